What follows belongs to an exercise in optimizing a design on an open flow for small area and a short achievable clock period; a production flow would make more cautious choices.
At most, simulation tests tie the RTL to the original design; equivalence was not proved.
Runs are listed by start time; runs that overlapped did not see each other's results, and the first one shown may already differ from the original design.
Some runs may be left out. An edit can pass the tests and still lose a function that they never use.
No functional check of the RTL was part of runs 1 to 10, 12, 13, 19 to 21, 24 to 28, 31 to 33, 36 and 46.

==> flow/run.sh <==
#!/bin/bash
# synth_recipe.tcl (not shown) runs the flow's synth.tcl, then flattens the netlist and writes it again
# the make line also repeats each setting of config.mk as NAME=value (left out here)
make -C /OpenROAD-flow-scripts/flow DESIGN_CONFIG=/design/flow/config.mk WORK_HOME=/design/flow/orfs CLKGATE_MAP_FILE= SYNTH_SCRIPT=/design/flow/synth_recipe.tcl finish
==> flow/design.v <==
`timescale 1ns / 1ps
module SPI_slave(
    input clk,
    input SCK,
    input MOSI,
    input SSEL,
    output reg [39:0] DATA
    );
reg [2:0] SCKr;  always @(posedge clk) SCKr <= {SCKr[1:0], SCK};
wire SCK_risingedge = (SCKr[2:1]==2'b01);   
wire SCK_fallingedge = (SCKr[2:1]==2'b10);   
reg [2:0] SSELr;  always @(posedge clk) SSELr <= {SSELr[1:0], SSEL};
wire SSEL_active = ~SSELr[1];   
wire SSEL_startmessage = (SSELr[2:1]==2'b10);   
wire SSEL_endmessage = (SSELr[2:1]==2'b01);   
reg [1:0] MOSIr;  always @(posedge clk) MOSIr <= {MOSIr[0], MOSI};
wire MOSI_data = MOSIr[1];
reg [63:0] byte_data_received;
always @(posedge clk)
begin
  if(SCK_risingedge)
  begin
    byte_data_received <= {byte_data_received[62:0], MOSI_data};
  end
end
assign MISO = MOSI_data;
always @(posedge clk)
begin 
    if( ~SSEL_active)
    begin
        DATA[39:0] <= byte_data_received[39:0];
    end
end
endmodule
`timescale 1ns / 1ps
module getOmega(
   input clk,
   input sck,
   input mosi,
   input ssel,
   output wire [39:0] omega
);
    wire [39:0] dataOut;
    wire misoOut;
    SPI_slave SPI(clk, sck, mosi, ssel, dataOut);
    assign omega[39:0]=dataOut[39:0];
endmodule
module capped_adder #(parameter BITWIDTH=32) (a, b, out);
	localparam smallBW = BITWIDTH-1;
	input [BITWIDTH-1:0] a, b;
	output [BITWIDTH-1:0] out;
	wire [BITWIDTH:0] tempsum;
	wire overflow;
	wire signcheck;
	assign signcheck = !(a[BITWIDTH-1] ^ b[BITWIDTH-1]);
	assign tempsum = a + b;
	assign overflow = tempsum[BITWIDTH] ^ tempsum[BITWIDTH-1];
	assign out = (!(overflow&signcheck)) ? tempsum[BITWIDTH-1:0] : ((a[BITWIDTH-1]) ? {1'b1, {smallBW{1'b0}} } :{1'b0, {smallBW{1'b1}}});
endmodule
module sd2 #(parameter BW = 12, parameter RESETVAL = 0) (clk, reset, en, sd_in, bs_out);
input clk, reset;
input en;                        
input signed [BW-1:0] sd_in;     
output bs_out;                   
wire signed [BW-1:0] feedback;   
reg signed [BW+1:0] sd_reg1;
reg signed [BW+1:0] sd_reg2;
assign bs_out = sd_reg1[BW+1] ? 0 : 1;
assign feedback = sd_reg1[BW+1] ? -(2**(BW-1)) : (2**(BW-1) - 1);
always@(posedge clk) begin
	sd_reg1 <= (reset) ? RESETVAL : (en) ? sd_reg1 + sd_reg2 + sd_in - (feedback <<< 1) : sd_reg1;
	sd_reg2 <= (reset) ? RESETVAL : (en) ? sd_reg2 + sd_in - feedback : sd_reg2;
end
endmodule
module sd_two_piece #(parameter BITWIDTH = 40, parameter RESETVAL = 0) (clk, reset, en, kin1, kin2, muxin1, sd_out);
input clk, reset;
input en;
input [BITWIDTH-1:0] kin1, kin2;
input muxin1;
output sd_out;
	wire [BITWIDTH-1:0] muxout1, muxout3;
	wire [BITWIDTH-1:0] intermediate_builder;
	wire [BITWIDTH-1:0] small_feedback_sum, mid_feedback_sum;
	wire [BITWIDTH-1:0] gained;
	reg signed [BITWIDTH-1:0] feedback;
	assign muxout1 = muxin1 ? kin2 : kin1;
	assign muxout3 = sd_out ?  40'h0000010000: 40'hffffff0000;
	assign intermediate_builder = muxout1; 
	capped_adder #(.BITWIDTH(BITWIDTH)) add_1 (intermediate_builder, muxout3, small_feedback_sum);
	capped_adder #(.BITWIDTH(BITWIDTH)) add_2 (small_feedback_sum, feedback, mid_feedback_sum);
	always@(posedge clk)
	begin
		feedback <= (reset) ? RESETVAL : (en) ? mid_feedback_sum : feedback;
	end
	assign gained = feedback;
	sd2 # (.RESETVAL(0),
	.BW(12))
	sd_one(
	.clk(clk),
	.reset(reset),
	.en(en),
	.sd_in(gained[BITWIDTH-1 -: 12]),
	.bs_out(sd_out));
endmodule
module sigma_delta_twopiece #(parameter FSIG = 1000, BITWIDTH = 40)(clk, reset, en, kin, sd_out);
localparam BW_TOP = 12;
input clk, reset;
input en;
input [BITWIDTH-13:0] kin;
output [1:0] sd_out;
wire [BITWIDTH-1:0] kpos, kneg;
wire [BITWIDTH-1:0] temp_kin;
assign temp_kin = {{BW_TOP{1'b0}}, kin};
assign kpos = (reset) ? 0 : temp_kin;
assign kneg = (reset) ? 0 : -temp_kin;
	sd_two_piece #(.BITWIDTH(BITWIDTH),
		.RESETVAL(40'h7fffffffff))
	piece_0 (
		.clk(clk),
		.reset(reset),
		.en(en),
		.kin1(kneg),
		.kin2(kpos),
		.muxin1(sd_out[1]),
		.sd_out(sd_out[0]));
	sd_two_piece #(.BITWIDTH(BITWIDTH),
		.RESETVAL(40'h0000000000))
	piece_1 (
		.clk(clk),
		.reset(reset),
		.en(en),
		.kin1(kpos),
		.kin2(kneg),
		.muxin1(sd_out[0]),
		.sd_out(sd_out[1]));
endmodule
`timescale 1ns / 1ps
module clkDivider(
    input inClk,
    input reset,
    input wire [3:0] n,      
    output wire outEn
    );
    reg [10:0] cnt;
    wire [3:0] neff = (n > 4'd11) ? 4'd11 : n;
    wire [10:0] mask = (11'd1 << neff) - 11'd1;
    always @(posedge inClk) begin
        if (reset)
            cnt <= 11'd0;
        else
            cnt <= cnt + 11'd1;
    end
    assign outEn = (neff == 4'd0) || ((cnt & mask) == (mask >> 1));
endmodule
`timescale 1ns / 1ps
module main(
    input CLK67MHZ,
    input sckPort,
    input mosiPort,
    input sselPort,
    input resetPort,
    output upPort,
    output downPort
    );
    wire [39:0] omegaOut;
    getOmega omega(CLK67MHZ,sckPort,mosiPort,sselPort,omegaOut);
    wire [3:0] n, ntemp;
	assign n = 4'b1100 - ntemp;
    wire clkEn;
    clkDivider getClk(CLK67MHZ, resetPort, n, clkEn);
    wire [1:0] sdOut;
	wire [27:0] sd_kin;
	bitShifter bs(CLK67MHZ, omegaOut, sd_kin, ntemp);
    sigma_delta_twopiece sigma_delta_twopiece(CLK67MHZ,resetPort,clkEn,sd_kin,sdOut);
    reg delayOut1;
    reg delayOut2;
    always @ (posedge CLK67MHZ)
    begin
        delayOut1 <= sdOut[0];
        delayOut2 <= delayOut1;
    end
    assign upPort = ~ (delayOut2 & delayOut1);
    assign downPort = ~ (delayOut2 | delayOut1);   
endmodule
module bitShifter(clk, inval, outval, outdivider);
input clk;
input [39:0] inval;
output reg [27:0] outval;
output reg [3:0] outdivider;
localparam bitmask = 12'hfff;
reg [39:0] previnval, internal_reg;
reg [3:0] countshift;
reg enable, inreg;
wire  finished;
assign finished = |(internal_reg[39:28] & bitmask);  
always@(posedge clk)
begin
	previnval <= inval;
	if (previnval != inval)
	begin
		enable <= 1;
		inreg <= 1;
		countshift <= 0;
	end
	else if (enable)
	begin
		inreg <= 0;
		if (!inreg && finished)
		begin
			countshift <= countshift + 1;
		end
	end
	else if (finished == 1'b0)
	begin
		enable <= 0;
	end
	if (inreg)
	begin
		internal_reg <= previnval;
	end
	else if (finished)
	begin
		internal_reg <= internal_reg >> 1;
	end
	if (!finished)
	begin
		outval <= internal_reg[27:0];
		outdivider <= countshift;
	end
end
endmodule
==> flow/config.mk <==
export PLATFORM = sky130hd
export DESIGN_NAME = main
export DESIGN_NICKNAME = main
export VERILOG_FILES = /design/flow/design.v
export SDC_FILE = /design/flow/constraint.sdc
export NUM_CORES = 4
export LEC_CHECK = 0
export CAP_MARGIN = 20
export CORE_MARGIN = 2
export CORE_UTILIZATION = 40
export SLEW_MARGIN = 20
==> flow/constraint.sdc <==
create_clock -name core_clock -period 10.0 [get_ports {CLK67MHZ}]
set_input_delay 2.0000 -clock core_clock [delete_from_list [all_inputs] [get_ports {CLK67MHZ}]]
set_output_delay 2.0000 -clock core_clock [all_outputs]
set_load 0.01 [all_outputs]
==> run notes, run 1 <==
DRC violations left 0; final worst slack between 800 and 900 ps; routed length per instance roughly 17 um; RSZ-0062 raised after global routing no; most common cell in the netlist a21oi_1; synthesized flop and latch total about 350; endpoints failing hold 0; Synth Cell Area 24,200 sq um; Final min period around 9200 ps; Iter 0 DRT Violations approximately 950; Initial Utilization 0.402; HPWL Detailed 42.3 mm; Yosys Warn Count 8; post-route cell area roughly 26,000 sq um; Die X roughly 250 um; FMAX ~0.11 GHz; Syn Area/Cell slightly above 9 sq um; kind of critical path reg2reg; GR Overflow Total 0; CTS tree yes; outcome complete, no violations; first-pass GRT wire length ~95 mm; Critical Path Slowest Stage Cell a2111oi_0; H-tree levels 2; Worst Path Max Fanout 37; Tcrit/Tclk final 0.919; commonest cells in the synthesized netlist a21oi_1, dfxtp_1, nor2_1; largest net degree at the start of global routing 86; CORE AREA about 60,000 sq um; CP endpoint kind flop; final hold slack 322 ps; initial antenna violation count 0; diode count 0; CP max stage delay 570 ps; CTS Hold Buffers Added 0; Die Ht 250 um; Yosys top cell area share 0.189; maxcap violations 0; Vias/cell approximately 5.6; Critical Path AT ~9600 ps; synth top area cells edfxtp_1, dfxtp_1, ha_1; # IOs 7; Crit path required time approximately 10,000 ps; top_reg_cell synth dfxtp_1; type of the worst min-delay path reg2reg; DR vias 18,704; clock buffer depth 3; setup TNS 0 ps; Pre-Repair DR Iteration Count 6; Final Setup Violations 0; Final #Nets roughly 2,800; slew margin rel. 0.261; GRT Util Overall 0.183; CTS clock-pin slew for the worst setup and hold paths around 60 ps; Register Area around 8600 sq um; Post-Place Worst Slack between 5 and 6 ps; Worst Skew about 26 ps; area of the multi-input gates 14,800 sq um; post-synthesis cell type count 84; Clock Tree Root clkbuf_16; vias in the first global route 18,369; Routed Wire Length between 50 and 60 mm; placed cell areas roughly 25,000 sq um; sequential-to-total area share from yosys stat 0.356; remaining antenna violation count after routing 0; Post-synth ARST share 0; Inserted Clock Buffers 43; Mapped Cells 2,585; RePlAce Congestion between 0.8 and 0.9; Sink Count 353; # port buffers 6; row count 90; Worst-Skew Late Latency a little under 600 ps; startpoint types flop; # fillers around 5,700; layout cells sized above 1 0.0807; Die Area 62,400 sq um; final slew viol count 0; Post-synth EDFFs 152; cell accounting for the most synthesized area edfxtp_1; Syn Nets around 2,800; Slew @ Worst Pin 1100 ps; Layout area overhead 9.63%
[critical path, delay by kind of cell (launching register included)]
kind,cells,cell delay [ps]
flip-flops,1,430
multiplexers,1,510
adder cells (fa/ha/maj),3,920
XOR/XNOR,1,280
AO/OA/AOI/OAI,15,3800
AND/OR/NAND/NOR,11,2640
buffers and inverters,2,440
[kinds of logic after synthesis]
group,share of synthesized area
mux,0.0250
simple gates,0.146
compound gates,0.201
xor+xnor,0.0925
buf+inv,0.0337
flops,0.356
fa+ha+maj,0.146
[cell usage in the layout (no fill, tap or decap), types with 41 or more instances in the layout]
cell type and count:
a21oi_1 224, nor2_1 200, dfxtp_1 198, nand2_1 192, o21ai_0 189, ha_1 189
xnor2_1 152, edfxtp_1 152, xor2_1 103, inv_1 80, a21o_1 73, a211oi_1 61
fa_1 58, nand3_1 45, clkbuf_16 43, mux2_2 42, nor3_1 41
[final timing paths]
check	startpoint	end	slack, ps	cells past startpoint
worst max-delay path	bs.outval[1]$_DFFE_PN_	sigma_delta_twopiece.piece_0.feedback[0]$_SDFFE_PP1P_	810	33
worst min register to register	omega.SPI.SSELr[0]$_DFF_P_	omega.SPI.SSELr[1]$_DFF_P_	320	0
worst min-delay path	omega.SPI.SSELr[0]$_DFF_P_	omega.SPI.SSELr[1]$_DFF_P_	320	0
worst max register to register	bs.outval[1]$_DFFE_PN_	sigma_delta_twopiece.piece_0.feedback[0]$_SDFFE_PP1P_	810	33
[per-layer routing]
layer | routed length (um) | part of all wire | global-route usage
met1 | 26200 | 0.45 | 0.238
met2 | 28000 | 0.48 | 0.317
met3 | 2330 | 0.040 | 0.0242
met4 | 1260 | 0.022 | 0.0523
met5 | 0 | 0 | 0
[what timing repair did]
item	4_1_cts	5_1_grt
hold endpoints to repair	0	0
pin swaps	1	0
endpoints found under the setup margin	16	44
gates resized for setup	0	8
buffers inserted	1	0
[through the flow]
| step | utilization | cells |
|---|---|---|
| floorplan | - | 2585 |
| global placement | 0.415 | 3279 |
| detailed placement | 0.415 | 3279 |
| CTS | 0.440 | 3359 |
| global route | 0.441 | 3360 |
| finish | 0.441 | 3360 |
[final cells by class]
| cell class | count | share of cell area |
|---|---|---|
| inverters | 80 | 0.0113 |
| clock inverters | 24 | 0.0131 |
| multi-input cells | 2035 | 0.560 |
| well taps | 782 | 0.0369 |
| repair buffers | 31 | 0.00987 |
| flip-flops and latches | 353 | 0.324 |
| clock buffers | 55 | 0.0442 |
Power of run 1 is not shown: the default activity estimate is doubtful for this run.
==> run 2: changes to the inputs <==
==> flow/design.v (replaced) <==
`timescale 1ns / 1ps
module getOmega(
   input clk,
   input sck,
   input mosi,
   input ssel,
   output reg [39:0] omega,
   output reg chg,
   output wire [39:0] prev
);
    reg [2:0] SCKr;
    reg [1:0] SSELr;
    reg [1:0] MOSIr;
    always @(posedge clk) begin
        SCKr  <= {SCKr[1:0], sck};
        SSELr <= {SSELr[0], ssel};
        MOSIr <= {MOSIr[0], mosi};
    end
    wire sck_rise = ~SCKr[2] & SCKr[1];
    wire idle = SSELr[1];
    reg [40:0] sr;
    always @(posedge clk)
        if (sck_rise)
            sr <= {sr[39:0], MOSIr[1]};
    always @(posedge clk) begin
        if (idle)
            omega <= sr[39:0];
        chg <= idle & (sr[39:0] != omega);
    end
    assign prev = chg ? sr[40:1] : omega;
endmodule
module capped_adder(f, kin, en, sk, so, out);
	input [39:0] f;
	input [27:0] kin;
	input en, sk, so;
	output [39:0] out;
	wire nk = en & ~sk;                  
	wire no = en & ~so;                  
	wire [29:0] k = en ? (sk ? {2'b00, kin} : ~{2'b00, kin}) : 30'd0;
	wire [29:0] c = {{13{no}}, en, 16'd0};
	wire [29:0] hs = f[29:0] ^ k ^ c;
	wire [29:0] hc = (f[29:0] & k) | (f[29:0] & c) | (k & c);
	wire [30:0] t = {1'b0, hs} + {1'b0, hc[28:0], nk};
	wire [1:0] q = {1'b0, hc[29]} + {1'b0, t[30]};
	wire [1:0] m = {1'b0, nk} + {1'b0, no};
	wire inc = q > m;
	wire dec = q < m;
	wire [9:0] fh = f[39:30];
	wire [9:0] fh_inc = fh + 10'd1;
	wire [9:0] fh_dec = fh - 10'd1;
	wire [9:0] hi = inc ? fh_inc : dec ? fh_dec : fh;
	wire povf = inc & (fh == 10'h1ff);
	wire novf = dec & (fh == 10'h200);
	assign out = povf ? 40'h7fffffffff : novf ? 40'h8000000000 : {hi, t[29:0]};
endmodule
module sd2(clk, reset, en, sd_in, bs_out);
input clk, reset;
input en;
input [11:0] sd_in;
output bs_out;
reg [13:0] sd_reg1;
reg [13:0] sd_reg2;
wire s = sd_reg1[13];
assign bs_out = ~s;
wire [13:0] in = {{2{sd_in[11]}}, sd_in};
wire [13:0] c2 = s ? 14'h0800 : 14'h3801;
wire [13:0] c1 = s ? 14'h1000 : 14'h3002;
always @(posedge clk) begin
	sd_reg1 <= reset ? 14'd0 : en ? sd_reg1 + sd_reg2 + in + c1 : sd_reg1;
	sd_reg2 <= reset ? 14'd0 : en ? sd_reg2 + in + c2 : sd_reg2;
end
endmodule
module sd_two_piece #(parameter [39:0] RESETVAL = 40'd0) (clk, reset, en, kin, sk, sd_out);
input clk, reset;
input en;
input [27:0] kin;
input sk;
output sd_out;
	reg [39:0] feedback;
	wire [39:0] next;
	capped_adder add(feedback, kin, en, sk, sd_out, next);
	always @(posedge clk)
		feedback <= reset ? RESETVAL : next;
	sd2 sd_one(
	.clk(clk),
	.reset(reset),
	.en(en),
	.sd_in(feedback[39:28]),
	.bs_out(sd_out));
endmodule
module sigma_delta_twopiece(clk, reset, en, kin, sd_out);
input clk, reset;
input en;
input [27:0] kin;
output [1:0] sd_out;
	sd_two_piece #(.RESETVAL(40'h7fffffffff))
	piece_0 (
		.clk(clk),
		.reset(reset),
		.en(en),
		.kin(kin),
		.sk(sd_out[1]),
		.sd_out(sd_out[0]));
	sd_two_piece #(.RESETVAL(40'h0000000000))
	piece_1 (
		.clk(clk),
		.reset(reset),
		.en(en),
		.kin(kin),
		.sk(~sd_out[0]),
		.sd_out(sd_out[1]));
endmodule
`timescale 1ns / 1ps
module clkDivider(
    input inClk,
    input reset,
    input wire [3:0] od_nx,    
    output reg outEn
    );
    reg [10:0] cnt;
    wire [10:0] cnt_nx = reset ? 11'd0 : cnt + 11'd1;
    wire [3:0] n = 4'd12 - od_nx;
    wire [3:0] neff = (n > 4'd11) ? 4'd11 : n;
    wire [10:0] mask = (11'd1 << neff) - 11'd1;
    always @(posedge inClk) begin
        cnt <= cnt_nx;
        outEn <= (neff == 4'd0) || ((cnt_nx & mask) == (mask >> 1));
    end
endmodule
`timescale 1ns / 1ps
module main(
    input CLK67MHZ,
    input sckPort,
    input mosiPort,
    input sselPort,
    input resetPort,
    output upPort,
    output downPort
    );
    wire clk = CLK67MHZ;
    wire reset = resetPort;
    wire [39:0] data;
    wire        chg;
    wire [39:0] prev;
    getOmega omega(clk, sckPort, mosiPort, sselPort, data, chg, prev);
    wire [27:0] kin;
    wire [3:0]  od, od_nx;
    bitShifter bs(clk, chg, prev, kin, od, od_nx);
    wire en;
    clkDivider getClk(clk, reset, od_nx, en);
    wire [1:0] sdOut;
    sigma_delta_twopiece sigma_delta_twopiece(clk, reset, en, kin, sdOut);
    reg d1, up_r, dn_r;
    always @(posedge clk) begin
        d1   <= sdOut[0];
        up_r <= ~(d1 & sdOut[0]);
        dn_r <= ~(d1 | sdOut[0]);
    end
    assign upPort = up_r;
    assign downPort = dn_r;
endmodule
module bitShifter(clk, chg, prev, outval, outdivider, outdivider_nx);
input clk;
input chg;                   
input [39:0] prev;           
output reg [27:0] outval;
output reg [3:0] outdivider;
output [3:0] outdivider_nx;
reg [39:0] internal_reg;
reg [3:0] countshift;
reg enable, inreg;
wire finished = |internal_reg[39:28];
assign outdivider_nx = finished ? outdivider : countshift;
always @(posedge clk) begin
    if (chg) begin
        enable <= 1'b1;
        inreg <= 1'b1;
        countshift <= 4'd0;
    end else if (enable) begin
        inreg <= 1'b0;
        if (!inreg && finished)
            countshift <= countshift + 4'd1;
    end
    if (inreg)
        internal_reg <= prev;
    else if (finished)
        internal_reg <= internal_reg >> 1;
    if (!finished) begin
        outval <= internal_reg[27:0];
        outdivider <= countshift;
    end
end
endmodule
==> run 2 against run 1 <==
Compared with the run above:
- still clean
- worst hold slack improved by 6.9 ps
- utilization up 0.36 points
- first-iteration DRC count is 30% lower
- final area fell by 16%
- sequential cell count down 36
==> run notes, run 2 <==
layout cells sized above 1 0.0548; final hold slack between 300 and 400 ps; type of the worst min-delay path reg2reg; CTS tree yes; CP endpoint kind flop; setup bufs post-CTS 0; DR vias between 10,000 and 15,000; remaining antenna violation count after routing 0; Crit path required time approximately 10,000 ps; largest net degree at the start of global routing slightly above 80; Die X between 200 and 250 um; Sink Count between 300 and 400; # port buffers 6; sequential-to-total area share from yosys stat 0.386; Worst Hold End omega.SCKr[1]$_DFF_P_; post-synthesis cell type count 75; Mapped Cells 1,972; Iter 0 DRT Violations roughly 660; # IOs 7; CTS clock-pin slew for the worst setup and hold paths roughly 60 ps; max reg flops 41; final slew viol count 0; most frequent cells in the layout ha_1, dfxtp_1, nor2_1; FF-to-FF setup slack 2310 ps; Slew @ Worst Pin 1050 ps; Critical Path AT between 8000 and 9000 ps; Worst Path Max Fanout 81; final worst slack approximately 2300 ps; Syn Nets 2,257; Post-synth ARST share 0; setup TNS 0 ps; first-pass GRT wire length between 70 and 80 mm; outcome complete, no violations; RePlAce Congestion between 0.8 and 0.9; Synth Cell Area roughly 20,000 sq um; DRC violations left 0; clock buffer depth 3; dpl cells around 2,600; Yosys top cell area share 0.220; worst reg2reg path endpoint sigma_delta_twopiece.piece_1.feedback[38]$_SDFFE_PP0P_; GR Overflow Total 0; Reg2Reg Depth 34; synthesized flop and latch total between 300 and 400; Die Ht around 230 um; Final #Nets between 2,000 and 2,500; row count 82; Worst-Skew Late Latency 560 ps; CP max stage delay between 800 and 900 ps; Inserted Clock Buffers 38; Vias/cell between 5 and 6; Initial Utilization 0.405; Clock Tree Root clkbuf_16; Pre-Repair DR Iteration Count 5; diode count 0; Critical Path Slowest Stage Cell buf_4; Worst Skew approximately 24 ps; CORE AREA ~50,000 sq um; Layout area overhead 9.79%; worst r2r src getClk.outEn$_DFF_P_; Top reg by flops omega.sr; synth top area cells edfxtp_1, dfxtp_1, ha_1; post-cts sizing count 0; FMAX between 0.1 and 0.15 GHz; most common cell in the netlist ha_1; Final Setup Violations 0; Hold Crit Depth 0; HPWL Detailed approximately 30 mm; Tcrit/Tclk final 0.769; slew margin rel. 0.301; CTS Hold Buffers Added 0; endpoints failing hold 0; initial antenna violation count 0; vias in the first global route 14,288; hold wc startpoint omega.SCKr[0]$_DFF_P_; # fillers around 4,700; H-tree levels 2; Syn Area/Cell just over 10 sq um; Post-Place Worst Slack ~2300 ps; Die Area 52,600 sq um; GRT Util Overall 0.164; top_reg_cell synth dfxtp_1; cell accounting for the most synthesized area edfxtp_1; number of non-filler instances in the completed layout ~2,700; most common cell after layout, fill and taps aside ha_1; Yosys Warn Count 7; Final min period just under 8000 ps; startpoint types flop; kind of critical path reg2reg; routed length per instance approximately 16 um; commonest cells in the synthesized netlist ha_1, dfxtp_1, nor2_1; Post-synth EDFFs approximately 150; maxcap violations 0; RSZ-0062 raised after global routing no; Routed Wire Length around 42 mm
==> run 2: cell count changes after synthesis, moves of 33 or more <==
cell      delta
dfxtp_1     -33
xnor2_1     -43
a211oi_1    -48
nor2_1      -39
mux2i_1     +74
and2_1      +34
mux2_2      -42
a21oi_1     -73
o21ai_0    -103
nand2_1    -103
==> run 2: stage by stage <==
stage / util / area [sq um]
floorplan: - / 20300
global placement: 0.420 / 21100
detailed placement: 0.420 / 21100
CTS: 0.445 / 22300
global route: 0.445 / 22300
finish: 0.445 / 22300
==> run 2: critical path: cells and delay by family (launching register included) <==
family          cells  cell delay (ps)
compound gates     15             3160
xor+xnor            1              150
fa+ha+maj           6             1470
buf+inv             5             1230
flops               1              770
simple gates        7              770
==> run 2: logic make-up after synthesis <==
logic type | share of synthesized area
xor+xnor | 0.100
buf+inv | 0.0300
compound gates | 0.129
simple gates | 0.114
fa+ha+maj | 0.197
mux | 0.0443
flops | 0.386
==> run 2: area by class of cell <==
cell class / instances / area [sq um] / share of cell area
Tap cell: 672 / 841 / 0.0377
Clock inverter: 15 / 126 / 0.00566
Inverter: 90 / 339 / 0.0152
Timing Repair Buffer: 17 / 140 / 0.00628
Clock buffer: 55 / 1120 / 0.0500
Multi-Input combinational cell: 1495 / 11900 / 0.534
Sequential cell: 317 / 7850 / 0.352
==> run 2: metal layers <==
layer	routed length, um	vias up	track usage	part of all wire
met5	0	-	0	0
met4	1170	0	0.0574	0.028
met1	20100	6650	0.216	0.48
met2	19800	141	0.276	0.47
met3	1160	63	0.0232	0.027
li1	-	6996	-	-
==> run 2: how the worst max path moves through the flow <==
| stage | end | cells after the start | startpoint |
|---|---|---|---|
| after floorplan | sigma_delta_twopiece.piece_0.feedback[39]$_SDFFE_PP0P_ | 33 | sigma_delta_twopiece.piece_0.sd_one.sd_reg1[13]$_SDFFE_PP0P_ |
| after global placement | sigma_delta_twopiece.piece_1.feedback[38]$_SDFFE_PP0P_ | 34 | getClk.outEn$_DFF_P_ |
| after detailed placement | sigma_delta_twopiece.piece_1.feedback[38]$_SDFFE_PP0P_ | 34 | getClk.outEn$_DFF_P_ |
| after CTS | sigma_delta_twopiece.piece_1.feedback[38]$_SDFFE_PP0P_ | 34 | getClk.outEn$_DFF_P_ |
| after global routing | sigma_delta_twopiece.piece_1.feedback[38]$_SDFFE_PP0P_ | 34 | getClk.outEn$_DFF_P_ |
| final | sigma_delta_twopiece.piece_1.feedback[38]$_SDFFE_PP0P_ | 34 | getClk.outEn$_DFF_P_ |
Power of run 2 is not shown: the default activity estimate is doubtful for this run.
==> run 3: changes to the inputs <==
--- a/flow/config.mk
+++ b/flow/config.mk
@@ -8,4 +8,5 @@
 export CAP_MARGIN = 20
 export CORE_MARGIN = 2
 export CORE_UTILIZATION = 40
+export SETUP_SLACK_MARGIN = 5
 export SLEW_MARGIN = 20
==> run 3 against run 2 <==
Compared with the run above:
- still clean
- sequential share of layout area shrank 3.0 points
- synthesized cell count did not move
- clock skew is 9.0 ps higher
- sequential cell count stayed put
- worst setup slack better by 1600 ps
- first-iteration DRC count is 4.9% lower
- cell count increased by 3.7%
- worst hold slack barely moved
- critical path type unchanged
==> run notes, run 3 <==
outcome complete, no violations; CP max stage delay approximately 480 ps; CTS clock-pin slew for the worst setup and hold paths approximately 70 ps; Yosys top cell area share 0.220; fraction of synthesized cell area in xor and xnor cells 0.100; most common cell in the netlist ha_1; initial antenna violation count 0; Post-synth EDFFs 149; remaining antenna violation count after routing 0; Sink Count approximately 320; most common cell after layout, fill and taps aside ha_1; Vias/cell about 5.3; max reg flops between 40 and 50; row count 82; Final #Nets between 2,000 and 2,500; CTS Hold Buffers Added 0; synthesized flop and latch total 317; Mapped Cells 1,972; type of the worst min-delay path reg2reg; kind of critical path reg2reg; Layout area overhead 20.0%; CORE AREA around 50,000 sq um; Tcrit/Tclk final 0.606; endpoints failing hold 0; most frequent cells in the layout ha_1, dfxtp_1, nor2_1; Final Setup Violations 0; DRC violations left 0; H-tree levels 2; DR vias 14,553; Syn Nets about 2,300; # IOs 7; HPWL Detailed approximately 30 mm; FMAX between 0.15 and 0.2 GHz; Die X 229 um; Die Ht 229 um; maxcap violations 0; slew margin rel. 0.296; # port buffers 6; CP endpoint kind flop; largest family of logic cells by synthesized area adder cells; Final min period approximately 6100 ps; RSZ-0062 raised after global routing yes; routed length per instance around 17 um; synth top area cells edfxtp_1, dfxtp_1, ha_1; post-synthesis cell type count 75; final hold slack 329 ps; Iter 0 DRT Violations around 630; Syn Area/Cell 10.3 sq um; synthesized-area fraction occupied by adder cells 0.197; Post-Synth Simple-Gate Area 0.114; Synth Area in Compound Gates 0.129; GR Overflow Total 0; Worst-Skew Late Latency a little under 600 ps; mux cell area share after synthesis 0.0443; worst r2r src bs.outval[0]$_DFFE_PP_; Yosys Warn Count 7; Crit path required time around 10,000 ps; layout cells sized above 1 0.159; Clock Tree Root clkbuf_16; Inserted Clock Buffers 38; Routed Wire Length just under 50 mm; hold wc startpoint omega.SSELr[0]$_DFF_P_; Synth Cell Area approximately 20,000 sq um; cell accounting for the most synthesized area edfxtp_1; GRT Util Overall 0.180; Worst Path Max Fanout 3; commonest cells in the synthesized netlist ha_1, dfxtp_1, nor2_1; Post-synth ARST share 0; startpoint types flop; Top reg by flops omega.sr; sequential-to-total area share from yosys stat 0.386; first-pass GRT wire length about 77 mm; FF-to-FF setup slack around 3900 ps; Critical Path Slowest Stage Cell edfxtp_1; clock buffer depth 3; Die Area 52,600 sq um; top_reg_cell synth dfxtp_1; vias in the first global route between 10,000 and 15,000; Initial Utilization 0.405; largest net degree at the start of global routing slightly above 80; Slew @ Worst Pin 1060 ps; crit path from bs.outval[0]$_DFFE_PP_; final slew viol count 0; Post-Route Utilization 0.486; CTS tree yes; setup TNS 0 ps; RePlAce Congestion 0.823; diode count 0; Worst Skew roughly 33 ps; Pre-Repair DR Iteration Count 6; Critical Path AT between 6000 and 7000 ps
-- run 3: cell counts after synthesis --
No cell type changed its count.
-- run 3: area by class of cell --
type	count	area, sq um
tap	672	841
timing repair buffer	114	1250
clock inverter	15	223
fill	4532	25800
clock buffer	54	1110
multi-input combinational	1498	12700
sequential	317	7850
inverter	90	362
-- run 3: logic make-up (layout without fill, tap and decap cells) --
logic type               after synthesis  after routing
adder cells (fa/ha/maj)              280            280
flip-flops                           317            317
buffers and inverters                160            273
AND/OR/NAND/NOR                      475            478
XOR/XNOR                             233            233
AO/OA/AOI/OAI                        418            418
multiplexers                          89             89
-- run 3: metal layers --
metal  part of all wire  GRT usage
met1               0.46      0.234
met2               0.47      0.298
met3              0.036     0.0289
met4              0.036     0.0749
met5                  0          0
-- run 3: final timing paths --
path                                                                                to  depth (start not counted)
worst min-delay path                                            omega.SSELr[1]$_DFF_P_                          0
worst max register to register  sigma_delta_twopiece.piece_0.feedback[36]$_SDFFE_PP1P_                         35
worst max-delay path            sigma_delta_twopiece.piece_0.feedback[36]$_SDFFE_PP1P_                         35
worst min register to register                                  omega.SSELr[1]$_DFF_P_                          0
-- run 3: critical path, delay by kind of cell (launching register included) --
family,cells,cell delay (ps)
AND/OR/NAND/NOR,3,360
buffers and inverters,9,820
XOR/XNOR,2,260
adder cells (fa/ha/maj),6,1460
flip-flops,1,480
AO/OA/AOI/OAI,15,2560
-- run 3: through the flow --
step                      instances  worst slack [ps]  cell area [sq um]
after floorplan                1972              4050              20800
after detailed placement       2590              3050              21400
after global placement         2590              3230              21400
after CTS                      2724              3990              23700
final                          2760              3940              24400
after global routing           2760              3670              24400
-- run 3: what timing repair did --
item                                   in CTS  in global routing
setup endpoints to repair                  81                 81
cloned                                      7                  6
endpoints found under the hold margin       0                  0
buffers inserted                           58                 29
gates resized for setup                    83                 65
pin swaps                                  72                 30
Power of run 3 is not shown: the default activity estimate is doubtful for this run.
==> run 4: changes to the inputs <==
==> flow/design.v (replaced) <==
`timescale 1ns / 1ps
module getOmega(
   input clk,
   input sck,
   input mosi,
   input ssel,
   output reg [39:0] omega,
   output reg chg,
   output wire [39:0] prev
);
    reg [2:0] SCKr;
    reg [1:0] SSELr;
    reg [1:0] MOSIr;
    always @(posedge clk) begin
        SCKr  <= {SCKr[1:0], sck};
        SSELr <= {SSELr[0], ssel};
        MOSIr <= {MOSIr[0], mosi};
    end
    wire sck_rise = ~SCKr[2] & SCKr[1];
    wire idle = SSELr[1];
    reg [40:0] sr;
    always @(posedge clk)
        if (sck_rise)
            sr <= {sr[39:0], MOSIr[1]};
    always @(posedge clk) begin
        if (idle)
            omega <= sr[39:0];
        chg <= idle & (sr[39:0] != omega);
    end
    assign prev = chg ? sr[40:1] : omega;
endmodule
module pfx_add #(parameter W = 8) (a, b, ci, s, co);
	input [W-1:0] a, b;
	input ci;
	output [W-1:0] s;
	output co;
	localparam L = $clog2(W);
	wire [W-1:0] p = a ^ b;
	wire [W-1:0] g = a & b;
	wire [(L+1)*W-1:0] gg, pp;
	assign gg[W-1:0] = g;
	assign pp[W-1:0] = p;
	genvar l, i;
	generate
		for (l = 0; l < L; l = l + 1) begin : lv
			for (i = 0; i < W; i = i + 1) begin : bt
				if ((i >> l) & 1) begin : join_
					localparam integer J = ((i >> l) << l) - 1;
					assign gg[(l+1)*W+i] = gg[l*W+i] | (pp[l*W+i] & gg[l*W+J]);
					assign pp[(l+1)*W+i] = pp[l*W+i] & pp[l*W+J];
				end else begin : pass_
					assign gg[(l+1)*W+i] = gg[l*W+i];
					assign pp[(l+1)*W+i] = pp[l*W+i];
				end
			end
		end
	endgenerate
	wire [W-1:0] c = gg[L*W +: W] | (pp[L*W +: W] & {W{ci}});    
	assign s = p ^ {c[W-2:0], ci};
	assign co = c[W-1];
endmodule
module capped_adder(f, kl, kp, km, en, sk, so, out);
	input [39:0] f;
	input [15:0] kl;
	input [12:0] kp;
	input [13:0] km;
	input en, sk, so;
	output [39:0] out;
	wire q1 = en & sk;
	wire nk = en & ~sk;
	wire a1 = q1 & so, a2 = q1 & ~so, a3 = nk & so, a4 = nk & ~so;
	wire [29:0] k;
	assign k[15:0] = ({16{q1}} & kl) | ({16{nk}} & ~kl);
	assign k[29:16] = ({14{a1}} & {1'b0, kp}) | ({14{a4}} & ~{1'b0, kp})
	                | ({14{a2}} & km) | ({14{a3}} & ~km);
	wire [29:0] t;
	wire c30;
	pfx_add #(.W(30)) add(.a(f[29:0]), .b(k), .ci(nk), .s(t), .co(c30));
	wire inc = c30 & ~k[29];
	wire dec = ~c30 & k[29];
	wire [9:0] fh = f[39:30];
	wire [9:0] fh_inc = fh + 10'd1;
	wire [9:0] fh_dec = fh - 10'd1;
	wire [9:0] hi = ({10{inc}} & fh_inc) | ({10{dec}} & fh_dec) | ({10{~(inc | dec)}} & fh);
	wire povf = inc & (fh == 10'h1ff);
	wire novf = dec & (fh == 10'h200);
	assign out = povf ? 40'h7fffffffff : novf ? 40'h8000000000 : {hi, t};
endmodule
module sd2(clk, reset, en, sd_in, bs_out);
input clk, reset;
input en;
input [11:0] sd_in;
output bs_out;
reg [13:0] sd_reg1;
reg [13:0] sd_reg2;
wire ns = ~sd_reg1[13];
assign bs_out = ns;
wire [11:0] v = {~sd_in[11], sd_in[10:0]};
wire [12:0] w = {~sd_in[11], sd_in[11:0]};
wire [13:0] s2;
wire c2_unused;
pfx_add #(.W(14)) add2(.a(sd_reg2), .b({1'b0, ns, v}), .ci(ns), .s(s2), .co(c2_unused));
wire [13:0] nx2 = {s2[13] ^ ns, s2[12:0]};
wire [13:0] hs = sd_reg1 ^ sd_reg2 ^ {1'b0, w};
wire [12:0] hc = (sd_reg1[12:0] & sd_reg2[12:0]) | (sd_reg1[12:0] & w) | (sd_reg2[12:0] & w);
wire [13:0] s1;
wire c1_unused;
pfx_add #(.W(14)) add1(.a(hs), .b({hc, ns}), .ci(ns), .s(s1), .co(c1_unused));
wire [13:0] nx1 = {s1[13] ^ ns, s1[12:0]};
always @(posedge clk) begin
	sd_reg1 <= reset ? 14'd0 : en ? nx1 : sd_reg1;
	sd_reg2 <= reset ? 14'd0 : en ? nx2 : sd_reg2;
end
endmodule
module sd_two_piece #(parameter [39:0] RESETVAL = 40'd0) (clk, reset, en, kl, kp, km, sk, sd_out);
input clk, reset;
input en;
input [15:0] kl;
input [12:0] kp;
input [13:0] km;
input sk;
output sd_out;
	reg [39:0] feedback;
	wire [39:0] next;
	capped_adder add(feedback, kl, kp, km, en, sk, sd_out, next);
	always @(posedge clk)
		feedback <= reset ? RESETVAL : next;
	sd2 sd_one(
	.clk(clk),
	.reset(reset),
	.en(en),
	.sd_in(feedback[39:28]),
	.bs_out(sd_out));
endmodule
module sigma_delta_twopiece(clk, reset, en, kl, kp, km, sd_out);
input clk, reset;
input en;
input [15:0] kl;
input [12:0] kp;
input [13:0] km;
output [1:0] sd_out;
	sd_two_piece #(.RESETVAL(40'h7fffffffff))
	piece_0 (
		.clk(clk),
		.reset(reset),
		.en(en),
		.kl(kl), .kp(kp), .km(km),
		.sk(sd_out[1]),
		.sd_out(sd_out[0]));
	sd_two_piece #(.RESETVAL(40'h0000000000))
	piece_1 (
		.clk(clk),
		.reset(reset),
		.en(en),
		.kl(kl), .kp(kp), .km(km),
		.sk(~sd_out[0]),
		.sd_out(sd_out[1]));
endmodule
`timescale 1ns / 1ps
module clkDivider(
    input inClk,
    input reset,
    input wire [3:0] od_nx,    
    output reg outEn
    );
    reg [10:0] cnt;
    wire [10:0] cnt_nx = reset ? 11'd0 : cnt + 11'd1;
    wire [3:0] n = 4'd12 - od_nx;
    wire [3:0] neff = (n > 4'd11) ? 4'd11 : n;
    wire [11:0] t;
    genvar j;
    generate
        for (j = 0; j < 12; j = j + 1) begin : th
            assign t[j] = (j < neff);
        end
    endgenerate
    wire [10:0] ok = ~t[10:0] | ~(cnt_nx ^ t[11:1]);
    always @(posedge inClk) begin
        cnt <= cnt_nx;
        outEn <= &ok;
    end
endmodule
`timescale 1ns / 1ps
module main(
    input CLK67MHZ,
    input sckPort,
    input mosiPort,
    input sselPort,
    input resetPort,
    output upPort,
    output downPort
    );
    wire clk = CLK67MHZ;
    wire reset = resetPort;
    wire [39:0] data;
    wire        chg;
    wire [39:0] prev;
    getOmega omega(clk, sckPort, mosiPort, sselPort, data, chg, prev);
    wire [15:0] kl;
    wire [12:0] kp;
    wire [13:0] km;
    wire [3:0]  od, od_nx;
    bitShifter bs(clk, chg, prev, kl, kp, km, od, od_nx);
    wire en;
    clkDivider getClk(clk, reset, od_nx, en);
    wire [1:0] sdOut;
    sigma_delta_twopiece sigma_delta_twopiece(clk, reset, en, kl, kp, km, sdOut);
    reg d1, up_r, dn_r;
    always @(posedge clk) begin
        d1   <= sdOut[0];
        up_r <= ~(d1 & sdOut[0]);
        dn_r <= ~(d1 | sdOut[0]);
    end
    assign upPort = up_r;
    assign downPort = dn_r;
endmodule
module bitShifter(clk, chg, prev, kl, kp, km, outdivider, outdivider_nx);
input clk;
input chg;                   
input [39:0] prev;           
output reg [15:0] kl;
output reg [12:0] kp;
output reg [13:0] km;
output reg [3:0] outdivider;
output [3:0] outdivider_nx;
reg [39:0] internal_reg;
reg [3:0] countshift;
reg enable, inreg;
wire finished = |internal_reg[39:28];
assign outdivider_nx = finished ? outdivider : countshift;
always @(posedge clk) begin
    if (chg) begin
        enable <= 1'b1;
        inreg <= 1'b1;
        countshift <= 4'd0;
    end else if (enable) begin
        inreg <= 1'b0;
        if (!inreg && finished)
            countshift <= countshift + 4'd1;
    end
    if (inreg)
        internal_reg <= prev;
    else if (finished)
        internal_reg <= internal_reg >> 1;
    if (!finished) begin
        kl <= internal_reg[15:0];
        kp <= {1'b0, internal_reg[27:16]} + 13'd1;
        km <= {2'b00, internal_reg[27:16]} - 14'd1;
        outdivider <= countshift;
    end
end
endmodule
==> run 4 against run 3 <==
Compared with the run above:
- worst hold slack worse by 4.8 ps
- final area down 14%
- sequential share of layout area up 7.0 points
- non-clock buffer count down 78
- still clean
- register-to-register slack better by 1400 ps
- clock-buffer cell count up 2
- die area down 6.9%
- worst setup slack better by 1400 ps
- first-iteration DRC count up 15%
- critical path type unchanged
- synthesized area down 7.0%
==> run notes, run 4 <==
endpoints failing hold 0; sequential-to-total area share from yosys stat 0.435; Post-synth EDFFs approximately 160; cell accounting for the most synthesized area edfxtp_1; RePlAce Congestion 0.791; Tcrit/Tclk final 0.467; Inserted Clock Buffers 39; Die Ht roughly 220 um; Post-Route Utilization 0.450; Initial Utilization 0.405; final worst slack 5330 ps; commonest cells in the synthesized netlist nor2_1, dfxtp_1, edfxtp_1; diode count 0; Synth Cell Area roughly 19,000 sq um; Yosys Warn Count 7; Post-synth ARST share 0; placed cell areas approximately 19,000 sq um; # fillers around 4,400; Clock Tree Root clkbuf_16; most common cell after layout, fill and taps aside nor2_1; Sink Count between 300 and 400; top_reg_cell synth dfxtp_1; Pre-Repair DR Iteration Count 5; CORE AREA 46,700 sq um; vias in the first global route 13,485; Vias/cell roughly 5.4; GR Overflow Total 0; kind of critical path reg2reg; Die Area approximately 49,000 sq um; type of the worst min-delay path reg2reg; initial antenna violation count 0; H-tree levels 2; layout cells sized above 1 0.0701; DRC violations left 0; startpoint types flop; Syn Nets around 2,100; synthesized flop and latch total 330; Mapped Cells 1,911; Routed Wire Length just over 40 mm; most common cell in the netlist nor2_1; Worst Path Max Fanout 35; max reg flops 41; post-route cell area between 20,000 and 25,000 sq um; Final min period 4670 ps; setup TNS 0 ps; clock buffer depth 3; CP endpoint kind flop; outcome complete, no violations; Die X approximately 220 um; GRT Util Overall 0.166; Top reg by flops omega.sr; routed length per instance 16.1 um; Yosys top cell area share 0.257; HPWL Detailed between 20 and 30 mm; maxcap violations 0; hold wc startpoint omega.SCKr[0]$_DFF_P_; Layout area overhead 11.1%; CTS tree yes; worst r2r src sigma_delta_twopiece.piece_1.sd_one.sd_reg1[13]$_SDFFE_PP0P_; Iter 0 DRT Violations about 700; Slew @ Worst Pin just over 1000 ps; row count between 70 and 80; first-pass GRT wire length around 68 mm; post-synthesis cell type count 75; largest net degree at the start of global routing 82; slew margin rel. 0.316; Worst-Skew Late Latency ~570 ps; Final Setup Violations 0; synth top area cells edfxtp_1, dfxtp_1, ha_1; Syn Area/Cell 9.90 sq um; RSZ-0062 raised after global routing yes; Critical Path AT roughly 5100 ps; DR vias around 14,000; CTS clock-pin slew for the worst setup and hold paths around 60 ps; # port buffers 6; Crit path required time roughly 10,000 ps; FMAX roughly 0.21 GHz; Final #Nets ~2,000; remaining antenna violation count after routing 0; crit path from sigma_delta_twopiece.piece_1.sd_one.sd_reg1[13]$_SDFFE_PP0P_; Post-Place Worst Slack between 3000 and 4000 ps; # IOs 7; most frequent cells in the layout nor2_1, dfxtp_1, edfxtp_1; Worst Skew about 23 ps; final slew viol count 0
## run 4: changes by cell type after synthesis, sizes merged, moves of 16 or more
cell	previous run	this run
fa	66	30
nor2	163	212
mux2i	87	68
xnor2	109	89
xor2	124	105
and2	61	4
ha	214	125
a211oi	13	60
nor3	31	62
clkbuf	60	76
inv	89	60
nand2	91	110
## run 4: layout make-up
type	instances	area, sq um	area share
clock buffers	56	1080	0.0514
clock inverters	15	109	0.00518
inverters	61	253	0.0120
multi-input cells	1429	10200	0.487
flip-flops and latches	330	8240	0.392
well taps	607	759	0.0361
repair buffers	36	353	0.0168
## run 4: timing repair
item                       in CTS  in global routing
gates cloned                    1                  1
hold buffers                    0                  0
gates resized for setup        18                 26
setup buffers                  10                  8
setup endpoints to repair      80                 80
pin swaps                       1                  4
## run 4: final timing paths
path,slack [ps],cells past startpoint,endpoint
setup / recovery,5330,23,sigma_delta_twopiece.piece_1.feedback[15]$_SDFF_PP0_
hold / removal,320,0,omega.SCKr[1]$_DFF_P_
setup reg to reg,5330,23,sigma_delta_twopiece.piece_1.feedback[15]$_SDFF_PP0_
hold reg to reg,320,0,omega.SCKr[1]$_DFF_P_
## run 4: cells by family after synthesis
group / after synthesis / share of synthesized area
compound gates: 464 / 0.157
xor+xnor: 194 / 0.0902
fa+ha+maj: 155 / 0.114
buf+inv: 153 / 0.0307
flops: 330 / 0.435
mux: 72 / 0.0386
simple gates: 543 / 0.134
## run 4: worst max-delay path, stage by stage (launching register included)
cell and delay, ps:
dfxtp_2 380, buf_12 170, clkinvlp_4 120, buf_6 190
nor2_2 160, a21oi_1 70, a211oi_2 230, ha_1 300
a21o_1 190, a21oi_1 210, o21ai_1 140, o41ai_2 340
nor3b_4 270, a211oi_2 110, o31ai_2 260, a21oi_2 120
nor2_2 160, ha_4 170, nand4_1 70, buf_4 200
nor2b_1 170, and3_1 220, mux2i_1 120, o311ai_0 130
## run 4: per-stage QoR
| step | cells | hold slack (ps) |
|---|---|---|
| global route | 2534 | 336 |
| CTS | 2525 | 327 |
| floorplan | 1911 | 310 |
| detailed placement | 2443 | 313 |
| finish | 2534 | 324 |
| global placement | 2443 | 313 |
## run 4: layer usage
metal,wire [um],track usage
met3,1290,0.0235
met4,1090,0.0602
met1,19300,0.220
met5,0,0
met2,19100,0.277
Power of run 4 is not shown: the default activity estimate is doubtful for this run.
==> run 5: changes to the inputs <==
--- a/flow/config.mk
+++ b/flow/config.mk
@@ -8,5 +8,4 @@
 export CAP_MARGIN = 20
 export CORE_MARGIN = 2
 export CORE_UTILIZATION = 40
-export SETUP_SLACK_MARGIN = 5
 export SLEW_MARGIN = 20
==> run 5 against run 4 <==
Compared with the run above:
- clock-buffer cell count stayed put
- largest cell class unchanged
- sequential share of layout area is 0.66 points higher
- critical path depth is 4 lower
- routed wire length is 2.0% lower
- die area stayed put
- cell count is 0.79% lower
- via count is 0.82% lower
- non-clock buffer count is 19 lower
- worst setup slack worse by 2200 ps
- sequential cell count stayed put
- still clean on timing, DRC and antenna
- clock skew is 3.6 ps higher
- critical path type unchanged
==> run notes, run 5 <==
row count 79; setup TNS 0 ps; # port buffers 6; RePlAce Congestion a little under 0.8; Yosys top cell area share 0.257; Final Setup Violations 0; remaining antenna violation count after routing 0; post-synthesis cell type count between 70 and 80; Slew @ Worst Pin between 1000 and 1500 ps; Worst Path Max Fanout around 60; met1 usage 0.218; synthesized flop and latch total 330; hold wc startpoint omega.SCKr[0]$_DFF_P_; RSZ-0062 raised after global routing no; Tcrit/Tclk final 0.688; sequential-to-total area share from yosys stat 0.435; clock buffer depth 3; # IOs 7; most frequent cells in the layout nor2_1, dfxtp_1, edfxtp_1; vias in the first global route 13,438; CP endpoint kind flop; Final #Nets ~2,000; Inserted Clock Buffers 39; cell accounting for the most synthesized area edfxtp_1; Critical Path AT ~7300 ps; Vias/cell roughly 5.4; Routed Wire Length roughly 40 mm; GRT busiest layer met2; CORE AREA roughly 47,000 sq um; DR vias 13,615; Layout area overhead 9.28%; most common cell in the netlist nor2_1; Mapped Cells 1,911; endpoints failing hold 0; Pre-Repair DR Iteration Count 5; Initial Utilization 0.405; CTS clock-pin slew for the worst setup and hold paths 60 ps; GRT met2 Usage 0.275; Die Ht between 200 and 250 um; type of the worst min-delay path reg2reg; Post-synth EDFFs roughly 160; Crit path required time about 10,000 ps; Top reg by flops omega.sr; max reg flops 41; post-cts sizing count 0; Die X between 200 and 250 um; CTS Hold Buffers Added 0; first-pass GRT wire length roughly 67 mm; Syn Nets 2,071; Die Area roughly 49,000 sq um; layout cells sized above 1 0.0493; GR Layer Usage met3 0.0234; Clock Tree Root clkbuf_16; CTS tree yes; largest net degree at the start of global routing 82; synth top area cells edfxtp_1, dfxtp_1, ha_1; GR Overflow Total 0; most common cell after layout, fill and taps aside nor2_1; initial antenna violation count 0; Yosys Warn Count 7; Synth Cell Area roughly 19,000 sq um; HPWL Detailed between 20 and 30 mm; setup bufs post-CTS 0; Sink Count 330; worst r2r src getClk.outEn$_DFF_P_; final slew viol count 0; Worst-Skew Late Latency approximately 570 ps; H-tree levels 2; commonest cells in the synthesized netlist nor2_1, dfxtp_1, edfxtp_1; FMAX between 0.1 and 0.15 GHz; startpoint types flop; DRC violations left 0; routed length per instance between 15 and 20 um; Syn Area/Cell between 9 and 10 sq um; maxcap violations 0; GRT Util Overall 0.164; kind of critical path reg2reg; Iter 0 DRT Violations roughly 730; Worst Skew between 20 and 30 ps; Post-synth ARST share 0; final hold slack approximately 320 ps; outcome complete, no violations; slew margin rel. 0.303; crit path from getClk.outEn$_DFF_P_; diode count 0; top_reg_cell synth dfxtp_1; Final min period a little under 7000 ps
==> run 5: cell counts after synthesis <==
Identical to the previous run, type by type.
==> run 5: kinds of logic (layout without fill, tap and decap cells) <==
family,after synthesis,count (layout),share of synthesized area
AND/OR/NAND/NOR,543,543,0.134
XOR/XNOR,194,194,0.0902
adder cells (fa/ha/maj),155,155,0.114
multiplexers,72,72,0.0386
buffers and inverters,153,149,0.0307
flip-flops,330,330,0.435
AO/OA/AOI/OAI,464,464,0.157
==> run 5: routing by layer <==
metal	routed length [um]	share of wire
met1	19000	0.48
met4	875	0.022
met2	18800	0.47
met5	0	0
met3	1230	0.031
==> run 5: worst max-delay path, stage by stage (launching register included) <==
cell,delay (ps)
dfxtp_2,330
clkinv_2,670
buf_4,620
a211oi_1,260
ha_1,310
a21o_1,190
a21oi_1,210
o21ai_1,130
o41ai_1,330
nor3b_2,300
a211oi_1,130
o31ai_1,300
a21oi_1,160
nor2_1,120
ha_1,490
nand4_1,820
nand2b_1,980
nor2_1,70
mux2i_1,140
o311ai_0,130
==> run 5: layout make-up <==
cell class	instances	area (sq um)
Fill cell	4425	26000
Multi-Input combinational cell	1428	10100
Sequential cell	330	8230
Clock buffer	56	1080
Tap cell	607	759
Inverter	61	230
Timing Repair Buffer	17	140
Clock inverter	15	109
==> run 5: path summary, 6_finish.rpt <==
check | endpoint | slack (ps) | cells after the start
setup / recovery | sigma_delta_twopiece.piece_1.feedback[15]$_SDFF_PP0_ | 3120 | 19
hold / removal | omega.SCKr[1]$_DFF_P_ | 320 | 0
setup reg to reg | sigma_delta_twopiece.piece_1.feedback[15]$_SDFF_PP0_ | 3120 | 19
hold reg to reg | omega.SCKr[1]$_DFF_P_ | 320 | 0
==> run 5: through the flow <==
step	utilization	area [sq um]	worst slack [ps]	std cells
finish	0.443	20700	3120	2514
global route	0.443	20700	2240	2514
CTS	0.443	20700	3130	2514
detailed placement	0.417	19500	3140	2443
global placement	0.417	19500	3210	2443
floorplan	-	18900	5160	1911
Power of run 5 is not shown: the default activity estimate is doubtful for this run.
==> run 6: changes to the inputs <==
--- a/flow/design.v
+++ b/flow/design.v
@@ -59,12 +59,12 @@
 	assign s = p ^ {c[W-2:0], ci};
 	assign co = c[W-1];
 endmodule
-module capped_adder(f, kl, kp, km, en, sk, so, out);
+module capped_adder #(parameter RV1 = 0) (f, kl, kp, km, en, sk, so, reset, out);
 	input [39:0] f;
 	input [15:0] kl;
 	input [12:0] kp;
 	input [13:0] km;
-	input en, sk, so;
+	input en, sk, so, reset;
 	output [39:0] out;
 	wire q1 = en & sk;
 	wire nk = en & ~sk;
@@ -76,15 +76,27 @@
 	wire [29:0] t;
 	wire c30;
 	pfx_add #(.W(30)) add(.a(f[29:0]), .b(k), .ci(nk), .s(t), .co(c30));
-	wire inc = c30 & ~k[29];
-	wire dec = ~c30 & k[29];
 	wire [9:0] fh = f[39:30];
 	wire [9:0] fh_inc = fh + 10'd1;
 	wire [9:0] fh_dec = fh - 10'd1;
-	wire [9:0] hi = ({10{inc}} & fh_inc) | ({10{dec}} & fh_dec) | ({10{~(inc | dec)}} & fh);
-	wire povf = inc & (fh == 10'h1ff);
-	wire novf = dec & (fh == 10'h200);
-	assign out = povf ? 40'h7fffffffff : novf ? 40'h8000000000 : {hi, t};
+	wire [9:0] h1 = k[29] ? fh : fh_inc;
+	wire [9:0] h0 = k[29] ? fh_dec : fh;
+	wire [9:0] hi = ({10{c30}} & h1) | ({10{~c30}} & h0);
+	wire up_ok = ~k[29] & (fh == 10'h1ff);
+	wire dn_ok = k[29] & (fh == 10'h200);
+	wire pos, neg;    
+	generate
+		if (RV1) begin : rv1
+			assign pos = (c30 & up_ok) | reset;
+			assign neg = ~c30 & dn_ok & ~reset;
+		end else begin : rv0
+			assign pos = c30 & up_ok;
+			assign neg = (~c30 & dn_ok) | reset;
+		end
+	endgenerate
+	wire [38:0] x = {hi[8:0], t};
+	assign out[38:0] = (x | {39{pos}}) & ~{39{neg}};
+	assign out[39] = ~reset & ((hi[9] & ~(c30 & up_ok)) | (~c30 & dn_ok));
 endmodule
 module sd2(clk, reset, en, sd_in, bs_out);
 input clk, reset;
@@ -122,9 +134,9 @@
 output sd_out;
 	reg [39:0] feedback;
 	wire [39:0] next;
-	capped_adder add(feedback, kl, kp, km, en, sk, sd_out, next);
+	capped_adder #(.RV1(RESETVAL != 40'd0)) add(feedback, kl, kp, km, en, sk, sd_out, reset, next);
 	always @(posedge clk)
-		feedback <= reset ? RESETVAL : next;
+		feedback <= next;    
 	sd2 sd_one(
 	.clk(clk),
 	.reset(reset),
--- a/flow/config.mk
+++ b/flow/config.mk
@@ -7,5 +7,6 @@
 export LEC_CHECK = 0
 export CAP_MARGIN = 20
 export CORE_MARGIN = 2
-export CORE_UTILIZATION = 40
+export CORE_UTILIZATION = 60
+export SETUP_SLACK_MARGIN = 5
 export SLEW_MARGIN = 20
==> run 6 against run 5 <==
Compared with the run above:
- still clean
- synthesized cell count decreased by 3.9%
- non-clock buffer count grew 8
- synthesized area down 1.0%
- utilization increased by 22 points
- clock skew is 15 ps lower
- critical path depth shrank 3
- final area fell by 1.9%
- register-to-register slack better by 2200 ps
- cell count fell by 11%
- sequential share of layout area rose by 0.79 points
- via count decreased by 4.0%
- critical path type unchanged
==> run notes, run 6 <==
outcome complete, no violations; kind of critical path reg2reg; # fillers 2,434; Top reg by flops omega.sr; max reg flops 41; largest net degree at the start of global routing 81; Routed Wire Length between 30 and 40 mm; Vias/cell a little under 6; Syn Nets 1,993; Yosys top cell area share 0.260; worst r2r src sigma_delta_twopiece.piece_1.sd_one.sd_reg1[13]$_SDFFE_PP0P_; Sink Count between 300 and 400; Pre-Repair DR Iteration Count 5; Critical Path AT around 5100 ps; routed length per instance between 15 and 20 um; type of the worst min-delay path reg2reg; Inserted Clock Buffers 37; FMAX around 0.22 GHz; row count 64; layout cells sized above 1 0.0720; remaining antenna violation count after routing 0; hold wc startpoint omega.MOSIr[0]$_DFF_P_; CTS clock-pin slew for the worst setup and hold paths 60 ps; final slew viol count 0; RePlAce Congestion 0.849; Hold Crit Depth 0; Synth Cell Area 18,700 sq um; initial antenna violation count 0; Final min period about 4700 ps; Worst Path Max Fanout 44; Crit path required time around 10,000 ps; CP endpoint kind flop; Reg2Reg Depth 16; HPWL Detailed approximately 26 mm; post-synthesis cell type count between 70 and 80; most common cell after layout, fill and taps aside nor2_1; CTS Hold Buffers Added 0; Yosys Warn Count 7; clock buffer depth 3; Tcrit/Tclk final 0.465; Mapped Cells 1,837; Iter 0 DRT Violations 800; commonest cells in the synthesized netlist nor2_1, dfxtp_1, a21oi_1; DRC violations left 0; first-pass GRT wire length between 60 and 70 mm; Syn Area/Cell 10.2 sq um; CTS tree yes; vias in the first global route approximately 13,000; DR vias around 13,000; # IOs 7; GR Overflow Total 0; Worst Skew 11.8 ps; setup TNS 0 ps; Post-synth ARST share 0; cell accounting for the most synthesized area edfxtp_1; H-tree levels 2; area of the multi-input gates 9980 sq um; diode count 0; Worst-Skew Late Latency approximately 520 ps; Die X approximately 180 um; Post-synth EDFFs 162; most common cell in the netlist nor2_1; Layout area overhead 8.27%; crit path from sigma_delta_twopiece.piece_1.sd_one.sd_reg1[13]$_SDFFE_PP0P_; synthesized flop and latch total 330; synth top area cells edfxtp_1, dfxtp_1, ha_1; slew margin rel. 0.338; endpoints failing hold 0; startpoint types flop; CORE AREA 30,700 sq um; most frequent cells in the layout nor2_1, a21oi_1, dfxtp_1; top_reg_cell synth dfxtp_1; maxcap violations 0; GRT Util Overall 0.237; Clock Tree Root clkbuf_16; # port buffers 6; Die Area 32,600 sq um; sequential-to-total area share from yosys stat 0.440; Slew @ Worst Pin roughly 990 ps; RSZ-0062 raised after global routing no; Initial Utilization 0.610; Register Area approximately 8000 sq um; Final #Nets a little under 2,000; Die Ht between 150 and 200 um; Final Setup Violations 0
-- run 6: logic make-up after synthesis --
| group | Yosys count | synth area share |
|---|---|---|
| adder cells (fa/ha/maj) | 151 | 0.113 |
| buffers and inverters | 129 | 0.0293 |
| multiplexers | 88 | 0.0474 |
| AND/OR/NAND/NOR | 521 | 0.128 |
| XOR/XNOR | 210 | 0.0987 |
| flip-flops | 330 | 0.440 |
| AO/OA/AOI/OAI | 408 | 0.144 |
-- run 6: cell type report --
class,instances,area share
clock buffer,59,0.0533
clock inverter,7,0.00333
inverter,48,0.00951
multi-input combinational,1378,0.493
sequential,330,0.406
tap,396,0.0245
timing repair buffer,25,0.0104
-- run 6: routing by layer --
layer,global-route usage,wire length (um)
met1,0.317,17500
met4,0.0645,883
met3,0.0301,1320
met2,0.408,18200
met5,0,0
-- run 6: worst paths after layout --
| kind | end | slack [ps] |
|---|---|---|
| setup / recovery | sigma_delta_twopiece.piece_1.feedback[34]$_DFF_P_ | 5350 |
| hold / removal | omega.MOSIr[1]$_DFF_P_ | 330 |
| setup reg to reg | sigma_delta_twopiece.piece_1.feedback[34]$_DFF_P_ | 5350 |
| hold reg to reg | omega.MOSIr[1]$_DFF_P_ | 330 |
-- run 6: critical path, cell delays in order (launching register included) --
cell,delay [ps]
dfxtp_1,300
buf_4,380
clkinv_1,120
buf_4,300
nor2_1,200
a21oi_1,60
a211oi_1,380
ha_1,260
and4_1,250
o21a_1,120
o21ai_0,160
a32oi_4,390
a221oi_4,140
buf_4,180
or4_4,810
and3_1,290
nor3_1,160
-- run 6: per-stage QoR --
stage	hold WS [ps]	instance area [sq um]	setup slack, ps	utilization	instances
after floorplan	310	18700	6150	-	1837
after global placement	309	19000	4110	0.620	2171
after detailed placement	316	19000	3970	0.620	2171
after CTS	330	20200	5090	0.659	2237
after global routing	332	20300	5010	0.661	2243
final	328	20300	5350	0.661	2243
-- run 6: timing repair --
action / in CTS / in global routing
buffers inserted: 0 / 6
endpoints found under the setup margin: 80 / 63
pin swaps: 0 / 2
resized for setup: 7 / 3
Power of run 6 is not shown: the default activity estimate is doubtful for this run.
==> run 7: changes to the inputs <==
--- a/flow/config.mk
+++ b/flow/config.mk
@@ -7,6 +7,6 @@
 export LEC_CHECK = 0
 export CAP_MARGIN = 20
 export CORE_MARGIN = 2
-export CORE_UTILIZATION = 60
+export CORE_UTILIZATION = 40
 export SETUP_SLACK_MARGIN = 5
 export SLEW_MARGIN = 20
==> run 7 against run 6 <==
Compared with the run above:
- still clean
- clock skew rose by 4.8 ps
- die area is 49% higher
- synthesized cell count unchanged
==> run notes, run 7 <==
Die Area 48,500 sq um; Mapped Cells between 1,500 and 2,000; CP endpoint sigma_delta_twopiece.piece_1.feedback[35]$_DFF_P_; Tcrit/Tclk final 0.462; clock buffer depth 3; RSZ-0062 raised after global routing no; CORE AREA between 40,000 and 50,000 sq um; synthesized flop and latch total 330; HPWL Detailed between 20 and 30 mm; routed length per instance around 16 um; CTS tree yes; cell accounting for the most synthesized area edfxtp_1; Final Setup Violations 0; GR Overflow Total 0; type of the worst min-delay path reg2reg; FF-to-FF setup slack approximately 5400 ps; kind of critical path reg2reg; Post-synth ARST share 0; post-synthesis cell type count 75; Syn Nets about 2,000; Final #Nets roughly 2,000; Routed Wire Length between 30 and 40 mm; layout cells sized above 1 0.0703; top_reg_cell synth dfxtp_1; # port buffers 6; slew margin rel. 0.324; initial antenna violation count 0; startpoint types flop; Clock Tree Root clkbuf_16; DRC violations left 0; FMAX approximately 0.22 GHz; Final min period approximately 4600 ps; Worst Skew 16.7 ps; synth top area cells edfxtp_1, dfxtp_1, ha_1; GRT Util Overall 0.167; crit path from sigma_delta_twopiece.piece_1.sd_one.sd_reg1[13]$_SDFFE_PP0P_; Pre-Repair DR Iteration Count 5; most frequent cells in the layout nor2_1, a21oi_1, dfxtp_1; H-tree levels 2; # IOs 7; Yosys top cell area share 0.260; worst reg2reg path endpoint sigma_delta_twopiece.piece_1.feedback[35]$_DFF_P_; Initial Utilization 0.404; Yosys Warn Count 7; CTS clock-pin slew for the worst setup and hold paths ~60 ps; remaining antenna violation count after routing 0; diode count 0; row count 79; endpoints failing hold 0; Vias/cell 5.33; most common cell after layout, fill and taps aside nor2_1; setup TNS 0 ps; Worst-Skew Late Latency 570 ps; largest net degree at the start of global routing roughly 80; max reg flops 41; vias in the first global route approximately 13,000; Crit path required time ~10,000 ps; most common cell in the netlist nor2_1; DR vias between 10,000 and 15,000; commonest cells in the synthesized netlist nor2_1, dfxtp_1, a21oi_1; Synth Cell Area between 15,000 and 20,000 sq um; CTS Hold Buffers Added 0; maxcap violations 0; Iter 0 DRT Violations slightly above 700; RePlAce Congestion 0.826; CP endpoint kind flop; Layout area overhead 9.67%; Post-synth EDFFs 162; Critical Path AT around 5000 ps; Die Ht about 220 um; final slew viol count 0; first-pass GRT wire length 65.4 mm; Die X around 220 um; worst r2r src sigma_delta_twopiece.piece_1.sd_one.sd_reg1[13]$_SDFFE_PP0P_; Sink Count 330; outcome complete, no violations; Syn Area/Cell slightly above 10 sq um; Top reg by flops omega.sr; Slew @ Worst Pin roughly 1000 ps; Worst Path Max Fanout 44; Inserted Clock Buffers 37; Reg2Reg Depth 18; sequential-to-total area share from yosys stat 0.440
run 7: cell counts after synthesis:
No cell type changed its count.
run 7: worst min path at each step:
stage,startpoint,end,slack (ps),cells after the start
after floorplan,omega.MOSIr[0]$_DFF_P_,omega.MOSIr[1]$_DFF_P_,310,0
after global placement,omega.SSELr[0]$_DFF_P_,omega.SSELr[1]$_DFF_P_,310,0
after detailed placement,omega.MOSIr[0]$_DFF_P_,omega.MOSIr[1]$_DFF_P_,320,0
after CTS,omega.SCKr[0]$_DFF_P_,omega.SCKr[1]$_DFF_P_,330,0
after global routing,omega.SSELr[0]$_DFF_P_,omega.SSELr[1]$_DFF_P_,340,0
final,omega.SCKr[0]$_DFF_P_,omega.SCKr[1]$_DFF_P_,330,0
run 7: kinds of logic after synthesis:
group	Yosys count	synth area share
AOI/OAI and AO/OA	408	0.144
DFF	330	0.440
muxes	88	0.0474
xor gates and xnor gates	210	0.0987
buffers and inverters	129	0.0293
adders and majority gates	151	0.113
and+or+nand+nor	521	0.128
run 7: repair_timing:
item / 4_1_cts / 5_1_grt
resized for setup: 2 / 5
pin swaps: 0 / 1
endpoints found under the setup margin: 73 / 72
gates cloned: 0 / 0
buffers inserted: 0 / 3
run 7: critical path, cell delays in order (launching register included):
cell and delay [ps]:
dfxtp_1 320, buf_4 390, clkinv_1 120, buf_4 300, nor2_1 200, a21oi_1 80
a211oi_1 280, ha_1 320, a21o_1 200, a21o_1 170, a21oi_1 180, and3_1 230
a32oi_4 160, a221oi_4 410, nand3_1 240, o21ai_4 180, buf_6 390, o21bai_1 190
a31oi_1 60
run 7: cell type report:
type / instances / area, sq um
fillers: 4328 / 25800
multi-input cells: 1378 / 9980
flip-flops and latches: 330 / 8230
clock buffers: 52 / 1010
well taps: 607 / 759
repair buffers: 24 / 205
inverters: 48 / 185
clock inverters: 16 / 151
run 7: per-stage QoR:
| stage | setup WS [ps] | hold WS (ps) | utilization | instances | area, sq um |
|---|---|---|---|---|---|
| after CTS | 4990 | 332 | 0.442 | 2452 | 20500 |
| after global placement | 4700 | 313 | 0.416 | 2384 | 19300 |
| after global routing | 5010 | 337 | 0.443 | 2455 | 20500 |
| after detailed placement | 4570 | 318 | 0.416 | 2384 | 19300 |
| after floorplan | 6150 | 310 | - | 1837 | 18700 |
| final | 5380 | 328 | 0.443 | 2455 | 20500 |
run 7: layer usage:
layer / part of all wire / GRT usage / up-vias
met1: 0.47 / 0.221 / 6201
met3: 0.041 / 0.0316 / 69
li1: - / - / 6594
met5: 0 / 0 / -
met2: 0.46 / 0.274 / 214
met4: 0.030 / 0.0613 / 0
Power of run 7 is not shown: the default activity estimate is doubtful for this run.
==> run 8: changes to the inputs <==
--- a/flow/design.v
+++ b/flow/design.v
@@ -59,16 +59,14 @@
 	assign s = p ^ {c[W-2:0], ci};
 	assign co = c[W-1];
 endmodule
-module capped_adder #(parameter RV1 = 0) (f, kl, kp, km, en, sk, so, reset, out);
+module capped_adder #(parameter RV1 = 0) (f, kl, kp, km, q1, nk, a1, a2, a3, a4, reset, out);
 	input [39:0] f;
 	input [15:0] kl;
 	input [12:0] kp;
 	input [13:0] km;
-	input en, sk, so, reset;
+	input q1, nk, a1, a2, a3, a4;    
+	input reset;
 	output [39:0] out;
-	wire q1 = en & sk;
-	wire nk = en & ~sk;
-	wire a1 = q1 & so, a2 = q1 & ~so, a3 = nk & so, a4 = nk & ~so;
 	wire [29:0] k;
 	assign k[15:0] = ({16{q1}} & kl) | ({16{nk}} & ~kl);
 	assign k[29:16] = ({14{a1}} & {1'b0, kp}) | ({14{a4}} & ~{1'b0, kp})
@@ -98,11 +96,12 @@
 	assign out[38:0] = (x | {39{pos}}) & ~{39{neg}};
 	assign out[39] = ~reset & ((hi[9] & ~(c30 & up_ok)) | (~c30 & dn_ok));
 endmodule
-module sd2(clk, reset, en, sd_in, bs_out);
+module sd2(clk, reset, en, sd_in, bs_out, bs_out_nx);
 input clk, reset;
 input en;
 input [11:0] sd_in;
 output bs_out;
+output bs_out_nx;                
 reg [13:0] sd_reg1;
 reg [13:0] sd_reg2;
 wire ns = ~sd_reg1[13];
@@ -119,22 +118,26 @@
 wire c1_unused;
 pfx_add #(.W(14)) add1(.a(hs), .b({hc, ns}), .ci(ns), .s(s1), .co(c1_unused));
 wire [13:0] nx1 = {s1[13] ^ ns, s1[12:0]};
+wire [13:0] reg1_nx = reset ? 14'd0 : en ? nx1 : sd_reg1;
+assign bs_out_nx = ~reg1_nx[13];
 always @(posedge clk) begin
-	sd_reg1 <= reset ? 14'd0 : en ? nx1 : sd_reg1;
+	sd_reg1 <= reg1_nx;
 	sd_reg2 <= reset ? 14'd0 : en ? nx2 : sd_reg2;
 end
 endmodule
-module sd_two_piece #(parameter [39:0] RESETVAL = 40'd0) (clk, reset, en, kl, kp, km, sk, sd_out);
+module sd_two_piece #(parameter [39:0] RESETVAL = 40'd0) (clk, reset, en, kl, kp, km, sel, sd_out, sd_out_nx);
 input clk, reset;
 input en;
 input [15:0] kl;
 input [12:0] kp;
 input [13:0] km;
-input sk;
+input [5:0] sel;              
 output sd_out;
+output sd_out_nx;             
 	reg [39:0] feedback;
 	wire [39:0] next;
-	capped_adder #(.RV1(RESETVAL != 40'd0)) add(feedback, kl, kp, km, en, sk, sd_out, reset, next);
+	capped_adder #(.RV1(RESETVAL != 40'd0)) add(feedback, kl, kp, km,
+		sel[5], sel[4], sel[3], sel[2], sel[1], sel[0], reset, next);
 	always @(posedge clk)
 		feedback <= next;    
 	sd2 sd_one(
@@ -142,38 +145,51 @@
 	.reset(reset),
 	.en(en),
 	.sd_in(feedback[39:28]),
-	.bs_out(sd_out));
-endmodule
-module sigma_delta_twopiece(clk, reset, en, kl, kp, km, sd_out);
+	.bs_out(sd_out),
+	.bs_out_nx(sd_out_nx));
+endmodule
+module sigma_delta_twopiece(clk, reset, en, en_nx, kl, kp, km, sd_out);
 input clk, reset;
-input en;
+input en, en_nx;
 input [15:0] kl;
 input [12:0] kp;
 input [13:0] km;
 output [1:0] sd_out;
+	wire [1:0] nx;    
+	function [5:0] selects(input e, input sk, input so);
+		selects = {e & sk, e & ~sk, e & sk & so, e & sk & ~so, e & ~sk & so, e & ~sk & ~so};
+	endfunction
+	reg [5:0] sel0, sel1;
+	always @(posedge clk) begin
+		sel0 <= selects(en_nx, nx[1], nx[0]);
+		sel1 <= selects(en_nx, ~nx[0], nx[1]);
+	end
 	sd_two_piece #(.RESETVAL(40'h7fffffffff))
 	piece_0 (
 		.clk(clk),
 		.reset(reset),
 		.en(en),
 		.kl(kl), .kp(kp), .km(km),
-		.sk(sd_out[1]),
-		.sd_out(sd_out[0]));
+		.sel(sel0),
+		.sd_out(sd_out[0]),
+		.sd_out_nx(nx[0]));
 	sd_two_piece #(.RESETVAL(40'h0000000000))
 	piece_1 (
 		.clk(clk),
 		.reset(reset),
 		.en(en),
 		.kl(kl), .kp(kp), .km(km),
-		.sk(~sd_out[0]),
-		.sd_out(sd_out[1]));
+		.sel(sel1),
+		.sd_out(sd_out[1]),
+		.sd_out_nx(nx[1]));
 endmodule
 `timescale 1ns / 1ps
 module clkDivider(
     input inClk,
     input reset,
     input wire [3:0] od_nx,    
-    output reg outEn
+    output reg outEn,
+    output wire outEn_nx       
     );
     reg [10:0] cnt;
     wire [10:0] cnt_nx = reset ? 11'd0 : cnt + 11'd1;
@@ -187,9 +203,10 @@
         end
     endgenerate
     wire [10:0] ok = ~t[10:0] | ~(cnt_nx ^ t[11:1]);
+    assign outEn_nx = &ok;
     always @(posedge inClk) begin
         cnt <= cnt_nx;
-        outEn <= &ok;
+        outEn <= outEn_nx;
     end
 endmodule
 `timescale 1ns / 1ps
@@ -213,10 +230,10 @@
     wire [13:0] km;
     wire [3:0]  od, od_nx;
     bitShifter bs(clk, chg, prev, kl, kp, km, od, od_nx);
-    wire en;
-    clkDivider getClk(clk, reset, od_nx, en);
+    wire en, en_nx;
+    clkDivider getClk(clk, reset, od_nx, en, en_nx);
     wire [1:0] sdOut;
-    sigma_delta_twopiece sigma_delta_twopiece(clk, reset, en, kl, kp, km, sdOut);
+    sigma_delta_twopiece sigma_delta_twopiece(clk, reset, en, en_nx, kl, kp, km, sdOut);
     reg d1, up_r, dn_r;
     always @(posedge clk) begin
         d1   <= sdOut[0];
==> run 8 against run 7 <==
Compared with the run above:
- critical endpoint is now sigma_delta_twopiece.piece_0.feedback[37]$_DFF_P_
- largest cell class unchanged
- final area rose by 1.5%
- register-to-register slack improved by 80 ps
- die area rose by 0.83%
- cell count stayed put
- clock-buffer cell count rose by 7
- sequential cell count increased by 12
==> run notes, run 8 <==
outcome complete, no violations; GRT Util Overall 0.158; endpoints failing hold 0; Clock Tree Root clkbuf_16; Register Area between 8000 and 9000 sq um; sequential-to-total area share from yosys stat 0.449; Tcrit/Tclk final 0.453; Inserted Clock Buffers 40; largest net degree at the start of global routing 82; CTS Hold Buffers Added 0; final worst slack 5470 ps; most frequent cells in the layout dfxtp_1, nor2_1, edfxtp_1; GRT busiest layer met2; RePlAce Congestion slightly above 0.8; GR Overflow Total 0; initial antenna violation count 0; post-cts sizing count 0; Post-synth EDFFs ~160; startpoint types flop; GRT met2 Usage 0.264; synth top area cells edfxtp_1, dfxtp_1, ha_1; worst r2r src sigma_delta_twopiece.sel0[4]$_DFF_P_; CTS tree yes; cell mode on critical path inv_1; Final min period between 4000 and 5000 ps; mux cell area share after synthesis 0.0778; final slew viol count 0; RSZ-0062 raised after global routing no; Critical Path Slowest Stage Cell nor4_4; area of the multi-input gates roughly 10000 sq um; Initial Utilization 0.405; DRC violations left 0; Worst-Skew Late Latency 570 ps; CTS clock-pin slew for the worst setup and hold paths around 60 ps; largest family of logic cells by synthesized area simple AND/OR/NAND/NOR gates; DR vias 12,866; slew margin rel. 0.299; most common cell after layout, fill and taps aside dfxtp_1; clock buffer depth 3; Pre-Repair DR Iteration Count 6; final hold slack between 300 and 400 ps; Yosys Warn Count 8; Iter 0 DRT Violations roughly 750; Routed Wire Length 38.8 mm; Layout area overhead 10.4%; Post-Synth Simple-Gate Area 0.130; first-pass GRT wire length 64.4 mm; Top reg by flops omega.sr; Post-Place Worst Slack between 5000 and 6000 ps; CP Buf/Inv Count 3; setup TNS 0 ps; hold wc startpoint omega.SCKr[0]$_DFF_P_; row count ~80; HPWL Detailed between 20 and 30 mm; kind of critical path reg2reg; CP max stage delay approximately 810 ps; Mapped Cells roughly 1,800; Final Setup Violations 0; Die Ht 221 um; Die Area slightly below 50,000 sq um; Post-synth ARST share 0; worst-path cell chain inv_1 > o21a_1 > inv_1 > ha_1 > a211oi_1 > o21ai_1 > a2111oi_4 > o21ba_2 > a2bb2oi_2 > a21oi_2 > nor4_4 > buf_4 > nor2_1 > mux2i_1 > nand2_1; post-synthesis cell type count 83; cell family with most CP delay compound AO/OA/AOI/OAI gates; crit path from sigma_delta_twopiece.sel0[4]$_DFF_P_; # port buffers 6; cell accounting for the most synthesized area edfxtp_1; GR Layer Usage met3 0.0250; max reg flops about 40; Critical Path AT approximately 5000 ps; H-tree levels 2; setup bufs post-CTS 0; Worst Skew slightly above 20 ps; most common cell in the netlist dfxtp_1; CORE AREA roughly 47,000 sq um; Yosys top cell area share 0.258; Synth Area in Compound Gates 0.119; CP endpoint kind flop; Synth Cell Area 18,900 sq um; synthesized-area fraction occupied by adder cells 0.112; type of the worst min-delay path reg2reg; diode count 0; Vias/cell 5.24; commonest cells in the synthesized netlist dfxtp_1, nor2_1, edfxtp_1; Syn Area/Cell 10.3 sq um; met1 usage 0.211; synthesized flop and latch total roughly 340; maxcap violations 0; Slew @ Worst Pin around 1100 ps; top_reg_cell synth dfxtp_1; # fillers around 4,300; Die X between 200 and 250 um; Final #Nets ~2,000; remaining antenna violation count after routing 0; Worst Path Max Fanout 24; Crit path required time 10,450 ps; layout cells sized above 1 0.0601; Sink Count ~340; vias in the first global route between 10,000 and 15,000; # IOs 7; routed length per instance between 15 and 20 um; FMAX around 0.22 GHz; Syn Nets about 2,000; fraction of synthesized cell area in xor and xnor cells 0.0863
[run 8: changes by cell type after synthesis, sizes merged, moves of 12 or more]
cell | before | now
nor2 | 237 | 174
mux2i | 86 | 141
a211oi | 54 | 13
nand2 | 91 | 131
o21ai | 43 | 76
a21oi | 192 | 161
xor2 | 127 | 105
buf | 36 | 22
dfxtp | 168 | 180
nand3 | 47 | 35
[run 8: cells by family after synthesis]
family,after synthesis
buffers and inverters,124
and+or+nand+nor,515
adders and majority gates,151
DFF,342
AOI/OAI and AO/OA,366
xor gates and xnor gates,186
muxes,145
[run 8: metal layers]
metal	share of wire	routed length (um)
met5	0	0
met4	0.018	715
met3	0.032	1250
met2	0.47	18300
met1	0.48	18500
[run 8: final cells by class]
cell class	count	area share
multi-input combinational	1363	0.477
inverter	51	0.00919
timing repair buffer	18	0.00696
tap	607	0.0364
clock buffer	59	0.0553
sequential	342	0.407
clock inverter	15	0.00859
[run 8: per-stage QoR]
| step | cell area (sq um) | utilization | instances |
|---|---|---|---|
| 6_report | 20800 | 0.448 | 2455 |
| 3_3_place_gp | 19500 | 0.419 | 2381 |
| 2_1_floorplan | 18900 | - | 1829 |
| 5_1_grt | 20800 | 0.448 | 2455 |
| 3_5_place_dp | 19500 | 0.419 | 2381 |
| 4_1_cts | 20800 | 0.448 | 2455 |
[run 8: worst register-to-register path: stages (launching register included)]
cell	delay, ps
dfxtp_1	320
inv_1	340
o21a_1	240
inv_1	60
ha_1	300
a211oi_1	320
o21ai_1	200
a2111oi_4	380
o21ba_2	320
a2bb2oi_2	210
a21oi_2	220
nor4_4	810
buf_4	420
nor2_1	70
mux2i_1	150
nand2_1	60
[run 8: final timing paths]
check | end | cells past startpoint | slack (ps)
worst max-delay path | sigma_delta_twopiece.piece_0.feedback[37]$_DFF_P_ | 15 | 5470
worst min-delay path | omega.SCKr[1]$_DFF_P_ | 0 | 330
worst max register to register | sigma_delta_twopiece.piece_0.feedback[37]$_DFF_P_ | 15 | 5470
worst min register to register | omega.SCKr[1]$_DFF_P_ | 0 | 330
Power of run 8 is not shown: the default activity estimate is doubtful for this run.
==> run 9: changes to the inputs <==
==> flow/flow/run.sh (new file) <==
#!/bin/bash
set -euo pipefail
bash standard.sh SETUP_SLACK_MARGIN=7 finish > flow_standard.log 2>&1
==> flow/standard.sh (new file) <==
#!/bin/bash
# synth_recipe.tcl (not shown) runs the flow's synth.tcl, then flattens the netlist and writes it again
# the make line also repeats each setting of config.mk as NAME=value (left out here)
make -C /OpenROAD-flow-scripts/flow DESIGN_CONFIG=/design/flow/config.mk WORK_HOME=/design/flow/orfs CLKGATE_MAP_FILE= SYNTH_SCRIPT=/design/flow/synth_recipe.tcl "${@:-finish}"
--- a/flow/config.mk
+++ b/flow/config.mk
@@ -8,5 +8,4 @@
 export CAP_MARGIN = 20
 export CORE_MARGIN = 2
 export CORE_UTILIZATION = 40
-export SETUP_SLACK_MARGIN = 5
 export SLEW_MARGIN = 20
removed: flow/run.sh
==> run 9 against run 8 <==
Compared with the run above:
- highest routed layer unchanged
- global-route usage increased by 1.9 points
- cell count is 6.3% higher
- non-clock buffer count increased by 156
- critical path depth rose by 1
- worst setup slack better by 1200 ps
==> run notes, run 9 <==
CORE AREA 46,600 sq um; Inserted Clock Buffers 40; Vias/cell roughly 5.3; largest net degree at the start of global routing slightly above 80; Die Area approximately 49,000 sq um; layout cells sized above 1 0.226; type of the worst min-delay path reg2reg; RePlAce Congestion around 0.82; Final Setup Violations 0; synthesized flop and latch total approximately 340; HPWL Detailed approximately 26 mm; outcome complete, no violations; Syn Area/Cell 10.3 sq um; DRC violations left 0; Routed Wire Length 45.4 mm; initial antenna violation count 0; RSZ-0062 raised after global routing yes; top_reg_cell synth dfxtp_1; endpoints failing hold 0; maxcap violations 0; synth top area cells edfxtp_1, dfxtp_1, ha_1; slew margin rel. 0.282; Final #Nets ~2,100; Die X 221 um; most frequent cells in the layout edfxtp_1, nor2_1, dfxtp_1; Die Ht approximately 220 um; Slew @ Worst Pin around 1100 ps; Mapped Cells between 1,500 and 2,000; startpoint types flop; Post-synth ARST share 0; # port buffers 6; CP endpoint kind flop; Post-synth EDFFs approximately 160; sequential-to-total area share from yosys stat 0.449; Crit path required time roughly 10,000 ps; CTS tree yes; CTS Hold Buffers Added 0; post-synthesis cell type count between 80 and 90; first-pass GRT wire length 71.5 mm; Worst Path Max Fanout 5; Yosys top cell area share 0.258; # IOs 7; Worst Skew around 20 ps; clock buffer depth 3; GR Overflow Total 0; vias in the first global route about 14,000; commonest cells in the synthesized netlist dfxtp_1, nor2_1, edfxtp_1; max reg flops approximately 40; routed length per instance between 15 and 20 um; Final min period roughly 3300 ps; final slew viol count 0; Pre-Repair DR Iteration Count 5; area of the multi-input gates 10,900 sq um; FMAX between 0.2 and 0.3 GHz; most common cell after layout, fill and taps aside edfxtp_1; Clock Tree Root clkbuf_16; Synth Cell Area between 15,000 and 20,000 sq um; Initial Utilization 0.405; Tcrit/Tclk final 0.334; # fillers between 4,000 and 5,000; Sink Count about 340; diode count 0; Yosys Warn Count 8; CTS clock-pin slew for the worst setup and hold paths about 60 ps; most common cell in the netlist dfxtp_1; Critical Path AT about 3800 ps; Iter 0 DRT Violations roughly 730; H-tree levels 2; Layout area overhead 26.4%; Top reg by flops omega.sr; Syn Nets between 1,500 and 2,000; DR vias around 14,000; Worst-Skew Late Latency between 500 and 600 ps; GRT Util Overall 0.177; kind of critical path reg2reg; setup TNS 0 ps; row count 79; cell accounting for the most synthesized area edfxtp_1; Register Area roughly 8500 sq um; remaining antenna violation count after routing 0
run 9: cell counts after synthesis:
Identical to the previous run, type by type.
run 9: cells by family after synthesis:
kind of cell	Yosys count	share of synthesized area
buffers and inverters	124	0.0256
adder cells (fa/ha/maj)	151	0.112
AND/OR/NAND/NOR	515	0.130
flip-flops	342	0.449
AO/OA/AOI/OAI	366	0.119
XOR/XNOR	186	0.0863
multiplexers	145	0.0778
run 9: metal layers:
metal	routed length, um	vias up	GRT usage
met4	1340	0	0.0626
met1	20100	6757	0.226
met3	1410	88	0.0247
met2	22500	223	0.308
met5	0	-	0
li1	-	6874	-
run 9: critical path, stage by stage, from the launching register on:
cell and delay (ps):
dfxtp_4 380, clkinvlp_4 130, o21ai_1 220, ha_1 330, a211oi_1 320, o21bai_1 190, nor3_2 180, o21ai_2 90
o211ai_2 210, nand3_2 150, nand2_4 120, buf_4 110, buf_6 90, buf_6 80, mux2_4 290, and3_4 180
nor3_2 180
run 9: through the flow:
step	hold WS (ps)	std cells	worst slack (ps)	instance area, sq um	util
floorplan	310	1829	6710	19100	-
global placement	315	2381	5590	19600	0.420
detailed placement	315	2381	5540	19600	0.420
CTS	330	2571	6670	23000	0.494
global route	331	2609	6510	23900	0.513
finish	326	2609	6660	23900	0.513
run 9: what timing repair did:
action                     4_1_cts  5_1_grt
setup endpoints to repair      109      111
setup buffers                   97       36
cloned                          22        2
gates resized for setup        224      130
pin swaps                       71       58
run 9: final timing paths:
path                                             start                                                 to  slack (ps)  depth (start not counted)
setup / recovery  sigma_delta_twopiece.sel1[4]$_DFF_P_  sigma_delta_twopiece.piece_1.feedback[33]$_DFF_P_        6660                         16
hold / removal                  omega.MOSIr[0]$_DFF_P_                             omega.MOSIr[1]$_DFF_P_         330                          0
hold reg to reg                 omega.MOSIr[0]$_DFF_P_                             omega.MOSIr[1]$_DFF_P_         330                          0
setup reg to reg  sigma_delta_twopiece.sel1[4]$_DFF_P_  sigma_delta_twopiece.piece_1.feedback[33]$_DFF_P_        6660                         16
run 9: final cells by class:
| cell class | count | share of cell area |
|---|---|---|
| tap | 607 | 0.0318 |
| sequential | 342 | 0.357 |
| multi-input combinational | 1363 | 0.457 |
| clock buffer | 60 | 0.0468 |
| clock inverter | 11 | 0.00587 |
| timing repair inverter | 1 | 0.000262 |
| timing repair buffer | 174 | 0.0922 |
| inverter | 51 | 0.00881 |
Power of run 9 is not shown: the default activity estimate is doubtful for this run.
==> run 10: changes to the inputs <==
--- a/flow/design.v
+++ b/flow/design.v
@@ -59,14 +59,15 @@
 	assign s = p ^ {c[W-2:0], ci};
 	assign co = c[W-1];
 endmodule
-module capped_adder #(parameter RV1 = 0) (f, kl, kp, km, q1, nk, a1, a2, a3, a4, reset, out);
+module capped_adder #(parameter RV1 = 0) (f, kl, kp, km, q1, nk, a1, a2, a3, a4, reset, raw, pos, neg);
 	input [39:0] f;
 	input [15:0] kl;
 	input [12:0] kp;
 	input [13:0] km;
 	input q1, nk, a1, a2, a3, a4;    
 	input reset;
-	output [39:0] out;
+	output [39:0] raw;
+	output pos, neg;
 	wire [29:0] k;
 	assign k[15:0] = ({16{q1}} & kl) | ({16{nk}} & ~kl);
 	assign k[29:16] = ({14{a1}} & {1'b0, kp}) | ({14{a4}} & ~{1'b0, kp})
@@ -80,21 +81,18 @@
 	wire [9:0] h1 = k[29] ? fh : fh_inc;
 	wire [9:0] h0 = k[29] ? fh_dec : fh;
 	wire [9:0] hi = ({10{c30}} & h1) | ({10{~c30}} & h0);
+	assign raw = {hi, t};
 	wire up_ok = ~k[29] & (fh == 10'h1ff);
 	wire dn_ok = k[29] & (fh == 10'h200);
-	wire pos, neg;    
 	generate
 		if (RV1) begin : rv1
 			assign pos = (c30 & up_ok) | reset;
 			assign neg = ~c30 & dn_ok & ~reset;
 		end else begin : rv0
-			assign pos = c30 & up_ok;
+			assign pos = (c30 & up_ok) | reset;
 			assign neg = (~c30 & dn_ok) | reset;
 		end
 	endgenerate
-	wire [38:0] x = {hi[8:0], t};
-	assign out[38:0] = (x | {39{pos}}) & ~{39{neg}};
-	assign out[39] = ~reset & ((hi[9] & ~(c30 & up_ok)) | (~c30 & dn_ok));
 endmodule
 module sd2(clk, reset, en, sd_in, bs_out, bs_out_nx);
 input clk, reset;
@@ -134,12 +132,19 @@
 input [5:0] sel;              
 output sd_out;
 output sd_out_nx;             
-	reg [39:0] feedback;
-	wire [39:0] next;
+	reg [39:0] raw;
+	reg pos, neg;
+	wire [39:0] raw_nx;
+	wire pos_nx, neg_nx;
+	wire [39:0] feedback = {(raw[39] & ~pos) | (neg & ~pos),
+	                        (raw[38:0] | {39{pos & ~neg}}) & ~{39{neg}}};
 	capped_adder #(.RV1(RESETVAL != 40'd0)) add(feedback, kl, kp, km,
-		sel[5], sel[4], sel[3], sel[2], sel[1], sel[0], reset, next);
-	always @(posedge clk)
-		feedback <= next;    
+		sel[5], sel[4], sel[3], sel[2], sel[1], sel[0], reset, raw_nx, pos_nx, neg_nx);
+	always @(posedge clk) begin
+		raw <= raw_nx;
+		pos <= pos_nx;
+		neg <= neg_nx;
+	end
 	sd2 sd_one(
 	.clk(clk),
 	.reset(reset),
==> run 10 against run 9 <==
Compared with the run above:
- worst hold slack about the same
- still clean on timing, DRC and antenna
- synthesized area grew 2.8%
- worst setup slack got worse by 17 ps
- critical path depth is 1 higher
- cell count is 5.1% higher
- die area grew 2.8%
- final area increased by 4.3%
- sequential share of layout area down 1.3 points
==> run notes, run 10 <==
post-synthesis cell type count 81; number of non-filler instances in the completed layout about 2,700; layout cells sized above 1 0.269; startpoint types flop; final hold slack roughly 330 ps; HPWL Detailed 26.9 mm; worst r2r src sigma_delta_twopiece.piece_0.pos$_DFF_P_; GRT Util Overall 0.180; endpoints failing hold 0; GR Overflow Total 0; cell family with most CP delay buffers and inverters; diode count 0; clock buffer depth 3; final slew viol count 0; first-pass GRT wire length 73.2 mm; type of the worst min-delay path reg2reg; Layout area overhead 28.3%; kind of critical path reg2reg; Register Area 8570 sq um; Worst Path Max Fanout 8; Initial Utilization 0.406; Crit path required time 10,500 ps; area of the multi-input gates 11,700 sq um; CP max stage delay 390 ps; Final #Nets about 2,300; Post-synth EDFFs between 150 and 200; CTS Hold Buffers Added 0; cell mode on critical path buf_12; hold wc startpoint omega.SSELr[0]$_DFF_P_; crit path from sigma_delta_twopiece.piece_0.pos$_DFF_P_; row count 80; Critical Path Slowest Stage Cell dfxtp_4; CP endpoint sigma_delta_twopiece.piece_0.raw[34]$_DFF_P_; Syn Area/Cell approximately 10 sq um; Final min period 3360 ps; dpl cells ~2,500; H-tree levels 2; worst reg2reg path endpoint sigma_delta_twopiece.piece_0.raw[34]$_DFF_P_; initial antenna violation count 0; Die Area 50,300 sq um; commonest cells in the synthesized netlist nor2_1, dfxtp_1, edfxtp_1; Pre-Repair DR Iteration Count 5; sequential-to-total area share from yosys stat 0.441; CORE AREA roughly 48,000 sq um; DR vias between 10,000 and 15,000; Clock Tree Root clkbuf_16; maxcap violations 0; Yosys top cell area share 0.251; # IOs 7; cell accounting for the most synthesized area edfxtp_1; Final Setup Violations 0; # port buffers 6; Vias/cell about 5.2; worst-path cell chain buf_8 > buf_8 > buf_12 > buf_12 > nor2_4 > nor2_2 > ha_2 > nand4_1 > nor2_4 > nand4_1 > o211ai_1 > a41oi_4 > o31ai_4 > buf_12 > buf_12 > mux2i_2 > xor2_1; Worst-Skew Late Latency 590 ps; Top reg by flops omega.sr; Die X about 220 um; Inserted Clock Buffers 41; most common cell in the netlist nor2_1; Iter 0 DRT Violations 767; slew margin rel. 0.305; Routed Wire Length approximately 47 mm; Post-synth ARST share 0; FMAX just under 0.3 GHz; most common cell after layout, fill and taps aside nor2_1; synthesized flop and latch total about 350; DRC violations left 0; remaining antenna violation count after routing 0; max reg flops roughly 40; top_reg_cell synth dfxtp_1; vias in the first global route 14,280; Tcrit/Tclk final 0.336; Post-Place Worst Slack 5520 ps; routed length per instance around 17 um; RSZ-0062 raised after global routing yes; FF-to-FF setup slack 6640 ps; Slew @ Worst Pin roughly 1000 ps; RePlAce Congestion just over 0.8; Mapped Cells between 1,500 and 2,000; Synth Cell Area 19,400 sq um; Syn Nets approximately 2,100; CTS clock-pin slew for the worst setup and hold paths 60 ps; synth top area cells edfxtp_1, dfxtp_1, ha_1; CTS tree yes; Worst Skew ~43 ps; most frequent cells in the layout nor2_1, dfxtp_1, edfxtp_1; # fillers 4,077; Critical Path AT between 3000 and 4000 ps; CP endpoint kind flop; outcome complete, no violations; largest net degree at the start of global routing 83; Yosys Warn Count 8; Die Ht 224 um; CP Depth 17; CP Buf/Inv Count 6; Sink Count about 350; setup TNS 0 ps; Reg2Reg Depth 17; final worst slack around 6600 ps
==> run 10: cell families (layout without fill, tap and decap cells) <==
| group | count (synthesis) | count (layout) | share of synthesized area |
|---|---|---|---|
| buffers and inverters | 144 | 354 | 0.0297 |
| and+or+nand+nor | 638 | 638 | 0.150 |
| xor gates and xnor gates | 184 | 184 | 0.0844 |
| DFF | 346 | 346 | 0.441 |
| muxes | 164 | 164 | 0.0876 |
| adders and majority gates | 157 | 157 | 0.113 |
| AOI/OAI and AO/OA | 283 | 283 | 0.0947 |
==> run 10: how the worst min path moves through the flow <==
| stage | to | slack, ps | depth (start not counted) |
|---|---|---|---|
| after CTS | omega.SSELr[1]$_DFF_P_ | 330 | 0 |
| after floorplan | omega.MOSIr[1]$_DFF_P_ | 310 | 0 |
| after detailed placement | omega.SSELr[1]$_DFF_P_ | 310 | 0 |
| final | omega.SSELr[1]$_DFF_P_ | 330 | 0 |
| after global routing | omega.SSELr[1]$_DFF_P_ | 330 | 0 |
| after global placement | omega.SSELr[1]$_DFF_P_ | 310 | 0 |
==> run 10: area by class of cell <==
type                            count  area share
Sequential cell                   346       0.344
Clock buffer                       65      0.0497
Tap cell                          615      0.0309
Inverter                           68      0.0112
Clock inverter                     11     0.00648
Multi-Input combinational cell   1426       0.469
Timing Repair Buffer              210      0.0880
==> run 10: metrics by stage <==
stage | util | instance area (sq um)
finish | 0.520 | 24900
global route | 0.520 | 24900
CTS | 0.497 | 23800
detailed placement | 0.422 | 20200
global placement | 0.422 | 20200
floorplan | - | 19700
==> run 10: layer usage <==
layer / wire length, um / track usage / up-vias
met5: 0 / 0 / -
met4: 1660 / 0.0782 / 0
met3: 1380 / 0.0263 / 84
met2: 22800 / 0.303 / 228
met1: 21100 / 0.231 / 6970
li1: - / - / 7102
==> run 10: timing repair <==
action / CTS / global route
setup endpoints to repair: 114 / 91
gates cloned: 10 / 1
buffers inserted: 129 / 52
pin swaps: 113 / 122
gates resized for setup: 239 / 157
Power of run 10 is not shown: the default activity estimate is doubtful for this run.
==> run 11: changes to the inputs <==
--- a/flow/design.v
+++ b/flow/design.v
@@ -29,12 +29,11 @@
     end
     assign prev = chg ? sr[40:1] : omega;
 endmodule
-module pfx_add #(parameter W = 8) (a, b, ci, s, co);
+module pfx_add #(parameter W = 8, parameter L = 3) (a, b, ci, s, co);    
 	input [W-1:0] a, b;
 	input ci;
 	output [W-1:0] s;
 	output co;
-	localparam L = $clog2(W);
 	wire [W-1:0] p = a ^ b;
 	wire [W-1:0] g = a & b;
 	wire [(L+1)*W-1:0] gg, pp;
@@ -59,40 +58,42 @@
 	assign s = p ^ {c[W-2:0], ci};
 	assign co = c[W-1];
 endmodule
-module capped_adder #(parameter RV1 = 0) (f, kl, kp, km, q1, nk, a1, a2, a3, a4, reset, raw, pos, neg);
+module capped_adder #(parameter RV1 = 0) (f, kl, kp, km, q1, nk, a1, a2, a3, a4, reset, out);
 	input [39:0] f;
 	input [15:0] kl;
 	input [12:0] kp;
 	input [13:0] km;
 	input q1, nk, a1, a2, a3, a4;    
 	input reset;
-	output [39:0] raw;
-	output pos, neg;
+	output [39:0] out;
 	wire [29:0] k;
 	assign k[15:0] = ({16{q1}} & kl) | ({16{nk}} & ~kl);
 	assign k[29:16] = ({14{a1}} & {1'b0, kp}) | ({14{a4}} & ~{1'b0, kp})
 	                | ({14{a2}} & km) | ({14{a3}} & ~km);
 	wire [29:0] t;
 	wire c30;
-	pfx_add #(.W(30)) add(.a(f[29:0]), .b(k), .ci(nk), .s(t), .co(c30));
+	pfx_add #(.W(30), .L(5)) add(.a(f[29:0]), .b(k), .ci(nk), .s(t), .co(c30));
 	wire [9:0] fh = f[39:30];
 	wire [9:0] fh_inc = fh + 10'd1;
 	wire [9:0] fh_dec = fh - 10'd1;
 	wire [9:0] h1 = k[29] ? fh : fh_inc;
 	wire [9:0] h0 = k[29] ? fh_dec : fh;
 	wire [9:0] hi = ({10{c30}} & h1) | ({10{~c30}} & h0);
-	assign raw = {hi, t};
 	wire up_ok = ~k[29] & (fh == 10'h1ff);
 	wire dn_ok = k[29] & (fh == 10'h200);
+	wire pos, neg;    
 	generate
 		if (RV1) begin : rv1
 			assign pos = (c30 & up_ok) | reset;
 			assign neg = ~c30 & dn_ok & ~reset;
 		end else begin : rv0
-			assign pos = (c30 & up_ok) | reset;
+			assign pos = c30 & up_ok;
 			assign neg = (~c30 & dn_ok) | reset;
 		end
 	endgenerate
+	wire [38:0] x = {hi[8:0], t};
+	assign out[38:0] = (x | {39{pos}}) & ~{39{neg}};
+	assign out[39] = ~reset & ((hi[9] & ~(c30 & up_ok)) | (~c30 & dn_ok));
 endmodule
 module sd2(clk, reset, en, sd_in, bs_out, bs_out_nx);
 input clk, reset;
@@ -108,13 +109,13 @@
 wire [12:0] w = {~sd_in[11], sd_in[11:0]};
 wire [13:0] s2;
 wire c2_unused;
-pfx_add #(.W(14)) add2(.a(sd_reg2), .b({1'b0, ns, v}), .ci(ns), .s(s2), .co(c2_unused));
+pfx_add #(.W(14), .L(4)) add2(.a(sd_reg2), .b({1'b0, ns, v}), .ci(ns), .s(s2), .co(c2_unused));
 wire [13:0] nx2 = {s2[13] ^ ns, s2[12:0]};
 wire [13:0] hs = sd_reg1 ^ sd_reg2 ^ {1'b0, w};
 wire [12:0] hc = (sd_reg1[12:0] & sd_reg2[12:0]) | (sd_reg1[12:0] & w) | (sd_reg2[12:0] & w);
 wire [13:0] s1;
 wire c1_unused;
-pfx_add #(.W(14)) add1(.a(hs), .b({hc, ns}), .ci(ns), .s(s1), .co(c1_unused));
+pfx_add #(.W(14), .L(4)) add1(.a(hs), .b({hc, ns}), .ci(ns), .s(s1), .co(c1_unused));
 wire [13:0] nx1 = {s1[13] ^ ns, s1[12:0]};
 wire [13:0] reg1_nx = reset ? 14'd0 : en ? nx1 : sd_reg1;
 assign bs_out_nx = ~reg1_nx[13];
@@ -132,19 +133,12 @@
 input [5:0] sel;              
 output sd_out;
 output sd_out_nx;             
-	reg [39:0] raw;
-	reg pos, neg;
-	wire [39:0] raw_nx;
-	wire pos_nx, neg_nx;
-	wire [39:0] feedback = {(raw[39] & ~pos) | (neg & ~pos),
-	                        (raw[38:0] | {39{pos & ~neg}}) & ~{39{neg}}};
+	reg [39:0] feedback;
+	wire [39:0] next;
 	capped_adder #(.RV1(RESETVAL != 40'd0)) add(feedback, kl, kp, km,
-		sel[5], sel[4], sel[3], sel[2], sel[1], sel[0], reset, raw_nx, pos_nx, neg_nx);
-	always @(posedge clk) begin
-		raw <= raw_nx;
-		pos <= pos_nx;
-		neg <= neg_nx;
-	end
+		sel[5], sel[4], sel[3], sel[2], sel[1], sel[0], reset, next);
+	always @(posedge clk)
+		feedback <= next;    
 	sd2 sd_one(
 	.clk(clk),
 	.reset(reset),
==> run 11 against run 10 <==
Compared with the run above:
- worst hold slack barely moved
- first-iteration DRC count fell by 5.5%
- maximum frequency rose by 0.52%
- via count shrank 3.1%
- still clean on timing, DRC and antenna
- utilization shrank 0.77 points
==> run notes, run 11 <==
outcome complete, no violations; Post-synth ARST share 0; Final min period around 3300 ps; CP max stage delay 380 ps; slew margin rel. 0.282; CTS Hold Buffers Added 0; Clock Tree Root clkbuf_16; CP Buf/Inv Count 4; Yosys top cell area share 0.258; Layout area overhead 26.4%; layout cells sized above 1 0.226; Sink Count 342; most common cell after layout, fill and taps aside edfxtp_1; H-tree levels 2; FMAX 0.299 GHz; GRT Util Overall 0.177; post-synthesis cell type count 83; Yosys Warn Count 8; Initial Utilization 0.405; most frequent cells in the layout edfxtp_1, nor2_1, dfxtp_1; RePlAce Congestion slightly above 0.8; sequential-to-total area share from yosys stat 0.449; DRC violations left 0; Worst-Skew Late Latency ~560 ps; GR Overflow Total 0; top_reg_cell synth dfxtp_1; type of the worst min-delay path reg2reg; Iter 0 DRT Violations a little over 700; Die Ht ~220 um; Syn Area/Cell approximately 10 sq um; Tcrit/Tclk final 0.334; initial antenna violation count 0; Slew @ Worst Pin roughly 1100 ps; startpoint types flop; Synth Cell Area roughly 19,000 sq um; Worst Path Max Fanout 5; most common cell in the netlist dfxtp_1; endpoints failing hold 0; Mapped Cells roughly 1,800; setup TNS 0 ps; largest net degree at the start of global routing just over 80; Inserted Clock Buffers 40; vias in the first global route between 10,000 and 15,000; remaining antenna violation count after routing 0; Routed Wire Length ~45 mm; Final Setup Violations 0; CORE AREA 46,600 sq um; Die Area 48,900 sq um; worst-path cell chain clkinvlp_4 > o21ai_1 > ha_1 > a211oi_1 > o21bai_1 > nor3_2 > o21ai_2 > o211ai_2 > nand3_2 > nand2_4 > buf_4 > buf_6 > buf_6 > mux2_4 > and3_4 > nor3_2; commonest cells in the synthesized netlist dfxtp_1, nor2_1, edfxtp_1; synth top area cells edfxtp_1, dfxtp_1, ha_1; routed length per instance 17.4 um; Vias/cell about 5.3; Top reg by flops omega.sr; CP endpoint kind flop; Pre-Repair DR Iteration Count 5; max reg flops between 40 and 50; diode count 0; Critical Path Slowest Stage Cell dfxtp_4; HPWL Detailed 26.4 mm; Crit path required time between 10,000 and 15,000 ps; Syn Nets 1,985; Final #Nets roughly 2,100; CTS tree yes; maxcap violations 0; DR vias between 10,000 and 15,000; Die X 221 um; final slew viol count 0; CTS clock-pin slew for the worst setup and hold paths 60 ps; clock buffer depth 3; Post-synth EDFFs between 150 and 200; cell accounting for the most synthesized area edfxtp_1; Worst Skew ~20 ps; Critical Path AT roughly 3800 ps; kind of critical path reg2reg; cell family with most CP delay compound AO/OA/AOI/OAI gates; # port buffers 6; first-pass GRT wire length about 72 mm; synthesized flop and latch total 342; RSZ-0062 raised after global routing yes; row count between 70 and 80; # IOs 7
-- run 11: stage by stage --
stage	std cells	cell area, sq um	hold WS [ps]	util	worst slack, ps
floorplan	1829	19100	310	-	6710
global placement	2381	19600	315	0.420	5590
detailed placement	2381	19600	315	0.420	5540
CTS	2571	23000	330	0.494	6670
global route	2609	23900	331	0.513	6510
finish	2609	23900	326	0.513	6660
-- run 11: repair_timing --
item                                    in CTS  in global routing
setup buffers                               97                 36
gates cloned                                22                  2
endpoints found under the setup margin     109                111
pin swaps                                   71                 58
gates resized for setup                    224                130
-- run 11: cells by family after synthesis --
logic type	count (synthesis)	synth area share
AOI/OAI and AO/OA	366	0.119
xor gates and xnor gates	186	0.0863
adders and majority gates	151	0.112
muxes	145	0.0778
and+or+nand+nor	515	0.130
buffers and inverters	124	0.0256
DFF	342	0.449
-- run 11: worst paths after layout --
check	startpoint	end	slack, ps	depth (start not counted)
min	omega.MOSIr[0]$_DFF_P_	omega.MOSIr[1]$_DFF_P_	330	0
min reg2reg	omega.MOSIr[0]$_DFF_P_	omega.MOSIr[1]$_DFF_P_	330	0
max	sigma_delta_twopiece.sel1[4]$_DFF_P_	sigma_delta_twopiece.piece_1.feedback[33]$_DFF_P_	6660	16
max reg2reg	sigma_delta_twopiece.sel1[4]$_DFF_P_	sigma_delta_twopiece.piece_1.feedback[33]$_DFF_P_	6660	16
-- run 11: routing by layer --
layer  vias up  global-route usage  part of all wire
met2       223               0.308              0.50
li1       6874                   -                 -
met5         -                   0                 0
met1      6757               0.226              0.44
met3        88              0.0247             0.031
met4         0              0.0626             0.029
-- run 11: final cells by class --
type / instances / area [sq um]
Clock buffer: 60 / 1120
Clock inverter: 11 / 140
Fill cell: 4001 / 22700
Inverter: 51 / 210
Multi-Input combinational cell: 1363 / 10900
Sequential cell: 342 / 8520
Tap cell: 607 / 759
Timing Repair Buffer: 174 / 2200
Timing Repair inverter: 1 / 6.26
Power of run 11 is not shown: the default activity estimate is doubtful for this run.
==> run 12: changes to the inputs <==
--- a/flow/design.v
+++ b/flow/design.v
@@ -58,42 +58,40 @@
 	assign s = p ^ {c[W-2:0], ci};
 	assign co = c[W-1];
 endmodule
-module capped_adder #(parameter RV1 = 0) (f, kl, kp, km, q1, nk, a1, a2, a3, a4, reset, out);
+module capped_adder #(parameter RV1 = 0) (f, kl, kp, km, q1, nk, a1, a2, a3, a4, reset, hi, lo, pos, neg);
 	input [39:0] f;
 	input [15:0] kl;
 	input [12:0] kp;
 	input [13:0] km;
 	input q1, nk, a1, a2, a3, a4;    
 	input reset;
-	output [39:0] out;
+	output [9:0] hi;
+	output [29:0] lo;
+	output pos, neg;
 	wire [29:0] k;
 	assign k[15:0] = ({16{q1}} & kl) | ({16{nk}} & ~kl);
 	assign k[29:16] = ({14{a1}} & {1'b0, kp}) | ({14{a4}} & ~{1'b0, kp})
 	                | ({14{a2}} & km) | ({14{a3}} & ~km);
-	wire [29:0] t;
 	wire c30;
-	pfx_add #(.W(30), .L(5)) add(.a(f[29:0]), .b(k), .ci(nk), .s(t), .co(c30));
+	pfx_add #(.W(30), .L(5)) add(.a(f[29:0]), .b(k), .ci(nk), .s(lo), .co(c30));
 	wire [9:0] fh = f[39:30];
+	wire up_ok = ~k[29] & (fh == 10'h1ff);
+	wire dn_ok = k[29] & (fh == 10'h200);
 	wire [9:0] fh_inc = fh + 10'd1;
 	wire [9:0] fh_dec = fh - 10'd1;
-	wire [9:0] h1 = k[29] ? fh : fh_inc;
-	wire [9:0] h0 = k[29] ? fh_dec : fh;
-	wire [9:0] hi = ({10{c30}} & h1) | ({10{~c30}} & h0);
-	wire up_ok = ~k[29] & (fh == 10'h1ff);
-	wire dn_ok = k[29] & (fh == 10'h200);
-	wire pos, neg;    
+	wire [9:0] rv = RV1 ? 10'h1ff : 10'h000;
+	wire [9:0] h1 = reset ? rv : up_ok ? 10'h1ff : k[29] ? fh : fh_inc;
+	wire [9:0] h0 = reset ? rv : dn_ok ? 10'h200 : k[29] ? fh_dec : fh;
+	assign hi = ({10{c30}} & h1) | ({10{~c30}} & h0);
 	generate
 		if (RV1) begin : rv1
 			assign pos = (c30 & up_ok) | reset;
 			assign neg = ~c30 & dn_ok & ~reset;
 		end else begin : rv0
-			assign pos = c30 & up_ok;
+			assign pos = (c30 & up_ok) | reset;
 			assign neg = (~c30 & dn_ok) | reset;
 		end
 	endgenerate
-	wire [38:0] x = {hi[8:0], t};
-	assign out[38:0] = (x | {39{pos}}) & ~{39{neg}};
-	assign out[39] = ~reset & ((hi[9] & ~(c30 & up_ok)) | (~c30 & dn_ok));
 endmodule
 module sd2(clk, reset, en, sd_in, bs_out, bs_out_nx);
 input clk, reset;
@@ -133,12 +131,21 @@
 input [5:0] sel;              
 output sd_out;
 output sd_out_nx;             
-	reg [39:0] feedback;
-	wire [39:0] next;
+	reg [9:0] hi;
+	reg [29:0] lo;
+	reg pos, neg;
+	wire [9:0] hi_nx;
+	wire [29:0] lo_nx;
+	wire pos_nx, neg_nx;
+	wire [39:0] feedback = {hi, (lo | {30{pos}}) & ~{30{neg}}};
 	capped_adder #(.RV1(RESETVAL != 40'd0)) add(feedback, kl, kp, km,
-		sel[5], sel[4], sel[3], sel[2], sel[1], sel[0], reset, next);
-	always @(posedge clk)
-		feedback <= next;    
+		sel[5], sel[4], sel[3], sel[2], sel[1], sel[0], reset, hi_nx, lo_nx, pos_nx, neg_nx);
+	always @(posedge clk) begin
+		hi <= hi_nx;
+		lo <= lo_nx;
+		pos <= pos_nx;
+		neg <= neg_nx;
+	end
 	sd2 sd_one(
 	.clk(clk),
 	.reset(reset),
@@ -191,16 +198,24 @@
     output wire outEn_nx       
     );
     reg [10:0] cnt;
-    wire [10:0] cnt_nx = reset ? 11'd0 : cnt + 11'd1;
-    wire [3:0] n = 4'd12 - od_nx;
-    wire [3:0] neff = (n > 4'd11) ? 4'd11 : n;
-    wire [11:0] t;
+    wire [11:0] c;
+    assign c[0] = 1'b1;
     genvar j;
     generate
-        for (j = 0; j < 12; j = j + 1) begin : th
-            assign t[j] = (j < neff);
+        for (j = 0; j < 11; j = j + 1) begin : inc
+            assign c[j+1] = c[j] & cnt[j];
         end
     endgenerate
+    wire [10:0] cnt_inc = cnt ^ c[10:0];
+    wire [10:0] cnt_nx = reset ? 11'd0 : cnt_inc;
+    wire big = (od_nx <= 4'd1) | (od_nx >= 4'd13);
+    wire [11:0] t;
+    generate
+        for (j = 0; j < 11; j = j + 1) begin : th
+            assign t[j] = big | (od_nx <= 11 - j);
+        end
+    endgenerate
+    assign t[11] = 1'b0;
     wire [10:0] ok = ~t[10:0] | ~(cnt_nx ^ t[11:1]);
     assign outEn_nx = &ok;
     always @(posedge inClk) begin
==> run 12 against run 11 <==
Compared with the run above:
- register-to-register slack got worse by 250 ps
- worst setup slack got worse by 250 ps
- synthesized cell count rose by 6.9%
- worst hold slack got worse by 7.7 ps
- cell count rose by 2.6%
- maximum frequency fell by 7.0%
- synthesized area rose by 3.0%
- utilization fell by 2.3 points
- sequential share of layout area rose by 0.91 points
==> run notes, run 12 <==
HPWL Detailed approximately 28 mm; type of the worst min-delay path reg2reg; Die Area slightly above 50,000 sq um; Yosys Warn Count 8; Clock Tree Root clkbuf_16; Critical Path AT 4060 ps; Sink Count roughly 350; # IOs 7; Final Setup Violations 0; Worst Path Max Fanout 5; Yosys top cell area share 0.250; # fillers between 4,000 and 5,000; remaining antenna violation count after routing 0; post-synthesis cell type count 84; Synth Cell Area 19,400 sq um; most common cell in the netlist nor2_1; Vias/cell around 5.3; clock buffer depth 3; CORE AREA 47,800 sq um; max reg flops 41; CTS tree yes; Crit path required time around 10,000 ps; most frequent cells in the layout nor2_1, dfxtp_1, edfxtp_1; top_reg_cell synth dfxtp_1; DR vias 14,237; vias in the first global route approximately 14,000; slew margin rel. 0.305; sequential-to-total area share from yosys stat 0.440; Worst Skew 20.4 ps; RSZ-0062 raised after global routing yes; Syn Area/Cell approximately 9.9 sq um; Mapped Cells about 2,000; row count 80; endpoints failing hold 0; CTS Hold Buffers Added 0; kind of critical path reg2reg; Die Ht roughly 220 um; Worst-Skew Late Latency approximately 570 ps; GRT Util Overall 0.175; Die X ~220 um; startpoint types flop; GR Overflow Total 0; Pre-Repair DR Iteration Count 7; CP endpoint kind flop; post-route cell area about 23,000 sq um; synth top area cells edfxtp_1, dfxtp_1, ha_1; DRC violations left 0; Tcrit/Tclk final 0.360; Post-synth EDFFs approximately 160; diode count 0; layout cells sized above 1 0.190; # port buffers 6; maxcap violations 0; number of non-filler instances in the completed layout 2,677; routed length per instance 16.5 um; Register Area roughly 8600 sq um; final slew viol count 0; most common cell after layout, fill and taps aside nor2_1; first-pass GRT wire length 71.8 mm; RePlAce Congestion about 0.82; commonest cells in the synthesized netlist nor2_1, dfxtp_1, edfxtp_1; Routed Wire Length 44.1 mm; outcome complete, no violations; Slew @ Worst Pin approximately 1000 ps; Final #Nets roughly 2,200; Layout area overhead 20.5%; Final min period roughly 3600 ps; largest net degree at the start of global routing 82; Initial Utilization 0.406; H-tree levels 2; final hold slack ~320 ps; dpl cells between 2,000 and 3,000; cell accounting for the most synthesized area edfxtp_1; CTS clock-pin slew for the worst setup and hold paths ~60 ps; initial antenna violation count 0; Syn Nets about 2,100; placed cell areas slightly above 20,000 sq um; FMAX roughly 0.28 GHz; Iter 0 DRT Violations around 620; Inserted Clock Buffers 40; area of the multi-input gates 11,400 sq um; synthesized flop and latch total 346; setup TNS 0 ps; Post-synth ARST share 0
-- run 12: logic make-up after synthesis --
family | after synthesis | synth area share
compound gates | 334 | 0.113
xor+xnor | 163 | 0.0734
fa+ha+maj | 158 | 0.113
buf+inv | 150 | 0.0293
flops | 346 | 0.440
mux | 135 | 0.0717
simple gates | 670 | 0.159
-- run 12: final timing paths --
check                                                              start  slack (ps)                              endpoint  depth (start not counted)
worst min-delay path                               omega.SCKr[0]$_DFF_P_         320                 omega.SCKr[1]$_DFF_P_                          0
worst max-delay path            sigma_delta_twopiece.piece_0.neg$_DFF_P_        6400  sigma_delta_twopiece.sel0[1]$_DFF_P_                         16
worst min register to register                     omega.SCKr[0]$_DFF_P_         320                 omega.SCKr[1]$_DFF_P_                          0
worst max register to register  sigma_delta_twopiece.piece_0.neg$_DFF_P_        6400  sigma_delta_twopiece.sel0[1]$_DFF_P_                         16
-- run 12: metrics by stage --
stage,util,setup WS [ps]
2_1_floorplan,-,6290
3_3_place_gp,0.424,5510
3_5_place_dp,0.424,5480
4_1_cts,0.473,6290
5_1_grt,0.490,6200
6_report,0.490,6400
-- run 12: layout make-up --
| cell class | instances | area share |
|---|---|---|
| tap | 615 | 0.0328 |
| multi-input combinational | 1462 | 0.487 |
| timing repair buffer | 109 | 0.0479 |
| clock inverter | 24 | 0.0101 |
| clock buffer | 49 | 0.0442 |
| inverter | 72 | 0.0116 |
| sequential | 346 | 0.366 |
-- run 12: per-layer routing --
| metal | GRT usage | vias to the layer above | part of all wire | wire, um |
|---|---|---|---|---|
| li1 | - | 7114 | - | - |
| met1 | 0.237 | 6870 | 0.47 | 20800 |
| met2 | 0.295 | 199 | 0.48 | 21200 |
| met3 | 0.0242 | 54 | 0.030 | 1310 |
| met4 | 0.0457 | 0 | 0.016 | 714 |
| met5 | 0 | - | 0 | 0 |
-- run 12: worst max-delay path: stages, from the launching register on --
cell,delay [ps]
dfxtp_4,350
buf_12,120
nor2_4,110
inv_2,50
fa_1,500
inv_2,50
ha_4,200
nor2b_4,120
o21a_1,210
o21ai_2,160
nand3b_1,140
a221o_1,380
a211oi_4,360
a21oi_2,110
o32a_4,350
buf_6,140
and2_1,130
-- run 12: timing repair --
item,in CTS,in global routing
gates resized for setup,136,116
setup endpoints to repair,108,95
cloned,6,1
pin swaps,77,78
setup buffers,55,33
Power of run 12 is not shown: the default activity estimate is doubtful for this run.
==> run 13: changes to the inputs <==
--- a/flow/design.v
+++ b/flow/design.v
@@ -58,7 +58,7 @@
 	assign s = p ^ {c[W-2:0], ci};
 	assign co = c[W-1];
 endmodule
-module capped_adder #(parameter RV1 = 0) (f, kl, kp, km, q1, nk, a1, a2, a3, a4, reset, hi, lo, pos, neg);
+module capped_adder #(parameter RV1 = 0) (f, kl, kp, km, q1, nk, a1, a2, a3, a4, reset, hi, mid, lo, pos, neg);
 	input [39:0] f;
 	input [15:0] kl;
 	input [12:0] kp;
@@ -66,14 +66,17 @@
 	input q1, nk, a1, a2, a3, a4;    
 	input reset;
 	output [9:0] hi;
-	output [29:0] lo;
+	output [1:0] mid;
+	output [27:0] lo;
 	output pos, neg;
 	wire [29:0] k;
 	assign k[15:0] = ({16{q1}} & kl) | ({16{nk}} & ~kl);
 	assign k[29:16] = ({14{a1}} & {1'b0, kp}) | ({14{a4}} & ~{1'b0, kp})
 	                | ({14{a2}} & km) | ({14{a3}} & ~km);
+	wire [29:0] t;
 	wire c30;
-	pfx_add #(.W(30), .L(5)) add(.a(f[29:0]), .b(k), .ci(nk), .s(lo), .co(c30));
+	pfx_add #(.W(30), .L(5)) add(.a(f[29:0]), .b(k), .ci(nk), .s(t), .co(c30));
+	assign lo = t[27:0];
 	wire [9:0] fh = f[39:30];
 	wire up_ok = ~k[29] & (fh == 10'h1ff);
 	wire dn_ok = k[29] & (fh == 10'h200);
@@ -83,6 +86,7 @@
 	wire [9:0] h1 = reset ? rv : up_ok ? 10'h1ff : k[29] ? fh : fh_inc;
 	wire [9:0] h0 = reset ? rv : dn_ok ? 10'h200 : k[29] ? fh_dec : fh;
 	assign hi = ({10{c30}} & h1) | ({10{~c30}} & h0);
+	assign mid = (t[29:28] | {2{pos}}) & ~{2{neg}};
 	generate
 		if (RV1) begin : rv1
 			assign pos = (c30 & up_ok) | reset;
@@ -132,16 +136,19 @@
 output sd_out;
 output sd_out_nx;             
 	reg [9:0] hi;
-	reg [29:0] lo;
+	reg [1:0] mid;
+	reg [27:0] lo;
 	reg pos, neg;
 	wire [9:0] hi_nx;
-	wire [29:0] lo_nx;
+	wire [1:0] mid_nx;
+	wire [27:0] lo_nx;
 	wire pos_nx, neg_nx;
-	wire [39:0] feedback = {hi, (lo | {30{pos}}) & ~{30{neg}}};
+	wire [39:0] feedback = {hi, mid, (lo | {28{pos}}) & ~{28{neg}}};
 	capped_adder #(.RV1(RESETVAL != 40'd0)) add(feedback, kl, kp, km,
-		sel[5], sel[4], sel[3], sel[2], sel[1], sel[0], reset, hi_nx, lo_nx, pos_nx, neg_nx);
+		sel[5], sel[4], sel[3], sel[2], sel[1], sel[0], reset, hi_nx, mid_nx, lo_nx, pos_nx, neg_nx);
 	always @(posedge clk) begin
 		hi <= hi_nx;
+		mid <= mid_nx;
 		lo <= lo_nx;
 		pos <= pos_nx;
 		neg <= neg_nx;
==> run 13 against run 12 <==
Compared with the run above:
- non-clock buffer count is 32 lower
- first-iteration DRC count rose by 24%
- clock skew barely moved
- final area down 2.8%
- sequential share of layout area up 1.2 points
- register-to-register slack got worse by 30 ps
- critical path depth grew 2
- worst hold slack improved by 16 ps
- largest cell class unchanged
==> run notes, run 13 <==
outcome complete, no violations; maxcap violations 0; synth top area cells edfxtp_1, dfxtp_1, ha_1; GRT met2 Usage 0.286; worst r2r src getClk.cnt[1]$_DFF_P_; Die Ht 225 um; sequential-to-total area share from yosys stat 0.436; startpoint types flop; Final #Nets about 2,100; GR Overflow Total 0; remaining antenna violation count after routing 0; CP max stage delay between 300 and 400 ps; Syn Nets approximately 2,100; GRT Util Overall 0.171; Die X ~230 um; max reg flops approximately 40; Worst Path Max Fanout 7; Initial Utilization 0.403; Post-synth ARST share 0; Routed Wire Length 43.5 mm; H-tree levels 2; routed length per instance roughly 17 um; RSZ-0062 raised after global routing yes; cell mode on critical path ha_4; Die Area 50,800 sq um; Reg2Reg Depth 18; # port buffers 6; Worst Skew 20.5 ps; Final Setup Violations 0; slew margin rel. 0.290; Sink Count 346; # IOs 7; Final min period between 3000 and 4000 ps; Inserted Clock Buffers 39; cell accounting for the most synthesized area edfxtp_1; area of the multi-input gates about 11,000 sq um; synthesized flop and latch total about 350; DRC violations left 0; Synth Cell Area approximately 20,000 sq um; Mapped Cells 1,947; top_reg_cell synth dfxtp_1; most common cell after layout, fill and taps aside nor2_1; number of non-filler instances in the completed layout about 2,600; GRT busiest layer met2; row count between 80 and 90; FMAX ~0.28 GHz; hold wc startpoint omega.SSELr[0]$_DFF_P_; final hold slack ~330 ps; HPWL Detailed 28.4 mm; DR vias 14,183; Clock Tree Root clkbuf_16; Critical Path Slowest Stage Cell a221o_1; Vias/cell roughly 5.4; most common cell in the netlist nor2_1; Crit path required time around 10,000 ps; dpl cells 2,504; Layout area overhead 16.2%; largest net degree at the start of global routing 81; Syn Area/Cell 10.1 sq um; Post-Place Worst Slack ~4700 ps; layout cells sized above 1 0.155; kind of critical path reg2reg; GR Layer Usage met3 0.0206; Iter 0 DRT Violations between 700 and 800; Slew @ Worst Pin roughly 1100 ps; # fillers between 4,000 and 5,000; CTS clock-pin slew for the worst setup and hold paths roughly 60 ps; Tcrit/Tclk final 0.363; final slew viol count 0; RePlAce Congestion between 0.8 and 0.9; Critical Path AT roughly 4100 ps; first-pass GRT wire length between 70 and 80 mm; vias in the first global route around 14,000; CTS Hold Buffers Added 0; CTS tree yes; Post-synth EDFFs between 150 and 200; initial antenna violation count 0; most frequent cells in the layout nor2_1, edfxtp_1, dfxtp_1; type of the worst min-delay path reg2reg; commonest cells in the synthesized netlist nor2_1, dfxtp_1, edfxtp_1; crit path from getClk.cnt[1]$_DFF_P_; diode count 0; worst-path cell chain ha_4 > ha_4 > ha_4 > ha_4 > ha_4 > ha_4 > ha_4 > ha_4 > ha_4 > nor2b_4 > nand3b_1 > o21ai_2 > o21a_1 > a221o_1 > a2111oi_4 > buf_4 > nand4_4 > and3b_2; CP endpoint kind flop; final worst slack between 6000 and 7000 ps; clock buffer depth 3; Yosys Warn Count 8; endpoints failing hold 0; met1 usage 0.236; Yosys top cell area share 0.248; Pre-Repair DR Iteration Count 5; Register Area 8610 sq um; Worst-Skew Late Latency between 500 and 600 ps; Hold Crit Depth 0; post-synthesis cell type count between 80 and 90; CORE AREA around 50,000 sq um; setup TNS 0 ps
## run 13: cell count changes after synthesis, sizes merged, moves of 6 or more
cell	delta
buf	+8
nand2	-16
nand2b	-9
nand4	+6
nor2	-26
nor2b	+6
nor3	+9
o21ai	-8
xor2	-9
## run 13: routing by layer
layer | share of wire | vias to the layer above
met5 | 0 | -
met4 | 0.017 | 0
met3 | 0.035 | 54
met2 | 0.47 | 207
met1 | 0.47 | 6860
li1 | - | 7062
## run 13: final cells by class
cell class | count | area share
clock inverters | 15 | 0.00632
clock buffers | 53 | 0.0470
repair buffers | 77 | 0.0328
flip-flops and latches | 346 | 0.378
well taps | 622 | 0.0342
inverters | 72 | 0.0122
multi-input cells | 1447 | 0.489
## run 13: final timing paths
kind                                     endpoint  slack, ps
max          sigma_delta_twopiece.sel1[2]$_DFF_P_       6370
min                        omega.SSELr[1]$_DFF_P_        330
max reg2reg  sigma_delta_twopiece.sel1[2]$_DFF_P_       6370
min reg2reg                omega.SSELr[1]$_DFF_P_        330
## run 13: logic make-up (layout without fill, tap and decap cells)
family	Yosys count	count (layout)	share of synthesized area
multiplexers	137	137	0.0735
XOR/XNOR	158	158	0.0706
adder cells (fa/ha/maj)	159	159	0.113
flip-flops	346	346	0.436
AO/OA/AOI/OAI	353	353	0.120
buffers and inverters	157	217	0.0317
AND/OR/NAND/NOR	637	640	0.155
## run 13: per-stage QoR
stage	cell area (sq um)	utilization
after detailed placement	20300	0.418
after floorplan	19800	-
after global placement	20300	0.418
after CTS	22300	0.459
after global routing	22800	0.468
final	22800	0.468
## run 13: repair_timing
| action | 4_1_cts | 5_1_grt |
|---|---|---|
| setup endpoints to repair | 92 | 63 |
| resized for setup | 123 | 56 |
| cloned | 6 | 1 |
| setup buffers | 31 | 22 |
| pin swaps | 39 | 36 |
## run 13: critical path: cells and delay by family, from the launching register on
family          cells  cell delay, ps
buf+inv             1             190
simple gates        4             700
fa+ha+maj           9            1460
flops               1             330
compound gates      4             890
Power of run 13 is not shown: the default activity estimate is doubtful for this run.
==> run 14: changes to the inputs <==
--- a/flow/design.v
+++ b/flow/design.v
@@ -223,8 +223,9 @@
         end
     endgenerate
     assign t[11] = 1'b0;
-    wire [10:0] ok = ~t[10:0] | ~(cnt_nx ^ t[11:1]);
-    assign outEn_nx = &ok;
+    wire [10:0] r = {t[11:2], t[0] & ~t[1]};
+    wire [10:0] ok = ~t[10:0] | ~(cnt ^ r);
+    assign outEn_nx = reset ? ~t[1] : &ok;
     always @(posedge inClk) begin
         cnt <= cnt_nx;
         outEn <= outEn_nx;
==> flow/flow/run.sh (replaced) <==
#!/bin/bash
set -euo pipefail
bash standard.sh SETUP_SLACK_MARGIN=6.6 finish > flow_standard.log 2>&1
==> run 14 against run 13 <==
Compared with the run above:
- cell count fell by 1.3%
- clock-buffer cell count fell by 6
- synthesized area fell by 1.6%
- first-iteration DRC count rose by 1.0%
- sequential share of layout area rose by 0.21 points
- register-to-register slack improved by 20 ps
- final area fell by 0.65%
- via count fell by 3.6%
- non-clock buffer count rose by 7
- critical path type unchanged
- largest cell class unchanged
==> run notes, run 14 <==
largest net degree at the start of global routing 81; # IOs 7; Die Ht 224 um; Routed Wire Length 41.4 mm; Critical Path AT a little over 4000 ps; cell accounting for the most synthesized area edfxtp_1; H-tree levels 2; CORE AREA 47,600 sq um; GR Overflow Total 0; kind of critical path reg2reg; worst-path cell chain mux2_2 > ha_4 > a21o_1 > a221o_1 > a211o_1 > a2111o_1 > nand3_2 > o21ai_4 > buf_6 > nor4_4 > nor2_4 > or4_1 > a31oi_1; DR vias approximately 14,000; Crit path required time around 10,000 ps; Final Setup Violations 0; CTS clock-pin slew for the worst setup and hold paths around 60 ps; FMAX 0.278 GHz; max reg flops between 40 and 50; routed length per instance between 15 and 20 um; Tcrit/Tclk final 0.360; Sink Count approximately 350; Yosys top cell area share 0.252; most frequent cells in the layout nor2_1, edfxtp_1, dfxtp_1; Vias/cell between 5 and 6; endpoints failing hold 0; Yosys Warn Count 8; HPWL Detailed between 20 and 30 mm; synth top area cells edfxtp_1, dfxtp_1, ha_1; slew margin rel. 0.321; Iter 0 DRT Violations approximately 780; Mapped Cells 1,905; maxcap violations 0; diode count 0; row count 80; Critical Path Slowest Stage Cell a2111o_1; final slew viol count 0; Layout area overhead 17.3%; Final min period around 3600 ps; top_reg_cell synth dfxtp_1; # port buffers 6; remaining antenna violation count after routing 0; Worst Path Max Fanout 5; Slew @ Worst Pin slightly above 1000 ps; Inserted Clock Buffers 39; Die Area about 50,000 sq um; setup TNS 0 ps; Final #Nets 2,115; clock buffer depth 3; most common cell after layout, fill and taps aside nor2_1; most common cell in the netlist nor2_1; vias in the first global route between 10,000 and 15,000; post-synthesis cell type count 73; type of the worst min-delay path reg2reg; CP max stage delay approximately 450 ps; Pre-Repair DR Iteration Count 4; DRC violations left 0; CTS tree yes; initial antenna violation count 0; Syn Nets slightly above 2,000; RePlAce Congestion between 0.7 and 0.8; Syn Area/Cell a little over 10 sq um; startpoint types flop; Worst Skew roughly 31 ps; commonest cells in the synthesized netlist nor2_1, dfxtp_1, edfxtp_1; Initial Utilization 0.405; sequential-to-total area share from yosys stat 0.443; Worst-Skew Late Latency 570 ps; Post-synth EDFFs roughly 160; Post-synth ARST share 0; RSZ-0062 raised after global routing yes; Clock Tree Root clkbuf_16; Die X between 200 and 250 um; GRT Util Overall 0.167; synthesized flop and latch total 346; first-pass GRT wire length about 69 mm; # fillers 4,365; layout cells sized above 1 0.160; Synth Cell Area a little under 20,000 sq um; outcome complete, no violations; CP endpoint kind flop
-- run 14: final cells by class --
| cell class | count | area (sq um) | share of cell area |
|---|---|---|---|
| multi-input combinational | 1429 | 10900 | 0.483 |
| sequential | 346 | 8600 | 0.380 |
| clock buffer | 47 | 1020 | 0.0449 |
| timing repair buffer | 84 | 815 | 0.0360 |
| tap | 615 | 769 | 0.0340 |
| clock inverter | 24 | 288 | 0.0127 |
| inverter | 52 | 205 | 0.00907 |
-- run 14: layer usage --
metal | global-route usage | share of wire
met5 | 0 | 0
met4 | 0.0460 | 0.022
met3 | 0.0292 | 0.034
met2 | 0.277 | 0.46
met1 | 0.225 | 0.48
-- run 14: worst max-delay path, delay by kind of cell (launching register included) --
kind / cells / cell delay (ps)
DFF: 1 / 360
buffers and inverters: 1 / 140
and+or+nand+nor: 4 / 810
muxes: 1 / 370
AOI/OAI and AO/OA: 6 / 1580
adders and majority gates: 1 / 240
-- run 14: final timing paths --
check / start / to / slack [ps] / depth (start not counted)
setup reg to reg: bs.kl[5]$_DFFE_PP_ / sigma_delta_twopiece.piece_1.hi[8]$_DFF_P_ / 6400 / 13
setup / recovery: bs.kl[5]$_DFFE_PP_ / sigma_delta_twopiece.piece_1.hi[8]$_DFF_P_ / 6400 / 13
hold / removal: omega.MOSIr[0]$_DFF_P_ / omega.MOSIr[1]$_DFF_P_ / 330 / 0
hold reg to reg: omega.MOSIr[0]$_DFF_P_ / omega.MOSIr[1]$_DFF_P_ / 330 / 0
-- run 14: logic make-up after synthesis --
family,after synthesis,share of synthesized area
mux,163,0.0868
xor+xnor,161,0.0731
simple gates,642,0.154
buf+inv,131,0.0269
fa+ha+maj,158,0.114
flops,346,0.443
compound gates,304,0.101
-- run 14: per-stage QoR --
stage               utilization  hold slack [ps]  std cells  instance area, sq um  setup slack, ps
finish                    0.475              328       2597                 22600             6400
global route              0.475              339       2597                 22600             6300
detailed placement        0.418              316       2459                 19900             5570
CTS                       0.465              330       2577                 22200             6230
global placement          0.418              311       2459                 19900             5710
floorplan                     -              310       1905                 19400             6320
-- run 14: timing repair --
item,CTS,global route
setup buffers,42,20
endpoints found under the setup margin,52,55
gates cloned,5,0
hold buffers,0,0
pin swaps,51,41
resized for setup,117,83
Power of run 14 is not shown: the default activity estimate is doubtful for this run.
==> run 15: changes to the inputs <==
==> flow/flow/run.sh (replaced) <==
#!/bin/bash
set -euo pipefail
bash standard.sh SETUP_SLACK_MARGIN=7 finish > flow_standard.log 2>&1
==> run 15 against run 14 <==
Compared with the run above:
- first-iteration DRC count down 12%
- cell count increased by 0.89%
- synthesized area did not move
- maximum frequency down 0.36%
- critical path depth is the same
- synthesized cell count did not move
- die area stayed put
- routed wire length grew 3.2%
- sequential share of layout area shrank 1.1 points
- clock-buffer cell count increased by 5
- sequential cell count did not move
- via count up 1.0%
==> run notes, run 15 <==
initial antenna violation count 0; GRT Util Overall 0.171; Yosys Warn Count 8; final slew viol count 0; first-pass GRT wire length slightly above 70 mm; FF-to-FF setup slack 6390 ps; WL met3 1.45 mm; CTS clock-pin slew for the worst setup and hold paths approximately 60 ps; Syn Nets about 2,100; CP max stage delay approximately 470 ps; DR vias between 10,000 and 15,000; Post-synth ARST share 0; Met2 Routed Length roughly 20 mm; max reg flops 41; diode count 0; commonest cells in the synthesized netlist nor2_1, dfxtp_1, edfxtp_1; Iter 0 DRT Violations between 600 and 700; Die X around 220 um; post-route cell area about 23,000 sq um; Critical Path Slowest Stage Cell or4_1; worst-path cell chain mux2_4 > ha_4 > and3_4 > a221o_1 > a211o_1 > a2111o_1 > nand3_2 > o21ai_4 > buf_6 > nor4_4 > nor2_4 > or4_1 > a31oi_1; Sink Count approximately 350; slew margin rel. 0.322; row count 80; kind of critical path reg2reg; Critical Path AT about 4100 ps; setup TNS 0 ps; placed cell areas between 20,000 and 25,000 sq um; Worst Path Max Fanout 4; area of the multi-input gates between 10,000 and 15,000 sq um; HPWL Detailed roughly 27 mm; # port buffers 6; Slew @ Worst Pin just over 1000 ps; Final min period about 3600 ps; Final Setup Violations 0; Top Layer Used met4; Final #Nets 2,136; Die Area between 40,000 and 50,000 sq um; Crit path required time about 10,000 ps; Worst-Skew Late Latency about 570 ps; Die Ht ~220 um; Clock Tree Root clkbuf_16; Syn Area/Cell approximately 10 sq um; CP endpoint kind flop; DRC violations left 0; type of the worst min-delay path reg2reg; most common cell after layout, fill and taps aside nor2_1; FMAX 0.277 GHz; synth top area cells edfxtp_1, dfxtp_1, ha_1; cell accounting for the most synthesized area edfxtp_1; RePlAce Congestion roughly 0.77; H-tree levels 2; Yosys top cell area share 0.252; remaining antenna violation count after routing 0; sequential-to-total area share from yosys stat 0.443; Routed Wire Length around 43 mm; Vias/cell around 5.3; startpoint types flop; endpoints failing hold 0; Mapped Cells approximately 1,900; most common cell in the netlist nor2_1; layout cells sized above 1 0.194; top_reg_cell synth dfxtp_1; Pre-Repair DR Iteration Count 5; Initial Utilization 0.405; maxcap violations 0; post-synthesis cell type count 73; routed length per instance 16.3 um; # IOs 7; Inserted Clock Buffers 40; CTS tree yes; GR Overflow Total 0; largest net degree at the start of global routing approximately 80; Synth Cell Area ~19,000 sq um; Tcrit/Tclk final 0.361; synthesized flop and latch total roughly 350; Layout area overhead 21.0%; clock buffer depth 3; # fillers approximately 4,300; vias in the first global route around 14,000; Worst Skew 16.8 ps; Post-synth EDFFs between 150 and 200; Register Area roughly 8600 sq um; CORE AREA ~48,000 sq um; RSZ-0062 raised after global routing yes; outcome complete, no violations; detailed-routing wirelength on met1 slightly above 20 mm; most frequent cells in the layout nor2_1, edfxtp_1, dfxtp_1
[run 15: cell counts after synthesis]
No cell type changed its count.
[run 15: final cells by class]
class | count | share of cell area
Inverter | 52 | 0.00885
Sequential cell | 346 | 0.369
Timing Repair inverter | 1 | 0.000215
Timing Repair Buffer | 103 | 0.0483
Clock buffer | 52 | 0.0461
Tap cell | 615 | 0.0330
Clock inverter | 22 | 0.0135
Multi-Input combinational cell | 1429 | 0.481
[run 15: final timing paths]
kind,cells past startpoint,end,start
worst min-delay path,0,omega.SSELr[1]$_DFF_P_,omega.SSELr[0]$_DFF_P_
worst min register to register,0,omega.SSELr[1]$_DFF_P_,omega.SSELr[0]$_DFF_P_
worst max-delay path,13,sigma_delta_twopiece.piece_1.hi[8]$_DFF_P_,bs.kl[6]$_DFFE_PP_
worst max register to register,13,sigma_delta_twopiece.piece_1.hi[8]$_DFF_P_,bs.kl[6]$_DFFE_PP_
[run 15: kinds of logic (layout without fill, tap and decap cells)]
logic type	Yosys count	in the layout	synth area share
adder cells (fa/ha/maj)	158	158	0.114
multiplexers	163	163	0.0868
XOR/XNOR	161	161	0.0731
buffers and inverters	131	230	0.0269
flip-flops	346	346	0.443
AND/OR/NAND/NOR	642	643	0.154
AO/OA/AOI/OAI	304	304	0.101
[run 15: timing repair]
| action | CTS | global route |
|---|---|---|
| endpoints found under the setup margin | 118 | 119 |
| resized for setup | 180 | 65 |
| pin swaps | 76 | 39 |
| setup buffers | 51 | 27 |
| hold buffers | 0 | 0 |
| gates cloned | 9 | 1 |
[run 15: metal layers]
metal | vias up | track usage
li1 | 6953 | -
met1 | 6618 | 0.235
met2 | 190 | 0.278
met3 | 55 | 0.0278
met4 | 0 | 0.0503
met5 | - | 0
[run 15: metrics by stage]
step            util  hold WS (ps)  setup slack [ps]  instances
3_5_place_dp   0.422           312              5110       2458
5_1_grt        0.489           326              6230       2620
2_1_floorplan      -           310              6320       1905
4_1_cts        0.479           315              6240       2592
3_3_place_gp   0.422           310              5210       2458
6_report       0.489           317              6390       2620
[run 15: critical path, delay by kind of cell, from the launching register on]
| kind | cells | cell delay (ps) |
|---|---|---|
| muxes | 1 | 350 |
| and+or+nand+nor | 5 | 1030 |
| AOI/OAI and AO/OA | 5 | 1320 |
| adders and majority gates | 1 | 240 |
| buffers and inverters | 1 | 150 |
| DFF | 1 | 450 |
Power of run 15 is not shown: the default activity estimate is doubtful for this run.
==> run 16: changes to the inputs <==
==> flow/flow/run.sh (replaced) <==
#!/bin/bash
set -euo pipefail
bash standard.sh SETUP_SLACK_MARGIN=6.6 finish > flow_standard.log 2>&1
--- a/flow/config.mk
+++ b/flow/config.mk
@@ -7,5 +7,6 @@
 export LEC_CHECK = 0
 export CAP_MARGIN = 20
 export CORE_MARGIN = 2
-export CORE_UTILIZATION = 40
+export CORE_UTILIZATION = 55
+export PLACE_DENSITY = 0.7
 export SLEW_MARGIN = 20
==> run 16 against run 15 <==
Compared with the run above:
- still clean
- first-iteration DRC count up 35%
- worst setup slack better by 45 ps
- utilization grew 15 points
- clock skew grew 7.2 ps
- critical path type unchanged
- critical endpoint is now sigma_delta_twopiece.piece_1.hi[2]$_DFF_P_
==> run notes, run 16 <==
Syn Area/Cell 10.1 sq um; endpoints failing hold 0; Crit path required time between 10,000 and 15,000 ps; Yosys top cell area share 0.252; FF-to-FF setup slack 6430 ps; Die Area ~37,000 sq um; Layout area overhead 15.0%; # port buffers 6; synth top area cells edfxtp_1, dfxtp_1, ha_1; most common cell after layout, fill and taps aside nor2_1; largest net degree at the start of global routing 82; H-tree levels 2; most common cell in the netlist nor2_1; layout cells sized above 1 0.144; initial antenna violation count 0; Reg2Reg Depth 15; slew margin rel. 0.302; sequential-to-total area share from yosys stat 0.443; row count slightly below 70; most frequent cells in the layout nor2_1, dfxtp_1, edfxtp_1; type of the worst min-delay path reg2reg; final slew viol count 0; cell accounting for the most synthesized area edfxtp_1; vias in the first global route 13,677; outcome complete, no violations; maxcap violations 0; GR Overflow Total 0; worst reg2reg path endpoint sigma_delta_twopiece.piece_1.hi[2]$_DFF_P_; Final Setup Violations 0; RSZ-0062 raised after global routing yes; CTS clock-pin slew for the worst setup and hold paths approximately 60 ps; routed length per instance around 17 um; worst r2r src bs.kl[5]$_DFFE_PP_; DR vias roughly 14,000; Critical Path AT roughly 4000 ps; CORE AREA 34,500 sq um; Mapped Cells roughly 1,900; CTS Hold Buffers Added 0; CP endpoint kind flop; Synth Cell Area around 19,000 sq um; startpoint types flop; commonest cells in the synthesized netlist nor2_1, dfxtp_1, edfxtp_1; HPWL Detailed around 27 mm; Final min period between 3000 and 4000 ps; Post-synth EDFFs 162; Pre-Repair DR Iteration Count 7; Die Ht between 150 and 200 um; top_reg_cell synth dfxtp_1; first-pass GRT wire length ~68 mm; Iter 0 DRT Violations a little over 900; Die X approximately 190 um; max reg flops 41; DRC violations left 0; Routed Wire Length between 40 and 50 mm; crit path from bs.kl[5]$_DFFE_PP_; clock buffer depth 3; Final #Nets between 2,000 and 2,500; Clock Tree Root clkbuf_16; remaining antenna violation count after routing 0; synthesized flop and latch total 346; Vias/cell around 5.7; Yosys Warn Count 8; placed cell areas between 15,000 and 20,000 sq um; setup TNS 0 ps; Syn Nets between 2,000 and 2,500; FMAX roughly 0.28 GHz; # IOs 7; post-route cell area around 22,000 sq um; Slew @ Worst Pin between 1000 and 1500 ps; CP endpoint sigma_delta_twopiece.piece_1.hi[2]$_DFF_P_; Initial Utilization 0.558; Sink Count between 300 and 400; kind of critical path reg2reg; Post-synth ARST share 0; Worst-Skew Late Latency roughly 540 ps; Inserted Clock Buffers 38; post-synthesis cell type count between 70 and 80; CTS tree yes; Worst Skew 23.9 ps; # fillers ~2,800; RePlAce Congestion 0.825; GRT Util Overall 0.228; Tcrit/Tclk final 0.357; Worst Path Max Fanout 5; diode count 0
## run 16: cell type report
| class | count | area, sq um | area share |
|---|---|---|---|
| Clock inverter | 11 | 98.8 | 0.00446 |
| Clock buffer | 52 | 1010 | 0.0457 |
| Inverter | 52 | 201 | 0.00908 |
| Tap cell | 455 | 569 | 0.0257 |
| Sequential cell | 346 | 8590 | 0.387 |
| Timing Repair Buffer | 81 | 786 | 0.0354 |
| Multi-Input combinational cell | 1430 | 10900 | 0.492 |
## run 16: worst max-delay path, stage by stage (launching register included)
cell and delay, ps:
edfxtp_1 430, mux2_4 340, ha_4 240, and3_4 180
a221o_1 340, a211o_1 300, a2111o_1 430, nand3_2 100
o21ai_4 100, buf_4 160, buf_6 110, o41ai_4 280
buf_6 170, o21ai_0 90, o21ai_0 120, nor2_1 50
## run 16: how the worst min path moves through the flow
stage                                        end  slack [ps]  depth (start not counted)                   start
after floorplan           omega.MOSIr[1]$_DFF_P_         310                          0  omega.MOSIr[0]$_DFF_P_
after global placement    omega.SSELr[1]$_DFF_P_         310                          0  omega.SSELr[0]$_DFF_P_
after detailed placement  omega.MOSIr[1]$_DFF_P_         310                          0  omega.MOSIr[0]$_DFF_P_
after CTS                 omega.MOSIr[1]$_DFF_P_         330                          0  omega.MOSIr[0]$_DFF_P_
after global routing      omega.MOSIr[1]$_DFF_P_         330                          0  omega.MOSIr[0]$_DFF_P_
final                     omega.MOSIr[1]$_DFF_P_         330                          0  omega.MOSIr[0]$_DFF_P_
## run 16: what timing repair did
item / 4_1_cts / 5_1_grt
pin swaps: 47 / 41
buffers inserted: 45 / 17
endpoints found under the hold margin: 0 / 0
endpoints found under the setup margin: 53 / 54
gates cloned: 4 / 1
gates resized for setup: 113 / 56
## run 16: through the flow
step	hold slack, ps	cells	worst slack, ps	utilization
2_1_floorplan	310	1905	6320	-
3_3_place_gp	313	2297	5670	0.571
3_5_place_dp	312	2297	5570	0.571
4_1_cts	325	2409	6370	0.631
5_1_grt	330	2427	6320	0.642
6_report	325	2427	6430	0.642
## run 16: cell families after synthesis
kind of cell    count (synthesis)  share of synthesized area
flops                         346                      0.443
compound gates                304                      0.101
mux                           163                     0.0868
xor+xnor                      161                     0.0731
fa+ha+maj                     158                      0.114
simple gates                  642                      0.154
buf+inv                       131                     0.0269
## run 16: metal layers
metal	vias to the layer above	wire, um	part of all wire	GRT usage
li1	6882	-	-	-
met1	6691	19700	0.47	0.314
met2	239	19600	0.47	0.379
met3	60	1640	0.039	0.0325
met4	0	650	0.016	0.0533
met5	-	0	0	0
Power of run 16 is not shown: the default activity estimate is doubtful for this run.
==> run 17: changes to the inputs <==
--- a/flow/config.mk
+++ b/flow/config.mk
@@ -5,8 +5,8 @@
 export SDC_FILE = /design/flow/constraint.sdc
 export NUM_CORES = 4
 export LEC_CHECK = 0
+export ABC_AREA = 1
 export CAP_MARGIN = 20
 export CORE_MARGIN = 2
-export CORE_UTILIZATION = 55
-export PLACE_DENSITY = 0.7
+export CORE_UTILIZATION = 40
 export SLEW_MARGIN = 20
==> run 17 against run 16 <==
Compared with the run above:
- highest routed layer unchanged
- final area is 1.8% lower
- critical endpoint is now downPort
- maximum frequency up 12%
- critical path depth decreased by 14
- die area increased by 39%
- worst hold slack about the same
==> run notes, run 17 <==
outcome complete, no violations; Routed Wire Length roughly 40 mm; Clock Tree Root clkbuf_16; synth top area cells edfxtp_1, dfxtp_1, ha_1; worst-path cell chain dlygate4sd2_1; CP Buf/Inv Count 1; Sink Count between 300 and 400; final hold slack 326 ps; Die Ht between 200 and 250 um; Final Setup Violations 0; # port buffers 6; largest net degree at the start of global routing 82; largest family of logic cells by synthesized area simple AND/OR/NAND/NOR gates; Synth Area in Compound Gates 0.125; DRC violations left 0; final slew viol count 0; GR Overflow Total 0; most common cell in the netlist nor2_1; Pre-Repair DR Iteration Count 7; type of the worst min-delay path reg2reg; Post-Synth Simple-Gate Area 0.194; Layout area overhead 11.2%; remaining antenna violation count after routing 0; CP endpoint kind primary output; RePlAce Congestion about 0.85; Syn Area/Cell between 8 and 9 sq um; kind of critical path reg2out; sequential-to-total area share from yosys stat 0.437; Final min period approximately 3200 ps; initial antenna violation count 0; Critical Path AT around 1200 ps; routed length per instance between 10 and 15 um; Inserted Clock Buffers 40; Worst-Skew Late Latency roughly 580 ps; layout cells sized above 1 0.0689; CTS clock-pin slew for the worst setup and hold paths 60 ps; CORE AREA 48,600 sq um; cell accounting for the most synthesized area edfxtp_1; CTS Hold Buffers Added 0; diode count 0; mux cell area share after synthesis 0; CP max stage delay 320 ps; Yosys top cell area share 0.248; synthesized flop and latch total approximately 350; HPWL Detailed approximately 29 mm; Crit path required time 8000 ps; # IOs 7; Syn Nets about 2,500; startpoint types flop; max reg flops 41; GRT Util Overall 0.164; commonest cells in the synthesized netlist nor2_1, nand2_1, inv_1; RSZ-0062 raised after global routing no; fraction of synthesized cell area in xor and xnor cells 0.0742; FMAX 0.315 GHz; Worst Skew approximately 23 ps; vias in the first global route about 14,000; Tcrit/Tclk final 0.318; Critical Path Slowest Stage Cell dfxtp_1; endpoints failing hold 0; top_reg_cell synth dfxtp_1; Die Area between 50,000 and 60,000 sq um; row count just over 80; cell family with most CP delay flip-flops; post-synthesis cell type count 47; Iter 0 DRT Violations just over 700; most frequent cells in the layout nor2_1, nand2_1, inv_1; clock buffer depth 3; Post-synth EDFFs between 150 and 200; Die X about 230 um; setup TNS 0 ps; Post-synth ARST share 0; most common cell after layout, fill and taps aside nor2_1; maxcap violations 0; slew margin rel. 0.324; first-pass GRT wire length 68.7 mm; CTS tree yes; H-tree levels 2; Vias/cell 5.03; Yosys Warn Count 8; Final #Nets around 2,500; synthesized-area fraction occupied by adder cells 0.112; Synth Cell Area just under 20,000 sq um; Mapped Cells between 2,000 and 2,500; DR vias around 15,000; Worst Path Max Fanout 1; Slew @ Worst Pin around 1000 ps; Initial Utilization 0.403
run 17: cell type report:
class,instances,area (sq um)
sequential,346,8560
clock inverter,24,269
inverter,232,896
fill,4718,26900
multi-input combinational,1643,10000
timing repair buffer,27,214
tap,622,778
clock buffer,50,1070
run 17: kinds of logic after synthesis:
logic type      count (synthesis)
xor+xnor                      166
simple gates                  883
buf+inv                       301
fa+ha+maj                     158
compound gates                436
flops                         346
run 17: final timing paths:
| kind | from | to | slack (ps) | cells past startpoint |
|---|---|---|---|---|
| min | omega.MOSIr[0]$_DFF_P_ | omega.MOSIr[1]$_DFF_P_ | 330 | 0 |
| max | dn_r$_DFF_P_ | downPort | 6820 | 1 |
| min reg2reg | omega.MOSIr[0]$_DFF_P_ | omega.MOSIr[1]$_DFF_P_ | 330 | 0 |
| max reg2reg | sigma_delta_twopiece.sel1[0]$_DFF_P_ | sigma_delta_twopiece.piece_1.hi[4]$_DFF_P_ | 6900 | 14 |
run 17: per-stage QoR:
| step | util | setup slack [ps] | instances | instance area (sq um) |
|---|---|---|---|---|
| after floorplan | - | 6670 | 2290 | 19600 |
| after global placement | 0.416 | 5810 | 2861 | 20200 |
| after detailed placement | 0.416 | 5720 | 2861 | 20200 |
| after CTS | 0.444 | 6590 | 2935 | 21600 |
| after global routing | 0.448 | 6580 | 2944 | 21800 |
| final | 0.448 | 6820 | 2944 | 21800 |
run 17: repair_timing:
| action | CTS | global route |
|---|---|---|
| cloned | 0 | 0 |
| buffers inserted | 0 | 9 |
| gates resized for setup | 11 | 25 |
| hold endpoints to repair | 0 | 0 |
| pin swaps | 0 | 2 |
| endpoints found under the setup margin | 40 | 38 |
run 17: per-layer routing:
| layer | share of wire | track usage |
|---|---|---|
| met5 | 0 | 0 |
| met4 | 0.021 | 0.0442 |
| met3 | 0.032 | 0.0266 |
| met2 | 0.47 | 0.276 |
| met1 | 0.48 | 0.219 |
Power of run 17 is not shown: the default activity estimate is doubtful for this run.
==> run 18: changes to the inputs <==
==> flow/flow/run.sh (replaced) <==
#!/bin/bash
set -euo pipefail
bash standard.sh SETUP_SLACK_MARGIN=7.2 finish > flow_standard.log 2>&1
==> run 18 against run 17 <==
Compared with the run above:
- sequential cell count did not move
- global-route usage rose by 0.067 points
- highest routed layer unchanged
- register-to-register slack improved by 310 ps
- maximum frequency rose by 5.8%
- synthesized cell count did not move
- utilization rose by 2.8 points
- routed wire length rose by 5.7%
==> run notes, run 18 <==
outcome complete, no violations; WL met3 roughly 1.8 mm; diode count 0; Syn Area/Cell around 8.6 sq um; Vias/cell 5.15; post-synthesis cell type count 47; cell accounting for the most synthesized area edfxtp_1; CP Buf/Inv Count 1; max reg flops 41; GRT Util Overall 0.165; H-tree levels 2; kind of critical path reg2out; remaining antenna violation count after routing 0; Die Area between 50,000 and 60,000 sq um; CTS clock-pin slew for the worst setup and hold paths roughly 60 ps; Register Area approximately 8600 sq um; worst-path cell chain buf_6; Top Layer Used met4; FMAX between 0.3 and 0.4 GHz; detailed-routing wirelength on met1 19.8 mm; CP endpoint kind primary output; Tcrit/Tclk final 0.300; setup TNS 0 ps; Final #Nets ~2,500; top_reg_cell synth dfxtp_1; CTS tree yes; Critical Path AT 1000 ps; vias in the first global route between 10,000 and 15,000; clock buffer depth 3; RSZ-0062 raised after global routing yes; Syn Nets between 2,000 and 2,500; Sink Count between 300 and 400; first-pass GRT wire length 69.2 mm; Layout area overhead 18.1%; sequential-to-total area share from yosys stat 0.437; Final Setup Violations 0; synth top area cells edfxtp_1, dfxtp_1, ha_1; # port buffers 6; routed length per instance 14.4 um; Critical Path Slowest Stage Cell dfxtp_2; layout cells sized above 1 0.153; GR Overflow Total 0; # IOs 7; cell family with most CP delay flip-flops; final slew viol count 0; row count between 80 and 90; Mapped Cells 2,290; Final min period ~3000 ps; Post-synth ARST share 0; synthesized flop and latch total between 300 and 400; CORE AREA 48,600 sq um; maxcap violations 0; HPWL Detailed 28.7 mm; largest net degree at the start of global routing 83; Met2 Routed Length 20.8 mm; Clock Tree Root clkbuf_16; most common cell in the netlist nor2_1; DRC violations left 0; Yosys top cell area share 0.248; Slew @ Worst Pin 1000 ps; Die X between 200 and 250 um; Synth Cell Area 19,600 sq um; DR vias 15,501; CP Depth 1; slew margin rel. 0.332; Die Ht roughly 230 um; most common cell after layout, fill and taps aside nor2_1; # fillers 4,546; Initial Utilization 0.403; CP max stage delay slightly above 300 ps; endpoints failing hold 0; Hold Crit Depth 0; Post-synth EDFFs roughly 160; commonest cells in the synthesized netlist nor2_1, nand2_1, inv_1; Crit path required time 8000 ps; Worst Path Max Fanout 1; Routed Wire Length between 40 and 50 mm; Inserted Clock Buffers 39; Worst-Skew Late Latency approximately 580 ps; initial antenna violation count 0; most frequent cells in the layout nor2_1, nand2_1, inv_1; Yosys Warn Count 8; Reg2Reg Depth 16; RePlAce Congestion about 0.84; area of the multi-input gates ~11,000 sq um; Pre-Repair DR Iteration Count 5; startpoint types flop; Worst Skew roughly 24 ps; Iter 0 DRT Violations ~940; type of the worst min-delay path reg2reg
run 18: cell counts after synthesis:
No cell type changed its count.
run 18: path summary, 6_finish.rpt:
kind                                                            from                                         end  slack [ps]
worst min register to register                omega.SSELr[0]$_DFF_P_                      omega.SSELr[1]$_DFF_P_         330
worst min-delay path                          omega.SSELr[0]$_DFF_P_                      omega.SSELr[1]$_DFF_P_         330
worst max-delay path                                    up_r$_DFF_P_                                      upPort        7000
worst max register to register  sigma_delta_twopiece.sel1[0]$_DFF_P_  sigma_delta_twopiece.piece_1.hi[8]$_DFF_P_        7210
run 18: stage by stage:
| step | util | std cells | setup WS (ps) | hold WS, ps | cell area [sq um] |
|---|---|---|---|---|---|
| 2_1_floorplan | - | 2290 | 7200 | 310 | 19600 |
| 3_3_place_gp | 0.417 | 2861 | 6300 | 311 | 20300 |
| 3_5_place_dp | 0.417 | 2861 | 6260 | 313 | 20300 |
| 4_1_cts | 0.455 | 2959 | 6960 | 327 | 22100 |
| 5_1_grt | 0.475 | 3008 | 6960 | 331 | 23100 |
| 6_report | 0.475 | 3008 | 7000 | 326 | 23100 |
run 18: final cells by class:
cell class / instances / share of cell area
Clock buffer: 47 / 0.0435
Clock inverter: 25 / 0.0152
Inverter: 232 / 0.0403
Multi-Input combinational cell: 1645 / 0.462
Sequential cell: 346 / 0.373
Tap cell: 622 / 0.0337
Timing Repair Buffer: 89 / 0.0316
Timing Repair inverter: 2 / 0.000812
run 18: routing by layer:
metal  vias up  GRT usage
li1       7841          -
met1      7275      0.216
met2       309      0.279
met3        76     0.0213
met4         0     0.0617
met5         -          0
run 18: logic make-up (layout without fill, tap and decap cells):
kind of cell,count (synthesis),in the layout,synth area share
adder cells (fa/ha/maj),158,158,0.112
XOR/XNOR,166,166,0.0742
AND/OR/NAND/NOR,883,885,0.194
flip-flops,346,346,0.437
AO/OA/AOI/OAI,436,436,0.125
buffers and inverters,301,395,0.0581
run 18: timing repair:
item | in CTS | in global routing
setup buffers | 25 | 46
endpoints found under the setup margin | 92 | 60
resized for setup | 103 | 148
gates cloned | 1 | 3
hold buffers | 0 | 0
pin swaps | 12 | 53
Power of run 18 is not shown: the default activity estimate is doubtful for this run.
==> run 19: changes to the inputs <==
--- a/flow/design.v
+++ b/flow/design.v
@@ -29,7 +29,7 @@
     end
     assign prev = chg ? sr[40:1] : omega;
 endmodule
-module pfx_add #(parameter W = 8, parameter L = 3) (a, b, ci, s, co);    
+module pfx_add #(parameter W = 8, parameter L = 3, parameter CI_LATE = 1) (a, b, ci, s, co);    
 	input [W-1:0] a, b;
 	input ci;
 	output [W-1:0] s;
@@ -37,7 +37,7 @@
 	wire [W-1:0] p = a ^ b;
 	wire [W-1:0] g = a & b;
 	wire [(L+1)*W-1:0] gg, pp;
-	assign gg[W-1:0] = g;
+	assign gg[W-1:0] = CI_LATE ? g : {g[W-1:1], g[0] | (p[0] & ci)};
 	assign pp[W-1:0] = p;
 	genvar l, i;
 	generate
@@ -54,7 +54,7 @@
 			end
 		end
 	endgenerate
-	wire [W-1:0] c = gg[L*W +: W] | (pp[L*W +: W] & {W{ci}});    
+	wire [W-1:0] c = CI_LATE ? gg[L*W +: W] | (pp[L*W +: W] & {W{ci}}) : gg[L*W +: W];    
 	assign s = p ^ {c[W-2:0], ci};
 	assign co = c[W-1];
 endmodule
@@ -97,12 +97,12 @@
 		end
 	endgenerate
 endmodule
-module sd2(clk, reset, en, sd_in, bs_out, bs_out_nx);
+module sd2(clk, reset, en, sd_in, bs_out, bs_out_nr);
 input clk, reset;
 input en;
 input [11:0] sd_in;
 output bs_out;
-output bs_out_nx;                
+output bs_out_nr;                
 reg [13:0] sd_reg1;
 reg [13:0] sd_reg2;
 wire ns = ~sd_reg1[13];
@@ -111,22 +111,22 @@
 wire [12:0] w = {~sd_in[11], sd_in[11:0]};
 wire [13:0] s2;
 wire c2_unused;
-pfx_add #(.W(14), .L(4)) add2(.a(sd_reg2), .b({1'b0, ns, v}), .ci(ns), .s(s2), .co(c2_unused));
+pfx_add #(.W(14), .L(4), .CI_LATE(0)) add2(.a(sd_reg2), .b({1'b0, ns, v}), .ci(ns), .s(s2), .co(c2_unused));
 wire [13:0] nx2 = {s2[13] ^ ns, s2[12:0]};
 wire [13:0] hs = sd_reg1 ^ sd_reg2 ^ {1'b0, w};
 wire [12:0] hc = (sd_reg1[12:0] & sd_reg2[12:0]) | (sd_reg1[12:0] & w) | (sd_reg2[12:0] & w);
 wire [13:0] s1;
 wire c1_unused;
-pfx_add #(.W(14), .L(4)) add1(.a(hs), .b({hc, ns}), .ci(ns), .s(s1), .co(c1_unused));
+pfx_add #(.W(14), .L(4), .CI_LATE(0)) add1(.a(hs), .b({hc, ns}), .ci(ns), .s(s1), .co(c1_unused));
 wire [13:0] nx1 = {s1[13] ^ ns, s1[12:0]};
 wire [13:0] reg1_nx = reset ? 14'd0 : en ? nx1 : sd_reg1;
-assign bs_out_nx = ~reg1_nx[13];
+assign bs_out_nr = ~(en ? nx1[13] : sd_reg1[13]);
 always @(posedge clk) begin
 	sd_reg1 <= reg1_nx;
 	sd_reg2 <= reset ? 14'd0 : en ? nx2 : sd_reg2;
 end
 endmodule
-module sd_two_piece #(parameter [39:0] RESETVAL = 40'd0) (clk, reset, en, kl, kp, km, sel, sd_out, sd_out_nx);
+module sd_two_piece #(parameter [39:0] RESETVAL = 40'd0) (clk, reset, en, kl, kp, km, sel, sd_out, sd_out_nr);
 input clk, reset;
 input en;
 input [15:0] kl;
@@ -134,7 +134,7 @@
 input [13:0] km;
 input [5:0] sel;              
 output sd_out;
-output sd_out_nx;             
+output sd_out_nr;             
 	reg [9:0] hi;
 	reg [1:0] mid;
 	reg [27:0] lo;
@@ -159,23 +159,24 @@
 	.en(en),
 	.sd_in(feedback[39:28]),
 	.bs_out(sd_out),
-	.bs_out_nx(sd_out_nx));
+	.bs_out_nr(sd_out_nr));
 endmodule
-module sigma_delta_twopiece(clk, reset, en, en_nx, kl, kp, km, sd_out);
+module sigma_delta_twopiece(clk, reset, en, en_nr, en_rst, kl, kp, km, sd_out);
 input clk, reset;
-input en, en_nx;
+input en;
+input en_nr, en_rst;    
 input [15:0] kl;
 input [12:0] kp;
 input [13:0] km;
 output [1:0] sd_out;
-	wire [1:0] nx;    
+	wire [1:0] nr;    
 	function [5:0] selects(input e, input sk, input so);
 		selects = {e & sk, e & ~sk, e & sk & so, e & sk & ~so, e & ~sk & so, e & ~sk & ~so};
 	endfunction
 	reg [5:0] sel0, sel1;
 	always @(posedge clk) begin
-		sel0 <= selects(en_nx, nx[1], nx[0]);
-		sel1 <= selects(en_nx, ~nx[0], nx[1]);
+		sel0 <= reset ? selects(en_rst, 1'b1, 1'b1) : selects(en_nr, nr[1], nr[0]);
+		sel1 <= reset ? selects(en_rst, 1'b0, 1'b1) : selects(en_nr, ~nr[0], nr[1]);
 	end
 	sd_two_piece #(.RESETVAL(40'h7fffffffff))
 	piece_0 (
@@ -185,7 +186,7 @@
 		.kl(kl), .kp(kp), .km(km),
 		.sel(sel0),
 		.sd_out(sd_out[0]),
-		.sd_out_nx(nx[0]));
+		.sd_out_nr(nr[0]));
 	sd_two_piece #(.RESETVAL(40'h0000000000))
 	piece_1 (
 		.clk(clk),
@@ -194,7 +195,7 @@
 		.kl(kl), .kp(kp), .km(km),
 		.sel(sel1),
 		.sd_out(sd_out[1]),
-		.sd_out_nx(nx[1]));
+		.sd_out_nr(nr[1]));
 endmodule
 `timescale 1ns / 1ps
 module clkDivider(
@@ -202,7 +203,9 @@
     input reset,
     input wire [3:0] od_nx,    
     output reg outEn,
-    output wire outEn_nx       
+    output wire outEn_nx,      
+    output wire outEn_nr,      
+    output wire outEn_rst      
     );
     reg [10:0] cnt;
     wire [11:0] c;
@@ -225,7 +228,9 @@
     assign t[11] = 1'b0;
     wire [10:0] r = {t[11:2], t[0] & ~t[1]};
     wire [10:0] ok = ~t[10:0] | ~(cnt ^ r);
-    assign outEn_nx = reset ? ~t[1] : &ok;
+    assign outEn_nr = &ok;
+    assign outEn_rst = ~t[1];
+    assign outEn_nx = reset ? outEn_rst : outEn_nr;
     always @(posedge inClk) begin
         cnt <= cnt_nx;
         outEn <= outEn_nx;
@@ -252,10 +257,10 @@
     wire [13:0] km;
     wire [3:0]  od, od_nx;
     bitShifter bs(clk, chg, prev, kl, kp, km, od, od_nx);
-    wire en, en_nx;
-    clkDivider getClk(clk, reset, od_nx, en, en_nx);
+    wire en, en_nx, en_nr, en_rst;
+    clkDivider getClk(clk, reset, od_nx, en, en_nx, en_nr, en_rst);
     wire [1:0] sdOut;
-    sigma_delta_twopiece sigma_delta_twopiece(clk, reset, en, en_nx, kl, kp, km, sdOut);
+    sigma_delta_twopiece sigma_delta_twopiece(clk, reset, en, en_nr, en_rst, kl, kp, km, sdOut);
     reg d1, up_r, dn_r;
     always @(posedge clk) begin
         d1   <= sdOut[0];
==> run 19 against run 18 <==
Compared with the run above:
- maximum frequency about the same
- synthesized area decreased by 0.80%
- routed wire length decreased by 3.5%
- still clean
- largest cell class unchanged
- cell count shrank 2.6%
- global-route usage barely moved
- non-clock buffer count is the same
- critical path depth unchanged
- critical path type unchanged
- register-to-register slack got worse by 80 ps
- synthesized cell count is 3.1% lower
- first-iteration DRC count fell by 15%
- via count is 4.2% lower
- utilization increased by 0.15 points
==> run notes, run 19 <==
Syn Nets between 2,000 and 2,500; Final Setup Violations 0; commonest cells in the synthesized netlist nor2_1, nand2_1, inv_1; Syn Area/Cell 8.76 sq um; Critical Path AT between 1000 and 1500 ps; kind of critical path reg2out; row count 80; CTS tree yes; cell family with most CP delay flip-flops; post-synthesis cell type count 56; Vias/cell a little over 5; Pre-Repair DR Iteration Count 7; slew margin rel. 0.329; diode count 0; Worst Skew between 40 and 50 ps; Initial Utilization 0.406; Mapped Cells 2,218; max reg flops 41; Die Area around 50,000 sq um; outcome complete, no violations; FMAX about 0.33 GHz; CORE AREA 47,800 sq um; layout cells sized above 1 0.156; endpoints failing hold 0; post-route cell area ~23,000 sq um; Slew @ Worst Pin ~1000 ps; CP Buf/Inv Count 1; worst-path cell chain buf_6; Final #Nets roughly 2,500; Reg2Reg Depth 16; placed cell areas slightly above 20,000 sq um; Post-synth EDFFs 162; number of non-filler instances in the completed layout around 2,900; vias in the first global route roughly 14,000; routed length per instance approximately 14 um; synth top area cells edfxtp_1, dfxtp_1, ha_1; Post-synth ARST share 0; # IOs 7; CTS Hold Buffers Added 0; setup TNS 0 ps; worst r2r src sigma_delta_twopiece.piece_1.sd_one.sd_reg1[1]$_SDFFE_PP0P_; Yosys top cell area share 0.250; crit path from up_r$_DFF_P_; Worst-Skew Late Latency around 590 ps; DR vias 14,854; type of the worst min-delay path reg2reg; synthesized flop and latch total approximately 350; initial antenna violation count 0; sequential-to-total area share from yosys stat 0.440; Critical Path Slowest Stage Cell dfxtp_2; final hold slack approximately 330 ps; final slew viol count 0; RePlAce Congestion between 0.8 and 0.9; RSZ-0062 raised after global routing yes; HPWL Detailed ~28 mm; Layout area overhead 17.4%; # port buffers 6; Yosys Warn Count 8; top_reg_cell synth dfxtp_1; Routed Wire Length approximately 42 mm; worst reg2reg path endpoint sigma_delta_twopiece.sel0[3]$_DFF_P_; CP endpoint upPort; remaining antenna violation count after routing 0; maxcap violations 0; Die Ht between 200 and 250 um; largest net degree at the start of global routing 55; GRT Util Overall 0.165; Synth Cell Area about 20,000 sq um; CP Depth 1; cell accounting for the most synthesized area edfxtp_1; dpl cells approximately 2,800; most common cell in the netlist nor2_1; startpoint types flop; CP max stage delay 320 ps; Sink Count 346; Inserted Clock Buffers between 40 and 50; FF-to-FF setup slack ~7100 ps; Final min period 3010 ps; Die X between 200 and 250 um; H-tree levels 2; GR Overflow Total 0; Worst Path Max Fanout 1; Tcrit/Tclk final 0.301; Iter 0 DRT Violations 795; Clock Tree Root clkbuf_16; first-pass GRT wire length 69.1 mm; most common cell after layout, fill and taps aside nor2_1; CP endpoint kind primary output; most frequent cells in the layout nor2_1, nand2_1, inv_1; CTS clock-pin slew for the worst setup and hold paths 50 ps; clock buffer depth 3; DRC violations left 0; Crit path required time approximately 8000 ps
==> run 19: kinds of logic after synthesis <==
group	after synthesis	synth area share
AOI/OAI and AO/OA	451	0.132
buffers and inverters	318	0.0627
and+or+nand+nor	783	0.171
DFF	346	0.440
xor gates and xnor gates	154	0.0694
adders and majority gates	166	0.125
==> run 19: worst min-delay path by stage <==
stage	to	slack [ps]	cells after the start	start
6_report	omega.SCKr[1]$_DFF_P_	330	0	omega.SCKr[0]$_DFF_P_
5_1_grt	omega.SSELr[1]$_DFF_P_	330	0	omega.SSELr[0]$_DFF_P_
4_1_cts	omega.SCKr[1]$_DFF_P_	330	0	omega.SCKr[0]$_DFF_P_
3_5_place_dp	omega.SCKr[1]$_DFF_P_	310	0	omega.SCKr[0]$_DFF_P_
3_3_place_gp	omega.SCKr[1]$_DFF_P_	310	0	omega.SCKr[0]$_DFF_P_
2_1_floorplan	omega.MOSIr[1]$_DFF_P_	310	0	omega.MOSIr[0]$_DFF_P_
==> run 19: through the flow <==
step                      utilization  setup WS (ps)
after floorplan                     -           7210
after global placement          0.420           5910
after detailed placement        0.420           5930
after CTS                       0.459           6950
after global routing            0.477           6960
final                           0.477           6990
==> run 19: layer usage <==
layer	share of wire	routed length, um	global-route usage	vias to the layer above
met5	0	0	0	-
met4	0.027	1140	0.0596	0
met3	0.039	1630	0.0225	75
met2	0.46	19200	0.273	264
met1	0.48	20000	0.223	6920
li1	-	-	-	7595
==> run 19: repair_timing <==
item / in CTS / in global routing
pin swaps: 21 / 66
gates cloned: 3 / 0
gates resized for setup: 111 / 153
setup buffers: 30 / 40
setup endpoints to repair: 105 / 134
hold endpoints to repair: 0 / 0
==> run 19: final cells by class <==
| type | count | area, sq um |
|---|---|---|
| Multi-Input combinational cell | 1556 | 10400 |
| Clock buffer | 61 | 1210 |
| Tap cell | 615 | 769 |
| Sequential cell | 346 | 8590 |
| Timing Repair Buffer | 89 | 741 |
| Inverter | 248 | 958 |
| Timing Repair inverter | 1 | 7.51 |
| Clock inverter | 14 | 168 |
| Fill cell | 4468 | 25000 |
Power of run 19 is not shown: the default activity estimate is doubtful for this run.
==> run 20: changes to the inputs <==
==> flow/flow/run.sh (replaced) <==
#!/bin/bash
set -euo pipefail
bash standard.sh SETUP_SLACK_MARGIN=6.6 finish > flow_standard.log 2>&1
==> run 20 against run 19 <==
Compared with the run above:
- still clean on timing, DRC and antenna
- die area unchanged
- critical path depth unchanged
- highest routed layer unchanged
- largest cell class unchanged
- worst hold slack worse by 0.66 ps
==> run notes, run 20 <==
sequential-to-total area share from yosys stat 0.440; # fillers ~4,500; CORE AREA 47,800 sq um; Die X 224 um; Slew @ Worst Pin 1070 ps; most frequent cells in the layout nor2_1, nand2_1, inv_1; Critical Path AT between 1000 and 1500 ps; Worst-Skew Late Latency 570 ps; remaining antenna violation count after routing 0; slew margin rel. 0.290; H-tree levels 2; outcome complete, no violations; vias in the first global route ~14,000; largest net degree at the start of global routing 53; Die Area roughly 50,000 sq um; RePlAce Congestion about 0.84; # IOs 7; Syn Nets around 2,400; Hold Crit Depth 0; DRC violations left 0; worst-path cell chain dlygate4sd2_1; diode count 0; startpoint types flop; cell family with most CP delay flip-flops; # port buffers 6; Yosys Warn Count 8; most common cell after layout, fill and taps aside nor2_1; dpl cells 2,782; clock buffer depth 3; synth top area cells edfxtp_1, dfxtp_1, ha_1; initial antenna violation count 0; area of the multi-input gates 9730 sq um; DR vias about 15,000; worst r2r src sigma_delta_twopiece.piece_1.pos$_DFF_P_; endpoints failing hold 0; Tcrit/Tclk final 0.314; crit path from up_r$_DFF_P_; maxcap violations 0; Top Layer Used met4; setup TNS 0 ps; row count 80; Vias/cell a little over 5; Inserted Clock Buffers 40; Final #Nets about 2,400; Syn Area/Cell roughly 8.8 sq um; Sink Count ~350; HPWL Detailed approximately 28 mm; Die Ht 224 um; CTS clock-pin slew for the worst setup and hold paths 60 ps; Pre-Repair DR Iteration Count 5; CP endpoint kind primary output; detailed-routing wirelength on met1 19.8 mm; Worst Path Max Fanout 1; kind of critical path reg2out; Routed Wire Length approximately 41 mm; cell accounting for the most synthesized area edfxtp_1; Synth Cell Area 19,400 sq um; Mapped Cells about 2,200; Register Area between 8000 and 9000 sq um; CP Buf/Inv Count 1; max reg flops a little over 40; Yosys top cell area share 0.250; Layout area overhead 11.6%; Clock Tree Root clkbuf_16; layout cells sized above 1 0.0721; Final Setup Violations 0; GRT Util Overall 0.165; final slew viol count 0; WL met3 around 1.5 mm; GR Overflow Total 0; Critical Path Slowest Stage Cell dfxtp_1; post-synthesis cell type count 56; CTS tree yes; top_reg_cell synth dfxtp_1; FF-to-FF setup slack 6880 ps; Worst Skew 35.1 ps; routed length per instance 14.1 um; type of the worst min-delay path reg2reg; CP max stage delay just under 300 ps; final hold slack about 320 ps; FMAX around 0.32 GHz; Met2 Routed Length 18.3 mm; Initial Utilization 0.406; Final min period roughly 3100 ps; first-pass GRT wire length about 69 mm; Post-Route Utilization 0.453; CP Depth 1; most common cell in the netlist nor2_1; Post-synth ARST share 0; Crit path required time 8000 ps; synthesized flop and latch total between 300 and 400; hold wc startpoint omega.MOSIr[0]$_DFF_P_; number of non-filler instances in the completed layout between 2,000 and 3,000; Reg2Reg Depth 18; commonest cells in the synthesized netlist nor2_1, nand2_1, inv_1; Post-synth EDFFs 162; RSZ-0062 raised after global routing yes; Iter 0 DRT Violations between 800 and 900
-- run 20: worst register-to-register path, delay by kind of cell (launching register included) --
kind | cells | cell delay (ps)
fa+ha+maj | 1 | 280
buf+inv | 4 | 600
compound gates | 3 | 500
simple gates | 10 | 1330
flops | 1 | 310
-- run 20: what timing repair did --
item                       in CTS  in global routing
pin swaps                       1                  3
cloned                          0                  0
hold buffers                    0                  0
resized for setup              11                 24
setup buffers                   2                 18
setup endpoints to repair      30                 44
hold endpoints to repair        0                  0
-- run 20: logic make-up after synthesis --
| kind of cell | count (synthesis) | share of synthesized area |
|---|---|---|
| xor gates and xnor gates | 154 | 0.0694 |
| adders and majority gates | 166 | 0.125 |
| buffers and inverters | 318 | 0.0627 |
| and+or+nand+nor | 783 | 0.171 |
| AOI/OAI and AO/OA | 451 | 0.132 |
| DFF | 346 | 0.440 |
-- run 20: cell type report --
class                           count  share of cell area
Clock buffer                       52              0.0505
Clock inverter                     21              0.0122
Inverter                          248              0.0436
Multi-Input combinational cell   1554               0.449
Sequential cell                   346               0.395
Tap cell                          615              0.0355
Timing Repair Buffer               39              0.0149
-- run 20: worst paths after layout --
| kind | end |
|---|---|
| setup / recovery | upPort |
| hold / removal | omega.MOSIr[1]$_DFF_P_ |
| setup reg to reg | sigma_delta_twopiece.piece_1.mid[0]$_DFF_P_ |
| hold reg to reg | omega.MOSIr[1]$_DFF_P_ |
-- run 20: metal layers --
metal  GRT usage  up-vias
li1            -     7471
met1       0.223     6754
met2       0.272      238
met3      0.0243       70
met4      0.0566        0
met5           0        -
-- run 20: per-stage QoR --
stage	worst slack, ps	area, sq um
final	6860	21700
after global routing	6470	21700
after CTS	6620	21500
after detailed placement	6250	20100
after global placement	6280	20100
after floorplan	6740	19400
Power of run 20 is not shown: the default activity estimate is doubtful for this run.
==> run 21: changes to the inputs <==
==> flow/flow/run.sh (replaced) <==
#!/bin/bash
set -euo pipefail
bash standard.sh SETUP_SLACK_MARGIN=7.2 finish > flow_standard.log 2>&1
--- a/flow/config.mk
+++ b/flow/config.mk
@@ -9,4 +9,6 @@
 export CAP_MARGIN = 20
 export CORE_MARGIN = 2
 export CORE_UTILIZATION = 40
+export CTS_CLUSTER_DIAMETER = 150
+export CTS_CLUSTER_SIZE = 30
 export SLEW_MARGIN = 20
==> run 21 against run 20 <==
Compared with the run above:
- still clean on timing, DRC and antenna
- synthesized area stayed put
- die area stayed put
- final area is 0.88% higher
- sequential share of layout area is 0.13 points lower
- first-iteration DRC count is 11% higher
- critical path depth stayed put
- sequential cell count stayed put
- clock skew is 13 ps lower
- register-to-register slack better by 370 ps
- utilization is 0.40 points higher
- cell count is 0.31% higher
==> run notes, run 21 <==
post-synthesis cell type count between 50 and 60; Final Setup Violations 0; commonest cells in the synthesized netlist nor2_1, nand2_1, inv_1; CTS Hold Buffers Added 0; layout cells sized above 1 0.141; vias in the first global route approximately 14,000; CP max stage delay 340 ps; Synth Cell Area slightly below 20,000 sq um; setup TNS 0 ps; FF-to-FF setup slack 7250 ps; DRC violations left 0; kind of critical path reg2out; Crit path required time roughly 8000 ps; Yosys top cell area share 0.250; remaining antenna violation count after routing 0; Die X 224 um; Slew @ Worst Pin 1160 ps; Syn Nets around 2,400; Tcrit/Tclk final 0.298; Post-Route Utilization 0.457; most common cell in the netlist nor2_1; Register Area around 8600 sq um; # fillers 4,534; HPWL Detailed 27.8 mm; CP Buf/Inv Count 1; Worst-Skew Late Latency between 500 and 600 ps; CORE AREA 47,800 sq um; maxcap violations 0; cell family with most CP delay flip-flops; area of the multi-input gates between 10,000 and 15,000 sq um; startpoint types flop; Inserted Clock Buffers 15; worst-path cell chain buf_6; Layout area overhead 12.6%; Worst Path Max Fanout 1; Vias/cell 5.08; synthesized flop and latch total about 350; type of the worst min-delay path reg2reg; Final min period ~3000 ps; CP endpoint kind primary output; H-tree levels 1; clock buffer depth 3; Final #Nets ~2,400; Initial Utilization 0.406; Syn Area/Cell 8.76 sq um; diode count 0; Iter 0 DRT Violations between 900 and 1,000; DR vias roughly 15,000; FMAX 0.336 GHz; sequential-to-total area share from yosys stat 0.440; RePlAce Congestion ~0.86; routed length per instance roughly 14 um; Routed Wire Length approximately 41 mm; Post-synth ARST share 0; GRT Util Overall 0.160; cell accounting for the most synthesized area edfxtp_1; Yosys Warn Count 8; endpoints failing hold 0; Critical Path AT approximately 980 ps; # IOs 7; RSZ-0062 raised after global routing yes; largest net degree at the start of global routing 54; row count 80; CTS tree yes; Critical Path Slowest Stage Cell dfxtp_2; initial antenna violation count 0; most frequent cells in the layout nor2_1, nand2_1, inv_1; Die Ht 224 um; Pre-Repair DR Iteration Count 5; first-pass GRT wire length just under 70 mm; # port buffers 6; final slew viol count 0; final hold slack between 300 and 400 ps; CTS clock-pin slew for the worst setup and hold paths 120 ps; synth top area cells edfxtp_1, dfxtp_1, ha_1; Worst Skew 21.7 ps; max reg flops 41; most common cell after layout, fill and taps aside nor2_1; Post-synth EDFFs between 150 and 200; GR Overflow Total 0; Sink Count roughly 350; Die Area about 50,000 sq um; top_reg_cell synth dfxtp_1; Mapped Cells 2,218; Clock Tree Root clkbuf_16; outcome complete, no violations; slew margin rel. 0.219
[run 21: repair_timing]
| item | CTS | global route |
|---|---|---|
| endpoints found under the setup margin | 104 | 126 |
| pin swaps | 18 | 69 |
| resized for setup | 105 | 155 |
| buffers inserted | 33 | 44 |
| cloned | 1 | 1 |
[run 21: path summary, 6_finish.rpt]
check	start	endpoint	cells past startpoint
max	up_r$_DFF_P_	upPort	1
min	omega.SSELr[0]$_DFF_P_	omega.SSELr[1]$_DFF_P_	0
max reg2reg	sigma_delta_twopiece.piece_1.sd_one.sd_reg1[1]$_SDFFE_PP0P_	sigma_delta_twopiece.sel0[3]$_DFF_P_	17
min reg2reg	omega.SSELr[0]$_DFF_P_	omega.SSELr[1]$_DFF_P_	0
[run 21: per-layer routing]
layer | global-route usage | share of wire
met1 | 0.218 | 0.48
met2 | 0.270 | 0.47
met3 | 0.0170 | 0.032
met4 | 0.0414 | 0.022
met5 | 0 | 0
[run 21: cell type report]
type	count	area share
Timing Repair inverter	1	0.000343
Timing Repair Buffer	96	0.0373
Inverter	248	0.0442
Tap cell	615	0.0352
Clock inverter	2	0.00114
Multi-Input combinational cell	1555	0.470
Sequential cell	346	0.393
Clock buffer	21	0.0182
[run 21: stage by stage]
| stage | cells | cell area (sq um) | setup WS, ps |
|---|---|---|---|
| 5_1_grt | 2884 | 21900 | 6990 |
| 3_3_place_gp | 2782 | 20100 | 5910 |
| 6_report | 2884 | 21900 | 7020 |
| 3_5_place_dp | 2782 | 20100 | 5930 |
| 4_1_cts | 2839 | 21000 | 6990 |
| 2_1_floorplan | 2218 | 19500 | 7210 |
[run 21: logic make-up (layout without fill, tap and decap cells)]
group | count (synthesis) | count (layout) | synth area share
adder cells (fa/ha/maj) | 166 | 166 | 0.125
AND/OR/NAND/NOR | 783 | 784 | 0.171
AO/OA/AOI/OAI | 451 | 451 | 0.132
buffers and inverters | 318 | 368 | 0.0627
flip-flops | 346 | 346 | 0.440
XOR/XNOR | 154 | 154 | 0.0694
Power of run 21 is not shown: the default activity estimate is doubtful for this run.
==> run 22: changes to the inputs <==
--- a/flow/design.v
+++ b/flow/design.v
@@ -75,7 +75,7 @@
 	                | ({14{a2}} & km) | ({14{a3}} & ~km);
 	wire [29:0] t;
 	wire c30;
-	pfx_add #(.W(30), .L(5)) add(.a(f[29:0]), .b(k), .ci(nk), .s(t), .co(c30));
+	pfx_add #(.W(30), .L(5), .CI_LATE(0)) add(.a(f[29:0]), .b(k), .ci(nk), .s(t), .co(c30));
 	assign lo = t[27:0];
 	wire [9:0] fh = f[39:30];
 	wire up_ok = ~k[29] & (fh == 10'h1ff);
--- a/flow/config.mk
+++ b/flow/config.mk
@@ -9,6 +9,6 @@
 export CAP_MARGIN = 20
 export CORE_MARGIN = 2
 export CORE_UTILIZATION = 40
-export CTS_CLUSTER_DIAMETER = 150
-export CTS_CLUSTER_SIZE = 30
+export CTS_CLUSTER_DIAMETER = 120
+export CTS_CLUSTER_SIZE = 24
 export SLEW_MARGIN = 20
==> run 22 against run 21 <==
Compared with the run above:
- still clean on timing, DRC and antenna
- via count fell by 3.3%
- routed wire length fell by 2.3%
- synthesized area fell by 1.1%
- sequential share of layout area fell by 0.13 points
- highest routed layer unchanged
==> run notes, run 22 <==
outcome complete, no violations; # port buffers 6; final slew viol count 0; remaining antenna violation count after routing 0; max reg flops 41; Syn Area/Cell 8.91 sq um; Layout area overhead 14.4%; routed length per instance roughly 14 um; layout cells sized above 1 0.153; top_reg_cell synth dfxtp_1; # IOs 7; row count 80; Tcrit/Tclk final 0.298; post-route cell area between 20,000 and 25,000 sq um; most common cell after layout, fill and taps aside nor2_1; clock buffer depth 3; Routed Wire Length about 40 mm; dpl cells roughly 2,700; Die Area roughly 50,000 sq um; CORE AREA 47,500 sq um; CP endpoint kind primary output; CTS Hold Buffers Added 0; most frequent cells in the layout nor2_1, nand2_1, inv_1; synth top area cells edfxtp_1, dfxtp_1, ha_1; worst-path cell chain buf_6; Vias/cell 5.01; sequential-to-total area share from yosys stat 0.445; Die Ht ~220 um; Critical Path AT roughly 980 ps; Crit path required time ~8000 ps; RePlAce Congestion 0.825; post-synthesis cell type count 52; Final Setup Violations 0; vias in the first global route around 14,000; Mapped Cells around 2,200; DRC violations left 0; Post-synth ARST share 0; DR vias roughly 14,000; Worst-Skew Late Latency ~540 ps; setup TNS 0 ps; Synth Area in Compound Gates 0.119; FMAX 0.336 GHz; Die X 223 um; Inserted Clock Buffers 18; Syn Nets 2,335; largest net degree at the start of global routing 67; Hold Crit Depth 0; Synth Cell Area slightly below 20,000 sq um; kind of critical path reg2out; Worst Hold End omega.SSELr[1]$_DFF_P_; type of the worst min-delay path reg2reg; GR Overflow Total 0; worst r2r src bs.kl[0]$_DFFE_PP_; Final min period between 2000 and 3000 ps; Yosys Warn Count 8; Worst Path Max Fanout 1; number of non-filler instances in the completed layout about 2,800; diode count 0; initial antenna violation count 0; CP Buf/Inv Count 1; FF-to-FF setup slack roughly 7100 ps; Post-Place Worst Slack around 6500 ps; commonest cells in the synthesized netlist nor2_1, nand2_1, inv_1; hold wc startpoint omega.SSELr[0]$_DFF_P_; RSZ-0062 raised after global routing yes; worst reg2reg path endpoint sigma_delta_twopiece.piece_1.lo[17]$_DFF_P_; slew margin rel. 0.328; cell family with most CP delay flip-flops; largest family of logic cells by synthesized area simple AND/OR/NAND/NOR gates; Final #Nets approximately 2,400; CP max stage delay between 300 and 400 ps; Iter 0 DRT Violations just over 900; Reg2Reg Depth 16; CTS clock-pin slew for the worst setup and hold paths roughly 100 ps; HPWL Detailed 26.8 mm; mux cell area share after synthesis 0; cell accounting for the most synthesized area edfxtp_1; Worst Skew around 14 ps; Yosys top cell area share 0.253; GRT Util Overall 0.161; Clock Tree Root clkbuf_16; Critical Path Slowest Stage Cell dfxtp_2; first-pass GRT wire length ~67 mm; placed cell areas around 20,000 sq um; startpoint types flop; final worst slack between 7000 and 8000 ps; Post-synth EDFFs between 150 and 200; maxcap violations 0; Initial Utilization 0.404; Sink Count roughly 350; endpoints failing hold 0; most common cell in the netlist nor2_1; fraction of synthesized cell area in xor and xnor cells 0.0674; H-tree levels 1; Slew @ Worst Pin 1010 ps; synthesized flop and latch total between 300 and 400; CTS tree yes; Post-Synth Simple-Gate Area 0.175; synthesized-area fraction occupied by adder cells 0.134; Pre-Repair DR Iteration Count 5
-- run 22: changes by cell type after synthesis, sizes merged, moves of 5 or more --
cell / change
a21boi: -7
a211oi: -5
inv: -12
o21ai: -6
a21oi: -15
clkbuf: +5
nand3: +14
nor2: -6
nor4: -7
buf: -8
fa: +10
-- run 22: cell families after synthesis --
| group | Yosys count |
|---|---|
| AND/OR/NAND/NOR | 779 |
| AO/OA/AOI/OAI | 407 |
| flip-flops | 346 |
| buffers and inverters | 306 |
| adder cells (fa/ha/maj) | 172 |
| XOR/XNOR | 148 |
-- run 22: layout make-up --
class / count / area (sq um)
Fill cell: 4328 / 25600
Multi-Input combinational cell: 1507 / 10300
Sequential cell: 346 / 8620
Inverter: 239 / 932
Timing Repair Buffer: 88 / 902
Tap cell: 615 / 769
Clock buffer: 25 / 477
Clock inverter: 4 / 35.0
-- run 22: layer usage --
metal | wire length (um) | vias up | track usage
li1 | - | 7265 | -
met3 | 1400 | 36 | 0.0171
met4 | 661 | 0 | 0.0368
met2 | 19700 | 191 | 0.288
met5 | 0 | - | 0
met1 | 18400 | 6656 | 0.211
-- run 22: what timing repair did --
action                                  4_1_cts  5_1_grt
endpoints found under the hold margin         0        0
cloned                                        5        0
buffers inserted                             40       24
endpoints found under the setup margin      102       86
pin swaps                                    53       55
gates resized for setup                     161      109
-- run 22: how the worst max path moves through the flow --
stage                                                        to  cells past startpoint  slack [ps]                from
floorplan           sigma_delta_twopiece.piece_0.mid[0]$_DFF_P_                     18        7200  bs.kl[0]$_DFFE_PP_
global placement    sigma_delta_twopiece.piece_1.mid[0]$_DFF_P_                      8        6450           resetPort
detailed placement  sigma_delta_twopiece.piece_1.mid[0]$_DFF_P_                      8        6480           resetPort
CTS                                                      upPort                      1        7000        up_r$_DFF_P_
global route        sigma_delta_twopiece.piece_0.mid[0]$_DFF_P_                     19        6970  bs.kl[0]$_DFFE_PP_
finish                                                 downPort                      1        7020        dn_r$_DFF_P_
-- run 22: metrics by stage --
step	utilization	hold WS, ps
after floorplan	-	310
after global placement	0.421	312
after detailed placement	0.421	314
after CTS	0.451	332
after global routing	0.462	335
final	0.462	330
Power of run 22 is not shown: the default activity estimate is doubtful for this run.
==> run 23: changes to the inputs <==
--- a/flow/config.mk
+++ b/flow/config.mk
@@ -12,3 +12,4 @@
 export CTS_CLUSTER_DIAMETER = 120
 export CTS_CLUSTER_SIZE = 24
 export SLEW_MARGIN = 20
+export TNS_END_PERCENT = 10
==> run 23 against run 22 <==
Compared with the run above:
- register-to-register slack about the same
- highest routed layer unchanged
- clock-buffer cell count rose by 3
- final area down 2.2%
- critical path depth stayed put
- routed wire length is 0.79% lower
- global-route usage is essentially flat
- utilization fell by 1.0 points
- non-clock buffer count shrank 6
- critical endpoint is now upPort
==> run notes, run 23 <==
most common cell in the netlist nor2_1; Iter 0 DRT Violations slightly below 900; Worst Path Max Fanout 1; layout cells sized above 1 0.126; RSZ-0062 raised after global routing yes; sequential-to-total area share from yosys stat 0.445; GRT Util Overall 0.162; Vias/cell 5.00; largest net degree at the start of global routing 67; FMAX around 0.34 GHz; outcome complete, no violations; crit path from up_r$_DFF_P_; cell family with most CP delay flip-flops; worst r2r src sigma_delta_twopiece.piece_1.pos$_DFF_P_; Inserted Clock Buffers 18; Post-Route Utilization 0.452; max reg flops slightly above 40; final hold slack between 300 and 400 ps; Synth Cell Area slightly below 20,000 sq um; RePlAce Congestion between 0.8 and 0.9; Worst-Skew Late Latency approximately 540 ps; # fillers 4,468; worst-path cell chain buf_2; # port buffers 6; Synth Area in Compound Gates 0.119; Yosys Warn Count 8; Critical Path Slowest Stage Cell dfxtp_1; Tcrit/Tclk final 0.296; kind of critical path reg2out; endpoints failing hold 0; diode count 0; Clock Tree Root clkbuf_16; Final min period between 2000 and 3000 ps; first-pass GRT wire length about 67 mm; Final Setup Violations 0; post-route cell area between 20,000 and 25,000 sq um; hold wc startpoint omega.SSELr[0]$_DFF_P_; vias in the first global route between 10,000 and 15,000; CP endpoint kind primary output; Layout area overhead 11.8%; HPWL Detailed around 27 mm; CP max stage delay between 300 and 400 ps; Post-synth EDFFs about 160; # IOs 7; clock buffer depth 3; CTS tree yes; synthesized-area fraction occupied by adder cells 0.134; top_reg_cell synth dfxtp_1; mux cell area share after synthesis 0; type of the worst min-delay path reg2reg; fraction of synthesized cell area in xor and xnor cells 0.0674; GR Overflow Total 0; DRC violations left 0; Syn Nets about 2,300; startpoint types flop; Routed Wire Length 39.9 mm; synth top area cells edfxtp_1, dfxtp_1, ha_1; maxcap violations 0; routed length per instance between 10 and 15 um; Critical Path AT around 960 ps; DR vias 14,097; Die Ht 223 um; post-synthesis cell type count between 50 and 60; remaining antenna violation count after routing 0; Yosys top cell area share 0.253; Sink Count 346; Mapped Cells 2,158; Slew @ Worst Pin approximately 1000 ps; Syn Area/Cell just under 9 sq um; synthesized flop and latch total 346; Die X around 220 um; cell accounting for the most synthesized area edfxtp_1; Post-synth ARST share 0; most frequent cells in the layout nor2_1, nand2_1, inv_1; largest family of logic cells by synthesized area simple AND/OR/NAND/NOR gates; most common cell after layout, fill and taps aside nor2_1; Initial Utilization 0.404; row count 80; Pre-Repair DR Iteration Count 5; placed cell areas about 20,000 sq um; CP Buf/Inv Count 1; CTS Hold Buffers Added 0; slew margin rel. 0.332; CTS clock-pin slew for the worst setup and hold paths approximately 100 ps; Die Area 49,800 sq um; H-tree levels 1; Worst Skew 18.9 ps; CORE AREA ~48,000 sq um; Crit path required time 8000 ps; commonest cells in the synthesized netlist nor2_1, nand2_1, inv_1; final slew viol count 0; initial antenna violation count 0; Final #Nets around 2,400; setup TNS 0 ps; Post-Synth Simple-Gate Area 0.175
run 23: changes by cell type in the layout (fill, tap and decap cells not counted), moves of 6 or more:
cell / change
inv_2: -6
a21oi_1: +12
o21ai_1: -8
o21ai_4: -6
dfxtp_2: -9
buf_6: -11
dfxtp_1: +12
inv_1: +6
a21oi_4: -9
o21ai_0: +19
run 23: metal layers:
layer / up-vias / global-route usage / share of wire
met3: 43 / 0.0163 / 0.026
met5: - / 0 / 0
met2: 161 / 0.278 / 0.48
li1: 7249 / - / -
met4: 0 / 0.0511 / 0.024
met1: 6644 / 0.214 / 0.47
run 23: repair_timing:
| item | in CTS | in global routing |
|---|---|---|
| endpoints found under the setup margin | 95 | 130 |
| pin swaps | 22 | 38 |
| buffers inserted | 28 | 31 |
| hold endpoints to repair | 0 | 0 |
| cloned | 3 | 0 |
| resized for setup | 99 | 65 |
run 23: worst register-to-register path, cell delays in order (launching register included):
cell     delay (ps)
dfxtp_4         360
buf_12          130
nor2_4          110
nor2_2           50
fa_2            380
fa_2            350
nand3_1          70
nand2_1          80
nand2_1          90
nand2_2          60
nand3_2          60
nand2_2          80
a21oi_4         220
o21ai_4         130
buf_4           160
fa_2            320
xor2_1          140
run 23: cells by family after synthesis:
logic type               Yosys count
adder cells (fa/ha/maj)          172
AO/OA/AOI/OAI                    407
flip-flops                       346
XOR/XNOR                         148
buffers and inverters            306
AND/OR/NAND/NOR                  779
run 23: layout make-up:
class / instances / area (sq um) / area share
Tap cell: 615 / 769 / 0.0358
Timing Repair Buffer: 82 / 773 / 0.0360
Clock buffer: 28 / 541 / 0.0251
Clock inverter: 1 / 8.76 / 0.000407
Sequential cell: 346 / 8600 / 0.400
Multi-Input combinational cell: 1506 / 9880 / 0.460
Inverter: 239 / 923 / 0.0430
run 23: path summary, 6_finish.rpt:
check,to,slack (ps),depth (start not counted)
worst min register to register,omega.SSELr[1]$_DFF_P_,330,0
worst max register to register,sigma_delta_twopiece.piece_1.lo[17]$_DFF_P_,7110,16
worst max-delay path,upPort,7040,1
worst min-delay path,omega.SSELr[1]$_DFF_P_,330,0
run 23: through the flow:
step / cells / setup WS (ps)
4_1_cts: 2786 / 7010
2_1_floorplan: 2158 / 7120
6_report: 2817 / 7040
3_5_place_dp: 2726 / 6540
3_3_place_gp: 2726 / 6600
5_1_grt: 2817 / 6920
Power of run 23 is not shown: the default activity estimate is doubtful for this run.
==> run 24: changes to the inputs <==
--- a/flow/design.v
+++ b/flow/design.v
@@ -58,6 +58,47 @@
 	assign s = p ^ {c[W-2:0], ci};
 	assign co = c[W-1];
 endmodule
+module bk_add #(parameter W = 8, parameter L = 3) (a, b, ci, s, co);    
+	input [W-1:0] a, b;
+	input ci;
+	output [W-1:0] s;
+	output co;
+	wire [W-1:0] p = a ^ b;
+	wire [W-1:0] g = a & b;
+	wire [(L+1)*W-1:0] ug, up;
+	assign ug[W-1:0] = {g[W-1:1], g[0] | (p[0] & ci)};
+	assign up[W-1:0] = p;
+	genvar l, i;
+	generate
+		for (l = 0; l < L; l = l + 1) begin : us
+			for (i = 0; i < W; i = i + 1) begin : bt
+				if (((i + 1) % (1 << (l + 1)) == 0)) begin : join_
+					assign ug[(l+1)*W+i] = ug[l*W+i] | (up[l*W+i] & ug[l*W+i-(1<<l)]);
+					assign up[(l+1)*W+i] = up[l*W+i] & up[l*W+i-(1<<l)];
+				end else begin : pass_
+					assign ug[(l+1)*W+i] = ug[l*W+i];
+					assign up[(l+1)*W+i] = up[l*W+i];
+				end
+			end
+		end
+	endgenerate
+	wire [(L+1)*W-1:0] dg;
+	assign dg[L*W +: W] = ug[L*W +: W];
+	generate
+		for (l = L - 1; l >= 1; l = l - 1) begin : ds
+			for (i = 0; i < W; i = i + 1) begin : bt
+				if (((i + 1) % (1 << l) == (1 << (l - 1))) && (i >= (1 << l))) begin : join_
+					assign dg[l*W+i] = dg[(l+1)*W+i] | (up[(l-1)*W+i] & dg[(l+1)*W+i-(1<<(l-1))]);
+				end else begin : pass_
+					assign dg[l*W+i] = dg[(l+1)*W+i];
+				end
+			end
+		end
+	endgenerate
+	wire [W-1:0] c = dg[W +: W];    
+	assign s = p ^ {c[W-2:0], ci};
+	assign co = c[W-1];
+endmodule
 module capped_adder #(parameter RV1 = 0) (f, kl, kp, km, q1, nk, a1, a2, a3, a4, reset, hi, mid, lo, pos, neg);
 	input [39:0] f;
 	input [15:0] kl;
@@ -78,13 +119,21 @@
 	pfx_add #(.W(30), .L(5), .CI_LATE(0)) add(.a(f[29:0]), .b(k), .ci(nk), .s(t), .co(c30));
 	assign lo = t[27:0];
 	wire [9:0] fh = f[39:30];
-	wire up_ok = ~k[29] & (fh == 10'h1ff);
-	wire dn_ok = k[29] & (fh == 10'h200);
-	wire [9:0] fh_inc = fh + 10'd1;
-	wire [9:0] fh_dec = fh - 10'd1;
+	wire [10:0] ci1, bo0;
+	assign ci1[0] = ~k[29];
+	assign bo0[0] = k[29];
+	genvar j;
+	generate
+		for (j = 0; j < 10; j = j + 1) begin : hb
+			assign ci1[j+1] = ci1[j] & fh[j];
+			assign bo0[j+1] = bo0[j] & ~fh[j];
+		end
+	endgenerate
+	wire up_ok = ci1[9] & ~fh[9];    
+	wire dn_ok = bo0[9] & fh[9];     
 	wire [9:0] rv = RV1 ? 10'h1ff : 10'h000;
-	wire [9:0] h1 = reset ? rv : up_ok ? 10'h1ff : k[29] ? fh : fh_inc;
-	wire [9:0] h0 = reset ? rv : dn_ok ? 10'h200 : k[29] ? fh_dec : fh;
+	wire [9:0] h1 = reset ? rv : up_ok ? 10'h1ff : fh ^ ci1[9:0];
+	wire [9:0] h0 = reset ? rv : dn_ok ? 10'h200 : fh ^ bo0[9:0];
 	assign hi = ({10{c30}} & h1) | ({10{~c30}} & h0);
 	assign mid = (t[29:28] | {2{pos}}) & ~{2{neg}};
 	generate
@@ -111,7 +160,7 @@
 wire [12:0] w = {~sd_in[11], sd_in[11:0]};
 wire [13:0] s2;
 wire c2_unused;
-pfx_add #(.W(14), .L(4), .CI_LATE(0)) add2(.a(sd_reg2), .b({1'b0, ns, v}), .ci(ns), .s(s2), .co(c2_unused));
+bk_add #(.W(14), .L(4)) add2(.a(sd_reg2), .b({1'b0, ns, v}), .ci(ns), .s(s2), .co(c2_unused));
 wire [13:0] nx2 = {s2[13] ^ ns, s2[12:0]};
 wire [13:0] hs = sd_reg1 ^ sd_reg2 ^ {1'b0, w};
 wire [12:0] hc = (sd_reg1[12:0] & sd_reg2[12:0]) | (sd_reg1[12:0] & w) | (sd_reg2[12:0] & w);
==> flow/flow/run.sh (replaced) <==
#!/bin/bash
set -euo pipefail
bash standard.sh SETUP_SLACK_MARGIN=7.0 finish > flow_standard.log 2>&1
--- a/flow/config.mk
+++ b/flow/config.mk
@@ -12,4 +12,4 @@
 export CTS_CLUSTER_DIAMETER = 120
 export CTS_CLUSTER_SIZE = 24
 export SLEW_MARGIN = 20
-export TNS_END_PERCENT = 10
+export TNS_END_PERCENT = 5
==> run 24 against run 23 <==
Compared with the run above:
- worst setup slack lost 110 ps
- non-clock buffer count shrank 11
- worst hold slack lost 0.61 ps
- via count shrank 4.5%
- largest cell class unchanged
==> run notes, run 24 <==
CP max stage delay roughly 220 ps; endpoints failing hold 0; Die Area between 40,000 and 50,000 sq um; RePlAce Congestion around 0.81; Register Area between 8000 and 9000 sq um; CTS tree yes; worst reg2reg path endpoint sigma_delta_twopiece.piece_1.hi[7]$_DFF_P_; Critical Path Slowest Stage Cell buf_12; synth top area cells edfxtp_1, dfxtp_1, ha_1; type of the worst min-delay path reg2reg; Iter 0 DRT Violations ~740; synthesized flop and latch total about 350; DRC violations left 0; Pre-Repair DR Iteration Count 16; Vias/cell around 5; most common cell after layout, fill and taps aside nor2_1; Synth Area in Compound Gates 0.118; outcome complete, no violations; # fillers roughly 4,400; Synth Cell Area ~19,000 sq um; CTS clock-pin slew for the worst setup and hold paths 100 ps; GR Overflow Total 0; startpoint types input pin; Reg2Reg Depth 16; Routed Wire Length 37.8 mm; Inserted Clock Buffers 18; FF-to-FF setup slack roughly 7000 ps; Tcrit/Tclk final 0.308; top_reg_cell synth dfxtp_1; sequential-to-total area share from yosys stat 0.451; post-route cell area 21,400 sq um; Yosys Warn Count 8; final slew viol count 0; vias in the first global route 13,135; remaining antenna violation count after routing 0; most frequent cells in the layout nor2_1, inv_1, nand2_1; Layout area overhead 13.1%; Critical Path AT around 3500 ps; FMAX 0.325 GHz; row count roughly 80; fraction of synthesized cell area in xor and xnor cells 0.0569; # port buffers 6; most common cell in the netlist nor2_1; first-pass GRT wire length approximately 64 mm; worst r2r src bs.km[12]$_DFFE_PP_; placed cell areas slightly below 20,000 sq um; kind of critical path in2reg; Final Setup Violations 0; CP endpoint kind flop; Syn Area/Cell a little over 9 sq um; Die Ht between 200 and 250 um; slew margin rel. 0.341; mux cell area share after synthesis 0.000528; Syn Nets 2,267; largest net degree at the start of global routing 66; HPWL Detailed ~26 mm; Post-synth EDFFs 162; Worst Skew 17.7 ps; cell accounting for the most synthesized area edfxtp_1; CORE AREA roughly 47,000 sq um; H-tree levels 1; Final min period slightly above 3000 ps; Final #Nets roughly 2,300; # IOs 7; diode count 0; Initial Utilization 0.406; layout cells sized above 1 0.139; setup TNS 0 ps; Crit path required time around 10,000 ps; CTS Hold Buffers Added 0; Mapped Cells between 2,000 and 2,500; Worst-Skew Late Latency around 540 ps; worst-path cell chain buf_2 > buf_6 > inv_1 > buf_12 > nand2_1 > nor2_2 > nand3_2 > nor2_4 > nand3_4 > nor2_1; area of the multi-input gates ~10,000 sq um; largest family of logic cells by synthesized area adder cells; initial antenna violation count 0; max reg flops 41; Worst Path Max Fanout 49; synthesized-area fraction occupied by adder cells 0.161; Slew @ Worst Pin roughly 1000 ps; GRT Util Overall 0.154; Sink Count between 300 and 400; clock buffer depth 3; Worst Hold End omega.SSELr[1]$_DFF_P_; routed length per instance approximately 14 um; Yosys top cell area share 0.257; commonest cells in the synthesized netlist nor2_1, nand2_1, inv_1; Hold Crit Depth 0; Post-Synth Simple-Gate Area 0.153; DR vias 13,463; hold wc startpoint omega.SSELr[0]$_DFF_P_; post-synthesis cell type count 49; RSZ-0062 raised after global routing yes; Clock Tree Root clkbuf_16; Die X between 200 and 250 um; Post-synth ARST share 0; maxcap violations 0
==> run 24: changes by cell type after synthesis, sizes merged, moves of 9 or more <==
cell,previous run,this run
nand2,277,248
nand4,27,14
xor2,93,78
nor3,24,15
nor2,343,328
xnor2,55,45
nand3,88,60
ha,116,144
==> run 24: metal layers <==
layer,vias up,routed length [um],GRT usage,part of all wire
li1,6911,-,-,-
met5,-,0,0,0
met4,0,800,0.0364,0.021
met2,153,18100,0.268,0.48
met3,48,934,0.0148,0.025
met1,6351,17900,0.206,0.47
==> run 24: timing repair <==
| action | in CTS | in global routing |
|---|---|---|
| gates resized for setup | 173 | 79 |
| setup endpoints to repair | 95 | 81 |
| pin swaps | 41 | 43 |
| buffers inserted | 28 | 22 |
| cloned | 3 | 2 |
==> run 24: critical path: cells and delay by family <==
kind / cells / cell delay, ps
AND/OR/NAND/NOR: 6 / 760
buffers and inverters: 4 / 680
==> run 24: worst max path at each step <==
stage	start	to	slack (ps)	cells after the start
after floorplan	sigma_delta_twopiece.piece_1.neg$_DFF_P_	sigma_delta_twopiece.piece_1.hi[0]$_DFF_P_	6770	18
after global placement	resetPort	sigma_delta_twopiece.sel0[4]$_SDFF_PP0_	6180	10
after detailed placement	sigma_delta_twopiece.piece_0.mid[1]$_DFF_P_	sigma_delta_twopiece.sel1[4]$_DFF_P_	6040	17
after CTS	bs.kl[0]$_DFFE_PP_	sigma_delta_twopiece.piece_0.hi[5]$_DFF_P_	6950	18
after global routing	bs.km[12]$_DFFE_PP_	sigma_delta_twopiece.piece_1.hi[0]$_DFF_P_	6790	19
final	resetPort	sigma_delta_twopiece.sel0[4]$_SDFF_PP0_	6920	10
==> run 24: logic make-up (layout without fill, tap and decap cells) <==
| family | Yosys count | count (layout) |
|---|---|---|
| AO/OA/AOI/OAI | 401 | 401 |
| XOR/XNOR | 123 | 123 |
| adder cells (fa/ha/maj) | 206 | 206 |
| buffers and inverters | 296 | 332 |
| flip-flops | 346 | 346 |
| multiplexers | 1 | 1 |
| AND/OR/NAND/NOR | 683 | 685 |
==> run 24: cell type report <==
type,count,area share
clock inverters,2,0.00152
flip-flops and latches,346,0.401
clock buffers,25,0.0227
inverters,232,0.0420
repair inverters,2,0.000584
repair buffers,71,0.0297
multi-input cells,1416,0.467
well taps,607,0.0354
==> run 24: metrics by stage <==
stage                     hold slack [ps]   util  instances  setup slack, ps
after floorplan                       310      -       2056             6770
after global placement                310  0.421       2619             6180
final                                 330  0.459       2701             6920
after CTS                             331  0.448       2677             6950
after global routing                  349  0.459       2701             6790
after detailed placement              312  0.421       2619             6040
Power of run 24 is not shown: the default activity estimate is doubtful for this run.
==> run 25: changes to the inputs <==
--- a/flow/config.mk
+++ b/flow/config.mk
@@ -6,10 +6,10 @@
 export NUM_CORES = 4
 export LEC_CHECK = 0
 export ABC_AREA = 1
-export CAP_MARGIN = 20
+export CAP_MARGIN = 5
 export CORE_MARGIN = 2
 export CORE_UTILIZATION = 40
 export CTS_CLUSTER_DIAMETER = 120
 export CTS_CLUSTER_SIZE = 24
-export SLEW_MARGIN = 20
+export SLEW_MARGIN = 5
 export TNS_END_PERCENT = 5
==> run 25 against run 24 <==
Compared with the run above:
- sequential share of layout area did not move
- die area did not move
- routed wire length did not move
- final area did not move
- non-clock buffer count did not move
- critical path depth did not move
- highest routed layer unchanged
==> run notes, run 25 <==
worst r2r src bs.km[12]$_DFFE_PP_; setup TNS 0 ps; Iter 0 DRT Violations roughly 740; GRT Util Overall 0.154; Final Setup Violations 0; slew margin rel. 0.341; DRC violations left 0; kind of critical path in2reg; Die Area a little under 50,000 sq um; routed length per instance between 10 and 15 um; row count 79; Final min period 3080 ps; FF-to-FF setup slack 6930 ps; final slew viol count 0; number of non-filler instances in the completed layout between 2,000 and 3,000; Yosys top cell area share 0.257; layout cells sized above 1 0.139; type of the worst min-delay path reg2reg; # IOs 7; largest net degree at the start of global routing 66; hold wc startpoint omega.SSELr[0]$_DFF_P_; CP endpoint kind flop; outcome complete, no violations; Clock Tree Root clkbuf_16; clock buffer depth 3; Routed Wire Length about 38 mm; endpoints failing hold 0; Pre-Repair DR Iteration Count 16; CTS clock-pin slew for the worst setup and hold paths 100 ps; Sink Count between 300 and 400; Post-synth EDFFs 162; first-pass GRT wire length between 60 and 70 mm; Synth Cell Area ~19,000 sq um; # fillers approximately 4,400; RSZ-0062 raised after global routing yes; dpl cells about 2,600; Slew @ Worst Pin a little under 1000 ps; Vias/cell roughly 5; HPWL Detailed between 20 and 30 mm; startpoint types input pin; Post-synth ARST share 0; most common cell in the netlist nor2_1; maxcap violations 0; diode count 0; crit path from resetPort; most frequent cells in the layout nor2_1, inv_1, nand2_1; initial antenna violation count 0; DR vias about 13,000; Worst Skew roughly 18 ps; CP max stage delay roughly 220 ps; commonest cells in the synthesized netlist nor2_1, nand2_1, inv_1; post-synthesis cell type count 49; Die Ht 222 um; Worst-Skew Late Latency 540 ps; Layout area overhead 13.1%; Mapped Cells about 2,100; synthesized flop and latch total around 350; Die X 222 um; Initial Utilization 0.406; CP Buf/Inv Count 4; Yosys Warn Count 8; vias in the first global route between 10,000 and 15,000; synth top area cells edfxtp_1, dfxtp_1, ha_1; Final #Nets ~2,300; CORE AREA between 40,000 and 50,000 sq um; CTS tree yes; worst-path cell chain buf_2 > buf_6 > inv_1 > buf_12 > nand2_1 > nor2_2 > nand3_2 > nor2_4 > nand3_4 > nor2_1; max reg flops about 40; Worst Path Max Fanout 49; H-tree levels 1; Critical Path AT 3520 ps; Tcrit/Tclk final 0.308; FMAX 0.325 GHz; cell family with most CP delay simple AND/OR/NAND/NOR gates; GR Overflow Total 0; Critical Path Slowest Stage Cell buf_12; RePlAce Congestion about 0.8; # port buffers 6; sequential-to-total area share from yosys stat 0.451; Syn Nets about 2,300; Syn Area/Cell between 9 and 10 sq um; Inserted Clock Buffers 18; remaining antenna violation count after routing 0; Crit path required time 10,450 ps; most common cell after layout, fill and taps aside nor2_1; cell accounting for the most synthesized area edfxtp_1; top_reg_cell synth dfxtp_1
[run 25: cell counts after synthesis]
No cell type changed its count.
[run 25: path summary, 6_finish.rpt]
kind / to / cells past startpoint
worst max-delay path: sigma_delta_twopiece.sel0[4]$_SDFF_PP0_ / 10
worst min-delay path: omega.SSELr[1]$_DFF_P_ / 0
worst min register to register: omega.SSELr[1]$_DFF_P_ / 0
worst max register to register: sigma_delta_twopiece.piece_1.hi[7]$_DFF_P_ / 16
[run 25: area by class of cell]
| cell class | count | area (sq um) | share of cell area |
|---|---|---|---|
| Multi-Input combinational cell | 1416 | 10000 | 0.467 |
| Sequential cell | 346 | 8590 | 0.401 |
| Inverter | 232 | 900 | 0.0420 |
| Tap cell | 607 | 759 | 0.0354 |
| Timing Repair Buffer | 71 | 636 | 0.0297 |
| Clock buffer | 25 | 487 | 0.0227 |
| Clock inverter | 2 | 32.5 | 0.00152 |
| Timing Repair inverter | 2 | 12.5 | 0.000584 |
[run 25: repair_timing]
item | in CTS | in global routing
setup buffers | 28 | 22
endpoints found under the hold margin | 0 | 0
gates cloned | 3 | 2
pin swaps | 41 | 43
endpoints found under the setup margin | 95 | 81
hold buffers | 0 | 0
gates resized for setup | 173 | 79
[run 25: routing by layer]
layer  up-vias  GRT usage  share of wire
li1       6911          -              -
met1      6351      0.206           0.47
met2       153      0.268           0.48
met3        48     0.0148          0.025
met4         0     0.0364          0.021
met5         -          0              0
[run 25: logic make-up (layout without fill, tap and decap cells)]
logic type	count (synthesis)	in the layout	synth area share
buffers and inverters	296	332	0.0592
multiplexers	1	1	0.000528
flip-flops	346	346	0.451
adder cells (fa/ha/maj)	206	206	0.161
XOR/XNOR	123	123	0.0569
AND/OR/NAND/NOR	683	685	0.153
AO/OA/AOI/OAI	401	401	0.118
[run 25: worst register-to-register path: cells and delay by family (launching register included)]
family	cells	cell delay, ps
AO/OA/AOI/OAI	2	340
buffers and inverters	2	240
AND/OR/NAND/NOR	3	240
adder cells (fa/ha/maj)	9	1610
flip-flops	1	500
[run 25: metrics by stage]
step | utilization | worst slack (ps) | cell area, sq um | hold slack (ps)
floorplan | - | 6770 | 18900 | 310
global placement | 0.421 | 6180 | 19600 | 310
detailed placement | 0.421 | 6040 | 19600 | 312
CTS | 0.448 | 6950 | 20900 | 331
global route | 0.459 | 6790 | 21400 | 349
finish | 0.459 | 6920 | 21400 | 330
Power of run 25 is not shown: the default activity estimate is doubtful for this run.
==> run 26: changes to the inputs <==
--- a/flow/design.v
+++ b/flow/design.v
@@ -120,8 +120,8 @@
 	assign lo = t[27:0];
 	wire [9:0] fh = f[39:30];
 	wire [10:0] ci1, bo0;
-	assign ci1[0] = ~k[29];
-	assign bo0[0] = k[29];
+	assign ci1[0] = 1'b1;
+	assign bo0[0] = 1'b1;
 	genvar j;
 	generate
 		for (j = 0; j < 10; j = j + 1) begin : hb
@@ -129,11 +129,11 @@
 			assign bo0[j+1] = bo0[j] & ~fh[j];
 		end
 	endgenerate
-	wire up_ok = ci1[9] & ~fh[9];    
-	wire dn_ok = bo0[9] & fh[9];     
+	wire up_ok = ~k[29] & ci1[9] & ~fh[9];    
+	wire dn_ok = k[29] & bo0[9] & fh[9];      
 	wire [9:0] rv = RV1 ? 10'h1ff : 10'h000;
-	wire [9:0] h1 = reset ? rv : up_ok ? 10'h1ff : fh ^ ci1[9:0];
-	wire [9:0] h0 = reset ? rv : dn_ok ? 10'h200 : fh ^ bo0[9:0];
+	wire [9:0] h1 = reset ? rv : up_ok ? 10'h1ff : k[29] ? fh : fh ^ ci1[9:0];
+	wire [9:0] h0 = reset ? rv : dn_ok ? 10'h200 : k[29] ? fh ^ bo0[9:0] : fh;
 	assign hi = ({10{c30}} & h1) | ({10{~c30}} & h0);
 	assign mid = (t[29:28] | {2{pos}}) & ~{2{neg}};
 	generate
@@ -332,6 +332,19 @@
 reg [3:0] countshift;
 reg enable, inreg;
 wire finished = |internal_reg[39:28];
+wire [11:0] x = internal_reg[27:16];
+wire [12:0] xc, xb;
+assign xc[0] = 1'b1;
+assign xb[0] = 1'b1;
+genvar j;
+generate
+    for (j = 0; j < 12; j = j + 1) begin : kpm
+        assign xc[j+1] = xc[j] & x[j];
+        assign xb[j+1] = xb[j] & ~x[j];
+    end
+endgenerate
+wire [12:0] kp_nx = {xc[12], x ^ xc[11:0]};
+wire [13:0] km_nx = {xb[12], xb[12], x ^ xb[11:0]};
 assign outdivider_nx = finished ? outdivider : countshift;
 always @(posedge clk) begin
     if (chg) begin
@@ -349,8 +362,8 @@
         internal_reg <= internal_reg >> 1;
     if (!finished) begin
         kl <= internal_reg[15:0];
-        kp <= {1'b0, internal_reg[27:16]} + 13'd1;
-        km <= {2'b00, internal_reg[27:16]} - 14'd1;
+        kp <= kp_nx;
+        km <= km_nx;
         outdivider <= countshift;
     end
 end
--- a/flow/config.mk
+++ b/flow/config.mk
@@ -6,10 +6,10 @@
 export NUM_CORES = 4
 export LEC_CHECK = 0
 export ABC_AREA = 1
-export CAP_MARGIN = 5
+export CAP_MARGIN = 20
 export CORE_MARGIN = 2
 export CORE_UTILIZATION = 40
 export CTS_CLUSTER_DIAMETER = 120
 export CTS_CLUSTER_SIZE = 24
-export SLEW_MARGIN = 5
+export SLEW_MARGIN = 20
 export TNS_END_PERCENT = 5
==> run 26 against run 25 <==
Compared with the run above:
- die area rose by 1.6%
- synthesized area rose by 1.6%
- final area fell by 1.0%
- worst setup slack better by 6.5 ps
- sequential share of layout area increased by 0.39 points
- critical path type is now reg2reg
- via count is 2.9% higher
- synthesized cell count is 2.8% higher
- clock skew up 4.7 ps
- cell count grew 1.9%
- clock-buffer cell count rose by 3
- critical endpoint is now sigma_delta_twopiece.piece_1.sd_one.sd_reg1[9]$_SDFFE_PP0P_
- global-route usage grew 0.13 points
==> run notes, run 26 <==
Reg2Reg Depth 15; Sink Count between 300 and 400; slew margin rel. 0.303; Final min period 3070 ps; clock buffer depth 3; HPWL Detailed between 20 and 30 mm; RSZ-0062 raised after global routing yes; worst r2r src sigma_delta_twopiece.piece_1.mid[1]$_DFF_P_; setup TNS 0 ps; Top Layer Used met4; RePlAce Congestion between 0.8 and 0.9; detailed-routing wirelength on met1 between 15 and 20 mm; CTS tree yes; Die X 223 um; Final Setup Violations 0; synth top area cells edfxtp_1, dfxtp_1, ha_1; outcome complete, no violations; GR Overflow Total 0; Die Area about 50,000 sq um; FF-to-FF setup slack 6930 ps; Worst-Skew Late Latency between 500 and 600 ps; # fillers 4,482; Clock Tree Root clkbuf_16; DR vias between 10,000 and 15,000; worst reg2reg path endpoint sigma_delta_twopiece.piece_1.sd_one.sd_reg1[9]$_SDFFE_PP0P_; Tcrit/Tclk final 0.307; Vias/cell ~5.0; Final #Nets ~2,400; CTS clock-pin slew for the worst setup and hold paths 100 ps; final worst slack 6930 ps; CP endpoint sigma_delta_twopiece.piece_1.sd_one.sd_reg1[9]$_SDFFE_PP0P_; Post-Place Worst Slack ~5800 ps; CTS Hold Buffers Added 0; Post-synth ARST share 0; Routed Wire Length between 30 and 40 mm; cell accounting for the most synthesized area edfxtp_1; Inserted Clock Buffers 18; maxcap violations 0; DRC violations left 0; Pre-Repair DR Iteration Count 5; CORE AREA 47,600 sq um; largest net degree at the start of global routing 67; Synth Cell Area 19,200 sq um; Yosys Warn Count 8; max reg flops approximately 40; # port buffers 6; commonest cells in the synthesized netlist nor2_1, nand2_1, o21ai_0; Met2 Routed Length 18.4 mm; # IOs 7; sequential-to-total area share from yosys stat 0.444; endpoints failing hold 0; most frequent cells in the layout nor2_1, nand2_1, inv_1; Critical Path AT approximately 3500 ps; post-synthesis cell type count 48; Initial Utilization 0.404; final slew viol count 0; vias in the first global route roughly 14,000; Post-synth EDFFs between 150 and 200; kind of critical path reg2reg; Worst Skew ~22 ps; Syn Nets roughly 2,300; Die Ht 223 um; most common cell in the netlist nor2_1; CP endpoint kind flop; initial antenna violation count 0; FMAX around 0.33 GHz; Mapped Cells 2,114; remaining antenna violation count after routing 0; crit path from sigma_delta_twopiece.piece_1.mid[1]$_DFF_P_; Yosys top cell area share 0.253; Slew @ Worst Pin about 1000 ps; Iter 0 DRT Violations between 800 and 900; diode count 0; type of the worst min-delay path reg2reg; GRT Util Overall 0.155; startpoint types flop; Worst Path Max Fanout 3; routed length per instance 14.0 um; synthesized flop and latch total between 300 and 400; row count 80; most common cell after layout, fill and taps aside nor2_1; Syn Area/Cell 9.10 sq um; first-pass GRT wire length between 60 and 70 mm; top_reg_cell synth dfxtp_1; Layout area overhead 10.2%; H-tree levels 1; Crit path required time ~10,000 ps; WL met3 about 1.2 mm; layout cells sized above 1 0.0993
-- run 26: what timing repair did --
action / in CTS / in global routing
resized for setup: 114 / 38
hold endpoints to repair: 0 / 0
gates cloned: 2 / 0
endpoints found under the setup margin: 107 / 91
pin swaps: 26 / 10
buffers inserted: 29 / 10
-- run 26: layout make-up --
| cell class | count | area, sq um | area share |
|---|---|---|---|
| multi-input combinational | 1462 | 9870 | 0.465 |
| sequential | 346 | 8590 | 0.405 |
| inverter | 239 | 918 | 0.0433 |
| tap | 615 | 769 | 0.0363 |
| timing repair buffer | 59 | 529 | 0.0249 |
| clock buffer | 28 | 519 | 0.0245 |
| clock inverter | 2 | 25.0 | 0.00118 |
-- run 26: metal layers --
| layer | track usage | up-vias |
|---|---|---|
| li1 | - | 7052 |
| met1 | 0.209 | 6587 |
| met2 | 0.270 | 183 |
| met3 | 0.0161 | 36 |
| met4 | 0.0329 | 0 |
| met5 | 0 | - |
-- run 26: metrics by stage --
stage	instance area, sq um	utilization	std cells	hold WS, ps
after floorplan	19300	-	2114	310
after CTS	21000	0.441	2741	330
final	21200	0.445	2751	330
after global routing	21200	0.445	2751	347
after detailed placement	19900	0.418	2680	312
after global placement	19900	0.418	2680	310
-- run 26: logic make-up (layout without fill, tap and decap cells) --
group	count (synthesis)	count (layout)	share of synthesized area
xor gates and xnor gates	106	106	0.0482
muxes	6	6	0.00312
AOI/OAI and AO/OA	439	440	0.127
adders and majority gates	224	224	0.170
DFF	346	346	0.444
and+or+nand+nor	685	686	0.148
buffers and inverters	308	328	0.0604
-- run 26: how the worst min path moves through the flow --
| stage | start | end | slack (ps) | cells after the start |
|---|---|---|---|---|
| after global routing | omega.SSELr[0]$_DFF_P_ | omega.SSELr[1]$_DFF_P_ | 350 | 0 |
| after floorplan | omega.MOSIr[0]$_DFF_P_ | omega.MOSIr[1]$_DFF_P_ | 310 | 0 |
| after detailed placement | omega.SSELr[0]$_DFF_P_ | omega.SSELr[1]$_DFF_P_ | 310 | 0 |
| final | omega.SSELr[0]$_DFF_P_ | omega.SSELr[1]$_DFF_P_ | 330 | 0 |
| after CTS | omega.SSELr[0]$_DFF_P_ | omega.SSELr[1]$_DFF_P_ | 330 | 0 |
| after global placement | omega.SSELr[0]$_DFF_P_ | omega.SSELr[1]$_DFF_P_ | 310 | 0 |
-- run 26: worst max-delay path, stage by stage, from the launching register on --
cell	delay, ps
dfxtp_1	410
inv_1	80
fa_1	510
fa_2	460
inv_1	70
nand3_1	60
nand2_1	90
inv_2	50
o21ai_2	160
inv_2	70
o21ai_4	180
inv_1	100
fa_1	390
xnor2_1	140
o21ai_0	150
inv_1	50
Power of run 26 is not shown: the default activity estimate is doubtful for this run.
==> run 27: changes to the inputs <==
--- a/flow/design.v
+++ b/flow/design.v
@@ -120,8 +120,8 @@
 	assign lo = t[27:0];
 	wire [9:0] fh = f[39:30];
 	wire [10:0] ci1, bo0;
-	assign ci1[0] = 1'b1;
-	assign bo0[0] = 1'b1;
+	assign ci1[0] = ~k[29];
+	assign bo0[0] = k[29];
 	genvar j;
 	generate
 		for (j = 0; j < 10; j = j + 1) begin : hb
@@ -129,11 +129,11 @@
 			assign bo0[j+1] = bo0[j] & ~fh[j];
 		end
 	endgenerate
-	wire up_ok = ~k[29] & ci1[9] & ~fh[9];    
-	wire dn_ok = k[29] & bo0[9] & fh[9];      
+	wire up_ok = ci1[9] & ~fh[9];    
+	wire dn_ok = bo0[9] & fh[9];     
 	wire [9:0] rv = RV1 ? 10'h1ff : 10'h000;
-	wire [9:0] h1 = reset ? rv : up_ok ? 10'h1ff : k[29] ? fh : fh ^ ci1[9:0];
-	wire [9:0] h0 = reset ? rv : dn_ok ? 10'h200 : k[29] ? fh ^ bo0[9:0] : fh;
+	wire [9:0] h1 = reset ? rv : up_ok ? 10'h1ff : fh ^ ci1[9:0];
+	wire [9:0] h0 = reset ? rv : dn_ok ? 10'h200 : fh ^ bo0[9:0];
 	assign hi = ({10{c30}} & h1) | ({10{~c30}} & h0);
 	assign mid = (t[29:28] | {2{pos}}) & ~{2{neg}};
 	generate
==> flow/flow/run.sh (replaced) <==
#!/bin/bash
set -euo pipefail
bash standard.sh SETUP_SLACK_MARGIN=7.2 finish > flow_standard.log 2>&1
--- a/flow/config.mk
+++ b/flow/config.mk
@@ -12,4 +12,4 @@
 export CTS_CLUSTER_DIAMETER = 120
 export CTS_CLUSTER_SIZE = 24
 export SLEW_MARGIN = 20
-export TNS_END_PERCENT = 5
+export TNS_END_PERCENT = 10
==> run 27 against run 26 <==
Compared with the run above:
- global-route usage hardly changed
- synthesized cell count down 3.3%
- die area shrank 2.0%
- sequential cell count stayed put
- sequential share of layout area shrank 0.98 points
- non-clock buffer count up 40
- critical endpoint is now sigma_delta_twopiece.piece_0.hi[3]$_DFF_P_
==> run notes, run 27 <==
outcome complete, no violations; Critical Path AT between 3000 and 4000 ps; maxcap violations 0; Tcrit/Tclk final 0.307; Reg2Reg Depth 17; Synth Cell Area ~19,000 sq um; final worst slack 6930 ps; RSZ-0062 raised after global routing yes; Yosys top cell area share 0.258; layout cells sized above 1 0.156; remaining antenna violation count after routing 0; Syn Area/Cell slightly above 9 sq um; type of the worst min-delay path reg2reg; Synth Area in Compound Gates 0.119; worst r2r src bs.km[12]$_DFFE_PP_; final slew viol count 0; cell mode on critical path ha_1; Post-synth ARST share 0; CTS tree yes; Die Area 48,900 sq um; Sink Count ~350; post-synthesis cell type count 44; Vias/cell about 5; CP max stage delay ~490 ps; largest net degree at the start of global routing 66; Worst Skew ~21 ps; fraction of synthesized cell area in xor and xnor cells 0.0488; Critical Path Slowest Stage Cell edfxtp_1; commonest cells in the synthesized netlist nor2_1, inv_1, nand2_1; Post-Synth Simple-Gate Area 0.144; # IOs 7; Post-synth EDFFs around 160; number of non-filler instances in the completed layout roughly 2,700; most frequent cells in the layout nor2_1, inv_1, o21ai_0; Layout area overhead 15.5%; Mapped Cells 2,044; endpoints failing hold 0; Crit path required time 10,490 ps; clock buffer depth 3; crit path from bs.km[12]$_DFFE_PP_; RePlAce Congestion roughly 0.8; sequential-to-total area share from yosys stat 0.453; worst reg2reg path endpoint sigma_delta_twopiece.piece_0.hi[3]$_DFF_P_; CTS clock-pin slew for the worst setup and hold paths roughly 100 ps; diode count 0; Syn Nets around 2,300; CORE AREA 46,600 sq um; dpl cells between 2,000 and 3,000; FMAX 0.325 GHz; synth top area cells edfxtp_1, dfxtp_1, ha_1; FF-to-FF setup slack between 6000 and 7000 ps; top_reg_cell synth dfxtp_1; worst-path cell chain buf_4 > a21oi_2 > nand2_2 > ha_4 > ha_1 > ha_2 > ha_1 > ha_1 > ha_1 > ha_2 > ha_4 > nand2_4 > nor2_2 > nor2_4 > buf_4 > nand2_2 > nand3_2; CP endpoint kind flop; most common cell in the netlist nor2_1; first-pass GRT wire length roughly 64 mm; Die X between 200 and 250 um; HPWL Detailed approximately 25 mm; startpoint types flop; Initial Utilization 0.405; Worst-Skew Late Latency ~540 ps; Worst Path Max Fanout 4; Iter 0 DRT Violations between 900 and 1,000; synthesized-area fraction occupied by adder cells 0.175; placed cell areas 19,600 sq um; Clock Tree Root clkbuf_16; Post-Place Worst Slack roughly 6000 ps; # port buffers 6; GR Overflow Total 0; CP endpoint sigma_delta_twopiece.piece_0.hi[3]$_DFF_P_; Final min period between 3000 and 4000 ps; initial antenna violation count 0; vias in the first global route ~13,000; DRC violations left 0; max reg flops between 40 and 50; Pre-Repair DR Iteration Count 5; Final Setup Violations 0; slew margin rel. 0.329; most common cell after layout, fill and taps aside nor2_1; routed length per instance between 10 and 15 um; cell accounting for the most synthesized area edfxtp_1; H-tree levels 1; post-route cell area ~22,000 sq um; Yosys Warn Count 8; DR vias 13,655; mux cell area share after synthesis 0.000531; Die Ht about 220 um; largest family of logic cells by synthesized area adder cells; Slew @ Worst Pin between 1000 and 1500 ps; synthesized flop and latch total 346; setup TNS 0 ps; row count 79; Final #Nets 2,334; GRT Util Overall 0.155; Inserted Clock Buffers 18; kind of critical path reg2reg; Routed Wire Length a little under 40 mm
==> run 27: cell types whose count changed in the layout (fill, tap and decap cells not counted), moves of 10 or more <==
cell,delta
nand2_1,-41
nand3_1,-14
o211ai_1,-10
o21ai_0,-18
buf_4,+32
ha_1,-29
a21oi_1,-12
nand2_2,+11
ha_4,+24
==> run 27: worst max-delay path: cells and delay by family (launching register included) <==
kind            cells  cell delay, ps
simple gates        6             540
compound gates      1             140
buf+inv             2             350
flops               1             490
fa+ha+maj           8            1520
==> run 27: through the flow <==
step / utilization / hold slack (ps)
global route: 0.468 / 337
global placement: 0.421 / 311
floorplan: - / 310
detailed placement: 0.421 / 312
CTS: 0.451 / 330
finish: 0.468 / 329
==> run 27: logic make-up (layout without fill, tap and decap cells) <==
group | Yosys count | in the layout
and+or+nand+nor | 660 | 661
AOI/OAI and AO/OA | 404 | 404
DFF | 346 | 346
buffers and inverters | 302 | 369
adders and majority gates | 226 | 226
xor gates and xnor gates | 105 | 105
muxes | 1 | 1
==> run 27: how the worst min path moves through the flow <==
stage	startpoint	to	slack [ps]	depth (start not counted)
finish	omega.SSELr[0]$_DFF_P_	omega.SSELr[1]$_DFF_P_	330	0
CTS	omega.SSELr[0]$_DFF_P_	omega.SSELr[1]$_DFF_P_	330	0
global placement	omega.SSELr[0]$_DFF_P_	omega.SSELr[1]$_DFF_P_	310	0
detailed placement	omega.SSELr[0]$_DFF_P_	omega.SSELr[1]$_DFF_P_	310	0
global route	omega.SSELr[0]$_DFF_P_	omega.SSELr[1]$_DFF_P_	340	0
floorplan	omega.MOSIr[0]$_DFF_P_	omega.MOSIr[1]$_DFF_P_	310	0
==> run 27: area by class of cell <==
class / instances / area, sq um
clock buffers: 27 / 505
clock inverters: 2 / 17.5
fillers: 4310 / 24800
inverters: 239 / 945
multi-input cells: 1397 / 9980
flip-flops and latches: 346 / 8610
well taps: 607 / 759
repair buffers: 99 / 965
repair inverters: 2 / 13.8
==> run 27: metal layers <==
layer / share of wire / vias to the layer above / track usage / wire (um)
met1: 0.46 / 6534 / 0.205 / 18100
met2: 0.49 / 188 / 0.272 / 19500
met5: 0 / - / 0 / 0
met4: 0.013 / 0 / 0.0325 / 498
met3: 0.035 / 33 / 0.0177 / 1370
li1: - / 6900 / - / -
==> run 27: repair_timing <==
item,in CTS,in global routing
endpoints found under the setup margin,126,146
hold buffers,0,0
setup buffers,42,33
pin swaps,48,53
cloned,4,4
gates resized for setup,162,102
Power of run 27 is not shown: the default activity estimate is doubtful for this run.
==> run 28: changes to the inputs <==
--- a/flow/design.v
+++ b/flow/design.v
@@ -120,8 +120,8 @@
 	assign lo = t[27:0];
 	wire [9:0] fh = f[39:30];
 	wire [10:0] ci1, bo0;
-	assign ci1[0] = ~k[29];
-	assign bo0[0] = k[29];
+	assign ci1[0] = 1'b1;
+	assign bo0[0] = 1'b1;
 	genvar j;
 	generate
 		for (j = 0; j < 10; j = j + 1) begin : hb
@@ -129,11 +129,11 @@
 			assign bo0[j+1] = bo0[j] & ~fh[j];
 		end
 	endgenerate
-	wire up_ok = ci1[9] & ~fh[9];    
-	wire dn_ok = bo0[9] & fh[9];     
+	wire up_ok = ~k[29] & ci1[9] & ~fh[9];    
+	wire dn_ok = k[29] & bo0[9] & fh[9];      
 	wire [9:0] rv = RV1 ? 10'h1ff : 10'h000;
-	wire [9:0] h1 = reset ? rv : up_ok ? 10'h1ff : fh ^ ci1[9:0];
-	wire [9:0] h0 = reset ? rv : dn_ok ? 10'h200 : fh ^ bo0[9:0];
+	wire [9:0] h1 = reset ? rv : up_ok ? 10'h1ff : k[29] ? fh : fh ^ ci1[9:0];
+	wire [9:0] h0 = reset ? rv : dn_ok ? 10'h200 : k[29] ? fh ^ bo0[9:0] : fh;
 	assign hi = ({10{c30}} & h1) | ({10{~c30}} & h0);
 	assign mid = (t[29:28] | {2{pos}}) & ~{2{neg}};
 	generate
==> run 28 against run 27 <==
Compared with the run above:
- highest routed layer unchanged
- routed wire length increased by 2.2%
- final area fell by 0.98%
- clock skew about the same
- register-to-register slack about the same
- sequential cell count unchanged
- utilization fell by 1.5 points
- die area up 2.0%
- critical path type is now reg2out
- sequential share of layout area increased by 0.34 points
- global-route usage rose by 0.47 points
- first-iteration DRC count fell by 6.8%
==> run notes, run 28 <==
Clock Tree Root clkbuf_16; vias in the first global route around 13,000; CTS tree yes; Iter 0 DRT Violations around 860; worst-path cell chain clkdlybuf4s15_1; outcome complete, no violations; routed length per instance approximately 15 um; Final min period ~3100 ps; most frequent cells in the layout nor2_1, nand2_1, o21ai_0, inv_1; Register Area ~8600 sq um; Die X between 200 and 250 um; CP max stage delay approximately 320 ps; Crit path required time 8000 ps; RePlAce Congestion 0.810; cell accounting for the most synthesized area edfxtp_1; type of the worst min-delay path reg2reg; most common cell in the netlist nor2_1; row count 80; Syn Nets between 2,000 and 2,500; kind of critical path reg2out; Synth Cell Area between 15,000 and 20,000 sq um; Tcrit/Tclk final 0.307; Reg2Reg Depth 18; CORE AREA approximately 48,000 sq um; first-pass GRT wire length about 66 mm; max reg flops 41; Layout area overhead 12.1%; final worst slack between 6000 and 7000 ps; maxcap violations 0; Critical Path AT 1070 ps; Mapped Cells 2,114; Post-synth ARST share 0; CP endpoint kind primary output; Slew @ Worst Pin roughly 1000 ps; post-synthesis cell type count between 40 and 50; startpoint types flop; top_reg_cell synth dfxtp_1; hold wc startpoint omega.SSELr[0]$_DFF_P_; setup TNS 0 ps; Post-synth EDFFs 162; Routed Wire Length between 40 and 50 mm; RSZ-0062 raised after global routing yes; diode count 0; cell family with most CP delay flip-flops; Die Area 49,900 sq um; # fillers 4,484; H-tree levels 1; endpoints failing hold 0; # port buffers 6; CP Buf/Inv Count 1; Worst Hold End omega.SSELr[1]$_DFF_P_; sequential-to-total area share from yosys stat 0.444; CTS clock-pin slew for the worst setup and hold paths roughly 100 ps; DR vias 13,858; GR Overflow Total 0; Final #Nets approximately 2,400; area of the multi-input gates 10000 sq um; Worst Skew 21.9 ps; GRT Util Overall 0.159; Worst-Skew Late Latency approximately 540 ps; # IOs 7; Yosys top cell area share 0.253; synth top area cells edfxtp_1, dfxtp_1, ha_1; final hold slack about 330 ps; most common cell after layout, fill and taps aside nor2_1; Die Ht between 200 and 250 um; Syn Area/Cell about 9 sq um; Vias/cell between 5 and 6; Sink Count approximately 350; final slew viol count 0; Yosys Warn Count 8; DRC violations left 0; CTS Hold Buffers Added 0; worst r2r src sigma_delta_twopiece.piece_1.mid[0]$_DFF_P_; Critical Path Slowest Stage Cell dfxtp_1; Worst Path Max Fanout 1; layout cells sized above 1 0.112; synthesized flop and latch total 346; slew margin rel. 0.308; commonest cells in the synthesized netlist nor2_1, nand2_1, o21ai_0; Post-Place Worst Slack about 5800 ps; Initial Utilization 0.404; Pre-Repair DR Iteration Count 5; FMAX 0.326 GHz; remaining antenna violation count after routing 0; largest net degree at the start of global routing 54; Inserted Clock Buffers 18; Hold Crit Depth 0; FF-to-FF setup slack just under 7000 ps; Final Setup Violations 0; HPWL Detailed ~26 mm; clock buffer depth 3; worst reg2reg path endpoint sigma_delta_twopiece.piece_1.sd_one.sd_reg2[13]$_SDFFE_PP0P_; initial antenna violation count 0
## run 28: changes by cell type in the layout (fill, tap and decap cells not counted), moves of 6 or more
cell	delta
nand2_1	+40
inv_1	+6
ha_2	-7
inv_2	-6
ha_4	-24
o211ai_1	+10
a211oi_1	+8
ha_1	+29
o221ai_1	-8
o21ai_0	+21
nand3_1	+10
nand2_2	-13
buf_4	-26
## run 28: timing repair
item / 4_1_cts / 5_1_grt
pin swaps: 12 / 28
setup buffers: 31 / 13
endpoints found under the setup margin: 123 / 100
resized for setup: 93 / 54
cloned: 8 / 3
## run 28: worst max path at each step
stage                                                                     start                                                            to  cells past startpoint
floorplan                           sigma_delta_twopiece.piece_1.mid[1]$_DFF_P_   sigma_delta_twopiece.piece_1.sd_one.sd_reg1[9]$_SDFFE_PP0P_                     15
global placement                                                      resetPort                       sigma_delta_twopiece.sel1[0]$_SDFF_PP0_                     12
detailed placement                                                    resetPort                          sigma_delta_twopiece.sel1[1]$_DFF_P_                     12
CTS                                 sigma_delta_twopiece.piece_1.mid[0]$_DFF_P_  sigma_delta_twopiece.piece_1.sd_one.sd_reg2[12]$_SDFFE_PP0P_                     14
global route        sigma_delta_twopiece.piece_1.sd_one.sd_reg2[1]$_SDFFE_PP0P_                          sigma_delta_twopiece.sel1[1]$_DFF_P_                     16
finish                                                             dn_r$_DFF_P_                                                      downPort                      1
## run 28: cells by family (layout without fill, tap and decap cells)
kind of cell / after synthesis / count (layout) / share of synthesized area
AO/OA/AOI/OAI: 439 / 440 / 0.127
XOR/XNOR: 106 / 106 / 0.0482
AND/OR/NAND/NOR: 685 / 689 / 0.148
buffers and inverters: 308 / 340 / 0.0604
flip-flops: 346 / 346 / 0.444
multiplexers: 6 / 6 / 0.00312
adder cells (fa/ha/maj): 224 / 224 / 0.170
## run 28: metrics by stage
stage | instance area, sq um | std cells | util
6_report | 21600 | 2766 | 0.453
5_1_grt | 21600 | 2766 | 0.453
2_1_floorplan | 19400 | 2114 | -
3_3_place_gp | 20000 | 2680 | 0.420
3_5_place_dp | 20000 | 2680 | 0.420
4_1_cts | 21200 | 2750 | 0.446
## run 28: layout make-up
class,count,area share
Clock buffer,28,0.0226
Clock inverter,3,0.00157
Inverter,239,0.0431
Multi-Input combinational cell,1465,0.463
Sequential cell,346,0.398
Tap cell,615,0.0357
Timing Repair Buffer,70,0.0354
## run 28: routing by layer
| layer | track usage | vias up | share of wire |
|---|---|---|---|
| met2 | 0.269 | 195 | 0.47 |
| met1 | 0.215 | 6500 | 0.47 |
| met3 | 0.0187 | 63 | 0.031 |
| met5 | 0 | - | 0 |
| li1 | - | 7100 | - |
| met4 | 0.0482 | 0 | 0.027 |
Power of run 28 is not shown: the default activity estimate is doubtful for this run.
==> run 29: changes to the inputs <==
==> flow/design.v: back to that of run 22 <==
--- a/flow/config.mk
+++ b/flow/config.mk
@@ -12,4 +12,4 @@
 export CTS_CLUSTER_DIAMETER = 120
 export CTS_CLUSTER_SIZE = 24
 export SLEW_MARGIN = 20
-export TNS_END_PERCENT = 10
+export TNS_END_PERCENT = 20
==> run 29 against run 28 <==
Compared with the run above:
- still clean on timing, DRC and antenna
- clock-buffer cell count is the same
- worst setup slack gained 110 ps
- clock skew shrank 3.1 ps
- synthesized area shrank 0.14%
- via count grew 1.5%
- sequential share of layout area grew 0.17 points
- critical endpoint is now upPort
- highest routed layer unchanged
==> run notes, run 29 <==
Layout area overhead 11.9%; layout cells sized above 1 0.126; worst reg2reg path endpoint sigma_delta_twopiece.piece_1.mid[0]$_DFF_P_; cell accounting for the most synthesized area edfxtp_1; Reg2Reg Depth 16; type of the worst min-delay path reg2reg; slew margin rel. 0.329; clock buffer depth 3; most common cell in the netlist nor2_1; Vias/cell between 5 and 6; area of the multi-input gates 9910 sq um; met1 usage 0.214; # IOs 7; RePlAce Congestion between 0.8 and 0.9; Final #Nets approximately 2,400; Hold Crit Depth 0; hold wc startpoint omega.SSELr[0]$_DFF_P_; Syn Area/Cell about 9 sq um; Yosys top cell area share 0.253; Worst Skew about 19 ps; Mapped Cells between 2,000 and 2,500; Inserted Clock Buffers 18; # fillers approximately 4,500; Post-Synth Simple-Gate Area 0.175; RSZ-0062 raised after global routing yes; Pre-Repair DR Iteration Count 5; max reg flops 41; diode count 0; Sink Count 346; post-synthesis cell type count 52; Worst-Skew Late Latency approximately 540 ps; most common cell after layout, fill and taps aside nor2_1; initial antenna violation count 0; CP max stage delay roughly 320 ps; commonest cells in the synthesized netlist nor2_1, nand2_1, inv_1; CP endpoint kind primary output; Critical Path Slowest Stage Cell dfxtp_1; Post-Route Utilization 0.452; Final min period between 2000 and 3000 ps; worst-path cell chain buf_2; CP Buf/Inv Count 1; mux cell area share after synthesis 0; Die Ht ~220 um; kind of critical path reg2out; final slew viol count 0; Clock Tree Root clkbuf_16; CORE AREA between 40,000 and 50,000 sq um; Yosys Warn Count 8; synthesized-area fraction occupied by adder cells 0.134; worst r2r src bs.km[9]$_DFFE_PP_; maxcap violations 0; sequential-to-total area share from yosys stat 0.445; synth top area cells edfxtp_1, dfxtp_1, ha_1; Syn Nets 2,335; DR vias roughly 14,000; GRT met2 Usage 0.281; Tcrit/Tclk final 0.296; routed length per instance between 10 and 15 um; Final Setup Violations 0; HPWL Detailed between 20 and 30 mm; CTS tree yes; startpoint types flop; row count 80; Die X approximately 220 um; synthesized flop and latch total 346; remaining antenna violation count after routing 0; endpoints failing hold 0; Initial Utilization 0.404; DRC violations left 0; GR Overflow Total 0; CTS clock-pin slew for the worst setup and hold paths roughly 100 ps; GRT busiest layer met2; Post-synth EDFFs around 160; Iter 0 DRT Violations slightly below 900; H-tree levels 1; Routed Wire Length about 40 mm; GR Layer Usage met3 0.0170; largest family of logic cells by synthesized area simple AND/OR/NAND/NOR gates; FF-to-FF setup slack approximately 7100 ps; top_reg_cell synth dfxtp_1; # port buffers 6; outcome complete, no violations; FMAX 0.338 GHz; Crit path required time approximately 8000 ps; most frequent cells in the layout nor2_1, nand2_1, inv_1; setup TNS 0 ps; Post-synth ARST share 0; largest net degree at the start of global routing 67; vias in the first global route 13,976; cell family with most CP delay flip-flops; Worst Path Max Fanout 1; Register Area 8600 sq um; Worst Hold End omega.SSELr[1]$_DFF_P_; first-pass GRT wire length ~67 mm; fraction of synthesized cell area in xor and xnor cells 0.0674; Synth Cell Area ~19,000 sq um; Die Area roughly 50,000 sq um; Slew @ Worst Pin 1010 ps; GRT Util Overall 0.163; Critical Path AT roughly 960 ps; Synth Area in Compound Gates 0.119
run 29: changes by cell type after synthesis, moves of 8 or more:
cell / change
a211oi_1: -8
a21oi_1: -15
a22oi_1: +8
ha_1: -46
nand3_1: +26
nand4_1: +14
nor2_1: +23
nor3_1: +14
o21ai_0: -25
o221ai_1: +13
xnor2_1: +11
xor2_1: +31
run 29: kinds of logic after synthesis:
group                      after synthesis
AOI/OAI and AO/OA                      407
and+or+nand+nor                        779
buffers and inverters                  306
adders and majority gates              172
xor gates and xnor gates               148
DFF                                    346
run 29: layer usage:
layer / routed length, um / part of all wire
met4: 958 / 0.024
met2: 19100 / 0.48
met5: 0 / 0
met3: 1100 / 0.027
met1: 18800 / 0.47
run 29: how the worst max path moves through the flow:
stage / startpoint / slack [ps] / to / cells past startpoint
2_1_floorplan: sigma_delta_twopiece.sel1[5]$_SDFF_PP0_ / 7120 / sigma_delta_twopiece.piece_1.mid[0]$_DFF_P_ / 21
3_3_place_gp: sigma_delta_twopiece.sel0[4]$_SDFF_PP0_ / 6600 / sigma_delta_twopiece.piece_0.mid[1]$_DFF_P_ / 18
3_5_place_dp: sigma_delta_twopiece.sel0[4]$_SDFF_PP0_ / 6540 / sigma_delta_twopiece.piece_0.mid[1]$_DFF_P_ / 18
4_1_cts: up_r$_DFF_P_ / 7010 / upPort / 1
5_1_grt: bs.kp[1]$_DFFE_PP_ / 6900 / sigma_delta_twopiece.piece_0.mid[1]$_DFF_P_ / 14
6_report: up_r$_DFF_P_ / 7040 / upPort / 1
run 29: cell type report:
type	count	area share
inverters	239	0.0428
flip-flops and latches	346	0.400
well taps	615	0.0358
repair buffers	78	0.0353
multi-input cells	1506	0.461
clock buffers	28	0.0251
clock inverters	1	0.000407
run 29: repair_timing:
item                                   in CTS  in global routing
endpoints found under the hold margin       0                  0
hold buffers                                0                  0
setup endpoints to repair                  95                128
gates cloned                                3                  0
resized for setup                         110                 65
setup buffers                              33                 22
pin swaps                                  25                 32
run 29: stage by stage:
stage	setup slack (ps)	hold slack [ps]	area, sq um	cells
floorplan	7120	310	19300	2158
global placement	6600	311	19900	2726
detailed placement	6540	315	19900	2726
CTS	7010	334	21200	2791
global route	6900	343	21500	2813
finish	7040	331	21500	2813
Power of run 29 is not shown: the default activity estimate is doubtful for this run.
==> run 30: changes to the inputs <==
--- a/flow/config.mk
+++ b/flow/config.mk
@@ -8,8 +8,8 @@
 export ABC_AREA = 1
 export CAP_MARGIN = 20
 export CORE_MARGIN = 2
-export CORE_UTILIZATION = 40
+export CORE_UTILIZATION = 45
 export CTS_CLUSTER_DIAMETER = 120
 export CTS_CLUSTER_SIZE = 24
 export SLEW_MARGIN = 20
-export TNS_END_PERCENT = 20
+export TNS_END_PERCENT = 10
==> run 30 against run 29 <==
Compared with the run above:
- synthesized area stayed put
- still clean on timing, DRC and antenna
- clock-buffer cell count decreased by 1
- critical path depth stayed put
- sequential cell count stayed put
- cell count is 3.1% lower
- first-iteration DRC count is 8.8% higher
- routed wire length decreased by 0.56%
==> run notes, run 30 <==
cell accounting for the most synthesized area edfxtp_1; DRC violations left 0; initial antenna violation count 0; Initial Utilization 0.457; type of the worst min-delay path reg2reg; Inserted Clock Buffers 18; worst-path cell chain buf_6; number of non-filler instances in the completed layout 2,725; DR vias ~14,000; Register Area 8590 sq um; Post-synth ARST share 0; max reg flops between 40 and 50; dpl cells approximately 2,600; commonest cells in the synthesized netlist nor2_1, nand2_1, inv_1; startpoint types flop; clock buffer depth 3; kind of critical path reg2out; CP max stage delay between 300 and 400 ps; first-pass GRT wire length between 60 and 70 mm; largest net degree at the start of global routing 67; synth top area cells edfxtp_1, dfxtp_1, ha_1; Synth Cell Area ~19,000 sq um; Sink Count roughly 350; Iter 0 DRT Violations roughly 960; CORE AREA ~42,000 sq um; top_reg_cell synth dfxtp_1; Die X 211 um; # IOs 7; HPWL Detailed around 27 mm; layout cells sized above 1 0.113; Mapped Cells about 2,200; cell family with most CP delay flip-flops; H-tree levels 1; Worst Skew 20.2 ps; Final #Nets between 2,000 and 2,500; slew margin rel. 0.321; final slew viol count 0; Pre-Repair DR Iteration Count 5; Slew @ Worst Pin between 1000 and 1500 ps; Clock Tree Root clkbuf_16; Yosys top cell area share 0.253; CTS clock-pin slew for the worst setup and hold paths 100 ps; CP Buf/Inv Count 1; Final Setup Violations 0; row count 75; Syn Nets between 2,000 and 2,500; post-synthesis cell type count 52; Vias/cell 5.14; area of the multi-input gates 9930 sq um; Routed Wire Length roughly 40 mm; # fillers slightly below 4,000; Syn Area/Cell between 8 and 9 sq um; Final min period 2970 ps; RePlAce Congestion ~0.83; CTS tree yes; CTS Hold Buffers Added 0; CP endpoint kind primary output; GRT Util Overall 0.183; Yosys Warn Count 8; Worst-Skew Late Latency roughly 550 ps; sequential-to-total area share from yosys stat 0.445; Layout area overhead 11.0%; routed length per instance ~15 um; Die Ht approximately 210 um; Die Area 44,400 sq um; FMAX 0.336 GHz; diode count 0; GR Overflow Total 0; Crit path required time ~8000 ps; Worst Path Max Fanout 1; most frequent cells in the layout nor2_1, nand2_1, inv_1; Critical Path Slowest Stage Cell dfxtp_2; Critical Path AT 970 ps; endpoints failing hold 0; RSZ-0062 raised after global routing yes; outcome complete, no violations; most common cell in the netlist nor2_1; setup TNS 0 ps; most common cell after layout, fill and taps aside nor2_1; # port buffers 6; vias in the first global route 13,934; remaining antenna violation count after routing 0; Tcrit/Tclk final 0.297; Post-synth EDFFs ~160; maxcap violations 0; synthesized flop and latch total approximately 350
## run 30: cell counts after synthesis
No cell type changed its count.
## run 30: per-layer routing
layer	up-vias	wire length (um)	GRT usage	share of wire
met1	6576	18900	0.245	0.48
met2	167	18800	0.318	0.47
met4	0	933	0.0505	0.023
li1	7219	-	-	-
met5	-	0	0	0
met3	43	1050	0.0162	0.027
## run 30: worst register-to-register path, delay by kind of cell (launching register included)
kind	cells	cell delay [ps]
XOR/XNOR	1	140
adder cells (fa/ha/maj)	3	1080
flip-flops	1	480
AND/OR/NAND/NOR	7	520
AO/OA/AOI/OAI	3	430
buffers and inverters	1	150
## run 30: what timing repair did
item                                    in CTS  in global routing
pin swaps                                   25                 36
cloned                                       5                  0
buffers inserted                            28                 13
gates resized for setup                    103                 64
endpoints found under the setup margin     116                107
## run 30: layout make-up
cell class	count	area share
Clock buffer	27	0.0227
Clock inverter	3	0.00158
Inverter	239	0.0434
Multi-Input combinational cell	1507	0.466
Sequential cell	346	0.403
Tap cell	539	0.0316
Timing Repair Buffer	64	0.0323
## run 30: through the flow
step	area [sq um]	utilization	hold WS, ps	worst slack, ps
2_1_floorplan	19300	-	310	7120
3_3_place_gp	19800	0.472	311	6010
3_5_place_dp	19800	0.472	312	6350
4_1_cts	21000	0.501	327	6980
5_1_grt	21300	0.507	341	6940
6_report	21300	0.507	326	7030
## run 30: path summary, 6_finish.rpt
| check | startpoint | to | slack, ps | depth (start not counted) |
|---|---|---|---|---|
| min | omega.SSELr[0]$_DFF_P_ | omega.SSELr[1]$_DFF_P_ | 330 | 0 |
| min reg2reg | omega.SSELr[0]$_DFF_P_ | omega.SSELr[1]$_DFF_P_ | 330 | 0 |
| max | dn_r$_DFF_P_ | downPort | 7030 | 1 |
| max reg2reg | bs.kl[0]$_DFFE_PP_ | sigma_delta_twopiece.piece_1.lo[17]$_DFF_P_ | 7090 | 15 |
## run 30: cells by family (layout without fill, tap and decap cells)
kind of cell    count (synthesis)  count (layout)  synth area share
flops                         346             346             0.445
fa+ha+maj                     172             172             0.134
compound gates                407             407             0.119
buf+inv                       306             333            0.0602
xor+xnor                      148             148            0.0674
simple gates                  779             780             0.175
Power of run 30 is not shown: the default activity estimate is doubtful for this run.
==> run 31: changes to the inputs <==
--- a/flow/design.v
+++ b/flow/design.v
@@ -58,6 +58,47 @@
 	assign s = p ^ {c[W-2:0], ci};
 	assign co = c[W-1];
 endmodule
+module bk_add #(parameter W = 8, parameter L = 3) (a, b, ci, s, co);    
+	input [W-1:0] a, b;
+	input ci;
+	output [W-1:0] s;
+	output co;
+	wire [W-1:0] p = a ^ b;
+	wire [W-1:0] g = a & b;
+	wire [(L+1)*W-1:0] ug, up;
+	assign ug[W-1:0] = {g[W-1:1], g[0] | (p[0] & ci)};
+	assign up[W-1:0] = p;
+	genvar l, i;
+	generate
+		for (l = 0; l < L; l = l + 1) begin : us
+			for (i = 0; i < W; i = i + 1) begin : bt
+				if (((i + 1) % (1 << (l + 1)) == 0)) begin : join_
+					assign ug[(l+1)*W+i] = ug[l*W+i] | (up[l*W+i] & ug[l*W+i-(1<<l)]);
+					assign up[(l+1)*W+i] = up[l*W+i] & up[l*W+i-(1<<l)];
+				end else begin : pass_
+					assign ug[(l+1)*W+i] = ug[l*W+i];
+					assign up[(l+1)*W+i] = up[l*W+i];
+				end
+			end
+		end
+	endgenerate
+	wire [(L+1)*W-1:0] dg;
+	assign dg[L*W +: W] = ug[L*W +: W];
+	generate
+		for (l = L - 1; l >= 1; l = l - 1) begin : ds
+			for (i = 0; i < W; i = i + 1) begin : bt
+				if (((i + 1) % (1 << l) == (1 << (l - 1))) && (i >= (1 << l))) begin : join_
+					assign dg[l*W+i] = dg[(l+1)*W+i] | (up[(l-1)*W+i] & dg[(l+1)*W+i-(1<<(l-1))]);
+				end else begin : pass_
+					assign dg[l*W+i] = dg[(l+1)*W+i];
+				end
+			end
+		end
+	endgenerate
+	wire [W-1:0] c = dg[W +: W];    
+	assign s = p ^ {c[W-2:0], ci};
+	assign co = c[W-1];
+endmodule
 module capped_adder #(parameter RV1 = 0) (f, kl, kp, km, q1, nk, a1, a2, a3, a4, reset, hi, mid, lo, pos, neg);
 	input [39:0] f;
 	input [15:0] kl;
@@ -111,7 +152,7 @@
 wire [12:0] w = {~sd_in[11], sd_in[11:0]};
 wire [13:0] s2;
 wire c2_unused;
-pfx_add #(.W(14), .L(4), .CI_LATE(0)) add2(.a(sd_reg2), .b({1'b0, ns, v}), .ci(ns), .s(s2), .co(c2_unused));
+bk_add #(.W(14), .L(4)) add2(.a(sd_reg2), .b({1'b0, ns, v}), .ci(ns), .s(s2), .co(c2_unused));
 wire [13:0] nx2 = {s2[13] ^ ns, s2[12:0]};
 wire [13:0] hs = sd_reg1 ^ sd_reg2 ^ {1'b0, w};
 wire [12:0] hc = (sd_reg1[12:0] & sd_reg2[12:0]) | (sd_reg1[12:0] & w) | (sd_reg2[12:0] & w);
@@ -283,6 +324,19 @@
 reg [3:0] countshift;
 reg enable, inreg;
 wire finished = |internal_reg[39:28];
+wire [11:0] x = internal_reg[27:16];
+wire [12:0] xc, xb;
+assign xc[0] = 1'b1;
+assign xb[0] = 1'b1;
+genvar j;
+generate
+    for (j = 0; j < 12; j = j + 1) begin : kpm
+        assign xc[j+1] = xc[j] & x[j];
+        assign xb[j+1] = xb[j] & ~x[j];
+    end
+endgenerate
+wire [12:0] kp_nx = {xc[12], x ^ xc[11:0]};
+wire [13:0] km_nx = {xb[12], xb[12], x ^ xb[11:0]};
 assign outdivider_nx = finished ? outdivider : countshift;
 always @(posedge clk) begin
     if (chg) begin
@@ -300,8 +354,8 @@
         internal_reg <= internal_reg >> 1;
     if (!finished) begin
         kl <= internal_reg[15:0];
-        kp <= {1'b0, internal_reg[27:16]} + 13'd1;
-        km <= {2'b00, internal_reg[27:16]} - 14'd1;
+        kp <= kp_nx;
+        km <= km_nx;
         outdivider <= countshift;
     end
 end
--- a/flow/config.mk
+++ b/flow/config.mk
@@ -8,7 +8,7 @@
 export ABC_AREA = 1
 export CAP_MARGIN = 20
 export CORE_MARGIN = 2
-export CORE_UTILIZATION = 45
+export CORE_UTILIZATION = 40
 export CTS_CLUSTER_DIAMETER = 120
 export CTS_CLUSTER_SIZE = 24
 export SLEW_MARGIN = 20
==> run 31 against run 30 <==
Compared with the run above:
- worst hold slack gained 3.4 ps
- via count shrank 1.4%
- synthesized cell count shrank 2.2%
- routed wire length shrank 0.29%
- register-to-register slack lost 180 ps
- clock-buffer cell count grew 1
- worst setup slack lost 120 ps
- synthesized area is essentially flat
- maximum frequency shrank 3.7%
- cell count grew 1.4%
- critical path type is now reg2reg
- largest cell class unchanged
==> run notes, run 31 <==
outcome complete, no violations; type of the worst min-delay path reg2reg; # fillers about 4,500; Worst-Skew Late Latency 550 ps; # IOs 7; Yosys top cell area share 0.253; Sink Count around 350; Pre-Repair DR Iteration Count 5; commonest cells in the synthesized netlist nor2_1, nand2_1, o21ai_0; remaining antenna violation count after routing 0; Die Area between 40,000 and 50,000 sq um; Crit path required time 10,430 ps; CP endpoint kind flop; max reg flops between 40 and 50; CTS clock-pin slew for the worst setup and hold paths 100 ps; Critical Path Slowest Stage Cell edfxtp_1; Final #Nets roughly 2,300; top_reg_cell synth dfxtp_1; Post-synth EDFFs ~160; worst-path cell chain buf_6 > nand2_2 > o21ai_2 > fa_2 > fa_2 > nand3_2 > nand2_2 > nand2_2 > nand2_2 > nand3_2 > nand2_4 > a21oi_4 > o21ai_4 > buf_4 > fa_2 > xor2_1; synth top area cells edfxtp_1, dfxtp_1, ha_1; # port buffers 6; H-tree levels 1; vias in the first global route between 10,000 and 15,000; Initial Utilization 0.404; Final min period slightly above 3000 ps; Routed Wire Length 39.6 mm; GRT Util Overall 0.158; diode count 0; row count 80; clock buffer depth 3; CTS Hold Buffers Added 0; sequential-to-total area share from yosys stat 0.445; Post-Route Utilization 0.450; Die X ~220 um; initial antenna violation count 0; Register Area about 8600 sq um; CP Buf/Inv Count 2; placed cell areas roughly 20,000 sq um; largest net degree at the start of global routing 66; DRC violations left 0; most common cell after layout, fill and taps aside nor2_1; kind of critical path reg2reg; FMAX about 0.32 GHz; Yosys Warn Count 8; HPWL Detailed 27.0 mm; Die Ht roughly 220 um; most common cell in the netlist nor2_1; cell accounting for the most synthesized area edfxtp_1; CP max stage delay between 400 and 500 ps; area of the multi-input gates approximately 9900 sq um; Mapped Cells 2,110; Worst Path Max Fanout 7; synthesized flop and latch total 346; first-pass GRT wire length ~66 mm; post-route cell area 21,400 sq um; Syn Nets about 2,300; number of non-filler instances in the completed layout 2,763; Inserted Clock Buffers 18; Clock Tree Root clkbuf_16; dpl cells between 2,000 and 3,000; DR vias between 10,000 and 15,000; setup TNS 0 ps; routed length per instance 14.3 um; RePlAce Congestion 0.830; startpoint types flop; Worst Skew between 20 and 30 ps; Syn Area/Cell ~9 sq um; final slew viol count 0; Post-synth ARST share 0; RSZ-0062 raised after global routing yes; GR Overflow Total 0; cell mode on critical path nand2_2; cell family with most CP delay adder cells; slew margin rel. 0.307; Vias/cell 5.00; Critical Path AT roughly 3500 ps; CTS tree yes; Tcrit/Tclk final 0.309; layout cells sized above 1 0.126; Slew @ Worst Pin around 1000 ps; CORE AREA 47,500 sq um; Final Setup Violations 0; most frequent cells in the layout nor2_1, nand2_1, inv_1; endpoints failing hold 0; Synth Cell Area a little under 20,000 sq um; maxcap violations 0; Layout area overhead 11.4%; post-synthesis cell type count 60; Iter 0 DRT Violations around 950
## run 31: cell count changes in the layout (fill, tap and decap cells not counted), moves of 8 or more
cell      change
nand3_1      -18
buf_4         +8
o21ai_0       +9
ha_1         +18
nor2_1       -10
o221ai_1      -8
xnor2_1      -14
nand4_1       -9
xor2_1       -15
nand2_1      -25
## run 31: per-layer routing
layer / GRT usage / vias to the layer above / share of wire
met5: 0 / - / 0
met4: 0.0336 / 0 / 0.019
met3: 0.0162 / 45 / 0.025
met2: 0.279 / 165 / 0.48
met1: 0.210 / 6522 / 0.48
li1: - / 7076 / -
## run 31: final cells by class
type | instances | share of cell area
well taps | 615 | 0.0360
flip-flops and latches | 346 | 0.401
clock inverters | 3 | 0.00158
multi-input cells | 1463 | 0.462
repair buffers | 72 | 0.0317
clock buffers | 28 | 0.0228
inverters | 236 | 0.0443
## run 31: logic make-up (layout without fill, tap and decap cells)
group,Yosys count,after routing,share of synthesized area
fa+ha+maj,196,196,0.152
flops,346,346,0.445
buf+inv,301,339,0.0600
compound gates,431,431,0.127
simple gates,717,717,0.162
xor+xnor,119,119,0.0543
## run 31: per-stage QoR
step                      hold slack, ps  setup WS [ps]
after global routing                 335           6800
after detailed placement             312           6350
after global placement               310           6420
after CTS                            331           6880
final                                330           6910
after floorplan                      310           7090
## run 31: final timing paths
kind	cells after the start	startpoint	slack, ps	to
max	16	bs.kl[0]$_DFFE_PP_	6910	sigma_delta_twopiece.piece_1.lo[17]$_DFF_P_
min	0	omega.SSELr[0]$_DFF_P_	330	omega.SSELr[1]$_DFF_P_
min reg2reg	0	omega.SSELr[0]$_DFF_P_	330	omega.SSELr[1]$_DFF_P_
max reg2reg	16	bs.kl[0]$_DFFE_PP_	6910	sigma_delta_twopiece.piece_1.lo[17]$_DFF_P_
## run 31: worst register-to-register path: cells and delay by family (launching register included)
kind,cells,cell delay (ps)
simple gates,7,480
flops,1,470
buf+inv,2,340
xor+xnor,1,150
fa+ha+maj,3,1090
compound gates,3,450
## run 31: repair_timing
item                                    CTS  global route
endpoints found under the setup margin  102           147
gates resized for setup                  68            95
setup buffers                            26            26
pin swaps                                37            56
gates cloned                              1             0
Power of run 31 is not shown: the default activity estimate is doubtful for this run.
==> run 32: changes to the inputs <==
--- a/flow/design.v
+++ b/flow/design.v
@@ -6,7 +6,7 @@
    input ssel,
    output reg [39:0] omega,
    output reg chg,
-   output wire [39:0] prev
+   output wire sr40
 );
     reg [2:0] SCKr;
     reg [1:0] SSELr;
@@ -27,7 +27,7 @@
             omega <= sr[39:0];
         chg <= idle & (sr[39:0] != omega);
     end
-    assign prev = chg ? sr[40:1] : omega;
+    assign sr40 = sr[40];
 endmodule
 module pfx_add #(parameter W = 8, parameter L = 3, parameter CI_LATE = 1) (a, b, ci, s, co);    
 	input [W-1:0] a, b;
@@ -58,47 +58,6 @@
 	assign s = p ^ {c[W-2:0], ci};
 	assign co = c[W-1];
 endmodule
-module bk_add #(parameter W = 8, parameter L = 3) (a, b, ci, s, co);    
-	input [W-1:0] a, b;
-	input ci;
-	output [W-1:0] s;
-	output co;
-	wire [W-1:0] p = a ^ b;
-	wire [W-1:0] g = a & b;
-	wire [(L+1)*W-1:0] ug, up;
-	assign ug[W-1:0] = {g[W-1:1], g[0] | (p[0] & ci)};
-	assign up[W-1:0] = p;
-	genvar l, i;
-	generate
-		for (l = 0; l < L; l = l + 1) begin : us
-			for (i = 0; i < W; i = i + 1) begin : bt
-				if (((i + 1) % (1 << (l + 1)) == 0)) begin : join_
-					assign ug[(l+1)*W+i] = ug[l*W+i] | (up[l*W+i] & ug[l*W+i-(1<<l)]);
-					assign up[(l+1)*W+i] = up[l*W+i] & up[l*W+i-(1<<l)];
-				end else begin : pass_
-					assign ug[(l+1)*W+i] = ug[l*W+i];
-					assign up[(l+1)*W+i] = up[l*W+i];
-				end
-			end
-		end
-	endgenerate
-	wire [(L+1)*W-1:0] dg;
-	assign dg[L*W +: W] = ug[L*W +: W];
-	generate
-		for (l = L - 1; l >= 1; l = l - 1) begin : ds
-			for (i = 0; i < W; i = i + 1) begin : bt
-				if (((i + 1) % (1 << l) == (1 << (l - 1))) && (i >= (1 << l))) begin : join_
-					assign dg[l*W+i] = dg[(l+1)*W+i] | (up[(l-1)*W+i] & dg[(l+1)*W+i-(1<<(l-1))]);
-				end else begin : pass_
-					assign dg[l*W+i] = dg[(l+1)*W+i];
-				end
-			end
-		end
-	endgenerate
-	wire [W-1:0] c = dg[W +: W];    
-	assign s = p ^ {c[W-2:0], ci};
-	assign co = c[W-1];
-endmodule
 module capped_adder #(parameter RV1 = 0) (f, kl, kp, km, q1, nk, a1, a2, a3, a4, reset, hi, mid, lo, pos, neg);
 	input [39:0] f;
 	input [15:0] kl;
@@ -152,7 +111,7 @@
 wire [12:0] w = {~sd_in[11], sd_in[11:0]};
 wire [13:0] s2;
 wire c2_unused;
-bk_add #(.W(14), .L(4)) add2(.a(sd_reg2), .b({1'b0, ns, v}), .ci(ns), .s(s2), .co(c2_unused));
+pfx_add #(.W(14), .L(4), .CI_LATE(0)) add2(.a(sd_reg2), .b({1'b0, ns, v}), .ci(ns), .s(s2), .co(c2_unused));
 wire [13:0] nx2 = {s2[13] ^ ns, s2[12:0]};
 wire [13:0] hs = sd_reg1 ^ sd_reg2 ^ {1'b0, w};
 wire [12:0] hc = (sd_reg1[12:0] & sd_reg2[12:0]) | (sd_reg1[12:0] & w) | (sd_reg2[12:0] & w);
@@ -291,13 +250,13 @@
     wire reset = resetPort;
     wire [39:0] data;
     wire        chg;
-    wire [39:0] prev;
-    getOmega omega(clk, sckPort, mosiPort, sselPort, data, chg, prev);
+    wire        sr40;
+    getOmega omega(clk, sckPort, mosiPort, sselPort, data, chg, sr40);
     wire [15:0] kl;
     wire [12:0] kp;
     wire [13:0] km;
     wire [3:0]  od, od_nx;
-    bitShifter bs(clk, chg, prev, kl, kp, km, od, od_nx);
+    bitShifter bs(clk, chg, data, sr40, kl, kp, km, od, od_nx);
     wire en, en_nx, en_nr, en_rst;
     clkDivider getClk(clk, reset, od_nx, en, en_nx, en_nr, en_rst);
     wire [1:0] sdOut;
@@ -311,10 +270,11 @@
     assign upPort = up_r;
     assign downPort = dn_r;
 endmodule
-module bitShifter(clk, chg, prev, kl, kp, km, outdivider, outdivider_nx);
+module bitShifter(clk, chg, inval, sr40, kl, kp, km, outdivider, outdivider_nx);
 input clk;
 input chg;                   
-input [39:0] prev;           
+input [39:0] inval;          
+input sr40;                  
 output reg [15:0] kl;
 output reg [12:0] kp;
 output reg [13:0] km;
@@ -324,19 +284,6 @@
 reg [3:0] countshift;
 reg enable, inreg;
 wire finished = |internal_reg[39:28];
-wire [11:0] x = internal_reg[27:16];
-wire [12:0] xc, xb;
-assign xc[0] = 1'b1;
-assign xb[0] = 1'b1;
-genvar j;
-generate
-    for (j = 0; j < 12; j = j + 1) begin : kpm
-        assign xc[j+1] = xc[j] & x[j];
-        assign xb[j+1] = xb[j] & ~x[j];
-    end
-endgenerate
-wire [12:0] kp_nx = {xc[12], x ^ xc[11:0]};
-wire [13:0] km_nx = {xb[12], xb[12], x ^ xb[11:0]};
 assign outdivider_nx = finished ? outdivider : countshift;
 always @(posedge clk) begin
     if (chg) begin
@@ -348,14 +295,14 @@
         if (!inreg && finished)
             countshift <= countshift + 4'd1;
     end
-    if (inreg)
-        internal_reg <= prev;
-    else if (finished)
-        internal_reg <= internal_reg >> 1;
+    if (inreg | finished)
+        internal_reg <= ({40{inreg & ~chg}} & inval)
+                      | ({40{inreg & chg}} & {sr40, inval[39:1]})
+                      | ({40{~inreg}} & {1'b0, internal_reg[39:1]});
     if (!finished) begin
         kl <= internal_reg[15:0];
-        kp <= kp_nx;
-        km <= km_nx;
+        kp <= {1'b0, internal_reg[27:16]} + 13'd1;
+        km <= {2'b00, internal_reg[27:16]} - 14'd1;
         outdivider <= countshift;
     end
 end
==> run 32 against run 31 <==
Compared with the run above:
- still clean on timing, DRC and antenna
- global-route usage grew 0.58 points
- worst setup slack gained 100 ps
- first-iteration DRC count grew 2.2%
- utilization grew 0.51 points
- sequential cell count is the same
==> run notes, run 32 <==
Worst Path Max Fanout 1; diode count 0; worst-path cell chain buf_2; Layout area overhead 13.1%; clock buffer depth 3; outcome complete, no violations; Crit path required time around 8000 ps; routed length per instance roughly 14 um; endpoints failing hold 0; Sink Count about 350; Die Area 49,500 sq um; cell accounting for the most synthesized area edfxtp_1; post-route cell area between 20,000 and 25,000 sq um; startpoint types flop; CP Buf/Inv Count 1; setup TNS 0 ps; RePlAce Congestion ~0.79; Routed Wire Length just over 40 mm; Iter 0 DRT Violations a little under 1,000; Vias/cell between 5 and 6; DR vias around 14,000; FF-to-FF setup slack slightly above 7000 ps; # IOs 7; Register Area 8610 sq um; DRC violations left 0; RSZ-0062 raised after global routing yes; Final #Nets between 2,000 and 2,500; remaining antenna violation count after routing 0; Post-synth EDFFs 162; synthesized flop and latch total ~350; CTS clock-pin slew for the worst setup and hold paths approximately 100 ps; Initial Utilization 0.402; Tcrit/Tclk final 0.299; row count 80; Final min period between 2000 and 3000 ps; Synth Cell Area 19,100 sq um; # port buffers 6; Reg2Reg Depth 19; FMAX between 0.3 and 0.4 GHz; layout cells sized above 1 0.135; Clock Tree Root clkbuf_16; type of the worst min-delay path reg2reg; Mapped Cells about 2,100; Yosys Warn Count 8; GR Overflow Total 0; cell family with most CP delay flip-flops; CP max stage delay about 320 ps; Syn Nets approximately 2,300; # fillers about 4,500; sequential-to-total area share from yosys stat 0.448; final slew viol count 0; Die Ht 222 um; worst r2r src bs.kl[0]$_DFFE_PP_; hold wc startpoint omega.MOSIr[0]$_DFF_P_; Slew @ Worst Pin 1040 ps; maxcap violations 0; CP endpoint kind primary output; Hold Crit Depth 0; Die X 222 um; Post-synth ARST share 0; Worst Hold End omega.MOSIr[1]$_DFF_P_; post-synthesis cell type count 54; Worst-Skew Late Latency roughly 540 ps; Critical Path AT between 900 and 1000 ps; slew margin rel. 0.307; placed cell areas 19,800 sq um; Yosys top cell area share 0.255; worst reg2reg path endpoint sigma_delta_twopiece.piece_1.mid[0]$_DFF_P_; synth top area cells edfxtp_1, dfxtp_1, ha_1; Inserted Clock Buffers 18; Final Setup Violations 0; CTS tree yes; most common cell after layout, fill and taps aside nor2_1; initial antenna violation count 0; first-pass GRT wire length a little under 70 mm; Pre-Repair DR Iteration Count 7; H-tree levels 1; area of the multi-input gates roughly 10000 sq um; HPWL Detailed 27.4 mm; CORE AREA between 40,000 and 50,000 sq um; most common cell in the netlist nand2_1; largest net degree at the start of global routing 66; Syn Area/Cell around 9.0 sq um; kind of critical path reg2out; vias in the first global route 13,923; top_reg_cell synth dfxtp_1; CTS Hold Buffers Added 0; max reg flops 41; Critical Path Slowest Stage Cell dfxtp_1; commonest cells in the synthesized netlist nand2_1, nor2_1, inv_1; most frequent cells in the layout nor2_1, nand2_1, inv_1; Worst Skew 26.8 ps; GRT Util Overall 0.164
run 32: cell count changes in the layout (fill, tap and decap cells not counted), sizes merged, moves of 18 or more:
cell / before / now
nand2: 257 / 313
o21ai: 240 / 142
ha: 134 / 116
nand3: 62 / 102
nor2: 337 / 298
run 32: worst max path at each step:
| stage | from | slack (ps) | to | cells past startpoint |
|---|---|---|---|---|
| 2_1_floorplan | sigma_delta_twopiece.piece_1.neg$_DFF_P_ | 7130 | sigma_delta_twopiece.piece_1.mid[1]$_DFF_P_ | 20 |
| 6_report | dn_r$_DFF_P_ | 7010 | downPort | 1 |
| 5_1_grt | bs.kl[0]$_DFFE_PP_ | 6890 | sigma_delta_twopiece.piece_1.mid[1]$_DFF_P_ | 19 |
| 3_3_place_gp | resetPort | 6230 | sigma_delta_twopiece.piece_1.mid[0]$_DFF_P_ | 8 |
| 4_1_cts | dn_r$_DFF_P_ | 6980 | downPort | 1 |
| 3_5_place_dp | resetPort | 6230 | sigma_delta_twopiece.piece_1.mid[0]$_DFF_P_ | 8 |
run 32: layout make-up:
cell class	instances	share of cell area
Clock buffer	26	0.0232
Clock inverter	2	0.000985
Inverter	248	0.0448
Multi-Input combinational cell	1468	0.459
Sequential cell	346	0.399
Tap cell	615	0.0356
Timing Repair Buffer	81	0.0371
Timing Repair inverter	1	0.000348
run 32: through the flow:
step | util | std cells | setup WS [ps] | hold slack, ps
2_1_floorplan | - | 2121 | 7130 | 310
3_3_place_gp | 0.418 | 2691 | 6230 | 312
3_5_place_dp | 0.418 | 2692 | 6230 | 314
4_1_cts | 0.444 | 2760 | 6980 | 334
5_1_grt | 0.455 | 2787 | 6890 | 341
6_report | 0.455 | 2787 | 7010 | 333
run 32: cells by family (layout without fill, tap and decap cells):
family | after synthesis | in the layout | synth area share
simple gates | 785 | 788 | 0.178
flops | 346 | 346 | 0.448
compound gates | 363 | 363 | 0.112
xor+xnor | 145 | 145 | 0.0665
fa+ha+maj | 172 | 172 | 0.135
buf+inv | 310 | 358 | 0.0614
run 32: metal layers:
metal  up-vias  global-route usage  wire (um)
li1       7158                   -          -
met1      6699               0.218      18800
met2       197               0.283      19300
met3        32              0.0182       1460
met4         0              0.0465        718
met5         -                   0          0
run 32: what timing repair did:
| action | CTS | global route |
|---|---|---|
| setup endpoints to repair | 107 | 100 |
| setup buffers | 33 | 27 |
| gates cloned | 7 | 0 |
| pin swaps | 29 | 41 |
| resized for setup | 117 | 99 |
Power of run 32 is not shown: the default activity estimate is doubtful for this run.
==> run 33: changes to the inputs <==
==> flow/flow/run.sh (replaced) <==
#!/bin/bash
set -euo pipefail
bash standard.sh SETUP_SLACK_MARGIN=7.0 finish > flow_standard.log 2>&1
--- a/flow/config.mk
+++ b/flow/config.mk
@@ -12,4 +12,4 @@
 export CTS_CLUSTER_DIAMETER = 120
 export CTS_CLUSTER_SIZE = 24
 export SLEW_MARGIN = 20
-export TNS_END_PERCENT = 10
+export TNS_END_PERCENT = 5
==> run 33 against run 32 <==
Compared with the run above:
- critical path depth did not move
- sequential share of layout area rose by 0.64 points
- register-to-register slack improved by 40 ps
- final area fell by 1.8%
- still clean on timing, DRC and antenna
- synthesized cell count did not move
- routed wire length fell by 1.5%
- non-clock buffer count fell by 17
==> run notes, run 33 <==
outcome complete, no violations; vias in the first global route roughly 14,000; Synth Cell Area 19,100 sq um; detailed-routing wirelength on met1 between 15 and 20 mm; worst reg2reg path endpoint sigma_delta_twopiece.piece_1.mid[0]$_DFF_P_; Worst Skew around 17 ps; Final min period between 2000 and 3000 ps; worst r2r src sigma_delta_twopiece.sel1[0]$_SDFF_PP0_; Syn Area/Cell between 9 and 10 sq um; first-pass GRT wire length 66.0 mm; final slew viol count 0; Reg2Reg Depth 17; CTS clock-pin slew for the worst setup and hold paths ~100 ps; Crit path required time about 8000 ps; Top Layer Used met4; Inserted Clock Buffers 18; CP max stage delay 320 ps; FF-to-FF setup slack between 7000 and 8000 ps; CP Buf/Inv Count 1; RePlAce Congestion between 0.8 and 0.9; cell accounting for the most synthesized area edfxtp_1; # IOs 7; initial antenna violation count 0; Clock Tree Root clkbuf_16; Critical Path AT around 990 ps; Slew @ Worst Pin 1030 ps; Syn Nets 2,298; Synth Area in Compound Gates 0.112; Final #Nets around 2,300; WL met3 between 1 and 1.5 mm; Sink Count around 350; crit path from dn_r$_DFF_P_; sequential-to-total area share from yosys stat 0.448; Worst Path Max Fanout 1; GRT Util Overall 0.158; Post-synth ARST share 0; clock buffer depth 3; H-tree levels 1; Routed Wire Length roughly 40 mm; RSZ-0062 raised after global routing yes; maxcap violations 0; Initial Utilization 0.402; DRC violations left 0; Critical Path Slowest Stage Cell dfxtp_2; Mapped Cells 2,121; row count 80; worst-path cell chain buf_2; CP endpoint kind primary output; CTS Hold Buffers Added 0; routed length per instance 14.3 um; startpoint types flop; # port buffers 6; most common cell after layout, fill and taps aside nand2_1; setup TNS 0 ps; Die X around 220 um; mux cell area share after synthesis 0; Layout area overhead 11.1%; Die Ht ~220 um; Yosys Warn Count 8; HPWL Detailed about 27 mm; synthesized-area fraction occupied by adder cells 0.135; diode count 0; layout cells sized above 1 0.110; fraction of synthesized cell area in xor and xnor cells 0.0665; max reg flops 41; cell family with most CP delay flip-flops; synthesized flop and latch total between 300 and 400; Die Area ~49,000 sq um; Post-synth EDFFs 162; largest net degree at the start of global routing 66; Tcrit/Tclk final 0.299; post-synthesis cell type count between 50 and 60; GR Overflow Total 0; Iter 0 DRT Violations 824; CP Depth 1; Pre-Repair DR Iteration Count 5; largest family of logic cells by synthesized area simple AND/OR/NAND/NOR gates; Yosys top cell area share 0.255; Vias/cell 5.05; FMAX 0.334 GHz; kind of critical path reg2out; type of the worst min-delay path reg2reg; CP endpoint downPort; Worst-Skew Late Latency 540 ps; remaining antenna violation count after routing 0; synth top area cells edfxtp_1, dfxtp_1, ha_1; endpoints failing hold 0; CORE AREA roughly 47,000 sq um; Post-Synth Simple-Gate Area 0.178; most common cell in the netlist nand2_1; commonest cells in the synthesized netlist nand2_1, nor2_1, inv_1; top_reg_cell synth dfxtp_1; DR vias roughly 14,000; Final Setup Violations 0; CTS tree yes; slew margin rel. 0.311; Met2 Routed Length approximately 18 mm; most frequent cells in the layout nand2_1, nor2_1, inv_1
==> run 33: per-stage QoR <==
step | instances | hold slack (ps) | setup WS (ps) | instance area, sq um | utilization
after global placement | 2690 | 312 | 6180 | 19800 | 0.417
after floorplan | 2121 | 310 | 6730 | 19100 | -
after CTS | 2744 | 335 | 6910 | 20700 | 0.436
final | 2772 | 332 | 7010 | 21200 | 0.447
after global routing | 2772 | 338 | 6890 | 21200 | 0.447
after detailed placement | 2691 | 315 | 6090 | 19800 | 0.417
==> run 33: area by class of cell <==
| class | count | area (sq um) |
|---|---|---|
| fillers | 4566 | 26200 |
| inverters | 248 | 961 |
| well taps | 615 | 769 |
| repair inverters | 2 | 12.5 |
| repair buffers | 64 | 588 |
| flip-flops and latches | 346 | 8590 |
| clock buffers | 27 | 484 |
| clock inverters | 3 | 33.8 |
| multi-input cells | 1467 | 9760 |
==> run 33: kinds of logic (layout without fill, tap and decap cells) <==
logic type,count (synthesis),after routing
buf+inv,310,344
xor+xnor,145,145
fa+ha+maj,172,172
flops,346,346
simple gates,785,787
compound gates,363,363
==> run 33: worst min-delay path by stage <==
stage                                   endpoint              startpoint  cells after the start  slack, ps
after floorplan           omega.MOSIr[1]$_DFF_P_  omega.MOSIr[0]$_DFF_P_                      0        310
after global placement    omega.MOSIr[1]$_DFF_P_  omega.MOSIr[0]$_DFF_P_                      0        310
after detailed placement  omega.MOSIr[1]$_DFF_P_  omega.MOSIr[0]$_DFF_P_                      0        310
after CTS                 omega.MOSIr[1]$_DFF_P_  omega.MOSIr[0]$_DFF_P_                      0        330
after global routing      omega.MOSIr[1]$_DFF_P_  omega.MOSIr[0]$_DFF_P_                      0        340
final                     omega.MOSIr[1]$_DFF_P_  omega.MOSIr[0]$_DFF_P_                      0        330
==> run 33: worst reg2reg max path, stage by stage, from the launching register on <==
cell and delay [ps]:
dfxtp_2 410, clkinvlp_4 160, o22ai_1 180, a21oi_1 60, o21ai_0 120, ha_1 300, a21oi_1 170, inv_1 90
a31oi_1 190, o21ai_2 120, a21oi_2 170, o21ai_2 130, a21oi_4 280, nand2_8 130, o21ai_2 160, inv_1 70
nand2_1 60, inv_1 30
==> run 33: repair_timing <==
action	CTS	global route
gates resized for setup	77	93
endpoints found under the setup margin	94	129
setup buffers	19	26
pin swaps	12	32
gates cloned	4	2
==> run 33: metal layers <==
layer	track usage	vias to the layer above
met5	0	-
met1	0.220	6638
met2	0.265	186
met4	0.0455	0
li1	-	7129
met3	0.0141	54
Power of run 33 is not shown: the default activity estimate is doubtful for this run.
==> run 34: changes to the inputs <==
--- a/flow/design.v
+++ b/flow/design.v
@@ -6,7 +6,7 @@
    input ssel,
    output reg [39:0] omega,
    output reg chg,
-   output wire sr40
+   output wire [39:0] prev
 );
     reg [2:0] SCKr;
     reg [1:0] SSELr;
@@ -27,7 +27,7 @@
             omega <= sr[39:0];
         chg <= idle & (sr[39:0] != omega);
     end
-    assign sr40 = sr[40];
+    assign prev = chg ? sr[40:1] : omega;
 endmodule
 module pfx_add #(parameter W = 8, parameter L = 3, parameter CI_LATE = 1) (a, b, ci, s, co);    
 	input [W-1:0] a, b;
@@ -250,13 +250,13 @@
     wire reset = resetPort;
     wire [39:0] data;
     wire        chg;
-    wire        sr40;
-    getOmega omega(clk, sckPort, mosiPort, sselPort, data, chg, sr40);
+    wire [39:0] prev;
+    getOmega omega(clk, sckPort, mosiPort, sselPort, data, chg, prev);
     wire [15:0] kl;
     wire [12:0] kp;
     wire [13:0] km;
     wire [3:0]  od, od_nx;
-    bitShifter bs(clk, chg, data, sr40, kl, kp, km, od, od_nx);
+    bitShifter bs(clk, chg, prev, kl, kp, km, od, od_nx);
     wire en, en_nx, en_nr, en_rst;
     clkDivider getClk(clk, reset, od_nx, en, en_nx, en_nr, en_rst);
     wire [1:0] sdOut;
@@ -270,11 +270,10 @@
     assign upPort = up_r;
     assign downPort = dn_r;
 endmodule
-module bitShifter(clk, chg, inval, sr40, kl, kp, km, outdivider, outdivider_nx);
+module bitShifter(clk, chg, prev, kl, kp, km, outdivider, outdivider_nx);
 input clk;
 input chg;                   
-input [39:0] inval;          
-input sr40;                  
+input [39:0] prev;           
 output reg [15:0] kl;
 output reg [12:0] kp;
 output reg [13:0] km;
@@ -295,10 +294,10 @@
         if (!inreg && finished)
             countshift <= countshift + 4'd1;
     end
-    if (inreg | finished)
-        internal_reg <= ({40{inreg & ~chg}} & inval)
-                      | ({40{inreg & chg}} & {sr40, inval[39:1]})
-                      | ({40{~inreg}} & {1'b0, internal_reg[39:1]});
+    if (inreg)
+        internal_reg <= prev;
+    else if (finished)
+        internal_reg <= internal_reg >> 1;
     if (!finished) begin
         kl <= internal_reg[15:0];
         kp <= {1'b0, internal_reg[27:16]} + 13'd1;
==> run 34 against run 33 <==
Compared with the run above:
- first-iteration DRC count shrank 13%
- critical path depth is the same
- synthesized cell count grew 1.7%
- die area grew 0.66%
==> run notes, run 34 <==
kind of critical path reg2out; Inserted Clock Buffers 18; Vias/cell between 5 and 6; first-pass GRT wire length ~66 mm; CORE AREA about 48,000 sq um; CTS tree yes; GR Layer Usage met3 0.0183; Final #Nets ~2,300; slew margin rel. 0.331; cell family with most CP delay flip-flops; # port buffers 6; H-tree levels 1; row count 80; Final Setup Violations 0; CP max stage delay between 300 and 400 ps; Slew @ Worst Pin 1000 ps; Iter 0 DRT Violations 720; GR Overflow Total 0; Mapped Cells between 2,000 and 2,500; Worst Path Max Fanout 1; Die Area approximately 50,000 sq um; FF-to-FF setup slack 7090 ps; worst-path cell chain buf_2; Die X 223 um; CP Depth 1; met1 usage 0.210; startpoint types flop; Layout area overhead 10.4%; Routed Wire Length about 39 mm; Post-Route Utilization 0.446; GRT busiest layer met2; Reg2Reg Depth 15; final hold slack between 300 and 400 ps; outcome complete, no violations; RePlAce Congestion between 0.8 and 0.9; Yosys top cell area share 0.253; Critical Path AT 980 ps; Syn Nets 2,335; synthesized flop and latch total roughly 350; diode count 0; maxcap violations 0; Post-synth ARST share 0; cell accounting for the most synthesized area edfxtp_1; endpoints failing hold 0; DR vias 14,005; DRC violations left 0; Crit path required time about 8000 ps; type of the worst min-delay path reg2reg; Synth Cell Area 19,200 sq um; setup TNS 0 ps; layout cells sized above 1 0.101; most common cell after layout, fill and taps aside nor2_1; Syn Area/Cell slightly below 9 sq um; Post-Place Worst Slack 6350 ps; Die Ht approximately 220 um; commonest cells in the synthesized netlist nor2_1, nand2_1, inv_1; max reg flops 41; CP Buf/Inv Count 1; initial antenna violation count 1; largest net degree at the start of global routing 67; Final min period about 3000 ps; # fillers 4,525; synth top area cells edfxtp_1, dfxtp_1, ha_1; Critical Path Slowest Stage Cell dfxtp_1; CP endpoint kind primary output; HPWL Detailed 27.4 mm; Hold Crit Depth 0; Initial Utilization 0.404; routed length per instance about 14 um; post-synthesis cell type count 52; Clock Tree Root clkbuf_16; top_reg_cell synth dfxtp_1; Sink Count around 350; Yosys Warn Count 8; # IOs 7; Pre-Repair DR Iteration Count 6; vias in the first global route around 14,000; most common cell in the netlist nor2_1; Tcrit/Tclk final 0.298; final slew viol count 0; CTS clock-pin slew for the worst setup and hold paths roughly 100 ps; RSZ-0062 raised after global routing yes; sequential-to-total area share from yosys stat 0.445; Post-synth EDFFs around 160; GRT Util Overall 0.159; FMAX approximately 0.34 GHz; Worst-Skew Late Latency about 540 ps; most frequent cells in the layout nor2_1, nand2_1, inv_1; clock buffer depth 3; remaining antenna violation count after routing 0; final worst slack roughly 7000 ps; GRT met2 Usage 0.274; Worst Skew approximately 14 ps
[run 34: changes by cell type in the layout (fill, tap and decap cells not counted), sizes merged, moves of 7 or more]
cell / change
a221o: -12
inv: -8
a21oi: -10
nand3: -14
o22ai: -15
a211oi: -7
nand2: -34
a22oi: +12
nor2: +45
nand4: +7
o21ai: +79
[run 34: cell type report]
| cell class | instances | area [sq um] | area share |
|---|---|---|---|
| inverter | 239 | 922 | 0.0435 |
| tap | 615 | 769 | 0.0363 |
| multi-input combinational | 1507 | 9880 | 0.466 |
| timing repair buffer | 60 | 531 | 0.0250 |
| clock buffer | 26 | 512 | 0.0241 |
| sequential | 346 | 8580 | 0.404 |
| clock inverter | 2 | 25.0 | 0.00118 |
[run 34: timing repair]
item,CTS,global route
setup endpoints to repair,89,85
pin swaps,16,27
hold buffers,0,0
setup buffers,13,27
gates cloned,1,0
resized for setup,75,72
[run 34: metal layers]
layer | vias to the layer above | wire length [um]
met4 | 2 | 923
met1 | 6602 | 18700
li1 | 7204 | -
met3 | 51 | 979
met2 | 146 | 18800
met5 | - | 13
[run 34: metrics by stage]
stage / instance area [sq um] / cells
6_report: 21200 / 2795
5_1_grt: 21200 / 2795
4_1_cts: 20800 / 2768
3_5_place_dp: 19900 / 2726
3_3_place_gp: 19900 / 2726
2_1_floorplan: 19200 / 2158
[run 34: kinds of logic after synthesis]
logic type	share of synthesized area
AOI/OAI and AO/OA	0.119
xor gates and xnor gates	0.0674
adders and majority gates	0.134
and+or+nand+nor	0.175
buffers and inverters	0.0602
DFF	0.445
[run 34: worst paths after layout]
kind | from | to
worst min register to register | omega.SSELr[0]$_DFF_P_ | omega.SSELr[1]$_DFF_P_
worst max register to register | bs.kl[0]$_DFFE_PP_ | sigma_delta_twopiece.piece_0.lo[17]$_DFF_P_
worst max-delay path | up_r$_DFF_P_ | upPort
worst min-delay path | omega.SSELr[0]$_DFF_P_ | omega.SSELr[1]$_DFF_P_
Power of run 34 is not shown: the default activity estimate is doubtful for this run.
==> run 35: changes to the inputs <==
--- a/flow/config.mk
+++ b/flow/config.mk
@@ -11,5 +11,6 @@
 export CORE_UTILIZATION = 40
 export CTS_CLUSTER_DIAMETER = 120
 export CTS_CLUSTER_SIZE = 24
+export PLACE_DENSITY = 0.75
 export SLEW_MARGIN = 20
 export TNS_END_PERCENT = 5
==> run 35 against run 34 <==
Compared with the run above:
- highest routed layer is now met4
- worst hold slack lost 0.88 ps
- worst setup slack gained 6.3 ps
- synthesized cell count is the same
- via count grew 3.5%
==> run notes, run 35 <==
Sink Count 346; GR Overflow Total 0; Syn Nets 2,335; DR vias between 10,000 and 15,000; Initial Utilization 0.404; setup TNS 0 ps; type of the worst min-delay path reg2reg; # port buffers 6; post-synthesis cell type count 52; Critical Path AT between 900 and 1000 ps; routed length per instance 14.0 um; Synth Cell Area between 15,000 and 20,000 sq um; Final Setup Violations 0; GRT Util Overall 0.154; Iter 0 DRT Violations slightly below 1,000; Die Area about 50,000 sq um; Final #Nets about 2,300; synth top area cells edfxtp_1, dfxtp_1, ha_1; Worst Path Max Fanout 1; layout cells sized above 1 0.106; CTS Hold Buffers Added 0; H-tree levels 1; most frequent cells in the layout nor2_1, nand2_1, inv_1; clock buffer depth 3; # IOs 7; final slew viol count 0; cell accounting for the most synthesized area edfxtp_1; Die Ht about 220 um; diode count 0; Die X between 200 and 250 um; Tcrit/Tclk final 0.297; Vias/cell 5.19; Layout area overhead 10.3%; Crit path required time about 8000 ps; largest net degree at the start of global routing 67; worst-path cell chain buf_2; CTS clock-pin slew for the worst setup and hold paths around 90 ps; DRC violations left 0; Yosys top cell area share 0.253; CP Depth 1; Reg2Reg Depth 15; cell family with most CP delay flip-flops; CP endpoint kind primary output; Inserted Clock Buffers 18; initial antenna violation count 0; Routed Wire Length 39.0 mm; Yosys Warn Count 8; dpl cells 2,726; Syn Area/Cell between 8 and 9 sq um; Post-synth EDFFs between 150 and 200; most common cell in the netlist nor2_1; startpoint types flop; remaining antenna violation count after routing 0; Final min period ~3000 ps; sequential-to-total area share from yosys stat 0.445; first-pass GRT wire length 65.4 mm; Worst-Skew Late Latency between 500 and 600 ps; Critical Path Slowest Stage Cell dfxtp_2; synthesized flop and latch total ~350; commonest cells in the synthesized netlist nor2_1, nand2_1, inv_1; endpoints failing hold 0; kind of critical path reg2out; max reg flops just over 40; Worst Skew about 17 ps; CORE AREA between 40,000 and 50,000 sq um; Post-synth ARST share 0; Post-Route Utilization 0.446; outcome complete, no violations; RePlAce Congestion approximately 0.86; Hold Crit Depth 0; top_reg_cell synth dfxtp_1; Slew @ Worst Pin around 1000 ps; CP max stage delay about 320 ps; row count 80; maxcap violations 0; HPWL Detailed between 20 and 30 mm; CP Buf/Inv Count 1; most common cell after layout, fill and taps aside nor2_1; Clock Tree Root clkbuf_16; RSZ-0062 raised after global routing yes; number of non-filler instances in the completed layout 2,792; FMAX about 0.34 GHz; Mapped Cells 2,158; slew margin rel. 0.335; CTS tree yes; vias in the first global route approximately 14,000; Pre-Repair DR Iteration Count 5
run 35: repair_timing:
action | in CTS | in global routing
setup buffers | 10 | 25
pin swaps | 14 | 34
gates cloned | 1 | 2
endpoints found under the setup margin | 85 | 86
resized for setup | 75 | 82
run 35: path summary, 6_finish.rpt:
path | start | end | slack (ps)
worst max-delay path | dn_r$_DFF_P_ | downPort | 7030
worst min-delay path | omega.SCKr[0]$_DFF_P_ | omega.SCKr[1]$_DFF_P_ | 330
worst max register to register | bs.kl[0]$_DFFE_PP_ | sigma_delta_twopiece.piece_1.lo[27]$_DFF_P_ | 7050
worst min register to register | omega.SCKr[0]$_DFF_P_ | omega.SCKr[1]$_DFF_P_ | 330
run 35: final cells by class:
class,instances,area (sq um)
clock buffers,25,477
clock inverters,3,37.5
fillers,4291,26300
inverters,239,920
multi-input cells,1507,9870
flip-flops and latches,346,8590
well taps,615,769
repair buffers,56,527
repair inverters,1,5.00
run 35: cell families after synthesis:
logic type	share of synthesized area
xor+xnor	0.0674
simple gates	0.175
buf+inv	0.0602
flops	0.445
fa+ha+maj	0.134
compound gates	0.119
run 35: metal layers:
metal | share of wire | GRT usage
met4 | 0.023 | 0.0483
met2 | 0.50 | 0.279
met5 | 0 | 0
met3 | 0.043 | 0.0149
met1 | 0.43 | 0.194
run 35: through the flow:
| stage | cell area [sq um] | hold WS, ps | worst slack [ps] |
|---|---|---|---|
| final | 21200 | 331 | 7030 |
| after global routing | 21200 | 344 | 6890 |
| after CTS | 20700 | 333 | 6910 |
| after detailed placement | 19900 | 314 | 6330 |
| after global placement | 19900 | 313 | 6410 |
| after floorplan | 19200 | 310 | 6790 |
Power of run 35 is not shown: the default activity estimate is doubtful for this run.
==> run 36: changes to the inputs <==
--- a/flow/design.v
+++ b/flow/design.v
@@ -6,7 +6,7 @@
    input ssel,
    output reg [39:0] omega,
    output reg chg,
-   output wire [39:0] prev
+   output wire sr40
 );
     reg [2:0] SCKr;
     reg [1:0] SSELr;
@@ -27,7 +27,7 @@
             omega <= sr[39:0];
         chg <= idle & (sr[39:0] != omega);
     end
-    assign prev = chg ? sr[40:1] : omega;
+    assign sr40 = sr[40];
 endmodule
 module pfx_add #(parameter W = 8, parameter L = 3, parameter CI_LATE = 1) (a, b, ci, s, co);    
 	input [W-1:0] a, b;
@@ -104,17 +104,23 @@
 output bs_out;
 output bs_out_nr;                
 reg [13:0] sd_reg1;
-reg [13:0] sd_reg2;
+reg [13:0] sd_diff;              
 wire ns = ~sd_reg1[13];
 assign bs_out = ns;
-wire [11:0] v = {~sd_in[11], sd_in[10:0]};
 wire [12:0] w = {~sd_in[11], sd_in[11:0]};
-wire [13:0] s2;
-wire c2_unused;
-pfx_add #(.W(14), .L(4), .CI_LATE(0)) add2(.a(sd_reg2), .b({1'b0, ns, v}), .ci(ns), .s(s2), .co(c2_unused));
-wire [13:0] nx2 = {s2[13] ^ ns, s2[12:0]};
-wire [13:0] hs = sd_reg1 ^ sd_reg2 ^ {1'b0, w};
-wire [12:0] hc = (sd_reg1[12:0] & sd_reg2[12:0]) | (sd_reg1[12:0] & w) | (sd_reg2[12:0] & w);
+wire [11:0] dc;
+assign dc[0] = ns;
+genvar j;
+generate
+	for (j = 0; j < 11; j = j + 1) begin : dinc
+		assign dc[j+1] = dc[j] & sd_reg1[j];
+	end
+endgenerate
+wire [2:0] dh = sd_reg1[13:11] + {ns, ns, 1'b1} + {2'b00, dc[11]};
+wire [13:0] nxd = {dh, sd_reg1[10:0] ^ dc[10:0]};
+wire [13:0] r2 = {sd_reg1[12:0], 1'b1};
+wire [13:0] hs = r2 ^ ~sd_diff ^ {1'b0, w};
+wire [12:0] hc = (r2[12:0] & ~sd_diff[12:0]) | (r2[12:0] & w) | (~sd_diff[12:0] & w);
 wire [13:0] s1;
 wire c1_unused;
 pfx_add #(.W(14), .L(4), .CI_LATE(0)) add1(.a(hs), .b({hc, ns}), .ci(ns), .s(s1), .co(c1_unused));
@@ -123,7 +129,7 @@
 assign bs_out_nr = ~(en ? nx1[13] : sd_reg1[13]);
 always @(posedge clk) begin
 	sd_reg1 <= reg1_nx;
-	sd_reg2 <= reset ? 14'd0 : en ? nx2 : sd_reg2;
+	sd_diff <= reset ? 14'd0 : en ? nxd : sd_diff;
 end
 endmodule
 module sd_two_piece #(parameter [39:0] RESETVAL = 40'd0) (clk, reset, en, kl, kp, km, sel, sd_out, sd_out_nr);
@@ -250,13 +256,13 @@
     wire reset = resetPort;
     wire [39:0] data;
     wire        chg;
-    wire [39:0] prev;
-    getOmega omega(clk, sckPort, mosiPort, sselPort, data, chg, prev);
+    wire        sr40;
+    getOmega omega(clk, sckPort, mosiPort, sselPort, data, chg, sr40);
     wire [15:0] kl;
     wire [12:0] kp;
     wire [13:0] km;
     wire [3:0]  od, od_nx;
-    bitShifter bs(clk, chg, prev, kl, kp, km, od, od_nx);
+    bitShifter bs(clk, chg, data, sr40, kl, kp, km, od, od_nx);
     wire en, en_nx, en_nr, en_rst;
     clkDivider getClk(clk, reset, od_nx, en, en_nx, en_nr, en_rst);
     wire [1:0] sdOut;
@@ -270,10 +276,11 @@
     assign upPort = up_r;
     assign downPort = dn_r;
 endmodule
-module bitShifter(clk, chg, prev, kl, kp, km, outdivider, outdivider_nx);
+module bitShifter(clk, chg, inval, sr40, kl, kp, km, outdivider, outdivider_nx);
 input clk;
 input chg;                   
-input [39:0] prev;           
+input [39:0] inval;          
+input sr40;                  
 output reg [15:0] kl;
 output reg [12:0] kp;
 output reg [13:0] km;
@@ -294,10 +301,10 @@
         if (!inreg && finished)
             countshift <= countshift + 4'd1;
     end
-    if (inreg)
-        internal_reg <= prev;
-    else if (finished)
-        internal_reg <= internal_reg >> 1;
+    if (inreg | finished)
+        internal_reg <= ({40{inreg & ~chg}} & inval)
+                      | ({40{inreg & chg}} & {sr40, inval[39:1]})
+                      | ({40{~inreg}} & {1'b0, internal_reg[39:1]});
     if (!finished) begin
         kl <= internal_reg[15:0];
         kp <= {1'b0, internal_reg[27:16]} + 13'd1;
--- a/flow/config.mk
+++ b/flow/config.mk
@@ -11,6 +11,5 @@
 export CORE_UTILIZATION = 40
 export CTS_CLUSTER_DIAMETER = 120
 export CTS_CLUSTER_SIZE = 24
-export PLACE_DENSITY = 0.75
 export SLEW_MARGIN = 20
 export TNS_END_PERCENT = 5
==> run 36 against run 35 <==
Compared with the run above:
- still clean
- global-route usage rose by 0.63 points
- critical endpoint is now sigma_delta_twopiece.piece_1.sd_one.sd_diff[12]$_SDFFE_PP0P_
- cell count fell by 2.4%
- register-to-register slack got worse by 30 ps
- non-clock buffer count rose by 3
- worst hold slack improved by 2.8 ps
- routed wire length rose by 2.6%
- clock skew rose by 6.9 ps
- final area fell by 0.34%
- critical path depth rose by 15
==> run notes, run 36 <==
Mapped Cells between 2,000 and 2,500; Sink Count about 350; Critical Path AT around 3500 ps; layout cells sized above 1 0.117; largest net degree at the start of global routing 57; remaining antenna violation count after routing 0; synthesized flop and latch total ~350; vias in the first global route ~13,000; Worst-Skew Late Latency approximately 540 ps; Post-synth ARST share 0; endpoints failing hold 0; Initial Utilization 0.404; diode count 0; type of the worst min-delay path reg2reg; DRC violations left 0; Final min period 2980 ps; Post-synth EDFFs ~160; commonest cells in the synthesized netlist nand2_1, inv_1, nor2_1; Layout area overhead 12.6%; GRT met2 Usage 0.275; CTS tree yes; Routed Wire Length roughly 40 mm; met1 usage 0.220; Die Area approximately 49,000 sq um; Post-Place Worst Slack 5920 ps; kind of critical path reg2reg; CTS clock-pin slew for the worst setup and hold paths ~100 ps; startpoint types flop; Final Setup Violations 0; worst-path cell chain inv_2 > ha_2 > ha_4 > ha_4 > ha_4 > ha_4 > ha_2 > ha_2 > ha_4 > ha_4 > ha_4 > ha_2 > inv_2 > ha_4 > fa_1 > a21oi_2; Register Area approximately 8600 sq um; final slew viol count 0; Synth Cell Area 18,800 sq um; number of non-filler instances in the completed layout about 2,700; final worst slack 7020 ps; Die Ht around 220 um; maxcap violations 0; Syn Area/Cell 8.96 sq um; area of the multi-input gates between 9000 and 10,000 sq um; synth top area cells edfxtp_1, dfxtp_1, ha_1; RSZ-0062 raised after global routing yes; cell accounting for the most synthesized area edfxtp_1; DR vias roughly 14,000; top_reg_cell synth dfxtp_1; outcome complete, no violations; Critical Path Slowest Stage Cell fa_1; first-pass GRT wire length between 60 and 70 mm; CORE AREA roughly 46,000 sq um; H-tree levels 1; GRT Util Overall 0.161; Worst Path Max Fanout 2; Die X approximately 220 um; max reg flops 41; GRT busiest layer met2; setup TNS 0 ps; most frequent cells in the layout nand2_1, inv_1, nor2_1; RePlAce Congestion roughly 0.8; Tcrit/Tclk final 0.298; FMAX about 0.34 GHz; sequential-to-total area share from yosys stat 0.455; cell mode on critical path ha_4; Clock Tree Root clkbuf_16; # port buffers 6; clock buffer depth 3; placed cell areas approximately 19,000 sq um; GR Overflow Total 0; Slew @ Worst Pin slightly below 1000 ps; Inserted Clock Buffers 18; # fillers between 4,000 and 5,000; HPWL Detailed about 27 mm; post-synthesis cell type count 56; # IOs 7; Worst Skew between 20 and 25 ps; most common cell in the netlist nand2_1; Yosys Warn Count 8; Vias/cell slightly above 5; Iter 0 DRT Violations around 800; CP endpoint kind flop; Pre-Repair DR Iteration Count 5; GR Layer Usage met3 0.0173; slew margin rel. 0.352; Final #Nets between 2,000 and 2,500; routed length per instance about 15 um; post-route cell area between 20,000 and 25,000 sq um; Yosys top cell area share 0.259; row count between 70 and 80; initial antenna violation count 0; Crit path required time 10,480 ps; Syn Nets roughly 2,300; dpl cells about 2,700; CP max stage delay ~430 ps; most common cell after layout, fill and taps aside nand2_1
==> run 36: worst max-delay path, delay by kind of cell, from the launching register on <==
kind / cells / cell delay [ps]
DFF: 1 / 370
AOI/OAI and AO/OA: 1 / 140
adders and majority gates: 13 / 2340
buffers and inverters: 2 / 100
==> run 36: what timing repair did <==
| action | in CTS | in global routing |
|---|---|---|
| resized for setup | 114 | 98 |
| pin swaps | 16 | 26 |
| buffers inserted | 20 | 17 |
| cloned | 2 | 4 |
| hold buffers | 0 | 0 |
| setup endpoints to repair | 117 | 98 |
==> run 36: final cells by class <==
type / count / share of cell area
Clock buffer: 25 / 0.0226
Clock inverter: 3 / 0.00272
Inverter: 284 / 0.0524
Multi-Input combinational cell: 1399 / 0.450
Sequential cell: 346 / 0.407
Tap cell: 607 / 0.0360
Timing Repair Buffer: 59 / 0.0291
Timing Repair inverter: 1 / 0.000237
==> run 36: path summary, 6_finish.rpt <==
kind	start	endpoint	slack, ps	cells past startpoint
hold reg to reg	omega.SSELr[0]$_DFF_P_	omega.SSELr[1]$_DFF_P_	330	0
setup / recovery	sigma_delta_twopiece.piece_1.sd_one.sd_reg1[13]$_SDFFE_PP0P_	sigma_delta_twopiece.piece_1.sd_one.sd_diff[12]$_SDFFE_PP0P_	7020	16
setup reg to reg	sigma_delta_twopiece.piece_1.sd_one.sd_reg1[13]$_SDFFE_PP0P_	sigma_delta_twopiece.piece_1.sd_one.sd_diff[12]$_SDFFE_PP0P_	7020	16
hold / removal	omega.SSELr[0]$_DFF_P_	omega.SSELr[1]$_DFF_P_	330	0
==> run 36: metrics by stage <==
| stage | util | hold slack [ps] |
|---|---|---|
| floorplan | - | 310 |
| detailed placement | 0.418 | 314 |
| finish | 0.455 | 333 |
| global placement | 0.418 | 311 |
| CTS | 0.442 | 338 |
| global route | 0.455 | 346 |
==> run 36: cells by family after synthesis <==
family,share of synthesized area
AND/OR/NAND/NOR,0.170
AO/OA/AOI/OAI,0.110
buffers and inverters,0.0706
flip-flops,0.455
adder cells (fa/ha/maj),0.129
XOR/XNOR,0.0635
multiplexers,0.00160
==> run 36: metal layers <==
layer / share of wire / routed length (um) / vias up
li1: - / - / 6947
met1: 0.48 / 19100 / 6503
met3: 0.036 / 1460 / 36
met5: 0 / 0 / -
met4: 0.017 / 669 / 0
met2: 0.47 / 18800 / 223
Power of run 36 is not shown: the default activity estimate is doubtful for this run.
==> run 37: changes to the inputs <==
--- a/flow/design.v
+++ b/flow/design.v
@@ -108,16 +108,9 @@
 wire ns = ~sd_reg1[13];
 assign bs_out = ns;
 wire [12:0] w = {~sd_in[11], sd_in[11:0]};
-wire [11:0] dc;
-assign dc[0] = ns;
-genvar j;
-generate
-	for (j = 0; j < 11; j = j + 1) begin : dinc
-		assign dc[j+1] = dc[j] & sd_reg1[j];
-	end
-endgenerate
-wire [2:0] dh = sd_reg1[13:11] + {ns, ns, 1'b1} + {2'b00, dc[11]};
-wire [13:0] nxd = {dh, sd_reg1[10:0] ^ dc[10:0]};
+wire [11:0] dl = {1'b0, sd_reg1[10:0]} + {11'd0, ns};
+wire [2:0] dh = sd_reg1[13:11] + {ns, ns, 1'b1} + {2'b00, dl[11]};
+wire [13:0] nxd = {dh, dl[10:0]};
 wire [13:0] r2 = {sd_reg1[12:0], 1'b1};
 wire [13:0] hs = r2 ^ ~sd_diff ^ {1'b0, w};
 wire [12:0] hc = (r2[12:0] & ~sd_diff[12:0]) | (r2[12:0] & w) | (~sd_diff[12:0] & w);
==> run 37 against run 36 <==
Compared with the run above:
- cell count about the same
- highest routed layer unchanged
- die area is 0.17% lower
- sequential cell count unchanged
- largest cell class unchanged
- worst hold slack lost 5.4 ps
- register-to-register slack is essentially flat
- still clean
- critical path type unchanged
- global-route usage decreased by 0.36 points
- clock-buffer cell count increased by 2
- sequential share of layout area grew 0.64 points
- synthesized area is 0.17% lower
- first-iteration DRC count increased by 7.8%
- routed wire length decreased by 4.3%
==> run notes, run 37 <==
remaining antenna violation count after routing 0; first-pass GRT wire length between 60 and 70 mm; FMAX about 0.34 GHz; cell mode on critical path o21ai_0; cell family with most CP delay compound AO/OA/AOI/OAI gates; top_reg_cell synth dfxtp_1; kind of critical path reg2reg; synth top area cells edfxtp_1, dfxtp_1, ha_1; CP max stage delay between 600 and 700 ps; # IOs 7; Synth Cell Area ~19,000 sq um; most frequent cells in the layout inv_1, nand2_1, nor2_1; Pre-Repair DR Iteration Count 5; Syn Area/Cell 8.98 sq um; startpoint types flop; H-tree levels 1; Worst Path Max Fanout 14; commonest cells in the synthesized netlist inv_1, nand2_1, nor2_1; vias in the first global route around 13,000; GR Overflow Total 0; type of the worst min-delay path reg2reg; initial antenna violation count 0; FF-to-FF setup slack ~7000 ps; Iter 0 DRT Violations between 800 and 900; Final min period 2980 ps; CORE AREA 46,400 sq um; Syn Nets between 2,000 and 2,500; Top Layer Used met4; dpl cells about 2,600; crit path from sigma_delta_twopiece.sel1[0]$_SDFF_PP0_; Post-synth EDFFs approximately 160; clock buffer depth 3; Critical Path Slowest Stage Cell dfxtp_1; worst r2r src sigma_delta_twopiece.sel1[0]$_SDFF_PP0_; Final #Nets 2,259; number of non-filler instances in the completed layout between 2,000 and 3,000; Reg2Reg Depth 13; slew margin rel. 0.356; worst reg2reg path endpoint sigma_delta_twopiece.piece_1.hi[9]$_DFF_P_; row count a little under 80; cell accounting for the most synthesized area edfxtp_1; Critical Path AT about 3400 ps; Clock Tree Root clkbuf_16; Die X ~220 um; CTS Hold Buffers Added 0; Final Setup Violations 0; routed length per instance 14.1 um; setup TNS 0 ps; Initial Utilization 0.404; # port buffers 6; HPWL Detailed ~27 mm; CP Buf/Inv Count 1; max reg flops slightly above 40; Post-synth ARST share 0; Yosys Warn Count 8; synthesized flop and latch total between 300 and 400; sequential-to-total area share from yosys stat 0.456; CP endpoint kind flop; Tcrit/Tclk final 0.298; Inserted Clock Buffers 18; Die Ht between 200 and 250 um; Slew @ Worst Pin 965 ps; Vias/cell around 5; RSZ-0062 raised after global routing yes; most common cell after layout, fill and taps aside inv_1; final slew viol count 0; Met2 Routed Length roughly 18 mm; Routed Wire Length 38.3 mm; Die Area just under 50,000 sq um; Layout area overhead 10.9%; maxcap violations 0; DRC violations left 0; outcome complete, no violations; hold wc startpoint omega.SSELr[0]$_DFF_P_; RePlAce Congestion approximately 0.86; most common cell in the netlist inv_1; DR vias around 14,000; worst-path cell chain o21ai_0 > o211ai_1 > ha_1 > a21o_1 > a31oi_1 > o21ai_0 > a21oi_1 > o21ai_1 > nand2_2 > buf_12 > nand3_2 > o21ai_0 > a21oi_1; endpoints failing hold 0; CP endpoint sigma_delta_twopiece.piece_1.hi[9]$_DFF_P_; Worst Skew around 21 ps; GRT Util Overall 0.157; Yosys top cell area share 0.260; CP Depth 13; WL met3 about 1.2 mm; layout cells sized above 1 0.101; largest net degree at the start of global routing 57; Sink Count approximately 350; diode count 0; Crit path required time between 10,000 and 15,000 ps; post-synthesis cell type count 56; Mapped Cells roughly 2,100; detailed-routing wirelength on met1 ~19 mm; Worst-Skew Late Latency roughly 560 ps; CTS clock-pin slew for the worst setup and hold paths roughly 110 ps; CTS tree yes
run 37: area by class of cell:
| cell class | instances | area, sq um |
|---|---|---|
| Sequential cell | 346 | 8580 |
| Tap cell | 607 | 759 |
| Multi-Input combinational cell | 1396 | 9250 |
| Clock buffer | 27 | 484 |
| Inverter | 286 | 1100 |
| Clock inverter | 2 | 46.3 |
| Timing Repair inverter | 2 | 15.0 |
| Timing Repair Buffer | 56 | 539 |
| Fill cell | 4385 | 25600 |
run 37: logic make-up after synthesis:
| family | after synthesis | share of synthesized area |
|---|---|---|
| compound gates | 348 | 0.108 |
| xor+xnor | 164 | 0.0767 |
| fa+ha+maj | 148 | 0.117 |
| buf+inv | 349 | 0.0707 |
| flops | 346 | 0.456 |
| mux | 4 | 0.00214 |
| simple gates | 728 | 0.169 |
run 37: how the worst min path moves through the flow:
stage	endpoint	depth (start not counted)	slack (ps)
4_1_cts	omega.SSELr[1]$_DFF_P_	0	330
6_report	omega.SSELr[1]$_DFF_P_	0	330
5_1_grt	omega.SSELr[1]$_DFF_P_	0	340
3_3_place_gp	omega.MOSIr[1]$_DFF_P_	0	310
3_5_place_dp	omega.SCKr[1]$_DFF_P_	0	310
2_1_floorplan	omega.MOSIr[1]$_DFF_P_	0	310
run 37: per-stage QoR:
stage / hold slack [ps] / setup WS (ps) / utilization / instance area [sq um]
finish: 328 / 7020 / 0.448 / 20800
CTS: 332 / 6910 / 0.439 / 20300
floorplan: 310 / 6740 / - / 18700
detailed placement: 314 / 5800 / 0.419 / 19400
global placement: 313 / 5890 / 0.418 / 19400
global route: 338 / 6860 / 0.448 / 20800
run 37: what timing repair did:
item,in CTS,in global routing
gates resized for setup,68,75
setup buffers,20,18
endpoints found under the setup margin,79,78
pin swaps,16,28
cloned,3,4
hold endpoints to repair,0,0
run 37: metal layers:
layer,GRT usage,vias to the layer above
met5,0,-
met4,0.0327,0
met3,0.0151,38
met2,0.261,203
met1,0.223,6338
li1,-,6937
Power of run 37 is not shown: the default activity estimate is doubtful for this run.
==> run 38: changes to the inputs <==
==> flow/flow/run.sh (replaced) <==
#!/bin/bash
set -euo pipefail
bash standard.sh SETUP_SLACK_MARGIN=7.2 finish > flow_standard.log 2>&1
--- a/flow/config.mk
+++ b/flow/config.mk
@@ -12,4 +12,4 @@
 export CTS_CLUSTER_DIAMETER = 120
 export CTS_CLUSTER_SIZE = 24
 export SLEW_MARGIN = 20
-export TNS_END_PERCENT = 5
+export TNS_END_PERCENT = 10
==> run 38 against run 37 <==
Compared with the run above:
- die area is the same
- clock skew grew 0.73 ps
- non-clock buffer count grew 19
- global-route usage grew 0.68 points
- critical endpoint is now sigma_delta_twopiece.sel0[3]$_DFF_P_
- first-iteration DRC count shrank 8.2%
==> run notes, run 38 <==
FMAX around 0.33 GHz; synthesized flop and latch total 346; Worst Hold End omega.SSELr[1]$_DFF_P_; most common cell after layout, fill and taps aside inv_1; Tcrit/Tclk final 0.306; worst r2r src bs.kl[0]$_DFFE_PP_; Worst-Skew Late Latency about 550 ps; sequential-to-total area share from yosys stat 0.456; Synth Cell Area between 15,000 and 20,000 sq um; GRT Util Overall 0.164; GR Overflow Total 0; Syn Nets roughly 2,200; routed length per instance approximately 14 um; Final #Nets approximately 2,300; layout cells sized above 1 0.118; top_reg_cell synth dfxtp_1; most common cell in the netlist inv_1; DRC violations left 0; CP Depth 7; Yosys Warn Count 8; Critical Path AT ~3500 ps; Iter 0 DRT Violations roughly 780; slew margin rel. 0.335; remaining antenna violation count after routing 0; Inserted Clock Buffers 18; max reg flops 41; Post-synth EDFFs around 160; Reg2Reg Depth 15; Routed Wire Length 38.8 mm; worst reg2reg path endpoint sigma_delta_twopiece.piece_1.lo[5]$_DFF_P_; worst-path cell chain buf_2 > buf_4 > buf_4 > o211ai_1 > nand2_4 > nand2_2 > nor2_2; # fillers roughly 4,400; CP max stage delay 400 ps; Clock Tree Root clkbuf_16; commonest cells in the synthesized netlist inv_1, nand2_1, nor2_1; most frequent cells in the layout inv_1, nand2_1, nor2_1; clock buffer depth 3; outcome complete, no violations; largest net degree at the start of global routing 57; RSZ-0062 raised after global routing yes; first-pass GRT wire length approximately 65 mm; Yosys top cell area share 0.260; Worst Path Max Fanout 32; Layout area overhead 11.9%; Initial Utilization 0.404; maxcap violations 0; CORE AREA ~46,000 sq um; DR vias 13,575; FF-to-FF setup slack 6970 ps; CTS Hold Buffers Added 0; Syn Area/Cell 8.98 sq um; Final min period about 3100 ps; Slew @ Worst Pin between 900 and 1000 ps; kind of critical path in2reg; setup TNS 0 ps; Post-synth ARST share 0; Critical Path Slowest Stage Cell buf_4; Crit path required time approximately 10,000 ps; cell mode on critical path buf_4; Die X between 200 and 250 um; synth top area cells edfxtp_1, dfxtp_1, ha_1; CP Buf/Inv Count 3; endpoints failing hold 0; startpoint types input pin; Worst Skew roughly 22 ps; Hold Crit Depth 0; Die Ht approximately 220 um; Pre-Repair DR Iteration Count 5; CP endpoint kind flop; # port buffers 6; hold wc startpoint omega.SSELr[0]$_DFF_P_; HPWL Detailed roughly 27 mm; cell accounting for the most synthesized area edfxtp_1; RePlAce Congestion 0.854; final slew viol count 0; CTS tree yes; Vias/cell between 4 and 5; vias in the first global route 13,136; Sink Count ~350; H-tree levels 1; initial antenna violation count 0; type of the worst min-delay path reg2reg; row count 79; # IOs 7; diode count 0; Mapped Cells 2,087; Die Area approximately 49,000 sq um; CTS clock-pin slew for the worst setup and hold paths approximately 90 ps; Final Setup Violations 0; post-synthesis cell type count 56; cell family with most CP delay buffers and inverters
==> run 38: cell counts after synthesis <==
Identical to the previous run, type by type.
==> run 38: per-layer routing <==
metal / share of wire / GRT usage
met5: 0 / 0
met4: 0.016 / 0.0345
met3: 0.038 / 0.0184
met2: 0.46 / 0.272
met1: 0.49 / 0.231
==> run 38: layout make-up <==
cell class,instances,area (sq um),share of cell area
clock buffer,26,480,0.0229
clock inverter,2,32.5,0.00155
timing repair buffer,75,734,0.0350
sequential,346,8590,0.410
tap,607,759,0.0362
inverter,286,1120,0.0534
timing repair inverter,1,5.00,0.000239
multi-input combinational,1395,9240,0.441
==> run 38: cells by family (layout without fill, tap and decap cells) <==
family	after synthesis	in the layout	synth area share
adders and majority gates	148	148	0.117
xor gates and xnor gates	164	164	0.0767
AOI/OAI and AO/OA	348	348	0.108
and+or+nand+nor	728	731	0.169
muxes	4	4	0.00214
DFF	346	346	0.456
buffers and inverters	349	390	0.0707
==> run 38: worst max-delay path by stage <==
stage / to / slack [ps] / start
final: sigma_delta_twopiece.sel0[3]$_DFF_P_ / 6940 / resetPort
after global routing: sigma_delta_twopiece.piece_1.hi[3]$_DFF_P_ / 6820 / bs.kl[0]$_DFFE_PP_
after CTS: downPort / 6980 / dn_r$_DFF_P_
after detailed placement: sigma_delta_twopiece.sel1[0]$_SDFF_PP0_ / 6300 / resetPort
after global placement: sigma_delta_twopiece.sel1[1]$_DFF_P_ / 6320 / resetPort
after floorplan: sigma_delta_twopiece.piece_1.mid[1]$_DFF_P_ / 7090 / sigma_delta_twopiece.piece_1.neg$_DFF_P_
==> run 38: repair_timing <==
item | 4_1_cts | 5_1_grt
resized for setup | 93 | 62
gates cloned | 7 | 0
pin swaps | 38 | 15
endpoints found under the setup margin | 86 | 132
buffers inserted | 44 | 11
==> run 38: through the flow <==
step                worst slack, ps  hold WS (ps)   util  std cells  instance area [sq um]
floorplan                      7090           310      -       2087                  18800
detailed placement             6300           313  0.420       2648                  19500
global route                   6820           337  0.452       2738                  21000
global placement               6320           310  0.420       2647                  19500
finish                         6940           329  0.452       2738                  21000
CTS                            6980           329  0.447       2727                  20700
==> run 38: worst reg2reg max path, stage by stage (launching register included) <==
cell      delay (ps)
edfxtp_1         430
buf_6            150
nand2_2           60
o21ai_2           60
fa_2             400
fa_2             410
nand3_2           80
nand2_2           70
buf_4            140
buf_4            120
buf_4            120
buf_4            120
buf_4            120
buf_4            120
fa_1             370
xor2_1           170
Power of run 38 is not shown: the default activity estimate is doubtful for this run.
==> run 39: changes to the inputs <==
==> flow/design.v: back to that of run 22 <==
==> flow/run.sh (new file) <==
#!/bin/bash
# synth_recipe.tcl (not shown) runs the flow's synth.tcl, then flattens the netlist and writes it again
# the make line also repeats each setting of config.mk as NAME=value (left out here)
make -C /OpenROAD-flow-scripts/flow DESIGN_CONFIG=/design/flow/config.mk WORK_HOME=/design/flow/orfs CLKGATE_MAP_FILE= SYNTH_SCRIPT=/design/flow/synth_recipe.tcl finish
--- a/flow/config.mk
+++ b/flow/config.mk
@@ -11,5 +11,6 @@
 export CORE_UTILIZATION = 40
 export CTS_CLUSTER_DIAMETER = 120
 export CTS_CLUSTER_SIZE = 24
+export SETUP_SLACK_MARGIN = 5
 export SLEW_MARGIN = 20
 export TNS_END_PERCENT = 10
removed: flow/flow/run.sh
removed: flow/standard.sh
==> run 39 against run 38 <==
Compared with the run above:
- worst setup slack worse by 630 ps
- sequential share of layout area grew 0.90 points
- sequential cell count stayed put
- clock skew decreased by 8.7 ps
- die area is 2.5% higher
- global-route usage fell by 1.2 points
- critical path type is now reg2reg
- critical endpoint is now sigma_delta_twopiece.piece_1.hi[2]$_DFF_P_
- synthesized area is 2.6% higher
- routed wire length is 2.2% lower
==> run notes, run 39 <==
Worst Skew about 13 ps; placed cell areas 19,900 sq um; Post-synth EDFFs around 160; Die Area about 50,000 sq um; row count 80; Yosys top cell area share 0.253; diode count 0; Pre-Repair DR Iteration Count 5; Slew @ Worst Pin 1030 ps; routed length per instance around 14 um; initial antenna violation count 0; commonest cells in the synthesized netlist nor2_1, nand2_1, inv_1; Layout area overhead 6.24%; post-cts sizing count 0; CTS tree yes; synthesized flop and latch total 346; kind of critical path reg2reg; top_reg_cell synth dfxtp_1; first-pass GRT wire length around 64 mm; Final #Nets about 2,300; CP endpoint sigma_delta_twopiece.piece_1.hi[2]$_DFF_P_; Yosys Warn Count 8; Clock Tree Root clkbuf_16; slew margin rel. 0.311; worst reg2reg path endpoint sigma_delta_twopiece.piece_1.hi[2]$_DFF_P_; type of the worst min-delay path reg2reg; Post-Place Worst Slack about 6300 ps; post-synthesis cell type count 52; Register Area 8550 sq um; # fillers roughly 4,500; Die X approximately 220 um; FMAX ~0.27 GHz; CTS Hold Buffers Added 0; most common cell in the netlist nor2_1; Reg2Reg Depth 17; CORE AREA between 40,000 and 50,000 sq um; vias in the first global route between 10,000 and 15,000; setup TNS 0 ps; Vias/cell around 5.0; final worst slack between 6000 and 7000 ps; Die Ht about 220 um; crit path from sigma_delta_twopiece.sel1[4]$_DFF_P_; RSZ-0062 raised after global routing no; cell accounting for the most synthesized area edfxtp_1; Inserted Clock Buffers 18; outcome complete, no violations; Final min period roughly 3700 ps; sequential-to-total area share from yosys stat 0.445; DRC violations left 0; Post-synth ARST share 0; Final Setup Violations 0; final slew viol count 0; layout cells sized above 1 0.0430; Crit path required time around 10,000 ps; Critical Path AT 4160 ps; worst r2r src sigma_delta_twopiece.sel1[4]$_DFF_P_; CP endpoint kind flop; startpoint types flop; # IOs 7; GR Overflow Total 0; # port buffers 6; Sink Count between 300 and 400; Worst Path Max Fanout 16; Routed Wire Length 37.9 mm; Synth Cell Area a little under 20,000 sq um; endpoints failing hold 0; CTS clock-pin slew for the worst setup and hold paths 100 ps; Mapped Cells approximately 2,200; clock buffer depth 3; Tcrit/Tclk final 0.369; most common cell after layout, fill and taps aside nor2_1; FF-to-FF setup slack approximately 6300 ps; Iter 0 DRT Violations between 900 and 1,000; GRT Util Overall 0.152; max reg flops 41; area of the multi-input gates 9520 sq um; synth top area cells edfxtp_1, dfxtp_1, ha_1; Syn Nets ~2,300; remaining antenna violation count after routing 0; setup bufs post-CTS 0; post-route cell area between 20,000 and 25,000 sq um; Syn Area/Cell roughly 8.9 sq um; most frequent cells in the layout nor2_1, nand2_1, inv_1; Worst-Skew Late Latency about 530 ps; largest net degree at the start of global routing 67; H-tree levels 1; RePlAce Congestion around 0.83; HPWL Detailed roughly 27 mm; DR vias approximately 14,000; Initial Utilization 0.404; maxcap violations 0
-- run 39: kinds of logic (layout without fill, tap and decap cells) --
kind of cell | Yosys count | in the layout | synth area share
DFF | 346 | 346 | 0.445
adders and majority gates | 172 | 172 | 0.134
xor gates and xnor gates | 148 | 148 | 0.0674
buffers and inverters | 306 | 288 | 0.0602
AOI/OAI and AO/OA | 407 | 407 | 0.119
and+or+nand+nor | 779 | 779 | 0.175
-- run 39: area by class of cell --
cell class,instances,area share
multi-input cells,1506,0.466
flip-flops and latches,346,0.419
inverters,239,0.0439
well taps,615,0.0377
clock buffers,25,0.0233
repair buffers,21,0.00821
clock inverters,3,0.00172
-- run 39: stage by stage --
step	utilization	instances	hold WS, ps
after global placement	0.419	2727	310
after floorplan	-	2158	310
after CTS	0.429	2755	332
final	0.429	2755	333
after detailed placement	0.419	2727	313
after global routing	0.429	2755	337
-- run 39: critical path, cell delays in order (launching register included) --
cell and delay [ps]:
dfxtp_1 370, inv_1 310, o21ai_0 180, fa_1 430, fa_1 420, nand3_1 90, nand2_1 80, nand2_1 70
nand2_1 100, nand3_1 90, nand2_1 110, a21oi_2 250, o21ai_2 180, nand3_1 110, nand2_1 280, nand2_1 330
o21ai_0 120, a21oi_1 120
-- run 39: worst min-delay path by stage --
stage	cells after the start	startpoint	end	slack (ps)
detailed placement	0	omega.SSELr[0]$_DFF_P_	omega.SSELr[1]$_DFF_P_	310
floorplan	0	omega.MOSIr[0]$_DFF_P_	omega.MOSIr[1]$_DFF_P_	310
CTS	0	omega.SSELr[0]$_DFF_P_	omega.SSELr[1]$_DFF_P_	330
global route	0	omega.SSELr[0]$_DFF_P_	omega.SSELr[1]$_DFF_P_	340
global placement	0	omega.SSELr[0]$_DFF_P_	omega.SSELr[1]$_DFF_P_	310
finish	0	omega.SSELr[0]$_DFF_P_	omega.SSELr[1]$_DFF_P_	330
-- run 39: metal layers --
metal	vias to the layer above	routed length, um	track usage	share of wire
met3	40	933	0.0148	0.025
met1	6587	18600	0.207	0.49
met4	0	779	0.0396	0.021
li1	7112	-	-	-
met5	-	0	0	0
met2	163	17600	0.261	0.46
Power of run 39 is not shown: the default activity estimate is doubtful for this run.
==> run 40: changes to the inputs <==
==> flow/design.v: back to that of run 37 <==
==> flow/flow/run.sh (new file) <==
#!/bin/bash
set -euo pipefail
bash standard.sh SETUP_SLACK_MARGIN=7.0 finish > flow_standard.log 2>&1
==> flow/standard.sh (new file) <==
#!/bin/bash
# synth_recipe.tcl (not shown) runs the flow's synth.tcl, then flattens the netlist and writes it again
# the make line also repeats each setting of config.mk as NAME=value (left out here)
make -C /OpenROAD-flow-scripts/flow DESIGN_CONFIG=/design/flow/config.mk WORK_HOME=/design/flow/orfs CLKGATE_MAP_FILE= SYNTH_SCRIPT=/design/flow/synth_recipe.tcl "${@:-finish}"
--- a/flow/config.mk
+++ b/flow/config.mk
@@ -11,6 +11,5 @@
 export CORE_UTILIZATION = 40
 export CTS_CLUSTER_DIAMETER = 120
 export CTS_CLUSTER_SIZE = 24
-export SETUP_SLACK_MARGIN = 5
 export SLEW_MARGIN = 20
 export TNS_END_PERCENT = 10
removed: flow/run.sh
==> run 40 against run 39 <==
Compared with the run above:
- critical path depth fell by 16
- critical path type is now reg2out
- first-iteration DRC count is 14% lower
- sequential cell count unchanged
- sequential share of layout area shrank 0.64 points
- worst hold slack worse by 4.9 ps
- highest routed layer unchanged
- cell count down 1.1%
- die area decreased by 2.5%
- maximum frequency increased by 24%
- final area up 1.9%
==> run notes, run 40 <==
synth top area cells edfxtp_1, dfxtp_1, ha_1; most common cell in the netlist inv_1; first-pass GRT wire length around 63 mm; worst r2r src bs.kl[0]$_DFFE_PP_; Reg2Reg Depth 15; Critical Path Slowest Stage Cell dfxtp_1; CTS Hold Buffers Added 0; mux cell area share after synthesis 0.00214; endpoints failing hold 0; Critical Path AT slightly below 1000 ps; CP max stage delay 310 ps; CTS tree yes; slew margin rel. 0.362; Worst Hold End omega.SSELr[1]$_DFF_P_; hold wc startpoint omega.SSELr[0]$_DFF_P_; kind of critical path reg2out; Post-synth ARST share 0; startpoint types flop; commonest cells in the synthesized netlist inv_1, nand2_1, nor2_1; largest net degree at the start of global routing 57; most frequent cells in the layout inv_1, nand2_1, nor2_1; FF-to-FF setup slack approximately 7000 ps; Die Ht 220 um; # port buffers 6; FMAX ~0.34 GHz; GR Overflow Total 0; remaining antenna violation count after routing 0; Worst Skew about 23 ps; Clock Tree Root clkbuf_16; GR Layer Usage met3 0.0151; HPWL Detailed roughly 27 mm; CP Buf/Inv Count 1; CP Depth 1; Layout area overhead 11.1%; GRT busiest layer met2; diode count 0; initial antenna violation count 0; Sink Count 346; Pre-Repair DR Iteration Count 5; Inserted Clock Buffers 18; Yosys top cell area share 0.260; row count 79; met1 usage 0.223; Iter 0 DRT Violations between 800 and 900; Vias/cell between 4 and 5; top_reg_cell synth dfxtp_1; max reg flops between 40 and 50; Worst Path Max Fanout 1; largest family of logic cells by synthesized area simple AND/OR/NAND/NOR gates; routed length per instance approximately 14 um; clock buffer depth 3; Worst-Skew Late Latency between 500 and 600 ps; Die Area just under 50,000 sq um; Final #Nets 2,261; setup TNS 0 ps; Final min period between 2000 and 3000 ps; Hold Crit Depth 0; layout cells sized above 1 0.103; Routed Wire Length ~38 mm; Tcrit/Tclk final 0.298; Yosys Warn Count 8; Mapped Cells between 2,000 and 2,500; DR vias between 10,000 and 15,000; Post-synth EDFFs about 160; Die X ~220 um; # IOs 7; outcome complete, no violations; type of the worst min-delay path reg2reg; # fillers 4,385; RePlAce Congestion 0.858; synthesized flop and latch total around 350; final slew viol count 0; RSZ-0062 raised after global routing yes; Initial Utilization 0.404; Final Setup Violations 0; Syn Area/Cell approximately 9.0 sq um; CP endpoint kind primary output; Post-Synth Simple-Gate Area 0.169; Syn Nets 2,240; Slew @ Worst Pin 954 ps; GRT met2 Usage 0.261; maxcap violations 0; Crit path required time 8000 ps; cell family with most CP delay flip-flops; fraction of synthesized cell area in xor and xnor cells 0.0767; GRT Util Overall 0.157; Synth Area in Compound Gates 0.108; DRC violations left 0; post-synthesis cell type count 56; worst-path cell chain buf_2; cell accounting for the most synthesized area edfxtp_1; worst reg2reg path endpoint sigma_delta_twopiece.piece_0.lo[17]$_DFF_P_; synthesized-area fraction occupied by adder cells 0.117; H-tree levels 1; sequential-to-total area share from yosys stat 0.456; most common cell after layout, fill and taps aside inv_1; vias in the first global route 12,831; CORE AREA approximately 46,000 sq um; CTS clock-pin slew for the worst setup and hold paths approximately 100 ps; Synth Cell Area 18,700 sq um
## run 40: timing repair
item	CTS	global route
setup buffers	20	20
pin swaps	16	30
gates cloned	3	4
endpoints found under the setup margin	79	78
gates resized for setup	68	80
## run 40: through the flow
step / utilization / hold slack (ps) / instances / area (sq um) / setup slack (ps)
CTS: 0.439 / 332 / 2700 / 20300 / 6910
detailed placement: 0.419 / 314 / 2648 / 19400 / 5800
finish: 0.449 / 328 / 2724 / 20800 / 7020
global placement: 0.418 / 313 / 2647 / 19400 / 5890
global route: 0.449 / 338 / 2724 / 20800 / 6860
floorplan: - / 310 / 2087 / 18700 / 6740
## run 40: per-layer routing
layer	vias up	share of wire
li1	6942	-
met1	6327	0.50
met2	195	0.46
met3	46	0.030
met4	0	0.016
met5	-	0
## run 40: how the worst max path moves through the flow
stage	from	end	slack, ps
2_1_floorplan	sigma_delta_twopiece.piece_1.neg$_DFF_P_	sigma_delta_twopiece.piece_1.mid[1]$_DFF_P_	6740
3_3_place_gp	sigma_delta_twopiece.sel1[4]$_DFF_P_	sigma_delta_twopiece.piece_1.mid[1]$_DFF_P_	5890
3_5_place_dp	sigma_delta_twopiece.sel1[4]$_DFF_P_	sigma_delta_twopiece.piece_1.mid[1]$_DFF_P_	5800
4_1_cts	sigma_delta_twopiece.piece_0.pos$_DFF_P_	sigma_delta_twopiece.piece_0.hi[1]$_DFF_P_	6910
5_1_grt	sigma_delta_twopiece.sel1[0]$_SDFF_PP0_	sigma_delta_twopiece.piece_1.mid[1]$_DFF_P_	6860
6_report	up_r$_DFF_P_	upPort	7020
## run 40: worst reg2reg max path, cell delays in order (launching register included)
cell,delay (ps)
edfxtp_1,450
nand2_1,150
o21ai_4,70
fa_2,380
fa_2,420
nand3_2,90
nand2_2,70
nand2_2,70
nand2_2,70
nand3_2,80
nand2_4,60
a21oi_4,170
o21ai_4,130
buf_4,160
fa_1,360
xor2_1,150
## run 40: kinds of logic after synthesis
| logic type | after synthesis |
|---|---|
| muxes | 4 |
| xor gates and xnor gates | 164 |
| adders and majority gates | 148 |
| AOI/OAI and AO/OA | 348 |
| DFF | 346 |
| and+or+nand+nor | 728 |
| buffers and inverters | 349 |
## run 40: final cells by class
type,count,area (sq um),share of cell area
clock inverters,2,46.3,0.00222
flip-flops and latches,346,8580,0.412
repair inverters,2,15.0,0.000722
clock buffers,27,484,0.0233
well taps,607,759,0.0365
multi-input cells,1396,9260,0.445
repair buffers,58,558,0.0268
inverters,286,1100,0.0529
Power of run 40 is not shown: the default activity estimate is doubtful for this run.
==> run 41: changes to the inputs <==
--- a/flow/config.mk
+++ b/flow/config.mk
@@ -12,4 +12,4 @@
 export CTS_CLUSTER_DIAMETER = 120
 export CTS_CLUSTER_SIZE = 24
 export SLEW_MARGIN = 20
-export TNS_END_PERCENT = 10
+export TNS_END_PERCENT = 30
==> run 41 against run 40 <==
Compared with the run above:
- via count is 0.21% lower
- clock-buffer cell count did not move
- worst setup slack worse by 1.3 ps
- sequential cell count unchanged
- synthesized cell count unchanged
- register-to-register slack better by 20 ps
- sequential share of layout area about the same
- synthesized area stayed put
- die area did not move
- cell count grew 0.15%
- critical path type unchanged
==> run notes, run 41 <==
Worst-Skew Late Latency about 560 ps; diode count 0; Layout area overhead 11.2%; final slew viol count 0; first-pass GRT wire length roughly 64 mm; Pre-Repair DR Iteration Count 5; CTS tree yes; Worst Skew around 19 ps; Clock Tree Root clkbuf_16; type of the worst min-delay path reg2reg; Iter 0 DRT Violations between 800 and 900; maxcap violations 0; Synth Cell Area about 19,000 sq um; Slew @ Worst Pin around 950 ps; Critical Path AT slightly below 1000 ps; layout cells sized above 1 0.108; FMAX ~0.34 GHz; Yosys Warn Count 8; Vias/cell 4.94; routed length per instance between 10 and 15 um; most frequent cells in the layout inv_1, nand2_1, nor2_1; dpl cells approximately 2,600; Yosys top cell area share 0.260; Die X between 200 and 250 um; CP endpoint kind primary output; GR Overflow Total 0; final hold slack between 300 and 400 ps; RePlAce Congestion approximately 0.86; # port buffers 6; Mapped Cells around 2,100; DRC violations left 0; Die Ht approximately 220 um; Routed Wire Length roughly 38 mm; remaining antenna violation count after routing 0; CP max stage delay between 300 and 400 ps; endpoints failing hold 0; DR vias 13,482; startpoint types flop; slew margin rel. 0.363; most common cell in the netlist inv_1; # IOs 7; max reg flops 41; cell accounting for the most synthesized area edfxtp_1; synthesized flop and latch total between 300 and 400; worst-path cell chain buf_2; kind of critical path reg2out; sequential-to-total area share from yosys stat 0.456; Initial Utilization 0.404; Die Area 48,600 sq um; row count 79; setup TNS 0 ps; top_reg_cell synth dfxtp_1; Crit path required time about 8000 ps; Sink Count 346; vias in the first global route 12,897; CORE AREA between 40,000 and 50,000 sq um; placed cell areas between 15,000 and 20,000 sq um; HPWL Detailed around 27 mm; Syn Nets approximately 2,200; CTS clock-pin slew for the worst setup and hold paths 100 ps; Final #Nets 2,265; Syn Area/Cell 8.98 sq um; initial antenna violation count 0; Critical Path Slowest Stage Cell dfxtp_1; most common cell after layout, fill and taps aside inv_1; Final Setup Violations 0; Worst Path Max Fanout 1; Tcrit/Tclk final 0.298; Post-synth EDFFs around 160; RSZ-0062 raised after global routing yes; H-tree levels 1; commonest cells in the synthesized netlist inv_1, nand2_1, nor2_1; post-synthesis cell type count 56; cell family with most CP delay flip-flops; GRT Util Overall 0.159; synth top area cells edfxtp_1, dfxtp_1, ha_1; largest net degree at the start of global routing 57; Inserted Clock Buffers 18; number of non-filler instances in the completed layout around 2,700; outcome complete, no violations; clock buffer depth 3; Final min period ~3000 ps; CP Buf/Inv Count 1; post-route cell area about 21,000 sq um; Post-synth ARST share 0
-- run 41: cell types whose count changed in the layout (fill, tap and decap cells not counted), sizes merged --
cell / change
inv: +1
clkinvlp: -1
clkbuf: -1
bufbuf: +1
clkinv: -1
buf: +5
-- run 41: metrics by stage --
stage                     utilization  setup WS (ps)
after floorplan                     -           6740
after global placement          0.418           5890
after detailed placement        0.419           5800
after CTS                       0.441           6920
after global routing            0.450           6880
final                           0.450           7020
-- run 41: logic make-up after synthesis --
| logic type | share of synthesized area |
|---|---|
| buffers and inverters | 0.0707 |
| flip-flops | 0.456 |
| adder cells (fa/ha/maj) | 0.117 |
| AO/OA/AOI/OAI | 0.108 |
| AND/OR/NAND/NOR | 0.169 |
| XOR/XNOR | 0.0767 |
| multiplexers | 0.00214 |
-- run 41: path summary, 6_finish.rpt --
| path | depth (start not counted) | start | slack [ps] | end |
|---|---|---|---|---|
| worst min register to register | 0 | omega.SSELr[0]$_DFF_P_ | 330 | omega.SSELr[1]$_DFF_P_ |
| worst max-delay path | 1 | up_r$_DFF_P_ | 7020 | upPort |
| worst min-delay path | 0 | omega.SSELr[0]$_DFF_P_ | 330 | omega.SSELr[1]$_DFF_P_ |
| worst max register to register | 19 | sigma_delta_twopiece.piece_0.sd_one.sd_diff[1]$_SDFFE_PP0P_ | 7050 | sigma_delta_twopiece.sel1[1]$_DFF_P_ |
-- run 41: cell type report --
cell class | instances | area (sq um)
repair inverters | 1 | 5.00
clock inverters | 2 | 46.3
flip-flops and latches | 346 | 8590
repair buffers | 63 | 598
clock buffers | 27 | 484
well taps | 607 | 759
fillers | 4392 | 25500
multi-input cells | 1396 | 9260
inverters | 286 | 1100
-- run 41: timing repair --
| item | in CTS | in global routing |
|---|---|---|
| hold buffers | 0 | 0 |
| pin swaps | 21 | 30 |
| buffers inserted | 27 | 18 |
| gates resized for setup | 77 | 76 |
| cloned | 5 | 1 |
| endpoints found under the setup margin | 79 | 72 |
-- run 41: layer usage --
metal  vias to the layer above  global-route usage  share of wire
li1                       6941                   -              -
met1                      6324               0.223           0.49
met2                       183               0.266           0.46
met3                        34              0.0148          0.028
met4                         0              0.0324          0.013
met5                         -                   0              0
Power of run 41 is not shown: the default activity estimate is doubtful for this run.
==> run 42: changes to the inputs <==
--- a/flow/config.mk
+++ b/flow/config.mk
@@ -9,7 +9,7 @@
 export CAP_MARGIN = 20
 export CORE_MARGIN = 2
 export CORE_UTILIZATION = 40
-export CTS_CLUSTER_DIAMETER = 120
-export CTS_CLUSTER_SIZE = 24
+export CTS_CLUSTER_DIAMETER = 140
+export CTS_CLUSTER_SIZE = 28
 export SLEW_MARGIN = 20
 export TNS_END_PERCENT = 30
==> run 42 against run 41 <==
Compared with the run above:
- largest cell class unchanged
- highest routed layer unchanged
- synthesized cell count stayed put
- worst setup slack worse by 2.2 ps
- via count is 0.15% higher
- still clean
- critical path depth stayed put
- clock-buffer cell count is 4 lower
- critical path type unchanged
==> run notes, run 42 <==
Vias/cell about 5.0; kind of critical path reg2out; most frequent cells in the layout inv_1, nand2_1, nor2_1; Iter 0 DRT Violations approximately 760; slew margin rel. 0.352; Die Area between 40,000 and 50,000 sq um; cell accounting for the most synthesized area edfxtp_1; Post-Synth Simple-Gate Area 0.169; Final #Nets 2,266; Hold Crit Depth 0; sequential-to-total area share from yosys stat 0.456; CTS tree yes; final worst slack roughly 7000 ps; Reg2Reg Depth 17; commonest cells in the synthesized netlist inv_1, nand2_1, nor2_1; synth top area cells edfxtp_1, dfxtp_1, ha_1; routed length per instance 14.1 um; Post-synth ARST share 0; CTS Hold Buffers Added 0; RePlAce Congestion ~0.86; Inserted Clock Buffers 16; max reg flops a little over 40; CORE AREA approximately 46,000 sq um; diode count 0; largest family of logic cells by synthesized area simple AND/OR/NAND/NOR gates; GRT Util Overall 0.159; H-tree levels 1; HPWL Detailed 26.7 mm; most common cell in the netlist inv_1; cell family with most CP delay flip-flops; Clock Tree Root clkbuf_16; clock buffer depth 3; synthesized-area fraction occupied by adder cells 0.117; Slew @ Worst Pin ~970 ps; Crit path required time 8000 ps; Final Setup Violations 0; setup TNS 0 ps; Post-synth EDFFs ~160; # IOs 7; maxcap violations 0; Critical Path Slowest Stage Cell dfxtp_2; hold wc startpoint omega.MOSIr[0]$_DFF_P_; Initial Utilization 0.404; RSZ-0062 raised after global routing yes; mux cell area share after synthesis 0.00214; CTS clock-pin slew for the worst setup and hold paths ~110 ps; Mapped Cells 2,087; startpoint types flop; row count 79; Post-Place Worst Slack approximately 5800 ps; Die X 220 um; Register Area ~8600 sq um; FMAX roughly 0.34 GHz; Worst Path Max Fanout 1; Synth Area in Compound Gates 0.108; worst reg2reg path endpoint sigma_delta_twopiece.sel0[0]$_SDFF_PP0_; Routed Wire Length 38.5 mm; # port buffers 6; outcome complete, no violations; Syn Nets 2,240; CP Buf/Inv Count 1; synthesized flop and latch total around 350; top_reg_cell synth dfxtp_1; CP endpoint kind primary output; initial antenna violation count 0; endpoints failing hold 0; DRC violations left 0; Layout area overhead 11.2%; Final min period roughly 3000 ps; Yosys top cell area share 0.260; remaining antenna violation count after routing 0; CP max stage delay ~320 ps; final slew viol count 0; Sink Count about 350; Worst-Skew Late Latency 540 ps; layout cells sized above 1 0.110; most common cell after layout, fill and taps aside inv_1; post-synthesis cell type count 56; Tcrit/Tclk final 0.298; area of the multi-input gates slightly above 9000 sq um; vias in the first global route 12,993; Worst Skew ~16 ps; worst-path cell chain buf_2; Pre-Repair DR Iteration Count 5; Die Ht 220 um; worst r2r src sigma_delta_twopiece.piece_0.sd_one.sd_diff[1]$_SDFFE_PP0P_; first-pass GRT wire length between 60 and 70 mm; Worst Hold End omega.MOSIr[1]$_DFF_P_; Synth Cell Area around 19,000 sq um; # fillers between 4,000 and 5,000; type of the worst min-delay path reg2reg; largest net degree at the start of global routing between 50 and 60; fraction of synthesized cell area in xor and xnor cells 0.0767; FF-to-FF setup slack approximately 7000 ps; GR Overflow Total 0; DR vias ~14,000; Critical Path AT 980 ps; Yosys Warn Count 8; Syn Area/Cell 8.98 sq um
## run 42: metal layers
layer  track usage  vias up  wire length, um
li1              -     6930                -
met1         0.224     6318            19000
met2         0.268      224            17800
met3        0.0157       30             1320
met4        0.0298        0              445
met5             0        -                0
## run 42: cells by family after synthesis
kind of cell / count (synthesis)
XOR/XNOR: 164
flip-flops: 346
adder cells (fa/ha/maj): 148
AO/OA/AOI/OAI: 348
AND/OR/NAND/NOR: 728
multiplexers: 4
buffers and inverters: 349
## run 42: how the worst max path moves through the flow
stage / startpoint / cells past startpoint / to
after floorplan: sigma_delta_twopiece.piece_1.neg$_DFF_P_ / 20 / sigma_delta_twopiece.piece_1.mid[1]$_DFF_P_
after global placement: sigma_delta_twopiece.sel1[4]$_DFF_P_ / 18 / sigma_delta_twopiece.piece_1.mid[1]$_DFF_P_
after detailed placement: sigma_delta_twopiece.sel1[4]$_DFF_P_ / 18 / sigma_delta_twopiece.piece_1.mid[1]$_DFF_P_
after CTS: up_r$_DFF_P_ / 1 / upPort
after global routing: sigma_delta_twopiece.piece_0.sd_one.sd_diff[1]$_SDFFE_PP0P_ / 18 / sigma_delta_twopiece.sel1[3]$_SDFF_PP0_
final: up_r$_DFF_P_ / 1 / upPort
## run 42: layout make-up
cell class	instances	area share
repair inverters	2	0.000480
inverters	286	0.0529
flip-flops and latches	346	0.412
repair buffers	67	0.0314
clock inverters	2	0.00174
multi-input cells	1394	0.444
well taps	607	0.0365
clock buffers	23	0.0205
## run 42: what timing repair did
item,in CTS,in global routing
gates resized for setup,77,84
endpoints found under the setup margin,79,74
buffers inserted,29,19
endpoints found under the hold margin,0,0
pin swaps,22,33
cloned,4,2
## run 42: through the flow
stage / utilization / instance area [sq um] / hold slack [ps] / instances
floorplan: - / 18700 / 310 / 2087
global placement: 0.418 / 19400 / 313 / 2647
detailed placement: 0.419 / 19400 / 314 / 2648
CTS: 0.441 / 20500 / 336 / 2706
global route: 0.449 / 20800 / 342 / 2727
finish: 0.449 / 20800 / 333 / 2727
Power of run 42 is not shown: the default activity estimate is doubtful for this run.
==> run 43: changes to the inputs <==
--- a/flow/config.mk
+++ b/flow/config.mk
@@ -9,7 +9,7 @@
 export CAP_MARGIN = 20
 export CORE_MARGIN = 2
 export CORE_UTILIZATION = 40
-export CTS_CLUSTER_DIAMETER = 140
-export CTS_CLUSTER_SIZE = 28
+export CTS_CLUSTER_DIAMETER = 120
+export CTS_CLUSTER_SIZE = 24
 export SLEW_MARGIN = 20
-export TNS_END_PERCENT = 30
+export TNS_END_PERCENT = 50
==> run 43 against run 42 <==
Compared with the run above:
- highest routed layer unchanged
- register-to-register slack about the same
- sequential cell count unchanged
- largest cell class unchanged
- global-route usage about the same
- cell count increased by 0.40%
- die area unchanged
- sequential share of layout area decreased by 0.32 points
- critical path depth increased by 5
- routed wire length decreased by 0.18%
- utilization increased by 0.37 points
==> run notes, run 43 <==
outcome complete, no violations; dpl cells between 2,000 and 3,000; DRC violations left 0; most common cell after layout, fill and taps aside inv_1; CP max stage delay 530 ps; first-pass GRT wire length between 60 and 70 mm; Worst Path Max Fanout 52; remaining antenna violation count after routing 0; Synth Cell Area between 15,000 and 20,000 sq um; Tcrit/Tclk final 0.301; Crit path required time ~10,000 ps; post-synthesis cell type count 56; Die Ht 220 um; Inserted Clock Buffers 18; cell accounting for the most synthesized area edfxtp_1; final slew viol count 0; Mapped Cells ~2,100; H-tree levels 1; # port buffers 6; RSZ-0062 raised after global routing yes; row count between 70 and 80; Clock Tree Root clkbuf_16; synth top area cells edfxtp_1, dfxtp_1, ha_1; # fillers roughly 4,300; Syn Area/Cell about 9.0 sq um; synthesized flop and latch total 346; Die Area between 40,000 and 50,000 sq um; CORE AREA 46,400 sq um; Final Setup Violations 0; DR vias around 14,000; routed length per instance ~14 um; max reg flops between 40 and 50; Routed Wire Length between 30 and 40 mm; Final #Nets 2,273; most common cell in the netlist inv_1; Pre-Repair DR Iteration Count 5; HPWL Detailed about 27 mm; Vias/cell 4.99; Critical Path Slowest Stage Cell buf_4; post-route cell area around 21,000 sq um; initial antenna violation count 0; largest net degree at the start of global routing 57; startpoint types input pin; # IOs 7; Syn Nets around 2,200; maxcap violations 0; Worst Skew about 18 ps; placed cell areas between 15,000 and 20,000 sq um; Worst-Skew Late Latency between 500 and 600 ps; Die X between 200 and 250 um; Sink Count 346; Yosys top cell area share 0.260; Final min period approximately 3000 ps; GRT Util Overall 0.159; Initial Utilization 0.404; CP endpoint kind flop; endpoints failing hold 0; most frequent cells in the layout inv_1, nand2_1, nor2_1; Critical Path AT roughly 3500 ps; Post-Route Utilization 0.453; setup TNS 0 ps; clock buffer depth 3; FF-to-FF setup slack roughly 7000 ps; worst-path cell chain buf_2 > buf_4 > o211ai_1 > nand2_4 > nand2_2 > inv_1; diode count 0; top_reg_cell synth dfxtp_1; Yosys Warn Count 8; layout cells sized above 1 0.119; GR Overflow Total 0; number of non-filler instances in the completed layout ~2,700; kind of critical path in2reg; slew margin rel. 0.323; Post-synth ARST share 0; CTS tree yes; sequential-to-total area share from yosys stat 0.456; type of the worst min-delay path reg2reg; RePlAce Congestion 0.858; Slew @ Worst Pin 1020 ps; vias in the first global route 12,956; Post-synth EDFFs 162; commonest cells in the synthesized netlist inv_1, nand2_1, nor2_1; CTS clock-pin slew for the worst setup and hold paths 100 ps; Layout area overhead 12.1%; Iter 0 DRT Violations 840; FMAX roughly 0.33 GHz
## run 43: cells by family after synthesis
family | Yosys count | share of synthesized area
xor gates and xnor gates | 164 | 0.0767
DFF | 346 | 0.456
AOI/OAI and AO/OA | 348 | 0.108
adders and majority gates | 148 | 0.117
buffers and inverters | 349 | 0.0707
and+or+nand+nor | 728 | 0.169
muxes | 4 | 0.00214
## run 43: path summary, 6_finish.rpt
check,startpoint,endpoint,cells past startpoint
min,omega.SSELr[0]$_DFF_P_,omega.SSELr[1]$_DFF_P_,0
min reg2reg,omega.SSELr[0]$_DFF_P_,omega.SSELr[1]$_DFF_P_,0
max,resetPort,sigma_delta_twopiece.sel0[5]$_DFF_P_,6
max reg2reg,sigma_delta_twopiece.piece_1.mid[1]$_DFF_P_,sigma_delta_twopiece.sel0[5]$_DFF_P_,17
## run 43: timing repair
item / 4_1_cts / 5_1_grt
pin swaps: 28 / 33
hold buffers: 0 / 0
setup buffers: 31 / 21
resized for setup: 82 / 89
gates cloned: 3 / 4
setup endpoints to repair: 79 / 73
## run 43: routing by layer
| metal | up-vias | GRT usage | part of all wire |
|---|---|---|---|
| li1 | 6976 | - | - |
| met1 | 6419 | 0.226 | 0.48 |
| met2 | 225 | 0.266 | 0.47 |
| met3 | 31 | 0.0166 | 0.038 |
| met4 | 0 | 0.0246 | 0.011 |
| met5 | - | 0 | 0 |
## run 43: layout make-up
class,instances,area [sq um],share of cell area
Sequential cell,346,8590,0.409
Timing Repair inverter,2,12.5,0.000596
Tap cell,607,759,0.0362
Multi-Input combinational cell,1395,9290,0.442
Clock inverter,2,16.3,0.000774
Inverter,286,1110,0.0528
Clock buffer,29,523,0.0249
Timing Repair Buffer,71,698,0.0332
## run 43: through the flow
step           hold WS [ps]  worst slack [ps]
6_report                334              6990
5_1_grt                 341              6880
4_1_cts                 338              6930
3_5_place_dp            315              5930
3_3_place_gp            315              5990
2_1_floorplan           310              6890
## run 43: critical path: cells and delay by family
kind / cells / cell delay (ps)
compound gates: 1 / 420
simple gates: 2 / 250
buf+inv: 3 / 780
Power of run 43 is not shown: the default activity estimate is doubtful for this run.
==> run 44: changes to the inputs <==
--- a/flow/config.mk
+++ b/flow/config.mk
@@ -8,8 +8,9 @@
 export ABC_AREA = 1
 export CAP_MARGIN = 20
 export CORE_MARGIN = 2
-export CORE_UTILIZATION = 40
+export CORE_UTILIZATION = 65
 export CTS_CLUSTER_DIAMETER = 120
 export CTS_CLUSTER_SIZE = 24
+export PLACE_DENSITY = 0.8
 export SLEW_MARGIN = 20
-export TNS_END_PERCENT = 50
+export TNS_END_PERCENT = 30
==> run 44 against run 43 <==
Compared with the run above:
- first-iteration DRC count up 56%
- clock skew up 5.6 ps
- die area down 38%
- synthesized cell count unchanged
- global-route usage up 9.6 points
- critical path type is now reg2out
- critical endpoint is now upPort
- highest routed layer unchanged
==> run notes, run 44 <==
outcome complete, no violations; number of non-filler instances in the completed layout around 2,500; CORE AREA roughly 29,000 sq um; Die Ht 174 um; Slew @ Worst Pin 973 ps; vias in the first global route around 14,000; FMAX 0.328 GHz; GRT Util Overall 0.255; row count 62; Worst-Skew Late Latency 530 ps; Mapped Cells between 2,000 and 2,500; CTS Hold Buffers Added 0; worst reg2reg path endpoint sigma_delta_twopiece.piece_1.lo[17]$_DFF_P_; final slew viol count 0; CP Buf/Inv Count 1; type of the worst min-delay path reg2reg; CP max stage delay between 300 and 400 ps; worst r2r src sigma_delta_twopiece.piece_1.pos$_DFF_P_; Synth Cell Area between 15,000 and 20,000 sq um; routed length per instance 15.5 um; Worst Path Max Fanout 1; setup TNS 0 ps; Clock Tree Root clkbuf_16; Final min period just over 3000 ps; kind of critical path reg2out; top_reg_cell synth dfxtp_1; DRC violations left 0; most frequent cells in the layout inv_1, nand2_1, nor2_1; Yosys top cell area share 0.260; RSZ-0062 raised after global routing yes; first-pass GRT wire length roughly 65 mm; Routed Wire Length between 30 and 40 mm; remaining antenna violation count after routing 0; max reg flops 41; Post-Route Utilization 0.717; slew margin rel. 0.349; endpoints failing hold 0; dpl cells roughly 2,400; worst-path cell chain clkdlybuf4s15_2; Vias/cell between 5 and 6; Critical Path AT between 1000 and 1500 ps; Final Setup Violations 0; diode count 0; cell family with most CP delay flip-flops; CP endpoint kind primary output; CTS clock-pin slew for the worst setup and hold paths 90 ps; # IOs 7; Critical Path Slowest Stage Cell dfxtp_1; sequential-to-total area share from yosys stat 0.456; most common cell after layout, fill and taps aside inv_1; commonest cells in the synthesized netlist inv_1, nand2_1, nor2_1; largest net degree at the start of global routing between 50 and 60; startpoint types flop; hold wc startpoint omega.SSELr[0]$_DFF_P_; Iter 0 DRT Violations roughly 1,300; Post-synth ARST share 0; FF-to-FF setup slack 7020 ps; Syn Area/Cell ~9 sq um; synthesized flop and latch total roughly 350; Worst Skew about 24 ps; initial antenna violation count 0; Initial Utilization 0.656; RePlAce Congestion between 0.9 and 1; CTS tree yes; # fillers about 2,100; Reg2Reg Depth 16; Layout area overhead 9.33%; Pre-Repair DR Iteration Count 7; cell accounting for the most synthesized area edfxtp_1; post-synthesis cell type count between 50 and 60; HPWL Detailed 26.8 mm; GR Overflow Total 0; # port buffers 6; most common cell in the netlist inv_1; Inserted Clock Buffers 18; clock buffer depth 3; layout cells sized above 1 0.106; Sink Count between 300 and 400; synth top area cells edfxtp_1, dfxtp_1, ha_1; Syn Nets between 2,000 and 2,500; Final #Nets 2,262; maxcap violations 0; DR vias 14,115; Die X 174 um; Worst Hold End omega.SSELr[1]$_DFF_P_; Post-synth EDFFs about 160; final hold slack approximately 340 ps; H-tree levels 1; Crit path required time approximately 8000 ps; Die Area roughly 30,000 sq um; Hold Crit Depth 0; Yosys Warn Count 8; Tcrit/Tclk final 0.305
## run 44: cell counts after synthesis
Identical to the previous run, type by type.
## run 44: kinds of logic after synthesis
group,after synthesis,share of synthesized area
compound gates,348,0.108
xor+xnor,164,0.0767
fa+ha+maj,148,0.117
buf+inv,349,0.0707
flops,346,0.456
mux,4,0.00214
simple gates,728,0.169
## run 44: repair_timing
item                                    in CTS  in global routing
pin swaps                                   19                 30
endpoints found under the setup margin      79                 74
resized for setup                           76                 76
setup buffers                               19                 26
gates cloned                                 2                  1
## run 44: worst max path at each step
stage               slack (ps)                                        from  cells after the start                                           to
global route              6880  sigma_delta_twopiece.piece_0.hi[7]$_DFF_P_                     14         sigma_delta_twopiece.sel1[1]$_DFF_P_
finish                    6950                                up_r$_DFF_P_                      1                                       upPort
global placement          6040        sigma_delta_twopiece.sel1[4]$_DFF_P_                     18  sigma_delta_twopiece.piece_1.mid[1]$_DFF_P_
CTS                       6930                                up_r$_DFF_P_                      1                                       upPort
floorplan                 6740    sigma_delta_twopiece.piece_1.neg$_DFF_P_                     20  sigma_delta_twopiece.piece_1.mid[1]$_DFF_P_
detailed placement        5950        sigma_delta_twopiece.sel1[4]$_DFF_P_                     18  sigma_delta_twopiece.piece_1.mid[1]$_DFF_P_
## run 44: layer usage
metal	GRT usage	wire [um]
met2	0.428	18600
met5	0	0
met1	0.352	17100
met4	0.0690	890
met3	0.0314	2140
## run 44: final cells by class
class	count	area, sq um	area share
clock inverter	2	32.5	0.00159
clock buffer	26	480	0.0235
tap	384	480	0.0235
inverter	286	1100	0.0539
sequential	346	8580	0.419
multi-input combinational	1394	9220	0.450
timing repair buffer	63	578	0.0282
## run 44: through the flow
step / setup slack, ps / cell area, sq um
2_1_floorplan: 6740 / 18700
3_3_place_gp: 6040 / 19100
3_5_place_dp: 5950 / 19100
4_1_cts: 6930 / 20000
5_1_grt: 6880 / 20500
6_report: 6950 / 20500
Power of run 44 is not shown: the default activity estimate is doubtful for this run.
==> run 45: changes to the inputs <==
==> flow/design.v: back to that of run 22 <==
--- a/flow/config.mk
+++ b/flow/config.mk
@@ -8,9 +8,8 @@
 export ABC_AREA = 1
 export CAP_MARGIN = 20
 export CORE_MARGIN = 2
-export CORE_UTILIZATION = 65
+export CORE_UTILIZATION = 40
 export CTS_CLUSTER_DIAMETER = 120
 export CTS_CLUSTER_SIZE = 24
-export PLACE_DENSITY = 0.8
 export SLEW_MARGIN = 20
 export TNS_END_PERCENT = 30
==> run 45 against run 44 <==
Compared with the run above:
- critical endpoint unchanged
- first-iteration DRC count fell by 40%
- non-clock buffer count down 4
- cell count increased by 12%
- worst hold slack got worse by 9.6 ps
- via count shrank 0.62%
- utilization shrank 27 points
- final area increased by 3.8%
- synthesized cell count grew 3.4%
- clock-buffer cell count unchanged
- maximum frequency rose by 2.6%
==> run notes, run 45 <==
outcome complete, no violations; FF-to-FF setup slack between 7000 and 8000 ps; Crit path required time roughly 8000 ps; Critical Path AT between 900 and 1000 ps; Post-synth ARST share 0; worst-path cell chain buf_2; Iter 0 DRT Violations 781; placed cell areas about 20,000 sq um; remaining antenna violation count after routing 0; Initial Utilization 0.404; Post-Synth Simple-Gate Area 0.175; Yosys top cell area share 0.253; Inserted Clock Buffers 18; Critical Path Slowest Stage Cell dfxtp_1; # IOs 7; CTS clock-pin slew for the worst setup and hold paths roughly 100 ps; CP max stage delay about 320 ps; most common cell in the netlist nor2_1; CTS tree yes; Die Area between 40,000 and 50,000 sq um; Final min period 2980 ps; Clock Tree Root clkbuf_16; Syn Area/Cell between 8 and 9 sq um; vias in the first global route between 10,000 and 15,000; RePlAce Congestion roughly 0.84; Register Area 8590 sq um; sequential-to-total area share from yosys stat 0.445; GRT Util Overall 0.160; Worst Path Max Fanout 1; top_reg_cell synth dfxtp_1; FMAX 0.336 GHz; Reg2Reg Depth 17; first-pass GRT wire length approximately 67 mm; startpoint types flop; worst r2r src bs.kl[0]$_DFFE_PP_; max reg flops between 40 and 50; type of the worst min-delay path reg2reg; mux cell area share after synthesis 0; RSZ-0062 raised after global routing yes; Final #Nets between 2,000 and 2,500; final slew viol count 0; Synth Area in Compound Gates 0.119; Die X ~220 um; Yosys Warn Count 8; kind of critical path reg2out; routed length per instance about 14 um; Worst Skew between 10 and 15 ps; maxcap violations 0; Final Setup Violations 0; Post-synth EDFFs around 160; fraction of synthesized cell area in xor and xnor cells 0.0674; Worst-Skew Late Latency 540 ps; cell accounting for the most synthesized area edfxtp_1; CP Buf/Inv Count 1; Layout area overhead 10.6%; crit path from up_r$_DFF_P_; Sink Count around 350; area of the multi-input gates approximately 9900 sq um; synthesized-area fraction occupied by adder cells 0.134; Synth Cell Area slightly below 20,000 sq um; setup TNS 0 ps; synthesized flop and latch total 346; CTS Hold Buffers Added 0; commonest cells in the synthesized netlist nor2_1, nand2_1, inv_1; post-route cell area approximately 21,000 sq um; clock buffer depth 3; Syn Nets 2,335; largest net degree at the start of global routing 67; Vias/cell ~5; cell family with most CP delay flip-flops; initial antenna violation count 1; synth top area cells edfxtp_1, dfxtp_1, ha_1; # port buffers 6; CP Depth 1; Pre-Repair DR Iteration Count 7; layout cells sized above 1 0.105; Tcrit/Tclk final 0.298; GR Overflow Total 0; row count 80; Routed Wire Length a little under 40 mm; Slew @ Worst Pin just under 1000 ps; DRC violations left 0; slew margin rel. 0.336; CP endpoint kind primary output; worst reg2reg path endpoint sigma_delta_twopiece.piece_1.mid[1]$_DFF_P_; most frequent cells in the layout nor2_1, nand2_1, inv_1; most common cell after layout, fill and taps aside nor2_1; largest family of logic cells by synthesized area simple AND/OR/NAND/NOR gates; diode count 0; DR vias 14,028; endpoints failing hold 0; H-tree levels 1; HPWL Detailed roughly 27 mm; Mapped Cells 2,158; # fillers ~4,500; Die Ht between 200 and 250 um; CP endpoint upPort; CORE AREA 47,500 sq um; post-synthesis cell type count 52
## run 45: per-layer routing
layer	vias up	wire (um)	GRT usage
li1	7205	-	-
met1	6617	18800	0.211
met2	151	18800	0.276
met3	53	967	0.0184
met4	2	872	0.0457
met5	-	13	0
## run 45: how the worst min path moves through the flow
stage / from / end / slack, ps / cells after the start
floorplan: omega.MOSIr[0]$_DFF_P_ / omega.MOSIr[1]$_DFF_P_ / 310 / 0
global placement: omega.SSELr[0]$_DFF_P_ / omega.SSELr[1]$_DFF_P_ / 310 / 0
detailed placement: omega.MOSIr[0]$_DFF_P_ / omega.MOSIr[1]$_DFF_P_ / 310 / 0
CTS: omega.MOSIr[0]$_DFF_P_ / omega.MOSIr[1]$_DFF_P_ / 330 / 0
global route: omega.MOSIr[0]$_DFF_P_ / omega.MOSIr[1]$_DFF_P_ / 340 / 0
finish: omega.SSELr[0]$_DFF_P_ / omega.SSELr[1]$_DFF_P_ / 330 / 0
## run 45: area by class of cell
cell class | count | area share
timing repair buffer | 59 | 0.0257
multi-input combinational | 1507 | 0.466
clock inverter | 2 | 0.00118
sequential | 346 | 0.404
clock buffer | 26 | 0.0241
tap | 615 | 0.0362
inverter | 239 | 0.0433
## run 45: cell families (layout without fill, tap and decap cells)
family / Yosys count / in the layout
compound gates: 407 / 407
xor+xnor: 148 / 148
fa+ha+maj: 172 / 172
buf+inv: 306 / 326
flops: 346 / 346
simple gates: 779 / 780
## run 45: what timing repair did
action | 4_1_cts | 5_1_grt
buffers inserted | 18 | 20
resized for setup | 80 | 77
pin swaps | 18 | 29
cloned | 2 | 0
endpoints found under the setup margin | 89 | 82
## run 45: metrics by stage
step	hold slack [ps]	util	instances	setup slack (ps)
detailed placement	312	0.419	2726	6350
global route	338	0.447	2794	6930
global placement	310	0.419	2726	6500
CTS	334	0.439	2774	6910
finish	332	0.447	2794	7020
floorplan	310	-	2158	6790
Power of run 45 is not shown: the default activity estimate is doubtful for this run.
==> run 46: changes to the inputs <==
--- a/flow/design.v
+++ b/flow/design.v
@@ -6,7 +6,7 @@
    input ssel,
    output reg [39:0] omega,
    output reg chg,
-   output wire [39:0] prev
+   output wire sr40
 );
     reg [2:0] SCKr;
     reg [1:0] SSELr;
@@ -27,7 +27,7 @@
             omega <= sr[39:0];
         chg <= idle & (sr[39:0] != omega);
     end
-    assign prev = chg ? sr[40:1] : omega;
+    assign sr40 = sr[40];
 endmodule
 module pfx_add #(parameter W = 8, parameter L = 3, parameter CI_LATE = 1) (a, b, ci, s, co);    
 	input [W-1:0] a, b;
@@ -250,13 +250,13 @@
     wire reset = resetPort;
     wire [39:0] data;
     wire        chg;
-    wire [39:0] prev;
-    getOmega omega(clk, sckPort, mosiPort, sselPort, data, chg, prev);
+    wire        sr40;
+    getOmega omega(clk, sckPort, mosiPort, sselPort, data, chg, sr40);
     wire [15:0] kl;
     wire [12:0] kp;
     wire [13:0] km;
     wire [3:0]  od, od_nx;
-    bitShifter bs(clk, chg, prev, kl, kp, km, od, od_nx);
+    bitShifter bs(clk, chg, data, sr40, kl, kp, km, od, od_nx);
     wire en, en_nx, en_nr, en_rst;
     clkDivider getClk(clk, reset, od_nx, en, en_nx, en_nr, en_rst);
     wire [1:0] sdOut;
@@ -270,10 +270,11 @@
     assign upPort = up_r;
     assign downPort = dn_r;
 endmodule
-module bitShifter(clk, chg, prev, kl, kp, km, outdivider, outdivider_nx);
+module bitShifter(clk, chg, inval, sr40, kl, kp, km, outdivider, outdivider_nx);
 input clk;
 input chg;                   
-input [39:0] prev;           
+input [39:0] inval;          
+input sr40;                  
 output reg [15:0] kl;
 output reg [12:0] kp;
 output reg [13:0] km;
@@ -294,10 +295,10 @@
         if (!inreg && finished)
             countshift <= countshift + 4'd1;
     end
-    if (inreg)
-        internal_reg <= prev;
-    else if (finished)
-        internal_reg <= internal_reg >> 1;
+    if (inreg | finished)
+        internal_reg <= ({40{inreg & ~chg}} & inval)
+                      | ({40{inreg & chg}} & {sr40, inval[39:1]})
+                      | ({40{~inreg}} & {1'b0, internal_reg[39:1]});
     if (!finished) begin
         kl <= internal_reg[15:0];
         kp <= {1'b0, internal_reg[27:16]} + 13'd1;
==> run 46 against run 45 <==
Compared with the run above:
- still clean
- via count down 0.19%
- synthesized area shrank 0.67%
- sequential share of layout area shrank 0.20 points
- clock skew is 4.5 ps higher
- worst setup slack lost 16 ps
- non-clock buffer count up 18
==> run notes, run 46 <==
Tcrit/Tclk final 0.299; Crit path required time roughly 8000 ps; Worst Hold End omega.MOSIr[1]$_DFF_P_; worst r2r src sigma_delta_twopiece.sel1[1]$_DFF_P_; cell family with most CP delay flip-flops; cell accounting for the most synthesized area edfxtp_1; maxcap violations 0; Clock Tree Root clkbuf_16; HPWL Detailed roughly 27 mm; layout cells sized above 1 0.120; Final Setup Violations 0; routed length per instance 14.4 um; Critical Path AT approximately 990 ps; Reg2Reg Depth 15; # IOs 7; type of the worst min-delay path reg2reg; Yosys top cell area share 0.255; row count 80; RSZ-0062 raised after global routing yes; post-synthesis cell type count 54; initial antenna violation count 0; synthesized-area fraction occupied by adder cells 0.135; Synth Cell Area between 15,000 and 20,000 sq um; CP endpoint kind primary output; CTS tree yes; startpoint types flop; # port buffers 6; Die X ~220 um; FF-to-FF setup slack between 7000 and 8000 ps; outcome complete, no violations; Syn Area/Cell ~9 sq um; Pre-Repair DR Iteration Count 6; setup TNS 0 ps; commonest cells in the synthesized netlist nand2_1, nor2_1, inv_1; mux cell area share after synthesis 0; GR Overflow Total 0; CP max stage delay roughly 320 ps; CTS clock-pin slew for the worst setup and hold paths approximately 100 ps; largest family of logic cells by synthesized area simple AND/OR/NAND/NOR gates; GRT Util Overall 0.159; CORE AREA roughly 47,000 sq um; hold wc startpoint omega.MOSIr[0]$_DFF_P_; most common cell after layout, fill and taps aside nand2_1; final slew viol count 0; Sink Count 346; H-tree levels 1; Inserted Clock Buffers 18; Post-Synth Simple-Gate Area 0.178; Post-Place Worst Slack 6090 ps; Final #Nets approximately 2,300; remaining antenna violation count after routing 0; slew margin rel. 0.311; Iter 0 DRT Violations 770; worst-path cell chain buf_2; DRC violations left 0; sequential-to-total area share from yosys stat 0.448; final hold slack about 330 ps; Synth Area in Compound Gates 0.112; Hold Crit Depth 0; Syn Nets between 2,000 and 2,500; top_reg_cell synth dfxtp_1; Initial Utilization 0.402; post-route cell area ~21,000 sq um; RePlAce Congestion ~0.82; endpoints failing hold 0; Post-synth EDFFs between 150 and 200; Final min period about 3000 ps; Post-synth ARST share 0; placed cell areas between 15,000 and 20,000 sq um; Critical Path Slowest Stage Cell dfxtp_2; largest net degree at the start of global routing 66; vias in the first global route 13,628; diode count 0; Mapped Cells between 2,000 and 2,500; # fillers roughly 4,500; synthesized flop and latch total 346; synth top area cells edfxtp_1, dfxtp_1, ha_1; most common cell in the netlist nand2_1; worst reg2reg path endpoint sigma_delta_twopiece.piece_1.mid[0]$_DFF_P_; Yosys Warn Count 8; Worst-Skew Late Latency approximately 540 ps; DR vias around 14,000; first-pass GRT wire length between 60 and 70 mm; CP Depth 1; CP Buf/Inv Count 1; most frequent cells in the layout nand2_1, nor2_1, inv_1; Vias/cell about 5.0; Worst Path Max Fanout 1; Layout area overhead 12.1%; clock buffer depth 3; final worst slack about 7000 ps; Die Area between 40,000 and 50,000 sq um; kind of critical path reg2out; Routed Wire Length 40.0 mm; Die Ht around 220 um; FMAX roughly 0.33 GHz; fraction of synthesized cell area in xor and xnor cells 0.0665; max reg flops 41; Worst Skew around 19 ps; Slew @ Worst Pin around 1000 ps
[run 46: changes by cell type after synthesis, sizes merged, moves of 6 or more]
cell and change:
nand3b +6, nand4 -7, clkbuf -16, nor2 -46, nand3 +14, buf +11
o22ai +15, a211oi +7, nand2 +34, o21ai -79, a21oi +10, a22oi -12
inv +12, a221o +12
[run 46: metrics by stage]
step | utilization | instances
after global placement | 0.417 | 2690
after CTS | 0.437 | 2749
after global routing | 0.451 | 2786
after detailed placement | 0.417 | 2691
after floorplan | - | 2121
final | 0.451 | 2786
[run 46: worst max-delay path by stage]
stage                                                                              to  slack [ps]                                                          from
after floorplan                           sigma_delta_twopiece.piece_1.lo[27]$_DFF_P_        6730                      sigma_delta_twopiece.piece_1.neg$_DFF_P_
after detailed placement                  sigma_delta_twopiece.piece_1.mid[0]$_DFF_P_        6090                          sigma_delta_twopiece.sel1[4]$_DFF_P_
after CTS                 sigma_delta_twopiece.piece_0.sd_one.sd_reg2[9]$_SDFFE_PP0P_        6910  sigma_delta_twopiece.piece_0.sd_one.sd_reg1[13]$_SDFFE_PP0P_
final                                                                        downPort        7010                                                  dn_r$_DFF_P_
after global routing                      sigma_delta_twopiece.piece_1.mid[0]$_DFF_P_        6910                       sigma_delta_twopiece.sel1[2]$_SDFF_PP0_
after global placement                    sigma_delta_twopiece.piece_1.mid[1]$_DFF_P_        6180                      sigma_delta_twopiece.piece_1.neg$_DFF_P_
[run 46: logic make-up after synthesis]
family          Yosys count
compound gates          363
buf+inv                 310
flops                   346
simple gates            785
fa+ha+maj               172
xor+xnor                145
[run 46: repair_timing]
| item | in CTS | in global routing |
|---|---|---|
| hold buffers | 0 | 0 |
| pin swaps | 17 | 40 |
| gates cloned | 4 | 4 |
| setup buffers | 24 | 33 |
| gates resized for setup | 86 | 105 |
| setup endpoints to repair | 94 | 127 |
[run 46: final cells by class]
cell class                 instances  area [sq um]  area share
clock buffer                      27           484      0.0226
multi-input combinational       1468          9830       0.459
tap                              615           769      0.0360
timing repair buffer              77           707      0.0330
timing repair inverter             2          12.5    0.000585
sequential                       346          8600       0.402
inverter                         248           965      0.0451
clock inverter                     3          33.8     0.00158
[run 46: per-layer routing]
metal  share of wire  track usage  vias up
li1                -            -     7156
met1            0.48        0.220     6601
met2            0.47        0.266      197
met3           0.031       0.0141       47
met4           0.022       0.0455        0
met5               0            0        -
Power of run 46 is not shown: the default activity estimate is doubtful for this run.
==> run 47: changes to the inputs <==
--- a/flow/design.v
+++ b/flow/design.v
@@ -104,17 +104,16 @@
 output bs_out;
 output bs_out_nr;                
 reg [13:0] sd_reg1;
-reg [13:0] sd_reg2;
+reg [13:0] sd_diffn;             
 wire ns = ~sd_reg1[13];
 assign bs_out = ns;
-wire [11:0] v = {~sd_in[11], sd_in[10:0]};
 wire [12:0] w = {~sd_in[11], sd_in[11:0]};
-wire [13:0] s2;
-wire c2_unused;
-pfx_add #(.W(14), .L(4), .CI_LATE(0)) add2(.a(sd_reg2), .b({1'b0, ns, v}), .ci(ns), .s(s2), .co(c2_unused));
-wire [13:0] nx2 = {s2[13] ^ ns, s2[12:0]};
-wire [13:0] hs = sd_reg1 ^ sd_reg2 ^ {1'b0, w};
-wire [12:0] hc = (sd_reg1[12:0] & sd_reg2[12:0]) | (sd_reg1[12:0] & w) | (sd_reg2[12:0] & w);
+wire [11:0] dl = {1'b0, sd_reg1[10:0]} + {11'd0, ns};
+wire [2:0] dh = sd_reg1[13:11] + {ns, ns, 1'b1} + {2'b00, dl[11]};
+wire [13:0] nxd = {dh, dl[10:0]};
+wire [13:0] r2 = {sd_reg1[12:0], 1'b1};
+wire [13:0] hs = r2 ^ sd_diffn ^ {1'b0, w};
+wire [12:0] hc = (r2[12:0] & sd_diffn[12:0]) | (r2[12:0] & w) | (sd_diffn[12:0] & w);
 wire [13:0] s1;
 wire c1_unused;
 pfx_add #(.W(14), .L(4), .CI_LATE(0)) add1(.a(hs), .b({hc, ns}), .ci(ns), .s(s1), .co(c1_unused));
@@ -123,7 +122,7 @@
 assign bs_out_nr = ~(en ? nx1[13] : sd_reg1[13]);
 always @(posedge clk) begin
 	sd_reg1 <= reg1_nx;
-	sd_reg2 <= reset ? 14'd0 : en ? nx2 : sd_reg2;
+	sd_diffn <= reset ? 14'h3fff : en ? ~nxd : sd_diffn;
 end
 endmodule
 module sd_two_piece #(parameter [39:0] RESETVAL = 40'd0) (clk, reset, en, kl, kp, km, sel, sd_out, sd_out_nr);
==> run 47 against run 46 <==
Compared with the run above:
- still clean on timing, DRC and antenna
- register-to-register slack about the same
- sequential share of layout area up 1.3 points
- global-route usage up 0.10 points
- sequential cell count unchanged
- synthesized area down 2.5%
- cell count down 2.6%
- clock-buffer cell count unchanged
- via count down 3.1%
- utilization down 0.41 points
- synthesized cell count down 1.9%
- routed wire length down 4.5%
- critical endpoint is now sigma_delta_twopiece.piece_0.hi[4]$_DFF_P_
==> run notes, run 47 <==
Worst Path Max Fanout 5; Syn Nets roughly 2,200; most frequent cells in the layout nand2_1, inv_1, nor2_1; Slew @ Worst Pin 996 ps; most common cell after layout, fill and taps aside nand2_1; H-tree levels 1; routed length per instance around 14 um; FMAX ~0.34 GHz; Crit path required time around 10,000 ps; outcome complete, no violations; vias in the first global route ~13,000; cell accounting for the most synthesized area edfxtp_1; Reg2Reg Depth 19; kind of critical path reg2reg; GR Overflow Total 0; CP max stage delay around 480 ps; Final min period approximately 3000 ps; slew margin rel. 0.336; type of the worst min-delay path reg2reg; CTS tree yes; CP Depth 19; CP Buf/Inv Count 2; dpl cells around 2,600; HPWL Detailed roughly 27 mm; Syn Area/Cell slightly below 9 sq um; top_reg_cell synth dfxtp_1; CP endpoint sigma_delta_twopiece.piece_0.hi[4]$_DFF_P_; Tcrit/Tclk final 0.297; startpoint types flop; CTS Hold Buffers Added 0; Vias/cell between 5 and 6; post-synthesis cell type count 51; Critical Path AT 3400 ps; Post-synth EDFFs 162; Yosys top cell area share 0.261; row count 79; Initial Utilization 0.402; DR vias roughly 14,000; synthesized flop and latch total about 350; Yosys Warn Count 8; Clock Tree Root clkbuf_16; RePlAce Congestion approximately 0.84; # fillers about 4,400; Worst Skew slightly below 20 ps; RSZ-0062 raised after global routing yes; first-pass GRT wire length ~64 mm; CP endpoint kind flop; Post-synth ARST share 0; # port buffers 6; maxcap violations 0; Final Setup Violations 0; worst r2r src bs.kl[0]$_DFFE_PP_; Iter 0 DRT Violations 948; layout cells sized above 1 0.109; worst-path cell chain nand2_1 > o21ai_2 > fa_2 > fa_2 > nand3_2 > nand2_2 > nand2_2 > nand2_4 > nand3_2 > nand2_2 > a21oi_4 > o21ai_4 > nand3_2 > nand2_4 > clkinv_4 > nor2_4 > nor2_4 > clkbuf_16 > nand3_2; FF-to-FF setup slack 7030 ps; sequential-to-total area share from yosys stat 0.459; endpoints failing hold 0; Die Ht roughly 220 um; remaining antenna violation count after routing 0; Pre-Repair DR Iteration Count 6; Synth Cell Area 18,600 sq um; Register Area between 8000 and 9000 sq um; synth top area cells edfxtp_1, dfxtp_1, nand2_1; Worst-Skew Late Latency 540 ps; Routed Wire Length between 30 and 40 mm; number of non-filler instances in the completed layout about 2,700; diode count 0; cell mode on critical path nand3_2; Final #Nets roughly 2,300; DRC violations left 0; commonest cells in the synthesized netlist nand2_1, inv_1, nor2_1; Layout area overhead 11.0%; largest net degree at the start of global routing 53; setup TNS 0 ps; final slew viol count 0; area of the multi-input gates ~9300 sq um; Inserted Clock Buffers 18; most common cell in the netlist nand2_1; CORE AREA 46,300 sq um; GRT Util Overall 0.160; Sink Count approximately 350; Mapped Cells between 2,000 and 2,500; initial antenna violation count 0; Hold Crit Depth 0; Critical Path Slowest Stage Cell edfxtp_1; Post-Route Utilization 0.447; crit path from bs.kl[0]$_DFFE_PP_; # IOs 7; cell family with most CP delay simple AND/OR/NAND/NOR gates; max reg flops 41; CTS clock-pin slew for the worst setup and hold paths ~100 ps; clock buffer depth 3; Die X between 200 and 250 um; worst reg2reg path endpoint sigma_delta_twopiece.piece_0.hi[4]$_DFF_P_; Die Area 48,300 sq um
## run 47: timing repair
| action | in CTS | in global routing |
|---|---|---|
| setup endpoints to repair | 73 | 102 |
| resized for setup | 68 | 91 |
| pin swaps | 12 | 36 |
| cloned | 1 | 3 |
| buffers inserted | 13 | 25 |
| endpoints found under the hold margin | 0 | 0 |
## run 47: per-layer routing
metal	vias up	global-route usage	wire length, um	share of wire
met3	41	0.0173	1200	0.031
met2	165	0.277	18300	0.48
li1	6972	-	-	-
met5	-	0	0	0
met4	0	0.0336	658	0.017
met1	6395	0.216	18000	0.47
## run 47: through the flow
stage / area (sq um) / setup WS [ps] / hold slack (ps)
floorplan: 18600 / 6790 / 310
global placement: 19300 / 6500 / 313
detailed placement: 19300 / 6410 / 314
CTS: 20100 / 6920 / 335
global route: 20700 / 6860 / 346
finish: 20700 / 7030 / 330
## run 47: worst min path at each step
stage                           start                     end  slack (ps)
2_1_floorplan  omega.MOSIr[0]$_DFF_P_  omega.MOSIr[1]$_DFF_P_         310
3_3_place_gp   omega.SSELr[0]$_DFF_P_  omega.SSELr[1]$_DFF_P_         310
3_5_place_dp   omega.SSELr[0]$_DFF_P_  omega.SSELr[1]$_DFF_P_         310
4_1_cts        omega.MOSIr[0]$_DFF_P_  omega.MOSIr[1]$_DFF_P_         330
5_1_grt         omega.SCKr[0]$_DFF_P_   omega.SCKr[1]$_DFF_P_         350
6_report       omega.MOSIr[0]$_DFF_P_  omega.MOSIr[1]$_DFF_P_         330
## run 47: layout make-up
type | instances | area share
clock inverter | 2 | 0.00157
inverter | 237 | 0.0445
timing repair buffer | 58 | 0.0272
tap | 607 | 0.0367
clock buffer | 27 | 0.0239
multi-input combinational | 1435 | 0.451
timing repair inverter | 1 | 0.000242
sequential | 346 | 0.415
## run 47: cells by family (layout without fill, tap and decap cells)
logic type	count (synthesis)	after routing	share of synthesized area
buffers and inverters	301	325	0.0609
multiplexers	2	2	0.00108
flip-flops	346	346	0.459
adder cells (fa/ha/maj)	148	148	0.118
AND/OR/NAND/NOR	777	778	0.181
XOR/XNOR	141	141	0.0663
AO/OA/AOI/OAI	366	366	0.114
Power of run 47 is not shown: the default activity estimate is doubtful for this run.

-- afterwards: timing with drivers on the ports --
The flow's constraints put no driver on any port. The routed layouts listed below were extracted and timed again, unchanged, in two steps.
Step 1 sets driving cells, clkbuf_16 on the clock port and buf_2 on the other inputs (assumed; they add their load-dependent delay and slew).
Step 2, shift: input delay + t, output delay - t, t = (earliest + latest rising clock arrival at the registers) / 2. This alone moves slack from input paths to output paths.
Three values: ideal, step 1, step 2; two values: the first two.
run	t, ns	setup WS [ns]	worst setup path at the end
run 1	0.625	0.809 / 0.809 / 0.613	input to register
run 2	0.599	2.311 / 2.311 / 2.311	register to register
run 3	0.621	3.943 / 3.943 / 3.943	register to register
run 4	0.607	5.326 / 5.326 / 5.326	register to register
run 5	0.607	3.119 / 3.119 / 3.119	register to register
run 6	0.563	5.350 / 5.350 / 5.350	register to register
run 7	0.611	5.384 / 5.384 / 5.384	register to register
run 8	0.619	5.467 / 5.467 / 5.467	register to register
run 9	0.611	6.655 / 6.655 / 6.195	input to register
run 10	0.625	6.638 / 6.638 / 6.112	input to register
run 11	0.611	6.655 / 6.655 / 6.195	input to register
run 12	0.611	6.402 / 6.402 / 6.156	input to register
run 13	0.585	6.375 / 6.375 / 5.822	input to register
run 14	0.605	6.399 / 6.399 / 5.902	input to register
run 15	0.617	6.386 / 6.386 / 5.903	input to register
run 16	0.579	6.432 / 6.432 / 5.975	input to register
run 17	0.626	6.822 / 6.767 / 6.263	input to register
run 18	0.627	6.996 / 6.937 / 6.705	input to register
run 19	0.622	6.994 / 6.939 / 6.829	input to register
run 20	0.616	6.863 / 6.805 / 6.353	input to register
run 21	0.585	7.021 / 6.965 / 6.791	input to register
run 22	0.588	7.023 / 6.968 / 6.608	input to register
run 23	0.585	7.038 / 6.982 / 6.579	input to register
run 24	0.584	6.924 / 6.930 / 6.370	input to register
run 25	0.584	6.924 / 6.930 / 6.370	input to register
run 26	0.589	6.931 / 6.892 / 6.409	input to register
run 27	0.585	6.927 / 6.927 / 6.571	input to register
run 28	0.591	6.929 / 6.871 / 6.582	input to register
run 29	0.585	7.041 / 6.984 / 6.672	input to register
run 30	0.587	7.027 / 6.976 / 6.538	input to register
run 31	0.589	6.911 / 6.877 / 6.577	input to register
run 32	0.579	7.015 / 6.961 / 6.727	input to register
run 33	0.586	7.008 / 6.956 / 6.491	input to register
run 34	0.592	7.023 / 6.966 / 6.510	input to register
run 35	0.575	7.030 / 6.979 / 6.540	input to register
run 36	0.581	7.018 / 6.977 / 6.567	input to register
run 37	0.605	7.016 / 6.967 / 6.527	input to register
run 38	0.595	6.942 / 6.951 / 6.380	input to register
run 39	0.583	6.314 / 6.314 / 6.310	input to register
run 40	0.605	7.025 / 6.969 / 6.550	input to register
run 41	0.605	7.024 / 6.967 / 6.563	input to register
run 42	0.583	7.021 / 6.966 / 6.575	input to register
run 43	0.569	6.989 / 6.993 / 6.447	input to register
run 44	0.570	6.948 / 6.899 / 6.488	input to register
run 45	0.591	7.024 / 6.967 / 6.607	input to register
run 46	0.587	7.008 / 6.956 / 6.597	input to register
run 47	0.591	7.027 / 6.973 / 6.578	input to register
After both steps every run listed still meets setup and hold. The setup slack of run 38, which loses most, moves by +0.009 ns with the drivers and by -0.562 ns with both steps.
